This is an optimization exercise on Yosys and OpenROAD, whose aim is small area, not a production implementation. Where RTL was checked, it was by simulation tests only, not by an equivalence proof against the original. Runs are listed by start time; runs that overlapped did not see each other's results, and the first one shown may already differ from the original design. Not every run is shown, and edits may drop behaviour that the tests do not exercise. Only the layout flow was run in runs 1, 7, 10, 11 and 24; the RTL was not checked for function there. Power and IR drop assume default switching activity.

--- flow/config.mk ---
export PLATFORM = sky130hd
export DESIGN_NAME = tot6502
export DESIGN_NICKNAME = tot6502
export VERILOG_FILES = /design/flow/design.v
export SDC_FILE = /design/flow/constraint.sdc
export NUM_CORES = 4
export LEC_CHECK = 0
export CAP_MARGIN = 20
export CORE_MARGIN = 2
export CORE_UTILIZATION = 40
export SLEW_MARGIN = 20
--- flow/constraint.sdc ---
create_clock -name core_clock -period 8.5 [get_ports {clk}]
set_input_delay 1.7000 -clock core_clock [delete_from_list [all_inputs] [get_ports {clk}]]
set_output_delay 1.7000 -clock core_clock [all_outputs]
set_load 0.01 [all_outputs]
--- flow/design.v ---
module tot6502(
	input  clk,
	input  enable,
	input  [7:0]dati,
	output reg[7:0]dato,
	output [15:0]addr,
	output rw,
	input  rst_n,
	input  irq_n,
	input  nmi_n,
	input  rdy
);
	parameter AM_ABS		= 5'h00;
	parameter AM_ZPG		= 5'h01;
	parameter AM_IND		= 5'h02;
	parameter AM_REL		= 5'h03;
	parameter AM_IMM		= 5'h04;
	parameter AM_IMP_X	= 5'h05; 
	parameter AM_IMP_2	= 5'h06; 
	parameter AM_ABS_J	= 5'h07;
	parameter AM_ABS_X	= 5'h08;
	parameter AM_ABS_Y	= 5'h09;
	parameter AM_ZPG_X	= 5'h0A;
	parameter AM_ZPG_Y	= 5'h0B;
	parameter AM_IND_X	= 5'h0C;
	parameter AM_IND_Y	= 5'h0D;
	parameter AM_XXX		= 5'h0F;
	parameter IS_OADR		= 0; 
	parameter IS_WREN 	= 1; 
	parameter IS_WROR	   = 2; 
	parameter IS_EXEC		= 3; 
	parameter SR_C			= 0;
	parameter SR_Z			= 1;
	parameter SR_I			= 2;
	parameter SR_D			= 3;
	parameter SR_B			= 4;
	parameter SR_5			= 5;
	parameter SR_V			= 6;
	parameter SR_N			= 7;
	parameter VE_NMI		= 4'hA;
	parameter VE_RST		= 4'hC;
	parameter VE_IRQ		= 4'hE;
	reg [7:0]a, x, y, sr, sp;
	reg [15:0]pc;
	reg [15:0]oaddr;
	reg [7:0]inst;
	reg [2:0]tctr;
	reg [7:0]tmp;
	reg [4:0]is;
	reg pb; 
	reg [1:0]nmi_st;
	reg [1:0]nmi_tg;
	reg [1:0]irq_st;
	reg [3:0]brk_addr;
	reg brk_flag;
	reg nmi_n_st;
	wire [2:0]ia = inst[7:5];
	wire [2:0]ib = inst[4:2];
	wire [1:0]ic = inst[1:0];
	wire i_bra		= ib == 4 & ic == 0; 
	wire i_jmp_ind	= inst == 8'h6C;
	wire i_jmp_abs	= inst == 8'h4C;
	wire i_jsr		= inst == 8'h20;
	wire i_rts		= inst == 8'h60;
	wire i_rti		= inst == 8'h40;
	wire i_brk		= inst == 8'h00; 
	wire i_php		= inst == 8'h08;
	wire i_pha		= inst == 8'h48;
	wire i_plp		= inst == 8'h28;
	wire i_pla		= inst == 8'h68;
	wire i_clc		= inst == 8'h18;
	wire i_cld		= inst == 8'hD8;
	wire i_cli		= inst == 8'h58;
	wire i_clv		= inst == 8'hB8;
	wire i_sec		= inst == 8'h38;
	wire i_sed		= inst == 8'hF8;
	wire i_sei		= inst == 8'h78;
	wire i_bit		= inst == 8'h24 | inst == 8'h2C;
	wire i_sty		= ia == 4 & ic == 0 & ib[0];
	wire i_dey		= inst == 8'h88;
	wire i_tya		= inst == 8'h98;
	wire i_shy		= inst == 8'h9C;
	wire i_shx		= inst == 8'h9E;
	wire i_tay		= inst == 8'hA8;
	wire i_ldy		= ia == 5 & ic == 0 & (ib[0] | ib == 0);
	wire i_iny		= inst == 8'hC8;
	wire i_cpy 		= ia == 6 & ic == 0 & (ib == 0 | ib == 1 | ib == 3);
	wire i_cpx 		= ia == 7 & ic == 0 & (ib == 0 | ib == 1 | ib == 3);
	wire i_inx		= inst == 8'hE8;
	wire i_ora		= ia == 0 & ic[0];
	wire i_asl_a	= ia == 0 & ic[1] & ib == 2;
	wire i_asl_m	= ia == 0 & ic[1] & ib != 2;
	wire i_and 		= ia == 1 & ic[0];
	wire i_rol_a	= ia == 1 & ic[1] & ib == 2;
	wire i_rol_m	= ia == 1 & ic[1] & ib != 2;
	wire i_eor		= ia == 2 & ic[0];
	wire i_lsr_a	= ia == 2 & ic[1] & ib == 2;
	wire i_lsr_m	= ia == 2 & ic[1] & ib != 2;
	wire i_adc		= ia == 3 & ic[0];
	wire i_ror_a	= ia == 3 & ic[1] & ib == 2;
	wire i_ror_m	= ia == 3 & ic[1] & ib != 2;
	wire i_sta		= ia == 4 & ic[0];
	wire i_stx		= ia == 4 & ic[1] & ib != 2 & ib != 6;
	wire i_txa		= inst == 8'h8A;
	wire i_txs		= inst == 8'h9A;
	wire i_lda		= ia == 5 & ic[0];
	wire i_ldx		= ia == 5 & ic[1] & ib != 2 & ib != 6;
	wire i_tax		= ia == 5 & ic[1] & ib == 2;
	wire i_tsx		= ia == 5 & ic[1] & ib == 6;
	wire i_cmp 		= ia == 6 & ic[0]; 
	wire i_dex		= ia == 6 & ic[1] & ib == 2;
	wire i_dec		= ia == 6 & ic[1] & ib != 2;
	wire i_sbc		= ia == 7 & ic[0];
	wire i_inc		= ia == 7 & ic[1] & ib != 2;
	wire [3:0]amode  ;
	assign amode[3:0] =
	ib == 0 & ic == 0 & ia    == 1	? AM_ABS_J : 
	ib == 0 & ic == 0 & ia[2] == 0	? AM_IMP_X :
	ib == 0 & ic == 0 & ia[2] == 1	? AM_IMM   :
	ib == 0 & ic[0] 	   				? AM_IND_X : 
	ib == 0				   				? AM_IMM   : 
	ib == 1 		    						? AM_ZPG   : 
	ib == 2 & ic == 0 & ia[2] == 0 	? AM_IMP_X :
	ib == 2 & ic == 0 & ia[2] == 1 	? AM_IMP_2 :
	ib == 2 & ic[0] 				 		? AM_IMM   : 
	ib == 2									? AM_IMP_2 : 
	ib == 3 & ic == 0 & ia    == 3   ? AM_IND   : 
	ib == 3 			 						? AM_ABS   : 
	ib == 4 & ic == 0 				 	? AM_REL   :
	ib == 4				 				 	? AM_IND_Y :
	ib == 5 & ic[1] & ia[2:1] == 2   ? AM_ZPG_Y :
	ib == 5   								? AM_ZPG_X :
	ib == 6 & ic[0] == 0					? AM_IMP_2 : 
	ib == 6 									? AM_ABS_Y : 
	ib == 7 & ic[1] & ia[2:1] == 2   ? AM_ABS_Y :
	ib == 7   								? AM_ABS_X :
	AM_XXX;
	wire long_abs_xy	= tctr < 6 & ic == 3 & (amode == AM_ABS_X | amode == AM_ABS_Y);
	wire long_ind_xy	= tctr < 7 & ic == 3 & (ib == 0 | ib == 4) & (ia != 4 & ia != 5); 
	wire op_rdy 		= is[IS_EXEC] | (amode == AM_IMM & tctr == 1); 
	wire bra	= 
	ia == 0 ? (sr[SR_N] == 0) :  
	ia == 1 ? (sr[SR_N] != 0) :  
	ia == 2 ? (sr[SR_V] == 0) :  
	ia == 3 ? (sr[SR_V] != 0) :  
	ia == 4 ? (sr[SR_C] == 0) :  
	ia == 5 ? (sr[SR_C] != 0) :  
	ia == 6 ? (sr[SR_Z] == 0) :  
				 (sr[SR_Z] != 0) ;  
	wire [8:0]bra_val = pc[7:0] + tmp[7:0];
	wire bra_pb			= bra_val[8] ^ tmp[7]; 
	wire ldm_c3		= ic[0] & ib != 2; 
	wire ldm_act	= ic[1] & (ib[0] | ldm_c3) & ia != 4 & ia != 5;
	wire ldm_wre =	
	amode == AM_ZPG 	? tctr == 2 :
	amode == AM_ABS_X ? tctr == 4 :
	amode == AM_ABS_Y ? tctr == 4 :  
	amode == AM_IND_X ? tctr == 5 :  
	amode == AM_IND_Y ? tctr == 5 :  
	tctr == 3; 
	wire ldm_dle =	
	amode == AM_ZPG 	? tctr == 3 : 
	amode == AM_ABS_X ? tctr == 5 :
	amode == AM_ABS_Y ? tctr == 5 :  
	amode == AM_IND_X ? tctr == 6 :  
	amode == AM_IND_Y ? tctr == 6 :  
	tctr == 4; 
	wire op_end_ldm = 
	amode == AM_ZPG 	? tctr >= 4 : 
	amode == AM_ABS_X ? tctr >= 6 :
	amode == AM_ABS_Y ? tctr >= 6 :  
	amode == AM_IND_X ? tctr == 7 :  
	amode == AM_IND_Y ? tctr == 7 :  
	tctr == 5; 
	wire op_end_sta = 
	amode == AM_IND_Y ? tctr >= 5 : 
	amode == AM_ABS_Y ? tctr >= 4 :
	amode == AM_ABS_X ? tctr >= 4 : 
	op_rdy;
	wire op_end_bra 	= tctr >= (bra == 0 ? 1 : bra_pb ? 3 : 2);
	wire op_end = 
	ldm_act				? op_end_ldm :
	i_bra 				? op_end_bra :  
	i_sta 				? op_end_sta :
	i_shy					? tctr >= 4 :
	i_shx					? tctr >= 4 :
	amode == AM_IMP_2 ? tctr >= 1 :
	i_pha	| i_php		? tctr >= 2 : 
	i_jmp_abs			? tctr >= 2 :  
	i_pla | i_plp		? tctr >= 3 : 
	i_jmp_ind			? tctr >= 4 :  
	i_jsr					? tctr >= 5 :
	i_rti					? tctr >= 5 :	
	i_rts					? tctr >= 5 :
	i_brk					? tctr >= 6 :
	op_rdy;
	wire [7:0]operand = ic[1] & ib != 2 ? dato[7:0] : dati[7:0]; 
	wire [7:0]inc_val = dato[7:0] + 1;
	wire [7:0]dec_val = dato[7:0] - 1;
	wire [8:0]adc_val = a[7:0] + operand[7:0] + sr[SR_C];
	wire [8:0]sbc_val = a[7:0] + (operand[7:0] ^ 8'hff) + sr[SR_C];
	wire [7:0]ora_val = a[7:0] | operand[7:0];
	wire [7:0]and_val = a[7:0] & operand[7:0];
	wire [7:0]eor_val = a[7:0] ^ operand[7:0];
	wire [7:0]dex_val = x[7:0] - 1;
	wire [7:0]inx_val = x[7:0] + 1;
	wire [7:0]dey_val = y[7:0] - 1;
	wire [7:0]iny_val = y[7:0] + 1;
	wire [7:0]cmp_val = operand[7:0];
	wire [7:0]sbx_val = (a[7:0] & x[7:0]) - dati[7:0];
	wire nmi_req 		= nmi_tg[0] != nmi_tg[1];
	wire irq_req 		= irq_st[1] == 0 & sr[SR_I] == 0;
	wire ie_req  		= nmi_req | irq_req;
	wire wr_cycle		= !rw; 
	assign addr[15:0] = is[IS_OADR] ? oaddr[15:0] : pc[15:0];
	assign rw 			= !(is[IS_WREN] | (is[IS_WROR] & op_end));
	always @(posedge clk)
	if(enable)
	begin
		nmi_n_st <= nmi_n;
	end
	always @(posedge clk)
	if(!rst_n)
	begin
		inst 			<= 8'h00; 
		brk_addr		<= VE_RST;
		sr				<= (1 << SR_5) | (1 << SR_B);
		tctr 	   	<= 1;
		nmi_tg		<= 0;
		nmi_st		<= 0;
		brk_flag		<= 0;
		is				<= 0;
	end
		else
	if(enable & (rdy | wr_cycle))
	begin
		nmi_st[1:0] <= {nmi_st[0], nmi_n_st};
		irq_st[1:0] <= {irq_st[0], irq_n};
		if(nmi_st[1:0] == 2'b10)
		begin
			nmi_tg[0] <= !nmi_tg[1];
		end
		if(tctr == 0 & ie_req)
		begin
			inst[7:0] 		<= 8'h00;
			brk_flag			<= 0;
			if(nmi_req)
			begin
				nmi_tg[1]	<= nmi_tg[0];
				brk_addr		<= VE_NMI;
			end
				else
			begin
				brk_addr		<= VE_IRQ;
			end
		end
			else
		if(tctr == 0)
		begin
			inst[7:0] 		<= dati[7:0];
			pc[15:0] 		<= pc + 1;
			brk_flag			<= 1;
			brk_addr			<= VE_IRQ;
		end
		if(amode == AM_IND_X)
		case(tctr)
			1:begin
				oaddr[15:8]		<= 0;
				oaddr[7:0]  	<= dati[7:0]; 
				pc 				<= pc + 1;
				is[IS_OADR] 	<= 1;
			end
			2:begin
				oaddr[7:0]		<= oaddr[7:0] + x[7:0];
			end
			3:begin
				tmp[7:0]			<= dati[7:0];
				oaddr[7:0] 		<= oaddr[7:0] + 1;
			end
			4:begin
				oaddr[15:0]		<= {dati[7:0], tmp[7:0]};
				is[IS_EXEC] 	<= 1;
			end
		endcase
		if(amode == AM_IND_Y)
		case(tctr)
			1:begin
				oaddr[15:0]  	<= {8'h00, dati[7:0]};
				pc 				<= pc + 1;
				is[IS_OADR] 	<= 1;
			end
			2:begin
				{pb, tmp[7:0]}	<= dati[7:0] + y[7:0];
				oaddr[7:0] 		<= oaddr[7:0] + 1;
			end
			3:begin
				oaddr[15:0]		<= {dati[7:0], tmp[7:0]};
				is[IS_EXEC] 	<= !pb;
			end
			4:if(pb == 1)begin
				oaddr[15:8]		<= oaddr[15:8] + 1;
				is[IS_EXEC] 	<= 1;
			end
		endcase
		if(amode == AM_IMM & tctr == 1)
		begin
			pc <= pc + 1;
		end
		if(amode == AM_ABS)
		case(tctr)
			1:begin
				tmp[7:0]  		<= dati[7:0];
				pc 				<= pc + 1;
			end
			2:begin
				oaddr[15:0]  	<= {dati[7:0], tmp[7:0]};
				pc 				<= pc + 1;
				is[IS_OADR] 	<= 1;
				is[IS_EXEC] 	<= 1;
			end
		endcase
		if(amode == AM_ABS_X | amode == AM_ABS_Y)
		case(tctr)
			1:begin
				{pb, tmp[7:0]}	<= dati[7:0] + (amode == AM_ABS_X ? x[7:0] : y[7:0]);
				pc 				<= pc + 1;
			end
			2:begin
				oaddr[15:0]  	<= {dati[7:0], tmp[7:0]};
				pc 				<= pc + 1;
				is[IS_OADR] 	<= 1;
				is[IS_EXEC] 	<= !pb;
			end
			3:if(pb == 1)begin
				oaddr[15:8]		<= oaddr[15:8] + 1;
				is[IS_EXEC] 	<= 1;
			end
		endcase
		if(amode == AM_ZPG)
		case(tctr)
			1:begin
				oaddr[15:0]  	<= {8'h00, dati[7:0]};
				pc 				<= pc + 1;
				is[IS_OADR] 	<= 1;
				is[IS_EXEC] 	<= 1;
			end
		endcase
		if(amode == AM_ZPG_X | amode == AM_ZPG_Y)
		case(tctr)
			1:begin
				oaddr[15:0]  	<= {8'h00, dati[7:0]};
				pc 				<= pc + 1;
				is[IS_OADR] 	<= 1;
			end
			2:begin
				oaddr[7:0]		<= oaddr[7:0] + (amode == AM_ZPG_X ? x[7:0] : y[7:0]);
				is[IS_EXEC] 	<= 1;
			end
		endcase
		if(amode == AM_REL & tctr == 1)
		begin
			pc 					<= pc + 1;
		end	
		if(ldm_act & ldm_wre)
		begin
			dato[7:0]	<= dati[7:0];
			is[IS_WREN] <= 1;
		end
		if(i_jmp_ind)
		case(tctr)
			1:begin
				oaddr[7:0]  	<= dati[7:0];
				pc 				<= pc + 1;
			end
			2:begin
				oaddr[15:8] 	<= dati[7:0];
				is[IS_OADR] 	<= 1;
			end
			3:begin
				oaddr[7:0] 		<= oaddr[7:0] + 1;
				tmp[7:0] 		<= dati[7:0];
			end
			4:begin
				pc[15:0]			<= {dati[7:0], tmp[7:0]};
			end
		endcase
		if(i_jmp_abs & tctr == 2)
		begin
			pc[15:0]				<= {dati[7:0], tmp[7:0]};
		end
		if(i_jsr)
		case(tctr)
			1:begin
				tmp[7:0]			<= dati[7:0];
				pc 				<= pc + 1;
				oaddr[15:0]		<= {8'h01, sp[7:0]};
				is[IS_OADR] 	<= 1;
			end
			2:begin
				dato[7:0]		<= pc[15:8];
				is[IS_WREN]		<= 1;
			end
			3:begin
				dato[7:0]		<= pc[7:0];
				oaddr[7:0]		<= oaddr[7:0]-1;
			end
			4:begin
				oaddr[7:0]		<= oaddr[7:0]-1;
				is[IS_WREN]		<= 0;
				is[IS_OADR] 	<= 0;
			end
			5:begin
				pc[15:0]			<= {dati[7:0], tmp[7:0]};
				sp[7:0]			<= oaddr[7:0];
			end
		endcase
		if(i_rts)
		case(tctr)
			1:begin
				oaddr[15:0]		<= {8'h01, sp[7:0]};
				is[IS_OADR] 	<= 1;
			end
			2:begin
				oaddr[7:0]		<= oaddr[7:0] + 1;
			end
			3:begin
				tmp[7:0]			<= dati[7:0];
				oaddr[7:0]		<= oaddr[7:0] + 1;
				sp[7:0]			<= oaddr[7:0] + 1;
			end
			4:begin
				pc[15:0]			<= {dati[7:0], tmp[7:0]};
				is[IS_OADR] 	<= 0;
			end
			5:begin
				pc 				<= pc + 1;
			end
		endcase
		if(i_rti)
		case(tctr)
			1:begin
				oaddr[15:0]		<= {8'h01, sp[7:0]};
				is[IS_OADR] 	<= 1;
			end
			2:begin
				oaddr[7:0]		<= oaddr[7:0] + 1;
			end
			3:begin
				sr[7:0]			<= {dati[7:6], sr[5:4], dati[3:0]};
				oaddr[7:0]		<= oaddr[7:0] + 1;
			end
			4:begin
				tmp[7:0]			<= dati[7:0];
				oaddr[7:0]		<= oaddr[7:0] + 1;
				sp[7:0]			<= oaddr[7:0] + 1;
			end
			5:begin
				pc[15:0]			<= {dati[7:0], tmp[7:0]};
			end
		endcase
		if(i_bra)
		case(tctr)
			1:begin
				pc				<= pc + 1;
				tmp[7:0]		<= dati[7:0];
			end
			2:begin
				pc[7:0]		<= bra_val[7:0];
			end
			3:begin
				pc[15:8]		<= tmp[7] ? pc[15:8] - 1 : pc[15:8] + 1;
			end
		endcase
		if(i_brk)
		case(tctr)
			1:begin
				if(brk_flag)
				begin
					pc 			<=  pc+1;
					dato[7:0]	<= (pc+1) >> 8;
				end
					else
				begin
					dato[7:0]	<= pc[15:8];
				end
				oaddr[15:0]		<= {8'h01, sp[7:0]};
				is[IS_OADR] 	<= 1;
				is[IS_WREN]		<= brk_addr == VE_RST ? 0 : 1;
			end
			2:begin
				dato[7:0]		<= pc[7:0];
				oaddr[7:0]		<= oaddr[7:0]-1;
			end
			3:begin
				dato[7:0]		<= {sr[7:6], 1'b1, brk_flag, sr[3:0]};
				oaddr[7:0]		<= oaddr[7:0]-1;
				sr[SR_I]			<= 1;
			end
			4:begin				
				sp[7:0] 			<= oaddr[7:0]-1;
				oaddr[15:0]		<= {12'hfff, brk_addr[3:0]};
				is[IS_WREN]		<= 0;
			end
			5:begin
				tmp[7:0]			<= dati[7:0];
				oaddr[7:0]		<= oaddr[7:0] + 1;
			end
			6:begin
				pc[15:0]			<= {dati[7:0], tmp[7:0]};
			end
		endcase
		if(i_php | i_pha)
		case(tctr)
			1:begin
				dato[7:0] 		<= (i_pha ? a[7:0] : sr[7:0]);
				oaddr[15:8]		<= 8'h01;
				oaddr[7:0]		<= sp[7:0];
				is[IS_OADR] 	<= 1;
				is[IS_WREN]		<= 1;
			end
			2:begin
				sp[7:0]			<= sp[7:0] - 1;
			end
		endcase 
		if(i_plp | i_pla)
		case(tctr)
			1:begin
				oaddr[15:8]		<= 8'h01;
				oaddr[7:0]		<= sp[7:0];
				is[IS_OADR] 	<= 1;
			end
			2:begin
				sp[7:0]			<= sp[7:0] + 1;
				oaddr[7:0]		<= oaddr[7:0] + 1;
			end
			3:begin
				if(i_pla)
				begin
					a[7:0]		<= dati[7:0];
					sr[SR_Z] 	<= dati[7:0] == 0;
					sr[SR_N] 	<= dati[7];
				end
					else
				begin
					 sr[7:0] 	<= {dati[7:6], sr[5:4], dati[3:0]};
				end
			end
		endcase 		
		if(i_clc & tctr == 1) 
		begin
			sr[SR_C] <= 0;
		end
		if(i_cld & tctr == 1) 
		begin
			sr[SR_D] <= 0;
		end
		if(i_cli & tctr == 1) 
		begin
			sr[SR_I] <= 0;
		end
		if(i_clv & tctr == 1) 
		begin
			sr[SR_V] <= 0;
		end
		if(i_sec & tctr == 1) 
		begin
			sr[SR_C] <= 1;
		end
		if(i_sed & tctr == 1) 
		begin
			sr[SR_D] <= 1;
		end
		if(i_sei & tctr == 1) 
		begin
			sr[SR_I] <= 1;
		end
		if(i_bit & op_rdy)
		begin
			sr[SR_Z] 	<= (dati[7:0] & a[7:0]) == 0;
			sr[SR_V] 	<= dati[6];
			sr[SR_N] 	<= dati[7];
		end
		if(i_sty & tctr == 1)
		begin
			dato[7:0] 	<= y[7:0];
			is[IS_WROR]	<= 1;
		end
		if(i_dey & tctr == 1)
		begin
			y[7:0]		<= dey_val[7:0];
			sr[SR_Z] 	<= dey_val[7:0] == 0;
			sr[SR_N] 	<= dey_val[7];
		end
		if(i_tya & tctr == 1)
		begin
			a[7:0] 		<= y[7:0];
			sr[SR_Z] 	<= y[7:0] == 0;
			sr[SR_N] 	<= y[7];
		end
		if(i_shy & tctr == 3)
		begin
			dato[7:0] 	<= y[7:0] & (oaddr[15:8] + 1);
			oaddr[15:8] <= y[7:0] & (oaddr[15:8] + 1);
			is[IS_WROR]	<= 1;
		end
		if(i_shx & tctr == 3)
		begin
			dato[7:0] 	<= x[7:0] & (oaddr[15:8] + 1);
			oaddr[15:8] <= x[7:0] & (oaddr[15:8] + 1);
			is[IS_WROR]	<= 1;
		end
		if(i_tay & tctr == 1)
		begin
			y[7:0] 		<= a[7:0];
			sr[SR_Z] 	<= a[7:0] == 0;
			sr[SR_N] 	<= a[7];
		end
		if(i_ldy & op_rdy)
		begin
			y[7:0] 		<= dati[7:0];
			sr[SR_Z] 	<= dati[7:0] == 0;
			sr[SR_N] 	<= dati[7];
		end
		if(i_iny & tctr == 1)
		begin
			y[7:0]		<= iny_val[7:0];
			sr[SR_Z] 	<= iny_val[7:0] == 0;
			sr[SR_N] 	<= iny_val[7];
		end
		if(i_cpy & op_rdy)
		begin
			sr[SR_Z] 	<= y[7:0] == dati[7:0];
			sr[SR_C] 	<= y[7:0] >= dati[7:0];
			sr[SR_N] 	<= (y[7:0] - dati[7:0]) >> 7;
		end
		if(i_cpx & op_rdy)
		begin
			sr[SR_Z] 	<= x[7:0] == dati[7:0];
			sr[SR_C] 	<= x[7:0] >= dati[7:0];
			sr[SR_N] 	<= (x[7:0] - dati[7:0]) >> 7;
		end
		if(i_inx & tctr == 1)
		begin
			x[7:0]		<= inx_val[7:0];
			sr[SR_Z] 	<= inx_val[7:0] == 0;
			sr[SR_N] 	<= inx_val[7];
		end	
		if(i_ora & op_end)
		begin
			a[7:0]		<= ora_val[7:0];
			sr[SR_Z] 	<= ora_val[7:0] == 0;
			sr[SR_N] 	<= ora_val[7];
		end
		if(i_asl_a & tctr == 1)
		begin
			a[7:0] 		<= a[7:0] << 1;
			sr[SR_C]		<= a[7];
			sr[SR_Z] 	<= a[6:0] == 0;
			sr[SR_N] 	<= a[6];
		end
		if(i_asl_m & ldm_dle)
		begin
			dato[7:0] 	<= dato[7:0] << 1;
			sr[SR_C]		<= dato[7];
			sr[SR_Z] 	<= dato[6:0] == 0;
			sr[SR_N] 	<= dato[6];
		end
		if(i_and & op_end)
		begin
			a[7:0]		<= and_val[7:0];
			sr[SR_Z] 	<= and_val[7:0] == 0;
			sr[SR_N] 	<= and_val[7];
		end
		if(i_rol_a & tctr == 1)
		begin
			a[7:0] 		<= {a[6:0], sr[SR_C]};
			sr[SR_C]		<= a[7];
			sr[SR_Z] 	<= {a[6:0], sr[SR_C]} == 0;
			sr[SR_N] 	<= a[6];
		end
		if(i_rol_m & ldm_dle)
		begin
			dato[7:0]	<= {dato[6:0], sr[SR_C]};
			sr[SR_C]		<= dato[7];
			sr[SR_Z] 	<= {dato[6:0], sr[SR_C]} == 0;
			sr[SR_N] 	<= dato[6];
		end	
		if(((i_ora & i_asl_a) | (i_and & i_rol_a)) & op_rdy)
		begin
			a[7:0]		<= and_val[7:0];
			sr[SR_C]		<= and_val[7];
			sr[SR_Z] 	<= and_val[7:0] == 0;
			sr[SR_N] 	<= and_val[7];
		end
		if(i_eor & op_end)
		begin
			a[7:0]		<= eor_val[7:0];
			sr[SR_Z] 	<= eor_val[7:0] == 0;
			sr[SR_N] 	<= eor_val[7];
		end			
		if(i_lsr_a & tctr == 1)
		begin
			a[7:0] 		<= a[7:0] >> 1;
			sr[SR_C]		<= a[0];
			sr[SR_Z] 	<= a[7:1] == 0;
			sr[SR_N] 	<= 0;
		end
		if(i_lsr_m & ldm_dle)
		begin
			dato[7:0] 	<= dato[7:0] >> 1;
			sr[SR_C]		<= dato[0];
			sr[SR_Z] 	<= dato[7:1] == 0;
			sr[SR_N] 	<= 0;
		end
		if(i_eor & i_lsr_a & op_rdy)
		begin
			a[7:0]		<= and_val[7:0] >> 1;
			sr[SR_C]		<= and_val[0];
			sr[SR_Z] 	<= and_val[7:1] == 0;
			sr[SR_N] 	<= 0;
		end			
		if(i_adc & op_end)
		begin
			a[7:0]		<= adc_val[7:0];
			sr[SR_Z] 	<= adc_val[7:0] == 0;
			sr[SR_N] 	<= adc_val[7];
			sr[SR_C]		<= adc_val[8];
			sr[SR_V]		<= (a[7] != adc_val[7]) & (dati[7] != adc_val[7]);
		end
		if(i_ror_a & tctr == 1)
		begin
			a[7:0] 		<= {sr[SR_C], a[7:1]};
			sr[SR_C]		<= a[0];
			sr[SR_Z] 	<= {sr[SR_C], a[7:1]} == 0;
			sr[SR_N] 	<= sr[SR_C];
		end
		if(i_ror_m & ldm_dle)
		begin
			dato[7:0] 	<= {sr[SR_C], dato[7:1]};
			sr[SR_C]		<= dato[0];
			sr[SR_Z] 	<= {sr[SR_C], dato[7:1]} == 0;
			sr[SR_N] 	<= sr[SR_C];
		end
		if(i_adc & i_ror_a & op_rdy)
		begin
			a[7:0]		<= {sr[SR_C], and_val[7:1]};
			sr[SR_C]		<= and_val[7];
			sr[SR_Z] 	<= {sr[SR_C], and_val[7:1]} == 0;
			sr[SR_N] 	<= sr[SR_C];
			sr[SR_V]		<= and_val[7] ^ and_val[6];
		end	
		if(i_sta & tctr == 1)
		begin
			dato[7:0] 	<= a[7:0];
			is[IS_WROR]	<= 1;
		end
		if(i_stx & tctr == 1)
		begin
			dato[7:0] 	<= x[7:0];
			is[IS_WROR]	<= 1;
		end
		if(i_txa & tctr == 1)
		begin
			a[7:0] 		<= x[7:0];
			sr[SR_Z] 	<= x[7:0] == 0;
			sr[SR_N] 	<= x[7];
		end
		if(i_txs & tctr == 1)
		begin
			sp[7:0] 		<= x[7:0];
		end
		if(i_sta & i_stx & tctr == 1)
		begin
			dato[7:0] 	<= a[7:0] & x[7:0];
		end		
		if(i_lda & op_rdy)
		begin
			a[7:0] 		<= dati[7:0];
			sr[SR_Z] 	<= dati[7:0] == 0;
			sr[SR_N] 	<= dati[7];
		end
		if(i_ldx & op_rdy)
		begin
			x[7:0] 		<= dati[7:0];
			sr[SR_Z] 	<= dati[7:0] == 0;
			sr[SR_N] 	<= dati[7];
		end
		if(i_tax & tctr == 1)
		begin
			x[7:0] 		<= a[7:0];
			sr[SR_Z] 	<= a[7:0] == 0;
			sr[SR_N] 	<= a[7];
		end
		if(i_tsx & tctr == 1)
		begin
			x[7:0] 		<= sp[7:0];
			sr[SR_Z] 	<= sp[7:0] == 0;
			sr[SR_N] 	<= sp[7];
		end
		if(i_lda & i_tax & op_rdy)
		begin
			a[7:0] 		<= dati[7:0];
			x[7:0] 		<= dati[7:0];
			sr[SR_Z] 	<= dati[7:0] == 0;
			sr[SR_N] 	<= dati[7];
		end
		if(i_cmp & op_end)
		begin
			sr[SR_Z] 	<= a[7:0] == cmp_val[7:0];
			sr[SR_C] 	<= a[7:0] >= cmp_val[7:0];
			sr[SR_N] 	<= (a[7:0] - cmp_val[7:0]) >> 7;
		end
		if(i_dex & tctr == 1)
		begin
			x[7:0]		<= dex_val[7:0];
			sr[SR_Z] 	<= dex_val[7:0] == 0;
			sr[SR_N] 	<= dex_val[7];
		end		
		if(i_dec & ldm_dle)
		begin
			dato[7:0]	<= dec_val[7:0];
			sr[SR_Z] 	<= dec_val[7:0] == 0;
			sr[SR_N] 	<= dec_val[7];
		end
		if(i_cmp & i_dex & op_rdy)	
		begin
			x[7:0]		<= sbx_val[7:0];
			sr[SR_Z] 	<= sbx_val[7:0] == 0;
			sr[SR_N] 	<= sbx_val[7];
			sr[SR_C] 	<= (a & x) >= dati[7:0];
		end
		if(i_sbc & op_end)
		begin
			a[7:0]		<= sbc_val[7:0];
			sr[SR_Z] 	<= sbc_val[7:0] == 0;
			sr[SR_N] 	<= sbc_val[7];
			sr[SR_C]		<= sbc_val[8];
			sr[SR_V]		<= (a[7] != sbc_val[7]) & (dati[7] == sbc_val[7]);
		end
		if(i_inc & ldm_dle)
		begin
			dato[7:0]	<= inc_val[7:0];
			sr[SR_Z] 	<= inc_val[7:0] == 0;
			sr[SR_N] 	<= inc_val[7];
		end
		if(op_end)
		begin
			is				<= 0;
			tctr			<= 0;
		end
			else
		if(tctr != 7)
		begin
			tctr <= tctr + 1;
		end
		if(is[IS_EXEC] & !op_end)
		begin
			is[IS_EXEC] <= 0;
		end
	end
endmodule
--- flow/run.sh ---
#!/bin/bash
# synth_recipe.tcl (not shown) runs the flow's synth.tcl, then flattens the netlist and writes it again
# the make line also repeats each setting of config.mk as NAME=value (left out here)
make -C /OpenROAD-flow-scripts/flow DESIGN_CONFIG=/design/flow/config.mk WORK_HOME=/design/flow/orfs CLKGATE_MAP_FILE= SYNTH_SCRIPT=/design/flow/synth_recipe.tcl finish
==> results of run 1 <==
per-layer routing:
metal / up-vias / share of wire, % / global-route usage [%]
met3: 594 / 12 / 12.3
met2: 2011 / 41 / 69.5
li1: 10500 / - / -
met5: - / 0 / 0
met1: 12100 / 38 / 58.6
met4: 0 / 9.6 / 38.1
worst paths after layout:
check                      start                   to  slack [ns]  cells after the start
min          irq_st[0]$_DFFE_PP_  irq_st[1]$_DFFE_PP_        0.44                      0
max reg2reg      pc[0]$_DFFE_PP_     pc[11]$_DFFE_PP_        2.16                     22
max              pc[0]$_DFFE_PP_                   rw        1.09                     20
min reg2reg  irq_st[0]$_DFFE_PP_  irq_st[1]$_DFFE_PP_        0.44                      0
cells by family after synthesis:
group,Yosys count
AO/OA/AOI/OAI,1050
AND/OR/NAND/NOR,1029
multiplexers,62
XOR/XNOR,142
adder cells (fa/ha/maj),131
flip-flops,112
buffers and inverters,311
cells in the mapped netlist, types with 13 or more instances:
master	count	area [um2]
a21o_1	36	270
nor2b_1	31	194
a222oi_1	16	160
o22ai_1	54	338
o211ai_1	59	443
o31ai_1	16	120
a211oi_1	47	353
mux2_2	31	349
o21ai_0	233	1170
dfxtp_1	28	561
and3_1	20	125
nor4_1	34	213
clkbuf_1	196	736
buf_1	24	90.1
a22oi_1	54	405
and2_1	24	150
nor3_1	95	475
buf_2	13	65.1
mux2i_1	30	300
xor2_1	60	526
a31oi_1	38	238
inv_1	74	278
a221oi_1	41	359
a21oi_1	255	1280
nand3_1	93	465
nor2_1	304	1140
o21bai_1	17	128
ha_1	120	1500
nand2b_1	24	150
o221ai_1	39	342
or3_1	17	106
xnor2_1	82	718
edfxtp_1	84	2520
nand4_1	25	156
a21boi_0	14	105
nand2_1	308	1160
per-stage QoR:
| step | setup WS (ns) | power (W) |
|---|---|---|
| 6_report | 1.09 | 0.00191 |
| 5_1_grt | 0.898 | 0.00194 |
| 3_3_place_gp | 1.74 | 0.00134 |
| 4_1_cts | 1.17 | 0.00186 |
| 3_5_place_dp | 1.67 | 0.00134 |
| 2_1_floorplan | 3.14 | 0.00106 |
power by group through the flow:
stage               clock network (W)  registers, W  logic (W)
floorplan                           0      0.000636   0.000425
global placement                    0      0.000671   0.000669
detailed placement                  0      0.000671   0.000668
CTS                          0.000531      0.000659   0.000671
global route                 0.000545      0.000663   0.000730
finish                       0.000539      0.000663   0.000704
sequential cells by signal (all words and copies together), names as in the netlist, 2 cells and up:
| signal | cells |
|---|---|
| oaddr | 16 |
| pc | 16 |
| a | 8 |
| dato | 8 |
| inst | 8 |
| sp | 8 |
| tmp | 8 |
| x | 8 |
| y | 8 |
| sr | 6 |
| is | 4 |
| tctr | 3 |
| brk_addr | 2 |
| irq_st | 2 |
| nmi_st | 2 |
| nmi_tg | 2 |
area by class of cell:
cell class / instances / area (um2) / area share (%)
Antenna cell: 6 / 15.0 / 0.0711
Clock buffer: 9 / 225 / 1.07
Clock inverter: 7 / 91.3 / 0.433
Inverter: 74 / 278 / 1.32
Multi-Input combinational cell: 2414 / 15500 / 73.2
Sequential cell: 112 / 3080 / 14.6
Tap cell: 664 / 831 / 3.93
Timing Repair Buffer: 139 / 1140 / 5.39
critical path: cells and delay by family (launching register included):
| family | cells | cell delay [ns] |
|---|---|---|
| fa+ha+maj | 3 | 1.07 |
| xor+xnor | 1 | 0.23 |
| compound gates | 10 | 2.03 |
| buf+inv | 1 | 0.55 |
| flops | 1 | 0.62 |
| simple gates | 5 | 0.75 |
==> notes.md, run 1 <==
status finished clean; Most common cell on crit path a21oi_1; Post-DRT Antenna Nets 0; Die W 226 um; switching fraction of total power 44.3%; Pre-antenna DRT Iters 9; first-pass GRT wire length 173 mm; Hold Fails Final Rpt 0; clk_skew roughly 0.025 ns; Pleak 7.61 nW; Post-Syn Nets 2982; Mapped Cells approximately 2800; final std cells w/o fill ~3400; Final nets 2895; worst-path cell chain ha_1, fa_1, a21oi_1, o21bai_1, a21oi_1, nor2_1, nor2_1, o21bai_1, a21oi_1, xnor2_1, nand2b_1, ha_1, nand2b_1, a211o_1, a21boi_0, o211ai_2, a41oi_4, nor2_1, a21oi_1, clkdlybuf4s50_1; CP required 6.80 ns; EDFF count, synth 84; most frequent cells in the layout nand2_1, nor2_1, a21oi_1; CP arrival 5.71 ns; total negative slack 0 ns; syn_area_per_cell 6.93 um2; Post-Synthesis Cell Area 19700 um2; Port-buffer cells 38; layout cells sized above 1 7.15%; Detailed Route WL between 100 and 150 mm; unrepaired setup endpoints after global routing no; Worst Path Max Fanout 12; Crit-path slowest cell edfxtp_1; initial antenna violation count 1; commonest non-fill, non-tap cell in the layout nand2_1; XOR/XNOR Fraction of Synth Area 6.32%; Crit Path Class reg2out; clk sinks 112; core area 48700 um2; synth warn 1; HP Class reg2reg; register share of total power 34.8%; Synth Area in Simple Gates between 20% and 30%; #FFs+latches synth about 110; startpoint types register; Gates resized, CTS repair 0; Switching Power 0.000845 W; clk latency of the worst-skew pair 0.44 ns; sequential-to-total area share from yosys stat between 10% and 20%; Combinational Power Share between 30% and 40%; filler cell count about 5100; final setup vio count 0; Routed wire per std cell 36.0 um; vias in the first global route 23400; Die Span Y between 200 and 250 um; Internal 0.00106 W; Post-Synth Adder-Cell Area 8.75%; crit end category output port; largest net degree at the start of global routing slightly above 50; WHS 0.442 ns; Placed Area 20800 um2; full die area 51000 um2; complex-gate fraction of the synthesized area between 30% and 40%; peak supply drop 0.169 mV; Max stage delay on crit path between 0.6 and 0.7 ns; top_reg_cell synth edfxtp_1; fmax 135 MHz; Layout Utilization 43.3%; DR vias/cell 7.36; Placed Instances 3403; Detailed Route Iter0 Violations between 4000 and 5000; residual DRC count 0; area grow syn2layout 7.33%; final instance area 21100 um2; Remaining Overflow, GRT 0; power per standard cell area around 90 nW/um2; Final HPWL DP 89.5 mm; CTS max path bufs 2; GPL Wtd Cong 1.05; Tot GR Track Use between 40% and 50%; Synth cell types 94; CTS buffer count 9; I/O pin cnt 39; cts hold-fix bufs 0; min cycle time layout 7.41 ns; root buf cell clkbuf_16; fin. max-slew vios 0; Worst-Margin Slew 1.17 ns; multiplexer area fraction after synthesis between 3 and 4%; maxcap violations 0; Clock power frac 28.3%; htree depth 3; CTS clk-pin slew, worst paths approximately 0.10 ns; period utilisation layout 87.2%; Core Rows 81; max_slew headroom 21.9%; Initial Util 40.4%; Via Count 25200; CTS tree yes; Post-CTS Setup Inserts 0; largest family of logic cells by synthesized area compound AO/OA/AOI/OAI gates; Post-synth ARST share 0%
==> run 2: changes to the inputs <==
==> flow/design.v (replaced) <==
module tot6502(
	input  clk,
	input  enable,
	input  [7:0]dati,
	output reg[7:0]dato,
	output [15:0]addr,
	output rw,
	input  rst_n,
	input  irq_n,
	input  nmi_n,
	input  rdy
);
	reg [7:0]a, x, y, sp;
	reg fn, fv, fd, fi, fz, fc;             
	reg [15:0]pc;
	reg [15:0]oaddr;
	reg [7:0]inst;
	reg [2:0]tctr;
	reg [7:0]tmp;
	reg s_oadr, s_wren, s_wror;
	reg pb;
	reg [1:0]nmi_st;
	reg [1:0]nmi_tg;
	reg [1:0]irq_st;
	reg [1:0]brk_v;                          
	reg brk_flag;
	reg nmi_n_st;
	wire [2:0]ia = inst[7:5];
	wire [2:0]ib = inst[4:2];
	wire [1:0]ic = inst[1:0];
	wire t0 = tctr == 0;
	wire t1 = tctr == 1;
	wire t2 = tctr == 2;
	wire t3 = tctr == 3;
	wire t4 = tctr == 4;
	wire t5 = tctr == 5;
	wire t6 = tctr == 6;
	wire c0 = ic == 0;
	wire ia45 = ia[2:1] == 2;
	wire zy = ic[1] & ia45;
	wire m_indx = ib == 0 & ic[0];
	wire m_imm  = (ib == 0 & !ic[0] & (ic[1] | ia[2])) | (ib == 2 & ic[0]);
	wire m_zpg  = ib == 1;
	wire m_abs  = ib == 3 & !(c0 & ia == 3);
	wire m_rel  = ib == 4 & c0;
	wire m_indy = ib == 4 & !c0;
	wire m_zpgx = ib == 5 & !zy;
	wire m_zpgy = ib == 5 & zy;
	wire m_absy = (ib == 6 & ic[0]) | (ib == 7 & zy);
	wire m_absx = ib == 7 & !zy;
	wire m_imp2 = (ib == 2 & !ic[0] & (ic[1] | ia[2])) | (ib == 6 & !ic[0]);
	wire m_absxy = m_absx | m_absy;
	wire i_jmp_ind	= inst == 8'h6C;
	wire i_jmp_abs	= inst == 8'h4C;
	wire i_jsr		= inst == 8'h20;
	wire i_rts		= inst == 8'h60;
	wire i_rti		= inst == 8'h40;
	wire i_brk		= inst == 8'h00;
	wire i_php		= inst == 8'h08;
	wire i_pha		= inst == 8'h48;
	wire i_plp		= inst == 8'h28;
	wire i_pla		= inst == 8'h68;
	wire i_push		= i_php | i_pha;
	wire i_pull		= i_plp | i_pla;
	wire i_bra		= m_rel;
	wire i_shy		= inst == 8'h9C;
	wire i_shx		= inst == 8'h9E;
	wire i_sta		= ia == 4 & ic[0];
	wire i_stx		= ia == 4 & ic[1] & ib != 2 & ib != 6;
	wire i_sty		= ia == 4 & c0 & ib[0];
	wire i_bit		= ia == 1 & c0 & (ib == 1 | ib == 3);
	wire i_ldy		= ia == 5 & c0 & (ib[0] | ib == 0);
	wire i_cpxy		= ia[2:1] == 3 & c0 & (ib == 0 | ib == 1 | ib == 3);
	wire i_lda		= ia == 5 & ic[0];
	wire i_ldx		= ia == 5 & ic[1] & ib != 2 & ib != 6;
	wire i_spec		= ib == 2 & ic == 3;               
	wire ldm_act	= ic[1] & (ib[0] | (ic[0] & ib != 2)) & !ia45;
	wire bra_f =
	ia[2:1] == 0 ? fn :
	ia[2:1] == 1 ? fv :
	ia[2:1] == 2 ? fc : fz;
	wire bra = bra_f == ia[0];
	wire exec =
	(m_zpg & t2) |
	((m_abs | m_zpgx | m_zpgy) & t3) |
	(m_absxy & (pb ? t4 : t3)) |
	(m_indx & t5) |
	(m_indy & (pb ? t5 : t4));
	wire op_rdy = exec | (m_imm & t1);
	wire [2:0]ldm_k =
	m_zpg ? 3'd2 :
	m_absxy ? 3'd4 :
	(m_indx | m_indy) ? 3'd5 : 3'd3;
	wire ldm_wre = tctr == ldm_k;
	wire ldm_dle = tctr == ldm_k + 3'd1;
	wire ldm_end = tctr == ldm_k + 3'd2;
	wire [8:0]aadd;
	wire bra_pb = aadd[8] ^ tmp[7];
	wire op_end =
	ldm_act				? ldm_end :
	i_bra 				? (t1 & !bra) | (t2 & !bra_pb) | t3 :
	i_sta 				? (m_indy ? t5 : m_absxy ? t4 : op_rdy) :
	i_shy | i_shx		? t4 :
	m_imp2				? t1 :
	i_push | i_jmp_abs	? t2 :
	i_pull				? t3 :
	i_jmp_ind			? t4 :
	i_jsr | i_rti | i_rts	? t5 :
	i_brk					? t6 :
	op_rdy;
	wire nmi_req 		= nmi_tg[0] != nmi_tg[1];
	wire irq_req 		= irq_st[1] == 0 & fi == 0;
	wire ie_req  		= nmi_req | irq_req;
	assign addr[15:0] = s_oadr ? oaddr[15:0] : pc[15:0];
	assign rw 			= !(s_wren | (s_wror & op_end));
	wire en = enable & (rdy | !rw);
	wire e_t1  = t1;
	wire e_end = op_end;
	wire e_dle = ldm_act & ldm_dle;
	wire o_dey = inst == 8'h88;
	wire o_iny = inst == 8'hC8;
	wire o_inx = inst == 8'hE8;
	wire o_dex = inst == 8'hCA;
	wire o_tya = inst == 8'h98;
	wire o_txa = inst == 8'h8A;
	wire o_tay = inst == 8'hA8;
	wire o_tax = inst == 8'hAA;
	wire o_tsx = ia == 5 & ic[1] & ib == 6;      
	wire o_txs = inst == 8'h9A;
	wire o_sha = ic == 2 & ib == 2 & !ia[2];     
	wire o_flg = ib == 6 & c0;                   
	wire u_sub	= (ia == 7 | ia == 6);            
	wire alu_grp	= ic[0] & !ia45 & !i_spec;   
	wire x_alu	= alu_grp & e_end;
	wire x_spec	= i_spec & t1;                
	wire x_ld	= (i_lda | i_ldx | i_ldy) & op_rdy;
	wire x_cp	= i_cpxy & op_rdy;
	wire x_bit	= i_bit & op_rdy;
	wire x_pla	= i_pla & t3;
	wire [7:0]opnd = ic[1] & ib != 2 ? dato : dati;
	reg [7:0]aa_in;
	reg [7:0]ab_in;
	reg ac_in;
	always @* begin
		aa_in = a;
		ab_in = 8'h00;
		ac_in = 0;
		if(e_dle) begin
			aa_in = dato;
			ab_in = ia[0] ? 8'h00 : 8'hff;               
			ac_in = ia[0];
		end else if(x_cp) begin
			aa_in = ia[0] ? x : y;
			ab_in = ~dati;
			ac_in = 1;
		end else if(i_spec) begin                       
			aa_in = ia[0] ? a : (a & x);
			ab_in = ~dati;
			ac_in = ia[0] ? fc : 1'b1;
		end else if(alu_grp) begin
			ab_in = u_sub ? ~opnd : opnd;
			ac_in = ia == 6 ? 1'b1 : fc;
		end else if(o_dey | o_iny) begin
			aa_in = y;
			ab_in = o_dey ? 8'hff : 8'h00;
			ac_in = o_iny;
		end else if(o_dex | o_inx) begin
			aa_in = x;
			ab_in = o_dex ? 8'hff : 8'h00;
			ac_in = o_inx;
		end else if(o_tya | i_sty) begin
			aa_in = y;
		end else if(o_txa | o_txs | i_stx) begin
			aa_in = i_sta ? (a & x) : x;
		end else if(o_tsx) begin
			aa_in = sp;
		end
	end
	wire [8:0]sum = aa_in + ab_in + ac_in;
	wire [7:0]and_v = a & opnd;
	wire [7:0]lg =
	(ia == 0 & !i_spec) ? a | opnd :
	(ia == 2 & !i_spec & !x_bit) ? a ^ opnd : and_v;
	wire [7:0]sh_src = e_dle ? dato : i_spec ? and_v : a;
	wire sh_in = ia[0] & fc;
	wire [7:0]shv = ia[1] ? {sh_in, sh_src[7:1]} : {sh_src[6:0], sh_in};
	wire sh_c = ia[1] ? sh_src[0] : sh_src[7];
	wire sel_sh = (e_dle & ia[2:1] != 3) | (e_t1 & o_sha) | (x_spec & (ia == 2 | ia == 3));
	wire sel_lg = x_bit | (x_alu & ia[2:1] == 0) | (x_alu & ia == 2) | (x_spec & ia[2:1] == 0);
	wire sel_di = x_ld | x_pla;
	wire [7:0]res =
	sel_di ? dati :
	sel_sh ? shv :
	sel_lg ? lg : sum[7:0];
	wire we_a =
	(x_alu & ia != 6) | (x_spec & ia != 4 & ia != 6) | (x_ld & i_lda) | x_pla |
	(e_t1 & (o_tya | o_txa | o_sha));
	wire we_x =
	(x_ld & (i_ldx | inst == 8'hAB)) | (x_spec & ia == 6) |
	(e_t1 & (o_inx | o_dex | o_tax | o_tsx));
	wire we_y = (x_ld & i_ldy) | (e_t1 & (o_iny | o_dey | o_tay));
	wire we_zn =
	x_alu | (x_spec & ia != 4) | x_ld | x_pla | x_cp | x_bit | e_dle |
	(e_t1 & (o_inx | o_dex | o_iny | o_dey | o_tax | o_tay | o_tsx | o_tya | o_txa | o_sha));
	wire tr_a = o_tay | o_tax;
	wire n_res = x_bit ? dati[7] : res[7];
	wire z_res = res == 0;
	wire aa_bra = i_bra & t2;
	wire aa_brh = i_bra & t3;
	wire aa_hi  = !i_bra & (t3 | t4);            
	wire [7:0]ad_a =
	aa_bra ? pc[7:0] :
	aa_brh ? pc[15:8] :
	aa_hi ? oaddr[15:8] :
	t2 & !m_indy ? oaddr[7:0] : dati;
	wire [7:0]ad_b =
	aa_bra ? tmp :
	aa_brh ? {8{tmp[7]}} :
	aa_hi ? 8'h00 :
	(m_indx | m_zpgx | m_absx) ? x : y;
	wire ad_c = (aa_brh & !tmp[7]) | aa_hi;
	assign aadd = ad_a + ad_b + ad_c;
	wire lo_dec = i_jsr | i_push | (i_brk & !t5);
	wire [7:0]lo_id = oaddr[7:0] + (lo_dec ? 8'hff : 8'h01);
	wire [15:0]pc_inc = pc + 1;
	always @(posedge clk)
	if(enable)
	begin
		nmi_n_st <= nmi_n;
	end
	always @(posedge clk)
	if(!rst_n)
	begin
		inst 			<= 8'h00;
		brk_v			<= 2;
		fi				<= 0;
		fn				<= 0;
		fv				<= 0;
		fd				<= 0;
		fz				<= 0;
		fc				<= 0;
		tctr 	   	<= 1;
		nmi_tg		<= 0;
		nmi_st		<= 0;
		brk_flag		<= 0;
		s_oadr		<= 0;
		s_wren		<= 0;
		s_wror		<= 0;
	end
		else
	if(en)
	begin
		nmi_st[1:0] <= {nmi_st[0], nmi_n_st};
		irq_st[1:0] <= {irq_st[0], irq_n};
		if(nmi_st[1:0] == 2'b10)
			nmi_tg[0] <= !nmi_tg[1];
		if(t0)
		begin
			inst		<= ie_req ? 8'h00 : dati;
			brk_flag	<= !ie_req;
			brk_v		<= (ie_req & nmi_req) ? 2'd1 : 2'd3;
			if(ie_req & nmi_req)
				nmi_tg[1] <= nmi_tg[0];
		end
		if((t0 & !ie_req) | (t1 & !((ib == 0 & c0 & !ia[2] & ia != 1) | ((ib == 2 | ib == 6) & !ic[0]))) |
			(t2 & (m_abs | m_absxy)) | (i_rts & t5) | (i_brk & t1 & brk_flag))
			pc <= pc_inc;
		if((i_jmp_ind & t4) | (i_jmp_abs & t2) | (i_jsr & t5) | (i_rts & t4) | (i_rti & t5) | (i_brk & t6))
			pc <= {dati, tmp};
		if(aa_bra)
			pc[7:0] <= aadd[7:0];
		if(aa_brh)
			pc[15:8] <= aadd[7:0];
		if(t1 & (m_indx | m_indy | m_zpg | m_zpgx | m_zpgy))
			oaddr <= {8'h00, dati};
		if(t1 & i_jmp_ind)
			oaddr[7:0] <= dati;
		if(t2 & i_jmp_ind)
			oaddr[15:8] <= dati;
		if(t2 & (m_indx | m_zpgx | m_zpgy))
			oaddr[7:0] <= aadd[7:0];
		if((t3 & (m_indx | i_jmp_ind | i_jsr | i_rts | i_rti | i_brk)) |
			(t2 & (m_indy | i_rts | i_rti | i_brk | i_pull)) |
			(t4 & (i_rti | i_jsr)) | (t5 & i_brk))
			oaddr[7:0] <= lo_id;
		if((t4 & m_indx) | (t3 & m_indy) | (t2 & (m_abs | m_absxy)))
			oaddr <= {dati, tmp};
		if(((t4 & m_indy) | (t3 & m_absxy)) & pb)
			oaddr[15:8] <= aadd[7:0];
		if(t1 & (i_jsr | i_rts | i_rti | i_brk | i_push | i_pull))
			oaddr <= {8'h01, sp};
		if(t4 & i_brk)
			oaddr <= {12'hfff, 1'b1, brk_v, 1'b0};
		if(t3 & (i_shx | i_shy))
			oaddr[15:8] <= (i_shx ? x : y) & aadd[7:0];
		if((t1 & (m_absxy)) | (t2 & m_indy))
			{pb, tmp} <= aadd;
		if((t3 & (m_indx | i_jmp_ind | i_rts)) | (t1 & (m_abs | i_jsr | i_bra)) | (t4 & i_rti) | (t5 & i_brk))
			tmp <= dati;
		if(t2 & i_push)
			sp <= lo_id;
		if(t2 & i_pull)
			sp <= lo_id;
		if((t3 & i_rts) | (t4 & i_rti))
			sp <= lo_id;
		if(t4 & i_brk)
			sp <= lo_id;
		if(t5 & i_jsr)
			sp <= oaddr[7:0];
		if(t1 & o_txs)
			sp <= x;
		if(t1 & (m_indx | m_indy | m_zpg | m_zpgx | m_zpgy | i_jsr | i_rts | i_rti | i_brk | i_push | i_pull) |
			t2 & (m_abs | m_absxy | i_jmp_ind))
			s_oadr <= 1;
		if(t4 & (i_jsr | i_rts))
			s_oadr <= 0;
		if((ldm_act & ldm_wre) | (t2 & i_jsr) | (t1 & i_push) | (t1 & i_brk & brk_v != 2))
			s_wren <= 1;
		if(t4 & (i_jsr | i_brk))
			s_wren <= 0;
		if((t1 & (i_sty | i_sta | i_stx)) | (t3 & (i_shx | i_shy)))
			s_wror <= 1;
		if(ldm_act & ldm_wre)
			dato <= dati;
		if(t1 & (i_sta | i_stx | i_sty | i_pha))
			dato <= sum[7:0];
		if(e_dle)
			dato <= res;
		if((t2 & i_jsr) | (t1 & i_brk & !brk_flag))
			dato <= pc[15:8];
		if(t1 & i_brk & brk_flag)
			dato <= pc_inc[15:8];
		if((t3 & i_jsr) | (t2 & i_brk))
			dato <= pc[7:0];
		if((t1 & i_php) | (t3 & i_brk))
			dato <= {fn, fv, 1'b1, brk_flag | i_php, fd, fi, fz, fc};
		if(t3 & (i_shx | i_shy))
			dato <= (i_shx ? x : y) & aadd[7:0];
		if(we_a)
			a <= res;
		if(we_x)
			x <= res;
		if(we_y)
			y <= res;
		if(we_zn) begin
			fz <= z_res;
			fn <= n_res;
		end
		if((x_alu & ia[1:0] == 3) | (x_alu & ia[2:1] == 3) | x_cp | (x_spec & (ia == 6 | ia == 7)))
			fc <= sum[8];
		if(e_dle & ia[2:1] != 3 | (e_t1 & o_sha) | (x_spec & ia == 2))
			fc <= sh_c;
		if(x_spec & (ia[2:1] == 0 | ia == 3))
			fc <= and_v[7];
		if((x_alu & (ia == 3 | ia == 7)) | (x_spec & ia == 7))
			fv <= (a[7] ^ sum[7]) & (dati[7] ^ sum[7] ^ ia[2]);
		if(x_spec & ia == 3)
			fv <= and_v[7] ^ and_v[6];
		if(x_bit)
			fv <= dati[6];
		if(e_t1 & o_flg & ia != 4)
		case(ia[2:1])
			0: fc <= ia[0];
			1: fi <= ia[0];
			2: fv <= 0;
			3: fd <= ia[0];
		endcase
		if(t3 & i_brk)
			fi <= 1;
		if((t3 & (i_plp | i_rti)))
			{fn, fv, fd, fi, fz, fc} <= {dati[7:6], dati[3:0]};
		if(op_end)
		begin
			s_oadr <= 0;
			s_wren <= 0;
			s_wror <= 0;
			tctr <= 0;
		end
			else
		if(tctr != 7)
			tctr <= tctr + 1;
	end
endmodule
==> notes.md, run 2 <==
vias in the first global route 11600 (-50%); Gates resized, CTS repair 0 (unchanged); Mapped Cells 1474 (-48%); area grow syn2layout 9.79%; Post-CTS Setup Inserts 0 (unchanged); Post-synth ARST share 0% (unchanged); hold path start irq_st[0]$_DFFE_PP_; total negative slack 0 ns (unchanged); Layout Utilization 44.9% (+1.5 points); HP Class reg2reg; Initial Util 40.9% (+0.50 points); Detailed Route WL 53.2 mm (-57%); synth warn 1 (unchanged); commonest non-fill, non-tap cell in the layout nand2_1; pre-CTS setup slack 1.09 ns (-0.581 ns); Crit Path Class in2out; max_slew headroom 19.9% (-2.0 points); Post-Syn Nets 1536 (-48%); Synth area leaders edfxtp_1, o21ai_0, a21oi_1; Post-Synthesis Cell Area 11400 um2 (-42%); Die Span Y 173 um (-23%); CTS clk-pin slew, worst paths 0.07 ns (-0.03 ns); fin. max-slew vios 0 (unchanged); Synth cell types 88 (-6.4%); CTS tree yes; layout cells sized above 1 9.60% (+2.4 points); unrepaired setup endpoints after global routing no; Die W 173 um (-23%); clk sinks 111 (-0.89%); Pleak 4.73 nW (-38%); startpoint types input pin; WHS 0.436 ns (-0.00652 ns); crit end category output port; sequential-to-total area share from yosys stat 26.8% (+11 points); area leader, netlist edfxtp_1; CTS max path bufs 2 (unchanged); Final nets 1526 (-47%); DR vias/cell 6.71 (-8.8%); final std cells w/o fill 1848 (-46%); clk latency of the worst-skew pair 0.38 ns (-0.06 ns); maxcap violations 0 (unchanged); I/O pin cnt 39 (unchanged); Worst Path Max Fanout 3 (-9); peak supply drop 0.121 mV (-28%); Worst-Margin Slew 1.19 ns (+0.0209 ns); share of the synthesized area in the top cell type 22.1% (+9.3 points); most frequent cells in the layout nand2_1, nor2_1, o21ai_0; status finished clean; #FFs+latches synth 111 (-0.89%); syn_area_per_cell 7.74 um2 (+12%); Core Rows 61 (-25%); worst setup slack after layout 0.971 ns (-0.118 ns); Tot GR Track Use 34.9% (-13 points); Via Count 12400 (-51%); initial antenna violation count 3 (+2); htree depth 3 (unchanged); root buf cell clkbuf_16; residual DRC count 0 (unchanged); CTS buffer count 9 (unchanged); first-pass GRT wire length 78.6 mm (-55%); critical path launch point dati[0]; Hold Fails Final Rpt 0 (unchanged); Pre-antenna DRT Iters 7 (-2); Port-buffer cells 38 (unchanged); clk_skew 0.0127 ns (-0.0122 ns); core area 27900 um2 (-43%); cts hold-fix bufs 0 (unchanged); fmax 133 MHz (-1.6%); Placed Instances 1831 (-46%); Remaining Overflow, GRT 0 (unchanged); most instantiated library cell after synthesis nand2_1; full die area 29900 um2 (-41%); top cells by count, synth nand2_1, nor2_1, o21ai_0, a21oi_1, edfxtp_1; EDFF count, synth 84 (unchanged); period utilisation layout 88.6% (+1.4 points); largest net degree at the start of global routing 49 (-3.9%); top_reg_cell synth edfxtp_1; CP required 6.80 ns (about the same); CP arrival 5.83 ns (+0.12 ns); GPL Wtd Cong 1.01 (-3.2%); Largest regs oaddr (16), pc (16); Routed wire per std cell 28.8 um (-20%); final setup vio count 0 (unchanged); reg2reg start tctr[2]$_SDFFE_PN0P_; Post-DRT Antenna Nets 0 (unchanged); Final HPWL DP 39.7 mm (-56%); power per standard cell area 108 nW/um2 (+19%); Detailed Route Iter0 Violations 1829 (-55%); min cycle time layout 7.53 ns (+0.118 ns)
[run 2: cell count changes in the layout (fill, tap and decap cells not counted), moves of 47 or more]
| cell | previous run | this run |
|---|---|---|
| a21oi_1 | 255 | 136 |
| buf_4 | 101 | 50 |
| ha_1 | 119 | 43 |
| nand2_1 | 308 | 168 |
| nand3_1 | 93 | 35 |
| nor2_1 | 303 | 161 |
| nor3_1 | 94 | 25 |
| o21ai_0 | 233 | 146 |
| xnor2_1 | 82 | 27 |
| xor2_1 | 60 | 13 |
[run 2: cell type report]
class	count	area, um2
Timing Repair Buffer	88	756
Sequential cell	111	3060
Clock buffer	9	225
Tap cell	378	473
Inverter	51	191
Antenna cell	1	2.50
Multi-Input combinational cell	1203	7730
Fill cell	2866	15400
Clock inverter	7	87.6
[run 2: logic make-up after synthesis]
kind of cell / after synthesis / share of synthesized area (%)
buffers and inverters: 160 / 5.66
XOR/XNOR: 40 / 3.07
adder cells (fa/ha/maj): 48 / 5.59
AND/OR/NAND/NOR: 498 / 20.4
multiplexers: 111 / 10.5
flip-flops: 111 / 26.8
AO/OA/AOI/OAI: 506 / 27.9
[run 2: per-stage QoR]
stage | power, W | instance area [um2]
after floorplan | 0.000769 | 11400
after global placement | 0.000880 | 12200
after detailed placement | 0.000879 | 12200
after CTS | 0.00134 | 12500
after global routing | 0.00139 | 12500
final | 0.00135 | 12500
[run 2: worst paths after layout]
check,end,slack [ns],cells past startpoint
worst min register to register,irq_st[1]$_DFFE_PP_,0.44,0
worst min-delay path,irq_st[1]$_DFFE_PP_,0.44,0
worst max register to register,dato[5]$_DFFE_PP_,1.60,22
worst max-delay path,rw,0.97,19
[run 2: worst max-delay path, stage by stage]
cell	delay, ns
clkdlybuf4s50_1	0.59
mux2i_1	0.11
nor2_1	0.12
a21oi_1	0.05
nor2_1	0.09
a21oi_1	0.05
o21ai_0	0.24
fa_1	0.25
inv_1	0.07
fa_1	0.47
nor2b_1	0.17
o31a_1	0.20
o22a_1	0.25
mux2i_1	0.32
nand2_1	0.09
nor3_1	0.29
inv_1	0.07
a21oi_1	0.14
clkdlybuf4s50_1	0.55
[run 2: per-layer routing]
| metal | GRT usage [%] | vias up | part of all wire [%] |
|---|---|---|---|
| met5 | 0 | - | 0.024 |
| met4 | 16.5 | 2 | 5.3 |
| met3 | 7.81 | 162 | 11 |
| met2 | 52.6 | 794 | 43 |
| met1 | 47.4 | 5996 | 41 |
| li1 | - | 5455 | - |
[run 2: power breakdown]
part / internal, W / switching, W
sequential: 0.000590 / 0.0000108
clock: 0.000237 / 0.000236
combinational: 0.0000965 / 0.000182
total: 0.000923 / 0.000428
==> run 3: changes to the inputs <==
--- a/flow/design.v
+++ b/flow/design.v
@@ -4,3 +4,3 @@
 	input  [7:0]dati,
-	output reg[7:0]dato,
+	output [7:0]dato,
 	output [15:0]addr,
@@ -12,16 +12,29 @@
 );
+	function [8:0]radd(input [7:0]p, input [7:0]q, input ci);
+		integer k;
+		reg c;
+		begin
+			c = ci;
+			for(k = 0; k < 8; k = k + 1) begin
+				radd[k] = p[k] ^ q[k] ^ c;
+				c = (p[k] & q[k]) | (c & (p[k] ^ q[k]));
+			end
+			radd[8] = c;
+		end
+	endfunction
 	reg [7:0]a, x, y, sp;
+	reg [7:0]dl;                            
 	reg fn, fv, fd, fi, fz, fc;             
 	reg [15:0]pc;
-	reg [15:0]oaddr;
+	reg [15:0]ab;                            
 	reg [7:0]inst;
 	reg [2:0]tctr;
-	reg [7:0]tmp;
-	reg s_oadr, s_wren, s_wror;
+	reg s_oadr, s_wren;
 	reg pb;
 	reg [1:0]nmi_st;
-	reg [1:0]nmi_tg;
+	reg nmi_p;                               
 	reg [1:0]irq_st;
-	reg [1:0]brk_v;                          
-	reg brk_flag;
+	reg [1:0]brk_k;                          
+	wire brk_flag = brk_k == 0;
+	wire [1:0]brk_v = brk_flag ? 2'd3 : brk_k;
 	reg nmi_n_st;
@@ -97,3 +110,3 @@
 	wire [8:0]aadd;
-	wire bra_pb = aadd[8] ^ tmp[7];
+	wire bra_pb = aadd[8] ^ dl[7];
 	wire op_end =
@@ -110,7 +123,13 @@
 	op_rdy;
-	wire nmi_req 		= nmi_tg[0] != nmi_tg[1];
+	wire nmi_req 		= nmi_p;
 	wire irq_req 		= irq_st[1] == 0 & fi == 0;
 	wire ie_req  		= nmi_req | irq_req;
-	assign addr[15:0] = s_oadr ? oaddr[15:0] : pc[15:0];
-	assign rw 			= !(s_wren | (s_wror & op_end));
+	wire i_st = i_sta | i_stx | i_sty;
+	wire st_out = (i_st & !i_shx & !i_shy) | i_pha;
+	assign dato = st_out ? aa_in : dl;
+	assign addr[15:0] = ab;
+	wire st_end =
+	i_sta				? (m_indy ? t5 : m_absxy ? t4 : op_rdy) :
+	i_shy | i_shx		? t4 : op_rdy;
+	assign rw 			= !(s_wren | (i_st & !t1 & st_end));
 	wire en = enable & (rdy | !rw);
@@ -118,3 +137,3 @@
 	wire e_end = op_end;
-	wire e_dle = ldm_act & ldm_dle;
+	wire e_dl = ldm_act & ldm_dle;
 	wire o_dey = inst == 8'h88;
@@ -139,3 +158,3 @@
 	wire x_pla	= i_pla & t3;
-	wire [7:0]opnd = ic[1] & ib != 2 ? dato : dati;
+	wire [7:0]opnd = ic[1] & ib != 2 ? dl : dati;
 	reg [7:0]aa_in;
@@ -147,4 +166,4 @@
 		ac_in = 0;
-		if(e_dle) begin
-			aa_in = dato;
+		if(e_dl) begin
+			aa_in = dl;
 			ab_in = ia[0] ? 8'h00 : 8'hff;               
@@ -178,3 +197,3 @@
 	end
-	wire [8:0]sum = aa_in + ab_in + ac_in;
+	wire [8:0]sum = radd(aa_in, ab_in, ac_in);
 	wire [7:0]and_v = a & opnd;
@@ -183,3 +202,3 @@
 	(ia == 2 & !i_spec & !x_bit) ? a ^ opnd : and_v;
-	wire [7:0]sh_src = e_dle ? dato : i_spec ? and_v : a;
+	wire [7:0]sh_src = e_dl ? dl : i_spec ? and_v : a;
 	wire sh_in = ia[0] & fc;
@@ -187,3 +206,3 @@
 	wire sh_c = ia[1] ? sh_src[0] : sh_src[7];
-	wire sel_sh = (e_dle & ia[2:1] != 3) | (e_t1 & o_sha) | (x_spec & (ia == 2 | ia == 3));
+	wire sel_sh = (e_dl & ia[2:1] != 3) | (e_t1 & o_sha) | (x_spec & (ia == 2 | ia == 3));
 	wire sel_lg = x_bit | (x_alu & ia[2:1] == 0) | (x_alu & ia == 2) | (x_spec & ia[2:1] == 0);
@@ -202,3 +221,3 @@
 	wire we_zn =
-	x_alu | (x_spec & ia != 4) | x_ld | x_pla | x_cp | x_bit | e_dle |
+	x_alu | (x_spec & ia != 4) | x_ld | x_pla | x_cp | x_bit | e_dl |
 	(e_t1 & (o_inx | o_dex | o_iny | o_dey | o_tax | o_tay | o_tsx | o_tya | o_txa | o_sha));
@@ -213,14 +232,42 @@
 	aa_brh ? pc[15:8] :
-	aa_hi ? oaddr[15:8] :
-	t2 & !m_indy ? oaddr[7:0] : dati;
+	aa_hi ? ab[15:8] :
+	t2 & !m_indy ? ab[7:0] : dati;
 	wire [7:0]ad_b =
-	aa_bra ? tmp :
-	aa_brh ? {8{tmp[7]}} :
+	aa_bra ? dl :
+	aa_brh ? {8{dl[7]}} :
 	aa_hi ? 8'h00 :
 	(m_indx | m_zpgx | m_absx) ? x : y;
-	wire ad_c = (aa_brh & !tmp[7]) | aa_hi;
-	assign aadd = ad_a + ad_b + ad_c;
+	wire ad_c = (aa_brh & !dl[7]) | aa_hi;
+	assign aadd = radd(ad_a, ad_b, ad_c);
 	wire lo_dec = i_jsr | i_push | (i_brk & !t5);
-	wire [7:0]lo_id = oaddr[7:0] + (lo_dec ? 8'hff : 8'h01);
-	wire [15:0]pc_inc = pc + 1;
+	wire [8:0]lo_idc = radd(ab[7:0], {{7{lo_dec}}, 1'b1}, 1'b0);
+	wire [7:0]lo_id = lo_idc[7:0];
+	wire [8:0]pc_incl = radd(pc[7:0], 8'h00, 1'b1);
+	wire [8:0]pc_inch = radd(pc[15:8], 8'h00, pc_incl[8]);
+	wire [15:0]pc_inc = {pc_inch[7:0], pc_incl[7:0]};
+	wire pc_ld = (i_jmp_ind & t4) | (i_jmp_abs & t2) | (i_jsr & t5) | (i_rts & t4) | (i_rti & t5) | (i_brk & t6);
+	wire pc_up = (t0 & !ie_req) | (t1 & !((ib == 0 & c0 & !ia[2] & ia != 1) | ((ib == 2 | ib == 6) & !ic[0]))) |
+		(t2 & (m_abs | m_absxy)) | (i_rts & t5) | (i_brk & t1 & brk_flag);
+	wire [15:0]pc_next =
+	pc_ld ? {dati, dl} :
+	pc_up ? pc_inc :
+	aa_bra ? {pc[15:8], aadd[7:0]} :
+	aa_brh ? {aadd[7:0], pc[7:0]} : pc;
+	wire m_zp1 = m_indx | m_indy | m_zpg | m_zpgx | m_zpgy;
+	wire i_stk = i_jsr | i_rts | i_rti | i_brk | i_push | i_pull;
+	wire oadr_next = !op_end & !(t4 & (i_jsr | i_rts)) &
+		(s_oadr | (t1 & (m_zp1 | i_stk)) | (t2 & (m_abs | m_absxy | i_jmp_ind)));
+	wire ld_dt = (t4 & m_indx) | (t3 & m_indy) | (t2 & (m_abs | m_absxy | i_jmp_ind));
+	wire ld_id = (t3 & (m_indx | i_jmp_ind | i_jsr | i_rts | i_rti | i_brk)) |
+		(t2 & (m_indy | i_rts | i_rti | i_brk | i_pull)) | (t4 & i_rti) | (t5 & i_brk);
+	wire ld_hi = (((t4 & m_indy) | (t3 & m_absxy)) & pb) | (t3 & (i_shx | i_shy));
+	wire [7:0]shxy = (i_shx ? x : y) & aadd[7:0];
+	wire [15:0]oaddr_next =
+	(t1 & m_zp1) ? {8'h00, dati} :
+	(t1 & i_stk) ? {8'h01, sp} :
+	ld_dt ? {dati, dl} :
+	(t2 & (m_indx | m_zpgx | m_zpgy)) ? {ab[15:8], aadd[7:0]} :
+	ld_id ? {ab[15:8], lo_id} :
+	(t4 & i_brk) ? {12'hfff, 1'b1, brk_v, 1'b0} :
+	ld_hi ? {(i_shx | i_shy) ? shxy : aadd[7:0], ab[7:0]} : ab;
 	always @(posedge clk)
@@ -234,3 +281,3 @@
 		inst 			<= 8'h00;
-		brk_v			<= 2;
+		brk_k			<= 2;
 		fi				<= 0;
@@ -242,8 +289,6 @@
 		tctr 	   	<= 1;
-		nmi_tg		<= 0;
+		nmi_p			<= 0;
 		nmi_st		<= 0;
-		brk_flag		<= 0;
 		s_oadr		<= 0;
 		s_wren		<= 0;
-		s_wror		<= 0;
 	end
@@ -254,4 +299,3 @@
 		irq_st[1:0] <= {irq_st[0], irq_n};
-		if(nmi_st[1:0] == 2'b10)
-			nmi_tg[0] <= !nmi_tg[1];
+		nmi_p <= !(t0 & nmi_p) & (nmi_p | nmi_st[1:0] == 2'b10);
 		if(t0)
@@ -259,42 +303,7 @@
 			inst		<= ie_req ? 8'h00 : dati;
-			brk_flag	<= !ie_req;
-			brk_v		<= (ie_req & nmi_req) ? 2'd1 : 2'd3;
-			if(ie_req & nmi_req)
-				nmi_tg[1] <= nmi_tg[0];
+			brk_k		<= !ie_req ? 2'd0 : nmi_req ? 2'd1 : 2'd3;
 		end
-		if((t0 & !ie_req) | (t1 & !((ib == 0 & c0 & !ia[2] & ia != 1) | ((ib == 2 | ib == 6) & !ic[0]))) |
-			(t2 & (m_abs | m_absxy)) | (i_rts & t5) | (i_brk & t1 & brk_flag))
-			pc <= pc_inc;
-		if((i_jmp_ind & t4) | (i_jmp_abs & t2) | (i_jsr & t5) | (i_rts & t4) | (i_rti & t5) | (i_brk & t6))
-			pc <= {dati, tmp};
-		if(aa_bra)
-			pc[7:0] <= aadd[7:0];
-		if(aa_brh)
-			pc[15:8] <= aadd[7:0];
-		if(t1 & (m_indx | m_indy | m_zpg | m_zpgx | m_zpgy))
-			oaddr <= {8'h00, dati};
-		if(t1 & i_jmp_ind)
-			oaddr[7:0] <= dati;
-		if(t2 & i_jmp_ind)
-			oaddr[15:8] <= dati;
-		if(t2 & (m_indx | m_zpgx | m_zpgy))
-			oaddr[7:0] <= aadd[7:0];
-		if((t3 & (m_indx | i_jmp_ind | i_jsr | i_rts | i_rti | i_brk)) |
-			(t2 & (m_indy | i_rts | i_rti | i_brk | i_pull)) |
-			(t4 & (i_rti | i_jsr)) | (t5 & i_brk))
-			oaddr[7:0] <= lo_id;
-		if((t4 & m_indx) | (t3 & m_indy) | (t2 & (m_abs | m_absxy)))
-			oaddr <= {dati, tmp};
-		if(((t4 & m_indy) | (t3 & m_absxy)) & pb)
-			oaddr[15:8] <= aadd[7:0];
-		if(t1 & (i_jsr | i_rts | i_rti | i_brk | i_push | i_pull))
-			oaddr <= {8'h01, sp};
-		if(t4 & i_brk)
-			oaddr <= {12'hfff, 1'b1, brk_v, 1'b0};
-		if(t3 & (i_shx | i_shy))
-			oaddr[15:8] <= (i_shx ? x : y) & aadd[7:0];
-		if((t1 & (m_absxy)) | (t2 & m_indy))
-			{pb, tmp} <= aadd;
-		if((t3 & (m_indx | i_jmp_ind | i_rts)) | (t1 & (m_abs | i_jsr | i_bra)) | (t4 & i_rti) | (t5 & i_brk))
-			tmp <= dati;
+		pc <= pc_next;
+		s_oadr <= oadr_next;
+		ab <= oadr_next ? oaddr_next : pc_next;
 		if(t2 & i_push)
@@ -307,12 +316,9 @@
 			sp <= lo_id;
-		if(t5 & i_jsr)
-			sp <= oaddr[7:0];
+		if(t4 & i_jsr)
+			sp <= lo_id;
+		if(t1 & i_jsr)
+			sp <= dati;                          
 		if(t1 & o_txs)
-			sp <= x;
-		if(t1 & (m_indx | m_indy | m_zpg | m_zpgx | m_zpgy | i_jsr | i_rts | i_rti | i_brk | i_push | i_pull) |
-			t2 & (m_abs | m_absxy | i_jmp_ind))
-			s_oadr <= 1;
-		if(t4 & (i_jsr | i_rts))
-			s_oadr <= 0;
-		if((ldm_act & ldm_wre) | (t2 & i_jsr) | (t1 & i_push) | (t1 & i_brk & brk_v != 2))
+			sp <= res;
+		if((ldm_act & ldm_wre) | (t2 & i_jsr) | (t1 & i_push) | (t1 & i_brk & brk_k != 2))
 			s_wren <= 1;
@@ -320,20 +326,18 @@
 			s_wren <= 0;
-		if((t1 & (i_sty | i_sta | i_stx)) | (t3 & (i_shx | i_shy)))
-			s_wror <= 1;
-		if(ldm_act & ldm_wre)
-			dato <= dati;
-		if(t1 & (i_sta | i_stx | i_sty | i_pha))
-			dato <= sum[7:0];
-		if(e_dle)
-			dato <= res;
-		if((t2 & i_jsr) | (t1 & i_brk & !brk_flag))
-			dato <= pc[15:8];
-		if(t1 & i_brk & brk_flag)
-			dato <= pc_inc[15:8];
+		if((t1 & m_absxy) | (t2 & m_indy))
+			{pb, dl} <= aadd;
+		if((t3 & (m_indx | i_jmp_ind | i_rts)) | (t1 & (m_abs | i_bra | i_jmp_ind)) | (t4 & i_rti) | (t5 & i_brk) | (ldm_act & ldm_wre))
+			dl <= dati;
+		if(e_dl)
+			dl <= res;
+		if((t2 & i_jsr) | (t1 & i_brk))
+			dl <= pc_next[15:8];
 		if((t3 & i_jsr) | (t2 & i_brk))
-			dato <= pc[7:0];
+			dl <= pc_next[7:0];
 		if((t1 & i_php) | (t3 & i_brk))
-			dato <= {fn, fv, 1'b1, brk_flag | i_php, fd, fi, fz, fc};
+			dl <= {fn, fv, 1'b1, brk_flag | i_php, fd, fi, fz, fc};
 		if(t3 & (i_shx | i_shy))
-			dato <= (i_shx ? x : y) & aadd[7:0];
+			dl <= shxy;
+		if(t4 & i_jsr)
+			dl <= sp;
 		if(we_a)
@@ -350,3 +354,3 @@
 			fc <= sum[8];
-		if(e_dle & ia[2:1] != 3 | (e_t1 & o_sha) | (x_spec & ia == 2))
+		if(e_dl & ia[2:1] != 3 | (e_t1 & o_sha) | (x_spec & ia == 2))
 			fc <= sh_c;
@@ -375,3 +379,2 @@
 			s_wren <= 0;
-			s_wror <= 0;
 			tctr <= 0;
==> notes.md, run 3 <==
status finished clean; share of the synthesized area in the top cell type 21.1% (-0.96 points); top cells by count, synth nand2_1, nor2_1, o21ai_0, a21oi_1, mux2i_1; min cycle time layout 7.87 ns (+0.337 ns); WHS Endpoint irq_st[1]$_DFFE_PP_; Post-DRT Antenna Nets 0 (unchanged); Internal 0.000916 W (-0.81%); Die W 168 um (-2.7%); EDFF count, synth 76 (-9.5%); Mapped Cells 1381 (-6.3%); Final nets 1461 (-4.3%); sequential-to-total area share from yosys stat 25.6% (-1.3 points); clk latency of the worst-skew pair 0.37 ns (about the same); initial antenna violation count 4 (+1); CP arrival 7.92 ns (+2.09 ns); Gates resized, CTS repair 0 (unchanged); final instance area 12000 um2 (-4.4%); cts hold-fix bufs 0 (unchanged); r2r setup slk 0.74 ns (-0.86 ns); Post-CTS Setup Inserts 0 (unchanged); I/O pin cnt 39 (unchanged); unrepaired setup endpoints after global routing no; final setup vio count 0 (unchanged); Tot GR Track Use 35.0% (+0.051 points); Worst-Margin Slew 1.13 ns (-0.0652 ns); root buf cell clkbuf_16; GPL Wtd Cong 1.01 (about the same); Combinational Power Share 31.3% (+11 points); clk_skew 0.0187 ns (+0.00591 ns); CTS clk-pin slew, worst paths 0.08 ns (about the same); Switching Power 0.000548 W (+28%); power per standard cell area 122 nW/um2 (+13%); Post-Synthesis Cell Area 10800 um2 (-5.4%); Detailed Route Iter0 Violations 1855 (+1.4%); Port-buffer cells 38 (unchanged); total power 0.00146 W (+8.3%); full die area 28300 um2 (-5.3%); Largest regs ab (16), pc (16); max_slew headroom 24.2% (+4.3 points); clk sinks 100 (-9.9%); Remaining Overflow, GRT 0 (unchanged); most instantiated library cell after synthesis nand2_1; CTS max path bufs 2 (unchanged); startpoint types input pin; reg2reg start tctr[1]$_SDFFE_PN0P_; Die Span Y 168 um (-2.7%); total negative slack 0 ns (unchanged); vias in the first global route 11000 (-5.5%); worst reg2reg path depth 27 (+23%); top_reg_cell synth edfxtp_1; CP required 8.55 ns (+1.75 ns); HP Class reg2reg; Core Rows 60 (-1.6%); maxcap violations 0 (unchanged); Initial Util 40.4% (-0.46 points); htree depth 3 (unchanged); hold depth 0 (unchanged); Crit Path Class in2reg; Worst Path Max Fanout 8 (+5); syn_area_per_cell 7.82 um2 (+0.98%); reg-to-reg endpoint ab[15]$_DFFE_PP_; Final HPWL DP 38.2 mm (-3.7%); DR vias/cell 6.77 (+0.82%); Placed Area 11700 um2 (-4.5%); fin. max-slew vios 0 (unchanged); Synth area leaders edfxtp_1, mux2i_1, o21ai_0; first-pass GRT wire length 73.3 mm (-6.7%); peak supply drop 0.132 mV (+8.8%); switching fraction of total power 37.4% (+5.7 points); area grow syn2layout 11.0%; #FFs+latches synth 100 (-9.9%); Pre-antenna DRT Iters 7 (unchanged); filler cell count 2704 (-5.7%); Routed wire per std cell 28.8 um (about the same); Detailed Route WL 50.0 mm (-6.0%); Pleak 4.60 nW (-2.7%); largest net degree at the start of global routing 40 (-18%); layout cells sized above 1 10.3% (+0.66 points); CTS tree yes; CTS buffer count 9 (unchanged); core area 26700 um2 (-4.3%); most frequent cells in the layout nand2_1, nor2_1, o21ai_0; Hold Fails Final Rpt 0 (unchanged); synth warn 1 (unchanged); Post-synth ARST share 0% (unchanged); Clock power frac 29.5% (-5.5 points); area leader, netlist edfxtp_1; fmax 127 MHz (-4.3%); residual DRC count 0 (unchanged); commonest non-fill, non-tap cell in the layout nand2_1; crit end category register; Via Count 11800 (-5.1%); Post-Syn Nets 1453 (-5.4%); period utilisation layout 92.5% (+4.0 points); hold path start irq_st[0]$_DFFE_PP_; Synth cell types 88 (unchanged); register share of total power 39.2% (-5.3 points)
run 3: worst max-delay path by stage:
stage	start	endpoint	slack (ns)
6_report	dati[0]	ab[15]$_DFFE_PP_	0.63
5_1_grt	dati[0]	ab[0]$_DFFE_PP_	0.35
4_1_cts	dati[0]	ab[14]$_DFFE_PP_	0.68
3_5_place_dp	dati[0]	ab[2]$_DFFE_PP_	0.30
3_3_place_gp	dati[0]	ab[11]$_DFFE_PP_	0.39
2_1_floorplan	inst[1]$_SDFFE_PN0P_	ab[0]$_DFFE_PP_	1.08
run 3: cell families (layout without fill, tap and decap cells):
| family | Yosys count | count (layout) | synth area share [%] |
|---|---|---|---|
| AOI/OAI and AO/OA | 473 | 473 | 27.7 |
| xor gates and xnor gates | 18 | 18 | 1.46 |
| adders and majority gates | 58 | 58 | 8.25 |
| buffers and inverters | 164 | 177 | 6.25 |
| DFF | 100 | 100 | 25.6 |
| muxes | 123 | 123 | 12.1 |
| other | 0 | 4 | 0 |
| and+or+nand+nor | 445 | 445 | 18.7 |
run 3: final cells by class:
| cell class | count | area [um2] | share of cell area [%] |
|---|---|---|---|
| clock inverter | 7 | 62.6 | 0.522 |
| tap | 341 | 427 | 3.56 |
| sequential | 100 | 2760 | 23.1 |
| multi-input combinational | 1117 | 7380 | 61.6 |
| timing repair buffer | 106 | 911 | 7.60 |
| inverter | 55 | 206 | 1.72 |
| antenna | 4 | 10.0 | 0.0835 |
| clock buffer | 9 | 225 | 1.88 |
run 3: power groups by stage:
stage          clock (W)  combinational (W)  sequential [W]
2_1_floorplan          0           0.000268        0.000572
3_3_place_gp           0           0.000437        0.000583
3_5_place_dp           0           0.000436        0.000583
4_1_cts         0.000430           0.000438        0.000572
5_1_grt         0.000445           0.000483        0.000574
6_report        0.000432           0.000459        0.000573
run 3: per-stage QoR:
stage,worst slack (ns),hold WS [ns],util [%],std cells
2_1_floorplan,1.08,0.400,-,1381
3_3_place_gp,0.387,0.415,43.6,1718
3_5_place_dp,0.296,0.417,43.6,1718
4_1_cts,0.677,0.436,44.7,1734
5_1_grt,0.348,0.448,44.8,1736
6_report,0.634,0.436,44.8,1739
run 3: routing by layer:
metal / vias to the layer above / global-route usage [%] / wire length (um)
met2: 859 / 51.5 / 20900
met3: 158 / 11.5 / 6750
li1: 5127 / - / -
met5: - / 0 / 0
met4: 0 / 14.3 / 2450
met1: 5629 / 47.1 / 19900
run 3: worst max-delay path, stage by stage:
cell and delay (ns):
clkdlybuf4s50_1 0.52, mux2i_1 0.18, o21ai_0 0.09, nand2_1 0.11
a21oi_1 0.08, a21oi_1 0.17, fa_1 0.23, fa_1 0.18
inv_1 0.06, fa_1 0.45, fa_1 0.46, fa_1 0.46
fa_1 0.46, fa_1 0.46, fa_1 0.50, xnor2_1 0.15
a2111oi_0 0.42, o31a_1 0.24, nor2_1 0.08, a311o_1 0.36
nor3_1 0.26, a21oi_1 0.30
==> run 4: changes to the inputs <==
--- a/flow/design.v
+++ b/flow/design.v
@@ -159,45 +159,33 @@
 	wire [7:0]opnd = ic[1] & ib != 2 ? dl : dati;
-	reg [7:0]aa_in;
-	reg [7:0]ab_in;
-	reg ac_in;
+	wire s_dl = e_dl;
+	wire s_x  = !e_dl & ((i_cpxy & ia[0]) | o_dex | o_inx | o_txa | o_txs | (i_stx & !i_sta));
+	wire s_y  = !e_dl & ((i_cpxy & !ia[0]) | o_dey | o_iny | o_tya | i_sty);
+	wire s_ax = !e_dl & ((i_spec & ia == 6) | (i_stx & i_sta));
+	wire s_sp = !e_dl & o_tsx;
+	wire s_a  = !(s_dl | s_x | s_y | s_ax | s_sp);
+	wire [7:0]aa_in =
+	({8{s_dl}} & dl) | ({8{s_x}} & x) | ({8{s_y}} & y) | ({8{s_sp}} & sp) |
+	({8{s_a | s_ax}} & a & ({8{!s_ax}} | x));
+	wire use_op = !e_dl & (i_cpxy | i_spec | i_bit | alu_grp);
+	wire b_inv = e_dl ? !ia[0] : (i_cpxy | (i_spec & ia[2]) | (alu_grp & u_sub) | o_dey | o_dex);
+	wire [7:0]ab_in = ({8{use_op}} & opnd) ^ {8{b_inv}};
+	wire ac_in =
+	e_dl ? ia[0] :
+	(i_cpxy | o_iny | o_inx) |
+	(i_spec & ia[2] & (!ia[0] | fc)) |
+	(alu_grp & (ia == 6 | fc));
+	wire [7:0]h = aa_in ^ ab_in;
+	wire [7:0]g = aa_in & ab_in;
+	reg [8:0]sum;
+	integer k;
 	always @* begin
-		aa_in = a;
-		ab_in = 8'h00;
-		ac_in = 0;
-		if(e_dl) begin
-			aa_in = dl;
-			ab_in = ia[0] ? 8'h00 : 8'hff;               
-			ac_in = ia[0];
-		end else if(x_cp) begin
-			aa_in = ia[0] ? x : y;
-			ab_in = ~dati;
-			ac_in = 1;
-		end else if(i_spec) begin                       
-			aa_in = ia[0] ? a : (a & x);
-			ab_in = ~dati;
-			ac_in = ia[0] ? fc : 1'b1;
-		end else if(alu_grp) begin
-			ab_in = u_sub ? ~opnd : opnd;
-			ac_in = ia == 6 ? 1'b1 : fc;
-		end else if(o_dey | o_iny) begin
-			aa_in = y;
-			ab_in = o_dey ? 8'hff : 8'h00;
-			ac_in = o_iny;
-		end else if(o_dex | o_inx) begin
-			aa_in = x;
-			ab_in = o_dex ? 8'hff : 8'h00;
-			ac_in = o_inx;
-		end else if(o_tya | i_sty) begin
-			aa_in = y;
-		end else if(o_txa | o_txs | i_stx) begin
-			aa_in = i_sta ? (a & x) : x;
-		end else if(o_tsx) begin
-			aa_in = sp;
-		end
+		sum[0] = ac_in;
+		for(k = 0; k < 8; k = k + 1)
+			sum[k + 1] = g[k] | (h[k] & sum[k]);
+		sum[7:0] = h ^ sum[7:0];
 	end
-	wire [8:0]sum = radd(aa_in, ab_in, ac_in);
-	wire [7:0]and_v = a & opnd;
+	wire [7:0]and_v = g;
 	wire [7:0]lg =
-	(ia == 0 & !i_spec) ? a | opnd :
-	(ia == 2 & !i_spec & !x_bit) ? a ^ opnd : and_v;
+	(ia == 0 & !i_spec) ? h | g :
+	(ia == 2 & !i_spec & !x_bit) ? h : g;
 	wire [7:0]sh_src = e_dl ? dl : i_spec ? and_v : a;
@@ -209,6 +197,5 @@
 	wire sel_di = x_ld | x_pla;
+	wire sel_sm = !(sel_di | sel_sh | sel_lg);
 	wire [7:0]res =
-	sel_di ? dati :
-	sel_sh ? shv :
-	sel_lg ? lg : sum[7:0];
+	({8{sel_di}} & dati) | ({8{sel_sh}} & shv) | ({8{sel_lg}} & lg) | ({8{sel_sm}} & sum[7:0]);
 	wire we_a =
@@ -226,20 +213,22 @@
 	wire z_res = res == 0;
+	wire m_zp1 = m_indx | m_indy | m_zpg | m_zpgx | m_zpgy;
+	wire i_stk = i_jsr | i_rts | i_rti | i_brk | i_push | i_pull;
 	wire aa_bra = i_bra & t2;
 	wire aa_brh = i_bra & t3;
-	wire aa_hi  = !i_bra & (t3 | t4);            
+	wire hi_inc = (t3 & m_absxy) | (t4 & m_indy);           
+	wire b_idx  = (t1 & m_absxy) | (t2 & (m_indx | m_zpgx | m_zpgy)) | (t3 & m_indy);
+	wire b_zero = (t1 & m_zp1) | (t2 & m_indy) | hi_inc;
+	wire lo_dec = i_jsr | i_push | (i_brk & !t5);
+	wire sa_di = t1 & !i_bra;
+	wire sa_dl = t3 & m_indy;
+	wire sa_lo = !(aa_bra | aa_brh | sa_di | hi_inc | sa_dl);
 	wire [7:0]ad_a =
-	aa_bra ? pc[7:0] :
-	aa_brh ? pc[15:8] :
-	aa_hi ? ab[15:8] :
-	t2 & !m_indy ? ab[7:0] : dati;
+	({8{aa_bra}} & pc[7:0]) | ({8{aa_brh}} & pc[15:8]) | ({8{sa_di}} & dati) |
+	({8{hi_inc}} & ab[15:8]) | ({8{sa_dl}} & dl) | ({8{sa_lo}} & ab[7:0]);
+	wire ix = m_indx | m_zpgx | m_absx;
+	wire ad_s = aa_brh ? dl[7] : (!aa_bra & !b_idx & !b_zero & lo_dec);
 	wire [7:0]ad_b =
-	aa_bra ? dl :
-	aa_brh ? {8{dl[7]}} :
-	aa_hi ? 8'h00 :
-	(m_indx | m_zpgx | m_absx) ? x : y;
-	wire ad_c = (aa_brh & !dl[7]) | aa_hi;
+	({8{aa_bra}} & dl) | ({8{b_idx & ix}} & x) | ({8{b_idx & !ix}} & y) | {8{ad_s}};
+	wire ad_c = i_bra ? (t3 & !dl[7]) : (b_zero ? !(t1 & m_zp1) : (!b_idx & !lo_dec));
 	assign aadd = radd(ad_a, ad_b, ad_c);
-	wire lo_dec = i_jsr | i_push | (i_brk & !t5);
-	wire [8:0]lo_idc = radd(ab[7:0], {{7{lo_dec}}, 1'b1}, 1'b0);
-	wire [7:0]lo_id = lo_idc[7:0];
 	wire [8:0]pc_incl = radd(pc[7:0], 8'h00, 1'b1);
@@ -250,24 +239,45 @@
 		(t2 & (m_abs | m_absxy)) | (i_rts & t5) | (i_brk & t1 & brk_flag);
-	wire [15:0]pc_next =
-	pc_ld ? {dati, dl} :
-	pc_up ? pc_inc :
-	aa_bra ? {pc[15:8], aadd[7:0]} :
-	aa_brh ? {aadd[7:0], pc[7:0]} : pc;
-	wire m_zp1 = m_indx | m_indy | m_zpg | m_zpgx | m_zpgy;
-	wire i_stk = i_jsr | i_rts | i_rti | i_brk | i_push | i_pull;
+	wire pc_upx = pc_up & !pc_ld;
+	wire pc_hl = !(pc_ld | pc_upx | aa_brh);
+	wire pc_ll = !(pc_ld | pc_upx | aa_bra);
+	wire [15:0]pc_next = {
+	({8{pc_ld}} & dati) | ({8{pc_upx}} & pc_inc[15:8]) | ({8{aa_brh}} & aadd[7:0]) | ({8{pc_hl}} & pc[15:8]),
+	({8{pc_ld}} & dl) | ({8{pc_upx}} & pc_inc[7:0]) | ({8{aa_bra}} & aadd[7:0]) | ({8{pc_ll}} & pc[7:0])};
 	wire oadr_next = !op_end & !(t4 & (i_jsr | i_rts)) &
 		(s_oadr | (t1 & (m_zp1 | i_stk)) | (t2 & (m_abs | m_absxy | i_jmp_ind)));
-	wire ld_dt = (t4 & m_indx) | (t3 & m_indy) | (t2 & (m_abs | m_absxy | i_jmp_ind));
-	wire ld_id = (t3 & (m_indx | i_jmp_ind | i_jsr | i_rts | i_rti | i_brk)) |
+	wire ld_dt = (t4 & m_indx) | (t2 & (m_abs | m_absxy | i_jmp_ind));
+	wire ld_ad = (t1 & m_zp1) | (t2 & (m_indx | m_zpgx | m_zpgy)) | (t3 & m_indy) |
+		(t3 & (m_indx | i_jmp_ind | i_jsr | i_rts | i_rti | i_brk)) |
 		(t2 & (m_indy | i_rts | i_rti | i_brk | i_pull)) | (t4 & i_rti) | (t5 & i_brk);
-	wire ld_hi = (((t4 & m_indy) | (t3 & m_absxy)) & pb) | (t3 & (i_shx | i_shy));
+	wire ld_hi = (hi_inc & pb) | (t3 & (i_shx | i_shy));
 	wire [7:0]shxy = (i_shx ? x : y) & aadd[7:0];
-	wire [15:0]oaddr_next =
-	(t1 & m_zp1) ? {8'h00, dati} :
-	(t1 & i_stk) ? {8'h01, sp} :
-	ld_dt ? {dati, dl} :
-	(t2 & (m_indx | m_zpgx | m_zpgy)) ? {ab[15:8], aadd[7:0]} :
-	ld_id ? {ab[15:8], lo_id} :
-	(t4 & i_brk) ? {12'hfff, 1'b1, brk_v, 1'b0} :
-	ld_hi ? {(i_shx | i_shy) ? shxy : aadd[7:0], ab[7:0]} : ab;
+	wire o_sp = t1 & i_stk;
+	wire o_vec = t4 & i_brk;
+	wire o_lh = !(ld_ad | o_sp | ld_dt | o_vec);
+	wire [7:0]oaddr_lo =
+	({8{ld_ad}} & aadd[7:0]) | ({8{o_sp}} & sp) | ({8{ld_dt}} & dl) |
+	({8{o_vec}} & {4'hf, 1'b1, brk_v, 1'b0}) | ({8{o_lh}} & ab[7:0]);
+	wire o_hdi = ld_dt | (t3 & m_indy);
+	wire o_shxy = t3 & (i_shx | i_shy);
+	wire o_hadd = hi_inc & pb & !o_shxy;
+	wire o_hh = !((t1 & (m_zp1 | i_stk)) | o_hdi | o_vec | o_shxy | o_hadd);
+	wire [7:0]oaddr_hi =
+	{7'h00, o_sp} | {8{o_vec}} | ({8{o_hdi}} & dati) | ({8{o_shxy}} & shxy) |
+	({8{o_hadd}} & aadd[7:0]) | ({8{o_hh}} & ab[15:8]);
+	wire [15:0]oaddr_next = {oaddr_hi, oaddr_lo};
+	wire d_ad = t1 & m_absxy;
+	wire d_di = (t3 & (m_indx | i_jmp_ind | i_rts)) | (t1 & (m_abs | i_bra | i_jmp_ind)) | (t2 & m_indy) |
+		(t4 & i_rti) | (t5 & i_brk) | (ldm_act & ldm_wre);
+	wire d_ph = (t2 & i_jsr) | (t1 & i_brk);
+	wire d_pl = (t3 & i_jsr) | (t2 & i_brk);
+	wire d_st = (t1 & i_php) | (t3 & i_brk);
+	wire d_sp = t4 & i_jsr;
+	wire dl_we = d_ad | d_di | e_dl | d_ph | d_pl | d_st | o_shxy | d_sp;
+	wire [7:0]dl_next =
+	({8{d_ad}} & aadd[7:0]) | ({8{d_di}} & dati) | ({8{e_dl}} & res) | ({8{d_ph}} & pc_next[15:8]) |
+	({8{d_pl}} & pc_next[7:0]) | ({8{d_st}} & {fn, fv, 1'b1, brk_flag | i_php, fd, fi, fz, fc}) |
+	({8{o_shxy}} & shxy) | ({8{d_sp}} & sp);
+	wire sp_ad = (t2 & (i_push | i_pull)) | (t3 & i_rts) | (t4 & (i_rti | i_brk | i_jsr));
+	wire sp_di = t1 & i_jsr;                     
+	wire sp_rs = t1 & o_txs;
 	always @(posedge clk)
@@ -308,16 +318,4 @@
 		ab <= oadr_next ? oaddr_next : pc_next;
-		if(t2 & i_push)
-			sp <= lo_id;
-		if(t2 & i_pull)
-			sp <= lo_id;
-		if((t3 & i_rts) | (t4 & i_rti))
-			sp <= lo_id;
-		if(t4 & i_brk)
-			sp <= lo_id;
-		if(t4 & i_jsr)
-			sp <= lo_id;
-		if(t1 & i_jsr)
-			sp <= dati;                          
-		if(t1 & o_txs)
-			sp <= res;
+		if(sp_ad | sp_di | sp_rs)
+			sp <= ({8{sp_ad}} & aadd[7:0]) | ({8{sp_di}} & dati) | ({8{sp_rs}} & res);
 		if((ldm_act & ldm_wre) | (t2 & i_jsr) | (t1 & i_push) | (t1 & i_brk & brk_k != 2))
@@ -326,18 +324,6 @@
 			s_wren <= 0;
-		if((t1 & m_absxy) | (t2 & m_indy))
-			{pb, dl} <= aadd;
-		if((t3 & (m_indx | i_jmp_ind | i_rts)) | (t1 & (m_abs | i_bra | i_jmp_ind)) | (t4 & i_rti) | (t5 & i_brk) | (ldm_act & ldm_wre))
-			dl <= dati;
-		if(e_dl)
-			dl <= res;
-		if((t2 & i_jsr) | (t1 & i_brk))
-			dl <= pc_next[15:8];
-		if((t3 & i_jsr) | (t2 & i_brk))
-			dl <= pc_next[7:0];
-		if((t1 & i_php) | (t3 & i_brk))
-			dl <= {fn, fv, 1'b1, brk_flag | i_php, fd, fi, fz, fc};
-		if(t3 & (i_shx | i_shy))
-			dl <= shxy;
-		if(t4 & i_jsr)
-			dl <= sp;
+		if((t1 & m_absxy) | (t3 & m_indy))
+			pb <= aadd[8];
+		if(dl_we)
+			dl <= dl_next;
 		if(we_a)
--- a/flow/config.mk
+++ b/flow/config.mk
@@ -7,5 +7,6 @@
 export LEC_CHECK = 0
+export ABC_AREA = 1
 export CAP_MARGIN = 20
 export CORE_MARGIN = 2
-export CORE_UTILIZATION = 40
+export CORE_UTILIZATION = 60
 export SLEW_MARGIN = 20
==> notes.md, run 4 <==
status finished clean; Post-Synthesis Cell Area 9300 um2 (-14%); WHS 0.431 ns (-0.00478 ns); I/O pin cnt 39 (unchanged); met2 wire length 14.6 mm (-30%); startpoint types register; fmax 125 MHz (-1.8%); DR top layer met4; CTS max path bufs 2 (unchanged); EDFF count, synth 76 (unchanged); Initial Util 61.2% (+21 points); commonest non-fill, non-tap cell in the layout nand2_1; Final HPWL DP 28.0 mm (-27%); unrepaired setup endpoints after global routing no; Die W 129 um (-24%); htree depth 3 (unchanged); GPL Wtd Cong 1.07 (+5.2%); Crit-path slowest cell dfxtp_1; Synth area leaders edfxtp_1, nand2_1, inv_1; Placed Area 10000 um2 (-14%); Tot GR Track Use 43.1% (+8.1 points); syn_area_per_cell 7.15 um2 (-8.5%); Post-synth ARST share 0% (unchanged); Final nets 1419 (-2.9%); total negative slack 0 ns (unchanged); initial antenna violation count 0 (-4); Gates resized, CTS repair 0 (unchanged); first-pass GRT wire length 54.5 mm (-26%); Synth Area in Simple Gates 28.5% (+9.8 points); Post-DRT Antenna Nets 0 (unchanged); clk_skew 0.00807 ns (-0.0106 ns); Post-CTS Setup Inserts 0 (unchanged); Worst-Margin Slew 1.10 ns (-0.0252 ns); Crit Path Class reg2reg; CP required 8.77 ns (+0.22 ns); Most common cell on crit path nand2_1; core area 15200 um2 (-43%); Via Count 10400 (-11%); Worst Path Max Fanout 9 (+1); Remaining Overflow, GRT 0 (unchanged); Pleak 4.31 nW (-6.4%); most instantiated library cell after synthesis nand2_1; share of the synthesized area in the top cell type 24.5% (+3.4 points); clk latency of the worst-skew pair 0.35 ns (-0.02 ns); Post-Synth Adder-Cell Area 8.42% (+0.17 points); top_reg_cell synth edfxtp_1; worst reg2reg path depth 33 (+22%); largest net degree at the start of global routing 37 (-7.5%); Routed wire per std cell 22.8 um (-21%); period utilisation layout 94.2% (+1.7 points); synth warn 1 (unchanged); max_slew headroom 26.2% (+2.0 points); Max stage delay on crit path 0.53 ns (about the same); final setup vio count 0 (unchanged); largest family of logic cells by synthesized area simple AND/OR/NAND/NOR gates; vias in the first global route 9556 (-13%); multiplexer area fraction after synthesis 0% (-12 points); Detailed Route WL 35.3 mm (-30%); Synth cell types 63 (-28%); Placed Instances 1529 (-11%); Mapped Cells 1301 (-5.8%); hold depth 0 (unchanged); sequential cell area 2760 um2 (about the same); complex-gate fraction of the synthesized area 23.2% (-4.5 points); filler cell count 1345 (-50%); Layout Utilization 67.9% (+23 points); crit end category register; CTS clk-pin slew, worst paths 0.07 ns (about the same); antenna diode count 0 (-4); clk sinks 100 (unchanged); met3 WL 5.45 mm (-19%); maxcap violations 0 (unchanged); min cycle time layout 8.01 ns (+0.141 ns); top cells by count, synth nand2_1, inv_1, nor2_1, edfxtp_1, a21oi_1; Port-buffer cells 38 (unchanged); area grow syn2layout 10.9% (about the same); Largest regs ab (16), pc (16); area of the multi-input gates 5720 um2 (-22%); residual DRC count 0 (unchanged); final std cells w/o fill 1545 (-11%); wl on met1 13.7 mm (-32%); full die area 16500 um2 (-42%); Pre-antenna DRT Iters 7 (unchanged); final instance area 10300 um2 (-14%); cts hold-fix bufs 0 (unchanged); area leader, netlist edfxtp_1; CTS tree yes; DR vias/cell 6.75 (-0.23%); Core Rows 45 (-25%); power per standard cell area 128 nW/um2 (+5.1%); most frequent cells in the layout nand2_1, inv_1, nor2_1; Hold Fails Final Rpt 0 (unchanged); root buf cell clkbuf_16; Die Span Y 129 um (-24%); XOR/XNOR Fraction of Synth Area 1.32% (-0.14 points); Post-Syn Nets 1368 (-5.8%); HP Class reg2reg; layout cells sized above 1 8.18% (-2.1 points); sequential-to-total area share from yosys stat 29.7% (+4.1 points); CP arrival 8.28 ns (+0.36 ns); #FFs+latches synth 100 (unchanged); peak supply drop 0.150 mV (+13%); Detailed Route Iter0 Violations 1853 (-0.11%); fin. max-slew vios 0 (unchanged); CTS buffer count 9 (unchanged)
## run 4: worst paths after layout
path	from	to	slack, ns
worst max-delay path	inst[2]$_SDFFE_PN0P_	fv$_SDFFE_PN0P_	0.49
worst min-delay path	irq_st[0]$_DFFE_PP_	irq_st[1]$_DFFE_PP_	0.43
worst max register to register	inst[2]$_SDFFE_PN0P_	fv$_SDFFE_PN0P_	0.49
worst min register to register	irq_st[0]$_DFFE_PP_	irq_st[1]$_DFFE_PP_	0.43
## run 4: layout make-up
type	instances	area share, %
clock inverters	7	0.545
inverters	178	6.50
well taps	188	2.28
multi-input cells	989	55.4
flip-flops and latches	100	26.8
repair buffers	74	6.30
clock buffers	9	2.18
## run 4: report_power, final
part | total [W] | internal [W] | leakage (nW) | switching [W]
combinational | 0.000360 | 0.000116 | 3.29 | 0.000244
sequential | 0.000564 | 0.000549 | 0.880 | 0.0000146
clock | 0.000402 | 0.000203 | 0.132 | 0.000199
## run 4: critical path, delay by kind of cell, from the launching register on
| family | cells | cell delay (ns) |
|---|---|---|
| flip-flops | 1 | 0.53 |
| AO/OA/AOI/OAI | 3 | 0.39 |
| buffers and inverters | 7 | 1.18 |
| AND/OR/NAND/NOR | 15 | 2.17 |
| adder cells (fa/ha/maj) | 8 | 3.64 |
## run 4: kinds of logic after synthesis
family | count (synthesis)
DFF | 100
xor gates and xnor gates | 14
AOI/OAI and AO/OA | 317
adders and majority gates | 53
and+or+nand+nor | 605
buffers and inverters | 212
## run 4: metrics by stage
stage	power (W)	setup slack [ns]
after floorplan	0.000786	1.40
after global placement	0.000911	0.519
after detailed placement	0.000915	0.422
after CTS	0.00131	0.737
after global routing	0.00137	0.170
final	0.00133	0.493
## run 4: per-layer routing
layer  up-vias  GRT usage, %
li1       4636             -
met1      4747          60.3
met2       930          63.9
met3       123          11.5
met4         0          17.0
met5         -             0
==> run 5: changes to the inputs <==
--- a/flow/config.mk
+++ b/flow/config.mk
@@ -8,5 +8,5 @@
 export ABC_AREA = 1
-export CAP_MARGIN = 20
+export CAP_MARGIN = 0
 export CORE_MARGIN = 2
 export CORE_UTILIZATION = 60
-export SLEW_MARGIN = 20
+export SLEW_MARGIN = 0
==> notes.md, run 5 <==
status finished clean; critical path launch point inst[2]$_SDFFE_PN0P_; startpoint types register; XOR/XNOR Fraction of Synth Area 1.32% (unchanged); CTS buffer count 9 (unchanged); peak supply drop 0.150 mV (unchanged); #FFs+latches synth 100 (unchanged); Post-Syn Nets 1368 (unchanged); CTS clk-pin slew, worst paths 0.07 ns (about the same); maxcap violations 0 (unchanged); antenna diode count 0 (unchanged); Initial Util 61.2% (unchanged); Crit Path Class reg2reg; period utilisation layout 94.2% (unchanged); top cells by count, synth nand2_1, inv_1, nor2_1, edfxtp_1, a21oi_1; largest family of logic cells by synthesized area simple AND/OR/NAND/NOR gates; pre-CTS setup slack 0.422 ns (unchanged); EDFF count, synth 76 (unchanged); worst reg2reg path depth 33 (unchanged); GPL Wtd Cong 1.07 (unchanged); DR top layer met4; WHS Endpoint irq_st[1]$_DFFE_PP_; sequential-to-total area share from yosys stat 29.7% (unchanged); clk sinks 100 (unchanged); Post-DRT Antenna Nets 0 (unchanged); multiplexer area fraction after synthesis 0% (unchanged); clk_skew 0.00807 ns (unchanged); largest net degree at the start of global routing 37 (unchanged); Synth cell types 63 (unchanged); met3 WL 5.45 mm (unchanged); Largest regs ab (16), pc (16); layout cells sized above 1 8.18% (unchanged); hold path start irq_st[0]$_DFFE_PP_; Synth Area in Simple Gates 28.5% (unchanged); synth warn 1 (unchanged); area grow syn2layout 10.9% (unchanged); complex-gate fraction of the synthesized area 23.2% (unchanged); worst setup slack after layout 0.493 ns (unchanged); most instantiated library cell after synthesis nand2_1; Post-Synth Adder-Cell Area 8.42% (unchanged); power per standard cell area 128 nW/um2 (unchanged); CP arrival 8.28 ns (about the same); final setup vio count 0 (unchanged); Post-synth ARST share 0% (unchanged); first-pass GRT wire length 54.5 mm (unchanged); Hold Fails Final Rpt 0 (unchanged); core area 15200 um2 (unchanged); DR vias/cell 6.75 (unchanged); CTS max path bufs 2 (unchanged); Mapped Cells 1301 (unchanged); area of the multi-input gates 5720 um2 (unchanged); Tot GR Track Use 43.1% (unchanged); Synth area leaders edfxtp_1, nand2_1, inv_1; share of the synthesized area in the top cell type 24.5% (unchanged); Crit-path slowest cell dfxtp_1; Post-CTS Setup Inserts 0 (unchanged); Pre-antenna DRT Iters 7 (unchanged); Most common cell on crit path nand2_1; sequential cell area 2760 um2 (unchanged); Max stage delay on crit path 0.53 ns (about the same); clk latency of the worst-skew pair 0.35 ns (about the same); Worst-Margin Slew 1.10 ns (unchanged); residual DRC count 0 (unchanged); max_slew headroom 26.2% (unchanged); Via Count 10400 (unchanged); crit end category register; unrepaired setup endpoints after global routing no; top_reg_cell synth edfxtp_1; Port-buffer cells 38 (unchanged); Pleak 4.31 nW (unchanged); met2 wire length 14.6 mm (unchanged); Final nets 1419 (unchanged); I/O pin cnt 39 (unchanged); total negative slack 0 ns (unchanged); Worst Path Max Fanout 9 (unchanged); htree depth 3 (unchanged); Gates resized, CTS repair 0 (unchanged); Final HPWL DP 28.0 mm (unchanged); initial antenna violation count 0 (unchanged); wl on met1 13.7 mm (unchanged); area leader, netlist edfxtp_1; root buf cell clkbuf_16; r2r setup slk 0.49 ns (about the same); fin. max-slew vios 0 (unchanged); Remaining Overflow, GRT 0 (unchanged); commonest non-fill, non-tap cell in the layout nand2_1; fmax 125 MHz (unchanged); reg2reg start inst[2]$_SDFFE_PN0P_; syn_area_per_cell 7.15 um2 (unchanged); CTS tree yes; min cycle time layout 8.01 ns (unchanged); Detailed Route Iter0 Violations 1853 (unchanged); cts hold-fix bufs 0 (unchanged); filler cell count 1345 (unchanged); Die W 129 um (unchanged); hold depth 0 (unchanged); full die area 16500 um2 (unchanged); Post-Synthesis Cell Area 9300 um2 (unchanged); CP required 8.77 ns (about the same); most frequent cells in the layout nand2_1, inv_1, nor2_1; HP Class reg2reg; reg-to-reg endpoint fv$_SDFFE_PN0P_; Die Span Y 129 um (unchanged); Routed wire per std cell 22.8 um (unchanged); Detailed Route WL 35.3 mm (unchanged); Core Rows 45 (unchanged); vias in the first global route 9556 (unchanged)
-- run 5: power by group --
group | internal, W | switching, W
Clock | 0.000203 | 0.000199
Sequential | 0.000549 | 0.0000146
Combinational | 0.000116 | 0.000244
-- run 5: worst max path at each step --
stage / endpoint / depth (start not counted)
after floorplan: sp[7]$_DFFE_PP_ / 26
after global placement: sp[1]$_DFFE_PP_ / 27
after detailed placement: sp[7]$_DFFE_PP_ / 27
after CTS: sp[7]$_DFFE_PP_ / 28
after global routing: fv$_SDFFE_PN0P_ / 33
final: fv$_SDFFE_PN0P_ / 33
-- run 5: through the flow --
| step | total power [W] | util [%] | instances | hold slack (ns) | cell area [um2] |
|---|---|---|---|---|---|
| 2_1_floorplan | 0.000786 | - | 1301 | 0.400 | 9300 |
| 5_1_grt | 0.00137 | 67.9 | 1545 | 0.442 | 10300 |
| 6_report | 0.00133 | 67.9 | 1545 | 0.431 | 10300 |
| 3_5_place_dp | 0.000915 | 66.0 | 1529 | 0.419 | 10000 |
| 3_3_place_gp | 0.000911 | 66.0 | 1529 | 0.414 | 10000 |
| 4_1_cts | 0.00131 | 67.9 | 1545 | 0.436 | 10300 |
-- run 5: cells by family after synthesis --
group / Yosys count
XOR/XNOR: 14
AND/OR/NAND/NOR: 605
buffers and inverters: 212
AO/OA/AOI/OAI: 317
adder cells (fa/ha/maj): 53
flip-flops: 100
-- run 5: worst max-delay path: cells and delay by family (launching register included) --
family / cells / cell delay, ns
fa+ha+maj: 8 / 3.64
simple gates: 15 / 2.17
flops: 1 / 0.53
buf+inv: 7 / 1.18
compound gates: 3 / 0.39
-- run 5: cell type report --
cell class	instances	area share, %
clock buffer	9	2.18
clock inverter	7	0.545
inverter	178	6.50
multi-input combinational	989	55.4
sequential	100	26.8
tap	188	2.28
timing repair buffer	74	6.30
-- run 5: per-layer routing --
metal | track usage (%) | up-vias
met1 | 60.3 | 4747
met3 | 11.5 | 123
li1 | - | 4636
met5 | 0 | -
met2 | 63.9 | 930
met4 | 17.0 | 0
==> run 6: changes to the inputs <==
--- a/flow/design.v
+++ b/flow/design.v
@@ -31,3 +31,2 @@
 	reg [2:0]tctr;
-	reg s_oadr, s_wren;
 	reg pb;
@@ -111,14 +110,14 @@
 	wire bra_pb = aadd[8] ^ dl[7];
+	wire st_long = ia == 4 & (ic[0] | ib == 7) & (m_indy | m_absxy);
 	wire op_end =
-	ldm_act				? ldm_end :
-	i_bra 				? (t1 & !bra) | (t2 & !bra_pb) | t3 :
-	i_sta 				? (m_indy ? t5 : m_absxy ? t4 : op_rdy) :
-	i_shy | i_shx		? t4 :
-	m_imp2				? t1 :
-	i_push | i_jmp_abs	? t2 :
-	i_pull				? t3 :
-	i_jmp_ind			? t4 :
-	i_jsr | i_rti | i_rts	? t5 :
-	i_brk					? t6 :
-	op_rdy;
+	(ldm_act & ldm_end) |
+	(i_bra & ((t1 & !bra) | (t2 & !bra_pb) | t3)) |
+	(st_long & (m_indy ? t5 : t4)) |
+	(m_imp2 & t1) |
+	((i_push | i_jmp_abs) & t2) |
+	(i_pull & t3) |
+	(i_jmp_ind & t4) |
+	((i_jsr | i_rti | i_rts) & t5) |
+	(i_brk & t6) |
+	(!ldm_act & !st_long & op_rdy);
 	wire nmi_req 		= nmi_p;
@@ -130,5 +129,9 @@
 	assign addr[15:0] = ab;
-	wire st_end =
-	i_sta				? (m_indy ? t5 : m_absxy ? t4 : op_rdy) :
-	i_shy | i_shx		? t4 : op_rdy;
+	wire st_end = st_long ? (m_indy ? t5 : t4) : op_rdy;
+	wire t2p = tctr >= 2;
+	wire t3p = tctr >= 3;
+	wire s_oadr = (t2p & (m_indx | m_indy | m_zpg | m_zpgx | m_zpgy | i_rti | i_brk | i_push | i_pull |
+		((i_jsr | i_rts) & !t5))) | (t3p & (m_abs | m_absxy | i_jmp_ind));
+	wire s_wren = (ldm_act & (ldm_dle | ldm_end)) | (i_jsr & (t3 | t4)) | (i_push & t2) |
+		(i_brk & (t2 | t3 | t4) & brk_k != 2);
 	assign rw 			= !(s_wren | (i_st & !t1 & st_end));
@@ -158,3 +161,5 @@
 	wire x_pla	= i_pla & t3;
-	wire [7:0]opnd = ic[1] & ib != 2 ? dl : dati;
+	wire ls = (e_dl & ia[2:1] == 0) | (e_t1 & o_sha & !ia[1]);              
+	wire rs = (e_dl & ia[2:1] == 1) | (e_t1 & o_sha & ia[1]) | (x_spec & ia[2:1] == 1);    
+	wire z_a = x_ld | x_pla;                     
 	wire s_dl = e_dl;
@@ -163,4 +168,4 @@
 	wire s_ax = !e_dl & ((i_spec & ia == 6) | (i_stx & i_sta));
-	wire s_sp = !e_dl & o_tsx;
-	wire s_a  = !(s_dl | s_x | s_y | s_ax | s_sp);
+	wire s_sp = !e_dl & o_tsx & !z_a;
+	wire s_a  = !(s_dl | s_x | s_y | s_ax | s_sp | z_a);
 	wire [7:0]aa_in =
@@ -168,10 +173,10 @@
 	({8{s_a | s_ax}} & a & ({8{!s_ax}} | x));
-	wire use_op = !e_dl & (i_cpxy | i_spec | i_bit | alu_grp);
-	wire b_inv = e_dl ? !ia[0] : (i_cpxy | (i_spec & ia[2]) | (alu_grp & u_sub) | o_dey | o_dex);
-	wire [7:0]ab_in = ({8{use_op}} & opnd) ^ {8{b_inv}};
+	wire use_dl = alu_grp & !e_dl & ic[1];
+	wire use_di = !e_dl & (i_cpxy | i_spec | i_bit | z_a | (alu_grp & !ic[1]));
+	wire b_inv = (rs & !i_spec) | (e_dl & ia == 6) | i_cpxy | (i_spec & ia[2:1] == 3) | (alu_grp & u_sub & !e_dl) | o_dey | o_dex;
+	wire [7:0]ab_in = (({8{ls}} & aa_in) | ({8{use_di}} & dati) | ({8{use_dl}} & dl)) ^ {8{b_inv}};
 	wire ac_in =
-	e_dl ? ia[0] :
-	(i_cpxy | o_iny | o_inx) |
-	(i_spec & ia[2] & (!ia[0] | fc)) |
-	(alu_grp & (ia == 6 | fc));
+	(e_dl & ia == 7) | (ls & ia[0] & fc) | i_cpxy | o_iny | o_inx |
+	(i_spec & ia == 6) | (i_spec & ia == 7 & fc) |
+	(alu_grp & !e_dl & (ia == 6 | (ia[1:0] == 3 & fc)));
 	wire [7:0]h = aa_in ^ ab_in;
@@ -187,15 +192,10 @@
 	wire [7:0]and_v = g;
-	wire [7:0]lg =
-	(ia == 0 & !i_spec) ? h | g :
-	(ia == 2 & !i_spec & !x_bit) ? h : g;
-	wire [7:0]sh_src = e_dl ? dl : i_spec ? and_v : a;
 	wire sh_in = ia[0] & fc;
-	wire [7:0]shv = ia[1] ? {sh_in, sh_src[7:1]} : {sh_src[6:0], sh_in};
-	wire sh_c = ia[1] ? sh_src[0] : sh_src[7];
-	wire sel_sh = (e_dl & ia[2:1] != 3) | (e_t1 & o_sha) | (x_spec & (ia == 2 | ia == 3));
-	wire sel_lg = x_bit | (x_alu & ia[2:1] == 0) | (x_alu & ia == 2) | (x_spec & ia[2:1] == 0);
-	wire sel_di = x_ld | x_pla;
-	wire sel_sm = !(sel_di | sel_sh | sel_lg);
+	wire [7:0]shv = {sh_in, g[7:1]};
+	wire lg_any = x_bit | (x_alu & ia[2:1] == 0) | (x_alu & ia == 2) | (x_spec & ia[2:1] == 0);
+	wire sel_h = lg_any & !x_bit & !i_spec & (ia == 0 | ia == 2);
+	wire sel_g = lg_any & (ia != 2 | x_bit | i_spec);
+	wire sel_sm = !(rs | lg_any);
 	wire [7:0]res =
-	({8{sel_di}} & dati) | ({8{sel_sh}} & shv) | ({8{sel_lg}} & lg) | ({8{sel_sm}} & sum[7:0]);
+	({8{rs}} & shv) | ({8{sel_h}} & h) | ({8{sel_g}} & g) | ({8{sel_sm}} & sum[7:0]);
 	wire we_a =
@@ -240,7 +240,7 @@
 	wire pc_upx = pc_up & !pc_ld;
-	wire pc_hl = !(pc_ld | pc_upx | aa_brh);
-	wire pc_ll = !(pc_ld | pc_upx | aa_bra);
-	wire [15:0]pc_next = {
-	({8{pc_ld}} & dati) | ({8{pc_upx}} & pc_inc[15:8]) | ({8{aa_brh}} & aadd[7:0]) | ({8{pc_hl}} & pc[15:8]),
-	({8{pc_ld}} & dl) | ({8{pc_upx}} & pc_inc[7:0]) | ({8{aa_bra}} & aadd[7:0]) | ({8{pc_ll}} & pc[7:0])};
+	wire pc_hw = pc_ld | pc_upx | aa_brh;
+	wire pc_lw = pc_ld | pc_upx | aa_bra;
+	wire [7:0]pc_nvh = ({8{pc_ld}} & dati) | ({8{pc_upx}} & pc_inc[15:8]) | ({8{aa_brh}} & aadd[7:0]);
+	wire [7:0]pc_nvl = ({8{pc_ld}} & dl) | ({8{pc_upx}} & pc_inc[7:0]) | ({8{aa_bra}} & aadd[7:0]);
+	wire [15:0]pc_next = {pc_hw ? pc_nvh : pc[15:8], pc_lw ? pc_nvl : pc[7:0]};
 	wire oadr_next = !op_end & !(t4 & (i_jsr | i_rts)) &
@@ -255,6 +255,6 @@
 	wire o_vec = t4 & i_brk;
-	wire o_lh = !(ld_ad | o_sp | ld_dt | o_vec);
+	wire o_lw = ld_ad | o_sp | ld_dt | o_vec;
 	wire [7:0]oaddr_lo =
 	({8{ld_ad}} & aadd[7:0]) | ({8{o_sp}} & sp) | ({8{ld_dt}} & dl) |
-	({8{o_vec}} & {4'hf, 1'b1, brk_v, 1'b0}) | ({8{o_lh}} & ab[7:0]);
+	({8{o_vec}} & {4'hf, 1'b1, brk_v, 1'b0});
 	wire o_hdi = ld_dt | (t3 & m_indy);
@@ -262,6 +262,6 @@
 	wire o_hadd = hi_inc & pb & !o_shxy;
-	wire o_hh = !((t1 & (m_zp1 | i_stk)) | o_hdi | o_vec | o_shxy | o_hadd);
+	wire o_hw = (t1 & (m_zp1 | i_stk)) | o_hdi | o_vec | o_shxy | o_hadd;
 	wire [7:0]oaddr_hi =
 	{7'h00, o_sp} | {8{o_vec}} | ({8{o_hdi}} & dati) | ({8{o_shxy}} & shxy) |
-	({8{o_hadd}} & aadd[7:0]) | ({8{o_hh}} & ab[15:8]);
+	({8{o_hadd}} & aadd[7:0]);
 	wire [15:0]oaddr_next = {oaddr_hi, oaddr_lo};
@@ -282,2 +282,15 @@
 	wire sp_rs = t1 & o_txs;
+	wire f_pl  = t3 & (i_plp | i_rti);
+	wire f_op  = e_t1 & o_flg & ia != 4;
+	wire c_sum = (x_alu & (ia[1:0] == 3 | ia[2:1] == 3)) | x_cp | (x_spec & ia[2:1] == 3) | ls;
+	wire c_g0  = (e_dl & ia[2:1] == 1) | (e_t1 & o_sha & ia[1]) | (x_spec & ia == 2);
+	wire c_g7  = x_spec & (ia[2:1] == 0 | ia == 3);
+	wire c_op  = f_op & ia[2:1] == 0;
+	wire v_add = (x_alu & ia[1:0] == 3) | (x_spec & ia == 7);
+	wire v_arr = x_spec & ia == 3;
+	wire v_di  = x_bit | f_pl;
+	wire v_clv = f_op & ia[2:1] == 2;
+	wire i_op  = f_op & ia[2:1] == 1;
+	wire i_bk  = t3 & i_brk;
+	wire d_op  = f_op & ia[2:1] == 3;
 	always @(posedge clk)
@@ -292,3 +305,2 @@
 		brk_k			<= 2;
-		fi				<= 0;
 		fn				<= 0;
@@ -301,4 +313,2 @@
 		nmi_st		<= 0;
-		s_oadr		<= 0;
-		s_wren		<= 0;
 	end
@@ -315,11 +325,12 @@
 		end
-		pc <= pc_next;
-		s_oadr <= oadr_next;
-		ab <= oadr_next ? oaddr_next : pc_next;
+		if(pc_hw)
+			pc[15:8] <= pc_nvh;
+		if(pc_lw)
+			pc[7:0] <= pc_nvl;
+		if(oadr_next ? o_hw : (pc_hw | s_oadr))
+			ab[15:8] <= oadr_next ? oaddr_hi : pc_next[15:8];
+		if(oadr_next ? o_lw : (pc_lw | s_oadr))
+			ab[7:0] <= oadr_next ? oaddr_lo : pc_next[7:0];
 		if(sp_ad | sp_di | sp_rs)
 			sp <= ({8{sp_ad}} & aadd[7:0]) | ({8{sp_di}} & dati) | ({8{sp_rs}} & res);
-		if((ldm_act & ldm_wre) | (t2 & i_jsr) | (t1 & i_push) | (t1 & i_brk & brk_k != 2))
-			s_wren <= 1;
-		if(t4 & (i_jsr | i_brk))
-			s_wren <= 0;
 		if((t1 & m_absxy) | (t3 & m_indy))
@@ -338,29 +349,16 @@
 		end
-		if((x_alu & ia[1:0] == 3) | (x_alu & ia[2:1] == 3) | x_cp | (x_spec & (ia == 6 | ia == 7)))
-			fc <= sum[8];
-		if(e_dl & ia[2:1] != 3 | (e_t1 & o_sha) | (x_spec & ia == 2))
-			fc <= sh_c;
-		if(x_spec & (ia[2:1] == 0 | ia == 3))
-			fc <= and_v[7];
-		if((x_alu & (ia == 3 | ia == 7)) | (x_spec & ia == 7))
-			fv <= (a[7] ^ sum[7]) & (dati[7] ^ sum[7] ^ ia[2]);
-		if(x_spec & ia == 3)
-			fv <= and_v[7] ^ and_v[6];
-		if(x_bit)
-			fv <= dati[6];
-		if(e_t1 & o_flg & ia != 4)
-		case(ia[2:1])
-			0: fc <= ia[0];
-			1: fi <= ia[0];
-			2: fv <= 0;
-			3: fd <= ia[0];
-		endcase
-		if(t3 & i_brk)
-			fi <= 1;
-		if((t3 & (i_plp | i_rti)))
-			{fn, fv, fd, fi, fz, fc} <= {dati[7:6], dati[3:0]};
+		if(c_sum | c_g0 | c_g7 | c_op | f_pl)
+			fc <= (c_sum & sum[8]) | (c_g0 & g[0]) | (c_g7 & g[7]) | (c_op & ia[0]) | (f_pl & dati[0]);
+		if(v_add | v_arr | v_di | v_clv)
+			fv <= (v_add & (a[7] ^ sum[7]) & (dati[7] ^ sum[7] ^ ia[2])) | (v_arr & (g[7] ^ g[6])) | (v_di & dati[6]);
+		if(i_op | i_bk | f_pl)
+			fi <= (i_op & ia[0]) | i_bk | (f_pl & dati[2]);
+		if(d_op | f_pl)
+			fd <= (d_op & ia[0]) | (f_pl & dati[3]);
+		if(f_pl) begin
+			fn <= dati[7];
+			fz <= dati[1];
+		end
 		if(op_end)
 		begin
-			s_oadr <= 0;
-			s_wren <= 0;
 			tctr <= 0;
--- a/flow/config.mk
+++ b/flow/config.mk
@@ -8,5 +8,5 @@
 export ABC_AREA = 1
-export CAP_MARGIN = 0
+export CAP_MARGIN = 20
 export CORE_MARGIN = 2
 export CORE_UTILIZATION = 60
-export SLEW_MARGIN = 0
+export SLEW_MARGIN = 20
==> notes.md, run 6 <==
status finished clean; HP Class reg2reg; antenna diode count 0 (unchanged); startpoint types register; Placed Instances 1513 (-1.0%); CTS max path bufs 2 (unchanged); full die area 16000 um2 (-3.4%); Most common cell on crit path fa_1; peak supply drop 0.110 mV (-26%); fmax 125 MHz (+0.40%); Hold Fails Final Rpt 0 (unchanged); Mapped Cells 1271 (-2.3%); vias in the first global route 9406 (-1.6%); Pre-antenna DRT Iters 6 (-1); CP arrival 8.06 ns (-0.22 ns); Post-DRT Antenna Nets 0 (unchanged); Initial Util 61.5% (+0.33 points); Post-Synthesis Cell Area 8980 um2 (-3.5%); EDFF count, synth 77 (+1.3%); Worst Path Max Fanout 7 (-2); max_slew headroom 30.3% (+4.1 points); cts hold-fix bufs 0 (unchanged); I/O pin cnt 39 (unchanged); total negative slack 0 ns (unchanged); Worst-Margin Slew 1.04 ns (-0.0609 ns); htree depth 3 (unchanged); layout cells sized above 1 10.8% (+2.6 points); Port-buffer cells 38 (unchanged); Placed Area 9810 um2 (-2.3%); Final nets 1399 (-1.4%); CP required 8.58 ns (-0.19 ns); top_reg_cell synth edfxtp_1; min cycle time layout 7.98 ns (-0.0317 ns); Die W 126 um (-1.7%); area leader, netlist edfxtp_1; Die Span Y 126 um (-1.7%); CTS tree yes; maxcap violations 0 (unchanged); #FFs+latches synth 98 (-2.0%); area grow syn2layout 12.6%; clk sinks 98 (-2.0%); Post-Syn Nets 1330 (-2.8%); CTS clk-pin slew, worst paths 0.07 ns (about the same); final setup vio count 0 (unchanged); residual DRC count 0 (unchanged); Tot GR Track Use 44.5% (+1.4 points); final instance area 10100 um2 (-2.1%); initial antenna violation count 0 (unchanged); power per standard cell area 136 nW/um2 (+6.0%); Core Rows 44 (-2.2%); Synth area leaders edfxtp_1, nand2_1, inv_1; Final HPWL DP 28.2 mm (+0.63%); Synth cell types 58 (-7.9%); Max stage delay on crit path 0.51 ns (-0.02 ns); Post-CTS Setup Inserts 0 (unchanged); Remaining Overflow, GRT 0 (unchanged); CTS buffer count 9 (unchanged); root buf cell clkbuf_16; DR vias/cell 6.69 (-0.89%); Crit Path Class reg2reg; synth warn 1 (unchanged); Routed wire per std cell 23.5 um (+2.8%); clk latency of the worst-skew pair 0.37 ns (+0.02 ns); first-pass GRT wire length 54.4 mm (-0.10%); Layout Utilization 69.3% (+1.4 points); share of the synthesized area in the top cell type 25.8% (+1.2 points); sequential-to-total area share from yosys stat 30.4% (+0.75 points); commonest non-fill, non-tap cell in the layout nand2_1; Largest regs ab (16), pc (16); Crit-path slowest cell fa_1; crit end category register; most instantiated library cell after synthesis nand2_1; largest net degree at the start of global routing 22 (-41%); Pleak 4.38 nW (+1.8%); Detailed Route WL 35.9 mm (+1.7%); period utilisation layout 93.8% (-0.37 points); top cells by count, synth nand2_1, inv_1, nor2_1, edfxtp_1, a21oi_1; Via Count 10200 (-1.9%); final std cells w/o fill 1529 (-1.0%); GPL Wtd Cong 1.07 (+0.26%); fin. max-slew vios 0 (unchanged); unrepaired setup endpoints after global routing no; core area 14600 um2 (-4.0%); clk_skew 0.0114 ns (+0.00329 ns); syn_area_per_cell 7.06 um2 (-1.2%); most frequent cells in the layout nand2_1, inv_1, nor2_1; Post-synth ARST share 0% (unchanged); Detailed Route Iter0 Violations 1841 (-0.65%)
run 6: changes by cell type in the layout (fill, tap and decap cells not counted), sizes merged, moves of 7 or more:
cell	previous run	this run
inv	176	193
nand3	58	77
a211oi	29	8
o22ai	35	17
a21oi	66	82
o221ai	17	6
buf	36	49
nor2	147	161
nand2	350	320
nand4	8	15
ha	37	29
run 6: critical path, delay by kind of cell (launching register included):
| kind | cells | cell delay, ns |
|---|---|---|
| buffers and inverters | 8 | 1.13 |
| and+or+nand+nor | 5 | 0.70 |
| AOI/OAI and AO/OA | 5 | 1.24 |
| DFF | 1 | 0.47 |
| adders and majority gates | 10 | 4.15 |
run 6: cells by family (layout without fill, tap and decap cells):
logic type	Yosys count	in the layout	synth area share, %
AO/OA/AOI/OAI	282	282	20.9
XOR/XNOR	12	12	1.17
adder cells (fa/ha/maj)	45	45	7.61
buffers and inverters	223	297	9.81
flip-flops	98	98	30.4
AND/OR/NAND/NOR	611	611	30.1
run 6: per-stage QoR:
stage                     hold slack [ns]  setup WS (ns)  power (W)
after floorplan                     0.400          0.485   0.000791
after global placement              0.418          0.502   0.000931
after detailed placement            0.427          0.327   0.000932
after CTS                           0.444          0.548    0.00135
after global routing                0.450         0.0922    0.00141
final                               0.440          0.524    0.00138
run 6: area by class of cell:
cell class / count / area (um2)
multi-input cells: 950 / 5370
fillers: 1288 / 4480
flip-flops and latches: 98 / 2730
repair buffers: 87 / 748
inverters: 194 / 728
well taps: 184 / 230
clock buffers: 9 / 225
clock inverters: 7 / 70.1
run 6: path summary, 6_finish.rpt:
| check | from | slack [ns] | depth (start not counted) | to |
|---|---|---|---|---|
| worst max-delay path | tctr[1]$_SDFFE_PN0P_ | 0.52 | 28 | ab[13]$_DFFE_PP_ |
| worst min-delay path | irq_st[0]$_DFFE_PP_ | 0.44 | 0 | irq_st[1]$_DFFE_PP_ |
| worst max register to register | tctr[1]$_SDFFE_PN0P_ | 0.52 | 28 | ab[13]$_DFFE_PP_ |
| worst min register to register | irq_st[0]$_DFFE_PP_ | 0.44 | 0 | irq_st[1]$_DFFE_PP_ |
run 6: timing repair:
item | CTS | global route
gates resized for setup | 0 | 2
endpoints found under the hold margin | 0 | 0
setup endpoints to repair | 0 | 18
run 6: routing by layer:
metal	global-route usage [%]	up-vias	wire length, um
met5	0	-	0
met4	20.4	0	2080
met3	15.4	193	5720
met2	64.1	934	14700
met1	60.6	4589	13400
li1	-	4520	-
run 6: report_power, final:
group / total (W) / switching, W / leakage, nW / internal (W)
Clock: 0.000426 / 0.000219 / 0.142 / 0.000207
Combinational: 0.000392 / 0.000271 / 3.37 / 0.000121
Sequential: 0.000557 / 0.0000147 / 0.870 / 0.000542
Total: 0.00138 / 0.000505 / 4.38 / 0.000870
==> run 7: changes to the inputs <==
--- a/flow/design.v
+++ b/flow/design.v
@@ -31,2 +31,3 @@
 	reg [2:0]tctr;
+	reg s_oadr, s_wren;
 	reg pb;
@@ -130,8 +131,2 @@
 	wire st_end = st_long ? (m_indy ? t5 : t4) : op_rdy;
-	wire t2p = tctr >= 2;
-	wire t3p = tctr >= 3;
-	wire s_oadr = (t2p & (m_indx | m_indy | m_zpg | m_zpgx | m_zpgy | i_rti | i_brk | i_push | i_pull |
-		((i_jsr | i_rts) & !t5))) | (t3p & (m_abs | m_absxy | i_jmp_ind));
-	wire s_wren = (ldm_act & (ldm_dle | ldm_end)) | (i_jsr & (t3 | t4)) | (i_push & t2) |
-		(i_brk & (t2 | t3 | t4) & brk_k != 2);
 	assign rw 			= !(s_wren | (i_st & !t1 & st_end));
@@ -305,2 +300,3 @@
 		brk_k			<= 2;
+		fi				<= 0;
 		fn				<= 0;
@@ -313,2 +309,4 @@
 		nmi_st		<= 0;
+		s_oadr		<= 0;
+		s_wren		<= 0;
 	end
@@ -329,2 +327,3 @@
 			pc[7:0] <= pc_nvl;
+		s_oadr <= oadr_next;
 		if(oadr_next ? o_hw : (pc_hw | s_oadr))
@@ -335,2 +334,6 @@
 			sp <= ({8{sp_ad}} & aadd[7:0]) | ({8{sp_di}} & dati) | ({8{sp_rs}} & res);
+		if((ldm_act & ldm_wre) | (t2 & i_jsr) | (t1 & i_push) | (t1 & i_brk & brk_k != 2))
+			s_wren <= 1;
+		if(t4 & (i_jsr | i_brk))
+			s_wren <= 0;
 		if((t1 & m_absxy) | (t3 & m_indy))
@@ -363,2 +366,4 @@
 		begin
+			s_oadr <= 0;
+			s_wren <= 0;
 			tctr <= 0;
==> notes.md, run 7 <==
I/O pin cnt 39 (unchanged); CP arrival 8.15 ns (+0.09 ns); fmax 124 MHz (-0.81%); largest net degree at the start of global routing 24 (+9.1%); crit end category register; Gates resized, CTS repair 0 (unchanged); worst reg2reg path depth 35 (+25%); HP Class reg2reg; area grow syn2layout 11.3%; Post-DRT Antenna Nets 0 (unchanged); top cells by count, synth nand2_1, inv_1, nor2_1, edfxtp_1, a21oi_1; clk_skew 0.00564 ns (-0.00572 ns); residual DRC count 0 (unchanged); Largest regs ab (16), pc (16); initial antenna violation count 0 (unchanged); critical path launch point inst[0]$_SDFFE_PN0P_; #FFs+latches synth 100 (+2.0%); M3 GR Usage 13.0% (-2.3 points); Post-synth ARST share 0% (unchanged); Initial Util 60.7% (-0.88 points); grt met1 use 60.4% (-0.16 points); GPL Wtd Cong 1.03 (-4.0%); power per standard cell area 129 nW/um2 (-5.2%); syn_area_per_cell 7.16 um2 (+1.4%); total negative slack 0 ns (unchanged); Post-Synthesis Cell Area 9120 um2 (+1.6%); Max stage delay on crit path 0.60 ns (+0.09 ns); startpoint types register; cts hold-fix bufs 0 (unchanged); Worst-Margin Slew 1.14 ns (+0.0977 ns); reg-to-reg endpoint dl[7]$_DFFE_PP_; Crit Path Class reg2reg; CP required 8.61 ns (+0.03 ns); met2 usage 65.7% (+1.7 points); Crit-path slowest cell fa_1; commonest non-fill, non-tap cell in the layout nand2_1; Tot GR Track Use 44.3% (-0.18 points); Pre-antenna DRT Iters 7 (+1); most instantiated library cell after synthesis nand2_1; CTS clk-pin slew, worst paths 0.08 ns (about the same); Via Count 10300 (+1.1%); core area 15000 um2 (+3.0%); most frequent cells in the layout nand2_1, inv_1, nor2_1; clk sinks 100 (+2.0%); Final HPWL DP 28.0 mm (-0.90%); Post-CTS Setup Inserts 0 (unchanged); area leader, netlist edfxtp_1; share of the synthesized area in the top cell type 25.0% (-0.73 points); Mapped Cells 1273 (+0.16%); synth warn 1 (unchanged); sequential-to-total area share from yosys stat 30.3% (-0.14 points); htree depth 3 (unchanged); most used routing layer met2; Hold Fails Final Rpt 0 (unchanged); Core Rows 45 (+2.3%); status finished clean; Pleak 4.27 nW (-2.7%); vias in the first global route 9497 (+0.97%); peak supply drop 0.122 mV (+10%); hold path start irq_st[0]$_DFFE_PP_; period utilisation layout 94.6% (+0.77 points); EDFF count, synth 76 (-1.3%); Layout Utilization 67.5% (-1.8 points); Routed wire per std cell 23.6 um (+0.57%); Detailed Route WL 35.9 mm (+0.11%); maxcap violations 0 (unchanged); max_slew headroom 23.7% (-6.5 points); hold depth 0 (unchanged); DR vias/cell 6.80 (+1.6%); Synth area leaders edfxtp_1, nand2_1, inv_1; fin. max-slew vios 0 (unchanged); unrepaired setup endpoints after global routing no; root buf cell clkbuf_16; reg2reg start inst[0]$_SDFFE_PN0P_; full die area 16200 um2 (+1.5%); min cycle time layout 8.04 ns (+0.0653 ns); CTS max path bufs 2 (unchanged); Detailed Route Iter0 Violations 1994 (+8.3%); top_reg_cell synth edfxtp_1; Remaining Overflow, GRT 0 (unchanged); CTS tree yes; Most common cell on crit path fa_1; final setup vio count 0 (unchanged); r2r setup slk 0.46 ns (-0.07 ns); Worst Path Max Fanout 16 (+9); Die W 127 um (+0.76%); antenna diode count 0 (unchanged); Port-buffer cells 38 (unchanged); first-pass GRT wire length 54.6 mm (+0.34%); clk latency of the worst-skew pair 0.37 ns (about the same); Synth cell types 59 (+1.7%); Final nets 1388 (-0.79%); WHS Endpoint irq_st[1]$_DFFE_PP_; layout cells sized above 1 11.7% (+0.91 points); Die Span Y 127 um (+0.76%); Post-Syn Nets 1332 (+0.15%); CTS buffer count 9 (unchanged)
## run 7: cell count changes in the layout (fill, tap and decap cells not counted), sizes merged, moves of 5 or more
cell,previous run,this run
o21ai,67,86
buf,49,33
nand2,320,309
a21oi,82,72
nand4,15,25
xor2,2,12
o22ai,17,25
nor2,161,154
o2111ai,35,28
a22oi,15,21
nand3,77,71
xnor2,10,4
nor4,8,3
## run 7: power breakdown
| part | switching [W] | internal [W] |
|---|---|---|
| logic | 0.000232 | 0.000104 |
| clock network | 0.000210 | 0.000203 |
| registers | 0.0000135 | 0.000546 |
## run 7: worst max-delay path by stage
stage,to,cells past startpoint
global placement,dl[7]$_DFFE_PP_,34
detailed placement,dl[7]$_DFFE_PP_,33
global route,dl[7]$_DFFE_PP_,35
finish,dl[7]$_DFFE_PP_,35
floorplan,ab[0]$_DFFE_PP_,29
CTS,dl[7]$_DFFE_PP_,33
## run 7: through the flow
step	instances	hold WS, ns	instance area (um2)	power (W)	worst slack (ns)
floorplan	1273	0.400	9120	0.000761	1.27
global placement	1506	0.417	9830	0.000883	0.259
detailed placement	1506	0.408	9830	0.000885	0.152
CTS	1522	0.437	10100	0.00128	0.123
global route	1522	0.443	10100	0.00134	0.000862
finish	1522	0.435	10100	0.00131	0.459
## run 7: worst max-delay path: cells and delay by family, from the launching register on
family                   cells  cell delay [ns]
AND/OR/NAND/NOR             15             1.98
XOR/XNOR                     2             0.33
buffers and inverters        6             0.45
adder cells (fa/ha/maj)      9             4.18
AO/OA/AOI/OAI                3             0.38
flip-flops                   1             0.41
## run 7: cell type report
type                    count  area (um2)
fillers                  1308        4890
clock inverters             7        55.1
repair buffers             71         628
flip-flops and latches    100        2780
multi-input cells         953        5480
well taps                 188         235
clock buffers               9         225
inverters                 194         743
## run 7: layer usage
metal / vias to the layer above / part of all wire [%]
met4: 0 / 4.7
met5: - / 0
li1: 4524 / -
met3: 161 / 16
met1: 4680 / 37
met2: 983 / 42
## run 7: kinds of logic after synthesis
| group | Yosys count | synth area share [%] |
|---|---|---|
| flops | 100 | 30.3 |
| simple gates | 592 | 29.5 |
| xor+xnor | 16 | 1.54 |
| compound gates | 300 | 21.4 |
| buf+inv | 220 | 9.82 |
| fa+ha+maj | 45 | 7.49 |
==> run 8: changes to the inputs <==
--- a/flow/design.v
+++ b/flow/design.v
@@ -31,3 +31,2 @@
 	reg [2:0]tctr;
-	reg s_oadr, s_wren;
 	reg pb;
@@ -131,2 +130,8 @@
 	wire st_end = st_long ? (m_indy ? t5 : t4) : op_rdy;
+	wire t2p = tctr >= 2;
+	wire t3p = tctr >= 3;
+	wire s_oadr = (t2p & (m_indx | m_indy | m_zpg | m_zpgx | m_zpgy | i_rti | i_brk | i_push | i_pull |
+		((i_jsr | i_rts) & !t5))) | (t3p & (m_abs | m_absxy | i_jmp_ind));
+	wire s_wren = (ldm_act & (ldm_dle | ldm_end)) | (i_jsr & (t3 | t4)) | (i_push & t2) |
+		(i_brk & (t2 | t3 | t4) & brk_k != 2);
 	assign rw 			= !(s_wren | (i_st & !t1 & st_end));
@@ -213,19 +218,20 @@
 	wire hi_inc = (t3 & m_absxy) | (t4 & m_indy);           
-	wire b_idx  = (t1 & m_absxy) | (t2 & (m_indx | m_zpgx | m_zpgy)) | (t3 & m_indy);
-	wire b_zero = (t1 & m_zp1) | (t2 & m_indy) | hi_inc;
+	wire b_idx  = (t2 & (m_absxy | m_indx | m_zpgx | m_zpgy)) | (t3 & m_indy);
+	wire b_pass = (t2 & (m_abs | i_jmp_ind)) | (t4 & m_indx);
+	wire b_one  = (t2 & m_indy) | hi_inc;
 	wire lo_dec = i_jsr | i_push | (i_brk & !t5);
-	wire sa_di = t1 & !i_bra;
-	wire sa_dl = t3 & m_indy;
-	wire sa_lo = !(aa_bra | aa_brh | sa_di | hi_inc | sa_dl);
+	wire sa_dl = (t2 & (m_abs | m_absxy | i_jmp_ind)) | (t3 & m_indy) | (t4 & m_indx);
+	wire sa_lo = !(aa_bra | hi_inc | sa_dl);
 	wire [7:0]ad_a =
-	({8{aa_bra}} & pc[7:0]) | ({8{aa_brh}} & pc[15:8]) | ({8{sa_di}} & dati) |
+	({8{aa_bra}} & pc[7:0]) |
 	({8{hi_inc}} & ab[15:8]) | ({8{sa_dl}} & dl) | ({8{sa_lo}} & ab[7:0]);
 	wire ix = m_indx | m_zpgx | m_absx;
-	wire ad_s = aa_brh ? dl[7] : (!aa_bra & !b_idx & !b_zero & lo_dec);
+	wire b_oth = !aa_bra & !b_idx & !b_pass & !b_one;
+	wire ad_s = b_oth & lo_dec;
 	wire [7:0]ad_b =
 	({8{aa_bra}} & dl) | ({8{b_idx & ix}} & x) | ({8{b_idx & !ix}} & y) | {8{ad_s}};
-	wire ad_c = i_bra ? (t3 & !dl[7]) : (b_zero ? !(t1 & m_zp1) : (!b_idx & !lo_dec));
+	wire ad_c = b_one | (b_oth & !lo_dec);
 	assign aadd = radd(ad_a, ad_b, ad_c);
 	wire [8:0]pc_incl = radd(pc[7:0], 8'h00, 1'b1);
-	wire [8:0]pc_inch = radd(pc[15:8], 8'h00, pc_incl[8]);
+	wire [8:0]pc_inch = radd(pc[15:8], {8{aa_brh & dl[7]}}, aa_brh ? !dl[7] : pc_incl[8]);
 	wire [15:0]pc_inc = {pc_inch[7:0], pc_incl[7:0]};
@@ -237,3 +243,3 @@
 	wire pc_lw = pc_ld | pc_upx | aa_bra;
-	wire [7:0]pc_nvh = ({8{pc_ld}} & dati) | ({8{pc_upx}} & pc_inc[15:8]) | ({8{aa_brh}} & aadd[7:0]);
+	wire [7:0]pc_nvh = ({8{pc_ld}} & dati) | ({8{pc_upx | aa_brh}} & pc_inc[15:8]);
 	wire [7:0]pc_nvl = ({8{pc_ld}} & dl) | ({8{pc_upx}} & pc_inc[7:0]) | ({8{aa_bra}} & aadd[7:0]);
@@ -243,3 +249,3 @@
 	wire ld_dt = (t4 & m_indx) | (t2 & (m_abs | m_absxy | i_jmp_ind));
-	wire ld_ad = (t1 & m_zp1) | (t2 & (m_indx | m_zpgx | m_zpgy)) | (t3 & m_indy) |
+	wire ld_ad = ld_dt | (t2 & (m_indx | m_zpgx | m_zpgy)) | (t3 & m_indy) |
 		(t3 & (m_indx | i_jmp_ind | i_jsr | i_rts | i_rti | i_brk)) |
@@ -250,5 +256,6 @@
 	wire o_vec = t4 & i_brk;
-	wire o_lw = ld_ad | o_sp | ld_dt | o_vec;
+	wire o_zp = t1 & m_zp1;
+	wire o_lw = ld_ad | o_sp | o_zp | o_vec;
 	wire [7:0]oaddr_lo =
-	({8{ld_ad}} & aadd[7:0]) | ({8{o_sp}} & sp) | ({8{ld_dt}} & dl) |
+	({8{ld_ad}} & aadd[7:0]) | ({8{o_sp}} & sp) | ({8{o_zp}} & dati) |
 	({8{o_vec}} & {4'hf, 1'b1, brk_v, 1'b0});
@@ -262,4 +269,3 @@
 	wire [15:0]oaddr_next = {oaddr_hi, oaddr_lo};
-	wire d_ad = t1 & m_absxy;
-	wire d_di = (t3 & (m_indx | i_jmp_ind | i_rts)) | (t1 & (m_abs | i_bra | i_jmp_ind)) | (t2 & m_indy) |
+	wire d_di = (t3 & (m_indx | i_jmp_ind | i_rts)) | (t1 & (m_abs | m_absxy | i_bra | i_jmp_ind)) | (t2 & m_indy) |
 		(t4 & i_rti) | (t5 & i_brk) | (ldm_act & ldm_wre);
@@ -269,5 +275,5 @@
 	wire d_sp = t4 & i_jsr;
-	wire dl_we = d_ad | d_di | e_dl | d_ph | d_pl | d_st | o_shxy | d_sp;
+	wire dl_we = d_di | e_dl | d_ph | d_pl | d_st | o_shxy | d_sp;
 	wire [7:0]dl_next =
-	({8{d_ad}} & aadd[7:0]) | ({8{d_di}} & dati) | ({8{e_dl}} & res) | ({8{d_ph}} & pc_next[15:8]) |
+	({8{d_di}} & dati) | ({8{e_dl}} & res) | ({8{d_ph}} & pc_next[15:8]) |
 	({8{d_pl}} & pc_next[7:0]) | ({8{d_st}} & {fn, fv, 1'b1, brk_flag | i_php, fd, fi, fz, fc}) |
@@ -300,3 +306,2 @@
 		brk_k			<= 2;
-		fi				<= 0;
 		fn				<= 0;
@@ -309,4 +314,2 @@
 		nmi_st		<= 0;
-		s_oadr		<= 0;
-		s_wren		<= 0;
 	end
@@ -327,3 +330,2 @@
 			pc[7:0] <= pc_nvl;
-		s_oadr <= oadr_next;
 		if(oadr_next ? o_hw : (pc_hw | s_oadr))
@@ -334,7 +336,3 @@
 			sp <= ({8{sp_ad}} & aadd[7:0]) | ({8{sp_di}} & dati) | ({8{sp_rs}} & res);
-		if((ldm_act & ldm_wre) | (t2 & i_jsr) | (t1 & i_push) | (t1 & i_brk & brk_k != 2))
-			s_wren <= 1;
-		if(t4 & (i_jsr | i_brk))
-			s_wren <= 0;
-		if((t1 & m_absxy) | (t3 & m_indy))
+		if((t2 & m_absxy) | (t3 & m_indy))
 			pb <= aadd[8];
@@ -366,4 +364,2 @@
 		begin
-			s_oadr <= 0;
-			s_wren <= 0;
 			tctr <= 0;
--- a/flow/config.mk
+++ b/flow/config.mk
@@ -11,2 +11,3 @@
 export CORE_UTILIZATION = 60
+export CTS_CLUSTER_SIZE = 30
 export SLEW_MARGIN = 20
==> notes.md, run 8 <==
crit end category register; CP required 8.60 ns (about the same); first-pass GRT wire length 51.8 mm (-5.2%); status finished clean; Crit-path slowest cell dfxtp_1; maxcap violations 0 (unchanged); switching fraction of total power 34.0% (-0.79 points); Die Span Y 126 um (-0.79%); Port-buffer cells 38 (unchanged); Detailed Route WL 33.6 mm (-6.5%); delay-heaviest family, CP adder cells; Worst-Margin Slew 0.999 ns (-0.140 ns); CTS tree yes; startpoint types register; power per standard cell area 129 nW/um2 (+0.36%); Via Count 9583 (-7.4%); area grow syn2layout 10.4%; CP arrival 7.95 ns (-0.20 ns); grt met1 use 59.7% (-0.73 points); cts hold-fix bufs 0 (unchanged); synth warn 1 (unchanged); clk_skew 0.0134 ns (+0.00775 ns); most frequent cells in the layout nand2_1, inv_1, nor2_1; peak supply drop 0.119 mV (-1.8%); Crit path buffers/inverters 4 (-2); Switching Power 0.000436 W (-4.3%); Worst Path Max Fanout 9 (-7); min cycle time layout 7.85 ns (-0.192 ns); area of the multi-input gates 5380 um2 (-1.9%); I/O pin cnt 39 (unchanged); layout cells sized above 1 12.0% (+0.35 points); Tot GR Track Use 42.3% (-2.0 points); Final nets 1291 (-7.0%); clk latency of the worst-skew pair 0.37 ns (about the same); worst setup slack after layout 0.651 ns (+0.192 ns); #FFs+latches synth 98 (-2.0%); Remaining Overflow, GRT 0 (unchanged); Post-Syn Nets 1247 (-6.4%); htree depth 3 (unchanged); pre-CTS setup slack 0.751 ns (+0.599 ns); clk sinks 98 (-2.0%); CTS buffer count 9 (unchanged); Post-DRT Antenna Nets 0 (unchanged); initial antenna violation count 1 (+1); share of the synthesized area in the top cell type 25.8% (+0.75 points); Clock power frac 32.7% (+1.1 points); Synth area leaders edfxtp_1, nand2_1, inv_1; final setup vio count 0 (unchanged); EDFF count, synth 77 (+1.3%); CTS max path bufs 2 (unchanged); Most common cell on crit path fa_1; max_slew headroom 31.7% (+7.9 points); Pre-antenna DRT Iters 8 (+1); sequential-to-total area share from yosys stat 30.5% (+0.17 points); Mapped Cells 1188 (-6.7%); most used routing layer met2; Hold Fails Final Rpt 0 (unchanged); full die area 15900 um2 (-1.6%); r2r setup slk 0.65 ns (+0.19 ns); HP Class reg2reg; Synth cell types 66 (+12%); Max stage delay on crit path 0.65 ns (+0.05 ns); Detailed Route Iter0 Violations 1545 (-23%); M3 GR Usage 14.0% (+0.95 points); Crit Path Class reg2reg; most instantiated library cell after synthesis nand2_1; GPL Wtd Cong 1.07 (+3.9%); Die W 126 um (-0.79%); Combinational Power Share 24.2% (-1.5 points); met2 usage 59.9% (-5.8 points); Internal 0.000846 W (-0.84%); Pleak 4.13 nW (-3.2%); Post-synth ARST share 0% (unchanged); Layout Utilization 67.9% (+0.40 points); CTS clk-pin slew, worst paths 0.08 ns (about the same); area leader, netlist edfxtp_1; Core Rows 44 (-2.2%); commonest non-fill, non-tap cell in the layout nand2_1; syn_area_per_cell 7.55 um2 (+5.4%); Initial Util 61.5% (+0.83 points); residual DRC count 0 (unchanged); root buf cell clkbuf_16; Largest regs ab (16), pc (16); Post-Synthesis Cell Area 8970 um2 (-1.6%); fin. max-slew vios 0 (unchanged); fmax 127 MHz (+2.4%); core area 14600 um2 (-3.0%); Final HPWL DP 26.5 mm (-5.2%); period utilisation layout 92.3% (-2.3 points); total negative slack 0 ns (unchanged); Post-CTS Setup Inserts 0 (unchanged); antenna diode count 0 (unchanged); vias in the first global route 8872 (-6.6%); DR vias/cell 6.74 (-0.81%); top_reg_cell synth edfxtp_1; Gates resized, CTS repair 0 (unchanged); register share of total power 43.1% (+0.3 points); top cells by count, synth nand2_1, inv_1, nor2_1, edfxtp_1, o21ai_0; filler cell count 1261 (-3.6%); Routed wire per std cell 23.6 um (+0.16%); largest net degree at the start of global routing 23 (-4.2%); unrepaired setup endpoints after global routing no; sequential cell area 2730 um2 (-1.5%); WHS 0.432 ns (-0.00275 ns)
[run 8: cell count changes in the layout (fill, tap and decap cells not counted), moves of 9 or more]
| cell | previous run | this run |
|---|---|---|
| a2111oi_0 | 5 | 16 |
| a21oi_1 | 70 | 56 |
| buf_4 | 33 | 24 |
| nand2_1 | 292 | 274 |
| nand3_1 | 65 | 43 |
| nor2_1 | 125 | 114 |
| o21ai_1 | 16 | 7 |
| o221ai_1 | 10 | 20 |
| o22ai_1 | 24 | 12 |
[run 8: layout make-up]
cell class,instances,share of cell area (%)
inverters,183,7.04
well taps,184,2.32
flip-flops and latches,98,27.6
clock inverters,7,0.796
multi-input cells,878,54.3
clock buffers,9,2.27
repair buffers,62,5.66
[run 8: logic make-up after synthesis]
| family | count (synthesis) | synth area share (%) |
|---|---|---|
| compound gates | 281 | 21.4 |
| simple gates | 539 | 29.1 |
| fa+ha+maj | 45 | 8.20 |
| xor+xnor | 13 | 1.27 |
| flops | 98 | 30.5 |
| buf+inv | 212 | 9.60 |
[run 8: worst paths after layout]
check                                     startpoint             endpoint  depth (start not counted)
worst min-delay path             irq_st[0]$_DFFE_PP_  irq_st[1]$_DFFE_PP_                          0
worst max register to register  inst[2]$_SDFFE_PN0P_      sp[7]$_DFFE_PP_                         29
worst min register to register   irq_st[0]$_DFFE_PP_  irq_st[1]$_DFFE_PP_                          0
worst max-delay path            inst[2]$_SDFFE_PN0P_      sp[7]$_DFFE_PP_                         29
[run 8: per-stage QoR]
step / power [W] / area, um2 / std cells
final: 0.00128 / 9900 / 1421
after global routing: 0.00132 / 9900 / 1421
after CTS: 0.00127 / 9900 / 1421
after detailed placement: 0.000857 / 9600 / 1405
after global placement: 0.000854 / 9600 / 1405
after floorplan: 0.000746 / 8970 / 1188
[run 8: worst register-to-register path: cells and delay by family, from the launching register on]
family                     cells  cell delay (ns)
adders and majority gates      9             3.84
and+or+nand+nor               11             1.60
AOI/OAI and AO/OA              3             0.69
DFF                            1             0.65
buffers and inverters          4             0.44
xor gates and xnor gates       2             0.37
[run 8: power by group through the flow]
| stage | Combinational, W | Clock, W | Sequential [W] |
|---|---|---|---|
| 4_1_cts | 0.000296 | 0.000419 | 0.000552 |
| 3_5_place_dp | 0.000294 | 0 | 0.000563 |
| 6_report | 0.000310 | 0.000419 | 0.000553 |
| 2_1_floorplan | 0.000186 | 0 | 0.000560 |
| 3_3_place_gp | 0.000291 | 0 | 0.000563 |
| 5_1_grt | 0.000330 | 0.000440 | 0.000554 |
[run 8: per-layer routing]
| layer | part of all wire (%) | up-vias |
|---|---|---|
| met5 | 0 | - |
| met4 | 4.6 | 0 |
| met3 | 15 | 132 |
| met2 | 41 | 827 |
| met1 | 39 | 4394 |
| li1 | - | 4230 |
==> run 9: changes to the inputs <==
==> flow/flow/run.sh (new file) <==
#!/bin/bash
export BUFFER_PORTS_ARGS="-buffer_cell sky130_fd_sc_hd__buf_1"
bash standard.sh > standard_sh.log 2>&1
==> flow/standard.sh (new file) <==
#!/bin/bash
# synth_recipe.tcl (not shown) runs the flow's synth.tcl, then flattens the netlist and writes it again
# the make line also repeats each setting of config.mk as NAME=value (left out here)
make -C /OpenROAD-flow-scripts/flow DESIGN_CONFIG=/design/flow/config.mk WORK_HOME=/design/flow/orfs CLKGATE_MAP_FILE= SYNTH_SCRIPT=/design/flow/synth_recipe.tcl "${@:-finish}"
--- a/flow/config.mk
+++ b/flow/config.mk
@@ -11,3 +11,2 @@
 export CORE_UTILIZATION = 60
-export CTS_CLUSTER_SIZE = 30
 export SLEW_MARGIN = 20
removed: flow/run.sh
==> notes.md, run 9 <==
syn_area_per_cell 7.55 um2 (unchanged); Most common cell on crit path fa_1; XOR/XNOR Fraction of Synth Area 1.27% (unchanged); Crit Path Class reg2reg; full die area 15900 um2 (unchanged); CTS clk-pin slew, worst paths 0.08 ns (about the same); synth warn 1 (unchanged); peak supply drop 0.132 mV (+11%); area grow syn2layout 7.87%; vias in the first global route 8940 (+0.77%); Crit path buffers/inverters 3 (-1); CTS tree yes; final std cells w/o fill 1423 (+0.14%); share of the synthesized area in the top cell type 25.8% (unchanged); Crit-path slowest cell dfxtp_1; maxcap violations 0 (unchanged); Post-synth ARST share 0% (unchanged); CP required 8.56 ns (-0.04 ns); DR vias/cell 6.71 (-0.55%); critical path launch point inst[3]$_SDFFE_PN0P_; clk latency of the worst-skew pair 0.37 ns (about the same); hold path start irq_st[0]$_DFFE_PP_; crit end category register; Post-DRT Antenna Nets 0 (unchanged); largest net degree at the start of global routing 23 (unchanged); most instantiated library cell after synthesis nand2_1; period utilisation layout 92.0% (-0.38 points); Post-CTS Setup Inserts 0 (unchanged); top_reg_cell synth edfxtp_1; Die Span Y 126 um (unchanged); antenna diode count 0 (unchanged); I/O pin cnt 39 (unchanged); Tot GR Track Use 42.1% (-0.19 points); largest family of logic cells by synthesized area simple AND/OR/NAND/NOR gates; Post-Synthesis Cell Area 8970 um2 (unchanged); reg2reg start inst[3]$_SDFFE_PN0P_; root buf cell clkbuf_16; htree depth 3 (unchanged); Worst Path Max Fanout 9 (unchanged); Largest regs ab (16), pc (16); Placed Instances 1407 (+0.14%); status finished clean; CP arrival 7.88 ns (-0.07 ns); CTS buffer count 9 (unchanged); Detailed Route Iter0 Violations 1670 (+8.1%); top cells by count, synth nand2_1, inv_1, nor2_1, edfxtp_1, o21ai_0; core area 14600 um2 (unchanged); Pleak 4.04 nW (-2.2%); Hold Fails Final Rpt 0 (unchanged); complex-gate fraction of the synthesized area 21.4% (unchanged); delay-heaviest family, CP adder cells; layout cells sized above 1 12.1% (+0.061 points); first-pass GRT wire length 51.7 mm (-0.12%); min cycle time layout 7.82 ns (-0.0322 ns); Mapped Cells 1188 (unchanged); multiplexer area fraction after synthesis 0% (unchanged); fin. max-slew vios 0 (unchanged); Synth Area in Simple Gates 29.1% (unchanged); cts hold-fix bufs 0 (unchanged); HP Class reg2reg; register share of total power 43.3% (+0.2 points); power per standard cell area 132 nW/um2 (+1.9%); max_slew headroom 29.7% (-1.9 points); Combinational Power Share 23.5% (-0.7 points); fmax 128 MHz (+0.41%); Remaining Overflow, GRT 0 (unchanged); Core Rows 44 (unchanged); Clock power frac 33.2% (+0.5 points); Max stage delay on crit path 0.64 ns (about the same); Initial Util 61.5% (unchanged); Port-buffer cells 38 (unchanged); Switching Power 0.000442 W (+1.2%); Synth area leaders edfxtp_1, nand2_1, inv_1; startpoint types register; Pre-antenna DRT Iters 8 (unchanged); area leader, netlist edfxtp_1; Final nets 1293 (+0.15%); #FFs+latches synth 98 (unchanged); clk sinks 98 (unchanged); Final HPWL DP 26.3 mm (-0.93%); commonest non-fill, non-tap cell in the layout nand2_1; initial antenna violation count 0 (-1); residual DRC count 0 (unchanged); GPL Wtd Cong 1.10 (+3.2%); most frequent cells in the layout nand2_1, inv_1, nor2_1; switching fraction of total power 34.6% (+0.56 points); unrepaired setup endpoints after global routing no; total negative slack 0 ns (unchanged); Gates resized, CTS repair 0 (unchanged); Detailed Route WL 33.3 mm (-0.71%); final setup vio count 0 (unchanged); Internal 0.000835 W (-1.3%); Worst-Margin Slew 1.05 ns (+0.0549 ns); Post-Syn Nets 1247 (unchanged); EDFF count, synth 77 (unchanged); sequential-to-total area share from yosys stat 30.5% (unchanged); Routed wire per std cell 23.4 um (-0.85%); clk_skew 0.0125 ns (-0.000898 ns); Synth cell types 66 (unchanged); Post-Synth Adder-Cell Area 8.20% (unchanged); Via Count 9544 (-0.41%); CTS max path bufs 2 (unchanged); Die W 126 um (unchanged)
-- run 9: cell counts after synthesis --
No cell type changed its count.
-- run 9: metal layers --
| layer | share of wire, % | global-route usage [%] | vias up |
|---|---|---|---|
| met5 | 0 | 0 | - |
| met2 | 41 | 60.0 | 831 |
| li1 | - | - | 4222 |
| met4 | 4.7 | 16.9 | 0 |
| met1 | 40 | 60.2 | 4350 |
| met3 | 15 | 12.4 | 141 |
-- run 9: kinds of logic after synthesis --
family,Yosys count
compound gates,281
fa+ha+maj,45
buf+inv,212
xor+xnor,13
flops,98
simple gates,539
-- run 9: area by class of cell --
cell class / count / area [um2]
clock buffer: 9 / 225
clock inverter: 7 / 76.3
fill: 1292 / 4910
inverter: 183 / 697
multi-input combinational: 878 / 5380
sequential: 98 / 2730
tap: 184 / 230
timing repair buffer: 64 / 338
-- run 9: path summary, 6_finish.rpt --
path                                       endpoint  slack, ns  depth (start not counted)
worst max-delay path                sp[7]$_DFFE_PP_       0.68                         28
worst min-delay path            irq_st[1]$_DFFE_PP_       0.44                          0
worst max register to register      sp[7]$_DFFE_PP_       0.68                         28
worst min register to register  irq_st[1]$_DFFE_PP_       0.44                          0
-- run 9: power groups by stage --
| stage | sequential [W] | clock (W) | combinational (W) |
|---|---|---|---|
| after global placement | 0.000563 | 0 | 0.000280 |
| after detailed placement | 0.000563 | 0 | 0.000281 |
| after floorplan | 0.000560 | 0 | 0.000186 |
| after CTS | 0.000552 | 0.000423 | 0.000284 |
| final | 0.000553 | 0.000424 | 0.000299 |
| after global routing | 0.000554 | 0.000436 | 0.000318 |
-- run 9: through the flow --
step           setup slack (ns)  power [W]  instance area, um2  util (%)  hold slack [ns]
2_1_floorplan              1.19   0.000746                8970         -            0.400
3_3_place_gp              0.940   0.000842                9370      64.3            0.432
3_5_place_dp              0.798   0.000844                9370      64.3            0.421
4_1_cts                   0.768    0.00126                9680      66.3            0.450
5_1_grt                   0.272    0.00131                9680      66.3            0.462
6_report                  0.683    0.00128                9680      66.3            0.443
==> run 10: changes to the inputs <==
--- a/flow/design.v
+++ b/flow/design.v
@@ -176,3 +176,4 @@
 	wire b_inv = (rs & !i_spec) | (e_dl & ia == 6) | i_cpxy | (i_spec & ia[2:1] == 3) | (alu_grp & u_sub & !e_dl) | o_dey | o_dex;
-	wire [7:0]ab_in = (({8{ls}} & aa_in) | ({8{use_di}} & dati) | ({8{use_dl}} & dl)) ^ {8{b_inv}};
+	wire sh_t3 = t3 & (i_shx | i_shy);           
+	wire [7:0]ab_in = (({8{ls}} & aa_in) | ({8{use_di}} & dati) | ({8{use_dl}} & dl) | ({8{sh_t3}} & aadd[7:0])) ^ {8{b_inv}};
 	wire ac_in =
@@ -194,5 +195,5 @@
 	wire [7:0]shv = {sh_in, g[7:1]};
-	wire lg_any = x_bit | (x_alu & ia[2:1] == 0) | (x_alu & ia == 2) | (x_spec & ia[2:1] == 0);
+	wire lg_any = x_bit | (x_alu & ia[2:1] == 0) | (x_alu & ia == 2) | (x_spec & ia[2:1] == 0) | sh_t3;
 	wire sel_h = lg_any & !x_bit & !i_spec & (ia == 0 | ia == 2);
-	wire sel_g = lg_any & (ia != 2 | x_bit | i_spec);
+	wire sel_g = lg_any & (ia != 2 | x_bit | i_spec | sh_t3);
 	wire sel_sm = !(rs | lg_any);
@@ -253,3 +254,2 @@
 	wire ld_hi = (hi_inc & pb) | (t3 & (i_shx | i_shy));
-	wire [7:0]shxy = (i_shx ? x : y) & aadd[7:0];
 	wire o_sp = t1 & i_stk;
@@ -266,3 +266,3 @@
 	wire [7:0]oaddr_hi =
-	{7'h00, o_sp} | {8{o_vec}} | ({8{o_hdi}} & dati) | ({8{o_shxy}} & shxy) |
+	{7'h00, o_sp} | {8{o_vec}} | ({8{o_hdi}} & dati) | ({8{o_shxy}} & res) |
 	({8{o_hadd}} & aadd[7:0]);
@@ -277,5 +277,5 @@
 	wire [7:0]dl_next =
-	({8{d_di}} & dati) | ({8{e_dl}} & res) | ({8{d_ph}} & pc_next[15:8]) |
+	({8{d_di}} & dati) | ({8{e_dl | o_shxy}} & res) | ({8{d_ph}} & pc_next[15:8]) |
 	({8{d_pl}} & pc_next[7:0]) | ({8{d_st}} & {fn, fv, 1'b1, brk_flag | i_php, fd, fi, fz, fc}) |
-	({8{o_shxy}} & shxy) | ({8{d_sp}} & sp);
+	({8{d_sp}} & sp);
 	wire sp_ad = (t2 & (i_push | i_pull)) | (t3 & i_rts) | (t4 & (i_rti | i_brk | i_jsr));
==> flow/flow/run.sh (replaced) <==
#!/bin/bash
export BUFFER_PORTS_ARGS="-buffer_cell sky130_fd_sc_hd__buf_1"
export CTS_ARGS="-sink_clustering_enable -repair_clock_nets -dont_use_dummy_load"
bash standard.sh > standard_sh.log 2>&1
==> notes.md, run 10 <==
max_slew headroom 26.8% (-3.0 points); worst reg2reg path depth 31 (+11%); CP required 8.59 ns (+0.03 ns); final std cells w/o fill 1405 (-1.3%); r2r setup slk 0.39 ns (-0.29 ns); Crit Path Class reg2reg; first-pass GRT wire length 49.0 mm (-5.2%); Detailed Route Iter0 Violations 1873 (+12%); Largest regs ab (16), pc (16); largest net degree at the start of global routing 19 (-17%); sequential-to-total area share from yosys stat 31.6% (+1.1 points); DR vias/cell 6.65 (-0.79%); CTS clk-pin slew, worst paths 0.08 ns (about the same); core area 14000 um2 (-4.1%); min cycle time layout 8.11 ns (+0.293 ns); Pre-antenna DRT Iters 8 (unchanged); Worst-Margin Slew 1.09 ns (+0.0392 ns); CTS buffer count 9 (unchanged); Synth area leaders edfxtp_1, nand2_1, inv_1; layout cells sized above 1 9.47% (-2.6 points); final setup vio count 0 (unchanged); share of the synthesized area in the top cell type 26.7% (+0.94 points); clk sinks 98 (unchanged); Post-CTS Setup Inserts 0 (unchanged); Post-DRT Antenna Nets 0 (unchanged); most instantiated library cell after synthesis nand2_1; root buf cell clkbuf_16; most frequent cells in the layout nand2_1, inv_1, nor2_1; register share of total power 45.4% (+2.1 points); fin. max-slew vios 0 (unchanged); Switching Power 0.000401 W (-9.2%); Placed Instances 1396 (-0.78%); full die area 15400 um2 (-3.4%); fmax 123 MHz (-3.6%); clk latency of the worst-skew pair 0.36 ns (about the same); startpoint types register; Detailed Route WL 32.1 mm (-3.8%); htree depth 3 (unchanged); Die Span Y 124 um (-1.7%); top cells by count, synth nand2_1, inv_1, nor2_1, edfxtp_1, a21oi_1; cts hold-fix bufs 0 (unchanged); peak supply drop 0.136 mV (+3.4%); I/O pin cnt 39 (unchanged); total negative slack 0 ns (unchanged); antenna diode count 0 (unchanged); final instance area 9320 um2 (-3.6%); Port-buffer cells 38 (unchanged); Final HPWL DP 25.0 mm (-5.0%); Remaining Overflow, GRT 0 (unchanged); Via Count 9349 (-2.0%); Synth cell types 57 (-14%); Core Rows 43 (-2.3%); hold depth 0 (unchanged); clk_skew 0.0254 ns (+0.0129 ns); crit end category register; residual DRC count 0 (unchanged); Pleak 3.94 nW (-2.4%); maxcap violations 0 (unchanged); HP Class reg2reg; GPL Wtd Cong 1.08 (-1.6%); synth warn 1 (unchanged); Die W 124 um (-1.7%); CTS tree yes; CP arrival 8.20 ns (+0.32 ns); switching fraction of total power 32.8% (-1.8 points); period utilisation layout 95.4% (+3.4 points); Hold Fails Final Rpt 0 (unchanged); Gates resized, CTS repair 0 (unchanged); Routed wire per std cell 22.8 um (-2.5%); Crit-path slowest cell fa_1; syn_area_per_cell 7.37 um2 (-2.4%); area leader, netlist edfxtp_1; Placed Area 9100 um2 (-2.9%); Post-synth ARST share 0% (unchanged); status finished clean; power per standard cell area 131 nW/um2 (-0.66%); CTS max path bufs 2 (unchanged); EDFF count, synth 77 (unchanged); Mapped Cells 1175 (-1.1%); initial antenna violation count 0 (unchanged); Most common cell on crit path fa_1; Initial Util 61.9% (+0.39 points); vias in the first global route 8542 (-4.5%); area grow syn2layout 7.73%; filler cell count 1305 (+1.0%); Final nets 1286 (-0.54%); Post-Synthesis Cell Area 8650 um2 (-3.5%); Post-Syn Nets 1234 (-1.0%); Combinational Power Share 25.4% (+1.9 points); #FFs+latches synth 98 (unchanged); Clock power frac 29.2% (-4.0 points); Internal 0.000821 W (-1.7%); commonest non-fill, non-tap cell in the layout nand2_1; top_reg_cell synth edfxtp_1; Max stage delay on crit path 0.49 ns (-0.15 ns); Tot GR Track Use 43.0% (+0.82 points); Worst Path Max Fanout 9 (unchanged); unrepaired setup endpoints after global routing no
run 10: cell types whose count changed in the layout (fill, tap and decap cells not counted), sizes merged, moves of 5 or more:
cell and delta:
a2111oi -15, a22oi -6, a31oi +7, o21ai -18
nand4 -6, nand3 +12, nand2 -6, a21oi +10
inv -15, nor2 +6, o22ai +28, nor3 -6
xor2 +9, o221ai -5
run 10: critical path, delay by kind of cell (launching register included):
| family | cells | cell delay (ns) |
|---|---|---|
| xor gates and xnor gates | 1 | 0.25 |
| DFF | 1 | 0.34 |
| AOI/OAI and AO/OA | 5 | 0.79 |
| and+or+nand+nor | 9 | 1.21 |
| buffers and inverters | 6 | 0.85 |
| adders and majority gates | 10 | 4.41 |
run 10: power by group through the flow:
stage	clock network (W)	registers (W)	logic, W
finish	0.000357	0.000555	0.000310
global route	0.000372	0.000556	0.000333
CTS	0.000355	0.000554	0.000295
detailed placement	0	0.000565	0.000293
global placement	0	0.000564	0.000291
floorplan	0	0.000562	0.000193
run 10: routing by layer:
layer / track usage [%] / vias up / routed length (um)
met5: 0 / - / 0
met4: 16.9 / 0 / 1410
met3: 10.7 / 114 / 4810
met2: 61.1 / 854 / 13100
met1: 62.5 / 4224 / 12800
li1: - / 4157 / -
run 10: worst paths after layout:
path / from / endpoint
worst max-delay path: tctr[0]$_SDFFE_PN1P_ / sp[7]$_DFFE_PP_
worst min-delay path: irq_st[0]$_DFFE_PP_ / irq_st[1]$_DFFE_PP_
worst max register to register: tctr[0]$_SDFFE_PN1P_ / sp[7]$_DFFE_PP_
worst min register to register: irq_st[0]$_DFFE_PP_ / irq_st[1]$_DFFE_PP_
run 10: cells by family (layout without fill, tap and decap cells):
kind of cell               Yosys count  in the layout  share of synthesized area [%]
DFF                                 98             98                           31.6
buffers and inverters              200            250                           9.43
adders and majority gates           45             45                           8.50
AOI/OAI and AO/OA                  271            271                           20.2
and+or+nand+nor                    543            543                           28.5
xor gates and xnor gates            18             18                           1.82
run 10: final cells by class:
cell class                      instances  area (um2)  share of cell area, %
Clock buffer                            9         225                   2.42
Inverter                              173         661                   7.09
Multi-Input combinational cell        877        5110                   54.8
Sequential cell                        98        2730                   29.3
Tap cell                              180         225                   2.42
Timing Repair Buffer                   68         372                   3.99
run 10: through the flow:
stage / setup WS, ns / hold slack [ns] / utilization (%) / power, W
2_1_floorplan: 0.714 / 0.400 / - / 0.000755
3_3_place_gp: 0.591 / 0.414 / 65.0 / 0.000855
3_5_place_dp: 0.465 / 0.430 / 65.0 / 0.000858
4_1_cts: 0.485 / 0.448 / 66.7 / 0.00120
5_1_grt: 0.00150 / 0.451 / 66.7 / 0.00126
6_report: 0.390 / 0.450 / 66.7 / 0.00122
==> run 11: changes to the inputs <==
==> flow/flow/run.sh (replaced) <==
#!/bin/bash
export BUFFER_PORTS_ARGS="-buffer_cell sky130_fd_sc_hd__buf_1"
export CTS_ARGS="-sink_clustering_enable -repair_clock_nets -dont_use_dummy_load -buf_list sky130_fd_sc_hd__clkbuf_8"
bash standard.sh > standard_sh.log 2>&1
==> notes.md, run 11 <==
status finished clean; Routed wire per std cell 22.8 um (-0.19%); htree depth 3 (unchanged); Largest regs ab (16), pc (16); syn_area_per_cell 7.37 um2 (unchanged); Post-Synthesis Cell Area 8650 um2 (unchanged); Initial Util 61.9% (unchanged); pre-CTS setup slack 0.465 ns (unchanged); clk latency of the worst-skew pair 0.41 ns (+0.05 ns); commonest non-fill, non-tap cell in the layout nand2_1; CTS clk-pin slew, worst paths 0.12 ns (+0.04 ns); first-pass GRT wire length 48.8 mm (-0.41%); Post-synth ARST share 0% (unchanged); maxcap violations 0 (unchanged); Pre-antenna DRT Iters 8 (unchanged); sequential-to-total area share from yosys stat 31.6% (unchanged); peak supply drop 0.106 mV (-22%); Mapped Cells 1175 (unchanged); Post-Syn Nets 1234 (unchanged); Die W 124 um (unchanged); largest net degree at the start of global routing 19 (unchanged); min cycle time layout 8.01 ns (-0.101 ns); Worst-Margin Slew 1.10 ns (+0.0110 ns); Die Span Y 124 um (unchanged); Via Count 9345 (-0.043%); Pleak 3.89 nW (-1.2%); Max stage delay on crit path 0.55 ns (+0.06 ns); Crit-path slowest cell fa_1; final setup vio count 0 (unchanged); Crit path buffers/inverters 7 (+1); DR vias/cell 6.65 (about the same); Hold Fails Final Rpt 0 (unchanged); final std cells w/o fill 1405 (unchanged); period utilisation layout 94.2% (-1.2 points); core area 14000 um2 (unchanged); CP required 8.64 ns (+0.05 ns); cts hold-fix bufs 0 (unchanged); area leader, netlist edfxtp_1; CP arrival 8.15 ns (-0.05 ns); Crit Path Class reg2reg; Port-buffer cells 38 (unchanged); filler cell count 1325 (+1.5%); root buf cell clkbuf_8; Detailed Route WL 32.0 mm (-0.19%); I/O pin cnt 39 (unchanged); CTS tree yes; crit end category register; HP Class reg2reg; Final nets 1286 (unchanged); full die area 15400 um2 (unchanged); most instantiated library cell after synthesis nand2_1; Core Rows 43 (unchanged); Final HPWL DP 25.0 mm (unchanged); layout cells sized above 1 9.47% (unchanged); Gates resized, CTS repair 0 (unchanged); share of the synthesized area in the top cell type 26.7% (unchanged); Worst Path Max Fanout 9 (unchanged); clk_skew 0.0415 ns (+0.0161 ns); worst setup slack after layout 0.491 ns (+0.101 ns); Remaining Overflow, GRT 0 (unchanged); EDFF count, synth 77 (unchanged); unrepaired setup endpoints after global routing no; Detailed Route Iter0 Violations 1924 (+2.7%); startpoint types register; residual DRC count 0 (unchanged); CTS buffer count 9 (unchanged); delay-heaviest family, CP adder cells; fmax 125 MHz (+1.3%); Most common cell on crit path fa_1; Post-DRT Antenna Nets 0 (unchanged); power per standard cell area 122 nW/um2 (-7.1%); total negative slack 0 ns (unchanged); Tot GR Track Use 42.8% (-0.11 points); Post-CTS Setup Inserts 0 (unchanged); antenna diode count 0 (unchanged); fin. max-slew vios 0 (unchanged); vias in the first global route 8503 (-0.46%); area grow syn2layout 6.62%; top_reg_cell synth edfxtp_1; max_slew headroom 26.0% (-0.74 points); GPL Wtd Cong 1.08 (unchanged); most frequent cells in the layout nand2_1, inv_1, nor2_1; final instance area 9230 um2 (-1.0%); synth warn 1 (unchanged); top cells by count, synth nand2_1, inv_1, nor2_1, edfxtp_1, a21oi_1; initial antenna violation count 0 (unchanged); Placed Area 9100 um2 (unchanged); #FFs+latches synth 98 (unchanged); CTS max path bufs 2 (unchanged); Synth area leaders edfxtp_1, nand2_1, inv_1; clk sinks 98 (unchanged); Synth cell types 57 (unchanged); Placed Instances 1396 (unchanged)
## run 11: cell types whose count changed in the layout (fill, tap and decap cells not counted)
cell,previous run,this run
clkbuf_16,9,0
clkbuf_8,0,9
nor2_2,18,17
nor2_4,7,8
## run 11: worst register-to-register path, delay by kind of cell (launching register included)
kind | cells | cell delay (ns)
DFF | 1 | 0.34
adders and majority gates | 10 | 4.33
xor gates and xnor gates | 1 | 0.17
AOI/OAI and AO/OA | 5 | 0.79
and+or+nand+nor | 9 | 1.16
buffers and inverters | 7 | 1.01
## run 11: cell families (layout without fill, tap and decap cells)
family	count (synthesis)	in the layout	synth area share, %
simple gates	543	543	28.5
compound gates	271	271	20.2
flops	98	98	31.6
xor+xnor	18	18	1.82
fa+ha+maj	45	45	8.50
buf+inv	200	250	9.43
## run 11: worst paths after layout
path	startpoint	to	slack (ns)	depth (start not counted)
worst max-delay path	tctr[0]$_SDFFE_PN1P_	sp[7]$_DFFE_PP_	0.49	32
worst max register to register	tctr[0]$_SDFFE_PN1P_	sp[7]$_DFFE_PP_	0.49	32
worst min-delay path	irq_st[0]$_DFFE_PP_	irq_st[1]$_DFFE_PP_	0.46	0
worst min register to register	irq_st[0]$_DFFE_PP_	irq_st[1]$_DFFE_PP_	0.46	0
## run 11: final cells by class
type	count	area [um2]	share of cell area [%]
clock buffer	9	124	1.34
inverter	173	661	7.16
timing repair buffer	68	372	4.03
multi-input combinational	877	5110	55.4
tap	180	225	2.44
sequential	98	2730	29.6
## run 11: metrics by stage
| step | power (W) | utilization, % | hold slack [ns] |
|---|---|---|---|
| after floorplan | 0.000755 | - | 0.400 |
| after global placement | 0.000855 | 65.0 | 0.414 |
| after detailed placement | 0.000858 | 65.0 | 0.430 |
| after CTS | 0.00110 | 65.9 | 0.457 |
| after global routing | 0.00116 | 66.0 | 0.460 |
| final | 0.00112 | 66.0 | 0.464 |
## run 11: power breakdown
group | leakage (nW) | total [W] | switching [W] | internal (W)
sequential | 0.868 | 0.000554 | 0.0000120 | 0.000542
combinational | 2.96 | 0.000309 | 0.000218 | 0.0000906
clock | 0.0647 | 0.000259 | 0.000164 | 0.0000955
total | 3.89 | 0.00112 | 0.000394 | 0.000728
## run 11: routing by layer
metal / vias to the layer above / global-route usage [%] / part of all wire, %
li1: 4161 / - / -
met3: 109 / 9.98 / 14
met1: 4267 / 62.8 / 40
met4: 2 / 16.5 / 3.9
met2: 806 / 61.0 / 41
met5: - / 0 / 0.050
==> run 12: changes to the inputs <==
--- a/flow/design.v
+++ b/flow/design.v
@@ -49,2 +49,3 @@
 	wire t6 = tctr == 6;
+	wire t7 = tctr == 7;
 	wire c0 = ic == 0;
@@ -101,9 +102,7 @@
 	wire op_rdy = exec | (m_imm & t1);
-	wire [2:0]ldm_k =
-	m_zpg ? 3'd2 :
-	m_absxy ? 3'd4 :
-	(m_indx | m_indy) ? 3'd5 : 3'd3;
-	wire ldm_wre = tctr == ldm_k;
-	wire ldm_dle = tctr == ldm_k + 3'd1;
-	wire ldm_end = tctr == ldm_k + 3'd2;
+	wire k3 = m_abs | m_zpgx;
+	wire k5 = m_indx | m_indy;
+	wire ldm_wre = (m_zpg & t2) | (k3 & t3) | (m_absxy & t4) | (k5 & t5);
+	wire ldm_dle = (m_zpg & t3) | (k3 & t4) | (m_absxy & t5) | (k5 & t6);
+	wire ldm_end = (m_zpg & t4) | (k3 & t5) | (m_absxy & t6) | (k5 & t7);
 	wire [8:0]aadd;
@@ -367,3 +366,2 @@
 			else
-		if(tctr != 7)
 			tctr <= tctr + 1;
==> notes.md, run 12 <==
CP arrival 8.21 ns (+0.06 ns); final instance area 9260 um2 (+0.33%); Worst Setup EP ab[15]$_DFFE_PP_; Crit path buffers/inverters 7 (unchanged); r2r setup slk 0.42 ns (-0.08 ns); Core Rows 43 (unchanged); Mapped Cells 1199 (+2.0%); Most common cell on crit path fa_1; clk latency of the worst-skew pair 0.41 ns (about the same); most instantiated library cell after synthesis nand2_1; Die Span Y 124 um (about the same); clk sinks 98 (unchanged); first-pass GRT wire length 51.3 mm (+5.2%); Synth cell types 57 (unchanged); period utilisation layout 95.1% (+0.89 points); startpoint types register; Remaining Overflow, GRT 0 (unchanged); largest net degree at the start of global routing 21 (+2); commonest non-fill, non-tap cell in the layout nand2_1; Placed Area 9090 um2 (-0.12%); Synth area leaders edfxtp_1, nand2_1, inv_1; Post-Synthesis Cell Area 8660 um2 (about the same); Detailed Route WL 34.6 mm (+8.1%); CP Depth 33 (+3.1%); Pre-antenna DRT Iters 10 (+2); Routed wire per std cell 24.3 um (+6.4%); M3 GR Usage 14.9% (+4.9 points); htree depth 3 (unchanged); core area 14000 um2 (unchanged); CTS clk-pin slew, worst paths 0.09 ns (-0.03 ns); Post-DRT Antenna Nets 0 (unchanged); total negative slack 0 ns (unchanged); Final HPWL DP 27.0 mm (+8.1%); grt met1 use 63.8% (+0.93 points); Largest regs ab (16), pc (16); met2 usage 62.8% (+1.7 points); reg2reg start inst[1]$_SDFFE_PN0P_; most used routing layer met1; share of the synthesized area in the top cell type 26.7% (about the same); Hold Fails Final Rpt 0 (unchanged); final setup vio count 0 (unchanged); area grow syn2layout 6.92%; CTS buffer count 9 (unchanged); Initial Util 61.9% (about the same); min cycle time layout 8.08 ns (+0.0760 ns); #FFs+latches synth 98 (unchanged); reg-to-reg endpoint ab[15]$_DFFE_PP_; root buf cell clkbuf_8; Final nets 1307 (+1.6%); most frequent cells in the layout nand2_1, inv_1, nor2_1; max_slew headroom 30.6% (+4.5 points); worst reg2reg path depth 33 (+3.1%); layout cells sized above 1 11.5% (+2.0 points); Via Count 9804 (+4.9%); Post-synth ARST share 0% (unchanged); crit end category register; Worst-Margin Slew 1.04 ns (-0.0677 ns); CP required 8.63 ns (about the same); I/O pin cnt 39 (unchanged); Post-Syn Nets 1257 (+1.9%); area leader, netlist edfxtp_1; Post-CTS Setup Inserts 0 (unchanged); EDFF count, synth 77 (unchanged); cts hold-fix bufs 0 (unchanged); HP Class reg2reg; Pleak 3.85 nW (-1.1%); CTS max path bufs 2 (unchanged); delay-heaviest family, CP adder cells; maxcap violations 0 (unchanged); initial antenna violation count 0 (unchanged); vias in the first global route 8893 (+4.6%); GPL Wtd Cong 1.12 (+3.7%); antenna diode count 0 (unchanged); power per standard cell area 122 nW/um2 (-0.12%); full die area 15400 um2 (about the same); peak supply drop 0.0969 mV (-8.4%); sequential-to-total area share from yosys stat 31.6% (about the same); syn_area_per_cell 7.22 um2 (-2.0%); top cells by count, synth nand2_1, inv_1, nor2_1, edfxtp_1, nand3_1; residual DRC count 0 (unchanged); CTS tree yes; Detailed Route Iter0 Violations 1947 (+1.2%); Max stage delay on crit path 0.59 ns (+0.04 ns); critical path launch point inst[1]$_SDFFE_PN0P_; Port-buffer cells 38 (unchanged); Die W 124 um (about the same); Tot GR Track Use 45.9% (+3.0 points); clk_skew 0.0443 ns (+0.00277 ns); Crit-path slowest cell fa_1; fmax 124 MHz (-0.94%); filler cell count 1257 (-5.1%); synth warn 1 (unchanged); DR vias/cell 6.87 (+3.3%); Worst Path Max Fanout 9 (unchanged); fin. max-slew vios 0 (unchanged); top_reg_cell synth edfxtp_1; status finished clean; Crit Path Class reg2reg
run 12: changes by cell type after synthesis, sizes merged, moves of 6 or more:
| cell | delta |
|---|---|
| xor2 | -12 |
| o22ai | -29 |
| o221ai | -7 |
| nor3 | +7 |
| a21oi | -8 |
| inv | -12 |
| nand2 | +57 |
| nand3 | +9 |
| o2111ai | +8 |
| a221oi | +17 |
| o211ai | -6 |
run 12: metrics by stage:
step                      std cells  hold slack, ns  power [W]  utilization (%)  setup slack (ns)
after global routing           1427           0.435    0.00115             66.2          -0.00106
after floorplan                1199           0.400   0.000752                -             0.867
after CTS                      1427           0.431    0.00110             65.8            0.0859
final                          1427           0.429    0.00112             66.2             0.415
after detailed placement       1418           0.410   0.000859             65.0             0.105
after global placement         1418           0.417   0.000858             65.0             0.278
run 12: logic make-up after synthesis:
family	count (synthesis)	share of synthesized area, %
AOI/OAI and AO/OA	247	19.3
xor gates and xnor gates	5	0.506
adders and majority gates	44	8.35
buffers and inverters	191	8.94
DFF	98	31.6
and+or+nand+nor	614	31.3
run 12: metal layers:
| layer | vias to the layer above | part of all wire (%) | routed length [um] |
|---|---|---|---|
| li1 | 4222 | - | - |
| met1 | 4437 | 37 | 12800 |
| met2 | 944 | 40 | 13800 |
| met3 | 201 | 17 | 5770 |
| met4 | 0 | 6.5 | 2260 |
| met5 | - | 0 | 0 |
run 12: cell type report:
class	instances	area (um2)	area share, %
clock buffer	9	124	1.34
inverter	162	613	6.62
multi-input combinational	910	5180	56.0
sequential	98	2740	29.6
tap	180	225	2.43
timing repair buffer	68	368	3.97
run 12: where the power goes:
part / switching, W / internal (W) / total [W]
Combinational: 0.000224 / 0.0000898 / 0.000314
Clock: 0.000159 / 0.0000955 / 0.000254
Sequential: 0.0000139 / 0.000542 / 0.000556
run 12: worst min-delay path by stage:
stage | from | to | slack [ns] | cells after the start
floorplan | irq_st[0]$_DFFE_PP_ | irq_st[1]$_DFFE_PP_ | 0.40 | 0
global placement | irq_st[0]$_DFFE_PP_ | irq_st[1]$_DFFE_PP_ | 0.42 | 0
detailed placement | irq_st[0]$_DFFE_PP_ | irq_st[1]$_DFFE_PP_ | 0.41 | 0
CTS | irq_st[0]$_DFFE_PP_ | irq_st[1]$_DFFE_PP_ | 0.43 | 0
global route | irq_st[0]$_DFFE_PP_ | irq_st[1]$_DFFE_PP_ | 0.44 | 0
finish | irq_st[0]$_DFFE_PP_ | irq_st[1]$_DFFE_PP_ | 0.43 | 0
run 12: timing repair:
| item | CTS | global route |
|---|---|---|
| setup endpoints to repair | 0 | 9 |
| hold endpoints to repair | 0 | 0 |
| resized for setup | 0 | 15 |
==> run 13: changes to the inputs <==
--- a/flow/design.v
+++ b/flow/design.v
@@ -223,5 +223,4 @@
 	wire sa_dl = (t2 & (m_abs | m_absxy | i_jmp_ind)) | (t3 & m_indy) | (t4 & m_indx);
-	wire sa_lo = !(aa_bra | hi_inc | sa_dl);
+	wire sa_lo = !(hi_inc | sa_dl);
 	wire [7:0]ad_a =
-	({8{aa_bra}} & pc[7:0]) |
 	({8{hi_inc}} & ab[15:8]) | ({8{sa_dl}} & dl) | ({8{sa_lo}} & ab[7:0]);
==> notes.md, run 13 <==
largest family of logic cells by synthesized area simple AND/OR/NAND/NOR gates; CP required 8.59 ns (-0.04 ns); Worst Path Max Fanout 11 (+2); first-pass GRT wire length 49.8 mm (-3.0%); clk sinks 98 (unchanged); Pre-antenna DRT Iters 6 (-4); XOR/XNOR Fraction of Synth Area 0.606% (+0.10 points); antenna diode count 0 (unchanged); Most common cell on crit path fa_1; sequential-to-total area share from yosys stat 31.5% (-0.059 points); maxcap violations 0 (unchanged); most frequent cells in the layout nand2_1, inv_1, nor2_1; Tot GR Track Use 41.5% (-4.4 points); final setup vio count 0 (unchanged); peak supply drop 0.124 mV (+28%); HP Class reg2reg; total power 0.00109 W (-3.2%); Core Rows 43 (unchanged); largest net degree at the start of global routing 22 (+4.8%); #FFs+latches synth 98 (unchanged); total negative slack 0 ns (unchanged); clk latency of the worst-skew pair 0.39 ns (-0.02 ns); multiplexer area fraction after synthesis 0% (unchanged); final instance area 9260 um2 (about the same); CTS buffer count 9 (unchanged); Synth Area in Simple Gates 29.1% (-2.2 points); CP arrival 8.22 ns (about the same); Placed Area 9120 um2 (+0.39%); I/O pin cnt 39 (unchanged); startpoint types register; Routed wire per std cell 22.8 um (-6.0%); EDFF count, synth 77 (unchanged); Worst-Margin Slew 1.19 ns (+0.152 ns); Die Span Y 124 um (about the same); Detailed Route WL 32.4 mm (-6.3%); Final HPWL DP 25.7 mm (-5.0%); Post-DRT Antenna Nets 0 (unchanged); unrepaired setup endpoints after global routing no; Detailed Route Iter0 Violations 2047 (+5.1%); initial antenna violation count 0 (unchanged); Die W 124 um (about the same); CTS tree yes; DR vias/cell 6.72 (-2.1%); Crit-path slowest cell dfxtp_1; filler cell count 1275 (+1.4%); fin. max-slew vios 0 (unchanged); Synth area leaders edfxtp_1, nand2_1, inv_1; core area 14000 um2 (unchanged); syn_area_per_cell 7.28 um2 (+0.78%); Hold Fails Final Rpt 0 (unchanged); CTS clk-pin slew, worst paths 0.07 ns (-0.02 ns); Largest regs ab (16), pc (16); most instantiated library cell after synthesis nand2_1; CTS max path bufs 2 (unchanged); Initial Util 62.0% (+0.12 points); vias in the first global route 8609 (-3.2%); GPL Wtd Cong 1.13 (+0.92%); Post-Syn Nets 1250 (-0.56%); synth warn 1 (unchanged); Pleak 3.95 nW (+2.5%); area grow syn2layout 6.69%; min cycle time layout 8.13 ns (+0.0450 ns); power per standard cell area 118 nW/um2 (-3.2%); Port-buffer cells 38 (unchanged); full die area 15400 um2 (+0.19%); htree depth 3 (unchanged); WHS 0.447 ns (+0.0178 ns); clk_skew 0.0297 ns (-0.0146 ns); commonest non-fill, non-tap cell in the layout nand2_1; Layout Utilization 66.2% (about the same); Max stage delay on crit path 0.59 ns (about the same); complex-gate fraction of the synthesized area 20.9% (+1.6 points); residual DRC count 0 (unchanged); Via Count 9561 (-2.5%); Crit Path Class reg2reg; Post-Synthesis Cell Area 8670 um2 (+0.19%); share of the synthesized area in the top cell type 26.7% (-0.050 points); Post-synth ARST share 0% (unchanged); Synth cell types 61 (+7.0%); top_reg_cell synth edfxtp_1; fmax 123 MHz (-0.55%); max_slew headroom 20.8% (-9.8 points); crit end category register; Final nets 1302 (-0.38%); Mapped Cells 1192 (-0.58%); Post-Synth Adder-Cell Area 8.34% (-0.016 points); period utilisation layout 95.6% (+0.53 points); area leader, netlist edfxtp_1; top cells by count, synth nand2_1, inv_1, nor2_1, edfxtp_1, a21oi_1; layout cells sized above 1 9.66% (-1.8 points); Remaining Overflow, GRT 0 (unchanged); status finished clean; root buf cell clkbuf_8
## run 13: changes by cell type after synthesis, sizes merged, moves of 4 or more
cell	delta
nor4	+4
o21ai	+5
nand2	-25
o22ai	+12
a221oi	-13
o221ai	+8
nor2	-11
a21oi	+8
o2111ai	-8
inv	+18
nand3	-9
a2bb2oi	+7
or2	-5
## run 13: critical path: cells and delay by family (launching register included)
kind | cells | cell delay (ns)
AND/OR/NAND/NOR | 10 | 1.16
buffers and inverters | 9 | 1.22
AO/OA/AOI/OAI | 6 | 0.87
flip-flops | 1 | 0.59
adder cells (fa/ha/maj) | 9 | 4.00
## run 13: cell families (layout without fill, tap and decap cells)
family          after synthesis  in the layout
xor+xnor                      6              6
simple gates                565            565
compound gates              271            271
fa+ha+maj                    44             44
flops                        98             98
buf+inv                     208            258
## run 13: layer usage
| metal | GRT usage, % | wire (um) |
|---|---|---|
| met1 | 59.8 | 12500 |
| met2 | 58.1 | 13100 |
| met3 | 12.0 | 5280 |
| met4 | 17.6 | 1500 |
| met5 | 0 | 0 |
## run 13: worst paths after layout
kind / endpoint / from / slack (ns) / cells after the start
max reg2reg: dl[7]$_DFFE_PP_ / inst[3]$_SDFFE_PN0P_ / 0.37 / 34
min reg2reg: irq_st[1]$_DFFE_PP_ / irq_st[0]$_DFFE_PP_ / 0.45 / 0
min: irq_st[1]$_DFFE_PP_ / irq_st[0]$_DFFE_PP_ / 0.45 / 0
max: dl[7]$_DFFE_PP_ / inst[3]$_SDFFE_PN0P_ / 0.37 / 34
## run 13: stage by stage
stage          setup WS [ns]  instances
2_1_floorplan           1.21       1192
3_3_place_gp           0.589       1413
3_5_place_dp           0.449       1413
4_1_cts                0.453       1422
5_1_grt               0.0163       1422
6_report               0.370       1422
## run 13: cell type report
cell class | instances | area (um2) | share of cell area (%)
Multi-Input combinational cell | 886 | 5130 | 55.4
Sequential cell | 98 | 2740 | 29.6
Timing Repair Buffer | 66 | 353 | 3.81
Tap cell | 180 | 225 | 2.43
Inverter | 183 | 691 | 7.46
Clock buffer | 9 | 124 | 1.34
## run 13: power breakdown
group | switching (W) | internal, W | total [W]
combinational | 0.000203 | 0.0000826 | 0.000286
clock | 0.000155 | 0.0000953 | 0.000250
sequential | 0.0000120 | 0.000540 | 0.000552
total | 0.000370 | 0.000718 | 0.00109
## run 13: repair_timing
action | 4_1_cts | 5_1_grt
hold buffers | 0 | 0
endpoints found under the hold margin | 0 | 0
resized for setup | 0 | 2
setup endpoints to repair | 0 | 4
setup buffers | 0 | 0
==> run 14: changes to the inputs <==
--- a/flow/design.v
+++ b/flow/design.v
@@ -223,4 +223,5 @@
 	wire sa_dl = (t2 & (m_abs | m_absxy | i_jmp_ind)) | (t3 & m_indy) | (t4 & m_indx);
-	wire sa_lo = !(hi_inc | sa_dl);
+	wire sa_lo = !(aa_bra | hi_inc | sa_dl);
 	wire [7:0]ad_a =
+	({8{aa_bra}} & pc[7:0]) |
 	({8{hi_inc}} & ab[15:8]) | ({8{sa_dl}} & dl) | ({8{sa_lo}} & ab[7:0]);
--- a/flow/flow/run.sh
+++ b/flow/flow/run.sh
@@ -3,2 +3,3 @@
 export CTS_ARGS="-sink_clustering_enable -repair_clock_nets -dont_use_dummy_load -buf_list sky130_fd_sc_hd__clkbuf_8"
+export RECOVER_POWER=100
 bash standard.sh > standard_sh.log 2>&1
==> notes.md, run 14 <==
Crit-path slowest cell fa_1; reg-to-reg endpoint ab[9]$_DFFE_PP_; Pre-antenna DRT Iters 7 (+1); r2r setup slk 0.39 ns (+0.02 ns); min cycle time layout 8.11 ns (-0.0181 ns); GPL Wtd Cong 1.12 (-0.91%); top cells by count, synth nand2_1, inv_1, nor2_1, edfxtp_1, nand3_1; Post-Synthesis Cell Area 8660 um2 (-0.19%); core area 14000 um2 (unchanged); Tot GR Track Use 45.9% (+4.4 points); Post-DRT Antenna Nets 0 (unchanged); commonest non-fill, non-tap cell in the layout nand2_1; cts hold-fix bufs 0 (unchanged); max_slew headroom 8.57% (-12 points); Post-synth ARST share 0% (unchanged); status finished clean; Core Rows 43 (unchanged); area leader, netlist edfxtp_1; layout cells sized above 1 9.54% (-0.12 points); EDFF count, synth 77 (unchanged); first-pass GRT wire length 51.3 mm (+3.1%); CTS clk-pin slew, worst paths 0.09 ns (+0.02 ns); CTS tree yes; power per standard cell area 122 nW/um2 (+3.7%); clk_skew 0.0438 ns (+0.0140 ns); Mapped Cells 1199 (+0.59%); sequential cell area 2740 um2 (+0.27%); Die Span Y 124 um (about the same); residual DRC count 0 (unchanged); Placed Instances 1418 (+0.35%); initial antenna violation count 0 (unchanged); Worst-Margin Slew 1.37 ns (+0.183 ns); Synth area leaders edfxtp_1, nand2_1, inv_1; most instantiated library cell after synthesis nand2_1; peak supply drop 0.0973 mV (-21%); share of the synthesized area in the top cell type 26.7% (+0.050 points); full die area 15400 um2 (-0.19%); CP arrival 8.23 ns (about the same); Final nets 1307 (+0.38%); I/O pin cnt 39 (unchanged); top_reg_cell synth edfxtp_1; Most common cell on crit path nand2_1; CTS max path bufs 2 (unchanged); Detailed Route Iter0 Violations 2004 (-2.1%); CTS buffer count 9 (unchanged); final std cells w/o fill 1427 (+0.35%); Pleak 3.82 nW (-3.1%); Via Count 9776 (+2.2%); Detailed Route WL 34.6 mm (+6.8%); DR vias/cell 6.85 (+1.9%); Hold Fails Final Rpt 0 (unchanged); Routed wire per std cell 24.3 um (+6.4%); CP required 8.62 ns (+0.03 ns); root buf cell clkbuf_8; Post-Syn Nets 1257 (+0.56%); sequential-to-total area share from yosys stat 31.6% (+0.059 points); Placed Area 9090 um2 (-0.38%); Port-buffer cells 38 (unchanged); HP Class reg2reg; area of the multi-input gates 5140 um2 (+0.22%); total power 0.00112 W (+3.1%); worst reg2reg path depth 35 (+2.9%); largest net degree at the start of global routing 21 (-4.5%); Largest regs ab (16), pc (16); Remaining Overflow, GRT 0 (unchanged); clk latency of the worst-skew pair 0.41 ns (+0.02 ns); Die W 124 um (about the same); reg2reg start inst[0]$_SDFFE_PN0P_; Layout Utilization 65.7% (-0.44 points); startpoint types register; Post-CTS Setup Inserts 0 (unchanged); vias in the first global route 8893 (+3.3%); htree depth 3 (unchanged); antenna diode count 0 (unchanged); syn_area_per_cell 7.22 um2 (-0.77%); Worst Setup EP ab[9]$_DFFE_PP_; Synth cell types 57 (-6.6%); Initial Util 61.9% (-0.12 points); WHS 0.429 ns (-0.0172 ns); Final HPWL DP 27.0 mm (+5.2%); maxcap violations 0 (unchanged); Worst Path Max Fanout 16 (+5); #FFs+latches synth 98 (unchanged); filler cell count 1273 (-0.16%); synth warn 1 (unchanged); period utilisation layout 95.4% (-0.21 points); final setup vio count 0 (unchanged); critical path launch point inst[0]$_SDFFE_PN0P_; clk sinks 98 (unchanged); Crit Path Class reg2reg; most frequent cells in the layout nand2_1, inv_1, nor2_1; Max stage delay on crit path 0.48 ns (-0.11 ns); fmax 123 MHz (+0.22%); crit end category register; final instance area 9190 um2 (-0.66%); fin. max-slew vios 0 (unchanged); area grow syn2layout 6.18%
==> run 14: cell types whose count changed in the layout (fill, tap and decap cells not counted), sizes merged, moves of 7 or more <==
cell | previous run | this run
nor2 | 132 | 143
o221ai | 16 | 8
o2111ai | 24 | 32
a221oi | 12 | 25
nand3 | 67 | 76
inv | 176 | 158
nand2 | 322 | 347
a2bb2oi | 7 | 0
o22ai | 23 | 11
a21oi | 68 | 60
==> run 14: critical path: cells and delay by family, from the launching register on <==
family / cells / cell delay [ns]
simple gates: 16 / 2.56
flops: 1 / 0.41
fa+ha+maj: 8 / 3.51
compound gates: 5 / 0.51
buf+inv: 6 / 0.84
==> run 14: worst min-delay path by stage <==
stage / end / startpoint / depth (start not counted)
CTS: irq_st[1]$_DFFE_PP_ / irq_st[0]$_DFFE_PP_ / 0
detailed placement: irq_st[1]$_DFFE_PP_ / irq_st[0]$_DFFE_PP_ / 0
finish: irq_st[1]$_DFFE_PP_ / irq_st[0]$_DFFE_PP_ / 0
global placement: irq_st[1]$_DFFE_PP_ / irq_st[0]$_DFFE_PP_ / 0
global route: irq_st[1]$_DFFE_PP_ / irq_st[0]$_DFFE_PP_ / 0
floorplan: irq_st[1]$_DFFE_PP_ / irq_st[0]$_DFFE_PP_ / 0
==> run 14: cells by family after synthesis <==
family | Yosys count | synth area share, %
AOI/OAI and AO/OA | 247 | 19.3
xor gates and xnor gates | 5 | 0.506
adders and majority gates | 44 | 8.35
buffers and inverters | 191 | 8.94
DFF | 98 | 31.6
and+or+nand+nor | 614 | 31.3
==> run 14: layout make-up <==
| type | instances | share of cell area, % |
|---|---|---|
| tap | 180 | 2.45 |
| multi-input combinational | 910 | 55.9 |
| sequential | 98 | 29.8 |
| timing repair buffer | 68 | 3.81 |
| inverter | 162 | 6.67 |
| clock buffer | 9 | 1.35 |
==> run 14: what timing repair did <==
action                                  CTS  global route
hold endpoints to repair                  0             0
resized for setup                         0            15
endpoints found under the setup margin    0             9
==> run 14: power by group <==
| group | internal (W) | switching, W |
|---|---|---|
| clock | 0.0000954 | 0.000161 |
| sequential | 0.000542 | 0.0000140 |
| combinational | 0.0000861 | 0.000223 |
| total | 0.000724 | 0.000398 |
==> run 14: stage by stage <==
| step | TNS [ns] | setup WS (ns) |
|---|---|---|
| final | 0 | 0.389 |
| after global routing | -0.00167 | -0.00167 |
| after CTS | 0 | 0.0859 |
| after detailed placement | 0 | 0.105 |
| after global placement | 0 | 0.278 |
| after floorplan | 0 | 0.867 |
==> run 14: routing by layer <==
layer / global-route usage [%] / vias up / wire, um
met4: 24.5 / 0 / 2250
met3: 14.9 / 194 / 5620
met1: 63.8 / 4454 / 13000
met2: 62.8 / 909 / 13800
met5: 1.74 / - / 0
li1: - / 4219 / -
==> run 15: changes to the inputs <==
==> flow/flow/run.sh (replaced) <==
#!/bin/bash
# The standard layout (standard.sh) with these changes:
#  - synthesis: the standard flow's own synthesis script, with only the ABC mapping script replaced by
#    flow/abc_area.script (area-oriented mapping); registers are mapped exactly as before
#  - the smallest buffer cell for the port buffers
#  - clock tree synthesis without dummy loads
# Each tool's output goes to the logs under orfs/logs (ORFS) and to standard_sh.log.
set -e
here=$(pwd)
{ echo 'proc abc {args} { set i [lsearch $args -script]; if {$i >= 0} { lset args [expr {$i + 1}] $::env(AREA_ABC_SCRIPT) }; yosys abc {*}$args }'
  cat synth_recipe.tcl; } > synth_area.tcl
sed "s|SYNTH_SCRIPT=[^ ]*|SYNTH_SCRIPT=$here/synth_area.tcl|" standard.sh > standard_area.sh
export AREA_ABC_SCRIPT="$here/flow/abc_area.script"
export BUFFER_PORTS_ARGS="-buffer_cell sky130_fd_sc_hd__buf_1"
export CTS_ARGS="-sink_clustering_enable -repair_clock_nets -dont_use_dummy_load"
bash standard_area.sh > standard_sh.log 2>&1
==> flow/flow/abc_area.script (new file) <==
strash
&get -n
&st
&dch -f
&nf -p -R 1000
&put
topo
stime -c
dnsize -c
==> notes.md, run 15 <==
status finished clean; Detailed Route WL 31.2 mm (-10%); period utilisation layout 96.4% (+0.95 points); fin. max-slew vios 0 (unchanged); Final nets 1057 (-19%); Mapped Cells 883 (-26%); final std cells w/o fill 1169 (-18%); vias in the first global route 8282 (-6.9%); Pleak 3.13 nW (-18%); peak supply drop 0.0846 mV (-13%); largest net degree at the start of global routing 28 (+33%); Via Count 8987 (-8.1%); clk_skew 0.0196 ns (-0.0241 ns); Synth cell types 55 (-3.5%); Worst-Margin Slew 1.16 ns (-0.211 ns); total negative slack 0 ns (unchanged); Core Rows 41 (-4.7%); power per standard cell area 138 nW/um2 (+13%); clk latency of the worst-skew pair 0.36 ns (-0.05 ns); syn_area_per_cell 8.64 um2 (+20%); Remaining Overflow, GRT 0 (unchanged); maxcap violations 0 (unchanged); DR vias/cell 7.69 (+12%); min cycle time layout 8.19 ns (+0.0811 ns); fmax 122 MHz (-0.99%); area leader, netlist edfxtp_1; synth warn 1 (unchanged); CTS clk-pin slew, worst paths 0.07 ns (-0.02 ns); CTS buffer count 9 (unchanged); WHS 0.429 ns (+0.0000630 ns); top cells by count, synth nand2_1, nor2_1, edfxtp_1, a222oi_1, o21ai_0; layout cells sized above 1 9.53% (-0.014 points); sequential-to-total area share from yosys stat 35.8% (+4.3 points); Placed Instances 1155 (-19%); max_slew headroom 22.0% (+13 points); largest family of logic cells by synthesized area compound AO/OA/AOI/OAI gates; CTS tree yes; residual DRC count 0 (unchanged); multiplexer area fraction after synthesis 0.279% (+0.28 points); antenna diode count 0 (unchanged); Port-buffer cells 38 (unchanged); HP Class reg2reg; Post-Synthesis Cell Area 7630 um2 (-12%); Post-Syn Nets 941 (-25%); #FFs+latches synth 98 (unchanged); Die W 117 um (-5.9%); Post-synth ARST share 0% (unchanged); Detailed Route Iter0 Violations 2065 (+3.0%); Routed wire per std cell 26.7 um (+9.9%); most instantiated library cell after synthesis nand2_1; Final HPWL DP 23.2 mm (-14%); Pre-antenna DRT Iters 9 (+2); htree depth 3 (unchanged); full die area 13600 um2 (-12%); Tot GR Track Use 45.8% (about the same); top_reg_cell synth edfxtp_1; area grow syn2layout 15.3%; cts hold-fix bufs 0 (unchanged); first-pass GRT wire length 47.0 mm (-8.5%); root buf cell clkbuf_16; complex-gate fraction of the synthesized area 28.3% (+9.0 points); Crit Path Class reg2reg; share of the synthesized area in the top cell type 30.3% (+3.6 points); initial antenna violation count 0 (unchanged); crit end category register; Synth Area in Simple Gates 22.3% (-9.0 points); Die Span Y 117 um (-5.9%); Post-DRT Antenna Nets 0 (unchanged); commonest non-fill, non-tap cell in the layout nand2_1; startpoint types register; Largest regs ab (16), pc (16); most frequent cells in the layout nand2_1, nor2_1, edfxtp_1; Post-Synth Adder-Cell Area 9.48% (+1.1 points); XOR/XNOR Fraction of Synth Area 1.49% (+0.99 points); Initial Util 61.0% (-0.94 points); clk sinks 98 (unchanged); CP required 8.61 ns (about the same); GPL Wtd Cong 1.09 (-3.1%); core area 12500 um2 (-11%); Hold Fails Final Rpt 0 (unchanged); EDFF count, synth 77 (unchanged); Synth area leaders edfxtp_1, a222oi_1, nand2_1; CP arrival 8.30 ns (+0.07 ns); Worst Path Max Fanout 8 (-8); final setup vio count 0 (unchanged); CTS max path bufs 2 (unchanged); I/O pin cnt 39 (unchanged); filler cell count 1061 (-17%)
[run 15: cell types whose count changed after synthesis, moves of 17 or more]
cell       previous run  this run
a21oi_1              58        40
a221oi_1             25         6
a222oi_1              0        63
a22oi_1              11        30
clkinv_1              4        47
inv_1               131         0
inv_2                26         0
nand2_1             329       161
nand2_2              17         0
nand3_1              70        31
nor2_1              122        90
o2111ai_1            32         0
[run 15: area by class of cell]
type	count	area (um2)	area share (%)
clock buffers	9	225	2.56
inverters	47	176	2.01
multi-input cells	738	4800	54.6
flip-flops and latches	98	2730	31.1
well taps	172	215	2.45
repair buffers	105	646	7.34
[run 15: kinds of logic (layout without fill, tap and decap cells)]
kind of cell / count (synthesis) / in the layout
simple gates: 382 / 382
flops: 98 / 98
mux: 2 / 2
buf+inv: 47 / 161
compound gates: 297 / 297
xor+xnor: 13 / 13
fa+ha+maj: 44 / 44
[run 15: worst max-delay path, cell delays in order (launching register included)]
cell	delay (ns)
dfxtp_1	0.36
ha_1	0.26
ha_1	0.24
buf_4	0.18
nand2_1	0.05
o21ai_0	0.27
buf_4	0.29
a222oi_1	0.27
nand2_1	0.12
fa_2	0.36
fa_1	0.46
fa_2	0.41
fa_2	0.40
fa_1	0.64
a222oi_1	0.45
a21boi_0	0.28
xor2_1	0.26
clkinv_1	0.14
fa_1	0.41
clkinv_1	0.08
fa_1	0.17
clkinv_1	0.08
fa_1	0.49
fa_1	0.60
o21ai_0	0.15
buf_4	0.20
a221o_1	0.31
[run 15: path summary, 6_finish.rpt]
check,from,endpoint,slack (ns),cells after the start
max reg2reg,tctr[0]$_SDFFE_PN1P_,sp[7]$_DFFE_PP_,0.31,26
max,tctr[0]$_SDFFE_PN1P_,sp[7]$_DFFE_PP_,0.31,26
min reg2reg,irq_st[0]$_DFFE_PP_,irq_st[1]$_DFFE_PP_,0.43,0
min,irq_st[0]$_DFFE_PP_,irq_st[1]$_DFFE_PP_,0.43,0
[run 15: per-layer routing]
layer	wire length [um]	global-route usage, %	vias to the layer above	share of wire (%)
met2	12800	66.1	987	41
met1	10800	62.3	4088	35
met3	5690	13.7	191	18
met5	0	0	-	0
li1	-	-	3721	-
met4	1870	23.8	0	6.0
[run 15: where the power goes]
part           switching (W)  internal, W
Clock               0.000171     0.000187
Combinational       0.000201    0.0000989
Sequential         0.0000165     0.000543
Total               0.000389     0.000829
[run 15: metrics by stage]
stage	power, W	setup WS (ns)	area, um2	util (%)
global route	0.00125	-0.0170	8790	70.3
detailed placement	0.000841	-0.0109	8470	67.7
CTS	0.00118	0.0518	8700	69.5
finish	0.00122	0.307	8790	70.3
floorplan	0.000735	0.0899	7640	-
global placement	0.000835	0.169	8460	67.6
[run 15: repair_timing]
action | CTS | global route
pin swaps | 0 | 8
endpoints found under the setup margin | 7 | 59
setup buffers | 0 | 5
gates resized for setup | 1 | 23
==> run 16: changes to the inputs <==
==> flow/flow/abc_area.script (replaced) <==
strash
&get -n
&st
&syn2
&dch -f
&nf -p -R 1000
&st
&syn2
&dch -f
&nf -p -R 1000
&put
topo
stime -c
dnsize -c
==> notes.md, run 16 <==
Final HPWL DP 22.7 mm (-2.1%); Die W 117 um (+0.45%); status finished clean; fmax 120 MHz (-1.4%); first-pass GRT wire length 46.0 mm (-2.1%); max_slew headroom 21.4% (-0.66 points); vias in the first global route 8159 (-1.5%); commonest non-fill, non-tap cell in the layout nand2_1; Die Span Y 117 um (+0.45%); startpoint types register; CTS buffer count 9 (unchanged); antenna diode count 0 (unchanged); CP arrival 8.37 ns (+0.07 ns); Port-buffer cells 38 (unchanged); Pleak 3.07 nW (-1.8%); fin. max-slew vios 0 (unchanged); Final nets 1062 (+0.47%); Synth cell types 55 (unchanged); maxcap violations 0 (unchanged); Detailed Route WL 31.0 mm (-0.45%); cts hold-fix bufs 0 (unchanged); Routed wire per std cell 26.4 um (-0.87%); Pre-antenna DRT Iters 16 (+7); synth warn 1 (unchanged); area grow syn2layout 14.8%; largest net degree at the start of global routing 27 (-3.6%); CTS max path bufs 2 (unchanged); filler cell count 1013 (-4.5%); Worst-Margin Slew 1.18 ns (+0.0188 ns); CTS clk-pin slew, worst paths 0.06 ns (about the same); top cells by count, synth nand2_1, nor2_1, edfxtp_1, a21oi_1, o21ai_0; I/O pin cnt 39 (unchanged); Hold Fails Final Rpt 0 (unchanged); Tot GR Track Use 45.1% (-0.79 points); most instantiated library cell after synthesis nand2_1; Initial Util 61.3% (+0.32 points); layout cells sized above 1 9.28% (-0.25 points); final std cells w/o fill 1174 (+0.43%); final setup vio count 0 (unchanged); sequential cell area 2740 um2 (+0.14%); total power 0.00118 W (-2.8%); Largest regs ab (16), pc (16); Crit Path Class reg2reg; core area 12600 um2 (+0.41%); critical path launch point tctr[0]$_SDFFE_PN1P_; Synth area leaders edfxtp_1, nand2_1, a222oi_1; share of the synthesized area in the top cell type 30.0% (-0.28 points); initial antenna violation count 0 (unchanged); Placed Instances 1161 (+0.52%); most frequent cells in the layout nand2_1, nor2_1, edfxtp_1; crit end category register; area of the multi-input gates 4820 um2 (+0.42%); clk sinks 98 (unchanged); min cycle time layout 8.31 ns (+0.119 ns); CTS tree yes; full die area 13800 um2 (+0.90%); final instance area 8840 um2 (+0.53%); clk_skew 0.0185 ns (-0.00118 ns); Mapped Cells 889 (+0.68%); HP Class reg2reg; residual DRC count 0 (unchanged); Placed Area 8530 um2 (+0.77%); Post-Syn Nets 947 (+0.64%); peak supply drop 0.149 mV (+76%); Via Count 9029 (+0.47%); area leader, netlist edfxtp_1; CP required 8.56 ns (-0.05 ns); worst reg2reg path depth 27 (+3.8%); syn_area_per_cell 8.66 um2 (+0.25%); power per standard cell area 134 nW/um2 (-3.3%); #FFs+latches synth 98 (unchanged); hold path start irq_st[0]$_DFFE_PP_; EDFF count, synth 77 (unchanged); sequential-to-total area share from yosys stat 35.5% (-0.33 points); Post-synth ARST share 0% (unchanged); Post-DRT Antenna Nets 0 (unchanged); Core Rows 41 (unchanged); clk latency of the worst-skew pair 0.36 ns (about the same); root buf cell clkbuf_16; GPL Wtd Cong 1.10 (+1.3%); Worst Path Max Fanout 8 (unchanged); DR vias/cell 7.69 (about the same); reg2reg start tctr[0]$_SDFFE_PN1P_; Remaining Overflow, GRT 0 (unchanged); top_reg_cell synth edfxtp_1; Post-Synthesis Cell Area 7700 um2 (+0.93%); htree depth 3 (unchanged); Detailed Route Iter0 Violations 2215 (+7.3%); hold depth 0 (unchanged); period utilisation layout 97.8% (+1.4 points)
run 16: final timing paths:
check	to	slack [ns]
min reg2reg	irq_st[1]$_DFFE_PP_	0.44
min	irq_st[1]$_DFFE_PP_	0.44
max	ab[15]$_DFFE_PP_	0.19
max reg2reg	ab[15]$_DFFE_PP_	0.19
run 16: cell families after synthesis:
kind of cell	count (synthesis)	synth area share, %
adders and majority gates	44	9.39
DFF	98	35.5
AOI/OAI and AO/OA	303	28.2
muxes	12	1.58
xor gates and xnor gates	12	1.36
and+or+nand+nor	365	21.3
buffers and inverters	55	2.68
run 16: final cells by class:
| class | instances | share of cell area, % |
|---|---|---|
| Multi-Input combinational cell | 736 | 54.5 |
| Sequential cell | 98 | 31.0 |
| Timing Repair Buffer | 104 | 7.22 |
| Clock buffer | 9 | 2.55 |
| Tap cell | 172 | 2.43 |
| Inverter | 55 | 2.34 |
run 16: critical path: stages, from the launching register on:
cell and delay, ns:
dfxtp_2 0.38, clkinv_1 0.11, ha_1 0.28, nor2b_1 0.18, a22oi_2 0.30, nand2_2 0.15
a222oi_1 0.38, nand2_1 0.14, fa_1 0.56, a222oi_1 0.45, a21boi_2 0.24, xnor2_1 0.16
clkinv_1 0.12, fa_1 0.44, fa_1 0.48, fa_1 0.47, fa_1 0.47, fa_1 0.45
clkinv_1 0.08, fa_1 0.19, clkinv_1 0.09, fa_1 0.47, fa_1 0.59, nor3_1 0.08
a21oi_1 0.17, nand2_2 0.17, a21boi_0 0.26, o21ai_0 0.17
run 16: through the flow:
step	util, %	setup WS (ns)	hold WS, ns	TNS, ns
after floorplan	-	0.0513	0.400	0
after global placement	67.8	0.183	0.420	0
after detailed placement	67.9	-0.0769	0.414	-0.0769
after CTS	69.8	0.0874	0.442	0
after global routing	70.3	-0.0466	0.449	-0.0466
final	70.3	0.189	0.441	0
run 16: layer usage:
| metal | vias up | part of all wire (%) | track usage (%) |
|---|---|---|---|
| li1 | 3715 | - | - |
| met1 | 4169 | 36 | 61.1 |
| met2 | 962 | 42 | 65.7 |
| met3 | 183 | 17 | 14.6 |
| met4 | 0 | 5.6 | 20.5 |
| met5 | - | 0 | 1.48 |
run 16: where the power goes:
| part | total [W] | switching (W) | leakage (nW) | internal [W] |
|---|---|---|---|---|
| logic | 0.000270 | 0.000181 | 2.07 | 0.0000888 |
| registers | 0.000555 | 0.0000159 | 0.887 | 0.000539 |
| clock network | 0.000359 | 0.000172 | 0.111 | 0.000187 |
| total | 0.00118 | 0.000369 | 3.07 | 0.000815 |
run 16: timing repair:
item,CTS,global route
endpoints found under the setup margin,1,23
gates resized for setup,2,20
buffers inserted,0,3
pin swaps,0,7
==> run 17: changes to the inputs <==
--- a/flow/design.v
+++ b/flow/design.v
@@ -223,5 +223,4 @@
 	wire sa_dl = (t2 & (m_abs | m_absxy | i_jmp_ind)) | (t3 & m_indy) | (t4 & m_indx);
-	wire sa_lo = !(aa_bra | hi_inc | sa_dl);
+	wire sa_lo = !(hi_inc | sa_dl);
 	wire [7:0]ad_a =
-	({8{aa_bra}} & pc[7:0]) |
 	({8{hi_inc}} & ab[15:8]) | ({8{sa_dl}} & dl) | ({8{sa_lo}} & ab[7:0]);
--- a/flow/flow/run.sh
+++ b/flow/flow/run.sh
@@ -6,2 +6,3 @@
 #  - clock tree synthesis without dummy loads
+#  - power recovery (downsizing cells off the critical paths) after global routing
 # Each tool's output goes to the logs under orfs/logs (ORFS) and to standard_sh.log.
@@ -15,2 +16,3 @@
 export CTS_ARGS="-sink_clustering_enable -repair_clock_nets -dont_use_dummy_load"
+export RECOVER_POWER=100
 bash standard_area.sh > standard_sh.log 2>&1
==> flow/flow/abc_area.script (replaced) <==
strash
&get -n
&st
&dch -f
&nf -p -R 1000
&put
topo
stime -c
dnsize -c
==> notes.md, run 17 <==
largest net degree at the start of global routing 29 (+7.4%); Mapped Cells 878 (-1.2%); Detailed Route WL 30.9 mm (-0.28%); clk latency of the worst-skew pair 0.35 ns (about the same); CP arrival 8.56 ns (+0.19 ns); total negative slack 0 ns (unchanged); final instance area 9100 um2 (+2.9%); CTS max path bufs 2 (unchanged); top cells by count, synth nand2_1, edfxtp_1, nor2_1, o21ai_0, a222oi_1; HP Class reg2reg; antenna diode count 0 (unchanged); I/O pin cnt 39 (unchanged); peak supply drop 0.133 mV (-11%); initial antenna violation count 0 (unchanged); CTS buffer count 9 (unchanged); startpoint types register; clk_skew 0.0179 ns (-0.000554 ns); Post-DRT Antenna Nets 0 (unchanged); WHS 0.437 ns (-0.00325 ns); Routed wire per std cell 25.8 um (-2.4%); Switching Power 0.000389 W (+5.5%); fin. max-slew vios 0 (unchanged); status finished clean; power per standard cell area 135 nW/um2 (+0.96%); EDFF count, synth 77 (unchanged); vias in the first global route 8455 (+3.6%); full die area 13600 um2 (-1.0%); most frequent cells in the layout nand2_1, buf_4, edfxtp_1; Synth cell types 57 (+3.6%); Initial Util 60.9% (-0.42 points); area leader, netlist edfxtp_1; Port-buffer cells 38 (unchanged); sequential-to-total area share from yosys stat 35.9% (+0.39 points); crit end category register; max_slew headroom 27.1% (+5.8 points); final setup vio count 0 (unchanged); filler cell count 995 (-1.8%); Placed Area 8700 um2 (+2.0%); Layout Utilization 72.7% (+2.4 points); switching fraction of total power 31.6% (+0.48 points); GPL Wtd Cong 1.11 (+0.74%); CP required 8.75 ns (+0.19 ns); Final nets 1088 (+2.4%); residual DRC count 0 (unchanged); Die W 117 um (-0.52%); Final HPWL DP 23.6 mm (+4.0%); Remaining Overflow, GRT 0 (unchanged); delay-heaviest family, CP adder cells; Via Count 8904 (-1.4%); top_reg_cell synth edfxtp_1; min cycle time layout 8.31 ns (-0.000628 ns); CTS clk-pin slew, worst paths 0.06 ns (about the same); area grow syn2layout 19.5%; most instantiated library cell after synthesis nand2_1; Crit Path Class reg2reg; Post-synth ARST share 0% (unchanged); fmax 120 MHz (about the same); root buf cell clkbuf_16; pre-CTS setup slack -0.519 ns (-0.442 ns); #FFs+latches synth 98 (unchanged); Post-Syn Nets 936 (-1.2%); Crit path buffers/inverters 3 (-1); Die Span Y 117 um (-0.52%); Pleak 3.22 nW (+5.0%); first-pass GRT wire length 47.1 mm (+2.4%); Worst Path Max Fanout 8 (unchanged); core area 12500 um2 (-0.41%); Hold Fails Final Rpt 0 (unchanged); Worst-Margin Slew 1.08 ns (-0.0981 ns); synth warn 1 (unchanged); DR vias/cell 7.42 (-3.5%); period utilisation layout 97.8% (about the same); Max stage delay on crit path 0.48 ns (-0.11 ns); Core Rows 41 (unchanged); Combinational Power Share 26.0% (+3.2 points); Detailed Route Iter0 Violations 2112 (-4.7%); Clock power frac 28.5% (-1.8 points); Most common cell on crit path fa_1; Post-Synthesis Cell Area 7620 um2 (-1.1%); Synth area leaders edfxtp_1, nand2_1, a222oi_1; layout cells sized above 1 13.5% (+4.2 points); Pre-antenna DRT Iters 16 (unchanged); worst setup slack after layout 0.189 ns (+0.000628 ns); CTS tree yes; register share of total power 45.5% (-1.4 points); Crit-path slowest cell fa_1; Internal 0.000841 W (+3.2%); Largest regs ab (16), pc (16); htree depth 3 (unchanged); cts hold-fix bufs 0 (unchanged); commonest non-fill, non-tap cell in the layout nand2_1; maxcap violations 0 (unchanged); Tot GR Track Use 45.9% (+0.86 points); clk sinks 98 (unchanged); syn_area_per_cell 8.68 um2 (+0.15%); share of the synthesized area in the top cell type 30.4% (+0.33 points)
[run 17: through the flow]
stage          std cells  total power, W
2_1_floorplan        878        0.000740
3_3_place_gp        1183        0.000858
3_5_place_dp        1183        0.000866
4_1_cts             1196         0.00121
5_1_grt             1200         0.00126
6_report            1200         0.00123
[run 17: metal layers]
| layer | wire [um] | global-route usage (%) |
|---|---|---|
| met1 | 10900 | 60.9 |
| met2 | 13400 | 69.3 |
| met3 | 5010 | 12.9 |
| met4 | 1710 | 22.6 |
| met5 | 0 | 0.741 |
[run 17: logic make-up (layout without fill, tap and decap cells)]
group | Yosys count | after routing | synth area share (%)
buf+inv | 46 | 196 | 2.27
flops | 98 | 98 | 35.9
compound gates | 298 | 298 | 28.3
mux | 1 | 1 | 0.148
fa+ha+maj | 44 | 44 | 9.49
xor+xnor | 15 | 15 | 1.72
simple gates | 376 | 376 | 22.2
[run 17: power groups by stage]
stage          logic [W]  clock network, W  registers [W]
4_1_cts         0.000302          0.000349       0.000558
5_1_grt         0.000337          0.000365       0.000561
6_report        0.000320          0.000351       0.000560
2_1_floorplan   0.000174                 0       0.000566
3_3_place_gp    0.000291                 0       0.000567
3_5_place_dp    0.000298                 0       0.000569
[run 17: cell type report]
| class | instances | area [um2] | area share [%] |
|---|---|---|---|
| Clock buffer | 9 | 225 | 2.47 |
| Timing Repair Buffer | 141 | 861 | 9.46 |
| Inverter | 46 | 174 | 1.91 |
| Tap cell | 172 | 215 | 2.36 |
| Sequential cell | 98 | 2740 | 30.1 |
| Multi-Input combinational cell | 734 | 4890 | 53.7 |
[run 17: path summary, 6_finish.rpt]
kind                                           start                   to  slack (ns)  cells after the start
worst min-delay path             irq_st[0]$_DFFE_PP_  irq_st[1]$_DFFE_PP_        0.44                      0
worst max register to register  inst[4]$_SDFFE_PN0P_      fz$_SDFFE_PN0P_        0.19                     31
worst min register to register   irq_st[0]$_DFFE_PP_  irq_st[1]$_DFFE_PP_        0.44                      0
worst max-delay path            inst[4]$_SDFFE_PN0P_      fz$_SDFFE_PN0P_        0.19                     31
[run 17: timing repair]
item / CTS / global route
setup buffers: 4 / 4
pin swaps: 2 / 13
gates resized for setup: 16 / 41
setup endpoints to repair: 8 / 38
[run 17: worst register-to-register path, delay by kind of cell (launching register included)]
kind / cells / cell delay (ns)
fa+ha+maj: 8 / 3.32
compound gates: 13 / 2.86
simple gates: 7 / 1.14
buf+inv: 3 / 0.50
flops: 1 / 0.38
==> run 18: changes to the inputs <==
--- a/flow/config.mk
+++ b/flow/config.mk
@@ -11,2 +11,3 @@
 export CORE_UTILIZATION = 60
+export GPL_TIMING_DRIVEN = 0
 export SLEW_MARGIN = 20
==> notes.md, run 18 <==
period utilisation layout 101% (+2.9 points); clk sinks 98 (unchanged); Tot GR Track Use 44.5% (-1.4 points); Crit Path Class reg2reg; largest net degree at the start of global routing 27 (-6.9%); Combinational Power Share 25.3% (-0.7 points); layout cells sized above 1 13.8% (+0.29 points); initial antenna violation count 0 (unchanged); sequential-to-total area share from yosys stat 35.9% (unchanged); Final nets 1016 (-6.6%); Initial Util 60.9% (unchanged); Core Rows 41 (unchanged); CTS max path bufs 2 (unchanged); Mapped Cells 878 (unchanged); Detailed Route Iter0 Violations 2369 (+12%); Post-Synthesis Cell Area 7620 um2 (unchanged); cts hold-fix bufs 0 (unchanged); top_reg_cell synth edfxtp_1; Port-buffer cells 38 (unchanged); full die area 13600 um2 (unchanged); Post-DRT Antenna Nets 0 (unchanged); r2r setup slk -0.06 ns (-0.24 ns); power per standard cell area 137 nW/um2 (+1.4%); reg-to-reg endpoint fz$_SDFFE_PN0P_; Post-synth ARST share 0% (unchanged); CP Depth 27 (-13%); Post-Syn Nets 936 (unchanged); clk latency of the worst-skew pair 0.36 ns (about the same); switching fraction of total power 31.8% (+0.14 points); CP arrival 8.82 ns (+0.26 ns); Layout Utilization 71.1% (-1.6 points); worst setup slack after layout -0.0552 ns (-0.244 ns); Clock power frac 28.8% (+0.3 points); antenna diode count 0 (unchanged); Largest regs ab (16), pc (16); clk_skew 0.0151 ns (-0.00281 ns); GPL Wtd Cong 1.00 (-9.7%); area leader, netlist edfxtp_1; DR vias/cell 7.68 (+3.6%); commonest non-fill, non-tap cell in the layout nand2_1; htree depth 3 (unchanged); maxcap violations 0 (unchanged); EDFF count, synth 77 (unchanged); total negative slack -0.153 ns (-0.153 ns); syn_area_per_cell 8.68 um2 (unchanged); synth warn 1 (unchanged); min cycle time layout 8.56 ns (+0.244 ns); Internal 0.000833 W (-0.97%); Most common cell on crit path fa_2; Crit-path slowest cell a222oi_1; I/O pin cnt 39 (unchanged); fin. max-slew vios 0 (unchanged); startpoint types register; Detailed Route WL 30.1 mm (-2.6%); WHS 0.441 ns (+0.00362 ns); first-pass GRT wire length 45.7 mm (-2.9%); delay-heaviest family, CP adder cells; Pleak 3.00 nW (-6.9%); share of the synthesized area in the top cell type 30.4% (unchanged); fmax 117 MHz (-2.9%); Final HPWL DP 21.2 mm (-10%); max_slew headroom 22.3% (-4.8 points); residual DRC count 0 (unchanged); CTS buffer count 9 (unchanged); Worst Path Max Fanout 13 (+5); top cells by count, synth nand2_1, edfxtp_1, nor2_1, o21ai_0, a222oi_1; reg2reg start inst[6]$_SDFFE_PN0P_; area grow syn2layout 16.9%; CTS clk-pin slew, worst paths 0.07 ns (about the same); Failing Checks negative setup slack; critical path launch point inst[6]$_SDFFE_PN0P_; #FFs+latches synth 98 (unchanged); Max stage delay on crit path 0.55 ns (+0.07 ns); Worst-Margin Slew 1.15 ns (+0.0718 ns); peak supply drop 0.155 mV (+17%); most instantiated library cell after synthesis nand2_1; Hold Fails Final Rpt 0 (unchanged); Switching Power 0.000388 W (-0.30%); status complete, but fails checks; worst reg2reg path depth 27 (-13%); HP Class reg2reg; Die Span Y 117 um (unchanged); Via Count 8667 (-2.7%); most frequent cells in the layout nand2_1, edfxtp_1, nor2_1; Crit path buffers/inverters 5 (+2); Pre-antenna DRT Iters 14 (-2); vias in the first global route 8133 (-3.8%); CP required 8.76 ns (about the same); Synth area leaders edfxtp_1, nand2_1, a222oi_1; CTS tree yes; Worst Setup EP fz$_SDFFE_PN0P_; Synth cell types 57 (unchanged); Routed wire per std cell 26.7 um (+3.6%); Die W 117 um (unchanged); crit end category register; core area 12500 um2 (unchanged); final setup vio count 4 (+4); Remaining Overflow, GRT 0 (unchanged); register share of total power 45.9% (+0.4 points); root buf cell clkbuf_16
## run 18: cell count changes in the layout (fill, tap and decap cells not counted), sizes merged
cell,change
inv,+1
clkinv,-1
buf,-56
clkbuf,-16
## run 18: timing repair
| item | CTS | global route |
|---|---|---|
| gates resized for setup | 107 | 28 |
| setup endpoints to repair | 84 | 34 |
| buffers inserted | 17 | 9 |
| pin swaps | 13 | 15 |
## run 18: stage by stage
stage	instances	total power, W	area (um2)	setup WS, ns
finish	1128	0.00122	8900	-0.0552
global route	1128	0.00125	8900	-0.118
detailed placement	1093	0.000839	8040	-2.10
global placement	1088	0.000826	7980	-2.33
CTS	1119	0.00119	8740	0.000977
floorplan	878	0.000740	7620	0.0804
## run 18: cell type report
class                   count  area, um2
multi-input cells         734       5140
fillers                   998       3610
flip-flops and latches     98       2770
repair buffers             69        375
clock buffers               9        225
well taps                 172        215
inverters                  46        175
## run 18: power groups by stage
stage               combinational [W]  clock, W  sequential [W]
finish                       0.000309  0.000352        0.000561
global placement             0.000257         0        0.000570
detailed placement           0.000268         0        0.000571
floorplan                    0.000174         0        0.000566
CTS                          0.000284  0.000344        0.000559
global route                 0.000326  0.000360        0.000562
## run 18: cells by family after synthesis
kind of cell,count (synthesis),synth area share [%]
adder cells (fa/ha/maj),44,9.49
AND/OR/NAND/NOR,376,22.2
XOR/XNOR,15,1.72
flip-flops,98,35.9
multiplexers,1,0.148
AO/OA/AOI/OAI,298,28.3
buffers and inverters,46,2.27
## run 18: routing by layer
| layer | share of wire, % | wire length (um) | GRT usage (%) |
|---|---|---|---|
| met5 | 0 | 0 | 0 |
| met3 | 16 | 4880 | 12.2 |
| met4 | 5.5 | 1650 | 19.1 |
| met2 | 43 | 13000 | 66.5 |
| met1 | 35 | 10600 | 61.1 |
## run 18: how the worst min path moves through the flow
stage	startpoint	end	slack, ns	depth (start not counted)
detailed placement	irq_st[0]$_DFFE_PP_	irq_st[1]$_DFFE_PP_	0.43	0
floorplan	irq_st[0]$_DFFE_PP_	irq_st[1]$_DFFE_PP_	0.40	0
CTS	irq_st[0]$_DFFE_PP_	irq_st[1]$_DFFE_PP_	0.44	0
global placement	irq_st[0]$_DFFE_PP_	irq_st[1]$_DFFE_PP_	0.40	0
finish	irq_st[0]$_DFFE_PP_	irq_st[1]$_DFFE_PP_	0.44	0
global route	irq_st[0]$_DFFE_PP_	irq_st[1]$_DFFE_PP_	0.45	0
## run 18: worst register-to-register path: stages, from the launching register on
cell and delay, ns:
dfxtp_4 0.46, nor2b_4 0.21, clkbuf_1 0.36, nand2_1 0.23
a21oi_2 0.28, a211oi_4 0.13, a221o_1 0.40, fa_2 0.41
fa_2 0.36, fa_2 0.38, fa_2 0.51, a222oi_1 0.55
a21boi_2 0.26, xor2_1 0.22, clkinv_1 0.13, fa_2 0.40
fa_2 0.42, fa_1 0.46, fa_1 0.45, clkinv_1 0.09
fa_2 0.46, clkinv_1 0.06, o21ai_0 0.10, a221oi_2 0.35
clkinv_2 0.17, nor4_4 0.18, nand3_1 0.14, a221oi_2 0.30
==> run 19: changes to the inputs <==
==> flow/flow/abc_area.script (replaced) <==
strash
&get -n
&st
&dch -f
&nf -p -R 1000
&put
topo
stime -c
buffer -c
upsize -c
dnsize -c
--- a/flow/config.mk
+++ b/flow/config.mk
@@ -11,3 +11,2 @@
 export CORE_UTILIZATION = 60
-export GPL_TIMING_DRIVEN = 0
 export SLEW_MARGIN = 20
==> notes.md, run 19 <==
clk sinks 98 (unchanged); Mapped Cells 933 (+6.3%); startpoint types register; Pleak 3.33 nW (+11%); core area 13100 um2 (+4.5%); Crit Path Class reg2reg; clk_skew 0.0190 ns (+0.00396 ns); area leader, netlist edfxtp_1; Detailed Route WL 31.1 mm (+3.3%); Die Span Y 119 um (+2.1%); EDFF count, synth 77 (unchanged); total power 0.00124 W (+1.3%); Largest regs ab (16), pc (16); CTS buffer count 9 (unchanged); HP Class reg2reg; min cycle time layout 8.27 ns (-0.288 ns); max_slew headroom 24.3% (+2.0 points); synth warn 1 (unchanged); fmax 121 MHz (+3.5%); period utilisation layout 97.3% (-3.4 points); #FFs+latches synth 98 (unchanged); initial antenna violation count 0 (unchanged); maxcap violations 0 (unchanged); peak supply drop 0.0825 mV (-47%); Via Count 8838 (+2.0%); Pre-antenna DRT Iters 8 (-6); unrepaired setup endpoints after global routing yes; Worst-Margin Slew 1.13 ns (-0.0277 ns); GPL Wtd Cong 1.04 (+4.1%); commonest non-fill, non-tap cell in the layout nand2_1; residual DRC count 0 (unchanged); CP arrival 8.53 ns (-0.29 ns); vias in the first global route 8420 (+3.5%); sequential-to-total area share from yosys stat 34.3% (-1.5 points); htree depth 3 (unchanged); Hold Fails Final Rpt 0 (unchanged); clk latency of the worst-skew pair 0.36 ns (about the same); Synth area leaders edfxtp_1, nand2_1, a222oi_1; Die W 119 um (+2.1%); Final HPWL DP 23.4 mm (+10%); Worst Path Max Fanout 6 (-7); final setup vio count 0 (-4); crit end category register; layout cells sized above 1 12.1% (-1.7 points); CTS tree yes; Core Rows 42 (+2.4%); root buf cell clkbuf_16; first-pass GRT wire length 47.5 mm (+3.8%); Routed wire per std cell 26.5 um (-0.96%); filler cell count 1048 (+5.0%); Port-buffer cells 38 (unchanged); Remaining Overflow, GRT 0 (unchanged); CTS clk-pin slew, worst paths 0.06 ns (about the same); Layout Utilization 68.4% (-2.7 points); status finished clean; top cells by count, synth nand2_1, edfxtp_1, nor2_1, a222oi_1, a21oi_1; top_reg_cell synth edfxtp_1; share of the synthesized area in the top cell type 29.1% (-1.3 points); Final nets 1061 (+4.4%); most frequent cells in the layout nand2_1, edfxtp_1, buf_4; Initial Util 60.8% (about the same); CTS max path bufs 2 (unchanged); largest net degree at the start of global routing 36 (+33%); DR vias/cell 7.51 (-2.3%); fin. max-slew vios 0 (unchanged); Post-Syn Nets 991 (+5.9%); Detailed Route Iter0 Violations 2077 (-12%); Post-synth ARST share 0% (unchanged); syn_area_per_cell 8.53 um2 (-1.7%); I/O pin cnt 39 (unchanged); Tot GR Track Use 43.8% (-0.69 points); full die area 14200 um2 (+4.3%); area grow syn2layout 12.5%; Synth cell types 81 (+42%); Post-DRT Antenna Nets 0 (unchanged); most instantiated library cell after synthesis nand2_1; power per standard cell area 138 nW/um2 (+0.71%); CP required 8.77 ns (about the same); antenna diode count 0 (unchanged); Post-Synthesis Cell Area 7960 um2 (+4.5%)
[run 19: changes by cell type after synthesis, moves of 3 or more]
cell / change
and2_0: -6
and2_1: +6
buf_1: +10
buf_2: +9
clkbuf_1: +35
clkinv_1: -46
inv_1: +45
nand2_1: -3
nor2_1: -3
o21ai_0: -19
o21ai_1: +16
o21ai_2: +3
or2_0: -4
[run 19: worst paths after layout]
| kind | start | to | slack (ns) | cells past startpoint |
|---|---|---|---|---|
| max | inst[0]$_SDFFE_PN0P_ | fz$_SDFFE_PN0P_ | 0.23 | 27 |
| min reg2reg | irq_st[0]$_DFFE_PP_ | irq_st[1]$_DFFE_PP_ | 0.42 | 0 |
| min | irq_st[0]$_DFFE_PP_ | irq_st[1]$_DFFE_PP_ | 0.42 | 0 |
| max reg2reg | inst[0]$_SDFFE_PN0P_ | fz$_SDFFE_PN0P_ | 0.23 | 27 |
[run 19: critical path: stages, from the launching register on]
cell      delay (ns)
dfxtp_1         0.36
or2_1           0.35
and3_1          0.25
a21oi_2         0.22
a21oi_1         0.10
a222oi_1        0.40
nand2_1         0.13
fa_1            0.46
fa_1            0.48
fa_1            0.46
fa_1            0.51
a222oi_1        0.40
a21boi_1        0.25
xor2_1          0.24
inv_1           0.09
fa_1            0.44
fa_1            0.46
fa_1            0.46
fa_1            0.42
inv_1           0.09
fa_1            0.45
inv_1           0.09
o21ai_1         0.07
a221oi_2        0.24
inv_1           0.13
nor4_2          0.20
nand3_1         0.15
a221oi_2        0.26
[run 19: stage by stage]
| step | instances | instance area [um2] | TNS, ns | setup slack [ns] | hold slack [ns] |
|---|---|---|---|---|---|
| floorplan | 933 | 7960 | 0 | 0.0910 | 0.400 |
| global placement | 1166 | 8650 | 0 | 0.208 | 0.404 |
| detailed placement | 1166 | 8660 | 0 | 0.0687 | 0.405 |
| CTS | 1175 | 8890 | 0 | 0.000679 | 0.421 |
| global route | 1177 | 8960 | -0.311 | -0.153 | 0.425 |
| finish | 1177 | 8960 | 0 | 0.233 | 0.423 |
[run 19: metal layers]
layer	vias up	routed length (um)	track usage [%]
li1	3700	-	-
met1	4019	10400	54.2
met2	907	13900	69.1
met3	212	4410	9.43
met4	0	2410	28.7
met5	-	0	0
[run 19: repair_timing]
item,4_1_cts,5_1_grt
buffers inserted,0,2
hold endpoints to repair,0,0
setup endpoints to repair,0,34
gates resized for setup,0,20
hold buffers,0,0
[run 19: report_power, final]
part,total [W],switching [W],internal [W]
clock network,0.000363,0.000176,0.000187
registers,0.000559,0.0000160,0.000543
logic,0.000315,0.000205,0.000111
[run 19: cell families after synthesis]
logic type | share of synthesized area, %
DFF | 34.3
AOI/OAI and AO/OA | 27.4
muxes | 0.141
and+or+nand+nor | 22.4
buffers and inverters | 4.95
adders and majority gates | 9.09
xor gates and xnor gates | 1.65
[run 19: layout make-up]
type,instances,area [um2],area share (%)
Multi-Input combinational cell,734,4900,54.7
Tap cell,176,220,2.46
Clock buffer,9,225,2.51
Inverter,46,173,1.93
Sequential cell,98,2740,30.5
Timing Repair Buffer,114,706,7.88
==> run 20: changes to the inputs <==
--- a/flow/design.v
+++ b/flow/design.v
@@ -175,4 +175,3 @@
 	wire b_inv = (rs & !i_spec) | (e_dl & ia == 6) | i_cpxy | (i_spec & ia[2:1] == 3) | (alu_grp & u_sub & !e_dl) | o_dey | o_dex;
-	wire sh_t3 = t3 & (i_shx | i_shy);           
-	wire [7:0]ab_in = (({8{ls}} & aa_in) | ({8{use_di}} & dati) | ({8{use_dl}} & dl) | ({8{sh_t3}} & aadd[7:0])) ^ {8{b_inv}};
+	wire [7:0]ab_in = (({8{ls}} & aa_in) | ({8{use_di}} & dati) | ({8{use_dl}} & dl)) ^ {8{b_inv}};
 	wire ac_in =
@@ -194,5 +193,5 @@
 	wire [7:0]shv = {sh_in, g[7:1]};
-	wire lg_any = x_bit | (x_alu & ia[2:1] == 0) | (x_alu & ia == 2) | (x_spec & ia[2:1] == 0) | sh_t3;
+	wire lg_any = x_bit | (x_alu & ia[2:1] == 0) | (x_alu & ia == 2) | (x_spec & ia[2:1] == 0);
 	wire sel_h = lg_any & !x_bit & !i_spec & (ia == 0 | ia == 2);
-	wire sel_g = lg_any & (ia != 2 | x_bit | i_spec | sh_t3);
+	wire sel_g = lg_any & (ia != 2 | x_bit | i_spec);
 	wire sel_sm = !(rs | lg_any);
@@ -252,2 +251,3 @@
 	wire ld_hi = (hi_inc & pb) | (t3 & (i_shx | i_shy));
+	wire [7:0]shxy = (i_shx ? x : y) & aadd[7:0];    
 	wire o_sp = t1 & i_stk;
@@ -264,3 +264,3 @@
 	wire [7:0]oaddr_hi =
-	{7'h00, o_sp} | {8{o_vec}} | ({8{o_hdi}} & dati) | ({8{o_shxy}} & res) |
+	{7'h00, o_sp} | {8{o_vec}} | ({8{o_hdi}} & dati) | ({8{o_shxy}} & shxy) |
 	({8{o_hadd}} & aadd[7:0]);
@@ -275,3 +275,3 @@
 	wire [7:0]dl_next =
-	({8{d_di}} & dati) | ({8{e_dl | o_shxy}} & res) | ({8{d_ph}} & pc_next[15:8]) |
+	({8{d_di}} & dati) | ({8{e_dl}} & res) | ({8{o_shxy}} & shxy) | ({8{d_ph}} & pc_next[15:8]) |
 	({8{d_pl}} & pc_next[7:0]) | ({8{d_st}} & {fn, fv, 1'b1, brk_flag | i_php, fd, fi, fz, fc}) |
==> flow/flow/abc_area.script (replaced) <==
strash
&get -n
&st
&dch -f
&nf -p -R 1000
&put
topo
stime -c
dnsize -c
==> notes.md, run 20 <==
residual DRC count 0 (unchanged); top_reg_cell synth edfxtp_1; full die area 13800 um2 (-2.9%); DR top layer met4; filler cell count 995 (-5.1%); layout cells sized above 1 9.66% (-2.4 points); sequential-to-total area share from yosys stat 35.4% (+1.1 points); first-pass GRT wire length 46.2 mm (-2.7%); synth warn 1 (unchanged); CTS clk-pin slew, worst paths 0.06 ns (about the same); CTS max path bufs 2 (unchanged); DR vias/cell 7.58 (+0.99%); clk latency of the worst-skew pair 0.36 ns (about the same); min cycle time layout 8.16 ns (-0.109 ns); area grow syn2layout 15.5%; Max stage delay on crit path 0.51 ns (about the same); Pleak 3.13 nW (-6.2%); GPL Wtd Cong 1.08 (+4.2%); crit end category register; Die Span Y 117 um (-1.5%); r2r setup slk 0.34 ns (+0.11 ns); hold depth 0 (unchanged); clk sinks 98 (unchanged); antenna diode count 0 (unchanged); Initial Util 61.4% (+0.57 points); reg-to-reg endpoint fz$_SDFFE_PN0P_; CTS tree yes; Detailed Route WL 30.3 mm (-2.8%); peak supply drop 0.113 mV (+37%); initial antenna violation count 0 (unchanged); I/O pin cnt 39 (unchanged); htree depth 3 (unchanged); Synth cell types 56 (-31%); Core Rows 41 (-2.4%); max_slew headroom 25.7% (+1.4 points); Hold Fails Final Rpt 0 (unchanged); syn_area_per_cell 8.69 um2 (+1.9%); cts hold-fix bufs 0 (unchanged); CP required 8.77 ns (about the same); reg2reg start inst[7]$_SDFFE_PN0P_; top cells by count, synth nand2_1, nor2_1, edfxtp_1, o21ai_0, a21oi_1; maxcap violations 0 (unchanged); CTS buffer count 9 (unchanged); largest net degree at the start of global routing 29 (-19%); EDFF count, synth 77 (unchanged); final setup vio count 0 (unchanged); area leader, netlist edfxtp_1; Port-buffer cells 38 (unchanged); Worst Setup EP fz$_SDFFE_PN0P_; Worst-Margin Slew 1.11 ns (-0.0117 ns); Routed wire per std cell 25.7 um (-2.8%); status finished clean; power per standard cell area 136 nW/um2 (-1.4%); final instance area 8910 um2 (-0.53%); Post-synth ARST share 0% (unchanged); CP Depth 27 (unchanged); met2 wire length 13.5 mm (-3.2%); Final nets 1064 (+0.28%); clk_skew 0.0225 ns (+0.00341 ns); Detailed Route Iter0 Violations 1877 (-9.6%); Placed Area 8570 um2 (-1.1%); Synth area leaders edfxtp_1, nand2_1, a222oi_1; WHS 0.438 ns (+0.0154 ns); Crit path buffers/inverters 6 (+2); worst reg2reg path depth 27 (unchanged); most frequent cells in the layout nand2_1, nor2_1, edfxtp_1; Worst Path Max Fanout 13 (+7); wl on met1 10.3 mm (-0.66%); Post-Synthesis Cell Area 7710 um2 (-3.1%); Final HPWL DP 22.8 mm (-2.9%); period utilisation layout 96.0% (-1.3 points); critical path launch point inst[7]$_SDFFE_PN0P_; Largest regs ab (16), pc (16); core area 12600 um2 (-3.9%); CP arrival 8.43 ns (-0.10 ns); #FFs+latches synth 98 (unchanged); Post-DRT Antenna Nets 0 (unchanged); Mapped Cells 888 (-4.8%); share of the synthesized area in the top cell type 30.0% (+0.91 points); Crit-path slowest cell dfxtp_2; Pre-antenna DRT Iters 10 (+2); startpoint types register; vias in the first global route 8303 (-1.4%); most instantiated library cell after synthesis nand2_1; Die W 117 um (-1.5%); delay-heaviest family, CP adder cells; fin. max-slew vios 0 (unchanged); Via Count 8918 (+0.91%); Remaining Overflow, GRT 0 (unchanged); root buf cell clkbuf_16; Most common cell on crit path fa_1; Post-Syn Nets 946 (-4.5%); met3 WL 4.16 mm (-5.6%); commonest non-fill, non-tap cell in the layout nand2_1; Tot GR Track Use 42.9% (-0.89 points); fmax 123 MHz (+1.3%); HP Class reg2reg; Crit Path Class reg2reg
## run 20: cell count changes after synthesis, moves of 16 or more
| cell | before | now |
|---|---|---|
| nand2_1 | 167 | 132 |
| nor2_1 | 69 | 100 |
| o21ai_1 | 16 | 0 |
| a221oi_1 | 4 | 22 |
| clkinv_1 | 0 | 46 |
| inv_1 | 45 | 0 |
| clkbuf_1 | 35 | 0 |
| o21ai_0 | 40 | 57 |
## run 20: how the worst min path moves through the flow
stage | startpoint | end | slack, ns
floorplan | irq_st[0]$_DFFE_PP_ | irq_st[1]$_DFFE_PP_ | 0.40
global placement | irq_st[0]$_DFFE_PP_ | irq_st[1]$_DFFE_PP_ | 0.40
global route | irq_st[0]$_DFFE_PP_ | irq_st[1]$_DFFE_PP_ | 0.45
detailed placement | irq_st[0]$_DFFE_PP_ | irq_st[1]$_DFFE_PP_ | 0.43
CTS | irq_st[0]$_DFFE_PP_ | irq_st[1]$_DFFE_PP_ | 0.44
finish | irq_st[0]$_DFFE_PP_ | irq_st[1]$_DFFE_PP_ | 0.44
## run 20: cell type report
cell class                      count  area [um2]  share of cell area (%)
Clock buffer                        9         225                    2.53
Inverter                           46         173                    1.94
Multi-Input combinational cell    744        4920                    55.2
Sequential cell                    98        2740                    30.8
Tap cell                          172         215                    2.42
Timing Repair Buffer              107         634                    7.12
## run 20: kinds of logic after synthesis
kind of cell	after synthesis	share of synthesized area (%)
AND/OR/NAND/NOR	381	22.5
buffers and inverters	46	2.24
multiplexers	5	0.681
adder cells (fa/ha/maj)	44	9.37
flip-flops	98	35.4
AO/OA/AOI/OAI	300	28.2
XOR/XNOR	14	1.59
## run 20: through the flow
step | util, % | TNS (ns) | cells | total power [W] | worst slack [ns]
2_1_floorplan | - | 0 | 888 | 0.000744 | 0.293
3_3_place_gp | 68.2 | 0 | 1164 | 0.000844 | 0.213
6_report | 70.9 | 0 | 1176 | 0.00121 | 0.342
3_5_place_dp | 68.2 | -0.0521 | 1164 | 0.000851 | -0.0407
4_1_cts | 70.0 | 0 | 1173 | 0.00119 | 0.00977
5_1_grt | 70.9 | -0.0615 | 1176 | 0.00124 | -0.0615
## run 20: power by group
group | total (W) | internal (W) | switching, W
combinational | 0.000301 | 0.0000980 | 0.000203
clock | 0.000353 | 0.000187 | 0.000166
sequential | 0.000559 | 0.000544 | 0.0000148
total | 0.00121 | 0.000829 | 0.000384
## run 20: timing repair
item                                    in CTS  in global routing
endpoints found under the setup margin       3                 20
pin swaps                                    0                  7
endpoints found under the hold margin        0                  0
resized for setup                            3                 33
setup buffers                                0                  3
## run 20: per-layer routing
metal	vias up	global-route usage [%]
li1	3744	-
met1	4025	54.5
met2	904	67.2
met3	245	9.97
met4	0	25.1
met5	-	0
==> run 21: changes to the inputs <==
--- a/flow/design.v
+++ b/flow/design.v
@@ -175,3 +175,4 @@
 	wire b_inv = (rs & !i_spec) | (e_dl & ia == 6) | i_cpxy | (i_spec & ia[2:1] == 3) | (alu_grp & u_sub & !e_dl) | o_dey | o_dex;
-	wire [7:0]ab_in = (({8{ls}} & aa_in) | ({8{use_di}} & dati) | ({8{use_dl}} & dl)) ^ {8{b_inv}};
+	wire sh_t3 = t3 & (i_shx | i_shy);           
+	wire [7:0]ab_in = (({8{ls}} & aa_in) | ({8{use_di}} & dati) | ({8{use_dl}} & dl) | ({8{sh_t3}} & aadd[7:0])) ^ {8{b_inv}};
 	wire ac_in =
@@ -193,5 +194,5 @@
 	wire [7:0]shv = {sh_in, g[7:1]};
-	wire lg_any = x_bit | (x_alu & ia[2:1] == 0) | (x_alu & ia == 2) | (x_spec & ia[2:1] == 0);
+	wire lg_any = x_bit | (x_alu & ia[2:1] == 0) | (x_alu & ia == 2) | (x_spec & ia[2:1] == 0) | sh_t3;
 	wire sel_h = lg_any & !x_bit & !i_spec & (ia == 0 | ia == 2);
-	wire sel_g = lg_any & (ia != 2 | x_bit | i_spec);
+	wire sel_g = lg_any & (ia != 2 | x_bit | i_spec | sh_t3);
 	wire sel_sm = !(rs | lg_any);
@@ -251,3 +252,2 @@
 	wire ld_hi = (hi_inc & pb) | (t3 & (i_shx | i_shy));
-	wire [7:0]shxy = (i_shx ? x : y) & aadd[7:0];    
 	wire o_sp = t1 & i_stk;
@@ -264,3 +264,3 @@
 	wire [7:0]oaddr_hi =
-	{7'h00, o_sp} | {8{o_vec}} | ({8{o_hdi}} & dati) | ({8{o_shxy}} & shxy) |
+	{7'h00, o_sp} | {8{o_vec}} | ({8{o_hdi}} & dati) | ({8{o_shxy}} & res) |
 	({8{o_hadd}} & aadd[7:0]);
@@ -275,3 +275,3 @@
 	wire [7:0]dl_next =
-	({8{d_di}} & dati) | ({8{e_dl}} & res) | ({8{o_shxy}} & shxy) | ({8{d_ph}} & pc_next[15:8]) |
+	({8{d_di}} & dati) | ({8{e_dl | o_shxy}} & res) | ({8{d_ph}} & pc_next[15:8]) |
 	({8{d_pl}} & pc_next[7:0]) | ({8{d_st}} & {fn, fv, 1'b1, brk_flag | i_php, fd, fi, fz, fc}) |
--- a/flow/flow/run.sh
+++ b/flow/flow/run.sh
@@ -7,2 +7,3 @@
 #  - power recovery (downsizing cells off the critical paths) after global routing
+#  - timing-driven global placement keeps none of its trial buffering
 # Each tool's output goes to the logs under orfs/logs (ORFS) and to standard_sh.log.
@@ -17,2 +18,3 @@
 export RECOVER_POWER=100
+export GPL_KEEP_OVERFLOW=0
 bash standard_area.sh > standard_sh.log 2>&1
==> notes.md, run 21 <==
full die area 13600 um2 (-1.2%); Post-Synthesis Cell Area 7620 um2 (-1.3%); Pre-antenna DRT Iters 10 (unchanged); reg2reg start tctr[0]$_SDFFE_PN1P_; Largest regs ab (16), pc (16); CP arrival 8.60 ns (+0.17 ns); most instantiated library cell after synthesis nand2_1; CTS clk-pin slew, worst paths 0.07 ns (about the same); first-pass GRT wire length 45.3 mm (-1.8%); most frequent cells in the layout nand2_1, edfxtp_1, nor2_1; Mapped Cells 878 (-1.1%); CTS tree yes; Synth cell types 57 (+1.8%); EDFF count, synth 77 (unchanged); Remaining Overflow, GRT 0 (unchanged); peak supply drop 0.159 mV (+41%); residual DRC count 0 (unchanged); Crit-path slowest cell a222oi_1; r2r setup slk 0.16 ns (-0.18 ns); Max stage delay on crit path 0.53 ns (+0.02 ns); total power 0.00122 W (+0.57%); crit end category register; Tot GR Track Use 44.7% (+1.8 points); Crit Path Class reg2reg; CTS max path bufs 2 (unchanged); vias in the first global route 7877 (-5.1%); initial antenna violation count 0 (unchanged); startpoint types register; Placed Instances 1093 (-6.1%); WHS Endpoint nmi_st[0]$_SDFFE_PN0P_; sequential-to-total area share from yosys stat 35.9% (+0.45 points); HP Class reg2reg; Worst-Margin Slew 1.34 ns (+0.222 ns); maxcap violations 0 (unchanged); Pleak 3.05 nW (-2.6%); Worst Path Max Fanout 12 (-1); Synth area leaders edfxtp_1, nand2_1, a222oi_1; Initial Util 60.9% (-0.53 points); total negative slack 0 ns (unchanged); share of the synthesized area in the top cell type 30.4% (+0.38 points); cts hold-fix bufs 0 (unchanged); #FFs+latches synth 98 (unchanged); Post-DRT Antenna Nets 0 (unchanged); max_slew headroom 10.5% (-15 points); Placed Area 8030 um2 (-6.3%); min cycle time layout 8.34 ns (+0.185 ns); Via Count 8639 (-3.1%); hold depth 2 (+2); Hold Fails Final Rpt 0 (unchanged); syn_area_per_cell 8.68 um2 (-0.14%); area leader, netlist edfxtp_1; period utilisation layout 98.2% (+2.2 points); top cells by count, synth nand2_1, edfxtp_1, nor2_1, o21ai_0, a222oi_1; layout cells sized above 1 14.0% (+4.3 points); Post-Syn Nets 936 (-1.1%); GPL Wtd Cong 1.05 (-2.8%); hold path start nmi_st[0]$_SDFFE_PN0P_; antenna diode count 0 (unchanged); final std cells w/o fill 1138 (-3.2%); clk sinks 98 (unchanged); Most common cell on crit path fa_1; fmax 120 MHz (-2.2%); Die W 117 um (-0.61%); DR vias/cell 7.59 (+0.11%); Routed wire per std cell 27.0 um (+5.0%); Core Rows 41 (unchanged); Detailed Route Iter0 Violations 1911 (+1.8%); Die Span Y 117 um (-0.61%); top_reg_cell synth edfxtp_1; synth warn 1 (unchanged); WHS 0.443 ns (+0.00471 ns); worst reg2reg path depth 31 (+15%); I/O pin cnt 39 (unchanged); core area 12500 um2 (-0.41%); root buf cell clkbuf_16; final instance area 8960 um2 (+0.55%); final setup vio count 0 (unchanged); Post-synth ARST share 0% (unchanged); Final nets 1026 (-3.6%); clk_skew 0.0195 ns (-0.00297 ns); clk latency of the worst-skew pair 0.36 ns (about the same); fin. max-slew vios 0 (unchanged); Port-buffer cells 38 (unchanged); area grow syn2layout 17.6%; htree depth 3 (unchanged); CP required 8.76 ns (about the same); reg-to-reg endpoint fz$_SDFFE_PN0P_; CTS buffer count 9 (unchanged); Detailed Route WL 30.8 mm (+1.6%); largest net degree at the start of global routing 27 (-6.9%); commonest non-fill, non-tap cell in the layout nand2_1; status finished clean; power per standard cell area 136 nW/um2 (about the same); Final HPWL DP 21.8 mm (-4.1%)
==> run 21: changes by cell type after synthesis, moves of 4 or more <==
cell | previous run | this run
nand2_1 | 132 | 170
and3_1 | 14 | 6
nand2b_1 | 17 | 10
a31oi_1 | 19 | 13
xor2_1 | 2 | 11
a22o_1 | 6 | 1
nor2_1 | 100 | 72
a222oi_1 | 46 | 58
xnor2_1 | 12 | 4
a21boi_0 | 4 | 8
a221oi_1 | 22 | 5
a32oi_1 | 0 | 4
==> run 21: metal layers <==
metal / global-route usage, % / up-vias / wire length [um] / part of all wire, %
met5: 0 / - / 0 / 0
met4: 19.8 / 0 / 1530 / 5.0
met3: 13.0 / 164 / 5020 / 16
met2: 66.5 / 869 / 13200 / 43
met1: 60.9 / 3961 / 11000 / 36
li1: - / 3645 / - / -
==> run 21: worst max-delay path by stage <==
stage,end,cells past startpoint,slack (ns),from
2_1_floorplan,fz$_SDFFE_PN0P_,28,0.08,inst[4]$_SDFFE_PN0P_
3_3_place_gp,ab[10]$_DFFE_PP_,22,-1.73,inst[4]$_SDFFE_PN0P_
3_5_place_dp,fz$_SDFFE_PN0P_,28,-1.77,inst[4]$_SDFFE_PN0P_
4_1_cts,fz$_SDFFE_PN0P_,32,0.003,tctr[1]$_SDFFE_PN0P_
5_1_grt,fz$_SDFFE_PN0P_,31,-0.06,tctr[0]$_SDFFE_PN1P_
6_report,fz$_SDFFE_PN0P_,31,0.16,tctr[0]$_SDFFE_PN1P_
==> run 21: layout make-up <==
class / instances / area (um2)
Multi-Input combinational cell: 734 / 5130
Tap cell: 172 / 215
Inverter: 46 / 176
Timing Repair Buffer: 79 / 443
Fill cell: 970 / 3560
Clock buffer: 9 / 225
Sequential cell: 98 / 2770
==> run 21: power breakdown <==
part / switching [W] / leakage, nW / internal, W
Clock: 0.000166 / 0.111 / 0.000187
Sequential: 0.0000205 / 0.874 / 0.000541
Combinational: 0.000202 / 2.06 / 0.000104
==> run 21: kinds of logic after synthesis <==
kind of cell | count (synthesis) | synth area share [%]
compound gates | 298 | 28.3
xor+xnor | 15 | 1.72
fa+ha+maj | 44 | 9.49
buf+inv | 46 | 2.27
flops | 98 | 35.9
mux | 1 | 0.148
simple gates | 376 | 22.2
==> run 21: timing repair <==
item | CTS | global route
cloned | 0 | 0
pin swaps | 7 | 18
resized for setup | 84 | 49
setup buffers | 13 | 23
endpoints found under the setup margin | 84 | 42
endpoints found under the hold margin | 0 | 0
==> run 21: per-stage QoR <==
step	util [%]	setup slack, ns
6_report	71.6	0.157
5_1_grt	71.6	-0.0588
4_1_cts	69.0	0.00281
3_5_place_dp	64.1	-1.77
3_3_place_gp	63.7	-1.73
2_1_floorplan	-	0.0804
==> run 21: worst max-delay path, delay by kind of cell, from the launching register on <==
family | cells | cell delay (ns)
buffers and inverters | 5 | 0.50
DFF | 1 | 0.35
and+or+nand+nor | 5 | 0.77
adders and majority gates | 10 | 4.08
xor gates and xnor gates | 1 | 0.23
AOI/OAI and AO/OA | 10 | 2.31
==> run 22: changes to the inputs <==
--- a/flow/design.v
+++ b/flow/design.v
@@ -175,4 +175,3 @@
 	wire b_inv = (rs & !i_spec) | (e_dl & ia == 6) | i_cpxy | (i_spec & ia[2:1] == 3) | (alu_grp & u_sub & !e_dl) | o_dey | o_dex;
-	wire sh_t3 = t3 & (i_shx | i_shy);           
-	wire [7:0]ab_in = (({8{ls}} & aa_in) | ({8{use_di}} & dati) | ({8{use_dl}} & dl) | ({8{sh_t3}} & aadd[7:0])) ^ {8{b_inv}};
+	wire [7:0]ab_in = (({8{ls}} & aa_in) | ({8{use_di}} & dati) | ({8{use_dl}} & dl)) ^ {8{b_inv}};
 	wire ac_in =
@@ -194,5 +193,5 @@
 	wire [7:0]shv = {sh_in, g[7:1]};
-	wire lg_any = x_bit | (x_alu & ia[2:1] == 0) | (x_alu & ia == 2) | (x_spec & ia[2:1] == 0) | sh_t3;
+	wire lg_any = x_bit | (x_alu & ia[2:1] == 0) | (x_alu & ia == 2) | (x_spec & ia[2:1] == 0);
 	wire sel_h = lg_any & !x_bit & !i_spec & (ia == 0 | ia == 2);
-	wire sel_g = lg_any & (ia != 2 | x_bit | i_spec | sh_t3);
+	wire sel_g = lg_any & (ia != 2 | x_bit | i_spec);
 	wire sel_sm = !(rs | lg_any);
@@ -252,2 +251,3 @@
 	wire ld_hi = (hi_inc & pb) | (t3 & (i_shx | i_shy));
+	wire [7:0]shxy = (i_shx ? x : y) & aadd[7:0];    
 	wire o_sp = t1 & i_stk;
@@ -264,3 +264,3 @@
 	wire [7:0]oaddr_hi =
-	{7'h00, o_sp} | {8{o_vec}} | ({8{o_hdi}} & dati) | ({8{o_shxy}} & res) |
+	{7'h00, o_sp} | {8{o_vec}} | ({8{o_hdi}} & dati) | ({8{o_shxy}} & shxy) |
 	({8{o_hadd}} & aadd[7:0]);
@@ -275,3 +275,3 @@
 	wire [7:0]dl_next =
-	({8{d_di}} & dati) | ({8{e_dl | o_shxy}} & res) | ({8{d_ph}} & pc_next[15:8]) |
+	({8{d_di}} & dati) | ({8{e_dl}} & res) | ({8{o_shxy}} & shxy) | ({8{d_ph}} & pc_next[15:8]) |
 	({8{d_pl}} & pc_next[7:0]) | ({8{d_st}} & {fn, fv, 1'b1, brk_flag | i_php, fd, fi, fz, fc}) |
==> notes.md, run 22 <==
crit end category register; residual DRC count 0 (unchanged); most frequent cells in the layout nand2_1, nor2_1, edfxtp_1; Worst-Margin Slew 1.08 ns (-0.257 ns); Most common cell on crit path fa_1; Crit path buffers/inverters 2 (-3); Post-synth ARST share 0% (unchanged); Max stage delay on crit path 0.47 ns (-0.06 ns); final std cells w/o fill 1125 (-1.1%); CP required 8.60 ns (-0.16 ns); cts hold-fix bufs 0 (unchanged); EDFF count, synth 77 (unchanged); first-pass GRT wire length 47.0 mm (+3.7%); commonest non-fill, non-tap cell in the layout nand2_1; Post-Syn Nets 946 (+1.1%); r2r setup slk 0.33 ns (+0.17 ns); I/O pin cnt 39 (unchanged); top cells by count, synth nand2_1, nor2_1, edfxtp_1, o21ai_0, a21oi_1; total power 0.00122 W (about the same); fin. max-slew vios 0 (unchanged); reg-to-reg endpoint sp[5]$_DFFE_PP_; worst reg2reg path depth 28 (-9.7%); Final nets 1013 (-1.3%); final setup vio count 0 (unchanged); CTS max path bufs 2 (unchanged); CP arrival 8.27 ns (-0.33 ns); Final HPWL DP 22.2 mm (+1.7%); share of the synthesized area in the top cell type 30.0% (-0.38 points); Die W 117 um (+0.62%); Placed Instances 1101 (+0.73%); filler cell count 1038 (+7.0%); HP Class reg2reg; total negative slack 0 ns (unchanged); sequential-to-total area share from yosys stat 35.4% (-0.45 points); Worst Path Max Fanout 20 (+8); synth warn 1 (unchanged); peak supply drop 0.103 mV (-35%); DR vias/cell 7.68 (+1.2%); htree depth 3 (unchanged); min cycle time layout 8.17 ns (-0.173 ns); Crit Path Class reg2reg; WHS 0.435 ns (-0.00802 ns); max_slew headroom 27.3% (+17 points); reg2reg start inst[1]$_SDFFE_PN0P_; Synth area leaders edfxtp_1, nand2_1, a222oi_1; most instantiated library cell after synthesis nand2_1; startpoint types register; #FFs+latches synth 98 (unchanged); Remaining Overflow, GRT 0 (unchanged); full die area 13800 um2 (+1.2%); clk latency of the worst-skew pair 0.36 ns (about the same); hold path start irq_st[0]$_DFFE_PP_; delay-heaviest family, CP adder cells; CTS tree yes; Routed wire per std cell 27.1 um (+0.30%); Post-Synthesis Cell Area 7710 um2 (+1.3%); Synth cell types 56 (-1.8%); Mapped Cells 888 (+1.1%); Placed Area 8140 um2 (+1.3%); root buf cell clkbuf_16; Port-buffer cells 38 (unchanged); WHS Endpoint irq_st[1]$_DFFE_PP_; Largest regs ab (16), pc (16); area leader, netlist edfxtp_1; Detailed Route WL 30.5 mm (-0.85%); fmax 122 MHz (+2.1%); vias in the first global route 8190 (+4.0%); CTS buffer count 9 (unchanged); Hold Fails Final Rpt 0 (unchanged); antenna diode count 0 (unchanged); clk sinks 98 (unchanged); layout cells sized above 1 8.18% (-5.8 points); core area 12600 um2 (+0.41%); Die Span Y 117 um (+0.62%); Core Rows 41 (unchanged); period utilisation layout 96.1% (-2.0 points); initial antenna violation count 0 (unchanged); syn_area_per_cell 8.69 um2 (+0.14%); hold depth 0 (-2); top_reg_cell synth edfxtp_1; area grow syn2layout 13.4%; largest net degree at the start of global routing 37 (+37%); Via Count 8639 (unchanged); Tot GR Track Use 43.8% (-0.83 points); Initial Util 61.4% (+0.53 points); power per standard cell area 139 nW/um2 (+2.3%); Pleak 2.94 nW (-3.6%); Pre-antenna DRT Iters 12 (+2); clk_skew 0.0140 ns (-0.00553 ns); maxcap violations 0 (unchanged); Crit-path slowest cell fa_1; GPL Wtd Cong 1.04 (-1.7%); final instance area 8750 um2 (-2.3%); area of the multi-input gates 5070 um2 (-1.1%); status finished clean; Post-DRT Antenna Nets 0 (unchanged); Detailed Route Iter0 Violations 1934 (+1.2%); sequential cell area 2760 um2 (-0.23%); CTS clk-pin slew, worst paths 0.07 ns (about the same)
## run 22: cell types whose count changed in the layout (fill, tap and decap cells not counted), moves of 8 or more
cell	before	now
nand2_1	162	129
nor2_1	64	94
buf_4	37	12
a221oi_1	3	22
a222oi_1	58	46
a31oi_1	8	17
xnor2_1	4	12
## run 22: worst max-delay path by stage
stage | start | cells past startpoint | end
5_1_grt | inst[4]$_SDFFE_PN0P_ | 30 | sp[5]$_DFFE_PP_
3_3_place_gp | inst[1]$_SDFFE_PN0P_ | 27 | sp[5]$_DFFE_PP_
4_1_cts | tctr[0]$_SDFFE_PN1P_ | 29 | sp[5]$_DFFE_PP_
2_1_floorplan | tctr[2]$_SDFFE_PN0P_ | 29 | dl[7]$_DFFE_PP_
6_report | inst[1]$_SDFFE_PN0P_ | 28 | sp[5]$_DFFE_PP_
3_5_place_dp | inst[4]$_SDFFE_PN0P_ | 30 | sp[5]$_DFFE_PP_
## run 22: final cells by class
type	count	share of cell area, %
Inverter	46	1.99
Multi-Input combinational cell	744	58.0
Clock buffer	9	2.57
Tap cell	172	2.46
Timing Repair Buffer	56	3.43
Sequential cell	98	31.6
## run 22: logic make-up after synthesis
kind of cell | count (synthesis) | share of synthesized area (%)
and+or+nand+nor | 381 | 22.5
AOI/OAI and AO/OA | 300 | 28.2
DFF | 98 | 35.4
xor gates and xnor gates | 14 | 1.59
adders and majority gates | 44 | 9.37
buffers and inverters | 46 | 2.24
muxes | 5 | 0.681
## run 22: power by group
group          internal (W)  total (W)  switching [W]  leakage (nW)
logic             0.0000917   0.000295       0.000203          1.93
clock network      0.000187   0.000365       0.000178         0.111
registers          0.000542   0.000559      0.0000171         0.890
total              0.000821    0.00122       0.000398          2.94
## run 22: timing repair
action	4_1_cts	5_1_grt
endpoints found under the setup margin	84	59
pin swaps	3	11
resized for setup	34	48
buffers inserted	3	12
## run 22: routing by layer
metal	up-vias	routed length, um	GRT usage [%]	part of all wire [%]
li1	3642	-	-	-
met1	3927	10400	57.8	34
met2	858	13200	65.7	43
met3	212	4680	11.5	15
met4	0	2150	24.7	7.0
met5	-	0	0	0
## run 22: metrics by stage
step / setup slack [ns] / util [%]
global route: -0.0206 / 69.6
floorplan: 0.293 / -
finish: 0.331 / 69.6
global placement: -1.95 / 64.2
CTS: 0.00477 / 67.5
detailed placement: -1.75 / 64.7
==> run 23: changes to the inputs <==
==> flow/flow/abc_area.script (replaced) <==
strash
&get -n
&st
&dch -f
&nf -p -R 1000
&put
topo
stime -c
buffer -c
upsize -c
dnsize -c
==> notes.md, run 23 <==
GPL Wtd Cong 1.03 (-0.62%); Die W 120 um (+2.2%); crit end category register; synth warn 1 (unchanged); Clock power frac 29.4% (-0.5 points); Synth Area in Simple Gates 22.5% (about the same); sequential-to-total area share from yosys stat 33.8% (-1.6 points); status complete, but fails checks; CTS max path bufs 2 (unchanged); Max stage delay on crit path 0.48 ns (about the same); Remaining Overflow, GRT 0 (unchanged); Detailed Route WL 31.4 mm (+2.9%); power per standard cell area 138 nW/um2 (-0.64%); fmax 122 MHz (about the same); Mapped Cells 947 (+6.6%); root buf cell clkbuf_16; #FFs+latches synth 98 (unchanged); period utilisation layout 96.1% (about the same); most frequent cells in the layout nand2_1, nor2_1, edfxtp_1; Layout Utilization 66.8% (-2.8 points); DR vias/cell 7.79 (+1.5%); final setup vio count 0 (unchanged); largest net degree at the start of global routing 37 (unchanged); htree depth 3 (unchanged); r2r setup slk 0.33 ns (about the same); Hold Fails Final Rpt 0 (unchanged); Internal 0.000822 W (+0.15%); min cycle time layout 8.17 ns (+0.00301 ns); Routed wire per std cell 27.8 um (+2.5%); Tot GR Track Use 43.0% (-0.87 points); CTS tree yes; WHS 0.421 ns (-0.0142 ns); top cells by count, synth nand2_1, nor2_1, edfxtp_1, a21oi_1, o21ai_0; CP arrival 8.25 ns (-0.02 ns); CTS clk-pin slew, worst paths 0.06 ns (about the same); complex-gate fraction of the synthesized area 27.3% (-0.92 points); Crit-path slowest cell fa_1; clk_skew 0.0218 ns (+0.00787 ns); Final nets 1013 (unchanged); layout cells sized above 1 10.2% (+2.0 points); Detailed Route Iter0 Violations 1976 (+2.2%); final std cells w/o fill 1129 (+0.36%); top_reg_cell synth edfxtp_1; HP Class reg2reg; Post-synth ARST share 0% (unchanged); EDFF count, synth 77 (unchanged); Port-buffer cells 38 (unchanged); commonest non-fill, non-tap cell in the layout nand2_1; Initial Util 61.2% (-0.16 points); Post-Synth Adder-Cell Area 8.96% (-0.42 points); most instantiated library cell after synthesis nand2_1; area leader, netlist edfxtp_1; peak supply drop 0.105 mV (+2.4%); Post-Syn Nets 1005 (+6.2%); Worst Path Max Fanout 7 (-65%); vias in the first global route 8306 (+1.4%); residual DRC count 0 (unchanged); multiplexer area fraction after synthesis 0.651% (-0.030 points); register share of total power 45.9% (about the same); fin. max-slew vios 16 (+16); Via Count 8799 (+1.9%); Placed Area 8240 um2 (+1.3%); antenna diode count 0 (unchanged); CTS buffer count 9 (unchanged); max_slew headroom -36.7% (-64 points); Post-DRT Antenna Nets 0 (unchanged); worst reg2reg path depth 29 (+3.6%); XOR/XNOR Fraction of Synth Area 1.52% (-0.071 points); Most common cell on crit path fa_1; Combinational Power Share 24.7% (+0.5 points); Worst-Margin Slew 2.03 ns (+0.951 ns); CP required 8.57 ns (-0.03 ns); final instance area 8810 um2 (+0.69%); share of the synthesized area in the top cell type 28.6% (-1.3 points); first-pass GRT wire length 47.2 mm (+0.44%); Switching Power 0.000397 W (-0.19%); Failing Checks max-capacitance violations, max-slew violations; maxcap violations 1 (+1); Synth cell types 82 (+46%); clk latency of the worst-skew pair 0.36 ns (about the same); largest family of logic cells by synthesized area compound AO/OA/AOI/OAI gates; Core Rows 42 (+2.4%); Post-Synthesis Cell Area 8080 um2 (+4.7%); Pre-antenna DRT Iters 13 (+1); Crit Path Class reg2reg; Die Span Y 120 um (+2.2%); syn_area_per_cell 8.53 um2 (-1.9%); I/O pin cnt 39 (unchanged); full die area 14400 um2 (+4.5%); Final HPWL DP 22.4 mm (+0.87%); Synth area leaders edfxtp_1, nand2_1, a222oi_1; cts hold-fix bufs 0 (unchanged); clk sinks 98 (unchanged); startpoint types register; hold depth 0 (unchanged); Placed Instances 1104 (+0.27%); Pleak 3.14 nW (+6.9%); core area 13200 um2 (+4.9%); initial antenna violation count 0 (unchanged); switching fraction of total power 32.6% (-0.074 points); Largest regs ab (16), pc (16); area grow syn2layout 9.11%
-- run 23: changes by cell type in the layout (fill, tap and decap cells not counted), sizes merged, moves of 2 or more --
cell,change
clkbuf,-2
clkinv,-46
inv,+45
buf,+2
-- run 23: final cells by class --
class,count,area [um2]
repair buffers,56,302
flip-flops and latches,98,2760
inverters,46,176
multi-input cells,744,5130
well taps,176,220
clock buffers,9,225
fillers,1092,4380
-- run 23: power groups by stage --
stage / registers, W / clock network [W] / logic, W
after floorplan: 0.000564 / 0 / 0.000192
after global placement: 0.000569 / 0 / 0.000268
after detailed placement: 0.000570 / 0 / 0.000272
after CTS: 0.000560 / 0.000353 / 0.000277
after global routing: 0.000561 / 0.000368 / 0.000314
final: 0.000560 / 0.000358 / 0.000302
-- run 23: final timing paths --
check	start	endpoint
worst max-delay path	tctr[1]$_SDFFE_PN0P_	dl[7]$_DFFE_PP_
worst min-delay path	irq_st[0]$_DFFE_PP_	irq_st[1]$_DFFE_PP_
worst max register to register	tctr[1]$_SDFFE_PN0P_	dl[7]$_DFFE_PP_
worst min register to register	irq_st[0]$_DFFE_PP_	irq_st[1]$_DFFE_PP_
-- run 23: routing by layer --
layer / GRT usage, % / vias up / share of wire [%]
met4: 22.6 / 0 / 6.4
met2: 66.6 / 867 / 45
met5: 0 / - / 0
met1: 56.6 / 4103 / 35
li1: - / 3641 / -
met3: 9.03 / 188 / 13
-- run 23: metrics by stage --
step / power (W) / TNS [ns] / setup WS, ns
2_1_floorplan: 0.000756 / 0 / 0.707
3_3_place_gp: 0.000837 / -67.20 / -1.47
3_5_place_dp: 0.000842 / -57.35 / -1.29
4_1_cts: 0.00119 / 0 / 0.000474
5_1_grt: 0.00124 / -0.0683 / -0.0493
6_report: 0.00122 / 0 / 0.328
-- run 23: repair_timing --
action | 4_1_cts | 5_1_grt
setup endpoints to repair | 84 | 53
setup buffers | 1 | 14
pin swaps | 1 | 11
gates resized for setup | 18 | 45
-- run 23: cells by family (layout without fill, tap and decap cells) --
logic type               Yosys count  after routing
XOR/XNOR                          14             14
flip-flops                        98             98
AO/OA/AOI/OAI                    300            300
multiplexers                       5              5
AND/OR/NAND/NOR                  381            381
buffers and inverters            105            111
adder cells (fa/ha/maj)           44             44
-- run 23: worst max-delay path, delay by kind of cell (launching register included) --
kind,cells,cell delay (ns)
adder cells (fa/ha/maj),9,3.88
AND/OR/NAND/NOR,7,1.55
AO/OA/AOI/OAI,8,1.44
flip-flops,1,0.42
buffers and inverters,4,0.38
XOR/XNOR,1,0.25
==> run 24: changes to the inputs <==
--- a/flow/design.v
+++ b/flow/design.v
@@ -160,5 +160,6 @@
 	wire x_pla	= i_pla & t3;
-	wire ls = (e_dl & ia[2:1] == 0) | (e_t1 & o_sha & !ia[1]);              
-	wire rs = (e_dl & ia[2:1] == 1) | (e_t1 & o_sha & ia[1]) | (x_spec & ia[2:1] == 1);    
-	wire z_a = x_ld | x_pla;                     
+	wire ls = (e_dl & ia[2:1] == 0) | (o_sha & !ia[1]);              
+	wire rs = (e_dl & ia[2:1] == 1) | (o_sha & ia[1]) | (i_spec & ia[2:1] == 1);    
+	wire t1_tsx = t1 & o_tsx;
+	wire z_a = (i_lda | i_ldx | i_ldy | i_pla) & !t1_tsx;       
 	wire s_dl = e_dl;
@@ -167,3 +168,3 @@
 	wire s_ax = !e_dl & ((i_spec & ia == 6) | (i_stx & i_sta));
-	wire s_sp = !e_dl & o_tsx & !z_a;
+	wire s_sp = t1_tsx;
 	wire s_a  = !(s_dl | s_x | s_y | s_ax | s_sp | z_a);
@@ -193,5 +194,5 @@
 	wire [7:0]shv = {sh_in, g[7:1]};
-	wire lg_any = x_bit | (x_alu & ia[2:1] == 0) | (x_alu & ia == 2) | (x_spec & ia[2:1] == 0);
-	wire sel_h = lg_any & !x_bit & !i_spec & (ia == 0 | ia == 2);
-	wire sel_g = lg_any & (ia != 2 | x_bit | i_spec);
+	wire lg_any = !e_dl & (i_bit | (alu_grp & (ia[2:1] == 0 | ia == 2)) | (i_spec & ia[2:1] == 0));
+	wire sel_h = lg_any & !i_bit & !i_spec & (ia == 0 | ia == 2);
+	wire sel_g = lg_any & (ia != 2 | i_bit | i_spec);
 	wire sel_sm = !(rs | lg_any);
@@ -210,3 +211,3 @@
 	wire tr_a = o_tay | o_tax;
-	wire n_res = x_bit ? dati[7] : res[7];
+	wire n_res = i_bit ? dati[7] : res[7];
 	wire z_res = res == 0;
@@ -283,3 +284,4 @@
 	wire f_op  = e_t1 & o_flg & ia != 4;
-	wire c_sum = (x_alu & (ia[1:0] == 3 | ia[2:1] == 3)) | x_cp | (x_spec & ia[2:1] == 3) | ls;
+	wire c_sum = (x_alu & (ia[1:0] == 3 | ia[2:1] == 3)) | x_cp | (x_spec & ia[2:1] == 3) |
+		(e_dl & ia[2:1] == 0) | (e_t1 & o_sha & !ia[1]);
 	wire c_g0  = (e_dl & ia[2:1] == 1) | (e_t1 & o_sha & ia[1]) | (x_spec & ia == 2);
==> flow/flow/abc_area.script (replaced) <==
strash
&get -n
&st
&dch -f
&nf -p -R 1000
&put
topo
stime -c
dnsize -c
==> notes.md, run 24 <==
status finished clean; Crit-path slowest cell or4_1; synth warn 1 (unchanged); Final nets 1037 (+2.4%); WHS 0.450 ns (+0.0298 ns); Layout Utilization 69.1% (+2.3 points); startpoint types register; fin. max-slew vios 0 (-16); min cycle time layout 8.20 ns (+0.0316 ns); Mapped Cells 920 (-2.9%); Post-synth ARST share 0% (unchanged); core area 12700 um2 (-3.9%); first-pass GRT wire length 45.6 mm (-3.5%); CP required 8.78 ns (+0.21 ns); max_slew headroom 27.0% (+64 points); most instantiated library cell after synthesis nand2_1; Pre-antenna DRT Iters 13 (unchanged); I/O pin cnt 39 (unchanged); Die Span Y 118 um (-1.4%); CP arrival 8.49 ns (+0.24 ns); Via Count 8786 (-0.15%); Port-buffer cells 38 (unchanged); Post-Synthesis Cell Area 7840 um2 (-2.9%); crit end category register; initial antenna violation count 0 (unchanged); clk_skew 0.0217 ns (-0.000181 ns); CTS clk-pin slew, worst paths 0.06 ns (about the same); r2r setup slk 0.30 ns (-0.03 ns); Detailed Route Iter0 Violations 2129 (+7.7%); CTS tree yes; area grow syn2layout 11.7%; reg-to-reg endpoint fz$_SDFFE_PN0P_; worst reg2reg path depth 29 (unchanged); residual DRC count 0 (unchanged); Largest regs ab (16), pc (16); Pleak 2.98 nW (-5.0%); Core Rows 41 (-2.4%); EDFF count, synth 77 (unchanged); Worst Path Max Fanout 16 (+9); Worst Setup EP fz$_SDFFE_PN0P_; GPL Wtd Cong 1.05 (+2.1%); Final HPWL DP 22.5 mm (+0.43%); area of the multi-input gates 5130 um2 (+0.15%); reg2reg start inst[2]$_SDFFE_PN0P_; Hold Fails Final Rpt 0 (unchanged); Most common cell on crit path fa_1; DR vias/cell 7.65 (-1.9%); clk sinks 98 (unchanged); #FFs+latches synth 98 (unchanged); total negative slack 0 ns (unchanged); top cells by count, synth nand2_1, nor2_1, edfxtp_1, o21ai_0, clkinv_1; vias in the first global route 8053 (-3.0%); Initial Util 61.9% (+0.63 points); layout cells sized above 1 6.86% (-3.3 points); power per standard cell area 135 nW/um2 (-2.2%); Die W 118 um (-1.4%); filler cell count 1035 (-5.2%); final setup vio count 0 (unchanged); sequential-to-total area share from yosys stat 34.9% (+1.0 points); Tot GR Track Use 42.1% (-0.92 points); period utilisation layout 96.5% (+0.37 points); Post-DRT Antenna Nets 0 (unchanged); commonest non-fill, non-tap cell in the layout nand2_1; CTS max path bufs 2 (unchanged); sequential cell area 2760 um2 (about the same); peak supply drop 0.106 mV (+1.2%); Worst-Margin Slew 1.08 ns (-0.946 ns); top_reg_cell synth edfxtp_1; clk latency of the worst-skew pair 0.37 ns (about the same); largest net degree at the start of global routing 37 (unchanged); CTS buffer count 9 (unchanged); area leader, netlist edfxtp_1; maxcap violations 0 (-1); Synth area leaders edfxtp_1, nand2_1, fa_1; critical path launch point inst[2]$_SDFFE_PN0P_; share of the synthesized area in the top cell type 29.5% (+0.87 points); root buf cell clkbuf_16; Synth cell types 56 (-32%); htree depth 3 (unchanged); syn_area_per_cell 8.52 um2 (about the same); fmax 122 MHz (-0.38%); HP Class reg2reg; most frequent cells in the layout nand2_1, edfxtp_1, nor2_1; Crit Path Class reg2reg; antenna diode count 0 (unchanged); Remaining Overflow, GRT 0 (unchanged); Detailed Route WL 30.2 mm (-3.8%); Post-Syn Nets 978 (-2.7%); Max stage delay on crit path 0.63 ns (+0.15 ns); full die area 14000 um2 (-2.8%); Routed wire per std cell 26.3 um (-5.4%)
run 24: cell types whose count changed in the layout (fill, tap and decap cells not counted), moves of 7 or more:
cell / delta
clkinv_1: +50
nand2_1: +46
and2_1: -7
nor3_1: +8
buf_4: -7
o21ai_0: +10
and2_0: +9
mux2_1: +9
a22oi_1: +12
o21ai_1: -10
nor2_1: -22
inv_1: -44
or2_0: +7
run 24: report_power, final:
group / internal, W / switching (W) / leakage [nW]
sequential: 0.000541 / 0.0000187 / 0.881
combinational: 0.0000799 / 0.000187 / 1.99
clock: 0.000187 / 0.000170 / 0.111
run 24: critical path, delay by kind of cell, from the launching register on:
family | cells | cell delay [ns]
compound gates | 6 | 1.09
xor+xnor | 1 | 0.13
fa+ha+maj | 8 | 3.76
buf+inv | 2 | 0.19
flops | 1 | 0.45
simple gates | 12 | 2.50
run 24: final cells by class:
| cell class | count | area share [%] |
|---|---|---|
| Sequential cell | 98 | 31.5 |
| Inverter | 51 | 2.23 |
| Clock buffer | 9 | 2.57 |
| Multi-Input combinational cell | 771 | 58.7 |
| Tap cell | 172 | 2.46 |
| Timing Repair Buffer | 48 | 2.55 |
run 24: cell families (layout without fill, tap and decap cells):
family	Yosys count	count (layout)	share of synthesized area, %
adder cells (fa/ha/maj)	44	44	9.23
AO/OA/AOI/OAI	298	298	27.1
multiplexers	9	9	1.29
buffers and inverters	51	108	2.44
XOR/XNOR	15	15	1.68
flip-flops	98	98	34.9
AND/OR/NAND/NOR	405	405	23.4
run 24: metrics by stage:
stage | area [um2] | worst slack, ns | total power [W] | cells
floorplan | 7840 | 0.227 | 0.000726 | 920
global placement | 8200 | -1.45 | 0.000808 | 1130
detailed placement | 8260 | -0.725 | 0.000817 | 1134
CTS | 8550 | -0.0795 | 0.00116 | 1144
global route | 8750 | -0.00248 | 0.00121 | 1149
finish | 8750 | 0.296 | 0.00118 | 1149
run 24: how the worst min path moves through the flow:
stage	start	to	slack, ns	cells after the start
3_5_place_dp	irq_st[0]$_DFFE_PP_	irq_st[1]$_DFFE_PP_	0.42	0
5_1_grt	irq_st[0]$_DFFE_PP_	irq_st[1]$_DFFE_PP_	0.47	0
3_3_place_gp	irq_st[0]$_DFFE_PP_	irq_st[1]$_DFFE_PP_	0.42	0
2_1_floorplan	irq_st[0]$_DFFE_PP_	irq_st[1]$_DFFE_PP_	0.40	0
4_1_cts	irq_st[0]$_DFFE_PP_	irq_st[1]$_DFFE_PP_	0.45	0
6_report	irq_st[0]$_DFFE_PP_	irq_st[1]$_DFFE_PP_	0.45	0
run 24: repair_timing:
action / CTS / global route
hold buffers: 0 / 0
gates resized for setup: 20 / 38
pin swaps: 3 / 3
endpoints found under the setup margin: 41 / 33
buffers inserted: 1 / 5
run 24: per-layer routing:
| layer | up-vias | track usage, % | part of all wire, % |
|---|---|---|---|
| met5 | - | 0 | 0 |
| met4 | 0 | 15.4 | 4.1 |
| met3 | 130 | 12.4 | 17 |
| met2 | 886 | 63.7 | 43 |
| met1 | 4067 | 57.3 | 35 |
| li1 | 3703 | - | - |
==> run 25: changes to the inputs <==
--- a/flow/design.v
+++ b/flow/design.v
@@ -160,6 +160,5 @@
 	wire x_pla	= i_pla & t3;
-	wire ls = (e_dl & ia[2:1] == 0) | (o_sha & !ia[1]);              
-	wire rs = (e_dl & ia[2:1] == 1) | (o_sha & ia[1]) | (i_spec & ia[2:1] == 1);    
-	wire t1_tsx = t1 & o_tsx;
-	wire z_a = (i_lda | i_ldx | i_ldy | i_pla) & !t1_tsx;       
+	wire ls = (e_dl & ia[2:1] == 0) | (e_t1 & o_sha & !ia[1]);              
+	wire rs = (e_dl & ia[2:1] == 1) | (e_t1 & o_sha & ia[1]) | (x_spec & ia[2:1] == 1);    
+	wire z_a = x_ld | x_pla;                     
 	wire s_dl = e_dl;
@@ -168,3 +167,3 @@
 	wire s_ax = !e_dl & ((i_spec & ia == 6) | (i_stx & i_sta));
-	wire s_sp = t1_tsx;
+	wire s_sp = !e_dl & o_tsx & !z_a;
 	wire s_a  = !(s_dl | s_x | s_y | s_ax | s_sp | z_a);
@@ -194,5 +193,5 @@
 	wire [7:0]shv = {sh_in, g[7:1]};
-	wire lg_any = !e_dl & (i_bit | (alu_grp & (ia[2:1] == 0 | ia == 2)) | (i_spec & ia[2:1] == 0));
-	wire sel_h = lg_any & !i_bit & !i_spec & (ia == 0 | ia == 2);
-	wire sel_g = lg_any & (ia != 2 | i_bit | i_spec);
+	wire lg_any = x_bit | (x_alu & ia[2:1] == 0) | (x_alu & ia == 2) | (x_spec & ia[2:1] == 0);
+	wire sel_h = lg_any & !x_bit & !i_spec & (ia == 0 | ia == 2);
+	wire sel_g = lg_any & (ia != 2 | x_bit | i_spec);
 	wire sel_sm = !(rs | lg_any);
@@ -211,3 +210,3 @@
 	wire tr_a = o_tay | o_tax;
-	wire n_res = i_bit ? dati[7] : res[7];
+	wire n_res = x_bit ? dati[7] : res[7];
 	wire z_res = res == 0;
@@ -284,4 +283,3 @@
 	wire f_op  = e_t1 & o_flg & ia != 4;
-	wire c_sum = (x_alu & (ia[1:0] == 3 | ia[2:1] == 3)) | x_cp | (x_spec & ia[2:1] == 3) |
-		(e_dl & ia[2:1] == 0) | (e_t1 & o_sha & !ia[1]);
+	wire c_sum = (x_alu & (ia[1:0] == 3 | ia[2:1] == 3)) | x_cp | (x_spec & ia[2:1] == 3) | ls;
 	wire c_g0  = (e_dl & ia[2:1] == 1) | (e_t1 & o_sha & ia[1]) | (x_spec & ia == 2);
--- a/flow/flow/run.sh
+++ b/flow/flow/run.sh
@@ -5,3 +5,3 @@
 #  - the smallest buffer cell for the port buffers
-#  - clock tree synthesis without dummy loads
+#  - clock tree synthesis with clkbuf_8 buffers, small clusters, without dummy loads
 #  - power recovery (downsizing cells off the critical paths) after global routing
@@ -16,3 +16,3 @@
 export BUFFER_PORTS_ARGS="-buffer_cell sky130_fd_sc_hd__buf_1"
-export CTS_ARGS="-sink_clustering_enable -repair_clock_nets -dont_use_dummy_load"
+export CTS_ARGS="-sink_clustering_enable -repair_clock_nets -dont_use_dummy_load -buf_list sky130_fd_sc_hd__clkbuf_8 -sink_clustering_size 12 -sink_clustering_max_diameter 60"
 export RECOVER_POWER=100
==> notes.md, run 25 <==
fmax 122 MHz (+0.30%); reg2reg start inst[4]$_SDFFE_PN0P_; clk latency of the worst-skew pair 0.40 ns (+0.03 ns); status finished clean; core area 12600 um2 (-0.81%); syn_area_per_cell 8.69 um2 (+2.0%); Tot GR Track Use 43.8% (+1.7 points); largest family of logic cells by synthesized area compound AO/OA/AOI/OAI gates; CTS buffer count 9 (unchanged); Routed wire per std cell 27.2 um (+3.5%); final setup vio count 0 (unchanged); share of the synthesized area in the top cell type 30.0% (+0.47 points); CTS clk-pin slew, worst paths 0.10 ns (+0.04 ns); cts hold-fix bufs 0 (unchanged); Port-buffer cells 38 (unchanged); top_reg_cell synth edfxtp_1; Detailed Route Iter0 Violations 1732 (-19%); max_slew headroom 33.5% (+6.5 points); total power 0.00112 W (-5.8%); Detailed Route WL 30.6 mm (+1.5%); clk_skew 0.0281 ns (+0.00641 ns); total negative slack 0 ns (unchanged); root buf cell clkbuf_8; Synth Area in Simple Gates 22.5% (-0.94 points); Worst-Margin Slew 0.988 ns (-0.0960 ns); CTS max path bufs 2 (unchanged); residual DRC count 0 (unchanged); min cycle time layout 8.18 ns (-0.0244 ns); Synth cell types 56 (unchanged); multiplexer area fraction after synthesis 0.681% (-0.61 points); maxcap violations 0 (unchanged); hold depth 0 (unchanged); Mapped Cells 888 (-3.5%); Crit Path Class reg2reg; period utilisation layout 96.2% (-0.29 points); full die area 13800 um2 (-1.5%); Hold Fails Final Rpt 0 (unchanged); Final nets 1014 (-2.2%); clk sinks 98 (unchanged); area grow syn2layout 12.4%; initial antenna violation count 0 (unchanged); Largest regs ab (16), pc (16); Post-Synth Adder-Cell Area 9.37% (+0.15 points); fin. max-slew vios 0 (unchanged); Final HPWL DP 22.2 mm (-1.3%); critical path launch point inst[4]$_SDFFE_PN0P_; DR vias/cell 7.67 (+0.32%); XOR/XNOR Fraction of Synth Area 1.59% (-0.087 points); Die Span Y 117 um (-0.76%); HP Class reg2reg; #FFs+latches synth 98 (unchanged); EDFF count, synth 77 (unchanged); Synth area leaders edfxtp_1, nand2_1, a222oi_1; sequential-to-total area share from yosys stat 35.4% (+0.55 points); largest net degree at the start of global routing 37 (unchanged); Post-synth ARST share 0% (unchanged); Core Rows 41 (unchanged); worst reg2reg path depth 26 (-10%); CTS tree yes; most frequent cells in the layout nand2_1, nor2_1, edfxtp_1; Pre-antenna DRT Iters 12 (-1); commonest non-fill, non-tap cell in the layout nand2_1; synth warn 1 (unchanged); reg-to-reg endpoint ab[5]$_DFFE_PP_; Die W 117 um (-0.76%); crit end category register; Pleak 2.90 nW (-2.8%); htree depth 3 (unchanged); top cells by count, synth nand2_1, nor2_1, edfxtp_1, o21ai_0, a21oi_1; Worst Path Max Fanout 36 (+20); Post-DRT Antenna Nets 0 (unchanged); Via Count 8638 (-1.7%); r2r setup slk 0.32 ns (+0.02 ns); CP arrival 8.20 ns (-0.29 ns); I/O pin cnt 39 (unchanged); first-pass GRT wire length 46.9 mm (+2.8%); Remaining Overflow, GRT 0 (unchanged); CP required 8.52 ns (-0.26 ns); startpoint types register; Post-Syn Nets 946 (-3.3%); Initial Util 61.4% (-0.47 points); power per standard cell area 129 nW/um2 (-4.9%); GPL Wtd Cong 1.04 (-1.4%); complex-gate fraction of the synthesized area 28.2% (+1.1 points); area leader, netlist edfxtp_1; Post-Synthesis Cell Area 7710 um2 (-1.6%); vias in the first global route 8224 (+2.1%); antenna diode count 0 (unchanged); hold path start irq_st[0]$_DFFE_PP_; layout cells sized above 1 8.49% (+1.6 points); WHS Endpoint irq_st[1]$_DFFE_PP_; peak supply drop 0.103 mV (-3.0%); most instantiated library cell after synthesis nand2_1
## run 25: cell types whose count changed after synthesis, sizes merged, moves of 5 or more
cell     change
nand2       -42
nor2        +21
a22oi       -12
a221oi       +7
mux2         -7
nand2b       +7
or2          -6
a221o        +5
clkinv       -5
nor3         -5
o2111ai      +5
## run 25: cell type report
class | count | area, um2
timing repair buffer | 57 | 312
inverter | 46 | 174
tap | 172 | 215
multi-input combinational | 744 | 5080
clock buffer | 9 | 124
sequential | 98 | 2760
fill | 1049 | 3900
## run 25: per-layer routing
layer  vias to the layer above  routed length (um)  track usage [%]
met1                      3970               10700             57.4
met4                         0                2290             27.1
met2                       827               13200             64.8
li1                       3637                   -                -
met3                       204                4410             11.4
met5                         -                   0                0
## run 25: timing repair
item,CTS,global route
hold endpoints to repair,0,0
pin swaps,3,10
buffers inserted,3,13
resized for setup,35,47
endpoints found under the setup margin,84,59
## run 25: critical path, cell delays in order (launching register included)
cell and delay [ns]:
dfxtp_4 0.49, a31oi_1 0.18, nor2_4 0.24, nor2_1 0.11, nor2_1 0.19, nor2_1 0.10, nand2_4 0.23, nor2_1 0.21
nand2_1 0.15, nand2_1 0.08, fa_2 0.35, fa_1 0.47, fa_1 0.46, fa_1 0.46, fa_1 0.47, fa_1 0.46
fa_1 0.43, clkinv_1 0.07, fa_1 0.22, a21oi_1 0.08, o21ai_0 0.09, a21oi_1 0.12, nor4_4 0.35, buf_4 0.21
o221a_2 0.63, o22ai_1 0.18, nor2_1 0.74
## run 25: logic make-up (layout without fill, tap and decap cells)
kind of cell | after synthesis | in the layout
mux | 5 | 5
simple gates | 381 | 381
xor+xnor | 14 | 14
fa+ha+maj | 44 | 44
compound gates | 300 | 300
flops | 98 | 98
buf+inv | 46 | 112
## run 25: per-stage QoR
step                hold slack (ns)  cell area [um2]  util [%]  std cells  setup slack, ns
global route                  0.457             8670      69.0       1126          -0.0128
global placement              0.415             8070      64.2       1098            -1.95
detailed placement            0.406             8140      64.7       1101            -1.75
finish                        0.434             8670      69.0       1126            0.320
floorplan                     0.400             7710         -        888            0.293
CTS                           0.439             8390      66.7       1113           0.0141
## run 25: worst max path at each step
stage          slack, ns               to  cells after the start
6_report            0.32  ab[5]$_DFFE_PP_                     26
2_1_floorplan       0.29  dl[7]$_DFFE_PP_                     29
3_3_place_gp       -1.95  sp[5]$_DFFE_PP_                     27
3_5_place_dp       -1.75  sp[5]$_DFFE_PP_                     30
4_1_cts             0.01  sp[5]$_DFFE_PP_                     29
5_1_grt            -0.01  sp[5]$_DFFE_PP_                     30
## run 25: where the power goes
group / internal (W) / switching [W] / total [W]
Clock: 0.0000956 / 0.000167 / 0.000263
Combinational: 0.0000917 / 0.000203 / 0.000295
Sequential: 0.000542 / 0.0000168 / 0.000558
==> run 26: changes to the inputs <==
--- a/flow/design.v
+++ b/flow/design.v
@@ -110,5 +110,4 @@
 	wire st_long = ia == 4 & (ic[0] | ib == 7) & (m_indy | m_absxy);
-	wire op_end =
+	wire op_end_nb =
 	(ldm_act & ldm_end) |
-	(i_bra & ((t1 & !bra) | (t2 & !bra_pb) | t3)) |
 	(st_long & (m_indy ? t5 : t4)) |
@@ -121,2 +120,3 @@
 	(!ldm_act & !st_long & op_rdy);
+	wire op_end = op_end_nb | (i_bra & ((t1 & !bra) | (t2 & !bra_pb) | t3));
 	wire nmi_req 		= nmi_p;
@@ -138,3 +138,3 @@
 	wire e_t1  = t1;
-	wire e_end = op_end;
+	wire e_end = op_end_nb;                     
 	wire e_dl = ldm_act & ldm_dle;
@@ -175,3 +175,5 @@
 	wire b_inv = (rs & !i_spec) | (e_dl & ia == 6) | i_cpxy | (i_spec & ia[2:1] == 3) | (alu_grp & u_sub & !e_dl) | o_dey | o_dex;
-	wire [7:0]ab_in = (({8{ls}} & aa_in) | ({8{use_di}} & dati) | ({8{use_dl}} & dl)) ^ {8{b_inv}};
+	wire ls_a = e_t1 & o_sha & !ia[1];
+	wire ls_m = e_dl & ia[2:1] == 0;
+	wire [7:0]ab_in = (({8{ls_a}} & a) | ({8{use_di}} & dati) | ({8{use_dl | ls_m}} & dl)) ^ {8{b_inv}};
 	wire ac_in =
@@ -244,3 +246,3 @@
 	wire [15:0]pc_next = {pc_hw ? pc_nvh : pc[15:8], pc_lw ? pc_nvl : pc[7:0]};
-	wire oadr_next = !op_end & !(t4 & (i_jsr | i_rts)) &
+	wire oadr_next = !op_end_nb & !(t4 & (i_jsr | i_rts)) &
 		(s_oadr | (t1 & (m_zp1 | i_stk)) | (t2 & (m_abs | m_absxy | i_jmp_ind)));
--- a/flow/flow/run.sh
+++ b/flow/flow/run.sh
@@ -5,3 +5,3 @@
 #  - the smallest buffer cell for the port buffers
-#  - clock tree synthesis with clkbuf_8 buffers, small clusters, without dummy loads
+#  - clock tree synthesis without dummy loads
 #  - power recovery (downsizing cells off the critical paths) after global routing
@@ -16,3 +16,3 @@
 export BUFFER_PORTS_ARGS="-buffer_cell sky130_fd_sc_hd__buf_1"
-export CTS_ARGS="-sink_clustering_enable -repair_clock_nets -dont_use_dummy_load -buf_list sky130_fd_sc_hd__clkbuf_8 -sink_clustering_size 12 -sink_clustering_max_diameter 60"
+export CTS_ARGS="-sink_clustering_enable -repair_clock_nets -dont_use_dummy_load"
 export RECOVER_POWER=100
==> notes.md, run 26 <==
Pleak 2.82 nW (-2.6%); first-pass GRT wire length 45.7 mm (-2.5%); root buf cell clkbuf_16; syn_area_per_cell 8.69 um2 (about the same); Via Count 8539 (-1.1%); most instantiated library cell after synthesis nand2_1; DR vias/cell 7.64 (-0.35%); area leader, netlist edfxtp_1; Switching Power 0.000378 W (-2.2%); Synth area leaders edfxtp_1, nand2_1, a222oi_1; top cells by count, synth nand2_1, nor2_1, edfxtp_1, o21ai_0; synth warn 1 (unchanged); Post-synth ARST share 0% (unchanged); filler cell count 1119 (+6.7%); sequential-to-total area share from yosys stat 35.2% (-0.18 points); area of the multi-input gates 4890 um2 (-3.8%); maxcap violations 1 (+1); Placed Instances 1106 (+0.45%); Pre-antenna DRT Iters 11 (-1); Mapped Cells 892 (+0.45%); Initial Util 61.4% (about the same); Tot GR Track Use 42.1% (-1.7 points); Core Rows 41 (unchanged); layout cells sized above 1 2.86% (-5.6 points); power per standard cell area 141 nW/um2 (+9.7%); Worst-Margin Slew 2.01 ns (+1.02 ns); CTS buffer count 9 (unchanged); CP required 8.79 ns (+0.27 ns); I/O pin cnt 39 (unchanged); HP Class reg2reg; startpoint types register; peak supply drop 0.0954 mV (-7.5%); Layout Utilization 67.1% (-1.9 points); Final HPWL DP 21.6 mm (-2.5%); total power 0.00120 W (+7.1%); Placed Area 8210 um2 (+0.95%); Post-DRT Antenna Nets 0 (unchanged); commonest non-fill, non-tap cell in the layout nand2_1; min cycle time layout 7.84 ns (-0.342 ns); Failing Checks max-capacitance violations, max-slew violations; Synth cell types 51 (-8.9%); Detailed Route WL 29.2 mm (-4.6%); Final nets 1005 (-0.89%); fin. max-slew vios 18 (+18); full die area 13800 um2 (+0.49%); clk sinks 98 (unchanged); CTS max path bufs 2 (unchanged); max_slew headroom -35.4% (-69 points); vias in the first global route 7908 (-3.8%); most frequent cells in the layout nand2_1, nor2_1, edfxtp_1; Remaining Overflow, GRT 0 (unchanged); sequential cell area 2740 um2 (-0.72%); period utilisation layout 92.2% (-4.0 points); share of the synthesized area in the top cell type 29.8% (-0.15 points); final std cells w/o fill 1117 (-0.80%); Post-Syn Nets 950 (+0.42%); area grow syn2layout 9.21%; Die W 118 um (+0.24%); worst setup slack after layout 0.662 ns (+0.342 ns); pre-CTS setup slack -0.163 ns (+1.59 ns); Detailed Route Iter0 Violations 2169 (+25%); core area 12600 um2 (+0.41%); largest net degree at the start of global routing 39 (+5.4%); #FFs+latches synth 98 (unchanged); EDFF count, synth 77 (unchanged); Hold Fails Final Rpt 0 (unchanged); Routed wire per std cell 26.2 um (-3.9%); Largest regs ab (16), pc (16); clk latency of the worst-skew pair 0.36 ns (-0.04 ns); Combinational Power Share 23.1% (-3.3 points); GPL Wtd Cong 1.03 (-0.40%); htree depth 3 (unchanged); Worst Path Max Fanout 18 (-50%); Die Span Y 118 um (+0.24%); Internal 0.000817 W (+12%); Post-Synthesis Cell Area 7750 um2 (+0.50%); top_reg_cell synth edfxtp_1; unrepaired setup endpoints after global routing no; Crit Path Class reg2reg; antenna diode count 0 (unchanged); final setup vio count 0 (unchanged); CP arrival 8.12 ns (-0.08 ns); crit end category register; Port-buffer cells 38 (unchanged); CTS clk-pin slew, worst paths 0.07 ns (-0.03 ns); fmax 128 MHz (+4.4%); switching fraction of total power 31.6% (-3.0 points); status complete, but fails checks; register share of total power 46.8% (-3.2 points); Clock power frac 30.1% (+6.6 points); clk_skew 0.0180 ns (-0.0101 ns); CTS tree yes; residual DRC count 0 (unchanged); initial antenna violation count 0 (unchanged); final instance area 8470 um2 (-2.4%)
run 26: changes by cell type after synthesis, sizes merged, moves of 5 or more:
| cell | previous run | this run |
|---|---|---|
| and3 | 14 | 9 |
| a21oi | 49 | 36 |
| nand2 | 132 | 142 |
| nor2 | 100 | 82 |
| nor3 | 25 | 32 |
| nand2b | 17 | 9 |
| o21ai | 57 | 63 |
| nor2b | 13 | 24 |
| a221oi | 22 | 10 |
| o211ai | 17 | 22 |
run 26: worst max-delay path, stage by stage (launching register included):
cell and delay, ns:
dfxtp_1 0.71, or2_0 0.48, nand3_1 0.25, nand2_1 0.19, nand2_1 0.10, o21ai_0 0.22, nor3_2 0.11, a31oi_1 0.26
nor2b_1 0.14, and4b_1 0.19, o21ai_1 0.35, a222oi_1 0.16, xor2_1 0.29, fa_1 0.22, clkinv_1 0.09, fa_1 0.46
fa_1 0.47, fa_1 0.46, fa_1 0.46, fa_1 0.43, clkinv_1 0.07, fa_1 0.21, fa_1 0.46, clkinv_1 0.06
o21ai_0 0.28, nor4_1 0.35, nand3_1 0.11, a31oi_1 0.19
run 26: final cells by class:
class / count / share of cell area (%)
tap: 172 / 2.54
multi-input combinational: 746 / 57.8
inverter: 48 / 2.13
sequential: 98 / 32.4
clock buffer: 9 / 2.66
timing repair buffer: 44 / 2.50
run 26: logic make-up (layout without fill, tap and decap cells):
| family | count (synthesis) | count (layout) | synth area share [%] |
|---|---|---|---|
| DFF | 98 | 98 | 35.2 |
| xor gates and xnor gates | 15 | 15 | 1.69 |
| buffers and inverters | 48 | 101 | 2.32 |
| muxes | 12 | 12 | 1.63 |
| and+or+nand+nor | 388 | 388 | 23.1 |
| AOI/OAI and AO/OA | 287 | 287 | 26.6 |
| adders and majority gates | 44 | 44 | 9.33 |
run 26: what timing repair did:
item / in CTS / in global routing
resized for setup: 2 / 8
hold buffers: 0 / 0
hold endpoints to repair: 0 / 0
buffers inserted: 0 / 2
gates cloned: 0 / 0
pin swaps: 0 / 1
endpoints found under the setup margin: 4 / 13
run 26: power groups by stage:
stage | logic (W) | clock network, W | registers, W
2_1_floorplan | 0.000167 | 0 | 0.000565
3_3_place_gp | 0.000246 | 0 | 0.000568
3_5_place_dp | 0.000260 | 0 | 0.000569
4_1_cts | 0.000262 | 0.000355 | 0.000559
5_1_grt | 0.000291 | 0.000368 | 0.000561
6_report | 0.000276 | 0.000359 | 0.000560
run 26: final timing paths:
check | startpoint | to | slack [ns] | cells after the start
max | inst[1]$_SDFFE_PN0P_ | fz$_SDFFE_PN0P_ | 0.66 | 27
min reg2reg | irq_st[0]$_DFFE_PP_ | irq_st[1]$_DFFE_PP_ | 0.43 | 0
max reg2reg | inst[1]$_SDFFE_PN0P_ | fz$_SDFFE_PN0P_ | 0.66 | 27
min | irq_st[0]$_DFFE_PP_ | irq_st[1]$_DFFE_PP_ | 0.43 | 0
run 26: stage by stage:
step,hold slack (ns),TNS [ns]
2_1_floorplan,0.400,0
3_3_place_gp,0.419,-48.19
3_5_place_dp,0.418,-0.324
4_1_cts,0.436,0
5_1_grt,0.442,0
6_report,0.429,0
run 26: per-layer routing:
| layer | routed length [um] | GRT usage [%] |
|---|---|---|
| met4 | 1490 | 18.0 |
| met2 | 12800 | 64.4 |
| met3 | 4390 | 10.2 |
| met1 | 10600 | 57.2 |
| met5 | 0 | 0 |
==> run 27: changes to the inputs <==
--- a/flow/flow/run.sh
+++ b/flow/flow/run.sh
@@ -5,4 +5,3 @@
 #  - the smallest buffer cell for the port buffers
-#  - clock tree synthesis without dummy loads
-#  - power recovery (downsizing cells off the critical paths) after global routing
+#  - clock tree synthesis with clkbuf_8 buffers, small clusters, without dummy loads
 #  - timing-driven global placement keeps none of its trial buffering
@@ -16,4 +15,3 @@
 export BUFFER_PORTS_ARGS="-buffer_cell sky130_fd_sc_hd__buf_1"
-export CTS_ARGS="-sink_clustering_enable -repair_clock_nets -dont_use_dummy_load"
-export RECOVER_POWER=100
+export CTS_ARGS="-sink_clustering_enable -repair_clock_nets -dont_use_dummy_load -buf_list sky130_fd_sc_hd__clkbuf_8 -sink_clustering_size 12 -sink_clustering_max_diameter 60"
 export GPL_KEEP_OVERFLOW=0
==> notes.md, run 27 <==
root buf cell clkbuf_8; top cells by count, synth nand2_1, nor2_1, edfxtp_1, o21ai_0; initial antenna violation count 0 (unchanged); Tot GR Track Use 41.8% (-0.27 points); filler cell count 1126 (+0.63%); Pre-antenna DRT Iters 12 (+1); delay-heaviest family, CP adder cells; commonest non-fill, non-tap cell in the layout nand2_1; Port-buffer cells 38 (unchanged); Post-Synthesis Cell Area 7750 um2 (unchanged); Post-Syn Nets 950 (unchanged); core area 12600 um2 (unchanged); vias in the first global route 7904 (-0.051%); unrepaired setup endpoints after global routing no; sequential-to-total area share from yosys stat 35.2% (unchanged); Detailed Route Iter0 Violations 2093 (-3.5%); CP required 8.82 ns (+0.03 ns); cts hold-fix bufs 0 (unchanged); clk sinks 98 (unchanged); max_slew headroom 21.3% (+57 points); startpoint types register; switching fraction of total power 33.6% (+1.9 points); period utilisation layout 92.5% (+0.32 points); synth warn 1 (unchanged); Switching Power 0.000367 W (-3.0%); Post-synth ARST share 0% (unchanged); top_reg_cell synth edfxtp_1; clk_skew 0.0244 ns (+0.00636 ns); status finished clean; share of the synthesized area in the top cell type 29.8% (unchanged); Mapped Cells 892 (unchanged); Detailed Route WL 28.9 mm (-1.0%); CTS tree yes; DR vias/cell 7.56 (-1.2%); syn_area_per_cell 8.69 um2 (unchanged); full die area 13800 um2 (unchanged); CTS clk-pin slew, worst paths 0.10 ns (+0.03 ns); crit end category register; area of the multi-input gates 4910 um2 (+0.31%); Final HPWL DP 21.6 mm (unchanged); Final nets 1005 (unchanged); Worst-Margin Slew 1.17 ns (-0.842 ns); largest net degree at the start of global routing 39 (unchanged); Crit Path Class reg2reg; sequential cell area 2740 um2 (unchanged); peak supply drop 0.0736 mV (-23%); Worst Path Max Fanout 18 (unchanged); fin. max-slew vios 0 (-18); Via Count 8439 (-1.2%); EDFF count, synth 77 (unchanged); Synth cell types 51 (unchanged); Die Span Y 118 um (unchanged); register share of total power 51.2% (+4.4 points); pre-CTS setup slack -0.163 ns (unchanged); area leader, netlist edfxtp_1; first-pass GRT wire length 45.4 mm (-0.68%); Clock power frac 23.5% (-6.6 points); Max stage delay on crit path 0.73 ns (+0.02 ns); most frequent cells in the layout nand2_1, nor2_1, edfxtp_1; GPL Wtd Cong 1.03 (unchanged); maxcap violations 0 (-1); Synth area leaders edfxtp_1, nand2_1, a222oi_1; Combinational Power Share 25.4% (+2.3 points); Crit-path slowest cell dfxtp_1; area grow syn2layout 8.15%; layout cells sized above 1 3.28% (+0.42 points); Hold Fails Final Rpt 0 (unchanged); Die W 118 um (unchanged); fmax 127 MHz (-0.34%); Initial Util 61.4% (unchanged); #FFs+latches synth 98 (unchanged); total power 0.00109 W (-8.6%); Post-DRT Antenna Nets 0 (unchanged); residual DRC count 0 (unchanged); power per standard cell area 130 nW/um2 (-7.7%); Pleak 2.79 nW (-1.3%); HP Class reg2reg; most instantiated library cell after synthesis nand2_1; I/O pin cnt 39 (unchanged); min cycle time layout 7.87 ns (+0.0271 ns); Core Rows 41 (unchanged); CP arrival 8.19 ns (+0.07 ns); Largest regs ab (16), pc (16); CTS buffer count 9 (unchanged); Remaining Overflow, GRT 0 (unchanged); Most common cell on crit path fa_1; Routed wire per std cell 25.9 um (-1.0%); antenna diode count 0 (unchanged); Crit path buffers/inverters 3 (unchanged); worst setup slack after layout 0.635 ns (-0.0271 ns); clk latency of the worst-skew pair 0.39 ns (+0.03 ns); CTS max path bufs 2 (unchanged); Internal 0.000726 W (-11%); final setup vio count 0 (unchanged); htree depth 3 (unchanged)
## run 27: final cells by class
type,instances,share of cell area [%]
timing repair buffer,44,2.57
clock buffer,9,1.48
inverter,48,2.15
sequential,98,32.7
multi-input combinational,746,58.5
tap,172,2.57
## run 27: worst paths after layout
kind / to / start / cells after the start / slack [ns]
worst max-delay path: fz$_SDFFE_PN0P_ / inst[1]$_SDFFE_PN0P_ / 27 / 0.63
worst min-delay path: irq_st[1]$_DFFE_PP_ / irq_st[0]$_DFFE_PP_ / 0 / 0.43
worst max register to register: fz$_SDFFE_PN0P_ / inst[1]$_SDFFE_PN0P_ / 27 / 0.63
worst min register to register: irq_st[1]$_DFFE_PP_ / irq_st[0]$_DFFE_PP_ / 0 / 0.43
## run 27: power by group through the flow
stage	logic (W)	clock network (W)	registers, W
final	0.000277	0.000256	0.000559
after global routing	0.000293	0.000267	0.000560
after CTS	0.000261	0.000251	0.000558
after detailed placement	0.000260	0	0.000569
after global placement	0.000246	0	0.000568
after floorplan	0.000167	0	0.000565
## run 27: cells by family after synthesis
kind of cell | Yosys count | synth area share, %
adders and majority gates | 44 | 9.33
DFF | 98 | 35.2
AOI/OAI and AO/OA | 287 | 26.6
muxes | 12 | 1.63
xor gates and xnor gates | 15 | 1.69
and+or+nand+nor | 388 | 23.1
buffers and inverters | 48 | 2.32
## run 27: per-layer routing
layer	track usage, %	routed length [um]	share of wire (%)	up-vias
li1	-	-	-	3613
met1	57.8	10800	37	3892
met2	63.0	12500	43	795
met3	9.25	4160	14	139
met4	19.0	1460	5.0	0
met5	0	0	0	-
## run 27: through the flow
stage                     area [um2]  util, %  TNS (ns)  hold slack, ns  std cells
final                           8390     66.4         0           0.434       1117
after global routing            8390     66.4         0           0.447       1117
after CTS                       8340     66.1         0           0.440       1115
after detailed placement        8210     65.1    -0.324           0.418       1106
after global placement          8110     64.3    -48.19           0.419       1102
after floorplan                 7750        -         0           0.400        892
## run 27: repair_timing
action,4_1_cts,5_1_grt
endpoints found under the hold margin,0,0
buffers inserted,0,2
pin swaps,0,1
gates resized for setup,2,8
gates cloned,0,0
endpoints found under the setup margin,4,13
==> run 28: changes to the inputs <==
--- a/flow/flow/run.sh
+++ b/flow/flow/run.sh
@@ -5,3 +5,3 @@
 #  - the smallest buffer cell for the port buffers
-#  - clock tree synthesis with clkbuf_8 buffers, small clusters, without dummy loads
+#  - clock tree synthesis without dummy loads
 #  - timing-driven global placement keeps none of its trial buffering
@@ -15,3 +15,3 @@
 export BUFFER_PORTS_ARGS="-buffer_cell sky130_fd_sc_hd__buf_1"
-export CTS_ARGS="-sink_clustering_enable -repair_clock_nets -dont_use_dummy_load -buf_list sky130_fd_sc_hd__clkbuf_8 -sink_clustering_size 12 -sink_clustering_max_diameter 60"
+export CTS_ARGS="-sink_clustering_enable -repair_clock_nets -dont_use_dummy_load"
 export GPL_KEEP_OVERFLOW=0
==> notes.md, run 28 <==
GPL Wtd Cong 1.03 (unchanged); Via Count 8463 (+0.28%); Routed wire per std cell 26.1 um (+0.93%); Largest regs ab (16), pc (16); crit end category register; initial antenna violation count 0 (unchanged); Core Rows 41 (unchanged); fin. max-slew vios 0 (unchanged); CP arrival 8.16 ns (-0.03 ns); Synth cell types 51 (unchanged); Detailed Route Iter0 Violations 2214 (+5.8%); residual DRC count 0 (unchanged); clk latency of the worst-skew pair 0.36 ns (-0.03 ns); top cells by count, synth nand2_1, nor2_1, edfxtp_1, o21ai_0; filler cell count 1112 (-1.2%); Tot GR Track Use 42.1% (+0.27 points); CTS max path bufs 2 (unchanged); Worst Path Max Fanout 24 (+6); Pre-antenna DRT Iters 14 (+2); power per standard cell area 141 nW/um2 (+8.5%); status finished clean; Crit-path slowest cell dfxtp_2; EDFF count, synth 77 (unchanged); commonest non-fill, non-tap cell in the layout nand2_1; max_slew headroom 24.2% (+2.9 points); Post-synth ARST share 0% (unchanged); startpoint types register; Mapped Cells 892 (unchanged); total negative slack 0 ns (unchanged); vias in the first global route 7908 (+0.051%); worst-path cell chain nor2b_1, nand2_1, a21o_1, a221oi_1, a21boi_4, buf_16, a2111oi_0, and3_1, xor2_1, fa_1, clkinv_1, fa_1, fa_1, fa_1, fa_1, fa_1, clkinv_1, fa_1, fa_1, clkinv_1, o21ai_0, nor4_1, nand3_1, a31oi_1; maxcap violations 0 (unchanged); Max stage delay on crit path 0.59 ns (-0.14 ns); Most common cell on crit path fa_1; root buf cell clkbuf_16; core area 12600 um2 (unchanged); Die W 118 um (unchanged); sequential cell area 2740 um2 (unchanged); Synth area leaders edfxtp_1, nand2_1, a222oi_1; Final nets 1005 (unchanged); clk_skew 0.0179 ns (-0.00647 ns); DR vias/cell 7.58 (+0.28%); cts hold-fix bufs 0 (unchanged); syn_area_per_cell 8.69 um2 (unchanged); unrepaired setup endpoints after global routing no; Crit Path Class reg2reg; Die Span Y 118 um (unchanged); most frequent cells in the layout nand2_1, nor2_1, edfxtp_1; full die area 13800 um2 (unchanged); Post-Synthesis Cell Area 7750 um2 (unchanged); min cycle time layout 7.87 ns (+0.00610 ns); htree depth 3 (unchanged); Initial Util 61.4% (unchanged); Worst-Margin Slew 1.12 ns (-0.0429 ns); HP Class reg2reg; period utilisation layout 92.6% (about the same); peak supply drop 0.0966 mV (+31%); final setup vio count 0 (unchanged); first-pass GRT wire length 45.7 mm (+0.69%); clk sinks 98 (unchanged); area leader, netlist edfxtp_1; CTS clk-pin slew, worst paths 0.07 ns (-0.03 ns); synth warn 1 (unchanged); total power 0.00120 W (+9.8%); most instantiated library cell after synthesis nand2_1; #FFs+latches synth 98 (unchanged); Post-DRT Antenna Nets 0 (unchanged); area grow syn2layout 9.46%; Port-buffer cells 38 (unchanged); Post-Syn Nets 950 (unchanged); largest net degree at the start of global routing 39 (unchanged); fmax 127 MHz (about the same); CP required 8.79 ns (-0.03 ns); CTS tree yes; sequential-to-total area share from yosys stat 35.2% (unchanged); area of the multi-input gates 4910 um2 (unchanged); share of the synthesized area in the top cell type 29.8% (unchanged); Hold Fails Final Rpt 0 (unchanged); Final HPWL DP 21.6 mm (unchanged); antenna diode count 0 (unchanged); Detailed Route WL 29.2 mm (+0.93%); top_reg_cell synth edfxtp_1; Remaining Overflow, GRT 0 (unchanged); layout cells sized above 1 3.28% (unchanged); I/O pin cnt 39 (unchanged); Pleak 2.83 nW (+1.7%); WHS 0.429 ns (-0.00480 ns); CTS buffer count 9 (unchanged)
-- run 28: cell counts after synthesis --
Identical to the previous run, type by type.
-- run 28: per-layer routing --
layer	part of all wire, %	up-vias	wire [um]	global-route usage [%]
li1	-	3623	-	-
met1	36	3871	10600	57.2
met2	44	831	12800	64.4
met3	15	138	4400	10.2
met4	4.8	0	1390	18.0
met5	0	-	0	0
-- run 28: through the flow --
step                setup WS (ns)  area (um2)  utilization, %  instances
finish                      0.629        8490            67.3       1117
global route               0.0704        8490            67.3       1117
CTS                         0.124        8450            66.9       1115
detailed placement         -0.163        8210            65.1       1106
global placement            -2.31        8110            64.3       1102
floorplan                   0.245        7750               -        892
-- run 28: logic make-up (layout without fill, tap and decap cells) --
| kind of cell | after synthesis | in the layout | share of synthesized area [%] |
|---|---|---|---|
| AO/OA/AOI/OAI | 287 | 287 | 26.6 |
| XOR/XNOR | 15 | 15 | 1.69 |
| adder cells (fa/ha/maj) | 44 | 44 | 9.33 |
| buffers and inverters | 48 | 101 | 2.32 |
| flip-flops | 98 | 98 | 35.2 |
| multiplexers | 12 | 12 | 1.63 |
| AND/OR/NAND/NOR | 388 | 388 | 23.1 |
-- run 28: layout make-up --
| class | count | share of cell area (%) |
|---|---|---|
| multi-input combinational | 746 | 57.8 |
| timing repair buffer | 44 | 2.54 |
| clock buffer | 9 | 2.65 |
| inverter | 48 | 2.12 |
| sequential | 98 | 32.3 |
| tap | 172 | 2.54 |
-- run 28: final timing paths --
check / startpoint / to / depth (start not counted) / slack, ns
hold / removal: irq_st[0]$_DFFE_PP_ / irq_st[1]$_DFFE_PP_ / 0 / 0.43
setup / recovery: inst[7]$_SDFFE_PN0P_ / fz$_SDFFE_PN0P_ / 24 / 0.63
setup reg to reg: inst[7]$_SDFFE_PN0P_ / fz$_SDFFE_PN0P_ / 24 / 0.63
hold reg to reg: irq_st[0]$_DFFE_PP_ / irq_st[1]$_DFFE_PP_ / 0 / 0.43
-- run 28: critical path, delay by kind of cell, from the launching register on --
family,cells,cell delay (ns)
fa+ha+maj,8,3.18
compound gates,6,1.72
simple gates,5,1.57
flops,1,0.59
buf+inv,4,0.41
xor+xnor,1,0.29
-- run 28: power by group --
part	switching [W]	internal (W)
Clock	0.000174	0.000187
Sequential	0.0000177	0.000542
Combinational	0.000189	0.0000886
-- run 28: timing repair --
action	in CTS	in global routing
pin swaps	0	1
buffers inserted	0	2
resized for setup	2	8
gates cloned	0	0
endpoints found under the setup margin	4	13
==> run 29: changes to the inputs <==
--- a/flow/flow/run.sh
+++ b/flow/flow/run.sh
@@ -5,3 +5,3 @@
 #  - the smallest buffer cell for the port buffers
-#  - clock tree synthesis without dummy loads
+#  - clock tree synthesis with clkbuf_8 buffers, small clusters, without dummy loads
 #  - timing-driven global placement keeps none of its trial buffering
@@ -15,3 +15,3 @@
 export BUFFER_PORTS_ARGS="-buffer_cell sky130_fd_sc_hd__buf_1"
-export CTS_ARGS="-sink_clustering_enable -repair_clock_nets -dont_use_dummy_load"
+export CTS_ARGS="-sink_clustering_enable -repair_clock_nets -dont_use_dummy_load -buf_list sky130_fd_sc_hd__clkbuf_8 -sink_clustering_size 12 -sink_clustering_max_diameter 60"
 export GPL_KEEP_OVERFLOW=0
==> flow/flow/abc_area.script (replaced) <==
strash
&get -n
&st
&dch -f
&nf -p -R 1000
&put
strash
&get -n
&st
&dch -f
&nf -p -R 1000
&put
topo
stime -c
dnsize -c
==> notes.md, run 29 <==
status finished clean; CTS max path bufs 2 (unchanged); root buf cell clkbuf_8; Initial Util 61.1% (-0.30 points); Hold Fails Final Rpt 0 (unchanged); power per standard cell area 133 nW/um2 (-5.7%); Detailed Route WL 30.5 mm (+4.5%); Pre-antenna DRT Iters 13 (-1); clk sinks 98 (unchanged); peak supply drop 0.0796 mV (-18%); Detailed Route Iter0 Violations 2446 (+10%); total power 0.00110 W (-8.1%); Final HPWL DP 22.1 mm (+1.9%); top cells by count, synth nand2_1, nor2_1, edfxtp_1, a21oi_1, o21ai_0; Post-DRT Antenna Nets 0 (unchanged); crit end category register; clk latency of the worst-skew pair 0.40 ns (+0.04 ns); Via Count 8742 (+3.3%); fmax 123 MHz (-3.1%); Remaining Overflow, GRT 0 (unchanged); EDFF count, synth 77 (unchanged); Core Rows 41 (unchanged); grt met1 use 57.9% (+0.69 points); Post-synth ARST share 0% (unchanged); Tot GR Track Use 44.4% (+2.3 points); synth warn 1 (unchanged); area grow syn2layout 8.11%; M3 GR Usage 16.0% (+5.7 points); startpoint types register; initial antenna violation count 0 (unchanged); CTS clk-pin slew, worst paths 0.09 ns (+0.02 ns); Port-buffer cells 38 (unchanged); maxcap violations 0 (unchanged); most used routing layer met2; Post-Synthesis Cell Area 7650 um2 (-1.3%); Die W 117 um (-0.63%); Die Span Y 117 um (-0.63%); area leader, netlist edfxtp_1; Pleak 2.85 nW (+0.53%); DR vias/cell 7.85 (+3.7%); sequential-to-total area share from yosys stat 35.7% (+0.46 points); Worst-Margin Slew 1.12 ns (-0.000698 ns); max_slew headroom 24.3% (+0.047 points); min cycle time layout 8.12 ns (+0.249 ns); Routed wire per std cell 27.4 um (+4.9%); first-pass GRT wire length 45.0 mm (-1.5%); final setup vio count 0 (unchanged); share of the synthesized area in the top cell type 30.2% (+0.39 points); Crit Path Class reg2reg; filler cell count 1071 (-3.7%); most instantiated library cell after synthesis nand2_1; Synth cell types 53 (+3.9%); Mapped Cells 888 (-0.45%); CP arrival 8.25 ns (+0.09 ns); fin. max-slew vios 0 (unchanged); I/O pin cnt 39 (unchanged); CTS tree yes; Post-Syn Nets 946 (-0.42%); Synth area leaders edfxtp_1, nand2_1, fa_1; total negative slack 0 ns (unchanged); top_reg_cell synth edfxtp_1; CP required 8.63 ns (-0.16 ns); htree depth 3 (unchanged); GPL Wtd Cong 1.03 (+0.21%); HP Class reg2reg; cts hold-fix bufs 0 (unchanged); met2 usage 65.5% (+1.2 points); unrepaired setup endpoints after global routing no; most frequent cells in the layout nand2_1, nor2_1, edfxtp_1; Worst Path Max Fanout 18 (-25%); core area 12500 um2 (-0.81%); syn_area_per_cell 8.62 um2 (-0.85%); Final nets 1000 (-0.50%); full die area 13700 um2 (-1.3%); vias in the first global route 7945 (+0.47%); layout cells sized above 1 3.72% (+0.44 points); clk_skew 0.0243 ns (+0.00641 ns); residual DRC count 0 (unchanged); CTS buffer count 9 (unchanged); commonest non-fill, non-tap cell in the layout nand2_1; period utilisation layout 95.5% (+2.9 points); Largest regs ab (16), pc (16); #FFs+latches synth 98 (unchanged); largest net degree at the start of global routing 31 (-21%)
## run 29: worst paths after layout
| kind | to | from | cells after the start | slack, ns |
|---|---|---|---|---|
| worst min register to register | irq_st[1]$_DFFE_PP_ | irq_st[0]$_DFFE_PP_ | 0 | 0.45 |
| worst max register to register | dl[7]$_DFFE_PP_ | tctr[2]$_SDFFE_PN0P_ | 26 | 0.38 |
| worst max-delay path | dl[7]$_DFFE_PP_ | tctr[2]$_SDFFE_PN0P_ | 26 | 0.38 |
| worst min-delay path | irq_st[1]$_DFFE_PP_ | irq_st[0]$_DFFE_PP_ | 0 | 0.45 |
## run 29: metal layers
metal | part of all wire, % | vias up
met1 | 34 | 3952
met5 | 0 | -
li1 | - | 3581
met3 | 18 | 247
met2 | 41 | 962
met4 | 6.4 | 0
## run 29: timing repair
| action | in CTS | in global routing |
|---|---|---|
| gates cloned | 1 | 0 |
| gates resized for setup | 4 | 12 |
| buffers inserted | 0 | 1 |
| pin swaps | 1 | 1 |
| endpoints found under the setup margin | 7 | 8 |
## run 29: worst max-delay path: stages (launching register included)
cell and delay [ns]:
dfxtp_2 0.47, clkinv_1 0.23, ha_2 0.38, nand2_1 0.10
o21ai_1 0.13, nor2b_1 0.17, a211oi_1 0.21, o211ai_1 0.26
o311ai_0 0.32, nand3_1 0.27, nor4_2 0.69, o211ai_1 0.24
nand3_1 0.19, fa_1 0.20, clkinv_1 0.08, fa_1 0.46
fa_1 0.46, fa_1 0.46, fa_1 0.46, fa_1 0.45
clkinv_1 0.08, fa_1 0.19, fa_1 0.47, a221oi_2 0.41
clkinv_1 0.23, nand2_1 0.12, nand3_1 0.09
## run 29: power by group
group	switching, W	leakage, nW	internal, W
sequential	0.0000189	0.880	0.000543
combinational	0.000201	1.90	0.0000873
clock	0.000157	0.0647	0.0000952
## run 29: final cells by class
| type | count | area (um2) | area share (%) |
|---|---|---|---|
| antenna | 1 | 2.50 | 0.0302 |
| inverter | 43 | 161 | 1.95 |
| sequential | 98 | 2740 | 33.1 |
| timing repair buffer | 42 | 173 | 2.09 |
| clock buffer | 9 | 124 | 1.50 |
| tap | 172 | 215 | 2.60 |
| multi-input combinational | 748 | 4860 | 58.7 |
## run 29: metrics by stage
step	setup WS, ns	std cells	instance area [um2]	hold slack (ns)	utilization (%)
finish	0.380	1113	8270	0.450	66.1
global route	0.0209	1112	8270	0.472	66.1
CTS	0.00616	1111	8220	0.456	65.7
detailed placement	-0.267	1101	8070	0.422	64.5
global placement	-1.35	1098	8010	0.419	64.0
floorplan	0.685	888	7650	0.400	-
## run 29: logic make-up after synthesis
logic type | Yosys count | share of synthesized area (%)
simple gates | 390 | 23.1
mux | 7 | 0.965
flops | 98 | 35.7
buf+inv | 43 | 2.11
fa+ha+maj | 44 | 9.45
xor+xnor | 15 | 1.72
compound gates | 291 | 26.9
==> run 30: changes to the inputs <==
--- a/flow/config.mk
+++ b/flow/config.mk
@@ -10,3 +10,3 @@
 export CORE_MARGIN = 2
-export CORE_UTILIZATION = 60
+export CORE_UTILIZATION = 70
 export SLEW_MARGIN = 20
==> notes.md, run 30 <==
filler cell count 754 (-30%); fmax 124 MHz (+0.90%); pre-CTS setup slack -0.0104 ns (+0.257 ns); #FFs+latches synth 98 (unchanged); status finished clean; core area 10700 um2 (-14%); XOR/XNOR Fraction of Synth Area 1.72% (unchanged); Largest regs ab (16), pc (16); peak supply drop 0.104 mV (+31%); startpoint types register; clk_skew 0.0296 ns (+0.00527 ns); top cells by count, synth nand2_1, nor2_1, edfxtp_1, a21oi_1, o21ai_0; Mapped Cells 888 (unchanged); Remaining Overflow, GRT 0 (unchanged); Worst Path Max Fanout 28 (+10); Routed wire per std cell 28.0 um (+2.1%); complex-gate fraction of the synthesized area 26.9% (unchanged); CTS tree yes; Final HPWL DP 21.6 mm (-2.1%); largest net degree at the start of global routing 31 (unchanged); top_reg_cell synth edfxtp_1; r2r setup slk 0.45 ns (+0.07 ns); syn_area_per_cell 8.62 um2 (unchanged); Post-Synthesis Cell Area 7650 um2 (unchanged); Detailed Route WL 30.4 mm (-0.41%); initial antenna violation count 0 (unchanged); HP Class reg2reg; maxcap violations 0 (unchanged); Pre-antenna DRT Iters 17 (+4); CTS clk-pin slew, worst paths 0.09 ns (about the same); Hold Fails Final Rpt 0 (unchanged); worst setup slack after layout 0.452 ns (+0.0725 ns); antenna diode count 0 (-1); Worst-Margin Slew 1.15 ns (+0.0304 ns); area grow syn2layout 7.90%; DR vias/cell 8.26 (+5.1%); Die Span Y 109 um (-7.2%); critical path launch point inst[5]$_SDFFE_PN0P_; unrepaired setup endpoints after global routing no; full die area 11800 um2 (-14%); CP arrival 8.17 ns (-0.08 ns); synth warn 1 (unchanged); Tot GR Track Use 51.3% (+6.9 points); htree depth 3 (unchanged); Post-DRT Antenna Nets 0 (unchanged); Post-Synth Adder-Cell Area 9.45% (unchanged); Detailed Route Iter0 Violations 2384 (-2.5%); commonest non-fill, non-tap cell in the layout nand2_1; clk latency of the worst-skew pair 0.41 ns (about the same); reg-to-reg endpoint dl[7]$_DFFE_PP_; Crit Path Class reg2reg; worst reg2reg path depth 24 (-7.7%); Initial Util 71.2% (+10 points); final setup vio count 0 (unchanged); first-pass GRT wire length 45.4 mm (+0.95%); Synth cell types 53 (unchanged); residual DRC count 0 (unchanged); Pleak 2.88 nW (+0.98%); min cycle time layout 8.05 ns (-0.0725 ns); Via Count 8968 (+2.6%); layout cells sized above 1 4.02% (+0.29 points); vias in the first global route 8306 (+4.5%); Die W 109 um (-7.2%); total negative slack 0 ns (unchanged); crit end category register; GPL Wtd Cong 1.07 (+3.4%); Core Rows 38 (-7.3%); Post-synth ARST share 0% (unchanged); power per standard cell area 134 nW/um2 (+0.88%); area leader, netlist edfxtp_1; Layout Utilization 76.9% (+11 points); max_slew headroom 23.0% (-1.2 points); EDFF count, synth 77 (unchanged); Worst Setup EP dl[7]$_DFFE_PP_; Synth Area in Simple Gates 23.1% (unchanged); sequential-to-total area share from yosys stat 35.7% (unchanged); most instantiated library cell after synthesis nand2_1; reg2reg start inst[5]$_SDFFE_PN0P_; multiplexer area fraction after synthesis 0.965% (unchanged); period utilisation layout 94.7% (-0.85 points); Final nets 1006 (+0.60%); largest family of logic cells by synthesized area compound AO/OA/AOI/OAI gates; I/O pin cnt 39 (unchanged); Synth area leaders edfxtp_1, nand2_1, fa_1; CTS max path bufs 2 (unchanged); fin. max-slew vios 0 (unchanged); CP required 8.62 ns (about the same); clk sinks 98 (unchanged); Port-buffer cells 38 (unchanged); root buf cell clkbuf_8; most frequent cells in the layout nand2_1, nor2_1, edfxtp_1; CTS buffer count 9 (unchanged); share of the synthesized area in the top cell type 30.2% (unchanged); Post-Syn Nets 946 (unchanged)
[run 30: area by class of cell]
class | count | area (um2) | area share, %
flip-flops and latches | 98 | 2740 | 33.2
repair buffers | 48 | 205 | 2.48
clock buffers | 9 | 124 | 1.50
inverters | 43 | 161 | 1.95
multi-input cells | 748 | 4850 | 58.8
well taps | 140 | 175 | 2.12
[run 30: logic make-up after synthesis]
logic type	Yosys count
simple gates	390
compound gates	291
buf+inv	43
xor+xnor	15
flops	98
fa+ha+maj	44
mux	7
[run 30: worst min-delay path by stage]
stage / startpoint / endpoint / depth (start not counted)
floorplan: irq_st[0]$_DFFE_PP_ / irq_st[1]$_DFFE_PP_ / 0
detailed placement: irq_st[0]$_DFFE_PP_ / irq_st[1]$_DFFE_PP_ / 0
global route: irq_st[0]$_DFFE_PP_ / irq_st[1]$_DFFE_PP_ / 0
CTS: irq_st[0]$_DFFE_PP_ / irq_st[1]$_DFFE_PP_ / 0
finish: irq_st[0]$_DFFE_PP_ / irq_st[1]$_DFFE_PP_ / 0
global placement: irq_st[0]$_DFFE_PP_ / irq_st[1]$_DFFE_PP_ / 0
[run 30: repair_timing]
item | CTS | global route
hold buffers | 0 | 0
endpoints found under the setup margin | 1 | 9
gates resized for setup | 1 | 13
pin swaps | 0 | 2
setup buffers | 0 | 1
gates cloned | 0 | 1
[run 30: where the power goes]
part,switching (W),internal (W)
Sequential,0.0000185,0.000543
Clock,0.000165,0.0000956
Combinational,0.000200,0.0000876
[run 30: worst max-delay path, stage by stage (launching register included)]
cell and delay, ns:
dfxtp_1 1.03, nand2_1 0.28, o21a_1 0.28, o21bai_1 0.21, nand2_1 0.26, a41oi_4 0.33
nor2_1 0.33, a22o_1 0.38, a22o_1 0.21, a21oi_1 0.06, xnor2_1 0.31, fa_1 0.23
clkinv_1 0.08, fa_1 0.45, fa_1 0.46, fa_1 0.46, fa_1 0.46, fa_1 0.44
clkinv_1 0.07, fa_1 0.20, fa_1 0.47, a221oi_2 0.37, clkinv_1 0.21, nand2_1 0.10
nand3_1 0.07
[run 30: routing by layer]
metal  GRT usage [%]  wire (um)  vias up
li1                -          -     3591
met1            64.8       9730     3955
met2            73.9      12200     1063
met3            21.9       5670      357
met4            28.7       2740        2
met5           0.893         43        -
[run 30: metrics by stage]
step | cell area [um2] | power (W) | std cells | hold WS (ns)
after floorplan | 7650 | 0.000740 | 888 | 0.400
final | 8260 | 0.00111 | 1086 | 0.468
after CTS | 8180 | 0.00108 | 1082 | 0.477
after global routing | 8260 | 0.00113 | 1086 | 0.482
after global placement | 7970 | 0.000822 | 1066 | 0.418
after detailed placement | 8050 | 0.000835 | 1073 | 0.440
==> run 31: changes to the inputs <==
==> flow/flow/abc_area.script (replaced) <==
strash
&get -n
&st
&dch -f
&nf -p -R 1000 -F 8 -A 4
&put
strash
&get -n
&st
&dch -f
&nf -p -R 1000 -F 8 -A 4
&put
topo
stime -c
dnsize -c
--- a/flow/config.mk
+++ b/flow/config.mk
@@ -10,3 +10,3 @@
 export CORE_MARGIN = 2
-export CORE_UTILIZATION = 70
+export CORE_UTILIZATION = 60
 export SLEW_MARGIN = 20
==> notes.md, run 31 <==
Via Count 8551 (-4.6%); Post-Synthesis Cell Area 7620 um2 (-0.49%); Worst Setup EP fn$_SDFFE_PN0P_; worst reg2reg path depth 27 (+13%); initial antenna violation count 0 (unchanged); cts hold-fix bufs 0 (unchanged); Detailed Route WL 30.0 mm (-1.4%); final instance area 8260 um2 (about the same); top_reg_cell synth edfxtp_1; pre-CTS setup slack -0.331 ns (-0.320 ns); Post-Syn Nets 921 (-2.6%); status finished clean; final std cells w/o fill 1088 (+0.18%); fmax 123 MHz (-0.77%); Post-DRT Antenna Nets 0 (unchanged); peak supply drop 0.0686 mV (-34%); unrepaired setup endpoints after global routing no; root buf cell clkbuf_8; fin. max-slew vios 0 (unchanged); Crit-path slowest cell fa_1; Most common cell on crit path fa_1; Final nets 976 (-3.0%); Final HPWL DP 21.7 mm (+0.65%); top cells by count, synth nand2_1, nor2_1, edfxtp_1, a21oi_1, clkinv_1; most frequent cells in the layout nand2_1, nor2_1, edfxtp_1; startpoint types register; CP arrival 8.36 ns (+0.19 ns); Worst-Margin Slew 1.26 ns (+0.103 ns); commonest non-fill, non-tap cell in the layout nand2_1; synth warn 1 (unchanged); clk latency of the worst-skew pair 0.39 ns (-0.02 ns); crit end category register; Pre-antenna DRT Iters 11 (-6); power per standard cell area 131 nW/um2 (-2.3%); GPL Wtd Cong 0.994 (-7.1%); share of the synthesized area in the top cell type 30.4% (+0.15 points); WHS 0.437 ns (-0.0309 ns); max_slew headroom 15.3% (-7.8 points); CP required 8.75 ns (+0.13 ns); full die area 13600 um2 (+15%); Port-buffer cells 38 (unchanged); Worst Path Max Fanout 19 (-32%); I/O pin cnt 39 (unchanged); reg2reg start inst[1]$_SDFFE_PN0P_; period utilisation layout 95.4% (+0.74 points); most instantiated library cell after synthesis nand2_1; first-pass GRT wire length 44.8 mm (-1.4%); Post-synth ARST share 0% (unchanged); CTS clk-pin slew, worst paths 0.09 ns (about the same); area leader, netlist edfxtp_1; antenna diode count 0 (unchanged); core area 12500 um2 (+16%); CTS max path bufs 2 (unchanged); clk sinks 98 (unchanged); Pleak 2.79 nW (-3.1%); Remaining Overflow, GRT 0 (unchanged); reg-to-reg endpoint fn$_SDFFE_PN0P_; critical path launch point inst[1]$_SDFFE_PN0P_; HP Class reg2reg; maxcap violations 0 (unchanged); DR vias/cell 7.86 (-4.8%); CTS buffer count 9 (unchanged); Hold Fails Final Rpt 0 (unchanged); Routed wire per std cell 27.5 um (-1.5%); Die Span Y 117 um (+7.5%); Tot GR Track Use 43.9% (-7.5 points); vias in the first global route 7859 (-5.4%); Placed Instances 1079 (+0.56%); Post-CTS Setup Inserts 0 (unchanged); Max stage delay on crit path 0.50 ns (-0.53 ns); Placed Area 8060 um2 (+0.11%); clk_skew 0.0237 ns (-0.00584 ns); r2r setup slk 0.39 ns (-0.06 ns); sequential-to-total area share from yosys stat 35.9% (+0.18 points); Largest regs ab (16), pc (16); worst setup slack after layout 0.390 ns (-0.0627 ns); largest net degree at the start of global routing 32 (+3.2%); layout cells sized above 1 4.37% (+0.35 points); Crit Path Class reg2reg; area grow syn2layout 8.48%; syn_area_per_cell 8.83 um2 (+2.4%); htree depth 3 (unchanged); CTS tree yes; Core Rows 41 (+7.9%); residual DRC count 0 (unchanged); Layout Utilization 66.0% (-11 points); Synth area leaders edfxtp_1, fa_1, nand2_1; Die W 117 um (+7.5%); Mapped Cells 863 (-2.8%); Detailed Route Iter0 Violations 2080 (-13%); Initial Util 60.8% (-10 points); min cycle time layout 8.11 ns (+0.0627 ns); #FFs+latches synth 98 (unchanged); final setup vio count 0 (unchanged); Synth cell types 53 (unchanged); EDFF count, synth 77 (unchanged)
-- run 31: cell types whose count changed after synthesis, sizes merged, moves of 10 or more --
cell   before  now
o21ai      58   48
a31oi      11   22
nand2     150  113
a221o       6   17
nor2       92  102
-- run 31: through the flow --
stage / total power (W) / setup TNS [ns]
2_1_floorplan: 0.000729 / 0
3_3_place_gp: 0.000810 / -9.04
3_5_place_dp: 0.000825 / -1.78
4_1_cts: 0.00106 / 0
5_1_grt: 0.00111 / 0
6_report: 0.00108 / 0
-- run 31: cell type report --
class,instances,area [um2]
multi-input cells,716,4810
flip-flops and latches,98,2740
inverters,49,184
fillers,1061,4260
repair buffers,44,189
clock buffers,9,124
well taps,172,215
-- run 31: worst min-delay path by stage --
stage                        start             endpoint  slack, ns  cells past startpoint
3_3_place_gp   irq_st[0]$_DFFE_PP_  irq_st[1]$_DFFE_PP_       0.42                      0
3_5_place_dp   irq_st[0]$_DFFE_PP_  irq_st[1]$_DFFE_PP_       0.42                      0
6_report       irq_st[0]$_DFFE_PP_  irq_st[1]$_DFFE_PP_       0.44                      0
2_1_floorplan  irq_st[0]$_DFFE_PP_  irq_st[1]$_DFFE_PP_       0.40                      0
4_1_cts        irq_st[0]$_DFFE_PP_  irq_st[1]$_DFFE_PP_       0.43                      0
5_1_grt        irq_st[0]$_DFFE_PP_  irq_st[1]$_DFFE_PP_       0.43                      0
-- run 31: cells by family (layout without fill, tap and decap cells) --
| group | count (synthesis) | in the layout | share of synthesized area (%) |
|---|---|---|---|
| simple gates | 347 | 347 | 20.5 |
| compound gates | 301 | 301 | 28.8 |
| flops | 98 | 98 | 35.9 |
| buf+inv | 49 | 102 | 2.42 |
| fa+ha+maj | 44 | 44 | 9.50 |
| xor+xnor | 15 | 15 | 1.73 |
| mux | 9 | 9 | 1.23 |
-- run 31: timing repair --
action                                  CTS  global route
pin swaps                                 0             2
gates resized for setup                   4            13
endpoints found under the setup margin    9            10
-- run 31: critical path: cells and delay by family, from the launching register on --
family	cells	cell delay, ns
and+or+nand+nor	5	1.41
xor gates and xnor gates	1	0.19
DFF	1	0.45
adders and majority gates	8	3.31
muxes	1	0.17
buffers and inverters	4	0.42
AOI/OAI and AO/OA	8	1.99
-- run 31: report_power, final --
part	internal, W	switching (W)	total (W)	leakage, nW
sequential	0.000542	0.0000177	0.000560	0.885
combinational	0.0000868	0.000188	0.000275	1.84
clock	0.0000953	0.000155	0.000250	0.0647
total	0.000724	0.000361	0.00108	2.79
-- run 31: routing by layer --
layer | track usage, % | up-vias | wire length (um)
met2 | 65.4 | 900 | 12500
met5 | 0 | - | 0
met1 | 59.3 | 3919 | 10800
met4 | 21.0 | 0 | 1790
li1 | - | 3533 | -
met3 | 12.2 | 199 | 4910
==> run 32: changes to the inputs <==
--- a/flow/design.v
+++ b/flow/design.v
@@ -167,3 +167,3 @@
 	wire s_ax = !e_dl & ((i_spec & ia == 6) | (i_stx & i_sta));
-	wire s_sp = !e_dl & o_tsx & !z_a;
+	wire s_sp = (!e_dl & o_tsx & !z_a) | (i_jsr & t4);    
 	wire s_a  = !(s_dl | s_x | s_y | s_ax | s_sp | z_a);
@@ -276,6 +276,6 @@
 	wire dl_we = d_di | e_dl | d_ph | d_pl | d_st | o_shxy | d_sp;
+	wire d_rs = e_dl | d_sp;
 	wire [7:0]dl_next =
-	({8{d_di}} & dati) | ({8{e_dl}} & res) | ({8{o_shxy}} & shxy) | ({8{d_ph}} & pc_next[15:8]) |
-	({8{d_pl}} & pc_next[7:0]) | ({8{d_st}} & {fn, fv, 1'b1, brk_flag | i_php, fd, fi, fz, fc}) |
-	({8{d_sp}} & sp);
+	({8{d_di}} & dati) | ({8{d_rs}} & res) | ({8{o_shxy}} & shxy) | ({8{d_ph}} & pc_next[15:8]) |
+	({8{d_pl}} & pc_next[7:0]) | ({8{d_st}} & {fn, fv, 1'b1, brk_flag | i_php, fd, fi, fz, fc});
 	wire sp_ad = (t2 & (i_push | i_pull)) | (t3 & i_rts) | (t4 & (i_rti | i_brk | i_jsr));
==> flow/flow/abc_area.script (replaced) <==
strash
&get -n
&st
&dch -f
&nf -p -R 1000
&put
strash
&get -n
&st
&dch -f
&nf -p -R 1000
&put
topo
stime -c
dnsize -c
==> notes.md, run 32 <==
residual DRC count 0 (unchanged); commonest non-fill, non-tap cell in the layout nand2_1; sequential-to-total area share from yosys stat 35.8% (-0.094 points); delay-heaviest family, CP adder cells; Mapped Cells 881 (+2.1%); final std cells w/o fill 1108 (+1.8%); core area 12500 um2 (unchanged); Initial Util 61.0% (+0.16 points); power per standard cell area 133 nW/um2 (+1.2%); worst reg2reg path depth 26 (-3.7%); Detailed Route Iter0 Violations 1986 (-4.5%); Detailed Route WL 30.3 mm (+1.1%); initial antenna violation count 0 (unchanged); Tot GR Track Use 45.1% (+1.2 points); worst setup slack after layout 0.307 ns (-0.0826 ns); Synth area leaders edfxtp_1, nand2_1, fa_1; period utilisation layout 96.4% (+0.97 points); Post-Syn Nets 939 (+2.0%); crit end category register; Final nets 995 (+1.9%); r2r setup slk 0.31 ns (-0.08 ns); pre-CTS setup slack -0.767 ns (-0.436 ns); area grow syn2layout 8.47% (about the same); WHS Endpoint nmi_st[0]$_SDFFE_PN0P_; first-pass GRT wire length 45.8 mm (+2.2%); met2 usage 70.8% (+5.4 points); vias in the first global route 8179 (+4.1%); top_reg_cell synth edfxtp_1; Remaining Overflow, GRT 0 (unchanged); status finished clean; htree depth 3 (unchanged); synth warn 1 (unchanged); Worst Path Max Fanout 24 (+5); CTS clk-pin slew, worst paths 0.10 ns (about the same); Placed Instances 1097 (+1.7%); most instantiated library cell after synthesis nand2_1; maxcap violations 0 (unchanged); Die Span Y 117 um (+0.13%); clk_skew 0.0331 ns (+0.00938 ns); CP required 8.78 ns (+0.03 ns); CTS buffer count 9 (unchanged); root buf cell clkbuf_8; EDFF count, synth 77 (unchanged); max_slew headroom 22.1% (+6.8 points); share of the synthesized area in the top cell type 30.3% (-0.080 points); reg2reg start inst[7]$_SDFFE_PN0P_; Most common cell on crit path fa_1; min cycle time layout 8.19 ns (+0.0826 ns); layout cells sized above 1 4.39% (+0.018 points); GPL Wtd Cong 1.02 (+2.4%); Die W 117 um (+0.13%); #FFs+latches synth 98 (unchanged); fin. max-slew vios 0 (unchanged); Via Count 8633 (+0.96%); grt met1 use 56.8% (-2.4 points); peak supply drop 0.150 mV (+120%); Largest regs ab (16), pc (16); Port-buffer cells 38 (unchanged); Worst-Margin Slew 1.16 ns (-0.0945 ns); most frequent cells in the layout nand2_1, nor2_1, edfxtp_1; Post-Synthesis Cell Area 7640 um2 (+0.26%); top cells by count, synth nand2_1, nor2_1, edfxtp_1, a21oi_1, o21ai_0; final instance area 8280 um2 (+0.26%); Crit path buffers/inverters 5 (+1); hold depth 2 (+2); fmax 122 MHz (-1.0%); final setup vio count 0 (unchanged); Pre-antenna DRT Iters 12 (+1); Crit Path Class reg2reg; HP Class reg2reg; clk latency of the worst-skew pair 0.40 ns (about the same); Post-DRT Antenna Nets 0 (unchanged); syn_area_per_cell 8.67 um2 (-1.8%); sequential cell area 2740 um2 (about the same); most used routing layer met2; Core Rows 41 (unchanged); clk sinks 98 (unchanged); CTS tree yes; CTS max path bufs 2 (unchanged); reg-to-reg endpoint fn$_SDFFE_PN0P_; Synth cell types 53 (unchanged); Pleak 2.75 nW (-1.3%); Post-synth ARST share 0% (unchanged); startpoint types register; unrepaired setup endpoints after global routing no; Routed wire per std cell 27.3 um (-0.71%); largest net degree at the start of global routing 32 (unchanged); filler cell count 1060 (-0.094%); CP arrival 8.47 ns (+0.11 ns); I/O pin cnt 39 (unchanged); hold path start nmi_st[0]$_SDFFE_PN0P_; M3 GR Usage 12.2% (-0.043 points); area leader, netlist edfxtp_1; area of the multi-input gates 4830 um2 (+0.34%); Max stage delay on crit path 0.96 ns (+0.46 ns); DR vias/cell 7.79 (-0.86%); full die area 13600 um2 (+0.26%); Placed Area 8100 um2 (+0.43%); Crit-path slowest cell dfxtp_1; Hold Fails Final Rpt 0 (unchanged); Final HPWL DP 22.5 mm (+3.4%)
-- run 32: cell types whose count changed after synthesis, sizes merged, moves of 13 or more --
| cell | previous run | this run |
|---|---|---|
| nand2 | 113 | 131 |
| a21oi | 51 | 68 |
| nor2 | 102 | 87 |
| a221o | 17 | 3 |
| nor3 | 24 | 38 |
| a22oi | 32 | 45 |
-- run 32: through the flow --
| step | util (%) | hold WS, ns | setup TNS (ns) | total power (W) |
|---|---|---|---|---|
| 3_3_place_gp | 63.9 | 0.416 | -6.39 | 0.000826 |
| 2_1_floorplan | - | 0.400 | 0 | 0.000740 |
| 5_1_grt | 66.2 | 0.460 | 0 | 0.00113 |
| 6_report | 66.2 | 0.453 | 0 | 0.00110 |
| 3_5_place_dp | 64.7 | 0.435 | -4.40 | 0.000841 |
| 4_1_cts | 65.8 | 0.451 | 0 | 0.00108 |
-- run 32: worst register-to-register path, stage by stage (launching register included) --
cell,delay [ns]
dfxtp_1,0.96
nor2b_1,0.47
nand2_1,0.12
nand3_1,0.18
o21ai_0,0.17
nand2_1,0.13
a31oi_2,0.13
buf_6,0.20
clkinv_1,0.09
nor3_1,0.05
nor4_1,0.25
and3_1,0.53
xor2_1,0.33
fa_1,0.25
clkinv_1,0.09
fa_1,0.45
fa_1,0.48
fa_1,0.47
fa_1,0.46
fa_1,0.45
clkinv_1,0.08
fa_1,0.22
fa_1,0.48
a221oi_2,0.54
clkinv_1,0.29
mux2i_1,0.18
a21oi_1,0.08
-- run 32: worst max path at each step --
stage | to | depth (start not counted) | slack, ns | startpoint
after floorplan | fn$_SDFFE_PN0P_ | 24 | 1.00 | inst[1]$_SDFFE_PN0P_
after global placement | fn$_SDFFE_PN0P_ | 24 | -0.94 | inst[1]$_SDFFE_PN0P_
after detailed placement | fn$_SDFFE_PN0P_ | 28 | -0.77 | inst[1]$_SDFFE_PN0P_
after CTS | fn$_SDFFE_PN0P_ | 28 | 0.15 | inst[1]$_SDFFE_PN0P_
after global routing | fn$_SDFFE_PN0P_ | 26 | 0.05 | inst[7]$_SDFFE_PN0P_
final | fn$_SDFFE_PN0P_ | 26 | 0.31 | inst[7]$_SDFFE_PN0P_
-- run 32: what timing repair did --
action | 4_1_cts | 5_1_grt
endpoints found under the setup margin | 8 | 8
cloned | 0 | 0
pin swaps | 1 | 0
hold buffers | 0 | 0
endpoints found under the hold margin | 0 | 0
buffers inserted | 1 | 0
gates resized for setup | 5 | 8
-- run 32: per-layer routing --
layer	routed length, um	up-vias
met5	0	-
met4	2350	0
met3	4310	237
met2	13400	866
met1	10200	3969
li1	-	3561
-- run 32: report_power, final --
group / internal [W] / switching (W) / leakage, nW
clock network: 0.0000954 / 0.000157 / 0.0647
registers: 0.000543 / 0.0000183 / 0.880
logic: 0.0000879 / 0.000200 / 1.81
-- run 32: kinds of logic after synthesis --
kind of cell,count (synthesis),share of synthesized area [%]
AO/OA/AOI/OAI,302,27.6
adder cells (fa/ha/maj),44,9.47
multiplexers,10,1.36
XOR/XNOR,15,1.72
flip-flops,98,35.8
buffers and inverters,47,2.31
AND/OR/NAND/NOR,365,21.7
-- run 32: area by class of cell --
type,instances,share of cell area (%)
Sequential cell,98,33.1
Clock buffer,9,1.50
Tap cell,172,2.60
Antenna cell,1,0.0302
Inverter,47,2.13
Timing Repair Buffer,45,2.39
Multi-Input combinational cell,736,58.3

re-timing with driven ports:
Ports are ideal in the flow. The routed layouts listed here were re-timed in OpenROAD.
Step 1, drivers: a clkbuf_16 drives clk and a buf_2 each remaining input, both assumed.
Step 2 moves the port delays by t, midway between the first and last clock arrival at a register: inputs arrive t later, outputs are due t later. That takes back most of the time a late clock gives input paths.
Three values: ideal, step 1, step 2; two values: the first two.
run | t, ns | setup slack, ns | worst data-port slew with drivers (ns)
run 1 | 0.486 | 1.089 / 1.028 / 1.514 | 0.06
run 2 | 0.423 | 0.971 / 0.914 / 0.914 | 0.06
run 3 | 0.413 | 0.634 / 0.655 / 0.242 | 0.09
run 4 | 0.393 | 0.493 / 0.493 / 0.352 | 0.03
run 5 | 0.393 | 0.493 / 0.493 / 0.352 | 0.03
run 6 | 0.413 | 0.524 / 0.524 / 0.226 | 0.03
run 7 | 0.413 | 0.459 / 0.459 / 0.252 | 0.04
run 8 | 0.406 | 0.651 / 0.651 / 0.651 | 0.03
run 9 | 0.411 | 0.683 / 0.683 / 0.683 | 0.03
run 10 | 0.394 | 0.390 / 0.390 / 0.390 | 0.03
run 11 | 0.430 | 0.491 / 0.491 / 0.491 | 0.03
run 12 | 0.426 | 0.415 / 0.415 / 0.415 | 0.03
run 13 | 0.417 | 0.370 / 0.370 / 0.370 | 0.03
run 14 | 0.432 | 0.389 / 0.389 / 0.389 | 0.03
run 15 | 0.396 | 0.307 / 0.307 / 0.307 | 0.03
run 16 | 0.395 | 0.189 / 0.189 / 0.189 | 0.03
run 17 | 0.383 | 0.189 / 0.189 / 0.189 | 0.03
run 18 | 0.390 | -0.055 / -0.055 / -0.055 | 0.04
run 19 | 0.396 | 0.233 / 0.233 / 0.233 | 0.03
run 20 | 0.385 | 0.342 / 0.342 / 0.342 | 0.04
run 21 | 0.389 | 0.157 / 0.157 / 0.157 | 0.04
run 22 | 0.394 | 0.331 / 0.331 / 0.331 | 0.04
run 23 | 0.385 | 0.328 / 0.327 / 0.327 | 0.04
run 24 | 0.402 | 0.296 / 0.296 / 0.296 | 0.04
run 25 | 0.426 | 0.320 / 0.320 / 0.320 | 0.04
run 26 | 0.394 | 0.662 / 0.662 / 0.662 | 0.03
run 27 | 0.419 | 0.635 / 0.635 / 0.635 | 0.03
run 28 | 0.397 | 0.629 / 0.629 / 0.629 | 0.03
run 29 | 0.431 | 0.380 / 0.380 / 0.380 | 0.04
run 30 | 0.433 | 0.452 / 0.452 / 0.452 | 0.04
run 31 | 0.419 | 0.390 / 0.390 / 0.390 | 0.03
run 32 | 0.420 | 0.307 / 0.307 / 0.307 | 0.03
For run 3, which loses most, drivers alone change the setup slack by +0.021 ns; drivers and shift together by -0.392 ns.
